This is an optimization exercise on Yosys and OpenROAD, whose aim is small area, a short achievable clock period and few clock cycles per item, not a production implementation.
RTL that was checked went through simulation tests only; none was proved equivalent to the original.
Order is by start time. A run may have started before the one above it ended, and the first run may already hold edits.
Some runs may be left out. An edit can pass the tests and still lose a function that they never use.
For runs 2 to 4, 6, 7, 9, 10, 12 and 14, only the layout was checked, not whether the RTL still works.

==> flow/design.v <==
module pe_diag (
    input clk,
    input rst_n,
    input clr_pre,
    input [15:0] xqn,
    input [15:0] xin,
    output reg [32:0] acc
);
    reg clr;
    always @(posedge clk or negedge rst_n) begin
        if (!rst_n) begin
            clr <= 1'b0;
        end else begin
            clr <= clr_pre;
        end
    end
    wire n1;
    wire n2;
    wire n3;
    wire n4;
    wire n5;
    wire n6;
    wire n7;
    wire n8;
    wire n9;
    wire n10;
    wire n11;
    wire n12;
    wire n13;
    wire n14;
    wire n15;
    wire n16;
    wire n17;
    wire n18;
    wire n19;
    wire n20;
    wire n21;
    wire n22;
    wire n23;
    wire n24;
    wire n25;
    wire n26;
    wire n27;
    wire n28;
    wire n29;
    wire n30;
    wire n31;
    wire n32;
    wire n33;
    wire n34;
    wire n35;
    wire n36;
    wire n37;
    wire n38;
    wire n39;
    wire n40;
    wire n41;
    wire n42;
    wire n43;
    wire n44;
    wire n45;
    wire n46;
    wire n47;
    wire n48;
    wire n49;
    wire n50;
    wire n51;
    wire n52;
    wire n53;
    wire n54;
    wire n55;
    wire n56;
    wire n57;
    wire n58;
    wire n59;
    wire n60;
    wire n61;
    wire n62;
    wire n63;
    wire n64;
    wire n65;
    wire n66;
    wire n67;
    wire n68;
    wire n69;
    wire n70;
    wire n71;
    wire n72;
    wire n73;
    wire n74;
    wire n75;
    wire n76;
    wire n77;
    wire n78;
    wire n79;
    wire n80;
    wire n81;
    wire n82;
    wire n83;
    wire n84;
    wire n85;
    wire n86;
    wire n87;
    wire n88;
    wire n89;
    wire n90;
    wire n91;
    wire n92;
    wire n93;
    wire n94;
    wire n95;
    wire n96;
    wire n97;
    wire n98;
    wire n99;
    wire n100;
    wire n101;
    wire n102;
    wire n103;
    wire n104;
    wire n105;
    wire n106;
    wire n107;
    wire n108;
    wire n109;
    wire n110;
    wire n111;
    wire n112;
    wire n113;
    wire n114;
    wire n115;
    wire n116;
    wire n117;
    wire n118;
    wire n119;
    wire n120;
    wire n121;
    wire n122;
    wire n123;
    wire n124;
    wire n125;
    wire n126;
    wire n127;
    wire n128;
    wire n129;
    wire n130;
    wire n131;
    wire n132;
    wire n133;
    wire n134;
    wire n135;
    wire n136;
    wire n137;
    wire n138;
    wire n139;
    wire n140;
    wire n141;
    wire n142;
    wire n143;
    wire n144;
    wire n145;
    wire n146;
    wire n147;
    wire n148;
    wire n149;
    wire n150;
    wire n151;
    wire n152;
    wire n153;
    wire n154;
    wire n155;
    wire n156;
    wire n157;
    wire n158;
    wire n159;
    wire n160;
    wire n161;
    wire n162;
    wire n163;
    wire n164;
    wire n165;
    wire n166;
    wire n167;
    wire n168;
    wire n169;
    wire n170;
    wire n171;
    wire n172;
    wire n173;
    wire n174;
    wire n175;
    wire n176;
    wire n177;
    wire n178;
    wire n179;
    wire n180;
    wire n181;
    wire n182;
    wire n183;
    wire n184;
    wire n185;
    wire n186;
    wire n187;
    wire n188;
    wire n189;
    wire n190;
    wire n191;
    wire n192;
    wire n193;
    wire n194;
    wire n195;
    wire n196;
    wire n197;
    wire n198;
    wire n199;
    wire n200;
    wire n201;
    wire n202;
    wire n203;
    wire n204;
    wire n205;
    wire n206;
    wire n207;
    wire n208;
    wire n209;
    wire n210;
    wire n211;
    wire n212;
    wire n213;
    wire n214;
    wire n215;
    wire n216;
    wire n217;
    wire n218;
    wire n219;
    wire n220;
    wire n221;
    wire n222;
    wire n223;
    wire n224;
    wire n225;
    wire n226;
    wire n227;
    wire n228;
    wire n229;
    wire n230;
    wire n231;
    wire n232;
    wire n233;
    wire n234;
    wire n235;
    wire n236;
    wire n237;
    wire n238;
    wire n239;
    wire n240;
    wire n241;
    wire n242;
    wire n243;
    wire n244;
    wire n245;
    wire n246;
    wire n247;
    wire n248;
    wire n249;
    wire n250;
    wire n251;
    wire n252;
    wire n253;
    wire n254;
    wire n255;
    wire n256;
    wire n257;
    wire n258;
    wire n259;
    wire n260;
    wire n261;
    wire n262;
    wire n263;
    wire n264;
    wire n265;
    wire n266;
    wire n267;
    wire n268;
    wire n269;
    wire n270;
    wire n271;
    wire n272;
    wire n273;
    wire n274;
    wire n275;
    wire n276;
    wire n277;
    wire n278;
    wire n279;
    wire n280;
    wire n281;
    wire n282;
    wire n283;
    wire n284;
    wire n285;
    wire n286;
    wire n287;
    wire n288;
    wire n289;
    wire n290;
    wire n291;
    wire n292;
    wire n293;
    wire n294;
    wire n295;
    wire n296;
    wire n297;
    wire n298;
    wire n299;
    wire n300;
    wire n301;
    wire n302;
    wire n303;
    wire n304;
    wire n305;
    wire n306;
    wire n307;
    wire n308;
    wire n309;
    wire n310;
    wire n311;
    wire n312;
    wire n313;
    wire n314;
    wire n315;
    wire n316;
    wire n317;
    wire n318;
    wire n319;
    wire n320;
    wire n321;
    wire n322;
    wire n323;
    wire n324;
    wire n325;
    wire n326;
    wire n327;
    wire n328;
    wire n329;
    wire n330;
    wire n331;
    wire n332;
    wire n333;
    wire n334;
    wire n335;
    wire n336;
    wire n337;
    wire n338;
    wire n339;
    wire n340;
    wire n341;
    wire n342;
    wire n343;
    wire n344;
    wire n345;
    wire n346;
    wire n347;
    wire n348;
    wire n349;
    wire n350;
    wire n351;
    wire n352;
    wire n353;
    wire n354;
    wire n355;
    wire n356;
    wire n357;
    wire n358;
    wire n359;
    wire n360;
    wire n361;
    wire n362;
    wire n363;
    wire n364;
    wire n365;
    wire n366;
    wire n367;
    wire n368;
    wire n369;
    wire n370;
    wire n371;
    wire n372;
    wire n373;
    wire n374;
    wire n375;
    wire n376;
    wire n377;
    wire n378;
    wire n379;
    wire n380;
    wire n381;
    wire n382;
    wire n383;
    wire n384;
    wire n385;
    wire n386;
    wire n387;
    wire n388;
    wire n389;
    wire n390;
    wire n391;
    wire n392;
    wire n393;
    wire n394;
    wire n395;
    wire n396;
    wire n397;
    wire n398;
    wire n399;
    wire n400;
    wire n401;
    wire n402;
    wire n403;
    wire n404;
    wire n405;
    wire n406;
    wire n407;
    wire n408;
    wire n409;
    wire n410;
    wire n411;
    wire n412;
    wire n413;
    wire n414;
    wire n415;
    wire n416;
    wire n417;
    wire n418;
    wire n419;
    wire n420;
    wire n421;
    wire n422;
    wire n423;
    wire n424;
    wire n425;
    wire n426;
    wire n427;
    wire n428;
    wire n429;
    wire n430;
    wire n431;
    wire n432;
    wire n433;
    wire n434;
    wire n435;
    wire n436;
    wire n437;
    wire n438;
    wire n439;
    wire n440;
    wire n441;
    wire n442;
    wire n443;
    wire n444;
    wire n445;
    wire n446;
    wire n447;
    wire n448;
    wire n449;
    wire n450;
    wire n451;
    wire n452;
    wire n453;
    wire n454;
    wire n455;
    wire n456;
    cov_fa f2 (.a(~xqn[1]), .b(~xin[1]), .c(~(xqn[0] | xqn[1])), .s(n1), .co(n2));
    cov_ha h4 (.a(~(xqn[0] | xqn[2])), .b(~(xin[0] | xin[2])), .s(n3), .co(n4));
    cov_fa f6 (.a(~xqn[2]), .b(~xin[2]), .c(~(xqn[0] | xqn[3])), .s(n5), .co(n6));
    cov_fa f8 (.a(~(xqn[1] | xqn[2])), .b(~(xin[0] | xin[3])), .c(~(xin[1] | xin[2])), .s(n7), .co(n8));
    cov_ha h10 (.a(n4), .b(n5), .s(n9), .co(n10));
    cov_fa f12 (.a(~(xqn[0] | xqn[4])), .b(~(xqn[1] | xqn[3])), .c(~(xin[0] | xin[4])), .s(n11), .co(n12));
    cov_fa f14 (.a(~(xin[1] | xin[3])), .b(n6), .c(n8), .s(n13), .co(n14));
    cov_ha h16 (.a(n11), .b(n10), .s(n15), .co(n16));
    cov_fa f18 (.a(~xqn[3]), .b(~xin[3]), .c(~(xqn[0] | xqn[5])), .s(n17), .co(n18));
    cov_fa f20 (.a(~(xqn[1] | xqn[4])), .b(~(xqn[2] | xqn[3])), .c(~(xin[0] | xin[5])), .s(n19), .co(n20));
    cov_fa f22 (.a(~(xin[1] | xin[4])), .b(~(xin[2] | xin[3])), .c(n12), .s(n21), .co(n22));
    cov_fa f24 (.a(n17), .b(n19), .c(n14), .s(n23), .co(n24));
    cov_ha h26 (.a(n21), .b(n16), .s(n25), .co(n26));
    cov_fa f28 (.a(~(xqn[0] | xqn[6])), .b(~(xqn[1] | xqn[5])), .c(~(xqn[2] | xqn[4])), .s(n27), .co(n28));
    cov_fa f30 (.a(~(xin[0] | xin[6])), .b(~(xin[1] | xin[5])), .c(~(xin[2] | xin[4])), .s(n29), .co(n30));
    cov_fa f32 (.a(n18), .b(n20), .c(n27), .s(n31), .co(n32));
    cov_fa f34 (.a(n29), .b(n22), .c(n31), .s(n33), .co(n34));
    cov_ha h36 (.a(n26), .b(n24), .s(n35), .co(n36));
    cov_fa f38 (.a(~xqn[4]), .b(~xin[4]), .c(~(xqn[0] | xqn[7])), .s(n37), .co(n38));
    cov_fa f40 (.a(~(xqn[1] | xqn[6])), .b(~(xqn[2] | xqn[5])), .c(~(xqn[3] | xqn[4])), .s(n39), .co(n40));
    cov_fa f42 (.a(~(xin[0] | xin[7])), .b(~(xin[1] | xin[6])), .c(~(xin[2] | xin[5])), .s(n41), .co(n42));
    cov_fa f44 (.a(~(xin[3] | xin[4])), .b(n28), .c(n30), .s(n43), .co(n44));
    cov_fa f46 (.a(n37), .b(n39), .c(n41), .s(n45), .co(n46));
    cov_fa f48 (.a(n32), .b(n43), .c(n45), .s(n47), .co(n48));
    cov_ha h50 (.a(n34), .b(n47), .s(n49), .co(n50));
    cov_fa f52 (.a(~(xqn[0] | xqn[8])), .b(~(xqn[1] | xqn[7])), .c(~(xqn[2] | xqn[6])), .s(n51), .co(n52));
    cov_fa f54 (.a(~(xqn[3] | xqn[5])), .b(~(xin[0] | xin[8])), .c(~(xin[1] | xin[7])), .s(n53), .co(n54));
    cov_fa f56 (.a(~(xin[2] | xin[6])), .b(~(xin[3] | xin[5])), .c(n38), .s(n55), .co(n56));
    cov_fa f58 (.a(n40), .b(n42), .c(n51), .s(n57), .co(n58));
    cov_fa f60 (.a(n53), .b(n44), .c(n46), .s(n59), .co(n60));
    cov_fa f62 (.a(n55), .b(n57), .c(n48), .s(n61), .co(n62));
    cov_ha h64 (.a(n59), .b(n50), .s(n63), .co(n64));
    cov_fa f66 (.a(~xqn[5]), .b(~xin[5]), .c(~(xqn[0] | xqn[9])), .s(n65), .co(n66));
    cov_fa f68 (.a(~(xqn[1] | xqn[8])), .b(~(xqn[2] | xqn[7])), .c(~(xqn[3] | xqn[6])), .s(n67), .co(n68));
    cov_fa f70 (.a(~(xqn[4] | xqn[5])), .b(~(xin[0] | xin[9])), .c(~(xin[1] | xin[8])), .s(n69), .co(n70));
    cov_fa f72 (.a(~(xin[2] | xin[7])), .b(~(xin[3] | xin[6])), .c(~(xin[4] | xin[5])), .s(n71), .co(n72));
    cov_fa f74 (.a(n52), .b(n54), .c(n65), .s(n73), .co(n74));
    cov_fa f76 (.a(n67), .b(n69), .c(n71), .s(n75), .co(n76));
    cov_fa f78 (.a(n56), .b(n58), .c(n73), .s(n77), .co(n78));
    cov_fa f80 (.a(n75), .b(n60), .c(n77), .s(n79), .co(n80));
    cov_ha h82 (.a(n62), .b(n64), .s(n81), .co(n82));
    cov_fa f84 (.a(~(xqn[0] | xqn[10])), .b(~(xqn[1] | xqn[9])), .c(~(xqn[2] | xqn[8])), .s(n83), .co(n84));
    cov_fa f86 (.a(~(xqn[3] | xqn[7])), .b(~(xqn[4] | xqn[6])), .c(~(xin[0] | xin[10])), .s(n85), .co(n86));
    cov_fa f88 (.a(~(xin[1] | xin[9])), .b(~(xin[2] | xin[8])), .c(~(xin[3] | xin[7])), .s(n87), .co(n88));
    cov_fa f90 (.a(~(xin[4] | xin[6])), .b(n66), .c(n68), .s(n89), .co(n90));
    cov_fa f92 (.a(n70), .b(n72), .c(n83), .s(n91), .co(n92));
    cov_fa f94 (.a(n85), .b(n87), .c(n74), .s(n93), .co(n94));
    cov_fa f96 (.a(n76), .b(n89), .c(n91), .s(n95), .co(n96));
    cov_fa f98 (.a(n78), .b(n93), .c(n95), .s(n97), .co(n98));
    cov_ha h100 (.a(n80), .b(n97), .s(n99), .co(n100));
    cov_fa f102 (.a(~xqn[6]), .b(~xin[6]), .c(~(xqn[0] | xqn[11])), .s(n101), .co(n102));
    cov_fa f104 (.a(~(xqn[1] | xqn[10])), .b(~(xqn[2] | xqn[9])), .c(~(xqn[3] | xqn[8])), .s(n103), .co(n104));
    cov_fa f106 (.a(~(xqn[4] | xqn[7])), .b(~(xqn[5] | xqn[6])), .c(~(xin[0] | xin[11])), .s(n105), .co(n106));
    cov_fa f108 (.a(~(xin[1] | xin[10])), .b(~(xin[2] | xin[9])), .c(~(xin[3] | xin[8])), .s(n107), .co(n108));
    cov_fa f110 (.a(~(xin[4] | xin[7])), .b(~(xin[5] | xin[6])), .c(n84), .s(n109), .co(n110));
    cov_fa f112 (.a(n86), .b(n88), .c(n101), .s(n111), .co(n112));
    cov_fa f114 (.a(n103), .b(n105), .c(n107), .s(n113), .co(n114));
    cov_fa f116 (.a(n90), .b(n92), .c(n109), .s(n115), .co(n116));
    cov_fa f118 (.a(n111), .b(n113), .c(n94), .s(n117), .co(n118));
    cov_fa f120 (.a(n96), .b(n115), .c(n117), .s(n119), .co(n120));
    cov_ha h122 (.a(n98), .b(n100), .s(n121), .co(n122));
    cov_fa f124 (.a(~(xqn[0] | xqn[12])), .b(~(xqn[1] | xqn[11])), .c(~(xqn[2] | xqn[10])), .s(n123), .co(n124));
    cov_fa f126 (.a(~(xqn[3] | xqn[9])), .b(~(xqn[4] | xqn[8])), .c(~(xqn[5] | xqn[7])), .s(n125), .co(n126));
    cov_fa f128 (.a(~(xin[0] | xin[12])), .b(~(xin[1] | xin[11])), .c(~(xin[2] | xin[10])), .s(n127), .co(n128));
    cov_fa f130 (.a(~(xin[3] | xin[9])), .b(~(xin[4] | xin[8])), .c(~(xin[5] | xin[7])), .s(n129), .co(n130));
    cov_fa f132 (.a(n102), .b(n104), .c(n106), .s(n131), .co(n132));
    cov_fa f134 (.a(n108), .b(n123), .c(n125), .s(n133), .co(n134));
    cov_fa f136 (.a(n127), .b(n129), .c(n110), .s(n135), .co(n136));
    cov_fa f138 (.a(n112), .b(n114), .c(n131), .s(n137), .co(n138));
    cov_fa f140 (.a(n133), .b(n116), .c(n135), .s(n139), .co(n140));
    cov_fa f142 (.a(n137), .b(n118), .c(n139), .s(n141), .co(n142));
    cov_ha h144 (.a(n120), .b(n141), .s(n143), .co(n144));
    cov_fa f146 (.a(~xqn[7]), .b(~xin[7]), .c(~(xqn[0] | xqn[13])), .s(n145), .co(n146));
    cov_fa f148 (.a(~(xqn[1] | xqn[12])), .b(~(xqn[2] | xqn[11])), .c(~(xqn[3] | xqn[10])), .s(n147), .co(n148));
    cov_fa f150 (.a(~(xqn[4] | xqn[9])), .b(~(xqn[5] | xqn[8])), .c(~(xqn[6] | xqn[7])), .s(n149), .co(n150));
    cov_fa f152 (.a(~(xin[0] | xin[13])), .b(~(xin[1] | xin[12])), .c(~(xin[2] | xin[11])), .s(n151), .co(n152));
    cov_fa f154 (.a(~(xin[3] | xin[10])), .b(~(xin[4] | xin[9])), .c(~(xin[5] | xin[8])), .s(n153), .co(n154));
    cov_fa f156 (.a(~(xin[6] | xin[7])), .b(n124), .c(n126), .s(n155), .co(n156));
    cov_fa f158 (.a(n128), .b(n130), .c(n145), .s(n157), .co(n158));
    cov_fa f160 (.a(n147), .b(n149), .c(n151), .s(n159), .co(n160));
    cov_fa f162 (.a(n153), .b(n132), .c(n134), .s(n161), .co(n162));
    cov_fa f164 (.a(n155), .b(n157), .c(n159), .s(n163), .co(n164));
    cov_fa f166 (.a(n136), .b(n138), .c(n161), .s(n165), .co(n166));
    cov_fa f168 (.a(n163), .b(n140), .c(n165), .s(n167), .co(n168));
    cov_ha h170 (.a(n142), .b(n167), .s(n169), .co(n170));
    cov_fa f172 (.a(~(xqn[0] | xqn[14])), .b(~(xqn[1] | xqn[13])), .c(~(xqn[2] | xqn[12])), .s(n171), .co(n172));
    cov_fa f174 (.a(~(xqn[3] | xqn[11])), .b(~(xqn[4] | xqn[10])), .c(~(xqn[5] | xqn[9])), .s(n173), .co(n174));
    cov_fa f176 (.a(~(xqn[6] | xqn[8])), .b(~(xin[0] | xin[14])), .c(~(xin[1] | xin[13])), .s(n175), .co(n176));
    cov_fa f178 (.a(~(xin[2] | xin[12])), .b(~(xin[3] | xin[11])), .c(~(xin[4] | xin[10])), .s(n177), .co(n178));
    cov_fa f180 (.a(~(xin[5] | xin[9])), .b(~(xin[6] | xin[8])), .c(n146), .s(n179), .co(n180));
    cov_fa f182 (.a(n148), .b(n150), .c(n152), .s(n181), .co(n182));
    cov_fa f184 (.a(n154), .b(n171), .c(n173), .s(n183), .co(n184));
    cov_fa f186 (.a(n175), .b(n177), .c(n156), .s(n185), .co(n186));
    cov_fa f188 (.a(n158), .b(n160), .c(n179), .s(n187), .co(n188));
    cov_fa f190 (.a(n181), .b(n183), .c(n162), .s(n189), .co(n190));
    cov_fa f192 (.a(n185), .b(n164), .c(n187), .s(n191), .co(n192));
    cov_fa f194 (.a(n166), .b(n189), .c(n191), .s(n193), .co(n194));
    cov_ha h196 (.a(n168), .b(n193), .s(n195), .co(n196));
    cov_fa f198 (.a(~xqn[8]), .b(~xqn[15]), .c(~xin[8]), .s(n197), .co(n198));
    cov_fa f200 (.a(~xin[15]), .b(~(xqn[1] | xqn[14])), .c(~(xqn[2] | xqn[13])), .s(n199), .co(n200));
    cov_fa f202 (.a(~(xqn[3] | xqn[12])), .b(~(xqn[4] | xqn[11])), .c(~(xqn[5] | xqn[10])), .s(n201), .co(n202));
    cov_fa f204 (.a(~(xqn[6] | xqn[9])), .b(~(xqn[7] | xqn[8])), .c((xqn[0] & ~xqn[15])), .s(n203), .co(n204));
    cov_fa f206 (.a(~(xin[1] | xin[14])), .b(~(xin[2] | xin[13])), .c(~(xin[3] | xin[12])), .s(n205), .co(n206));
    cov_fa f208 (.a(~(xin[4] | xin[11])), .b(~(xin[5] | xin[10])), .c(~(xin[6] | xin[9])), .s(n207), .co(n208));
    cov_fa f210 (.a(~(xin[7] | xin[8])), .b((xin[0] & ~xin[15])), .c(n172), .s(n209), .co(n210));
    cov_fa f212 (.a(n174), .b(n176), .c(n178), .s(n211), .co(n212));
    cov_fa f214 (.a(n197), .b(n199), .c(n201), .s(n213), .co(n214));
    cov_fa f216 (.a(n203), .b(n205), .c(n207), .s(n215), .co(n216));
    cov_fa f218 (.a(n180), .b(n182), .c(n184), .s(n217), .co(n218));
    cov_fa f220 (.a(n209), .b(n211), .c(n213), .s(n219), .co(n220));
    cov_fa f222 (.a(n215), .b(n186), .c(n188), .s(n221), .co(n222));
    cov_fa f224 (.a(n217), .b(n219), .c(n190), .s(n223), .co(n224));
    cov_fa f226 (.a(n192), .b(n221), .c(n223), .s(n225), .co(n226));
    cov_ha h228 (.a(n194), .b(n196), .s(n227), .co(n228));
    cov_fa f230 (.a(~(xqn[2] | xqn[14])), .b(~(xqn[3] | xqn[13])), .c(~(xqn[4] | xqn[12])), .s(n229), .co(n230));
    cov_fa f232 (.a(~(xqn[5] | xqn[11])), .b(~(xqn[6] | xqn[10])), .c(~(xqn[7] | xqn[9])), .s(n231), .co(n232));
    cov_fa f234 (.a((xqn[1] & ~xqn[15])), .b(~(xin[2] | xin[14])), .c(~(xin[3] | xin[13])), .s(n233), .co(n234));
    cov_fa f236 (.a(~(xin[4] | xin[12])), .b(~(xin[5] | xin[11])), .c(~(xin[6] | xin[10])), .s(n235), .co(n236));
    cov_fa f238 (.a(~(xin[7] | xin[9])), .b((xin[1] & ~xin[15])), .c(n198), .s(n237), .co(n238));
    cov_fa f240 (.a(n200), .b(n202), .c(n204), .s(n239), .co(n240));
    cov_fa f242 (.a(n206), .b(n208), .c(n229), .s(n241), .co(n242));
    cov_fa f244 (.a(n231), .b(n233), .c(n235), .s(n243), .co(n244));
    cov_fa f246 (.a(n210), .b(n212), .c(n237), .s(n245), .co(n246));
    cov_fa f248 (.a(n214), .b(n216), .c(n239), .s(n247), .co(n248));
    cov_fa f250 (.a(n241), .b(n243), .c(n218), .s(n249), .co(n250));
    cov_fa f252 (.a(n245), .b(n220), .c(n247), .s(n251), .co(n252));
    cov_fa f254 (.a(n222), .b(n249), .c(n251), .s(n253), .co(n254));
    cov_fa f256 (.a(n224), .b(n253), .c(n226), .s(n255), .co(n256));
    cov_fa f258 (.a(~xqn[9]), .b(~xin[9]), .c(~(xqn[3] | xqn[14])), .s(n257), .co(n258));
    cov_fa f260 (.a(~(xqn[4] | xqn[13])), .b(~(xqn[5] | xqn[12])), .c(~(xqn[6] | xqn[11])), .s(n259), .co(n260));
    cov_fa f262 (.a(~(xqn[7] | xqn[10])), .b(~(xqn[8] | xqn[9])), .c((xqn[2] & ~xqn[15])), .s(n261), .co(n262));
    cov_fa f264 (.a(~(xin[3] | xin[14])), .b(~(xin[4] | xin[13])), .c(~(xin[5] | xin[12])), .s(n263), .co(n264));
    cov_fa f266 (.a(~(xin[6] | xin[11])), .b(~(xin[7] | xin[10])), .c(~(xin[8] | xin[9])), .s(n265), .co(n266));
    cov_fa f268 (.a((xin[2] & ~xin[15])), .b(n230), .c(n232), .s(n267), .co(n268));
    cov_fa f270 (.a(n234), .b(n236), .c(n257), .s(n269), .co(n270));
    cov_fa f272 (.a(n259), .b(n261), .c(n263), .s(n271), .co(n272));
    cov_fa f274 (.a(n265), .b(n238), .c(n240), .s(n273), .co(n274));
    cov_fa f276 (.a(n242), .b(n244), .c(n267), .s(n275), .co(n276));
    cov_fa f278 (.a(n269), .b(n271), .c(n246), .s(n277), .co(n278));
    cov_fa f280 (.a(n248), .b(n273), .c(n275), .s(n279), .co(n280));
    cov_fa f282 (.a(n250), .b(n277), .c(n252), .s(n281), .co(n282));
    cov_fa f284 (.a(n279), .b(n281), .c(n254), .s(n283), .co(n284));
    cov_fa f286 (.a(~(xqn[4] | xqn[14])), .b(~(xqn[5] | xqn[13])), .c(~(xqn[6] | xqn[12])), .s(n285), .co(n286));
    cov_fa f288 (.a(~(xqn[7] | xqn[11])), .b(~(xqn[8] | xqn[10])), .c((xqn[3] & ~xqn[15])), .s(n287), .co(n288));
    cov_fa f290 (.a(~(xin[4] | xin[14])), .b(~(xin[5] | xin[13])), .c(~(xin[6] | xin[12])), .s(n289), .co(n290));
    cov_fa f292 (.a(~(xin[7] | xin[11])), .b(~(xin[8] | xin[10])), .c((xin[3] & ~xin[15])), .s(n291), .co(n292));
    cov_fa f294 (.a(n258), .b(n260), .c(n262), .s(n293), .co(n294));
    cov_fa f296 (.a(n264), .b(n266), .c(n285), .s(n295), .co(n296));
    cov_fa f298 (.a(n287), .b(n289), .c(n291), .s(n297), .co(n298));
    cov_fa f300 (.a(n268), .b(n270), .c(n272), .s(n299), .co(n300));
    cov_fa f302 (.a(n293), .b(n295), .c(n297), .s(n301), .co(n302));
    cov_fa f304 (.a(n274), .b(n276), .c(n299), .s(n303), .co(n304));
    cov_fa f306 (.a(n301), .b(n278), .c(n280), .s(n305), .co(n306));
    cov_fa f308 (.a(n303), .b(n282), .c(n305), .s(n307), .co(n308));
    cov_fa f310 (.a(~xqn[10]), .b(~xin[10]), .c(~(xqn[5] | xqn[14])), .s(n309), .co(n310));
    cov_fa f312 (.a(~(xqn[6] | xqn[13])), .b(~(xqn[7] | xqn[12])), .c(~(xqn[8] | xqn[11])), .s(n311), .co(n312));
    cov_fa f314 (.a(~(xqn[9] | xqn[10])), .b((xqn[4] & ~xqn[15])), .c(~(xin[5] | xin[14])), .s(n313), .co(n314));
    cov_fa f316 (.a(~(xin[6] | xin[13])), .b(~(xin[7] | xin[12])), .c(~(xin[8] | xin[11])), .s(n315), .co(n316));
    cov_fa f318 (.a(~(xin[9] | xin[10])), .b((xin[4] & ~xin[15])), .c(n286), .s(n317), .co(n318));
    cov_fa f320 (.a(n288), .b(n290), .c(n292), .s(n319), .co(n320));
    cov_fa f322 (.a(n309), .b(n311), .c(n313), .s(n321), .co(n322));
    cov_fa f324 (.a(n315), .b(n294), .c(n296), .s(n323), .co(n324));
    cov_fa f326 (.a(n298), .b(n317), .c(n319), .s(n325), .co(n326));
    cov_fa f328 (.a(n321), .b(n300), .c(n302), .s(n327), .co(n328));
    cov_fa f330 (.a(n323), .b(n325), .c(n304), .s(n329), .co(n330));
    cov_fa f332 (.a(n327), .b(n306), .c(n329), .s(n331), .co(n332));
    cov_fa f334 (.a(~(xqn[6] | xqn[14])), .b(~(xqn[7] | xqn[13])), .c(~(xqn[8] | xqn[12])), .s(n333), .co(n334));
    cov_fa f336 (.a(~(xqn[9] | xqn[11])), .b((xqn[5] & ~xqn[15])), .c(~(xin[6] | xin[14])), .s(n335), .co(n336));
    cov_fa f338 (.a(~(xin[7] | xin[13])), .b(~(xin[8] | xin[12])), .c(~(xin[9] | xin[11])), .s(n337), .co(n338));
    cov_fa f340 (.a((xin[5] & ~xin[15])), .b(n310), .c(n312), .s(n339), .co(n340));
    cov_fa f342 (.a(n314), .b(n316), .c(n333), .s(n341), .co(n342));
    cov_fa f344 (.a(n335), .b(n337), .c(n318), .s(n343), .co(n344));
    cov_fa f346 (.a(n320), .b(n322), .c(n339), .s(n345), .co(n346));
    cov_fa f348 (.a(n341), .b(n324), .c(n326), .s(n347), .co(n348));
    cov_fa f350 (.a(n343), .b(n345), .c(n328), .s(n349), .co(n350));
    cov_fa f352 (.a(n347), .b(n330), .c(n349), .s(n351), .co(n352));
    cov_fa f354 (.a(~xqn[11]), .b(~xin[11]), .c(~(xqn[7] | xqn[14])), .s(n353), .co(n354));
    cov_fa f356 (.a(~(xqn[8] | xqn[13])), .b(~(xqn[9] | xqn[12])), .c(~(xqn[10] | xqn[11])), .s(n355), .co(n356));
    cov_fa f358 (.a((xqn[6] & ~xqn[15])), .b(~(xin[7] | xin[14])), .c(~(xin[8] | xin[13])), .s(n357), .co(n358));
    cov_fa f360 (.a(~(xin[9] | xin[12])), .b(~(xin[10] | xin[11])), .c((xin[6] & ~xin[15])), .s(n359), .co(n360));
    cov_fa f362 (.a(n334), .b(n336), .c(n338), .s(n361), .co(n362));
    cov_fa f364 (.a(n353), .b(n355), .c(n357), .s(n363), .co(n364));
    cov_fa f366 (.a(n359), .b(n340), .c(n342), .s(n365), .co(n366));
    cov_fa f368 (.a(n361), .b(n363), .c(n344), .s(n367), .co(n368));
    cov_fa f370 (.a(n346), .b(n365), .c(n348), .s(n369), .co(n370));
    cov_fa f372 (.a(n367), .b(n350), .c(n369), .s(n371), .co(n372));
    cov_fa f374 (.a(~(xqn[8] | xqn[14])), .b(~(xqn[9] | xqn[13])), .c(~(xqn[10] | xqn[12])), .s(n373), .co(n374));
    cov_fa f376 (.a((xqn[7] & ~xqn[15])), .b(~(xin[8] | xin[14])), .c(~(xin[9] | xin[13])), .s(n375), .co(n376));
    cov_fa f378 (.a(~(xin[10] | xin[12])), .b((xin[7] & ~xin[15])), .c(n354), .s(n377), .co(n378));
    cov_fa f380 (.a(n356), .b(n358), .c(n360), .s(n379), .co(n380));
    cov_fa f382 (.a(n373), .b(n375), .c(n362), .s(n381), .co(n382));
    cov_fa f384 (.a(n364), .b(n377), .c(n379), .s(n383), .co(n384));
    cov_fa f386 (.a(n366), .b(n381), .c(n383), .s(n385), .co(n386));
    cov_fa f388 (.a(n368), .b(n385), .c(n370), .s(n387), .co(n388));
    cov_fa f390 (.a(~xqn[12]), .b(~xin[12]), .c(~(xqn[9] | xqn[14])), .s(n389), .co(n390));
    cov_fa f392 (.a(~(xqn[10] | xqn[13])), .b(~(xqn[11] | xqn[12])), .c((xqn[8] & ~xqn[15])), .s(n391), .co(n392));
    cov_fa f394 (.a(~(xin[9] | xin[14])), .b(~(xin[10] | xin[13])), .c(~(xin[11] | xin[12])), .s(n393), .co(n394));
    cov_fa f396 (.a((xin[8] & ~xin[15])), .b(n374), .c(n376), .s(n395), .co(n396));
    cov_fa f398 (.a(n389), .b(n391), .c(n393), .s(n397), .co(n398));
    cov_fa f400 (.a(n378), .b(n380), .c(n395), .s(n399), .co(n400));
    cov_fa f402 (.a(n397), .b(n382), .c(n384), .s(n401), .co(n402));
    cov_fa f404 (.a(n399), .b(n386), .c(n401), .s(n403), .co(n404));
    cov_fa f406 (.a(~(xqn[10] | xqn[14])), .b(~(xqn[11] | xqn[13])), .c((xqn[9] & ~xqn[15])), .s(n405), .co(n406));
    cov_fa f408 (.a(~(xin[10] | xin[14])), .b(~(xin[11] | xin[13])), .c((xin[9] & ~xin[15])), .s(n407), .co(n408));
    cov_fa f410 (.a(n390), .b(n392), .c(n394), .s(n409), .co(n410));
    cov_fa f412 (.a(n405), .b(n407), .c(n396), .s(n411), .co(n412));
    cov_fa f414 (.a(n398), .b(n409), .c(n400), .s(n413), .co(n414));
    cov_fa f416 (.a(n411), .b(n402), .c(n413), .s(n415), .co(n416));
    cov_fa f418 (.a(~xqn[13]), .b(~xin[13]), .c(~(xqn[11] | xqn[14])), .s(n417), .co(n418));
    cov_fa f420 (.a(~(xqn[12] | xqn[13])), .b((xqn[10] & ~xqn[15])), .c(~(xin[11] | xin[14])), .s(n419), .co(n420));
    cov_fa f422 (.a(~(xin[12] | xin[13])), .b((xin[10] & ~xin[15])), .c(n406), .s(n421), .co(n422));
    cov_fa f424 (.a(n408), .b(n417), .c(n419), .s(n423), .co(n424));
    cov_fa f426 (.a(n410), .b(n421), .c(n423), .s(n425), .co(n426));
    cov_fa f428 (.a(n412), .b(n425), .c(n414), .s(n427), .co(n428));
    cov_fa f430 (.a(~(xqn[12] | xqn[14])), .b((xqn[11] & ~xqn[15])), .c(~(xin[12] | xin[14])), .s(n429), .co(n430));
    cov_fa f432 (.a((xin[11] & ~xin[15])), .b(n418), .c(n420), .s(n431), .co(n432));
    cov_fa f434 (.a(n429), .b(n422), .c(n424), .s(n433), .co(n434));
    cov_fa f436 (.a(n431), .b(n426), .c(n433), .s(n435), .co(n436));
    cov_fa f438 (.a(~xqn[14]), .b(~xin[14]), .c(~(xqn[13] | xqn[14])), .s(n437), .co(n438));
    cov_fa f440 (.a((xqn[12] & ~xqn[15])), .b(~(xin[13] | xin[14])), .c((xin[12] & ~xin[15])), .s(n439), .co(n440));
    cov_fa f442 (.a(n430), .b(n437), .c(n439), .s(n441), .co(n442));
    cov_fa f444 (.a(n432), .b(n441), .c(n434), .s(n443), .co(n444));
    cov_fa f446 (.a((xqn[13] & ~xqn[15])), .b((xin[13] & ~xin[15])), .c(n438), .s(n445), .co(n446));
    cov_fa f448 (.a(n440), .b(n442), .c(n445), .s(n447), .co(n448));
    cov_fa f450 (.a(~xqn[15]), .b(~xin[15]), .c((xqn[14] & ~xqn[15])), .s(n449), .co(n450));
    cov_fa f452 (.a((xin[14] & ~xin[15])), .b(n449), .c(n446), .s(n451), .co(n452));
    cov_fa f454 (.a(~xqn[15]), .b(~xin[15]), .c(n450), .s(n453), .co(n454));
    cov_ha h456 (.a(~xqn[15]), .b(~xin[15]), .s(n455), .co(n456));
    reg [32:0] ra, rb;
    always @(posedge clk) begin
        ra <= {n454, n452, n448, n444, n436, n428, n416, n404, n388, n372, n352, n332, n308, n284, n256, n228, n225, n170, n144, n122, n119, n82, n79, n61, n36, n33, n23, n13, n7, n2, ~(xin[0] | xin[1]), 1'b0, ~xqn[0]};
        rb <= {n455, n453, n451, n447, n443, n435, n427, n415, n403, n387, n371, n351, n331, n307, n283, n255, n227, n195, n169, n143, n121, n99, n81, n63, n49, n35, n25, n15, n9, n3, n1, 1'b0, ~xin[0]};
    end
    wire [32:0] fb = acc & {33{~clr}};
    wire [32:0] s2, c2;
    genvar j;
    generate for (j = 0; j < 33; j = j + 1) begin : g_csa
        cov_fa fs (.a(fb[j]), .b(ra[j]), .c(rb[j]), .s(s2[j]), .co(c2[j]));
    end endgenerate
    always @(posedge clk) acc <= s2 + {c2[31:0], 1'b0};
endmodule
module cov_fa (input a, input b, input c, output s, output co);
    assign s = a ^ b ^ c;
    assign co = (a & b) | (a & c) | (b & c);
endmodule
module cov_ha (input a, input b, output s, output co);
    assign s = a ^ b;
    assign co = a & b;
endmodule
module pe_offdiag (
    input clk,
    input rst_n,
    input clr_pre,
    input corr_pre,
    input [16:0] y1n,
    input [16:0] y2n,
    input [32:0] drn,
    input [32:0] dcn,
    output reg [32:0] acc
);
    reg clr;
    reg corr;
    always @(posedge clk or negedge rst_n) begin
        if (!rst_n) begin
            clr <= 1'b0;
            corr <= 1'b0;
        end else begin
            clr <= clr_pre;
            corr <= corr_pre;
        end
    end
    wire n1;
    wire n2;
    wire n3;
    wire n4;
    wire n5;
    wire n6;
    wire n7;
    wire n8;
    wire n9;
    wire n10;
    wire n11;
    wire n12;
    wire n13;
    wire n14;
    wire n15;
    wire n16;
    wire n17;
    wire n18;
    wire n19;
    wire n20;
    wire n21;
    wire n22;
    wire n23;
    wire n24;
    wire n25;
    wire n26;
    wire n27;
    wire n28;
    wire n29;
    wire n30;
    wire n31;
    wire n32;
    wire n33;
    wire n34;
    wire n35;
    wire n36;
    wire n37;
    wire n38;
    wire n39;
    wire n40;
    wire n41;
    wire n42;
    wire n43;
    wire n44;
    wire n45;
    wire n46;
    wire n47;
    wire n48;
    wire n49;
    wire n50;
    wire n51;
    wire n52;
    wire n53;
    wire n54;
    wire n55;
    wire n56;
    wire n57;
    wire n58;
    wire n59;
    wire n60;
    wire n61;
    wire n62;
    wire n63;
    wire n64;
    wire n65;
    wire n66;
    wire n67;
    wire n68;
    wire n69;
    wire n70;
    wire n71;
    wire n72;
    wire n73;
    wire n74;
    wire n75;
    wire n76;
    wire n77;
    wire n78;
    wire n79;
    wire n80;
    wire n81;
    wire n82;
    wire n83;
    wire n84;
    wire n85;
    wire n86;
    wire n87;
    wire n88;
    wire n89;
    wire n90;
    wire n91;
    wire n92;
    wire n93;
    wire n94;
    wire n95;
    wire n96;
    wire n97;
    wire n98;
    wire n99;
    wire n100;
    wire n101;
    wire n102;
    wire n103;
    wire n104;
    wire n105;
    wire n106;
    wire n107;
    wire n108;
    wire n109;
    wire n110;
    wire n111;
    wire n112;
    wire n113;
    wire n114;
    wire n115;
    wire n116;
    wire n117;
    wire n118;
    wire n119;
    wire n120;
    wire n121;
    wire n122;
    wire n123;
    wire n124;
    wire n125;
    wire n126;
    wire n127;
    wire n128;
    wire n129;
    wire n130;
    wire n131;
    wire n132;
    wire n133;
    wire n134;
    wire n135;
    wire n136;
    wire n137;
    wire n138;
    wire n139;
    wire n140;
    wire n141;
    wire n142;
    wire n143;
    wire n144;
    wire n145;
    wire n146;
    wire n147;
    wire n148;
    wire n149;
    wire n150;
    wire n151;
    wire n152;
    wire n153;
    wire n154;
    wire n155;
    wire n156;
    wire n157;
    wire n158;
    wire n159;
    wire n160;
    wire n161;
    wire n162;
    wire n163;
    wire n164;
    wire n165;
    wire n166;
    wire n167;
    wire n168;
    wire n169;
    wire n170;
    wire n171;
    wire n172;
    wire n173;
    wire n174;
    wire n175;
    wire n176;
    wire n177;
    wire n178;
    wire n179;
    wire n180;
    wire n181;
    wire n182;
    wire n183;
    wire n184;
    wire n185;
    wire n186;
    wire n187;
    wire n188;
    wire n189;
    wire n190;
    wire n191;
    wire n192;
    wire n193;
    wire n194;
    wire n195;
    wire n196;
    wire n197;
    wire n198;
    wire n199;
    wire n200;
    wire n201;
    wire n202;
    wire n203;
    wire n204;
    wire n205;
    wire n206;
    wire n207;
    wire n208;
    wire n209;
    wire n210;
    wire n211;
    wire n212;
    wire n213;
    wire n214;
    wire n215;
    wire n216;
    wire n217;
    wire n218;
    wire n219;
    wire n220;
    wire n221;
    wire n222;
    wire n223;
    wire n224;
    wire n225;
    wire n226;
    wire n227;
    wire n228;
    wire n229;
    wire n230;
    wire n231;
    wire n232;
    wire n233;
    wire n234;
    wire n235;
    wire n236;
    wire n237;
    wire n238;
    wire n239;
    wire n240;
    wire n241;
    wire n242;
    wire n243;
    wire n244;
    wire n245;
    wire n246;
    wire n247;
    wire n248;
    wire n249;
    wire n250;
    wire n251;
    wire n252;
    wire n253;
    wire n254;
    wire n255;
    wire n256;
    wire n257;
    wire n258;
    wire n259;
    wire n260;
    wire n261;
    wire n262;
    wire n263;
    wire n264;
    wire n265;
    wire n266;
    wire n267;
    wire n268;
    wire n269;
    wire n270;
    wire n271;
    wire n272;
    wire n273;
    wire n274;
    wire n275;
    wire n276;
    wire n277;
    wire n278;
    wire n279;
    wire n280;
    wire n281;
    wire n282;
    wire n283;
    wire n284;
    wire n285;
    wire n286;
    wire n287;
    wire n288;
    wire n289;
    wire n290;
    wire n291;
    wire n292;
    wire n293;
    wire n294;
    wire n295;
    wire n296;
    wire n297;
    wire n298;
    wire n299;
    wire n300;
    wire n301;
    wire n302;
    wire n303;
    wire n304;
    wire n305;
    wire n306;
    wire n307;
    wire n308;
    wire n309;
    wire n310;
    wire n311;
    wire n312;
    wire n313;
    wire n314;
    wire n315;
    wire n316;
    wire n317;
    wire n318;
    wire n319;
    wire n320;
    wire n321;
    wire n322;
    wire n323;
    wire n324;
    wire n325;
    wire n326;
    wire n327;
    wire n328;
    wire n329;
    wire n330;
    wire n331;
    wire n332;
    wire n333;
    wire n334;
    wire n335;
    wire n336;
    wire n337;
    wire n338;
    wire n339;
    wire n340;
    wire n341;
    wire n342;
    wire n343;
    wire n344;
    wire n345;
    wire n346;
    wire n347;
    wire n348;
    wire n349;
    wire n350;
    wire n351;
    wire n352;
    wire n353;
    wire n354;
    wire n355;
    wire n356;
    wire n357;
    wire n358;
    wire n359;
    wire n360;
    wire n361;
    wire n362;
    wire n363;
    wire n364;
    wire n365;
    wire n366;
    wire n367;
    wire n368;
    wire n369;
    wire n370;
    wire n371;
    wire n372;
    wire n373;
    wire n374;
    wire n375;
    wire n376;
    wire n377;
    wire n378;
    wire n379;
    wire n380;
    wire n381;
    wire n382;
    wire n383;
    wire n384;
    wire n385;
    wire n386;
    wire n387;
    wire n388;
    wire n389;
    wire n390;
    wire n391;
    wire n392;
    wire n393;
    wire n394;
    wire n395;
    wire n396;
    wire n397;
    wire n398;
    wire n399;
    wire n400;
    wire n401;
    wire n402;
    wire n403;
    wire n404;
    wire n405;
    wire n406;
    wire n407;
    wire n408;
    wire n409;
    wire n410;
    wire n411;
    wire n412;
    wire n413;
    wire n414;
    wire n415;
    wire n416;
    wire n417;
    wire n418;
    wire n419;
    wire n420;
    wire n421;
    wire n422;
    wire n423;
    wire n424;
    wire n425;
    wire n426;
    wire n427;
    wire n428;
    wire n429;
    wire n430;
    wire n431;
    wire n432;
    wire n433;
    wire n434;
    wire n435;
    wire n436;
    wire n437;
    wire n438;
    wire n439;
    wire n440;
    wire n441;
    wire n442;
    wire n443;
    wire n444;
    wire n445;
    wire n446;
    wire n447;
    wire n448;
    wire n449;
    wire n450;
    wire n451;
    wire n452;
    wire n453;
    wire n454;
    wire n455;
    wire n456;
    wire n457;
    wire n458;
    wire n459;
    wire n460;
    wire n461;
    wire n462;
    wire n463;
    wire n464;
    wire n465;
    wire n466;
    wire n467;
    wire n468;
    wire n469;
    wire n470;
    wire n471;
    wire n472;
    wire n473;
    wire n474;
    wire n475;
    wire n476;
    wire n477;
    wire n478;
    wire n479;
    wire n480;
    wire n481;
    wire n482;
    wire n483;
    wire n484;
    wire n485;
    wire n486;
    wire n487;
    wire n488;
    wire n489;
    wire n490;
    wire n491;
    wire n492;
    wire n493;
    wire n494;
    wire n495;
    wire n496;
    wire n497;
    wire n498;
    wire n499;
    wire n500;
    wire n501;
    wire n502;
    wire n503;
    wire n504;
    wire n505;
    wire n506;
    wire n507;
    wire n508;
    wire n509;
    wire n510;
    wire n511;
    wire n512;
    wire n513;
    wire n514;
    wire n515;
    wire n516;
    wire n517;
    wire n518;
    wire n519;
    wire n520;
    wire n521;
    wire n522;
    cov_ha h2 (.a((corr & drn[1])), .b((corr & dcn[1])), .s(n1), .co(n2));
    cov_fa f4 (.a(~y1n[1]), .b(~y2n[1]), .c((~(y1n[0] | y1n[1]) | (corr & drn[2]))), .s(n3), .co(n4));
    cov_ha h6 (.a((~(y2n[0] | y2n[1]) | (corr & dcn[2]))), .b(n2), .s(n5), .co(n6));
    cov_fa f8 (.a((~(y1n[0] | y1n[2]) | (corr & drn[3]))), .b((~(y2n[0] | y2n[2]) | (corr & dcn[3]))), .c(n4), .s(n7), .co(n8));
    cov_fa f10 (.a(~y1n[2]), .b(~y2n[2]), .c(~(y2n[0] | y2n[3])), .s(n9), .co(n10));
    cov_fa f12 (.a(~(y2n[1] | y2n[2])), .b((~(y1n[0] | y1n[3]) | (corr & drn[4]))), .c((~(y1n[1] | y1n[2]) | (corr & dcn[4]))), .s(n11), .co(n12));
    cov_ha h14 (.a(n9), .b(n11), .s(n13), .co(n14));
    cov_fa f16 (.a(~(y2n[0] | y2n[4])), .b(~(y2n[1] | y2n[3])), .c((~(y1n[0] | y1n[4]) | (corr & drn[5]))), .s(n15), .co(n16));
    cov_fa f18 (.a((~(y1n[1] | y1n[3]) | (corr & dcn[5]))), .b(n10), .c(n12), .s(n17), .co(n18));
    cov_ha h20 (.a(n15), .b(n14), .s(n19), .co(n20));
    cov_fa f22 (.a(~y1n[3]), .b(~y2n[3]), .c(~(y1n[2] | y1n[3])), .s(n21), .co(n22));
    cov_fa f24 (.a(~(y2n[0] | y2n[5])), .b(~(y2n[1] | y2n[4])), .c(~(y2n[2] | y2n[3])), .s(n23), .co(n24));
    cov_fa f26 (.a((~(y1n[0] | y1n[5]) | (corr & drn[6]))), .b((~(y1n[1] | y1n[4]) | (corr & dcn[6]))), .c(n21), .s(n25), .co(n26));
    cov_fa f28 (.a(n23), .b(n16), .c(n25), .s(n27), .co(n28));
    cov_ha h30 (.a(n18), .b(n20), .s(n29), .co(n30));
    cov_fa f32 (.a(~(y1n[2] | y1n[4])), .b(~(y2n[0] | y2n[6])), .c(~(y2n[1] | y2n[5])), .s(n31), .co(n32));
    cov_fa f34 (.a(~(y2n[2] | y2n[4])), .b((~(y1n[0] | y1n[6]) | (corr & drn[7]))), .c((~(y1n[1] | y1n[5]) | (corr & dcn[7]))), .s(n33), .co(n34));
    cov_fa f36 (.a(n22), .b(n24), .c(n31), .s(n35), .co(n36));
    cov_fa f38 (.a(n26), .b(n33), .c(n35), .s(n37), .co(n38));
    cov_ha h40 (.a(n28), .b(n37), .s(n39), .co(n40));
    cov_fa f42 (.a(~y1n[4]), .b(~y2n[4]), .c(~(y1n[2] | y1n[5])), .s(n41), .co(n42));
    cov_fa f44 (.a(~(y1n[3] | y1n[4])), .b(~(y2n[0] | y2n[7])), .c(~(y2n[1] | y2n[6])), .s(n43), .co(n44));
    cov_fa f46 (.a(~(y2n[2] | y2n[5])), .b(~(y2n[3] | y2n[4])), .c((~(y1n[0] | y1n[7]) | (corr & drn[8]))), .s(n45), .co(n46));
    cov_fa f48 (.a((~(y1n[1] | y1n[6]) | (corr & dcn[8]))), .b(n32), .c(n41), .s(n47), .co(n48));
    cov_fa f50 (.a(n43), .b(n34), .c(n36), .s(n49), .co(n50));
    cov_fa f52 (.a(n45), .b(n47), .c(n38), .s(n51), .co(n52));
    cov_ha h54 (.a(n49), .b(n40), .s(n53), .co(n54));
    cov_fa f56 (.a(~(y1n[2] | y1n[6])), .b(~(y1n[3] | y1n[5])), .c(~(y2n[0] | y2n[8])), .s(n55), .co(n56));
    cov_fa f58 (.a(~(y2n[1] | y2n[7])), .b(~(y2n[2] | y2n[6])), .c(~(y2n[3] | y2n[5])), .s(n57), .co(n58));
    cov_fa f60 (.a((~(y1n[0] | y1n[8]) | (corr & drn[9]))), .b((~(y1n[1] | y1n[7]) | (corr & dcn[9]))), .c(n42), .s(n59), .co(n60));
    cov_fa f62 (.a(n44), .b(n55), .c(n57), .s(n61), .co(n62));
    cov_fa f64 (.a(n46), .b(n48), .c(n59), .s(n63), .co(n64));
    cov_fa f66 (.a(n61), .b(n50), .c(n63), .s(n65), .co(n66));
    cov_ha h68 (.a(n52), .b(n65), .s(n67), .co(n68));
    cov_fa f70 (.a(~y1n[5]), .b(~y2n[5]), .c(~(y1n[2] | y1n[7])), .s(n69), .co(n70));
    cov_fa f72 (.a(~(y1n[3] | y1n[6])), .b(~(y1n[4] | y1n[5])), .c(~(y2n[0] | y2n[9])), .s(n71), .co(n72));
    cov_fa f74 (.a(~(y2n[1] | y2n[8])), .b(~(y2n[2] | y2n[7])), .c(~(y2n[3] | y2n[6])), .s(n73), .co(n74));
    cov_fa f76 (.a(~(y2n[4] | y2n[5])), .b((~(y1n[0] | y1n[9]) | (corr & drn[10]))), .c((~(y1n[1] | y1n[8]) | (corr & dcn[10]))), .s(n75), .co(n76));
    cov_fa f78 (.a(n56), .b(n58), .c(n69), .s(n77), .co(n78));
    cov_fa f80 (.a(n71), .b(n73), .c(n60), .s(n79), .co(n80));
    cov_fa f82 (.a(n62), .b(n75), .c(n77), .s(n81), .co(n82));
    cov_fa f84 (.a(n64), .b(n79), .c(n81), .s(n83), .co(n84));
    cov_ha h86 (.a(n66), .b(n83), .s(n85), .co(n86));
    cov_fa f88 (.a(~(y1n[2] | y1n[8])), .b(~(y1n[3] | y1n[7])), .c(~(y1n[4] | y1n[6])), .s(n87), .co(n88));
    cov_fa f90 (.a(~(y2n[0] | y2n[10])), .b(~(y2n[1] | y2n[9])), .c(~(y2n[2] | y2n[8])), .s(n89), .co(n90));
    cov_fa f92 (.a(~(y2n[3] | y2n[7])), .b(~(y2n[4] | y2n[6])), .c((~(y1n[0] | y1n[10]) | (corr & drn[11]))), .s(n91), .co(n92));
    cov_fa f94 (.a((~(y1n[1] | y1n[9]) | (corr & dcn[11]))), .b(n70), .c(n72), .s(n93), .co(n94));
    cov_fa f96 (.a(n74), .b(n87), .c(n89), .s(n95), .co(n96));
    cov_fa f98 (.a(n76), .b(n78), .c(n91), .s(n97), .co(n98));
    cov_fa f100 (.a(n93), .b(n95), .c(n80), .s(n99), .co(n100));
    cov_fa f102 (.a(n82), .b(n97), .c(n99), .s(n101), .co(n102));
    cov_ha h104 (.a(n84), .b(n86), .s(n103), .co(n104));
    cov_fa f106 (.a(~y1n[6]), .b(~y2n[6]), .c(~(y1n[2] | y1n[9])), .s(n105), .co(n106));
    cov_fa f108 (.a(~(y1n[3] | y1n[8])), .b(~(y1n[4] | y1n[7])), .c(~(y1n[5] | y1n[6])), .s(n107), .co(n108));
    cov_fa f110 (.a(~(y2n[0] | y2n[11])), .b(~(y2n[1] | y2n[10])), .c(~(y2n[2] | y2n[9])), .s(n109), .co(n110));
    cov_fa f112 (.a(~(y2n[3] | y2n[8])), .b(~(y2n[4] | y2n[7])), .c(~(y2n[5] | y2n[6])), .s(n111), .co(n112));
    cov_fa f114 (.a((~(y1n[0] | y1n[11]) | (corr & drn[12]))), .b((~(y1n[1] | y1n[10]) | (corr & dcn[12]))), .c(n88), .s(n113), .co(n114));
    cov_fa f116 (.a(n90), .b(n105), .c(n107), .s(n115), .co(n116));
    cov_fa f118 (.a(n109), .b(n111), .c(n92), .s(n117), .co(n118));
    cov_fa f120 (.a(n94), .b(n96), .c(n113), .s(n119), .co(n120));
    cov_fa f122 (.a(n115), .b(n98), .c(n117), .s(n121), .co(n122));
    cov_fa f124 (.a(n119), .b(n100), .c(n121), .s(n123), .co(n124));
    cov_ha h126 (.a(n102), .b(n123), .s(n125), .co(n126));
    cov_fa f128 (.a(~(y1n[2] | y1n[10])), .b(~(y1n[3] | y1n[9])), .c(~(y1n[4] | y1n[8])), .s(n127), .co(n128));
    cov_fa f130 (.a(~(y1n[5] | y1n[7])), .b(~(y2n[0] | y2n[12])), .c(~(y2n[1] | y2n[11])), .s(n129), .co(n130));
    cov_fa f132 (.a(~(y2n[2] | y2n[10])), .b(~(y2n[3] | y2n[9])), .c(~(y2n[4] | y2n[8])), .s(n131), .co(n132));
    cov_fa f134 (.a(~(y2n[5] | y2n[7])), .b((~(y1n[0] | y1n[12]) | (corr & drn[13]))), .c((~(y1n[1] | y1n[11]) | (corr & dcn[13]))), .s(n133), .co(n134));
    cov_fa f136 (.a(n106), .b(n108), .c(n110), .s(n135), .co(n136));
    cov_fa f138 (.a(n112), .b(n127), .c(n129), .s(n137), .co(n138));
    cov_fa f140 (.a(n131), .b(n114), .c(n116), .s(n139), .co(n140));
    cov_fa f142 (.a(n133), .b(n135), .c(n137), .s(n141), .co(n142));
    cov_fa f144 (.a(n118), .b(n120), .c(n139), .s(n143), .co(n144));
    cov_fa f146 (.a(n141), .b(n122), .c(n143), .s(n145), .co(n146));
    cov_ha h148 (.a(n124), .b(n145), .s(n147), .co(n148));
    cov_fa f150 (.a(~y1n[7]), .b(~y2n[7]), .c(~(y1n[2] | y1n[11])), .s(n149), .co(n150));
    cov_fa f152 (.a(~(y1n[3] | y1n[10])), .b(~(y1n[4] | y1n[9])), .c(~(y1n[5] | y1n[8])), .s(n151), .co(n152));
    cov_fa f154 (.a(~(y1n[6] | y1n[7])), .b(~(y2n[0] | y2n[13])), .c(~(y2n[1] | y2n[12])), .s(n153), .co(n154));
    cov_fa f156 (.a(~(y2n[2] | y2n[11])), .b(~(y2n[3] | y2n[10])), .c(~(y2n[4] | y2n[9])), .s(n155), .co(n156));
    cov_fa f158 (.a(~(y2n[5] | y2n[8])), .b(~(y2n[6] | y2n[7])), .c((~(y1n[0] | y1n[13]) | (corr & drn[14]))), .s(n157), .co(n158));
    cov_fa f160 (.a((~(y1n[1] | y1n[12]) | (corr & dcn[14]))), .b(n128), .c(n130), .s(n159), .co(n160));
    cov_fa f162 (.a(n132), .b(n149), .c(n151), .s(n161), .co(n162));
    cov_fa f164 (.a(n153), .b(n155), .c(n134), .s(n163), .co(n164));
    cov_fa f166 (.a(n136), .b(n138), .c(n157), .s(n165), .co(n166));
    cov_fa f168 (.a(n159), .b(n161), .c(n140), .s(n167), .co(n168));
    cov_fa f170 (.a(n163), .b(n142), .c(n165), .s(n169), .co(n170));
    cov_fa f172 (.a(n144), .b(n167), .c(n169), .s(n171), .co(n172));
    cov_ha h174 (.a(n146), .b(n171), .s(n173), .co(n174));
    cov_fa f176 (.a(~(y1n[2] | y1n[12])), .b(~(y1n[3] | y1n[11])), .c(~(y1n[4] | y1n[10])), .s(n175), .co(n176));
    cov_fa f178 (.a(~(y1n[5] | y1n[9])), .b(~(y1n[6] | y1n[8])), .c(~(y2n[0] | y2n[14])), .s(n177), .co(n178));
    cov_fa f180 (.a(~(y2n[1] | y2n[13])), .b(~(y2n[2] | y2n[12])), .c(~(y2n[3] | y2n[11])), .s(n179), .co(n180));
    cov_fa f182 (.a(~(y2n[4] | y2n[10])), .b(~(y2n[5] | y2n[9])), .c(~(y2n[6] | y2n[8])), .s(n181), .co(n182));
    cov_fa f184 (.a((~(y1n[0] | y1n[14]) | (corr & drn[15]))), .b((~(y1n[1] | y1n[13]) | (corr & dcn[15]))), .c(n150), .s(n183), .co(n184));
    cov_fa f186 (.a(n152), .b(n154), .c(n156), .s(n185), .co(n186));
    cov_fa f188 (.a(n175), .b(n177), .c(n179), .s(n187), .co(n188));
    cov_fa f190 (.a(n181), .b(n158), .c(n160), .s(n189), .co(n190));
    cov_fa f192 (.a(n162), .b(n183), .c(n185), .s(n191), .co(n192));
    cov_fa f194 (.a(n187), .b(n164), .c(n166), .s(n193), .co(n194));
    cov_fa f196 (.a(n189), .b(n191), .c(n168), .s(n195), .co(n196));
    cov_fa f198 (.a(n170), .b(n193), .c(n195), .s(n197), .co(n198));
    cov_ha h200 (.a(n172), .b(n174), .s(n199), .co(n200));
    cov_fa f202 (.a(~y1n[8]), .b(~y2n[8]), .c(~(y1n[2] | y1n[13])), .s(n201), .co(n202));
    cov_fa f204 (.a(~(y1n[3] | y1n[12])), .b(~(y1n[4] | y1n[11])), .c(~(y1n[5] | y1n[10])), .s(n203), .co(n204));
    cov_fa f206 (.a(~(y1n[6] | y1n[9])), .b(~(y1n[7] | y1n[8])), .c(~(y2n[0] | y2n[15])), .s(n205), .co(n206));
    cov_fa f208 (.a(~(y2n[1] | y2n[14])), .b(~(y2n[2] | y2n[13])), .c(~(y2n[3] | y2n[12])), .s(n207), .co(n208));
    cov_fa f210 (.a(~(y2n[4] | y2n[11])), .b(~(y2n[5] | y2n[10])), .c(~(y2n[6] | y2n[9])), .s(n209), .co(n210));
    cov_fa f212 (.a(~(y2n[7] | y2n[8])), .b((~(y1n[0] | y1n[15]) | (corr & drn[16]))), .c((~(y1n[1] | y1n[14]) | (corr & dcn[16]))), .s(n211), .co(n212));
    cov_fa f214 (.a(n176), .b(n178), .c(n180), .s(n213), .co(n214));
    cov_fa f216 (.a(n182), .b(n201), .c(n203), .s(n215), .co(n216));
    cov_fa f218 (.a(n205), .b(n207), .c(n209), .s(n217), .co(n218));
    cov_fa f220 (.a(n184), .b(n186), .c(n188), .s(n219), .co(n220));
    cov_fa f222 (.a(n211), .b(n213), .c(n215), .s(n221), .co(n222));
    cov_fa f224 (.a(n217), .b(n190), .c(n192), .s(n223), .co(n224));
    cov_fa f226 (.a(n219), .b(n221), .c(n194), .s(n225), .co(n226));
    cov_fa f228 (.a(n223), .b(n196), .c(n225), .s(n227), .co(n228));
    cov_ha h230 (.a(n198), .b(n227), .s(n229), .co(n230));
    cov_fa f232 (.a(~y1n[16]), .b(~y2n[16]), .c(~(y1n[3] | y1n[13])), .s(n231), .co(n232));
    cov_fa f234 (.a(~(y1n[4] | y1n[12])), .b(~(y1n[5] | y1n[11])), .c(~(y1n[6] | y1n[10])), .s(n233), .co(n234));
    cov_fa f236 (.a(~(y1n[7] | y1n[9])), .b((y1n[0] & ~y1n[16])), .c(~(y2n[1] | y2n[15])), .s(n235), .co(n236));
    cov_fa f238 (.a(~(y2n[2] | y2n[14])), .b(~(y2n[3] | y2n[13])), .c(~(y2n[4] | y2n[12])), .s(n237), .co(n238));
    cov_fa f240 (.a(~(y2n[5] | y2n[11])), .b(~(y2n[6] | y2n[10])), .c(~(y2n[7] | y2n[9])), .s(n239), .co(n240));
    cov_fa f242 (.a((y2n[0] & ~y2n[16])), .b((~(y1n[1] | y1n[15]) | (corr & drn[17]))), .c((~(y1n[2] | y1n[14]) | (corr & dcn[17]))), .s(n241), .co(n242));
    cov_fa f244 (.a(n202), .b(n204), .c(n206), .s(n243), .co(n244));
    cov_fa f246 (.a(n208), .b(n210), .c(n231), .s(n245), .co(n246));
    cov_fa f248 (.a(n233), .b(n235), .c(n237), .s(n247), .co(n248));
    cov_fa f250 (.a(n239), .b(n212), .c(n214), .s(n249), .co(n250));
    cov_fa f252 (.a(n216), .b(n218), .c(n241), .s(n251), .co(n252));
    cov_fa f254 (.a(n243), .b(n245), .c(n247), .s(n253), .co(n254));
    cov_fa f256 (.a(n220), .b(n249), .c(n222), .s(n255), .co(n256));
    cov_fa f258 (.a(n251), .b(n253), .c(n224), .s(n257), .co(n258));
    cov_fa f260 (.a(n255), .b(n226), .c(n257), .s(n259), .co(n260));
    cov_ha h262 (.a(n228), .b(n259), .s(n261), .co(n262));
    cov_fa f264 (.a(~y1n[9]), .b(~y2n[9]), .c(~(y1n[4] | y1n[13])), .s(n263), .co(n264));
    cov_fa f266 (.a(~(y1n[5] | y1n[12])), .b(~(y1n[6] | y1n[11])), .c(~(y1n[7] | y1n[10])), .s(n265), .co(n266));
    cov_fa f268 (.a(~(y1n[8] | y1n[9])), .b((y1n[1] & ~y1n[16])), .c(~(y2n[2] | y2n[15])), .s(n267), .co(n268));
    cov_fa f270 (.a(~(y2n[3] | y2n[14])), .b(~(y2n[4] | y2n[13])), .c(~(y2n[5] | y2n[12])), .s(n269), .co(n270));
    cov_fa f272 (.a(~(y2n[6] | y2n[11])), .b(~(y2n[7] | y2n[10])), .c(~(y2n[8] | y2n[9])), .s(n271), .co(n272));
    cov_fa f274 (.a((y2n[1] & ~y2n[16])), .b((~(y1n[2] | y1n[15]) | (corr & drn[18]))), .c((~(y1n[3] | y1n[14]) | (corr & dcn[18]))), .s(n273), .co(n274));
    cov_fa f276 (.a(n232), .b(n234), .c(n236), .s(n275), .co(n276));
    cov_fa f278 (.a(n238), .b(n240), .c(n263), .s(n277), .co(n278));
    cov_fa f280 (.a(n265), .b(n267), .c(n269), .s(n279), .co(n280));
    cov_fa f282 (.a(n271), .b(n242), .c(n244), .s(n281), .co(n282));
    cov_fa f284 (.a(n246), .b(n248), .c(n273), .s(n283), .co(n284));
    cov_fa f286 (.a(n275), .b(n277), .c(n279), .s(n285), .co(n286));
    cov_fa f288 (.a(n250), .b(n252), .c(n281), .s(n287), .co(n288));
    cov_fa f290 (.a(n254), .b(n283), .c(n285), .s(n289), .co(n290));
    cov_fa f292 (.a(n256), .b(n287), .c(n289), .s(n291), .co(n292));
    cov_fa f294 (.a(n258), .b(n291), .c(n260), .s(n293), .co(n294));
    cov_fa f296 (.a(~(y1n[5] | y1n[13])), .b(~(y1n[6] | y1n[12])), .c(~(y1n[7] | y1n[11])), .s(n295), .co(n296));
    cov_fa f298 (.a(~(y1n[8] | y1n[10])), .b((y1n[2] & ~y1n[16])), .c(~(y2n[3] | y2n[15])), .s(n297), .co(n298));
    cov_fa f300 (.a(~(y2n[4] | y2n[14])), .b(~(y2n[5] | y2n[13])), .c(~(y2n[6] | y2n[12])), .s(n299), .co(n300));
    cov_fa f302 (.a(~(y2n[7] | y2n[11])), .b(~(y2n[8] | y2n[10])), .c((y2n[2] & ~y2n[16])), .s(n301), .co(n302));
    cov_fa f304 (.a((~(y1n[3] | y1n[15]) | (corr & drn[19]))), .b((~(y1n[4] | y1n[14]) | (corr & dcn[19]))), .c(n264), .s(n303), .co(n304));
    cov_fa f306 (.a(n266), .b(n268), .c(n270), .s(n305), .co(n306));
    cov_fa f308 (.a(n272), .b(n295), .c(n297), .s(n307), .co(n308));
    cov_fa f310 (.a(n299), .b(n301), .c(n274), .s(n309), .co(n310));
    cov_fa f312 (.a(n276), .b(n278), .c(n280), .s(n311), .co(n312));
    cov_fa f314 (.a(n303), .b(n305), .c(n307), .s(n313), .co(n314));
    cov_fa f316 (.a(n282), .b(n284), .c(n309), .s(n315), .co(n316));
    cov_fa f318 (.a(n286), .b(n311), .c(n313), .s(n317), .co(n318));
    cov_fa f320 (.a(n288), .b(n315), .c(n290), .s(n319), .co(n320));
    cov_fa f322 (.a(n317), .b(n292), .c(n319), .s(n321), .co(n322));
    cov_fa f324 (.a(~y1n[10]), .b(~y2n[10]), .c(~(y1n[6] | y1n[13])), .s(n323), .co(n324));
    cov_fa f326 (.a(~(y1n[7] | y1n[12])), .b(~(y1n[8] | y1n[11])), .c(~(y1n[9] | y1n[10])), .s(n325), .co(n326));
    cov_fa f328 (.a((y1n[3] & ~y1n[16])), .b(~(y2n[4] | y2n[15])), .c(~(y2n[5] | y2n[14])), .s(n327), .co(n328));
    cov_fa f330 (.a(~(y2n[6] | y2n[13])), .b(~(y2n[7] | y2n[12])), .c(~(y2n[8] | y2n[11])), .s(n329), .co(n330));
    cov_fa f332 (.a(~(y2n[9] | y2n[10])), .b((y2n[3] & ~y2n[16])), .c((~(y1n[4] | y1n[15]) | (corr & drn[20]))), .s(n331), .co(n332));
    cov_fa f334 (.a((~(y1n[5] | y1n[14]) | (corr & dcn[20]))), .b(n296), .c(n298), .s(n333), .co(n334));
    cov_fa f336 (.a(n300), .b(n302), .c(n323), .s(n335), .co(n336));
    cov_fa f338 (.a(n325), .b(n327), .c(n329), .s(n337), .co(n338));
    cov_fa f340 (.a(n304), .b(n306), .c(n308), .s(n339), .co(n340));
    cov_fa f342 (.a(n331), .b(n333), .c(n335), .s(n341), .co(n342));
    cov_fa f344 (.a(n337), .b(n310), .c(n312), .s(n343), .co(n344));
    cov_fa f346 (.a(n314), .b(n339), .c(n341), .s(n345), .co(n346));
    cov_fa f348 (.a(n316), .b(n343), .c(n318), .s(n347), .co(n348));
    cov_fa f350 (.a(n345), .b(n320), .c(n347), .s(n349), .co(n350));
    cov_fa f352 (.a(~(y1n[7] | y1n[13])), .b(~(y1n[8] | y1n[12])), .c(~(y1n[9] | y1n[11])), .s(n351), .co(n352));
    cov_fa f354 (.a((y1n[4] & ~y1n[16])), .b(~(y2n[5] | y2n[15])), .c(~(y2n[6] | y2n[14])), .s(n353), .co(n354));
    cov_fa f356 (.a(~(y2n[7] | y2n[13])), .b(~(y2n[8] | y2n[12])), .c(~(y2n[9] | y2n[11])), .s(n355), .co(n356));
    cov_fa f358 (.a((y2n[4] & ~y2n[16])), .b((~(y1n[5] | y1n[15]) | (corr & drn[21]))), .c((~(y1n[6] | y1n[14]) | (corr & dcn[21]))), .s(n357), .co(n358));
    cov_fa f360 (.a(n324), .b(n326), .c(n328), .s(n359), .co(n360));
    cov_fa f362 (.a(n330), .b(n351), .c(n353), .s(n361), .co(n362));
    cov_fa f364 (.a(n355), .b(n332), .c(n334), .s(n363), .co(n364));
    cov_fa f366 (.a(n336), .b(n338), .c(n357), .s(n365), .co(n366));
    cov_fa f368 (.a(n359), .b(n361), .c(n340), .s(n367), .co(n368));
    cov_fa f370 (.a(n363), .b(n342), .c(n365), .s(n369), .co(n370));
    cov_fa f372 (.a(n344), .b(n367), .c(n346), .s(n371), .co(n372));
    cov_fa f374 (.a(n369), .b(n348), .c(n371), .s(n373), .co(n374));
    cov_fa f376 (.a(~y1n[11]), .b(~y2n[11]), .c(~(y1n[8] | y1n[13])), .s(n375), .co(n376));
    cov_fa f378 (.a(~(y1n[9] | y1n[12])), .b(~(y1n[10] | y1n[11])), .c((y1n[5] & ~y1n[16])), .s(n377), .co(n378));
    cov_fa f380 (.a(~(y2n[6] | y2n[15])), .b(~(y2n[7] | y2n[14])), .c(~(y2n[8] | y2n[13])), .s(n379), .co(n380));
    cov_fa f382 (.a(~(y2n[9] | y2n[12])), .b(~(y2n[10] | y2n[11])), .c((y2n[5] & ~y2n[16])), .s(n381), .co(n382));
    cov_fa f384 (.a((~(y1n[6] | y1n[15]) | (corr & drn[22]))), .b((~(y1n[7] | y1n[14]) | (corr & dcn[22]))), .c(n352), .s(n383), .co(n384));
    cov_fa f386 (.a(n354), .b(n356), .c(n375), .s(n385), .co(n386));
    cov_fa f388 (.a(n377), .b(n379), .c(n381), .s(n387), .co(n388));
    cov_fa f390 (.a(n358), .b(n360), .c(n362), .s(n389), .co(n390));
    cov_fa f392 (.a(n383), .b(n385), .c(n387), .s(n391), .co(n392));
    cov_fa f394 (.a(n364), .b(n366), .c(n389), .s(n393), .co(n394));
    cov_fa f396 (.a(n391), .b(n368), .c(n370), .s(n395), .co(n396));
    cov_fa f398 (.a(n393), .b(n395), .c(n372), .s(n397), .co(n398));
    cov_fa f400 (.a(~(y1n[9] | y1n[13])), .b(~(y1n[10] | y1n[12])), .c((y1n[6] & ~y1n[16])), .s(n399), .co(n400));
    cov_fa f402 (.a(~(y2n[7] | y2n[15])), .b(~(y2n[8] | y2n[14])), .c(~(y2n[9] | y2n[13])), .s(n401), .co(n402));
    cov_fa f404 (.a(~(y2n[10] | y2n[12])), .b((y2n[6] & ~y2n[16])), .c((~(y1n[7] | y1n[15]) | (corr & drn[23]))), .s(n403), .co(n404));
    cov_fa f406 (.a((~(y1n[8] | y1n[14]) | (corr & dcn[23]))), .b(n376), .c(n378), .s(n405), .co(n406));
    cov_fa f408 (.a(n380), .b(n382), .c(n399), .s(n407), .co(n408));
    cov_fa f410 (.a(n401), .b(n384), .c(n386), .s(n409), .co(n410));
    cov_fa f412 (.a(n388), .b(n403), .c(n405), .s(n411), .co(n412));
    cov_fa f414 (.a(n407), .b(n390), .c(n392), .s(n413), .co(n414));
    cov_fa f416 (.a(n409), .b(n411), .c(n394), .s(n415), .co(n416));
    cov_fa f418 (.a(n413), .b(n396), .c(n415), .s(n417), .co(n418));
    cov_fa f420 (.a(~y1n[12]), .b(~y2n[12]), .c(~(y1n[10] | y1n[13])), .s(n419), .co(n420));
    cov_fa f422 (.a(~(y1n[11] | y1n[12])), .b((y1n[7] & ~y1n[16])), .c(~(y2n[8] | y2n[15])), .s(n421), .co(n422));
    cov_fa f424 (.a(~(y2n[9] | y2n[14])), .b(~(y2n[10] | y2n[13])), .c(~(y2n[11] | y2n[12])), .s(n423), .co(n424));
    cov_fa f426 (.a((y2n[7] & ~y2n[16])), .b((~(y1n[8] | y1n[15]) | (corr & drn[24]))), .c((~(y1n[9] | y1n[14]) | (corr & dcn[24]))), .s(n425), .co(n426));
    cov_fa f428 (.a(n400), .b(n402), .c(n419), .s(n427), .co(n428));
    cov_fa f430 (.a(n421), .b(n423), .c(n404), .s(n429), .co(n430));
    cov_fa f432 (.a(n406), .b(n408), .c(n425), .s(n431), .co(n432));
    cov_fa f434 (.a(n427), .b(n410), .c(n412), .s(n433), .co(n434));
    cov_fa f436 (.a(n429), .b(n431), .c(n414), .s(n435), .co(n436));
    cov_fa f438 (.a(n433), .b(n416), .c(n435), .s(n437), .co(n438));
    cov_fa f440 (.a(~(y1n[11] | y1n[13])), .b((y1n[8] & ~y1n[16])), .c(~(y2n[9] | y2n[15])), .s(n439), .co(n440));
    cov_fa f442 (.a(~(y2n[10] | y2n[14])), .b(~(y2n[11] | y2n[13])), .c((y2n[8] & ~y2n[16])), .s(n441), .co(n442));
    cov_fa f444 (.a((~(y1n[9] | y1n[15]) | (corr & drn[25]))), .b((~(y1n[10] | y1n[14]) | (corr & dcn[25]))), .c(n420), .s(n443), .co(n444));
    cov_fa f446 (.a(n422), .b(n424), .c(n439), .s(n445), .co(n446));
    cov_fa f448 (.a(n441), .b(n426), .c(n428), .s(n447), .co(n448));
    cov_fa f450 (.a(n443), .b(n445), .c(n430), .s(n449), .co(n450));
    cov_fa f452 (.a(n432), .b(n447), .c(n434), .s(n451), .co(n452));
    cov_fa f454 (.a(n449), .b(n436), .c(n451), .s(n453), .co(n454));
    cov_fa f456 (.a(~y1n[13]), .b(~y2n[13]), .c(~(y1n[12] | y1n[13])), .s(n455), .co(n456));
    cov_fa f458 (.a((y1n[9] & ~y1n[16])), .b(~(y2n[10] | y2n[15])), .c(~(y2n[11] | y2n[14])), .s(n457), .co(n458));
    cov_fa f460 (.a(~(y2n[12] | y2n[13])), .b((y2n[9] & ~y2n[16])), .c((~(y1n[10] | y1n[15]) | (corr & drn[26]))), .s(n459), .co(n460));
    cov_fa f462 (.a((~(y1n[11] | y1n[14]) | (corr & dcn[26]))), .b(n440), .c(n442), .s(n461), .co(n462));
    cov_fa f464 (.a(n455), .b(n457), .c(n444), .s(n463), .co(n464));
    cov_fa f466 (.a(n446), .b(n459), .c(n461), .s(n465), .co(n466));
    cov_fa f468 (.a(n448), .b(n463), .c(n465), .s(n467), .co(n468));
    cov_fa f470 (.a(n450), .b(n467), .c(n452), .s(n469), .co(n470));
    cov_fa f472 (.a((y1n[10] & ~y1n[16])), .b(~(y2n[11] | y2n[15])), .c(~(y2n[12] | y2n[14])), .s(n471), .co(n472));
    cov_fa f474 (.a((y2n[10] & ~y2n[16])), .b((~(y1n[11] | y1n[15]) | (corr & drn[27]))), .c((~(y1n[12] | y1n[14]) | (corr & dcn[27]))), .s(n473), .co(n474));
    cov_fa f476 (.a(n456), .b(n458), .c(n471), .s(n475), .co(n476));
    cov_fa f478 (.a(n460), .b(n462), .c(n473), .s(n477), .co(n478));
    cov_fa f480 (.a(n475), .b(n464), .c(n466), .s(n479), .co(n480));
    cov_fa f482 (.a(n477), .b(n468), .c(n479), .s(n481), .co(n482));
    cov_fa f484 (.a(~y1n[14]), .b(~y2n[14]), .c((y1n[11] & ~y1n[16])), .s(n483), .co(n484));
    cov_fa f486 (.a(~(y2n[12] | y2n[15])), .b(~(y2n[13] | y2n[14])), .c((y2n[11] & ~y2n[16])), .s(n485), .co(n486));
    cov_fa f488 (.a((~(y1n[12] | y1n[15]) | (corr & drn[28]))), .b((~(y1n[13] | y1n[14]) | (corr & dcn[28]))), .c(n472), .s(n487), .co(n488));
    cov_fa f490 (.a(n483), .b(n485), .c(n474), .s(n489), .co(n490));
    cov_fa f492 (.a(n476), .b(n487), .c(n478), .s(n491), .co(n492));
    cov_fa f494 (.a(n489), .b(n480), .c(n491), .s(n493), .co(n494));
    cov_fa f496 (.a((y1n[12] & ~y1n[16])), .b((y2n[12] & ~y2n[16])), .c((~(y1n[13] | y1n[15]) | (corr & drn[29]))), .s(n495), .co(n496));
    cov_fa f498 (.a((~(y2n[13] | y2n[15]) | (corr & dcn[29]))), .b(n484), .c(n486), .s(n497), .co(n498));
    cov_fa f500 (.a(n488), .b(n495), .c(n497), .s(n499), .co(n500));
    cov_fa f502 (.a(n490), .b(n499), .c(n492), .s(n501), .co(n502));
    cov_fa f504 (.a(~y1n[15]), .b(~y2n[15]), .c((y1n[13] & ~y1n[16])), .s(n503), .co(n504));
    cov_fa f506 (.a((y2n[13] & ~y2n[16])), .b((~(y1n[14] | y1n[15]) | (corr & drn[30]))), .c((~(y2n[14] | y2n[15]) | (corr & dcn[30]))), .s(n505), .co(n506));
    cov_fa f508 (.a(n503), .b(n496), .c(n498), .s(n507), .co(n508));
    cov_fa f510 (.a(n505), .b(n500), .c(n507), .s(n509), .co(n510));
    cov_fa f512 (.a((y1n[14] & ~y1n[16])), .b((y2n[14] & ~y2n[16])), .c((corr & drn[31])), .s(n511), .co(n512));
    cov_fa f514 (.a((corr & dcn[31])), .b(n504), .c(n506), .s(n513), .co(n514));
    cov_fa f516 (.a(n511), .b(n508), .c(n513), .s(n515), .co(n516));
    cov_fa f518 (.a((y1n[15] & ~y1n[16])), .b((y2n[15] & ~y2n[16])), .c((~y1n[16] | (corr & drn[32]))), .s(n517), .co(n518));
    cov_fa f520 (.a((~y2n[16] | (corr & dcn[32]))), .b(n512), .c(n517), .s(n519), .co(n520));
    cov_ha h522 (.a(n514), .b(n519), .s(n521), .co(n522));
    reg [32:0] ra, rb;
    always @(posedge clk) begin
        ra <= {n516, n510, n502, n494, n482, n470, n454, n438, n418, n398, n374, n350, n322, n294, n262, n230, n200, n197, n148, n126, n104, n101, n68, n54, n51, n30, n27, n17, n8, n6, n3, (corr & 1'b1), (~y1n[0] | (corr & drn[0]))};
        rb <= {n521, n515, n509, n501, n493, n481, n469, n453, n437, n417, n397, n373, n349, n321, n293, n261, n229, n199, n173, n147, n125, n103, n85, n67, n53, n39, n29, n19, n13, n7, n5, n1, (~y2n[0] | (corr & dcn[0]))};
    end
    wire [32:0] fb = acc & {33{~clr}};
    wire [32:0] s2, c2;
    genvar j;
    generate for (j = 0; j < 33; j = j + 1) begin : g_csa
        cov_fa fs (.a(fb[j]), .b(ra[j]), .c(rb[j]), .s(s2[j]), .co(c2[j]));
    end endgenerate
    always @(posedge clk) acc <= s2 + {c2[31:0], 1'b0};
endmodule
module Calu_Covariance_Top #(
    parameter N           = 4,
    parameter DATA_WIDTH  = 16,
    parameter ACC_WIDTH   = 32,
    parameter SAMPLES_NUM = 128,
    parameter DONE_WAIT_CYCLES = 10
)(
    input  wire                       iclk,
    input  wire                       irst_n,
    input  wire                       istart,
    input  wire                       idata_valid,
    input  wire [N*DATA_WIDTH-1:0]    idata_i,
    input  wire [N*DATA_WIDTH-1:0]    idata_q,
    output wire [N*ACC_WIDTH-1:0]           oresult_diag,
    output wire [(N*(N-1)/2)*ACC_WIDTH-1:0] oresult_upper_q,
    output wire [(N*(N-1)/2)*ACC_WIDTH-1:0] oresult_upper_i,
    output wire                       oresult_valid,
    output wire                       ocalu_done
);
    localparam [2:0] S_IDLE = 3'd0, S_SKIP = 3'd1, S_COLL = 3'd2, S_P1 = 3'd3,
                     S_P2   = 3'd4, S_P3   = 3'd5, S_P4   = 3'd6, S_DONE = 3'd7;
    reg [2:0] st;
    reg [6:0] cnt;
    reg [3:0] dcnt;
    reg       done_r;
    wire idle  = (st == S_IDLE) || (st == S_DONE && dcnt == 4'd10);
    wire take  = (st == S_COLL) && idata_valid;
    wire start = idle && istart;
    always @(posedge iclk or negedge irst_n) begin
        if (!irst_n) begin
            st <= S_IDLE;
            cnt <= 7'd0;
            dcnt <= 4'd0;
            done_r <= 1'b0;
        end else begin
            if (start) begin
                st <= S_SKIP;
                done_r <= 1'b0;
            end else begin
                case (st)
                    S_SKIP: begin st <= S_COLL; cnt <= 7'd0; end
                    S_COLL: if (idata_valid) begin
                                cnt <= cnt + 7'd1;
                                if (cnt == 7'd127) st <= S_P1;
                            end
                    S_P1:   st <= S_P2;
                    S_P2:   st <= S_P3;
                    S_P3:   st <= S_P4;
                    S_P4:   begin st <= S_DONE; dcnt <= 4'd0; done_r <= 1'b1; end
                    S_DONE: begin
                                dcnt <= dcnt + 4'd1;
                                if (dcnt == 4'd10) begin st <= S_IDLE; done_r <= 1'b0; end
                            end
                    default: st <= S_IDLE;
                endcase
            end
        end
    end
    assign ocalu_done = done_r;
    assign oresult_valid = done_r;
    wire clr_pre  = (st == S_SKIP);
    wire corr_pre = (st == S_P2);
    reg [15:0] xq [0:3];
    reg [15:0] xi [0:3];
    wire [15:0] q [0:3];
    wire [15:0] i [0:3];
    genvar k;
    generate
        for (k = 0; k < 4; k = k + 1) begin : g_in
            always @(posedge iclk) begin
                xq[k] <= ~(idata_q[16*k +: 16] & {16{take}});
                xi[k] <= ~(idata_i[16*k +: 16] & {16{take}});
            end
            assign q[k] = ~xq[k];
            assign i[k] = ~xi[k];
        end
    endgenerate
    reg [16:0] ya0, yb0, yc0, yd0;
    always @(posedge iclk) begin
        ya0 <= ~({q[0][15], q[0]} + {q[1][15], q[1]});
        yb0 <= ~({i[0][15], i[0]} + {i[1][15], i[1]});
        yc0 <= ~({q[0][15], q[0]} - {i[1][15], i[1]});
        yd0 <= ~({i[0][15], i[0]} + {q[1][15], q[1]});
    end
    reg [16:0] ya1, yb1, yc1, yd1;
    always @(posedge iclk) begin
        ya1 <= ~({q[0][15], q[0]} + {q[2][15], q[2]});
        yb1 <= ~({i[0][15], i[0]} + {i[2][15], i[2]});
        yc1 <= ~({q[0][15], q[0]} - {i[2][15], i[2]});
        yd1 <= ~({i[0][15], i[0]} + {q[2][15], q[2]});
    end
    reg [16:0] ya2, yb2, yc2, yd2;
    always @(posedge iclk) begin
        ya2 <= ~({q[0][15], q[0]} + {q[3][15], q[3]});
        yb2 <= ~({i[0][15], i[0]} + {i[3][15], i[3]});
        yc2 <= ~({q[0][15], q[0]} - {i[3][15], i[3]});
        yd2 <= ~({i[0][15], i[0]} + {q[3][15], q[3]});
    end
    reg [16:0] ya3, yb3, yc3, yd3;
    always @(posedge iclk) begin
        ya3 <= ~({q[1][15], q[1]} + {q[2][15], q[2]});
        yb3 <= ~({i[1][15], i[1]} + {i[2][15], i[2]});
        yc3 <= ~({q[1][15], q[1]} - {i[2][15], i[2]});
        yd3 <= ~({i[1][15], i[1]} + {q[2][15], q[2]});
    end
    reg [16:0] ya4, yb4, yc4, yd4;
    always @(posedge iclk) begin
        ya4 <= ~({q[1][15], q[1]} + {q[3][15], q[3]});
        yb4 <= ~({i[1][15], i[1]} + {i[3][15], i[3]});
        yc4 <= ~({q[1][15], q[1]} - {i[3][15], i[3]});
        yd4 <= ~({i[1][15], i[1]} + {q[3][15], q[3]});
    end
    reg [16:0] ya5, yb5, yc5, yd5;
    always @(posedge iclk) begin
        ya5 <= ~({q[2][15], q[2]} + {q[3][15], q[3]});
        yb5 <= ~({i[2][15], i[2]} + {i[3][15], i[3]});
        yc5 <= ~({q[2][15], q[2]} - {i[3][15], i[3]});
        yd5 <= ~({i[2][15], i[2]} + {q[3][15], q[3]});
    end
    wire [32:0] d0;
    wire [32:0] dn0 = ~d0;
    pe_diag u_d0 (.clk(iclk), .rst_n(irst_n), .clr_pre(clr_pre), .xqn(xq[0]), .xin(xi[0]), .acc(d0));
    wire [32:0] d1;
    wire [32:0] dn1 = ~d1;
    pe_diag u_d1 (.clk(iclk), .rst_n(irst_n), .clr_pre(clr_pre), .xqn(xq[1]), .xin(xi[1]), .acc(d1));
    wire [32:0] d2;
    wire [32:0] dn2 = ~d2;
    pe_diag u_d2 (.clk(iclk), .rst_n(irst_n), .clr_pre(clr_pre), .xqn(xq[2]), .xin(xi[2]), .acc(d2));
    wire [32:0] d3;
    wire [32:0] dn3 = ~d3;
    pe_diag u_d3 (.clk(iclk), .rst_n(irst_n), .clr_pre(clr_pre), .xqn(xq[3]), .xin(xi[3]), .acc(d3));
    wire [32:0] re0, im0;
    pe_offdiag u_re0 (.clk(iclk), .rst_n(irst_n), .clr_pre(clr_pre), .corr_pre(corr_pre), .y1n(ya0), .y2n(yb0), .drn(dn0), .dcn(dn1), .acc(re0));
    pe_offdiag u_im0 (.clk(iclk), .rst_n(irst_n), .clr_pre(clr_pre), .corr_pre(corr_pre), .y1n(yc0), .y2n(yd0), .drn(dn0), .dcn(dn1), .acc(im0));
    wire [32:0] re1, im1;
    pe_offdiag u_re1 (.clk(iclk), .rst_n(irst_n), .clr_pre(clr_pre), .corr_pre(corr_pre), .y1n(ya1), .y2n(yb1), .drn(dn0), .dcn(dn2), .acc(re1));
    pe_offdiag u_im1 (.clk(iclk), .rst_n(irst_n), .clr_pre(clr_pre), .corr_pre(corr_pre), .y1n(yc1), .y2n(yd1), .drn(dn0), .dcn(dn2), .acc(im1));
    wire [32:0] re2, im2;
    pe_offdiag u_re2 (.clk(iclk), .rst_n(irst_n), .clr_pre(clr_pre), .corr_pre(corr_pre), .y1n(ya2), .y2n(yb2), .drn(dn0), .dcn(dn3), .acc(re2));
    pe_offdiag u_im2 (.clk(iclk), .rst_n(irst_n), .clr_pre(clr_pre), .corr_pre(corr_pre), .y1n(yc2), .y2n(yd2), .drn(dn0), .dcn(dn3), .acc(im2));
    wire [32:0] re3, im3;
    pe_offdiag u_re3 (.clk(iclk), .rst_n(irst_n), .clr_pre(clr_pre), .corr_pre(corr_pre), .y1n(ya3), .y2n(yb3), .drn(dn1), .dcn(dn2), .acc(re3));
    pe_offdiag u_im3 (.clk(iclk), .rst_n(irst_n), .clr_pre(clr_pre), .corr_pre(corr_pre), .y1n(yc3), .y2n(yd3), .drn(dn1), .dcn(dn2), .acc(im3));
    wire [32:0] re4, im4;
    pe_offdiag u_re4 (.clk(iclk), .rst_n(irst_n), .clr_pre(clr_pre), .corr_pre(corr_pre), .y1n(ya4), .y2n(yb4), .drn(dn1), .dcn(dn3), .acc(re4));
    pe_offdiag u_im4 (.clk(iclk), .rst_n(irst_n), .clr_pre(clr_pre), .corr_pre(corr_pre), .y1n(yc4), .y2n(yd4), .drn(dn1), .dcn(dn3), .acc(im4));
    wire [32:0] re5, im5;
    pe_offdiag u_re5 (.clk(iclk), .rst_n(irst_n), .clr_pre(clr_pre), .corr_pre(corr_pre), .y1n(ya5), .y2n(yb5), .drn(dn2), .dcn(dn3), .acc(re5));
    pe_offdiag u_im5 (.clk(iclk), .rst_n(irst_n), .clr_pre(clr_pre), .corr_pre(corr_pre), .y1n(yc5), .y2n(yd5), .drn(dn2), .dcn(dn3), .acc(im5));
    assign oresult_diag[0 +: 32] = {{7{d0[31]}}, d0[31:7]};
    assign oresult_diag[32 +: 32] = {{7{d1[31]}}, d1[31:7]};
    assign oresult_diag[64 +: 32] = {{7{d2[31]}}, d2[31:7]};
    assign oresult_diag[96 +: 32] = {{7{d3[31]}}, d3[31:7]};
    assign oresult_upper_q[0 +: 32] = {{7{re0[32]}}, re0[32:8]};
    assign oresult_upper_i[0 +: 32] = {{7{im0[32]}}, im0[32:8]};
    assign oresult_upper_q[32 +: 32] = {{7{re1[32]}}, re1[32:8]};
    assign oresult_upper_i[32 +: 32] = {{7{im1[32]}}, im1[32:8]};
    assign oresult_upper_q[64 +: 32] = {{7{re2[32]}}, re2[32:8]};
    assign oresult_upper_i[64 +: 32] = {{7{im2[32]}}, im2[32:8]};
    assign oresult_upper_q[96 +: 32] = {{7{re3[32]}}, re3[32:8]};
    assign oresult_upper_i[96 +: 32] = {{7{im3[32]}}, im3[32:8]};
    assign oresult_upper_q[128 +: 32] = {{7{re4[32]}}, re4[32:8]};
    assign oresult_upper_i[128 +: 32] = {{7{im4[32]}}, im4[32:8]};
    assign oresult_upper_q[160 +: 32] = {{7{re5[32]}}, re5[32:8]};
    assign oresult_upper_i[160 +: 32] = {{7{im5[32]}}, im5[32:8]};
endmodule
==> flow/run.sh <==
#!/bin/bash
# synth_recipe.tcl (not shown) runs the flow's synth.tcl, then flattens the netlist and writes it again
# the make line also repeats each setting of config.mk as NAME=value (left out here)
make -C /OpenROAD-flow-scripts/flow DESIGN_CONFIG=/design/flow/config.mk WORK_HOME=/design/flow/orfs CLKGATE_MAP_FILE= SYNTH_SCRIPT=/design/flow/synth_recipe.tcl finish
==> flow/config.mk <==
export PLATFORM = sky130hd
export DESIGN_NAME = Calu_Covariance_Top
export DESIGN_NICKNAME = Calu_Covariance_Top
export VERILOG_FILES = /design/flow/design.v
export SDC_FILE = /design/flow/constraint.sdc
export NUM_CORES = 8
export LEC_CHECK = 0
export CAP_MARGIN = 20
export CORE_MARGIN = 2
export CORE_UTILIZATION = 55
export SETUP_SLACK_MARGIN = 5
export SLEW_MARGIN = 20
export SYNTH_HIERARCHICAL = 1
==> flow/constraint.sdc <==
create_clock -name core_clock -period 9.0 [get_ports {iclk}]
set_input_delay 1.8000 -clock core_clock [delete_from_list [all_inputs] [get_ports {iclk}]]
set_output_delay 1.8000 -clock core_clock [all_outputs]
set_load 0.01 [all_outputs]
==> flow_metrics.py, run 1 <==
metrics = {
    "outcome": {
        "status": "no timing/DRC/antenna violations",
    },
    "finish": {
        "final_area_mm2": 0.232,
        "final_layout_size_suffix_gt1_frac": 0.0738,
        "reg_top3": "xi (64), xq (64)",
        "nNetsFinal": 26300,
        "fillers": 32000,
        "area_growth_pct": 10.9,
        "final_cells": 26200,
    },
    "grt": {
        "antenna_found_initial": 138,
        "grt_overflow_total": 0,
        "track_usage": 0.436,
        "grt_pass1_vias": 165000,
        "grt_max_degree": 89,
        "grt_pass1_wl_um": 1180000,
    },
    "clocking": {
        "clkLatencyLatePin_ps": 1000,
        "cts_tree": "built",
        "cts_sinks": 2155,
        "cts_hold_buf": 0,
        "cts.path.max_buffers": 4,
        "htreeDepth": 5,
        "cts.clk_slew.worst_paths_ps": 60,
        "cts_root_buffer": "clkbuf_16",
        "cts_made_buffers": 270,
    },
    "critical_path": {
        "worstSetupStartpointType": "flop",
        "cp.required_ps": 9840,
        "slowest_stage": "fa_1",
        "worstPathBufferInverterCount": 2,
        "cpPeakStageDelay_ps": 570,
        "crit_path_max_fanout": 5,
        "cp_data_arrival_time_ps": 4880,
        "crit_type": "flop to flop",
        "crit_path_end_kind": "flop",
        "cp_common_cell": "fa_1",
        "critical_path.top_delay_family": "adder cells",
        "crit_chain": "inv_1 > buf_4 > nand2_1 > o21ai_0 > fa_1 > fa_1 > fa_1 > fa_1 > ha_1 > ha_1",
    },
    "sta": {
        "clock.fmax_ghz": 0.247,
        "hold_slack_ps": 482,
        "fin_skew_ps": 58.6,
        "worstMarginPinSlew_ps": 1370,
        "finalHoldViolations": 0,
        "finalCritPeriodShare": 0.449,
        "rsz0062_at_grt": "yes",
        "setup_viol": 0,
        "relSlewSlack": 0.0844,
        "drv_slew": 0,
        "min_period_ps": 4050,
        "setup-tns-final_ps": 0,
    },
    "detailed_routing": {
        "top_layer": "met5",
        "dr_total_vias": 165000,
        "drt_pass1_iterations": 9,
        "drt-met1-wl_um": 297000,
        "met3RoutedLength_um": 126000,
        "vias_per_cell": 6.31,
        "drt-wirelength-per-cell_um": 31.8,
        "drt-total-wl_um": 835000,
        "drt-initial-drc-count": 18100,
        "antenna_left": 0,
        "wl_met2_um": 339000,
        "drc": 0,
    },
    "synth": {
        "yosysUniqueCellTypes": 101,
        "synth_area_mm2": 0.209,
        "synth_ff_type": "dfxtp_1",
        "synthArstFlopShare": 0.0200,
        "yosysSeqAreaShare": 0.207,
        "synth_edf_count": 0,
        "synth_warnings": 13,
        "postSynthAreaPerCell_um2": 10.2,
        "syn_inst": 20500,
        "ys_seq_elements": 2155,
    },
    "place": {
        "dp.cells": 25400,
        "dp_hpwl_um": 622000,
        "port_buffers": 645,
        "gp_congestion": 1.03,
        "post_dp_cell_area_mm2": 0.220,
    },
    "job": {
        "drv_cap": 0,
    },
    "power_and_ir_drop": {
        "peakVddDrop_mv": 0.232,
        "p_per_area_mw_per_mm2": 200,
        "leakagePower_uw": 0.117,
        "switching_share": 0.448,
        "total_power_uw": 46400,
        "combPwrFrac": 0.458,
        "clkPwrFrac": 0.257,
        "switching_power_uw": 20800,
        "power_frac_seq": 0.285,
        "internal_power_uw": 25600,
    },
    "floorplanning": {
        "die_h_um": 621,
        "pin_count": 646,
        "die_area_mm2": 0.386,
        "core_mm2": 0.379,
        "rows": 226,
        "start_util": 0.553,
        "die_width_um": 621,
    },
    "min_path": {
        "hold_class": "flop to flop",
    },
}
[power by group through the flow]
stage | clock [uW] | sequential (uW) | combinational (uW)
2_1_floorplan | 0 | 12700 | 10500
3_3_place_gp | 0 | 13300 | 20100
3_5_place_dp | 0 | 13300 | 20100
4_1_cts | 12100 | 13200 | 20300
5_1_grt | 12400 | 13300 | 22300
6_report | 11900 | 13200 | 21300
[per-module statistics from Yosys, one instance, submodules excluded]
module,times used,flip-flops and latches,cells inside
pe_diag,4,98,674
cov_fa,4308,0,1
cov_ha,264,0,1
pe_offdiag,12,101,801
Calu_Covariance_Top,1,551,3650
[worst reg2reg max path, delay by kind of cell, from the launching register on]
family | cells | cell delay, ps
simple gates | 1 | 130
compound gates | 1 | 170
fa+ha+maj | 6 | 2500
buf+inv | 2 | 800
flops | 1 | 320
[Yosys cell counts, types with 46 or more instances]
cell type,count,share of area
o21a_1,112,0.0040
a21o_1,328,0.012
clkbuf_1,883,0.016
xor2_1,375,0.016
o21bai_1,125,0.0045
xnor2_1,359,0.015
fa_1,4348,0.42
o211ai_1,57,0.0020
nand2b_1,90,0.0027
nand2_1,1379,0.025
dfxtp_1,2112,0.20
nor3_1,138,0.0033
nand4_1,117,0.0035
and3_1,57,0.0017
o31ai_1,53,0.0019
a21oi_1,758,0.018
nand3_1,106,0.0025
a211oi_1,117,0.0042
nor2_1,4026,0.072
ha_1,1147,0.069
buf_4,113,0.0041
o21ai_0,1149,0.027
and2_1,86,0.0026
nor2b_1,624,0.019
a31oi_1,83,0.0025
nor4_1,46,0.0014
inv_1,1024,0.018
[cell usage in the layout, fill, tap and decap left out, drive strengths merged, types with 37 or more instances in the layout]
master,count
a211oi,129
a21o,341
a21oi,758
a31o,42
a31oi,83
and2,86
and3,62
buf,313
bufinv,37
clkbuf,352
clkdlybuf4s50,627
clkinv,78
clkinvlp,37
dfrtp,43
dfxtp,2112
diode,288
fa,4348
ha,1147
inv,1014
nand2,1379
nand2b,90
nand3,106
nand4,117
nor2,4026
nor2b,628
nor3,138
nor4,46
o211ai,61
o21a,112
o21ai,1152
o21bai,125
o31ai,55
o41ai,37
xnor2,359
xor2,375
[through the flow]
step                worst slack (ps)   util
floorplan                       5020      -
global placement                4580  0.580
detailed placement              4550  0.580
CTS                             4940  0.607
global route                    4940  0.611
finish                          4950  0.613
[timing repair]
item / CTS / global route
gates resized for setup: 497 / 334
endpoints found under the hold margin: 0 / 0
cloned: 0 / 2
setup buffers: 6 / 25
setup endpoints to repair: 401 / 213
pin swaps: 0 / 1
[path summary, 6_finish.rpt]
kind | startpoint | slack (ps) | depth (start not counted) | endpoint
setup reg to reg | u_d2.acc[13]$_DFF_P_ | 4950 | 10 | u_re1.rb[15]$_DFF_P_
setup / recovery | u_d2.acc[13]$_DFF_P_ | 4950 | 10 | u_re1.rb[15]$_DFF_P_
hold reg to reg | u_d3.rb[0]$_DFF_P_ | 480 | 1 | u_d3.acc[0]$_DFF_P_
max in group asynchronous | irst_n | 6860 | 2 | u_re2.corr$_DFF_PN0_
min in group asynchronous | irst_n | 910 | 1 | u_d2.clr$_DFF_PN0_
hold / removal | u_d3.rb[0]$_DFF_P_ | 480 | 1 | u_d3.acc[0]$_DFF_P_
[layer usage]
metal  vias up  global-route usage
met5         -             0.00631
met4        83               0.343
met3      2897               0.205
met2     12500               0.581
met1     82900               0.538
li1      67100                   -
[logic make-up after synthesis]
family,synth area share
simple gates,0.139
compound gates,0.0988
fa+ha+maj,0.484
other cells,0.0000717
mux,0.000490
buf+inv,0.0398
flops,0.207
xor+xnor,0.0307
[final cells by class]
class,count,area (um^2),area share
Antenna cell,288,721,0.00311
Clock buffer,348,7580,0.0327
Clock inverter,142,1980,0.00855
Inverter,1024,3910,0.0169
Multi-Input combinational cell,16300,158000,0.680
Sequential cell,2155,44500,0.192
Tap cell,5016,6280,0.0270
Timing Repair Buffer,961,9380,0.0404
Testbench counts, summed over its fixed seeds: cycles 18,352, frames 128.
==> run 2, diff against run 1 <==
==> flow/design.v (replaced) <==
module pe_diag (
    input clk,
    input rst_n,
    input clr_pre,
    input [15:0] xqn,
    input [15:0] xin,
    output reg [32:0] acc
);
    reg clr;
    always @(posedge clk or negedge rst_n) begin
        if (!rst_n) begin
            clr <= 1'b0;
        end else begin
            clr <= clr_pre;
        end
    end
    wire ts1, tc1;
    wire ts2, tc2;
    wire ts3, tc3;
    wire ts4, tc4;
    wire ts5, tc5;
    wire ts6, tc6;
    wire ts7, tc7;
    wire ts8, tc8;
    wire ts9, tc9;
    wire ts10, tc10;
    wire ts11, tc11;
    wire ts12, tc12;
    wire ts13, tc13;
    wire ts14, tc14;
    wire ts15, tc15;
    wire ts16, tc16;
    wire ts17, tc17;
    wire ts18, tc18;
    wire ts19, tc19;
    wire ts20, tc20;
    wire ts21, tc21;
    wire ts22, tc22;
    wire ts23, tc23;
    wire ts24, tc24;
    wire ts25, tc25;
    wire ts26, tc26;
    wire ts27, tc27;
    wire ts28, tc28;
    wire ts29, tc29;
    wire ts30, tc30;
    wire ts31, tc31;
    wire ts32, tc32;
    wire ts33, tc33;
    wire ts34, tc34;
    wire ts35, tc35;
    wire ts36, tc36;
    wire ts37, tc37;
    wire ts38, tc38;
    wire ts39, tc39;
    wire ts40, tc40;
    wire ts41, tc41;
    wire ts42, tc42;
    wire ts43, tc43;
    wire ts44, tc44;
    wire ts45, tc45;
    wire ts46, tc46;
    wire ts47, tc47;
    wire ts48, tc48;
    wire ts49, tc49;
    wire ts50, tc50;
    wire ts51, tc51;
    wire ts52, tc52;
    wire ts53, tc53;
    wire ts54, tc54;
    wire ts55, tc55;
    wire ts56, tc56;
    wire ts57, tc57;
    wire ts58, tc58;
    wire ts59, tc59;
    wire ts60, tc60;
    wire ts61, tc61;
    wire ts62, tc62;
    wire ts63, tc63;
    wire ts64, tc64;
    wire ts65, tc65;
    wire ts66, tc66;
    wire ts67, tc67;
    wire ts68, tc68;
    wire ts69, tc69;
    wire ts70, tc70;
    wire ts71, tc71;
    wire ts72, tc72;
    wire ts73, tc73;
    wire ts74, tc74;
    wire ts75, tc75;
    wire ts76, tc76;
    wire ts77, tc77;
    wire ts78, tc78;
    wire ts79, tc79;
    wire ts80, tc80;
    wire ts81, tc81;
    wire ts82, tc82;
    wire ts83, tc83;
    wire ts84, tc84;
    wire ts85, tc85;
    wire ts86, tc86;
    wire ts87, tc87;
    wire ts88, tc88;
    wire ts89, tc89;
    wire ts90, tc90;
    wire ts91, tc91;
    wire ts92, tc92;
    wire ts93, tc93;
    wire ts94, tc94;
    wire ts95, tc95;
    wire ts96, tc96;
    wire ts97, tc97;
    wire ts98, tc98;
    wire ts99, tc99;
    wire ts100, tc100;
    wire ts101, tc101;
    wire ts102, tc102;
    wire ts103, tc103;
    wire ts104, tc104;
    wire ts105, tc105;
    wire ts106, tc106;
    wire ts107, tc107;
    wire ts108, tc108;
    wire ts109, tc109;
    wire ts110, tc110;
    wire ts111, tc111;
    wire ts112, tc112;
    wire ts113, tc113;
    wire ts114, tc114;
    wire ts115, tc115;
    wire ts116, tc116;
    wire ts117, tc117;
    wire ts118, tc118;
    wire ts119, tc119;
    wire ts120, tc120;
    wire ts121, tc121;
    wire ts122, tc122;
    wire ts123, tc123;
    wire ts124, tc124;
    wire ts125, tc125;
    wire ts126, tc126;
    wire ts127, tc127;
    wire ts128, tc128;
    wire ts129, tc129;
    wire ts130, tc130;
    wire ts131, tc131;
    wire ts132, tc132;
    wire ts133, tc133;
    wire ts134, tc134;
    wire ts135, tc135;
    wire ts136, tc136;
    wire ts137, tc137;
    wire ts138, tc138;
    wire ts139, tc139;
    wire ts140, tc140;
    wire ts141, tc141;
    wire ts142, tc142;
    wire ts143, tc143;
    wire ts144, tc144;
    wire ts145, tc145;
    wire ts146, tc146;
    wire ts147, tc147;
    wire ts148, tc148;
    wire ts149, tc149;
    wire ts150, tc150;
    wire ts151, tc151;
    wire ts152, tc152;
    wire ts153, tc153;
    wire ts154, tc154;
    wire ts155, tc155;
    wire ts156, tc156;
    wire ts157, tc157;
    wire ts158, tc158;
    wire ts159, tc159;
    wire ts160, tc160;
    wire ts161, tc161;
    wire ts162, tc162;
    wire ts163, tc163;
    wire ts164, tc164;
    wire ts165, tc165;
    wire ts166, tc166;
    wire ts167, tc167;
    wire ts168, tc168;
    wire ts169, tc169;
    wire ts170, tc170;
    wire ts171, tc171;
    wire ts172, tc172;
    wire ts173, tc173;
    wire ts174, tc174;
    wire ts175, tc175;
    wire ts176, tc176;
    wire ts177, tc177;
    wire ts178, tc178;
    wire ts179, tc179;
    wire ts180, tc180;
    wire ts181, tc181;
    wire ts182, tc182;
    wire ts183, tc183;
    wire ts184, tc184;
    wire ts185, tc185;
    wire ts186, tc186;
    wire ts187, tc187;
    wire ts188, tc188;
    wire ts189, tc189;
    wire ts190, tc190;
    wire ts191, tc191;
    wire ts192, tc192;
    wire ts193, tc193;
    wire ts194, tc194;
    wire ts195, tc195;
    wire ts196, tc196;
    wire ts197, tc197;
    wire ts198, tc198;
    wire ts199, tc199;
    wire ts200, tc200;
    wire ts201, tc201;
    wire ts202, tc202;
    wire ts203, tc203;
    wire ts204, tc204;
    wire ts205, tc205;
    wire ts206, tc206;
    wire ts207, tc207;
    wire ts208, tc208;
    wire ts209, tc209;
    wire ts210, tc210;
    wire ts211, tc211;
    wire ts212, tc212;
    wire ts213, tc213;
    wire ts214, tc214;
    wire ts215, tc215;
    wire ts216, tc216;
    wire ts217, tc217;
    wire ts218, tc218;
    wire ts219, tc219;
    wire ts220, tc220;
    wire ts221, tc221;
    wire ts222, tc222;
    wire ts223, tc223;
    wire ts224, tc224;
    wire ts225, tc225;
    wire ts226, tc226;
    wire ts227, tc227;
    wire ts228, tc228;
    wire ts229, tc229;
    wire ts230, tc230;
    cov_fa f1 (.a(~xqn[1]), .b(~xin[1]), .c(~(xqn[0] | xqn[1])), .s(ts1), .co(tc1));
    cov_ha h2 (.a(~(xqn[0] | xqn[2])), .b(~(xin[0] | xin[2])), .s(ts2), .co(tc2));
    cov_fa f3 (.a(~xqn[2]), .b(~xin[2]), .c(~(xqn[0] | xqn[3])), .s(ts3), .co(tc3));
    cov_fa f4 (.a(~(xqn[1] | xqn[2])), .b(~(xin[0] | xin[3])), .c(~(xin[1] | xin[2])), .s(ts4), .co(tc4));
    cov_ha h5 (.a(tc2), .b(ts3), .s(ts5), .co(tc5));
    cov_fa f6 (.a(~(xqn[0] | xqn[4])), .b(~(xqn[1] | xqn[3])), .c(~(xin[0] | xin[4])), .s(ts6), .co(tc6));
    cov_fa f7 (.a(~(xin[1] | xin[3])), .b(tc3), .c(tc4), .s(ts7), .co(tc7));
    cov_ha h8 (.a(ts6), .b(tc5), .s(ts8), .co(tc8));
    cov_fa f9 (.a(~xqn[3]), .b(~xin[3]), .c(~(xqn[0] | xqn[5])), .s(ts9), .co(tc9));
    cov_fa f10 (.a(~(xqn[1] | xqn[4])), .b(~(xqn[2] | xqn[3])), .c(~(xin[0] | xin[5])), .s(ts10), .co(tc10));
    cov_fa f11 (.a(~(xin[1] | xin[4])), .b(~(xin[2] | xin[3])), .c(ts9), .s(ts11), .co(tc11));
    cov_fa f12 (.a(tc6), .b(ts10), .c(ts11), .s(ts12), .co(tc12));
    cov_ha h13 (.a(tc7), .b(ts12), .s(ts13), .co(tc13));
    cov_fa f14 (.a(~(xqn[0] | xqn[6])), .b(~(xqn[1] | xqn[5])), .c(~(xqn[2] | xqn[4])), .s(ts14), .co(tc14));
    cov_fa f15 (.a(~(xin[0] | xin[6])), .b(~(xin[1] | xin[5])), .c(~(xin[2] | xin[4])), .s(ts15), .co(tc15));
    cov_fa f16 (.a(tc9), .b(tc10), .c(ts14), .s(ts16), .co(tc16));
    cov_fa f17 (.a(ts15), .b(tc11), .c(ts16), .s(ts17), .co(tc17));
    cov_ha h18 (.a(tc12), .b(tc13), .s(ts18), .co(tc18));
    cov_fx f19 (.a(~xqn[4]), .b(~xin[4]), .c(~(xqn[0] | xqn[7])), .s(ts19), .co(tc19));
    cov_fa f20 (.a(~(xqn[1] | xqn[6])), .b(~(xqn[2] | xqn[5])), .c(~(xqn[3] | xqn[4])), .s(ts20), .co(tc20));
    cov_fa f21 (.a(~(xin[0] | xin[7])), .b(~(xin[1] | xin[6])), .c(~(xin[2] | xin[5])), .s(ts21), .co(tc21));
    cov_fa f22 (.a(~(xin[3] | xin[4])), .b(ts19), .c(tc14), .s(ts22), .co(tc22));
    cov_fa f23 (.a(tc15), .b(ts20), .c(ts21), .s(ts23), .co(tc23));
    cov_fa f24 (.a(ts22), .b(tc16), .c(ts23), .s(ts24), .co(tc24));
    cov_ha h25 (.a(tc17), .b(ts24), .s(ts25), .co(tc25));
    cov_fx f26 (.a(~(xqn[0] | xqn[8])), .b(~(xqn[1] | xqn[7])), .c(~(xqn[2] | xqn[6])), .s(ts26), .co(tc26));
    cov_fx f27 (.a(~(xqn[3] | xqn[5])), .b(~(xin[0] | xin[8])), .c(~(xin[1] | xin[7])), .s(ts27), .co(tc27));
    cov_fa f28 (.a(~(xin[2] | xin[6])), .b(~(xin[3] | xin[5])), .c(tc19), .s(ts28), .co(tc28));
    cov_fa f29 (.a(tc20), .b(tc21), .c(ts26), .s(ts29), .co(tc29));
    cov_fa f30 (.a(ts27), .b(ts28), .c(tc22), .s(ts30), .co(tc30));
    cov_fa f31 (.a(tc23), .b(ts29), .c(ts30), .s(ts31), .co(tc31));
    cov_ha h32 (.a(tc24), .b(ts31), .s(ts32), .co(tc32));
    cov_fx f33 (.a(~xqn[5]), .b(~xin[5]), .c(~(xqn[0] | xqn[9])), .s(ts33), .co(tc33));
    cov_fx f34 (.a(~(xqn[1] | xqn[8])), .b(~(xqn[2] | xqn[7])), .c(~(xqn[3] | xqn[6])), .s(ts34), .co(tc34));
    cov_fx f35 (.a(~(xqn[4] | xqn[5])), .b(~(xin[0] | xin[9])), .c(~(xin[1] | xin[8])), .s(ts35), .co(tc35));
    cov_fx f36 (.a(~(xin[2] | xin[7])), .b(~(xin[3] | xin[6])), .c(~(xin[4] | xin[5])), .s(ts36), .co(tc36));
    cov_fx f37 (.a(ts33), .b(tc26), .c(tc27), .s(ts37), .co(tc37));
    cov_fa f38 (.a(ts34), .b(ts35), .c(ts36), .s(ts38), .co(tc38));
    cov_fa f39 (.a(tc28), .b(tc29), .c(ts37), .s(ts39), .co(tc39));
    cov_fa f40 (.a(ts38), .b(tc30), .c(ts39), .s(ts40), .co(tc40));
    cov_ha h41 (.a(tc31), .b(tc32), .s(ts41), .co(tc41));
    cov_fx f42 (.a(~(xqn[0] | xqn[10])), .b(~(xqn[1] | xqn[9])), .c(~(xqn[2] | xqn[8])), .s(ts42), .co(tc42));
    cov_fx f43 (.a(~(xqn[3] | xqn[7])), .b(~(xqn[4] | xqn[6])), .c(~(xin[0] | xin[10])), .s(ts43), .co(tc43));
    cov_fx f44 (.a(~(xin[1] | xin[9])), .b(~(xin[2] | xin[8])), .c(~(xin[3] | xin[7])), .s(ts44), .co(tc44));
    cov_fx f45 (.a(~(xin[4] | xin[6])), .b(tc33), .c(tc34), .s(ts45), .co(tc45));
    cov_fx f46 (.a(tc35), .b(tc36), .c(ts42), .s(ts46), .co(tc46));
    cov_fx f47 (.a(ts43), .b(ts44), .c(tc37), .s(ts47), .co(tc47));
    cov_fa f48 (.a(tc38), .b(ts45), .c(ts46), .s(ts48), .co(tc48));
    cov_fa f49 (.a(ts47), .b(tc39), .c(ts48), .s(ts49), .co(tc49));
    cov_ha h50 (.a(tc40), .b(ts49), .s(ts50), .co(tc50));
    cov_fx f51 (.a(~xqn[6]), .b(~xin[6]), .c(~(xqn[0] | xqn[11])), .s(ts51), .co(tc51));
    cov_fx f52 (.a(~(xqn[1] | xqn[10])), .b(~(xqn[2] | xqn[9])), .c(~(xqn[3] | xqn[8])), .s(ts52), .co(tc52));
    cov_fx f53 (.a(~(xqn[4] | xqn[7])), .b(~(xqn[5] | xqn[6])), .c(~(xin[0] | xin[11])), .s(ts53), .co(tc53));
    cov_fx f54 (.a(~(xin[1] | xin[10])), .b(~(xin[2] | xin[9])), .c(~(xin[3] | xin[8])), .s(ts54), .co(tc54));
    cov_fx f55 (.a(~(xin[4] | xin[7])), .b(~(xin[5] | xin[6])), .c(ts51), .s(ts55), .co(tc55));
    cov_fx f56 (.a(tc42), .b(tc43), .c(tc44), .s(ts56), .co(tc56));
    cov_fx f57 (.a(ts52), .b(ts53), .c(ts54), .s(ts57), .co(tc57));
    cov_fx f58 (.a(ts55), .b(tc45), .c(tc46), .s(ts58), .co(tc58));
    cov_fa f59 (.a(ts56), .b(ts57), .c(tc47), .s(ts59), .co(tc59));
    cov_fa f60 (.a(tc48), .b(ts58), .c(ts59), .s(ts60), .co(tc60));
    cov_ha h61 (.a(tc49), .b(ts60), .s(ts61), .co(tc61));
    cov_fx f62 (.a(~(xqn[0] | xqn[12])), .b(~(xqn[1] | xqn[11])), .c(~(xqn[2] | xqn[10])), .s(ts62), .co(tc62));
    cov_fx f63 (.a(~(xqn[3] | xqn[9])), .b(~(xqn[4] | xqn[8])), .c(~(xqn[5] | xqn[7])), .s(ts63), .co(tc63));
    cov_fx f64 (.a(~(xin[0] | xin[12])), .b(~(xin[1] | xin[11])), .c(~(xin[2] | xin[10])), .s(ts64), .co(tc64));
    cov_fx f65 (.a(~(xin[3] | xin[9])), .b(~(xin[4] | xin[8])), .c(~(xin[5] | xin[7])), .s(ts65), .co(tc65));
    cov_fx f66 (.a(tc51), .b(tc52), .c(tc53), .s(ts66), .co(tc66));
    cov_fx f67 (.a(tc54), .b(ts62), .c(ts63), .s(ts67), .co(tc67));
    cov_fx f68 (.a(ts64), .b(ts65), .c(tc55), .s(ts68), .co(tc68));
    cov_fx f69 (.a(tc56), .b(tc57), .c(ts66), .s(ts69), .co(tc69));
    cov_fa f70 (.a(ts67), .b(ts68), .c(tc58), .s(ts70), .co(tc70));
    cov_fa f71 (.a(ts69), .b(ts70), .c(tc59), .s(ts71), .co(tc71));
    cov_ha h72 (.a(tc60), .b(ts71), .s(ts72), .co(tc72));
    cov_fx f73 (.a(~xqn[7]), .b(~xin[7]), .c(~(xqn[0] | xqn[13])), .s(ts73), .co(tc73));
    cov_fx f74 (.a(~(xqn[1] | xqn[12])), .b(~(xqn[2] | xqn[11])), .c(~(xqn[3] | xqn[10])), .s(ts74), .co(tc74));
    cov_fx f75 (.a(~(xqn[4] | xqn[9])), .b(~(xqn[5] | xqn[8])), .c(~(xqn[6] | xqn[7])), .s(ts75), .co(tc75));
    cov_fx f76 (.a(~(xin[0] | xin[13])), .b(~(xin[1] | xin[12])), .c(~(xin[2] | xin[11])), .s(ts76), .co(tc76));
    cov_fa f77 (.a(~(xin[3] | xin[10])), .b(~(xin[4] | xin[9])), .c(~(xin[5] | xin[8])), .s(ts77), .co(tc77));
    cov_fx f78 (.a(~(xin[6] | xin[7])), .b(ts73), .c(tc62), .s(ts78), .co(tc78));
    cov_fx f79 (.a(tc63), .b(tc64), .c(tc65), .s(ts79), .co(tc79));
    cov_fx f80 (.a(ts74), .b(ts75), .c(ts76), .s(ts80), .co(tc80));
    cov_fx f81 (.a(ts77), .b(ts78), .c(tc66), .s(ts81), .co(tc81));
    cov_fx f82 (.a(tc67), .b(ts79), .c(ts80), .s(ts82), .co(tc82));
    cov_fa f83 (.a(tc68), .b(ts81), .c(tc69), .s(ts83), .co(tc83));
    cov_fa f84 (.a(ts82), .b(ts83), .c(tc70), .s(ts84), .co(tc84));
    cov_ha h85 (.a(ts84), .b(tc71), .s(ts85), .co(tc85));
    cov_fx f86 (.a(~xqn[8]), .b(~xqn[15]), .c(~xqn[8]), .s(ts86), .co(tc86));
    cov_fx f87 (.a(~xqn[15]), .b(~(xqn[0] | xqn[14])), .c(~(xqn[1] | xqn[13])), .s(ts87), .co(tc87));
    cov_fx f88 (.a(~(xqn[2] | xqn[12])), .b(~(xqn[3] | xqn[11])), .c(~(xqn[4] | xqn[10])), .s(ts88), .co(tc88));
    cov_fx f89 (.a(~(xqn[5] | xqn[9])), .b(~(xqn[6] | xqn[8])), .c(~(xin[0] | xin[14])), .s(ts89), .co(tc89));
    cov_fa f90 (.a(~(xin[1] | xin[13])), .b(~(xin[2] | xin[12])), .c(~(xin[3] | xin[11])), .s(ts90), .co(tc90));
    cov_fa f91 (.a(~(xin[4] | xin[10])), .b(~(xin[5] | xin[9])), .c(~(xin[6] | xin[8])), .s(ts91), .co(tc91));
    cov_fx f92 (.a(ts86), .b(tc73), .c(tc74), .s(ts92), .co(tc92));
    cov_fa f93 (.a(tc75), .b(tc76), .c(tc77), .s(ts93), .co(tc93));
    cov_fx f94 (.a(ts87), .b(ts88), .c(ts89), .s(ts94), .co(tc94));
    cov_fx f95 (.a(ts90), .b(ts91), .c(tc78), .s(ts95), .co(tc95));
    cov_fx f96 (.a(tc79), .b(tc80), .c(ts92), .s(ts96), .co(tc96));
    cov_fx f97 (.a(ts93), .b(ts94), .c(ts95), .s(ts97), .co(tc97));
    cov_fa f98 (.a(tc81), .b(tc82), .c(ts96), .s(ts98), .co(tc98));
    cov_fa f99 (.a(ts97), .b(tc83), .c(ts98), .s(ts99), .co(tc99));
    cov_ha h100 (.a(tc84), .b(ts99), .s(ts100), .co(tc100));
    cov_fx f101 (.a(~xin[8]), .b(~xin[15]), .c(~(xqn[1] | xqn[14])), .s(ts101), .co(tc101));
    cov_fx f102 (.a(~(xqn[2] | xqn[13])), .b(~(xqn[3] | xqn[12])), .c(~(xqn[4] | xqn[11])), .s(ts102), .co(tc102));
    cov_fx f103 (.a(~(xqn[5] | xqn[10])), .b(~(xqn[6] | xqn[9])), .c(~(xqn[7] | xqn[8])), .s(ts103), .co(tc103));
    cov_fa f104 (.a(~(xin[1] | xin[14])), .b(~(xin[2] | xin[13])), .c(~(xin[3] | xin[12])), .s(ts104), .co(tc104));
    cov_fa f105 (.a(~(xin[4] | xin[11])), .b(~(xin[5] | xin[10])), .c(~(xin[6] | xin[9])), .s(ts105), .co(tc105));
    cov_fa f106 (.a(~(xin[7] | xin[8])), .b((xqn[0] & ~xqn[15])), .c((xin[0] & ~xin[15])), .s(ts106), .co(tc106));
    cov_fx f107 (.a(tc86), .b(ts101), .c(tc87), .s(ts107), .co(tc107));
    cov_fx f108 (.a(tc88), .b(tc89), .c(tc90), .s(ts108), .co(tc108));
    cov_fx f109 (.a(tc91), .b(ts102), .c(ts103), .s(ts109), .co(tc109));
    cov_fa f110 (.a(ts104), .b(ts105), .c(ts106), .s(ts110), .co(tc110));
    cov_fx f111 (.a(ts107), .b(tc92), .c(tc93), .s(ts111), .co(tc111));
    cov_fx f112 (.a(tc94), .b(ts108), .c(ts109), .s(ts112), .co(tc112));
    cov_fx f113 (.a(ts110), .b(tc95), .c(tc96), .s(ts113), .co(tc113));
    cov_fx f114 (.a(ts111), .b(ts112), .c(tc97), .s(ts114), .co(tc114));
    cov_fa f115 (.a(ts113), .b(tc98), .c(ts114), .s(ts115), .co(tc115));
    cov_ha h116 (.a(tc99), .b(ts115), .s(ts116), .co(tc116));
    cov_fx f117 (.a(~(xqn[2] | xqn[14])), .b(~(xqn[3] | xqn[13])), .c(~(xqn[4] | xqn[12])), .s(ts117), .co(tc117));
    cov_fx f118 (.a(~(xqn[5] | xqn[11])), .b(~(xqn[6] | xqn[10])), .c(~(xqn[7] | xqn[9])), .s(ts118), .co(tc118));
    cov_fx f119 (.a(~(xin[2] | xin[14])), .b(~(xin[3] | xin[13])), .c(~(xin[4] | xin[12])), .s(ts119), .co(tc119));
    cov_fx f120 (.a(~(xin[5] | xin[11])), .b(~(xin[6] | xin[10])), .c(~(xin[7] | xin[9])), .s(ts120), .co(tc120));
    cov_fx f121 (.a((xqn[1] & ~xqn[15])), .b((xin[1] & ~xin[15])), .c(tc101), .s(ts121), .co(tc121));
    cov_fx f122 (.a(tc102), .b(tc103), .c(tc104), .s(ts122), .co(tc122));
    cov_fx f123 (.a(tc105), .b(ts117), .c(ts118), .s(ts123), .co(tc123));
    cov_fa f124 (.a(ts119), .b(ts120), .c(tc106), .s(ts124), .co(tc124));
    cov_fx f125 (.a(ts121), .b(tc107), .c(tc108), .s(ts125), .co(tc125));
    cov_fx f126 (.a(tc109), .b(ts122), .c(ts123), .s(ts126), .co(tc126));
    cov_fx f127 (.a(ts124), .b(tc110), .c(tc111), .s(ts127), .co(tc127));
    cov_fx f128 (.a(ts125), .b(tc112), .c(ts126), .s(ts128), .co(tc128));
    cov_fx f129 (.a(ts127), .b(tc113), .c(ts128), .s(ts129), .co(tc129));
    cov_fa f130 (.a(tc114), .b(ts129), .c(tc115), .s(ts130), .co(tc130));
    cov_fx f131 (.a(~xqn[9]), .b(~xin[9]), .c(~(xqn[3] | xqn[14])), .s(ts131), .co(tc131));
    cov_fx f132 (.a(~(xqn[4] | xqn[13])), .b(~(xqn[5] | xqn[12])), .c(~(xqn[6] | xqn[11])), .s(ts132), .co(tc132));
    cov_fx f133 (.a(~(xqn[7] | xqn[10])), .b(~(xqn[8] | xqn[9])), .c(~(xin[3] | xin[14])), .s(ts133), .co(tc133));
    cov_fx f134 (.a(~(xin[4] | xin[13])), .b(~(xin[5] | xin[12])), .c(~(xin[6] | xin[11])), .s(ts134), .co(tc134));
    cov_fa f135 (.a(~(xin[7] | xin[10])), .b(~(xin[8] | xin[9])), .c((xqn[2] & ~xqn[15])), .s(ts135), .co(tc135));
    cov_fx f136 (.a((xin[2] & ~xin[15])), .b(ts131), .c(tc117), .s(ts136), .co(tc136));
    cov_fa f137 (.a(tc118), .b(tc119), .c(tc120), .s(ts137), .co(tc137));
    cov_fa f138 (.a(ts132), .b(ts133), .c(ts134), .s(ts138), .co(tc138));
    cov_fx f139 (.a(ts135), .b(ts136), .c(tc121), .s(ts139), .co(tc139));
    cov_fx f140 (.a(tc122), .b(tc123), .c(ts137), .s(ts140), .co(tc140));
    cov_fa f141 (.a(ts138), .b(tc124), .c(ts139), .s(ts141), .co(tc141));
    cov_fa f142 (.a(tc125), .b(tc126), .c(ts140), .s(ts142), .co(tc142));
    cov_fx f143 (.a(ts141), .b(tc127), .c(tc128), .s(ts143), .co(tc143));
    cov_fa f144 (.a(ts142), .b(ts143), .c(tc129), .s(ts144), .co(tc144));
    cov_fx f145 (.a(~(xqn[4] | xqn[14])), .b(~(xqn[5] | xqn[13])), .c(~(xqn[6] | xqn[12])), .s(ts145), .co(tc145));
    cov_fx f146 (.a(~(xqn[7] | xqn[11])), .b(~(xqn[8] | xqn[10])), .c(~(xin[4] | xin[14])), .s(ts146), .co(tc146));
    cov_fx f147 (.a(~(xin[5] | xin[13])), .b(~(xin[6] | xin[12])), .c(~(xin[7] | xin[11])), .s(ts147), .co(tc147));
    cov_fx f148 (.a(~(xin[8] | xin[10])), .b((xqn[3] & ~xqn[15])), .c((xin[3] & ~xin[15])), .s(ts148), .co(tc148));
    cov_fa f149 (.a(tc131), .b(tc132), .c(tc133), .s(ts149), .co(tc149));
    cov_fa f150 (.a(tc134), .b(ts145), .c(ts146), .s(ts150), .co(tc150));
    cov_fa f151 (.a(ts147), .b(tc135), .c(ts148), .s(ts151), .co(tc151));
    cov_fa f152 (.a(tc136), .b(tc137), .c(tc138), .s(ts152), .co(tc152));
    cov_fa f153 (.a(ts149), .b(ts150), .c(ts151), .s(ts153), .co(tc153));
    cov_fa f154 (.a(tc139), .b(tc140), .c(ts152), .s(ts154), .co(tc154));
    cov_fx f155 (.a(ts153), .b(tc141), .c(tc142), .s(ts155), .co(tc155));
    cov_fa f156 (.a(ts154), .b(ts155), .c(tc143), .s(ts156), .co(tc156));
    cov_fx f157 (.a(~xqn[10]), .b(~xin[10]), .c(~(xqn[5] | xqn[14])), .s(ts157), .co(tc157));
    cov_fx f158 (.a(~(xqn[6] | xqn[13])), .b(~(xqn[7] | xqn[12])), .c(~(xqn[8] | xqn[11])), .s(ts158), .co(tc158));
    cov_fx f159 (.a(~(xqn[9] | xqn[10])), .b(~(xin[5] | xin[14])), .c(~(xin[6] | xin[13])), .s(ts159), .co(tc159));
    cov_fx f160 (.a(~(xin[7] | xin[12])), .b(~(xin[8] | xin[11])), .c(~(xin[9] | xin[10])), .s(ts160), .co(tc160));
    cov_fx f161 (.a((xqn[4] & ~xqn[15])), .b((xin[4] & ~xin[15])), .c(ts157), .s(ts161), .co(tc161));
    cov_fa f162 (.a(tc145), .b(tc146), .c(tc147), .s(ts162), .co(tc162));
    cov_fa f163 (.a(ts158), .b(ts159), .c(ts160), .s(ts163), .co(tc163));
    cov_fx f164 (.a(tc148), .b(ts161), .c(tc149), .s(ts164), .co(tc164));
    cov_fa f165 (.a(tc150), .b(ts162), .c(ts163), .s(ts165), .co(tc165));
    cov_fx f166 (.a(tc151), .b(ts164), .c(tc152), .s(ts166), .co(tc166));
    cov_fa f167 (.a(ts165), .b(tc153), .c(ts166), .s(ts167), .co(tc167));
    cov_fa f168 (.a(tc154), .b(ts167), .c(tc155), .s(ts168), .co(tc168));
    cov_fx f169 (.a(~(xqn[6] | xqn[14])), .b(~(xqn[7] | xqn[13])), .c(~(xqn[8] | xqn[12])), .s(ts169), .co(tc169));
    cov_fa f170 (.a(~(xqn[9] | xqn[11])), .b(~(xin[6] | xin[14])), .c(~(xin[7] | xin[13])), .s(ts170), .co(tc170));
    cov_fa f171 (.a(~(xin[8] | xin[12])), .b(~(xin[9] | xin[11])), .c((xqn[5] & ~xqn[15])), .s(ts171), .co(tc171));
    cov_fa f172 (.a((xin[5] & ~xin[15])), .b(tc157), .c(tc158), .s(ts172), .co(tc172));
    cov_fa f173 (.a(tc159), .b(tc160), .c(ts169), .s(ts173), .co(tc173));
    cov_fx f174 (.a(ts170), .b(ts171), .c(tc161), .s(ts174), .co(tc174));
    cov_fa f175 (.a(tc162), .b(tc163), .c(ts172), .s(ts175), .co(tc175));
    cov_fx f176 (.a(ts173), .b(ts174), .c(tc164), .s(ts176), .co(tc176));
    cov_fa f177 (.a(tc165), .b(ts175), .c(ts176), .s(ts177), .co(tc177));
    cov_fa f178 (.a(tc166), .b(ts177), .c(tc167), .s(ts178), .co(tc178));
    cov_fx f179 (.a(~xqn[11]), .b(~xin[11]), .c(~(xqn[7] | xqn[14])), .s(ts179), .co(tc179));
    cov_fx f180 (.a(~(xqn[8] | xqn[13])), .b(~(xqn[9] | xqn[12])), .c(~(xqn[10] | xqn[11])), .s(ts180), .co(tc180));
    cov_fx f181 (.a(~(xin[7] | xin[14])), .b(~(xin[8] | xin[13])), .c(~(xin[9] | xin[12])), .s(ts181), .co(tc181));
    cov_fa f182 (.a(~(xin[10] | xin[11])), .b((xqn[6] & ~xqn[15])), .c((xin[6] & ~xin[15])), .s(ts182), .co(tc182));
    cov_fa f183 (.a(ts179), .b(tc169), .c(tc170), .s(ts183), .co(tc183));
    cov_fa f184 (.a(ts180), .b(ts181), .c(tc171), .s(ts184), .co(tc184));
    cov_fa f185 (.a(ts182), .b(tc172), .c(tc173), .s(ts185), .co(tc185));
    cov_fx f186 (.a(ts183), .b(ts184), .c(tc174), .s(ts186), .co(tc186));
    cov_fa f187 (.a(tc175), .b(ts185), .c(ts186), .s(ts187), .co(tc187));
    cov_fa f188 (.a(tc176), .b(ts187), .c(tc177), .s(ts188), .co(tc188));
    cov_fx f189 (.a(~(xqn[8] | xqn[14])), .b(~(xqn[9] | xqn[13])), .c(~(xqn[10] | xqn[12])), .s(ts189), .co(tc189));
    cov_fa f190 (.a(~(xin[8] | xin[14])), .b(~(xin[9] | xin[13])), .c(~(xin[10] | xin[12])), .s(ts190), .co(tc190));
    cov_fa f191 (.a((xqn[7] & ~xqn[15])), .b((xin[7] & ~xin[15])), .c(tc179), .s(ts191), .co(tc191));
    cov_fa f192 (.a(tc180), .b(tc181), .c(ts189), .s(ts192), .co(tc192));
    cov_fa f193 (.a(ts190), .b(tc182), .c(ts191), .s(ts193), .co(tc193));
    cov_fa f194 (.a(tc183), .b(ts192), .c(tc184), .s(ts194), .co(tc194));
    cov_fa f195 (.a(ts193), .b(tc185), .c(ts194), .s(ts195), .co(tc195));
    cov_fa f196 (.a(tc186), .b(ts195), .c(tc187), .s(ts196), .co(tc196));
    cov_fx f197 (.a(~xqn[12]), .b(~xin[12]), .c(~(xqn[9] | xqn[14])), .s(ts197), .co(tc197));
    cov_fa f198 (.a(~(xqn[10] | xqn[13])), .b(~(xqn[11] | xqn[12])), .c(~(xin[9] | xin[14])), .s(ts198), .co(tc198));
    cov_fa f199 (.a(~(xin[10] | xin[13])), .b(~(xin[11] | xin[12])), .c((xqn[8] & ~xqn[15])), .s(ts199), .co(tc199));
    cov_fa f200 (.a((xin[8] & ~xin[15])), .b(ts197), .c(tc189), .s(ts200), .co(tc200));
    cov_fa f201 (.a(tc190), .b(ts198), .c(ts199), .s(ts201), .co(tc201));
    cov_fa f202 (.a(ts200), .b(tc191), .c(tc192), .s(ts202), .co(tc202));
    cov_fa f203 (.a(ts201), .b(tc193), .c(ts202), .s(ts203), .co(tc203));
    cov_fa f204 (.a(tc194), .b(ts203), .c(tc195), .s(ts204), .co(tc204));
    cov_fa f205 (.a(~(xqn[10] | xqn[14])), .b(~(xqn[11] | xqn[13])), .c(~(xin[10] | xin[14])), .s(ts205), .co(tc205));
    cov_fa f206 (.a(~(xin[11] | xin[13])), .b((xqn[9] & ~xqn[15])), .c((xin[9] & ~xin[15])), .s(ts206), .co(tc206));
    cov_fa f207 (.a(tc197), .b(tc198), .c(ts205), .s(ts207), .co(tc207));
    cov_fa f208 (.a(tc199), .b(ts206), .c(tc200), .s(ts208), .co(tc208));
    cov_fa f209 (.a(tc201), .b(ts207), .c(ts208), .s(ts209), .co(tc209));
    cov_fa f210 (.a(tc202), .b(ts209), .c(tc203), .s(ts210), .co(tc210));
    cov_fa f211 (.a(~xqn[13]), .b(~xin[13]), .c(~(xqn[11] | xqn[14])), .s(ts211), .co(tc211));
    cov_fa f212 (.a(~(xqn[12] | xqn[13])), .b(~(xin[11] | xin[14])), .c(~(xin[12] | xin[13])), .s(ts212), .co(tc212));
    cov_fa f213 (.a((xqn[10] & ~xqn[15])), .b((xin[10] & ~xin[15])), .c(ts211), .s(ts213), .co(tc213));
    cov_fa f214 (.a(tc205), .b(ts212), .c(tc206), .s(ts214), .co(tc214));
    cov_fa f215 (.a(ts213), .b(tc207), .c(ts214), .s(ts215), .co(tc215));
    cov_fa f216 (.a(tc208), .b(ts215), .c(tc209), .s(ts216), .co(tc216));
    cov_fa f217 (.a(~(xqn[12] | xqn[14])), .b(~(xin[12] | xin[14])), .c((xqn[11] & ~xqn[15])), .s(ts217), .co(tc217));
    cov_fa f218 (.a((xin[11] & ~xin[15])), .b(tc211), .c(tc212), .s(ts218), .co(tc218));
    cov_fa f219 (.a(ts217), .b(tc213), .c(ts218), .s(ts219), .co(tc219));
    cov_fa f220 (.a(tc214), .b(ts219), .c(tc215), .s(ts220), .co(tc220));
    cov_fa f221 (.a(~xqn[14]), .b(~xin[14]), .c(~(xqn[13] | xqn[14])), .s(ts221), .co(tc221));
    cov_fa f222 (.a(~(xin[13] | xin[14])), .b((xqn[12] & ~xqn[15])), .c((xin[12] & ~xin[15])), .s(ts222), .co(tc222));
    cov_fa f223 (.a(ts221), .b(tc217), .c(ts222), .s(ts223), .co(tc223));
    cov_fa f224 (.a(tc218), .b(ts223), .c(tc219), .s(ts224), .co(tc224));
    cov_fa f225 (.a((xqn[13] & ~xqn[15])), .b((xin[13] & ~xin[15])), .c(tc221), .s(ts225), .co(tc225));
    cov_fa f226 (.a(tc222), .b(ts225), .c(tc223), .s(ts226), .co(tc226));
    cov_fa f227 (.a(~xqn[15]), .b(~xin[15]), .c((xqn[14] & ~xqn[15])), .s(ts227), .co(tc227));
    cov_fa f228 (.a((xin[14] & ~xin[15])), .b(ts227), .c(tc225), .s(ts228), .co(tc228));
    cov_fa f229 (.a(~xqn[15]), .b(~xin[15]), .c(tc227), .s(ts229), .co(tc229));
    cov_ha h230 (.a(~xqn[15]), .b(~xin[15]), .s(ts230), .co(tc230));
    reg [32:0] ra, rb;
    always @(posedge clk) begin
        ra <= {tc229, tc228, tc226, tc224, tc220, tc216, tc210, tc204, tc196, tc188, tc178, tc168, tc156, tc144, tc130, tc116, tc100, tc85, tc72, tc61, tc50, tc41, ts40, tc25, tc18, ts17, tc8, ts7, ts4, tc1, ~(xin[0] | xin[1]), 1'b0, ~xqn[0]};
        rb <= {ts230, ts229, ts228, ts226, ts224, ts220, ts216, ts210, ts204, ts196, ts188, ts178, ts168, ts156, ts144, ts130, ts116, ts100, ts85, ts72, ts61, ts50, ts41, ts32, ts25, ts18, ts13, ts8, ts5, ts2, ts1, 1'b0, ~xin[0]};
    end
    wire [32:0] fb = acc & {33{~clr}};
    wire [32:0] s2, c2;
    genvar j;
    generate for (j = 0; j < 33; j = j + 1) begin : g_csa
        cov_fa fs (.a(ra[j]), .b(rb[j]), .c(fb[j]), .s(s2[j]), .co(c2[j]));
    end endgenerate
    always @(posedge clk) acc <= s2 + {c2[31:0], 1'b0};
endmodule
module cov_fa (input a, input b, input c, output s, output co);
    assign s = a ^ b ^ c;
    assign co = (a & b) | (a & c) | (b & c);
endmodule
module cov_fx (input a, input b, input c, output s, output co);
    wire x;
    cov_xor2 u_x (.a(a), .b(b), .y(x));
    cov_xor2 u_s (.a(x), .b(c), .y(s));
    cov_maj3 u_c (.a(a), .b(b), .c(c), .y(co));
endmodule
module cov_xor2 (input a, input b, output y);
    assign y = a ^ b;
endmodule
module cov_maj3 (input a, input b, input c, output y);
    assign y = (a & b) | (a & c) | (b & c);
endmodule
module cov_ha (input a, input b, output s, output co);
    assign s = a ^ b;
    assign co = a & b;
endmodule
module pe_offdiag (
    input clk,
    input rst_n,
    input clr_pre,
    input corr_pre,
    input [16:0] y1n,
    input [16:0] y2n,
    input [32:0] drn,
    input [32:0] dcn,
    output reg [32:0] acc
);
    reg clr;
    reg corr;
    always @(posedge clk or negedge rst_n) begin
        if (!rst_n) begin
            clr <= 1'b0;
            corr <= 1'b0;
        end else begin
            clr <= clr_pre;
            corr <= corr_pre;
        end
    end
    wire ts1, tc1;
    wire ts2, tc2;
    wire ts3, tc3;
    wire ts4, tc4;
    wire ts5, tc5;
    wire ts6, tc6;
    wire ts7, tc7;
    wire ts8, tc8;
    wire ts9, tc9;
    wire ts10, tc10;
    wire ts11, tc11;
    wire ts12, tc12;
    wire ts13, tc13;
    wire ts14, tc14;
    wire ts15, tc15;
    wire ts16, tc16;
    wire ts17, tc17;
    wire ts18, tc18;
    wire ts19, tc19;
    wire ts20, tc20;
    wire ts21, tc21;
    wire ts22, tc22;
    wire ts23, tc23;
    wire ts24, tc24;
    wire ts25, tc25;
    wire ts26, tc26;
    wire ts27, tc27;
    wire ts28, tc28;
    wire ts29, tc29;
    wire ts30, tc30;
    wire ts31, tc31;
    wire ts32, tc32;
    wire ts33, tc33;
    wire ts34, tc34;
    wire ts35, tc35;
    wire ts36, tc36;
    wire ts37, tc37;
    wire ts38, tc38;
    wire ts39, tc39;
    wire ts40, tc40;
    wire ts41, tc41;
    wire ts42, tc42;
    wire ts43, tc43;
    wire ts44, tc44;
    wire ts45, tc45;
    wire ts46, tc46;
    wire ts47, tc47;
    wire ts48, tc48;
    wire ts49, tc49;
    wire ts50, tc50;
    wire ts51, tc51;
    wire ts52, tc52;
    wire ts53, tc53;
    wire ts54, tc54;
    wire ts55, tc55;
    wire ts56, tc56;
    wire ts57, tc57;
    wire ts58, tc58;
    wire ts59, tc59;
    wire ts60, tc60;
    wire ts61, tc61;
    wire ts62, tc62;
    wire ts63, tc63;
    wire ts64, tc64;
    wire ts65, tc65;
    wire ts66, tc66;
    wire ts67, tc67;
    wire ts68, tc68;
    wire ts69, tc69;
    wire ts70, tc70;
    wire ts71, tc71;
    wire ts72, tc72;
    wire ts73, tc73;
    wire ts74, tc74;
    wire ts75, tc75;
    wire ts76, tc76;
    wire ts77, tc77;
    wire ts78, tc78;
    wire ts79, tc79;
    wire ts80, tc80;
    wire ts81, tc81;
    wire ts82, tc82;
    wire ts83, tc83;
    wire ts84, tc84;
    wire ts85, tc85;
    wire ts86, tc86;
    wire ts87, tc87;
    wire ts88, tc88;
    wire ts89, tc89;
    wire ts90, tc90;
    wire ts91, tc91;
    wire ts92, tc92;
    wire ts93, tc93;
    wire ts94, tc94;
    wire ts95, tc95;
    wire ts96, tc96;
    wire ts97, tc97;
    wire ts98, tc98;
    wire ts99, tc99;
    wire ts100, tc100;
    wire ts101, tc101;
    wire ts102, tc102;
    wire ts103, tc103;
    wire ts104, tc104;
    wire ts105, tc105;
    wire ts106, tc106;
    wire ts107, tc107;
    wire ts108, tc108;
    wire ts109, tc109;
    wire ts110, tc110;
    wire ts111, tc111;
    wire ts112, tc112;
    wire ts113, tc113;
    wire ts114, tc114;
    wire ts115, tc115;
    wire ts116, tc116;
    wire ts117, tc117;
    wire ts118, tc118;
    wire ts119, tc119;
    wire ts120, tc120;
    wire ts121, tc121;
    wire ts122, tc122;
    wire ts123, tc123;
    wire ts124, tc124;
    wire ts125, tc125;
    wire ts126, tc126;
    wire ts127, tc127;
    wire ts128, tc128;
    wire ts129, tc129;
    wire ts130, tc130;
    wire ts131, tc131;
    wire ts132, tc132;
    wire ts133, tc133;
    wire ts134, tc134;
    wire ts135, tc135;
    wire ts136, tc136;
    wire ts137, tc137;
    wire ts138, tc138;
    wire ts139, tc139;
    wire ts140, tc140;
    wire ts141, tc141;
    wire ts142, tc142;
    wire ts143, tc143;
    wire ts144, tc144;
    wire ts145, tc145;
    wire ts146, tc146;
    wire ts147, tc147;
    wire ts148, tc148;
    wire ts149, tc149;
    wire ts150, tc150;
    wire ts151, tc151;
    wire ts152, tc152;
    wire ts153, tc153;
    wire ts154, tc154;
    wire ts155, tc155;
    wire ts156, tc156;
    wire ts157, tc157;
    wire ts158, tc158;
    wire ts159, tc159;
    wire ts160, tc160;
    wire ts161, tc161;
    wire ts162, tc162;
    wire ts163, tc163;
    wire ts164, tc164;
    wire ts165, tc165;
    wire ts166, tc166;
    wire ts167, tc167;
    wire ts168, tc168;
    wire ts169, tc169;
    wire ts170, tc170;
    wire ts171, tc171;
    wire ts172, tc172;
    wire ts173, tc173;
    wire ts174, tc174;
    wire ts175, tc175;
    wire ts176, tc176;
    wire ts177, tc177;
    wire ts178, tc178;
    wire ts179, tc179;
    wire ts180, tc180;
    wire ts181, tc181;
    wire ts182, tc182;
    wire ts183, tc183;
    wire ts184, tc184;
    wire ts185, tc185;
    wire ts186, tc186;
    wire ts187, tc187;
    wire ts188, tc188;
    wire ts189, tc189;
    wire ts190, tc190;
    wire ts191, tc191;
    wire ts192, tc192;
    wire ts193, tc193;
    wire ts194, tc194;
    wire ts195, tc195;
    wire ts196, tc196;
    wire ts197, tc197;
    wire ts198, tc198;
    wire ts199, tc199;
    wire ts200, tc200;
    wire ts201, tc201;
    wire ts202, tc202;
    wire ts203, tc203;
    wire ts204, tc204;
    wire ts205, tc205;
    wire ts206, tc206;
    wire ts207, tc207;
    wire ts208, tc208;
    wire ts209, tc209;
    wire ts210, tc210;
    wire ts211, tc211;
    wire ts212, tc212;
    wire ts213, tc213;
    wire ts214, tc214;
    wire ts215, tc215;
    wire ts216, tc216;
    wire ts217, tc217;
    wire ts218, tc218;
    wire ts219, tc219;
    wire ts220, tc220;
    wire ts221, tc221;
    wire ts222, tc222;
    wire ts223, tc223;
    wire ts224, tc224;
    wire ts225, tc225;
    wire ts226, tc226;
    wire ts227, tc227;
    wire ts228, tc228;
    wire ts229, tc229;
    wire ts230, tc230;
    wire ts231, tc231;
    wire ts232, tc232;
    wire ts233, tc233;
    wire ts234, tc234;
    wire ts235, tc235;
    wire ts236, tc236;
    wire ts237, tc237;
    wire ts238, tc238;
    wire ts239, tc239;
    wire ts240, tc240;
    wire ts241, tc241;
    wire ts242, tc242;
    wire ts243, tc243;
    wire ts244, tc244;
    wire ts245, tc245;
    wire ts246, tc246;
    wire ts247, tc247;
    wire ts248, tc248;
    wire ts249, tc249;
    wire ts250, tc250;
    wire ts251, tc251;
    wire ts252, tc252;
    wire ts253, tc253;
    wire ts254, tc254;
    wire ts255, tc255;
    wire ts256, tc256;
    wire ts257, tc257;
    wire ts258, tc258;
    wire ts259, tc259;
    wire ts260, tc260;
    wire ts261, tc261;
    wire ts262, tc262;
    cov_ha h1 (.a((corr & drn[1])), .b((corr & dcn[1])), .s(ts1), .co(tc1));
    cov_fa f2 (.a(~y1n[1]), .b(~y2n[1]), .c((~(y1n[0] | y1n[1]) | (corr & drn[2]))), .s(ts2), .co(tc2));
    cov_ha h3 (.a((~(y2n[0] | y2n[1]) | (corr & dcn[2]))), .b(ts2), .s(ts3), .co(tc3));
    cov_fa f4 (.a((~(y1n[0] | y1n[2]) | (corr & drn[3]))), .b((~(y2n[0] | y2n[2]) | (corr & dcn[3]))), .c(tc2), .s(ts4), .co(tc4));
    cov_fa f5 (.a(~y1n[2]), .b(~y2n[2]), .c(~(y2n[0] | y2n[3])), .s(ts5), .co(tc5));
    cov_fa f6 (.a(~(y2n[1] | y2n[2])), .b((~(y1n[0] | y1n[3]) | (corr & drn[4]))), .c((~(y1n[1] | y1n[2]) | (corr & dcn[4]))), .s(ts6), .co(tc6));
    cov_ha h7 (.a(ts5), .b(ts6), .s(ts7), .co(tc7));
    cov_fa f8 (.a(~(y2n[0] | y2n[4])), .b(~(y2n[1] | y2n[3])), .c((~(y1n[0] | y1n[4]) | (corr & drn[5]))), .s(ts8), .co(tc8));
    cov_fa f9 (.a((~(y1n[1] | y1n[3]) | (corr & dcn[5]))), .b(tc5), .c(ts8), .s(ts9), .co(tc9));
    cov_ha h10 (.a(tc6), .b(tc7), .s(ts10), .co(tc10));
    cov_fa f11 (.a(~y1n[3]), .b(~y2n[3]), .c(~(y1n[2] | y1n[3])), .s(ts11), .co(tc11));
    cov_fa f12 (.a(~(y2n[0] | y2n[5])), .b(~(y2n[1] | y2n[4])), .c(~(y2n[2] | y2n[3])), .s(ts12), .co(tc12));
    cov_fa f13 (.a((~(y1n[0] | y1n[5]) | (corr & drn[6]))), .b((~(y1n[1] | y1n[4]) | (corr & dcn[6]))), .c(ts11), .s(ts13), .co(tc13));
    cov_fa f14 (.a(ts12), .b(tc8), .c(ts13), .s(ts14), .co(tc14));
    cov_ha h15 (.a(tc9), .b(ts14), .s(ts15), .co(tc15));
    cov_fa f16 (.a(~(y1n[2] | y1n[4])), .b(~(y2n[0] | y2n[6])), .c(~(y2n[1] | y2n[5])), .s(ts16), .co(tc16));
    cov_fa f17 (.a(~(y2n[2] | y2n[4])), .b((~(y1n[0] | y1n[6]) | (corr & drn[7]))), .c((~(y1n[1] | y1n[5]) | (corr & dcn[7]))), .s(ts17), .co(tc17));
    cov_fa f18 (.a(tc11), .b(tc12), .c(ts16), .s(ts18), .co(tc18));
    cov_fa f19 (.a(ts17), .b(tc13), .c(ts18), .s(ts19), .co(tc19));
    cov_ha h20 (.a(tc14), .b(ts19), .s(ts20), .co(tc20));
    cov_fx f21 (.a(~y1n[4]), .b(~y2n[4]), .c(~(y1n[2] | y1n[5])), .s(ts21), .co(tc21));
    cov_fa f22 (.a(~(y1n[3] | y1n[4])), .b(~(y2n[0] | y2n[7])), .c(~(y2n[1] | y2n[6])), .s(ts22), .co(tc22));
    cov_fa f23 (.a(~(y2n[2] | y2n[5])), .b(~(y2n[3] | y2n[4])), .c((~(y1n[0] | y1n[7]) | (corr & drn[8]))), .s(ts23), .co(tc23));
    cov_fa f24 (.a((~(y1n[1] | y1n[6]) | (corr & dcn[8]))), .b(ts21), .c(tc16), .s(ts24), .co(tc24));
    cov_fa f25 (.a(ts22), .b(ts23), .c(tc17), .s(ts25), .co(tc25));
    cov_fa f26 (.a(ts24), .b(tc18), .c(ts25), .s(ts26), .co(tc26));
    cov_ha h27 (.a(tc19), .b(ts26), .s(ts27), .co(tc27));
    cov_fx f28 (.a(~(y1n[2] | y1n[6])), .b(~(y1n[3] | y1n[5])), .c(~(y2n[0] | y2n[8])), .s(ts28), .co(tc28));
    cov_fx f29 (.a(~(y2n[1] | y2n[7])), .b(~(y2n[2] | y2n[6])), .c(~(y2n[3] | y2n[5])), .s(ts29), .co(tc29));
    cov_fa f30 (.a((~(y1n[0] | y1n[8]) | (corr & drn[9]))), .b((~(y1n[1] | y1n[7]) | (corr & dcn[9]))), .c(tc21), .s(ts30), .co(tc30));
    cov_fa f31 (.a(tc22), .b(ts28), .c(ts29), .s(ts31), .co(tc31));
    cov_fa f32 (.a(tc23), .b(ts30), .c(tc24), .s(ts32), .co(tc32));
    cov_fa f33 (.a(ts31), .b(tc25), .c(ts32), .s(ts33), .co(tc33));
    cov_ha h34 (.a(tc26), .b(ts33), .s(ts34), .co(tc34));
    cov_fx f35 (.a(~y1n[5]), .b(~y2n[5]), .c(~(y1n[2] | y1n[7])), .s(ts35), .co(tc35));
    cov_fx f36 (.a(~(y1n[3] | y1n[6])), .b(~(y1n[4] | y1n[5])), .c(~(y2n[0] | y2n[9])), .s(ts36), .co(tc36));
    cov_fx f37 (.a(~(y2n[1] | y2n[8])), .b(~(y2n[2] | y2n[7])), .c(~(y2n[3] | y2n[6])), .s(ts37), .co(tc37));
    cov_fa f38 (.a(~(y2n[4] | y2n[5])), .b((~(y1n[0] | y1n[9]) | (corr & drn[10]))), .c((~(y1n[1] | y1n[8]) | (corr & dcn[10]))), .s(ts38), .co(tc38));
    cov_fx f39 (.a(ts35), .b(tc28), .c(tc29), .s(ts39), .co(tc39));
    cov_fa f40 (.a(ts36), .b(ts37), .c(ts38), .s(ts40), .co(tc40));
    cov_fa f41 (.a(tc30), .b(tc31), .c(ts39), .s(ts41), .co(tc41));
    cov_fa f42 (.a(ts40), .b(tc32), .c(ts41), .s(ts42), .co(tc42));
    cov_ha h43 (.a(tc33), .b(tc34), .s(ts43), .co(tc43));
    cov_fx f44 (.a(~(y1n[2] | y1n[8])), .b(~(y1n[3] | y1n[7])), .c(~(y1n[4] | y1n[6])), .s(ts44), .co(tc44));
    cov_fx f45 (.a(~(y2n[0] | y2n[10])), .b(~(y2n[1] | y2n[9])), .c(~(y2n[2] | y2n[8])), .s(ts45), .co(tc45));
    cov_fa f46 (.a(~(y2n[3] | y2n[7])), .b(~(y2n[4] | y2n[6])), .c((~(y1n[0] | y1n[10]) | (corr & drn[11]))), .s(ts46), .co(tc46));
    cov_fx f47 (.a((~(y1n[1] | y1n[9]) | (corr & dcn[11]))), .b(tc35), .c(tc36), .s(ts47), .co(tc47));
    cov_fx f48 (.a(tc37), .b(ts44), .c(ts45), .s(ts48), .co(tc48));
    cov_fx f49 (.a(ts46), .b(tc38), .c(tc39), .s(ts49), .co(tc49));
    cov_fa f50 (.a(ts47), .b(ts48), .c(tc40), .s(ts50), .co(tc50));
    cov_fa f51 (.a(ts49), .b(tc41), .c(ts50), .s(ts51), .co(tc51));
    cov_ha h52 (.a(tc42), .b(ts51), .s(ts52), .co(tc52));
    cov_fx f53 (.a(~y1n[6]), .b(~y2n[6]), .c(~(y1n[2] | y1n[9])), .s(ts53), .co(tc53));
    cov_fx f54 (.a(~(y1n[3] | y1n[8])), .b(~(y1n[4] | y1n[7])), .c(~(y1n[5] | y1n[6])), .s(ts54), .co(tc54));
    cov_fx f55 (.a(~(y2n[0] | y2n[11])), .b(~(y2n[1] | y2n[10])), .c(~(y2n[2] | y2n[9])), .s(ts55), .co(tc55));
    cov_fx f56 (.a(~(y2n[3] | y2n[8])), .b(~(y2n[4] | y2n[7])), .c(~(y2n[5] | y2n[6])), .s(ts56), .co(tc56));
    cov_fx f57 (.a((~(y1n[0] | y1n[11]) | (corr & drn[12]))), .b((~(y1n[1] | y1n[10]) | (corr & dcn[12]))), .c(ts53), .s(ts57), .co(tc57));
    cov_fx f58 (.a(tc44), .b(tc45), .c(ts54), .s(ts58), .co(tc58));
    cov_fa f59 (.a(ts55), .b(ts56), .c(tc46), .s(ts59), .co(tc59));
    cov_fx f60 (.a(ts57), .b(tc47), .c(tc48), .s(ts60), .co(tc60));
    cov_fa f61 (.a(ts58), .b(ts59), .c(tc49), .s(ts61), .co(tc61));
    cov_fa f62 (.a(ts60), .b(tc50), .c(ts61), .s(ts62), .co(tc62));
    cov_ha h63 (.a(tc51), .b(ts62), .s(ts63), .co(tc63));
    cov_fx f64 (.a(~(y1n[2] | y1n[10])), .b(~(y1n[3] | y1n[9])), .c(~(y1n[4] | y1n[8])), .s(ts64), .co(tc64));
    cov_fx f65 (.a(~(y1n[5] | y1n[7])), .b(~(y2n[0] | y2n[12])), .c(~(y2n[1] | y2n[11])), .s(ts65), .co(tc65));
    cov_fx f66 (.a(~(y2n[2] | y2n[10])), .b(~(y2n[3] | y2n[9])), .c(~(y2n[4] | y2n[8])), .s(ts66), .co(tc66));
    cov_fa f67 (.a(~(y2n[5] | y2n[7])), .b((~(y1n[0] | y1n[12]) | (corr & drn[13]))), .c((~(y1n[1] | y1n[11]) | (corr & dcn[13]))), .s(ts67), .co(tc67));
    cov_fx f68 (.a(tc53), .b(tc54), .c(tc55), .s(ts68), .co(tc68));
    cov_fx f69 (.a(tc56), .b(ts64), .c(ts65), .s(ts69), .co(tc69));
    cov_fx f70 (.a(ts66), .b(ts67), .c(tc57), .s(ts70), .co(tc70));
    cov_fx f71 (.a(tc58), .b(ts68), .c(ts69), .s(ts71), .co(tc71));
    cov_fa f72 (.a(tc59), .b(ts70), .c(tc60), .s(ts72), .co(tc72));
    cov_fa f73 (.a(ts71), .b(ts72), .c(tc61), .s(ts73), .co(tc73));
    cov_ha h74 (.a(tc62), .b(ts73), .s(ts74), .co(tc74));
    cov_fx f75 (.a(~y1n[7]), .b(~y2n[7]), .c(~(y1n[2] | y1n[11])), .s(ts75), .co(tc75));
    cov_fx f76 (.a(~(y1n[3] | y1n[10])), .b(~(y1n[4] | y1n[9])), .c(~(y1n[5] | y1n[8])), .s(ts76), .co(tc76));
    cov_fx f77 (.a(~(y1n[6] | y1n[7])), .b(~(y2n[0] | y2n[13])), .c(~(y2n[1] | y2n[12])), .s(ts77), .co(tc77));
    cov_fx f78 (.a(~(y2n[2] | y2n[11])), .b(~(y2n[3] | y2n[10])), .c(~(y2n[4] | y2n[9])), .s(ts78), .co(tc78));
    cov_fx f79 (.a(~(y2n[5] | y2n[8])), .b(~(y2n[6] | y2n[7])), .c((~(y1n[0] | y1n[13]) | (corr & drn[14]))), .s(ts79), .co(tc79));
    cov_fx f80 (.a((~(y1n[1] | y1n[12]) | (corr & dcn[14]))), .b(ts75), .c(tc64), .s(ts80), .co(tc80));
    cov_fx f81 (.a(tc65), .b(tc66), .c(ts76), .s(ts81), .co(tc81));
    cov_fx f82 (.a(ts77), .b(ts78), .c(ts79), .s(ts82), .co(tc82));
    cov_fx f83 (.a(tc67), .b(ts80), .c(tc68), .s(ts83), .co(tc83));
    cov_fx f84 (.a(tc69), .b(ts81), .c(ts82), .s(ts84), .co(tc84));
    cov_fa f85 (.a(tc70), .b(ts83), .c(tc71), .s(ts85), .co(tc85));
    cov_fa f86 (.a(ts84), .b(ts85), .c(tc72), .s(ts86), .co(tc86));
    cov_ha h87 (.a(ts86), .b(tc73), .s(ts87), .co(tc87));
    cov_fx f88 (.a(~y1n[8]), .b(~y1n[8]), .c(~(y1n[2] | y1n[12])), .s(ts88), .co(tc88));
    cov_fx f89 (.a(~(y1n[3] | y1n[11])), .b(~(y1n[4] | y1n[10])), .c(~(y1n[5] | y1n[9])), .s(ts89), .co(tc89));
    cov_fx f90 (.a(~(y1n[6] | y1n[8])), .b(~(y2n[0] | y2n[14])), .c(~(y2n[1] | y2n[13])), .s(ts90), .co(tc90));
    cov_fx f91 (.a(~(y2n[2] | y2n[12])), .b(~(y2n[3] | y2n[11])), .c(~(y2n[4] | y2n[10])), .s(ts91), .co(tc91));
    cov_fx f92 (.a(~(y2n[5] | y2n[9])), .b(~(y2n[6] | y2n[8])), .c((~(y1n[0] | y1n[14]) | (corr & drn[15]))), .s(ts92), .co(tc92));
    cov_fx f93 (.a((~(y1n[1] | y1n[13]) | (corr & dcn[15]))), .b(ts88), .c(tc75), .s(ts93), .co(tc93));
    cov_fx f94 (.a(tc76), .b(tc77), .c(tc78), .s(ts94), .co(tc94));
    cov_fx f95 (.a(ts89), .b(ts90), .c(ts91), .s(ts95), .co(tc95));
    cov_fx f96 (.a(ts92), .b(tc79), .c(ts93), .s(ts96), .co(tc96));
    cov_fx f97 (.a(tc80), .b(tc81), .c(tc82), .s(ts97), .co(tc97));
    cov_fa f98 (.a(ts94), .b(ts95), .c(ts96), .s(ts98), .co(tc98));
    cov_fa f99 (.a(tc83), .b(tc84), .c(ts97), .s(ts99), .co(tc99));
    cov_fa f100 (.a(ts98), .b(tc85), .c(ts99), .s(ts100), .co(tc100));
    cov_ha h101 (.a(tc86), .b(ts100), .s(ts101), .co(tc101));
    cov_fx f102 (.a(~y2n[8]), .b(~(y1n[2] | y1n[13])), .c(~(y1n[3] | y1n[12])), .s(ts102), .co(tc102));
    cov_fx f103 (.a(~(y1n[4] | y1n[11])), .b(~(y1n[5] | y1n[10])), .c(~(y1n[6] | y1n[9])), .s(ts103), .co(tc103));
    cov_fx f104 (.a(~(y1n[7] | y1n[8])), .b(~(y2n[0] | y2n[15])), .c(~(y2n[1] | y2n[14])), .s(ts104), .co(tc104));
    cov_fx f105 (.a(~(y2n[2] | y2n[13])), .b(~(y2n[3] | y2n[12])), .c(~(y2n[4] | y2n[11])), .s(ts105), .co(tc105));
    cov_fx f106 (.a(~(y2n[5] | y2n[10])), .b(~(y2n[6] | y2n[9])), .c(~(y2n[7] | y2n[8])), .s(ts106), .co(tc106));
    cov_fx f107 (.a((~(y1n[0] | y1n[15]) | (corr & drn[16]))), .b((~(y1n[1] | y1n[14]) | (corr & dcn[16]))), .c(tc88), .s(ts107), .co(tc107));
    cov_fx f108 (.a(tc89), .b(tc90), .c(tc91), .s(ts108), .co(tc108));
    cov_fx f109 (.a(ts102), .b(ts103), .c(ts104), .s(ts109), .co(tc109));
    cov_fx f110 (.a(ts105), .b(ts106), .c(tc92), .s(ts110), .co(tc110));
    cov_fx f111 (.a(ts107), .b(tc93), .c(tc94), .s(ts111), .co(tc111));
    cov_fx f112 (.a(tc95), .b(ts108), .c(ts109), .s(ts112), .co(tc112));
    cov_fa f113 (.a(ts110), .b(tc96), .c(tc97), .s(ts113), .co(tc113));
    cov_fx f114 (.a(ts111), .b(ts112), .c(tc98), .s(ts114), .co(tc114));
    cov_fa f115 (.a(ts113), .b(tc99), .c(ts114), .s(ts115), .co(tc115));
    cov_ha h116 (.a(tc100), .b(ts115), .s(ts116), .co(tc116));
    cov_fx f117 (.a(~y1n[16]), .b(~y2n[16]), .c(~(y1n[3] | y1n[13])), .s(ts117), .co(tc117));
    cov_fx f118 (.a(~(y1n[4] | y1n[12])), .b(~(y1n[5] | y1n[11])), .c(~(y1n[6] | y1n[10])), .s(ts118), .co(tc118));
    cov_fx f119 (.a(~(y1n[7] | y1n[9])), .b(~(y2n[1] | y2n[15])), .c(~(y2n[2] | y2n[14])), .s(ts119), .co(tc119));
    cov_fx f120 (.a(~(y2n[3] | y2n[13])), .b(~(y2n[4] | y2n[12])), .c(~(y2n[5] | y2n[11])), .s(ts120), .co(tc120));
    cov_fa f121 (.a(~(y2n[6] | y2n[10])), .b(~(y2n[7] | y2n[9])), .c((y1n[0] & ~y1n[16])), .s(ts121), .co(tc121));
    cov_fa f122 (.a((y2n[0] & ~y2n[16])), .b((~(y1n[1] | y1n[15]) | (corr & drn[17]))), .c((~(y1n[2] | y1n[14]) | (corr & dcn[17]))), .s(ts122), .co(tc122));
    cov_fx f123 (.a(ts117), .b(tc102), .c(tc103), .s(ts123), .co(tc123));
    cov_fx f124 (.a(tc104), .b(tc105), .c(tc106), .s(ts124), .co(tc124));
    cov_fx f125 (.a(ts118), .b(ts119), .c(ts120), .s(ts125), .co(tc125));
    cov_fx f126 (.a(ts121), .b(ts122), .c(tc107), .s(ts126), .co(tc126));
    cov_fa f127 (.a(tc108), .b(tc109), .c(ts123), .s(ts127), .co(tc127));
    cov_fa f128 (.a(ts124), .b(ts125), .c(tc110), .s(ts128), .co(tc128));
    cov_fa f129 (.a(ts126), .b(tc111), .c(tc112), .s(ts129), .co(tc129));
    cov_fx f130 (.a(ts127), .b(ts128), .c(tc113), .s(ts130), .co(tc130));
    cov_fx f131 (.a(ts129), .b(tc114), .c(ts130), .s(ts131), .co(tc131));
    cov_ha h132 (.a(tc115), .b(ts131), .s(ts132), .co(tc132));
    cov_fx f133 (.a(~y1n[9]), .b(~y2n[9]), .c(~(y1n[4] | y1n[13])), .s(ts133), .co(tc133));
    cov_fx f134 (.a(~(y1n[5] | y1n[12])), .b(~(y1n[6] | y1n[11])), .c(~(y1n[7] | y1n[10])), .s(ts134), .co(tc134));
    cov_fx f135 (.a(~(y1n[8] | y1n[9])), .b(~(y2n[2] | y2n[15])), .c(~(y2n[3] | y2n[14])), .s(ts135), .co(tc135));
    cov_fx f136 (.a(~(y2n[4] | y2n[13])), .b(~(y2n[5] | y2n[12])), .c(~(y2n[6] | y2n[11])), .s(ts136), .co(tc136));
    cov_fx f137 (.a(~(y2n[7] | y2n[10])), .b(~(y2n[8] | y2n[9])), .c((y1n[1] & ~y1n[16])), .s(ts137), .co(tc137));
    cov_fa f138 (.a((y2n[1] & ~y2n[16])), .b((~(y1n[2] | y1n[15]) | (corr & drn[18]))), .c((~(y1n[3] | y1n[14]) | (corr & dcn[18]))), .s(ts138), .co(tc138));
    cov_fx f139 (.a(ts133), .b(tc117), .c(tc118), .s(ts139), .co(tc139));
    cov_fx f140 (.a(tc119), .b(tc120), .c(ts134), .s(ts140), .co(tc140));
    cov_fx f141 (.a(ts135), .b(ts136), .c(ts137), .s(ts141), .co(tc141));
    cov_fa f142 (.a(tc121), .b(tc122), .c(ts138), .s(ts142), .co(tc142));
    cov_fx f143 (.a(tc123), .b(tc124), .c(tc125), .s(ts143), .co(tc143));
    cov_fx f144 (.a(ts139), .b(ts140), .c(ts141), .s(ts144), .co(tc144));
    cov_fx f145 (.a(ts142), .b(tc126), .c(tc127), .s(ts145), .co(tc145));
    cov_fx f146 (.a(ts143), .b(ts144), .c(tc128), .s(ts146), .co(tc146));
    cov_fa f147 (.a(ts145), .b(tc129), .c(ts146), .s(ts147), .co(tc147));
    cov_fx f148 (.a(tc130), .b(ts147), .c(tc131), .s(ts148), .co(tc148));
    cov_fx f149 (.a(~(y1n[5] | y1n[13])), .b(~(y1n[6] | y1n[12])), .c(~(y1n[7] | y1n[11])), .s(ts149), .co(tc149));
    cov_fx f150 (.a(~(y1n[8] | y1n[10])), .b(~(y2n[3] | y2n[15])), .c(~(y2n[4] | y2n[14])), .s(ts150), .co(tc150));
    cov_fx f151 (.a(~(y2n[5] | y2n[13])), .b(~(y2n[6] | y2n[12])), .c(~(y2n[7] | y2n[11])), .s(ts151), .co(tc151));
    cov_fa f152 (.a(~(y2n[8] | y2n[10])), .b((y1n[2] & ~y1n[16])), .c((y2n[2] & ~y2n[16])), .s(ts152), .co(tc152));
    cov_fx f153 (.a((~(y1n[3] | y1n[15]) | (corr & drn[19]))), .b((~(y1n[4] | y1n[14]) | (corr & dcn[19]))), .c(tc133), .s(ts153), .co(tc153));
    cov_fx f154 (.a(tc134), .b(tc135), .c(tc136), .s(ts154), .co(tc154));
    cov_fx f155 (.a(ts149), .b(ts150), .c(ts151), .s(ts155), .co(tc155));
    cov_fa f156 (.a(tc137), .b(ts152), .c(tc138), .s(ts156), .co(tc156));
    cov_fx f157 (.a(ts153), .b(tc139), .c(tc140), .s(ts157), .co(tc157));
    cov_fx f158 (.a(tc141), .b(ts154), .c(ts155), .s(ts158), .co(tc158));
    cov_fx f159 (.a(ts156), .b(tc142), .c(tc143), .s(ts159), .co(tc159));
    cov_fx f160 (.a(ts157), .b(tc144), .c(ts158), .s(ts160), .co(tc160));
    cov_fx f161 (.a(ts159), .b(tc145), .c(ts160), .s(ts161), .co(tc161));
    cov_fa f162 (.a(tc146), .b(ts161), .c(tc147), .s(ts162), .co(tc162));
    cov_fx f163 (.a(~y1n[10]), .b(~y2n[10]), .c(~(y1n[6] | y1n[13])), .s(ts163), .co(tc163));
    cov_fx f164 (.a(~(y1n[7] | y1n[12])), .b(~(y1n[8] | y1n[11])), .c(~(y1n[9] | y1n[10])), .s(ts164), .co(tc164));
    cov_fa f165 (.a(~(y2n[4] | y2n[15])), .b(~(y2n[5] | y2n[14])), .c(~(y2n[6] | y2n[13])), .s(ts165), .co(tc165));
    cov_fa f166 (.a(~(y2n[7] | y2n[12])), .b(~(y2n[8] | y2n[11])), .c(~(y2n[9] | y2n[10])), .s(ts166), .co(tc166));
    cov_fx f167 (.a((y1n[3] & ~y1n[16])), .b((y2n[3] & ~y2n[16])), .c((~(y1n[4] | y1n[15]) | (corr & drn[20]))), .s(ts167), .co(tc167));
    cov_fx f168 (.a((~(y1n[5] | y1n[14]) | (corr & dcn[20]))), .b(ts163), .c(tc149), .s(ts168), .co(tc168));
    cov_fa f169 (.a(tc150), .b(tc151), .c(ts164), .s(ts169), .co(tc169));
    cov_fa f170 (.a(ts165), .b(ts166), .c(tc152), .s(ts170), .co(tc170));
    cov_fx f171 (.a(ts167), .b(ts168), .c(tc153), .s(ts171), .co(tc171));
    cov_fx f172 (.a(tc154), .b(tc155), .c(ts169), .s(ts172), .co(tc172));
    cov_fa f173 (.a(ts170), .b(tc156), .c(ts171), .s(ts173), .co(tc173));
    cov_fa f174 (.a(tc157), .b(tc158), .c(ts172), .s(ts174), .co(tc174));
    cov_fx f175 (.a(ts173), .b(tc159), .c(tc160), .s(ts175), .co(tc175));
    cov_fa f176 (.a(ts174), .b(ts175), .c(tc161), .s(ts176), .co(tc176));
    cov_fx f177 (.a(~(y1n[7] | y1n[13])), .b(~(y1n[8] | y1n[12])), .c(~(y1n[9] | y1n[11])), .s(ts177), .co(tc177));
    cov_fx f178 (.a(~(y2n[5] | y2n[15])), .b(~(y2n[6] | y2n[14])), .c(~(y2n[7] | y2n[13])), .s(ts178), .co(tc178));
    cov_fx f179 (.a(~(y2n[8] | y2n[12])), .b(~(y2n[9] | y2n[11])), .c((y1n[4] & ~y1n[16])), .s(ts179), .co(tc179));
    cov_fx f180 (.a((y2n[4] & ~y2n[16])), .b((~(y1n[5] | y1n[15]) | (corr & drn[21]))), .c((~(y1n[6] | y1n[14]) | (corr & dcn[21]))), .s(ts180), .co(tc180));
    cov_fx f181 (.a(tc163), .b(tc164), .c(tc165), .s(ts181), .co(tc181));
    cov_fa f182 (.a(tc166), .b(ts177), .c(ts178), .s(ts182), .co(tc182));
    cov_fa f183 (.a(ts179), .b(tc167), .c(ts180), .s(ts183), .co(tc183));
    cov_fa f184 (.a(tc168), .b(tc169), .c(ts181), .s(ts184), .co(tc184));
    cov_fa f185 (.a(ts182), .b(tc170), .c(ts183), .s(ts185), .co(tc185));
    cov_fa f186 (.a(tc171), .b(tc172), .c(ts184), .s(ts186), .co(tc186));
    cov_fx f187 (.a(ts185), .b(tc173), .c(tc174), .s(ts187), .co(tc187));
    cov_fa f188 (.a(ts186), .b(ts187), .c(tc175), .s(ts188), .co(tc188));
    cov_fx f189 (.a(~y1n[11]), .b(~y2n[11]), .c(~(y1n[8] | y1n[13])), .s(ts189), .co(tc189));
    cov_fx f190 (.a(~(y1n[9] | y1n[12])), .b(~(y1n[10] | y1n[11])), .c(~(y2n[6] | y2n[15])), .s(ts190), .co(tc190));
    cov_fx f191 (.a(~(y2n[7] | y2n[14])), .b(~(y2n[8] | y2n[13])), .c(~(y2n[9] | y2n[12])), .s(ts191), .co(tc191));
    cov_fa f192 (.a(~(y2n[10] | y2n[11])), .b((y1n[5] & ~y1n[16])), .c((y2n[5] & ~y2n[16])), .s(ts192), .co(tc192));
    cov_fx f193 (.a((~(y1n[6] | y1n[15]) | (corr & drn[22]))), .b((~(y1n[7] | y1n[14]) | (corr & dcn[22]))), .c(ts189), .s(ts193), .co(tc193));
    cov_fa f194 (.a(tc177), .b(tc178), .c(ts190), .s(ts194), .co(tc194));
    cov_fx f195 (.a(ts191), .b(tc179), .c(ts192), .s(ts195), .co(tc195));
    cov_fx f196 (.a(tc180), .b(ts193), .c(tc181), .s(ts196), .co(tc196));
    cov_fa f197 (.a(tc182), .b(ts194), .c(ts195), .s(ts197), .co(tc197));
    cov_fx f198 (.a(tc183), .b(ts196), .c(tc184), .s(ts198), .co(tc198));
    cov_fa f199 (.a(ts197), .b(tc185), .c(ts198), .s(ts199), .co(tc199));
    cov_fa f200 (.a(tc186), .b(ts199), .c(tc187), .s(ts200), .co(tc200));
    cov_fx f201 (.a(~(y1n[9] | y1n[13])), .b(~(y1n[10] | y1n[12])), .c(~(y2n[7] | y2n[15])), .s(ts201), .co(tc201));
    cov_fx f202 (.a(~(y2n[8] | y2n[14])), .b(~(y2n[9] | y2n[13])), .c(~(y2n[10] | y2n[12])), .s(ts202), .co(tc202));
    cov_fx f203 (.a((y1n[6] & ~y1n[16])), .b((y2n[6] & ~y2n[16])), .c((~(y1n[7] | y1n[15]) | (corr & drn[23]))), .s(ts203), .co(tc203));
    cov_fa f204 (.a((~(y1n[8] | y1n[14]) | (corr & dcn[23]))), .b(tc189), .c(tc190), .s(ts204), .co(tc204));
    cov_fa f205 (.a(tc191), .b(ts201), .c(ts202), .s(ts205), .co(tc205));
    cov_fx f206 (.a(tc192), .b(ts203), .c(tc193), .s(ts206), .co(tc206));
    cov_fa f207 (.a(tc194), .b(ts204), .c(ts205), .s(ts207), .co(tc207));
    cov_fx f208 (.a(tc195), .b(ts206), .c(tc196), .s(ts208), .co(tc208));
    cov_fa f209 (.a(ts207), .b(tc197), .c(ts208), .s(ts209), .co(tc209));
    cov_fa f210 (.a(tc198), .b(ts209), .c(tc199), .s(ts210), .co(tc210));
    cov_fx f211 (.a(~y1n[12]), .b(~y2n[12]), .c(~(y1n[10] | y1n[13])), .s(ts211), .co(tc211));
    cov_fx f212 (.a(~(y1n[11] | y1n[12])), .b(~(y2n[8] | y2n[15])), .c(~(y2n[9] | y2n[14])), .s(ts212), .co(tc212));
    cov_fx f213 (.a(~(y2n[10] | y2n[13])), .b(~(y2n[11] | y2n[12])), .c((y1n[7] & ~y1n[16])), .s(ts213), .co(tc213));
    cov_fa f214 (.a((y2n[7] & ~y2n[16])), .b((~(y1n[8] | y1n[15]) | (corr & drn[24]))), .c((~(y1n[9] | y1n[14]) | (corr & dcn[24]))), .s(ts214), .co(tc214));
    cov_fa f215 (.a(ts211), .b(tc201), .c(tc202), .s(ts215), .co(tc215));
    cov_fa f216 (.a(ts212), .b(ts213), .c(tc203), .s(ts216), .co(tc216));
    cov_fa f217 (.a(ts214), .b(tc204), .c(tc205), .s(ts217), .co(tc217));
    cov_fx f218 (.a(ts215), .b(ts216), .c(tc206), .s(ts218), .co(tc218));
    cov_fa f219 (.a(ts217), .b(tc207), .c(ts218), .s(ts219), .co(tc219));
    cov_fa f220 (.a(tc208), .b(ts219), .c(tc209), .s(ts220), .co(tc220));
    cov_fx f221 (.a(~(y1n[11] | y1n[13])), .b(~(y2n[9] | y2n[15])), .c(~(y2n[10] | y2n[14])), .s(ts221), .co(tc221));
    cov_fa f222 (.a(~(y2n[11] | y2n[13])), .b((y1n[8] & ~y1n[16])), .c((y2n[8] & ~y2n[16])), .s(ts222), .co(tc222));
    cov_fa f223 (.a((~(y1n[9] | y1n[15]) | (corr & drn[25]))), .b((~(y1n[10] | y1n[14]) | (corr & dcn[25]))), .c(tc211), .s(ts223), .co(tc223));
    cov_fx f224 (.a(tc212), .b(ts221), .c(tc213), .s(ts224), .co(tc224));
    cov_fa f225 (.a(ts222), .b(tc214), .c(ts223), .s(ts225), .co(tc225));
    cov_fa f226 (.a(tc215), .b(ts224), .c(tc216), .s(ts226), .co(tc226));
    cov_fa f227 (.a(ts225), .b(tc217), .c(ts226), .s(ts227), .co(tc227));
    cov_fa f228 (.a(tc218), .b(ts227), .c(tc219), .s(ts228), .co(tc228));
    cov_fx f229 (.a(~y1n[13]), .b(~y2n[13]), .c(~(y1n[12] | y1n[13])), .s(ts229), .co(tc229));
    cov_fa f230 (.a(~(y2n[10] | y2n[15])), .b(~(y2n[11] | y2n[14])), .c(~(y2n[12] | y2n[13])), .s(ts230), .co(tc230));
    cov_fa f231 (.a((y1n[9] & ~y1n[16])), .b((y2n[9] & ~y2n[16])), .c((~(y1n[10] | y1n[15]) | (corr & drn[26]))), .s(ts231), .co(tc231));
    cov_fa f232 (.a((~(y1n[11] | y1n[14]) | (corr & dcn[26]))), .b(ts229), .c(tc221), .s(ts232), .co(tc232));
    cov_fa f233 (.a(ts230), .b(tc222), .c(ts231), .s(ts233), .co(tc233));
    cov_fa f234 (.a(ts232), .b(tc223), .c(tc224), .s(ts234), .co(tc234));
    cov_fa f235 (.a(ts233), .b(tc225), .c(ts234), .s(ts235), .co(tc235));
    cov_fa f236 (.a(tc226), .b(ts235), .c(tc227), .s(ts236), .co(tc236));
    cov_fa f237 (.a(~(y2n[11] | y2n[15])), .b(~(y2n[12] | y2n[14])), .c((y1n[10] & ~y1n[16])), .s(ts237), .co(tc237));
    cov_fa f238 (.a((y2n[10] & ~y2n[16])), .b((~(y1n[11] | y1n[15]) | (corr & drn[27]))), .c((~(y1n[12] | y1n[14]) | (corr & dcn[27]))), .s(ts238), .co(tc238));
    cov_fa f239 (.a(tc229), .b(tc230), .c(ts237), .s(ts239), .co(tc239));
    cov_fa f240 (.a(tc231), .b(ts238), .c(tc232), .s(ts240), .co(tc240));
    cov_fa f241 (.a(ts239), .b(tc233), .c(ts240), .s(ts241), .co(tc241));
    cov_fa f242 (.a(tc234), .b(ts241), .c(tc235), .s(ts242), .co(tc242));
    cov_fa f243 (.a(~y1n[14]), .b(~y2n[14]), .c(~(y2n[12] | y2n[15])), .s(ts243), .co(tc243));
    cov_fa f244 (.a(~(y2n[13] | y2n[14])), .b((y1n[11] & ~y1n[16])), .c((y2n[11] & ~y2n[16])), .s(ts244), .co(tc244));
    cov_fa f245 (.a((~(y1n[12] | y1n[15]) | (corr & drn[28]))), .b((~(y1n[13] | y1n[14]) | (corr & dcn[28]))), .c(ts243), .s(ts245), .co(tc245));
    cov_fa f246 (.a(tc237), .b(ts244), .c(tc238), .s(ts246), .co(tc246));
    cov_fa f247 (.a(ts245), .b(tc239), .c(ts246), .s(ts247), .co(tc247));
    cov_fa f248 (.a(tc240), .b(ts247), .c(tc241), .s(ts248), .co(tc248));
    cov_fa f249 (.a((y1n[12] & ~y1n[16])), .b((y2n[12] & ~y2n[16])), .c((~(y1n[13] | y1n[15]) | (corr & drn[29]))), .s(ts249), .co(tc249));
    cov_fa f250 (.a((~(y2n[13] | y2n[15]) | (corr & dcn[29]))), .b(tc243), .c(tc244), .s(ts250), .co(tc250));
    cov_fa f251 (.a(ts249), .b(tc245), .c(ts250), .s(ts251), .co(tc251));
    cov_fa f252 (.a(tc246), .b(ts251), .c(tc247), .s(ts252), .co(tc252));
    cov_fa f253 (.a(~y1n[15]), .b(~y2n[15]), .c((y1n[13] & ~y1n[16])), .s(ts253), .co(tc253));
    cov_fa f254 (.a((y2n[13] & ~y2n[16])), .b((~(y1n[14] | y1n[15]) | (corr & drn[30]))), .c((~(y2n[14] | y2n[15]) | (corr & dcn[30]))), .s(ts254), .co(tc254));
    cov_fa f255 (.a(ts253), .b(tc249), .c(ts254), .s(ts255), .co(tc255));
    cov_fa f256 (.a(tc250), .b(ts255), .c(tc251), .s(ts256), .co(tc256));
    cov_fa f257 (.a((y1n[14] & ~y1n[16])), .b((y2n[14] & ~y2n[16])), .c((corr & drn[31])), .s(ts257), .co(tc257));
    cov_fa f258 (.a((corr & dcn[31])), .b(tc253), .c(ts257), .s(ts258), .co(tc258));
    cov_fa f259 (.a(tc254), .b(ts258), .c(tc255), .s(ts259), .co(tc259));
    cov_fa f260 (.a((y1n[15] & ~y1n[16])), .b((y2n[15] & ~y2n[16])), .c((~y1n[16] | (corr & drn[32]))), .s(ts260), .co(tc260));
    cov_fa f261 (.a((~y2n[16] | (corr & dcn[32]))), .b(ts260), .c(tc257), .s(ts261), .co(tc261));
    cov_ha h262 (.a(tc258), .b(ts261), .s(ts262), .co(tc262));
    reg [32:0] ra, rb;
    always @(posedge clk) begin
        ra <= {tc259, tc256, tc252, tc248, tc242, tc236, tc228, tc220, tc210, tc200, tc188, tc176, tc162, tc148, tc132, tc116, tc101, tc87, tc74, tc63, tc52, tc43, ts42, tc27, tc20, tc15, tc10, ts9, tc4, tc3, tc1, (corr & 1'b1), (~y1n[0] | (corr & drn[0]))};
        rb <= {ts262, ts259, ts256, ts252, ts248, ts242, ts236, ts228, ts220, ts210, ts200, ts188, ts176, ts162, ts148, ts132, ts116, ts101, ts87, ts74, ts63, ts52, ts43, ts34, ts27, ts20, ts15, ts10, ts7, ts4, ts3, ts1, (~y2n[0] | (corr & dcn[0]))};
    end
    wire [32:0] fb = acc & {33{~clr}};
    wire [32:0] s2, c2;
    genvar j;
    generate for (j = 0; j < 33; j = j + 1) begin : g_csa
        cov_fa fs (.a(ra[j]), .b(rb[j]), .c(fb[j]), .s(s2[j]), .co(c2[j]));
    end endgenerate
    always @(posedge clk) acc <= s2 + {c2[31:0], 1'b0};
endmodule
module Calu_Covariance_Top #(
    parameter N           = 4,
    parameter DATA_WIDTH  = 16,
    parameter ACC_WIDTH   = 32,
    parameter SAMPLES_NUM = 128,
    parameter DONE_WAIT_CYCLES = 10
)(
    input  wire                       iclk,
    input  wire                       irst_n,
    input  wire                       istart,
    input  wire                       idata_valid,
    input  wire [N*DATA_WIDTH-1:0]    idata_i,
    input  wire [N*DATA_WIDTH-1:0]    idata_q,
    output wire [N*ACC_WIDTH-1:0]           oresult_diag,
    output wire [(N*(N-1)/2)*ACC_WIDTH-1:0] oresult_upper_q,
    output wire [(N*(N-1)/2)*ACC_WIDTH-1:0] oresult_upper_i,
    output wire                       oresult_valid,
    output wire                       ocalu_done
);
    localparam [2:0] S_IDLE = 3'd0, S_SKIP = 3'd1, S_COLL = 3'd2, S_P1 = 3'd3,
                     S_P2   = 3'd4, S_P3   = 3'd5, S_P4   = 3'd6, S_DONE = 3'd7;
    reg [2:0] st;
    reg [6:0] cnt;
    reg [3:0] dcnt;
    reg       done_r;
    reg       coll;       
    wire idle  = (st == S_IDLE) || (st == S_DONE && dcnt == 4'd10);
    wire take  = coll && idata_valid;
    wire start = idle && istart;
    always @(posedge iclk or negedge irst_n) begin
        if (!irst_n) begin
            st <= S_IDLE;
            cnt <= 7'd0;
            dcnt <= 4'd0;
            done_r <= 1'b0;
            coll <= 1'b0;
        end else begin
            if (start) begin
                st <= S_SKIP;
                done_r <= 1'b0;
            end else begin
                case (st)
                    S_SKIP: begin st <= S_COLL; cnt <= 7'd0; coll <= 1'b1; end
                    S_COLL: if (idata_valid) begin
                                cnt <= cnt + 7'd1;
                                if (cnt == 7'd127) begin st <= S_P1; coll <= 1'b0; end
                            end
                    S_P1:   st <= S_P2;
                    S_P2:   st <= S_P3;
                    S_P3:   st <= S_P4;
                    S_P4:   begin st <= S_DONE; dcnt <= 4'd0; done_r <= 1'b1; end
                    S_DONE: begin
                                dcnt <= dcnt + 4'd1;
                                if (dcnt == 4'd10) begin st <= S_IDLE; done_r <= 1'b0; end
                            end
                    default: st <= S_IDLE;
                endcase
            end
        end
    end
    assign ocalu_done = done_r;
    assign oresult_valid = done_r;
    wire clr_pre  = (st == S_SKIP);
    wire corr_pre = (st == S_P2);
    reg [15:0] xq [0:3];
    reg [15:0] xi [0:3];
    wire [15:0] q [0:3];
    wire [15:0] i [0:3];
    genvar k;
    generate
        for (k = 0; k < 4; k = k + 1) begin : g_in
            always @(posedge iclk) begin
                xq[k] <= ~(idata_q[16*k +: 16] & {16{take}});
                xi[k] <= ~(idata_i[16*k +: 16] & {16{take}});
            end
            assign q[k] = ~xq[k];
            assign i[k] = ~xi[k];
        end
    endgenerate
    reg [16:0] ya0, yb0, yc0, yd0;
    always @(posedge iclk) begin
        ya0 <= ~({q[0][15], q[0]} + {q[1][15], q[1]});
        yb0 <= ~({i[0][15], i[0]} + {i[1][15], i[1]});
        yc0 <= ~({q[0][15], q[0]} - {i[1][15], i[1]});
        yd0 <= ~({i[0][15], i[0]} + {q[1][15], q[1]});
    end
    reg [16:0] ya1, yb1, yc1, yd1;
    always @(posedge iclk) begin
        ya1 <= ~({q[0][15], q[0]} + {q[2][15], q[2]});
        yb1 <= ~({i[0][15], i[0]} + {i[2][15], i[2]});
        yc1 <= ~({q[0][15], q[0]} - {i[2][15], i[2]});
        yd1 <= ~({i[0][15], i[0]} + {q[2][15], q[2]});
    end
    reg [16:0] ya2, yb2, yc2, yd2;
    always @(posedge iclk) begin
        ya2 <= ~({q[0][15], q[0]} + {q[3][15], q[3]});
        yb2 <= ~({i[0][15], i[0]} + {i[3][15], i[3]});
        yc2 <= ~({q[0][15], q[0]} - {i[3][15], i[3]});
        yd2 <= ~({i[0][15], i[0]} + {q[3][15], q[3]});
    end
    reg [16:0] ya3, yb3, yc3, yd3;
    always @(posedge iclk) begin
        ya3 <= ~({q[1][15], q[1]} + {q[2][15], q[2]});
        yb3 <= ~({i[1][15], i[1]} + {i[2][15], i[2]});
        yc3 <= ~({q[1][15], q[1]} - {i[2][15], i[2]});
        yd3 <= ~({i[1][15], i[1]} + {q[2][15], q[2]});
    end
    reg [16:0] ya4, yb4, yc4, yd4;
    always @(posedge iclk) begin
        ya4 <= ~({q[1][15], q[1]} + {q[3][15], q[3]});
        yb4 <= ~({i[1][15], i[1]} + {i[3][15], i[3]});
        yc4 <= ~({q[1][15], q[1]} - {i[3][15], i[3]});
        yd4 <= ~({i[1][15], i[1]} + {q[3][15], q[3]});
    end
    reg [16:0] ya5, yb5, yc5, yd5;
    always @(posedge iclk) begin
        ya5 <= ~({q[2][15], q[2]} + {q[3][15], q[3]});
        yb5 <= ~({i[2][15], i[2]} + {i[3][15], i[3]});
        yc5 <= ~({q[2][15], q[2]} - {i[3][15], i[3]});
        yd5 <= ~({i[2][15], i[2]} + {q[3][15], q[3]});
    end
    wire [32:0] d0;
    wire [32:0] dn0 = ~d0;
    pe_diag u_d0 (.clk(iclk), .rst_n(irst_n), .clr_pre(clr_pre), .xqn(xq[0]), .xin(xi[0]), .acc(d0));
    wire [32:0] d1;
    wire [32:0] dn1 = ~d1;
    pe_diag u_d1 (.clk(iclk), .rst_n(irst_n), .clr_pre(clr_pre), .xqn(xq[1]), .xin(xi[1]), .acc(d1));
    wire [32:0] d2;
    wire [32:0] dn2 = ~d2;
    pe_diag u_d2 (.clk(iclk), .rst_n(irst_n), .clr_pre(clr_pre), .xqn(xq[2]), .xin(xi[2]), .acc(d2));
    wire [32:0] d3;
    wire [32:0] dn3 = ~d3;
    pe_diag u_d3 (.clk(iclk), .rst_n(irst_n), .clr_pre(clr_pre), .xqn(xq[3]), .xin(xi[3]), .acc(d3));
    wire [32:0] re0, im0;
    pe_offdiag u_re0 (.clk(iclk), .rst_n(irst_n), .clr_pre(clr_pre), .corr_pre(corr_pre), .y1n(ya0), .y2n(yb0), .drn(dn0), .dcn(dn1), .acc(re0));
    pe_offdiag u_im0 (.clk(iclk), .rst_n(irst_n), .clr_pre(clr_pre), .corr_pre(corr_pre), .y1n(yc0), .y2n(yd0), .drn(dn0), .dcn(dn1), .acc(im0));
    wire [32:0] re1, im1;
    pe_offdiag u_re1 (.clk(iclk), .rst_n(irst_n), .clr_pre(clr_pre), .corr_pre(corr_pre), .y1n(ya1), .y2n(yb1), .drn(dn0), .dcn(dn2), .acc(re1));
    pe_offdiag u_im1 (.clk(iclk), .rst_n(irst_n), .clr_pre(clr_pre), .corr_pre(corr_pre), .y1n(yc1), .y2n(yd1), .drn(dn0), .dcn(dn2), .acc(im1));
    wire [32:0] re2, im2;
    pe_offdiag u_re2 (.clk(iclk), .rst_n(irst_n), .clr_pre(clr_pre), .corr_pre(corr_pre), .y1n(ya2), .y2n(yb2), .drn(dn0), .dcn(dn3), .acc(re2));
    pe_offdiag u_im2 (.clk(iclk), .rst_n(irst_n), .clr_pre(clr_pre), .corr_pre(corr_pre), .y1n(yc2), .y2n(yd2), .drn(dn0), .dcn(dn3), .acc(im2));
    wire [32:0] re3, im3;
    pe_offdiag u_re3 (.clk(iclk), .rst_n(irst_n), .clr_pre(clr_pre), .corr_pre(corr_pre), .y1n(ya3), .y2n(yb3), .drn(dn1), .dcn(dn2), .acc(re3));
    pe_offdiag u_im3 (.clk(iclk), .rst_n(irst_n), .clr_pre(clr_pre), .corr_pre(corr_pre), .y1n(yc3), .y2n(yd3), .drn(dn1), .dcn(dn2), .acc(im3));
    wire [32:0] re4, im4;
    pe_offdiag u_re4 (.clk(iclk), .rst_n(irst_n), .clr_pre(clr_pre), .corr_pre(corr_pre), .y1n(ya4), .y2n(yb4), .drn(dn1), .dcn(dn3), .acc(re4));
    pe_offdiag u_im4 (.clk(iclk), .rst_n(irst_n), .clr_pre(clr_pre), .corr_pre(corr_pre), .y1n(yc4), .y2n(yd4), .drn(dn1), .dcn(dn3), .acc(im4));
    wire [32:0] re5, im5;
    pe_offdiag u_re5 (.clk(iclk), .rst_n(irst_n), .clr_pre(clr_pre), .corr_pre(corr_pre), .y1n(ya5), .y2n(yb5), .drn(dn2), .dcn(dn3), .acc(re5));
    pe_offdiag u_im5 (.clk(iclk), .rst_n(irst_n), .clr_pre(clr_pre), .corr_pre(corr_pre), .y1n(yc5), .y2n(yd5), .drn(dn2), .dcn(dn3), .acc(im5));
    assign oresult_diag[0 +: 32] = {{7{d0[31]}}, d0[31:7]};
    assign oresult_diag[32 +: 32] = {{7{d1[31]}}, d1[31:7]};
    assign oresult_diag[64 +: 32] = {{7{d2[31]}}, d2[31:7]};
    assign oresult_diag[96 +: 32] = {{7{d3[31]}}, d3[31:7]};
    assign oresult_upper_q[0 +: 32] = {{7{re0[32]}}, re0[32:8]};
    assign oresult_upper_i[0 +: 32] = {{7{im0[32]}}, im0[32:8]};
    assign oresult_upper_q[32 +: 32] = {{7{re1[32]}}, re1[32:8]};
    assign oresult_upper_i[32 +: 32] = {{7{im1[32]}}, im1[32:8]};
    assign oresult_upper_q[64 +: 32] = {{7{re2[32]}}, re2[32:8]};
    assign oresult_upper_i[64 +: 32] = {{7{im2[32]}}, im2[32:8]};
    assign oresult_upper_q[96 +: 32] = {{7{re3[32]}}, re3[32:8]};
    assign oresult_upper_i[96 +: 32] = {{7{im3[32]}}, im3[32:8]};
    assign oresult_upper_q[128 +: 32] = {{7{re4[32]}}, re4[32:8]};
    assign oresult_upper_i[128 +: 32] = {{7{im4[32]}}, im4[32:8]};
    assign oresult_upper_q[160 +: 32] = {{7{re5[32]}}, re5[32:8]};
    assign oresult_upper_i[160 +: 32] = {{7{im5[32]}}, im5[32:8]};
endmodule
==> flow/flow/run.sh (new file) <==
#!/bin/bash
# Own layout flow: the standard layout (standard.sh, unchanged synthesis,
# floorplan, power grid, placement, CTS and routing), run with extra make
# settings on the command line:
#   SETUP_SLACK_MARGIN   timing repair aims for this much setup slack
#   BUFFER_PORTS_ARGS    port buffers are buf_4 cells, not delay buffers
#   MATCH_CELL_FOOTPRINT repair may swap a cell for any cell of the same function
# The clock period and constraints are the standard flow's (constraint.sdc).
# make's full output goes to flow_make.log in this folder; ORFS's per-step
# logs stay under orfs/logs/.
set -euo pipefail
EXTRA="SETUP_SLACK_MARGIN=${FLOW_SETUP_MARGIN:-5.6} 'BUFFER_PORTS_ARGS=-buffer_cell sky130_fd_sc_hd__buf_4' MATCH_CELL_FOOTPRINT=0"
sed "s|CLKGATE_MAP_FILE= |CLKGATE_MAP_FILE= ${EXTRA} |" standard.sh > flow_standard.sh
grep -q "SETUP_SLACK_MARGIN=" flow_standard.sh
bash flow_standard.sh > flow_make.log 2>&1
test -s out/final.def
==> flow/standard.sh (new file) <==
#!/bin/bash
# synth_recipe.tcl (not shown) runs the flow's synth.tcl, then flattens the netlist and writes it again
# the make line also repeats each setting of config.mk as NAME=value (left out here)
make -C /OpenROAD-flow-scripts/flow DESIGN_CONFIG=/design/flow/config.mk WORK_HOME=/design/flow/orfs CLKGATE_MAP_FILE= SYNTH_SCRIPT=/design/flow/synth_recipe.tcl "${@:-finish}"
--- a/flow/config.mk
+++ b/flow/config.mk
@@ -7,7 +7,9 @@
 export LEC_CHECK = 0
 export CAP_MARGIN = 20
 export CORE_MARGIN = 2
-export CORE_UTILIZATION = 55
-export SETUP_SLACK_MARGIN = 5
+export CORE_UTILIZATION = 60
+export CTS_CLUSTER_DIAMETER = 120
+export CTS_CLUSTER_SIZE = 20
+export PLACE_DENSITY = 0.68
 export SLEW_MARGIN = 20
 export SYNTH_HIERARCHICAL = 1
removed: flow/run.sh
==> run 2 against run 1 <==
Still clean on timing, DRC and antenna. First-iteration DRC count is 26% higher. Design area is 12% higher. Critical path depth rose by 2. Synthesized area increased by 7.6%. Global-route usage grew 2.1 points. Clock skew is 2.1 ps higher. Utilization rose by 8.2 points. Die area is 1.3% lower.
==> flow_metrics.py, run 2 <==
metrics = {
    "outcome": {
        "status": "no timing/DRC/antenna violations",
    },
    "sta": {
        "worstMarginPinSlew_ps": 1350,
        "relSlewSlack": 0.0971,
        "finalHoldViolations": 0,
        "min_period_ps": 3560,
        "rsz0062_at_grt": "yes",
        "fin_skew_ps": 60.7,
        "finalCritPeriodShare": 0.396,
        "clock.fmax_ghz": 0.281,
        "drv_slew": 0,
        "setup_slack_ps": 5440,
        "setup_viol": 0,
        "setup-tns-final_ps": 0,
    },
    "clocking": {
        "cts.path.max_buffers": 4,
        "cts_tree": "built",
        "clkLatencyLatePin_ps": 960,
        "cts_root_buffer": "clkbuf_16",
        "htreeDepth": 4,
        "cts_sinks": 2156,
        "cts_hold_buf": 0,
        "cts.clk_slew.worst_paths_ps": 90,
        "cts_made_buffers": 143,
    },
    "detailed_routing": {
        "drc": 0,
        "vias_per_cell": 6.33,
        "drt_pass1_iterations": 7,
        "drt-total-wl_um": 920000,
        "dr_total_vias": 195000,
        "drt-initial-drc-count": 22800,
        "antenna_left": 0,
        "drt-wirelength-per-cell_um": 29.9,
    },
    "grt": {
        "grt_pass1_vias": 181000,
        "grt_overflow_total": 0,
        "grt_pass1_wl_um": 1250000,
        "grt_max_degree": 82,
        "antenna_found_initial": 174,
        "track_usage": 0.457,
    },
    "synth": {
        "synth_area_mm2": 0.225,
        "yosysTopAreaCell": "fa_1",
        "yosysSeqAreaShare": 0.192,
        "yosysMostFrequentCell": "xor2_1",
        "ys_seq_elements": 2156,
        "synthArstFlopShare": 0.0204,
        "synth.area.top_cells": "fa_1, dfxtp_1, xor2_1",
        "synth_ff_type": "dfxtp_1",
        "ys_top_cells_by_count": "xor2_1, nor2_1, fa_1",
        "yosysUniqueCellTypes": 99,
        "postSynthAreaPerCell_um2": 9.34,
        "synth_edf_count": 0,
        "syn_inst": 24100,
        "synth_warnings": 13,
        "synth.top_cell.area_share": 0.221,
    },
    "place": {
        "dp_hpwl_um": 659000,
        "port_buffers": 645,
        "pre_cts_ws_ps": 4730,
        "gp_congestion": 1.04,
    },
    "finish": {
        "area_growth_pct": 15.6,
        "final_cell_mix": "xor2_1, nor2_1, fa_1",
        "layout.area.seq_mm2": 0.0450,
        "nNetsFinal": 29100,
        "reg_top3": "xi (64), xq (64)",
        "multi_input_area_mm2": 0.179,
        "mostFrequentLayoutCell": "xor2_1",
        "final_layout_size_suffix_gt1_frac": 0.240,
        "fillers": 29400,
    },
    "floorplanning": {
        "die_h_um": 617,
        "die_area_mm2": 0.381,
        "core_mm2": 0.375,
        "pin_count": 646,
        "die_width_um": 617,
        "start_util": 0.601,
        "rows": 225,
    },
    "min_path": {
        "hold_class": "flop to flop",
    },
    "critical_path": {
        "worstSetupStartpointType": "flop",
        "crit_chain": "buf_12 > buf_4 > nor2b_2 > fa_1 > ha_2 > nand2_1 > nor3b_4 > inv_1 > o311ai_4 > o2bb2ai_4 > o41ai_4 > xor2_1",
        "critical_path.top_delay_family": "compound AO/OA/AOI/OAI gates",
        "slowest_stage": "o311ai_4",
        "cp_data_arrival_time_ps": 4430,
        "cpPeakStageDelay_ps": 460,
        "crit_type": "flop to flop",
        "worstPathBufferInverterCount": 3,
        "cp.required_ps": 9860,
        "crit_path_max_fanout": 15,
        "crit_path_end_kind": "flop",
    },
    "job": {
        "drv_cap": 0,
    },
}
run 2: cell count changes in the layout (fill, tap and decap cells not counted), sizes merged, moves of 120 or more:
| cell | change |
|---|---|
| buf | +1729 |
| clkdlybuf4s50 | -627 |
| fa | -1864 |
| diode | +120 |
| maj3 | +1884 |
| clkbuf | -133 |
| xor2 | +3767 |
run 2: per-module statistics from Yosys (local to each module, per instance), a selection:
module               flops+latches  cells  area (um^2)
Calu_Covariance_Top            552   3457        31100
cov_fa                           0      1         20.0
cov_ha                           0      1         12.5
cov_maj3                         0      1         11.3
cov_xor2                         0      1         8.76
pe_diag                         98    674         5060
pe_offdiag                     101    801         5640
run 2: worst reg2reg max path, cell delays in order, from the launching register on:
cell       delay [ps]
dfrtp_2           450
buf_12            170
buf_4             150
nor2b_2           140
fa_1              450
ha_2              410
nand2_1           150
nor3b_4           240
inv_1             100
o311ai_4          460
o2bb2ai_4         170
o41ai_4           400
xor2_1            210
run 2: per-stage QoR:
stage          hold WS, ps  std cells  cell area, um^2   util
6_report               512      30800           260000  0.695
4_1_cts                515      29500           244000  0.651
5_1_grt                536      30600           260000  0.693
2_1_floorplan          382      24100           225000      -
3_3_place_gp           491      29000           235000  0.626
3_5_place_dp           500      29100           235000  0.626
run 2: area by class of cell:
| class | count | area share |
|---|---|---|
| Antenna cell | 408 | 0.00392 |
| Clock buffer | 172 | 0.0145 |
| Clock inverter | 42 | 0.00211 |
| Inverter | 1002 | 0.0161 |
| Multi-Input combinational cell | 19900 | 0.689 |
| Sequential cell | 2156 | 0.173 |
| Tap cell | 4994 | 0.0240 |
| Timing Repair Buffer | 2089 | 0.0775 |
run 2: kinds of logic (layout without fill, tap and decap cells):
group	Yosys count	count (layout)	share of synthesized area
AO/OA/AOI/OAI	3217	3217	0.0906
XOR/XNOR	4532	4532	0.176
adder cells (fa/ha/maj)	5515	5515	0.378
buffers and inverters	2048	3305	0.0364
flip-flops	2156	2156	0.192
multiplexers	6	6	0.000266
other	4	416	0.0000666
AND/OR/NAND/NOR	6647	6647	0.126
run 2: final timing paths:
| path | from | endpoint | slack, ps | cells past startpoint |
|---|---|---|---|---|
| min in group asynchronous | irst_n | u_re0.clr$_DFF_PN0_ | 940 | 1 |
| setup reg to reg | u_re0.clr$_DFF_PN0_ | u_re0.acc[30]$_DFF_P_ | 5440 | 12 |
| setup / recovery | u_re0.clr$_DFF_PN0_ | u_re0.acc[30]$_DFF_P_ | 5440 | 12 |
| max in group asynchronous | irst_n | u_d3.clr$_DFF_PN0_ | 6570 | 2 |
| hold / removal | u_re1.rb[0]$_DFF_P_ | u_re1.acc[0]$_DFF_P_ | 510 | 1 |
| hold reg to reg | u_re1.rb[0]$_DFF_P_ | u_re1.acc[0]$_DFF_P_ | 510 | 1 |
run 2: routing by layer:
metal  wire length [um]  global-route usage
met5               1280                   0
met1             338000               0.572
met3             131000               0.183
met2             369000               0.624
met4              79300               0.352
run 2: timing repair:
item                       4_1_cts  5_1_grt
setup endpoints to repair     1136      667
buffers inserted               195      880
pin swaps                      115      974
gates resized for setup       1155     1947
gates cloned                     7       33
Power of run 2 is not shown: the default activity estimate is doubtful for this run.
==> run 3: too many edits to list; what changed since run 2 <==
flow/design.v: 1236 -> 1232 lines; modules unchanged: 5
  pe_diag: edited, 489 -> 489 lines, not shown
  pe_offdiag: edited, 559 -> 559 lines, shown in part
  Calu_Covariance_Top: edited, 168 -> 164 lines, not shown
==> module pe_offdiag, changes in run 3, first 29 of 473 lines <==
@@ -5,8 +5,8 @@
     input corr_pre,
     input [16:0] y1n,
     input [16:0] y2n,
-    input [32:0] drn,
-    input [32:0] dcn,
+    input [32:0] dr,
+    input [32:0] dc,
     output reg [32:0] acc
 );
     reg clr;
@@ -282,272 +282,272 @@
     wire ts260, tc260;
     wire ts261, tc261;
     wire ts262, tc262;
-    cov_ha h1 (.a((corr & drn[1])), .b((corr & dcn[1])), .s(ts1), .co(tc1));
-    cov_fa f2 (.a(~y1n[1]), .b(~y2n[1]), .c((~(y1n[0] | y1n[1]) | (corr & drn[2]))), .s(ts2), .co(tc2));
-    cov_ha h3 (.a((~(y2n[0] | y2n[1]) | (corr & dcn[2]))), .b(ts2), .s(ts3), .co(tc3));
-    cov_fa f4 (.a((~(y1n[0] | y1n[2]) | (corr & drn[3]))), .b((~(y2n[0] | y2n[2]) | (corr & dcn[3]))), .c(tc2), .s(ts4), .co(tc4));
+    cov_ha h1 (.a((corr & 1'b1)), .b((corr & ~dr[1])), .s(ts1), .co(tc1));
+    cov_fa f2 (.a(~y1n[1]), .b(~y2n[1]), .c((~(y1n[0] | y1n[1]) | (corr & ~dr[2]))), .s(ts2), .co(tc2));
+    cov_ha h3 (.a((~(y2n[0] | y2n[1]) | (corr & ~dc[2]))), .b(tc1), .s(ts3), .co(tc3));
+    cov_fa f4 (.a((~(y1n[0] | y1n[2]) | (corr & ~dr[3]))), .b((~(y2n[0] | y2n[2]) | (corr & ~dc[3]))), .c(tc2), .s(ts4), .co(tc4));
     cov_fa f5 (.a(~y1n[2]), .b(~y2n[2]), .c(~(y2n[0] | y2n[3])), .s(ts5), .co(tc5));
-    cov_fa f6 (.a(~(y2n[1] | y2n[2])), .b((~(y1n[0] | y1n[3]) | (corr & drn[4]))), .c((~(y1n[1] | y1n[2]) | (corr & dcn[4]))), .s(ts6), .co(tc6));
-    cov_ha h7 (.a(ts5), .b(ts6), .s(ts7), .co(tc7));
-    cov_fa f8 (.a(~(y2n[0] | y2n[4])), .b(~(y2n[1] | y2n[3])), .c((~(y1n[0] | y1n[4]) | (corr & drn[5]))), .s(ts8), .co(tc8));
-    cov_fa f9 (.a((~(y1n[1] | y1n[3]) | (corr & dcn[5]))), .b(tc5), .c(ts8), .s(ts9), .co(tc9));
-    cov_ha h10 (.a(tc6), .b(tc7), .s(ts10), .co(tc10));
removed: flow/flow/run.sh
removed: flow/standard.sh
==> flow/run.sh (new file) <==
#!/bin/bash
# synth_recipe.tcl (not shown) runs the flow's synth.tcl, then flattens the netlist and writes it again
# the make line also repeats each setting of config.mk as NAME=value (left out here)
make -C /OpenROAD-flow-scripts/flow DESIGN_CONFIG=/design/flow/config.mk WORK_HOME=/design/flow/orfs CLKGATE_MAP_FILE= SYNTH_SCRIPT=/design/flow/synth_recipe.tcl finish
--- a/flow/config.mk
+++ b/flow/config.mk
@@ -11,5 +11,6 @@
 export CTS_CLUSTER_DIAMETER = 120
 export CTS_CLUSTER_SIZE = 20
 export PLACE_DENSITY = 0.68
+export SETUP_SLACK_MARGIN = 5
 export SLEW_MARGIN = 20
 export SYNTH_HIERARCHICAL = 1
==> run 3 against run 2 <==
Largest cell class unchanged. Non-clock buffer count is 1091 lower. Global-route usage is 0.83 points higher. Highest routed layer unchanged. Critical path type unchanged. Routed wire length is 9.4% lower. Still clean on timing, DRC and antenna. Via count is 13% lower.
==> flow_metrics.py, run 3 <==
metrics = {
    "critical_path": {
        "cpPeakStageDelay_ps": 870,
        "cp_common_cell": "o21ai_0",
        "crit_path_max_fanout": 22,
        "crit_type": "flop to flop",
        "worstPathBufferInverterCount": 2,
        "worstSetupStartpointType": "flop",
        "cp_data_arrival_time_ps": 4960,
        "crit_chain": "buf_6 > inv_1 > ha_1 > nor2b_1 > o21ai_0 > a21oi_1 > o41ai_1 > o21ai_0 > a31oi_1 > xor2_1",
        "critical_path.top_delay_family": "compound AO/OA/AOI/OAI gates",
        "cp.required_ps": 9880,
        "slowest_stage": "o41ai_1",
        "crit_path_end_kind": "flop",
    },
    "finish": {
        "area_growth_pct": 7.56,
        "mostFrequentLayoutCell": "nor2_1",
        "reg_top3": "xi (64), xq (64)",
        "final_area_mm2": 0.228,
        "final_layout_size_suffix_gt1_frac": 0.0884,
        "nNetsFinal": 25700,
        "final_cell_mix": "nor2_1, fa_1, dfxtp_1",
    },
    "floorplanning": {
        "start_util": 0.602,
        "die_area_mm2": 0.358,
        "die_width_um": 598,
        "rows": 218,
        "core_mm2": 0.352,
        "die_h_um": 598,
        "pin_count": 646,
    },
    "sta": {
        "worstMarginPinSlew_ps": 1340,
        "fin_skew_ps": 51.2,
        "finalCritPeriodShare": 0.453,
        "setup-tns-final_ps": 0,
        "hold_slack_ps": 510,
        "min_period_ps": 4080,
        "relSlewSlack": 0.108,
        "drv_slew": 0,
        "finalHoldViolations": 0,
        "setup_viol": 0,
        "rsz0062_at_grt": "yes",
        "clock.fmax_ghz": 0.245,
    },
    "synth": {
        "yosysSeqAreaShare": 0.205,
        "yosysUniqueCellTypes": 95,
        "ys_top_cells_by_count": "nor2_1, fa_1, dfxtp_1",
        "synth.top_cell.area_share": 0.366,
        "synth_ff_type": "dfxtp_1",
        "synthArstFlopShare": 0.0204,
        "yosysMostFrequentCell": "nor2_1",
        "synth_area_mm2": 0.212,
        "ys_seq_elements": 2156,
        "synth.area.top_cells": "fa_1, dfxtp_1, nor2_1",
        "syn_inst": 20700,
        "postSynthAreaPerCell_um2": 10.2,
        "synth_warnings": 13,
        "synth_edf_count": 0,
        "yosysTopAreaCell": "fa_1",
    },
    "place": {
        "post_dp_cell_area_mm2": 0.221,
        "dp_hpwl_um": 613000,
        "gp_congestion": 1.05,
        "port_buffers": 645,
    },
    "detailed_routing": {
        "drc": 0,
        "dr_total_vias": 169000,
        "drt-total-wl_um": 833000,
        "antenna_left": 0,
        "drt-wirelength-per-cell_um": 32.6,
        "drt_pass1_iterations": 9,
        "vias_per_cell": 6.62,
        "drt-initial-drc-count": 21000,
    },
    "grt": {
        "antenna_found_initial": 182,
        "grt_pass1_vias": 166000,
        "grt_max_degree": 75,
        "grt_overflow_total": 0,
        "grt_pass1_wl_um": 1170000,
        "track_usage": 0.465,
    },
    "clocking": {
        "cts.clk_slew.worst_paths_ps": 100,
        "cts_made_buffers": 137,
        "cts_root_buffer": "clkbuf_16",
        "cts.path.max_buffers": 4,
        "cts_tree": "built",
        "cts_sinks": 2156,
        "cts_hold_buf": 0,
        "clkLatencyLatePin_ps": 950,
        "htreeDepth": 4,
    },
    "outcome": {
        "status": "no timing/DRC/antenna violations",
    },
    "job": {
        "drv_cap": 0,
    },
    "min_path": {
        "hold_class": "flop to flop",
    },
}
## run 3: changes by cell type in the layout (fill, tap and decap cells not counted), sizes merged, moves of 71 or more
| cell | delta |
|---|---|
| o21ai | -674 |
| o22ai | +697 |
| clkdlybuf4s50 | +629 |
| fa | +1392 |
| maj3 | -1392 |
| diode | -79 |
| nand2 | -775 |
| clkinvlp | -71 |
| xor2 | -2777 |
| buf | -1689 |
## run 3: final timing paths
| path | cells after the start | start | endpoint | slack, ps |
|---|---|---|---|---|
| hold / removal | 1 | u_d3.rb[0]$_DFF_P_ | u_d3.acc[0]$_DFF_P_ | 510 |
| hold reg to reg | 1 | u_d3.rb[0]$_DFF_P_ | u_d3.acc[0]$_DFF_P_ | 510 |
| setup / recovery | 10 | xq[2][1]$_DFF_P_ | yc5[11]$_DFF_P_ | 4920 |
| min in group asynchronous | 1 | irst_n | u_re5.clr$_DFF_PN0_ | 1010 |
| setup reg to reg | 10 | xq[2][1]$_DFF_P_ | yc5[11]$_DFF_P_ | 4920 |
| max in group asynchronous | 2 | irst_n | u_im2.clr$_DFF_PN0_ | 6420 |
## run 3: kinds of logic (layout without fill, tap and decap cells)
kind of cell	count (synthesis)	after routing	share of synthesized area
adder cells (fa/ha/maj)	5515	5515	0.460
AO/OA/AOI/OAI	3236	3236	0.101
flip-flops	2156	2156	0.205
buffers and inverters	2173	2036	0.0410
XOR/XNOR	1742	1742	0.0720
multiplexers	8	8	0.000414
AND/OR/NAND/NOR	5888	5888	0.120
other	4	337	0.0000709
## run 3: routing by layer
metal	wire length (um)	global-route usage	vias to the layer above
li1	-	-	67800
met1	293000	0.563	83900
met2	333000	0.615	13800
met3	136000	0.255	3378
met4	69500	0.346	71
met5	1460	0.00976	-
## run 3: timing repair
item | CTS | global route
resized for setup | 635 | 147
buffers inserted | 75 | 21
cloned | 0 | 0
setup endpoints to repair | 405 | 250
pin swaps | 2 | 2
## run 3: Yosys stat by module, one instance, submodules excluded, excerpt
module               cells inside  flip-flops and latches
pe_offdiag                    762                     101
cov_maj3                        1                       0
cov_fa                          1                       0
Calu_Covariance_Top          3306                     552
cov_xor2                        1                       0
cov_ha                          1                       0
## run 3: metrics by stage
stage | worst slack, ps | instances | util
6_report | 4920 | 25500 | 0.647
5_1_grt | 4980 | 25300 | 0.646
4_1_cts | 4740 | 25200 | 0.643
3_5_place_dp | 4480 | 24900 | 0.627
3_3_place_gp | 4140 | 24900 | 0.627
2_1_floorplan | 5050 | 20700 | -
## run 3: layout make-up
cell class | instances | area, um^2
inverters | 851 | 3220
clock inverters | 22 | 284
multi-input cells | 16400 | 160000
flip-flops and latches | 2156 | 44200
clock buffers | 165 | 3620
fillers | 28500 | 124000
well taps | 4620 | 5780
repair buffers | 998 | 10000
diodes | 329 | 823
Power of run 3 is not shown: the default activity estimate is doubtful for this run.
==> run 4: too many edits to list; what changed since run 3 <==
flow/design.v: 1232 -> 1247 lines; modules unchanged: 5
  pe_diag: edited, 489 -> 490 lines, not shown
  pe_offdiag: edited, 559 -> 558 lines, shown in part
  Calu_Covariance_Top: edited, 164 -> 179 lines, not shown
==> module pe_offdiag, changes in run 4, first 21 of 457 lines <==
@@ -282,278 +282,277 @@
     wire ts260, tc260;
     wire ts261, tc261;
     wire ts262, tc262;
-    cov_ha h1 (.a((corr & 1'b1)), .b((corr & ~dr[1])), .s(ts1), .co(tc1));
-    cov_fa f2 (.a(~y1n[1]), .b(~y2n[1]), .c((~(y1n[0] | y1n[1]) | (corr & ~dr[2]))), .s(ts2), .co(tc2));
-    cov_ha h3 (.a((~(y2n[0] | y2n[1]) | (corr & ~dc[2]))), .b(tc1), .s(ts3), .co(tc3));
-    cov_fa f4 (.a((~(y1n[0] | y1n[2]) | (corr & ~dr[3]))), .b((~(y2n[0] | y2n[2]) | (corr & ~dc[3]))), .c(tc2), .s(ts4), .co(tc4));
+    cov_ha h1 (.a(dr[1]), .b(dc[1]), .s(ts1), .co(tc1));
+    cov_fa f2 (.a(~y1n[1]), .b(~y2n[1]), .c((~(y1n[0] | y1n[1]) | dr[2])), .s(ts2), .co(tc2));
+    cov_ha h3 (.a((~(y2n[0] | y2n[1]) | dc[2])), .b(tc1), .s(ts3), .co(tc3));
+    cov_fa f4 (.a((~(y1n[0] | y1n[2]) | dr[3])), .b((~(y2n[0] | y2n[2]) | dc[3])), .c(tc2), .s(ts4), .co(tc4));
     cov_fa f5 (.a(~y1n[2]), .b(~y2n[2]), .c(~(y2n[0] | y2n[3])), .s(ts5), .co(tc5));
-    cov_fa f6 (.a(~(y2n[1] | y2n[2])), .b(ts5), .c((~(y1n[0] | y1n[3]) | (corr & ~dr[4]))), .s(ts6), .co(tc6));
-    cov_ha h7 (.a((~(y1n[1] | y1n[2]) | (corr & ~dc[4]))), .b(ts6), .s(ts7), .co(tc7));
-    cov_fa f8 (.a(~(y2n[0] | y2n[4])), .b(~(y2n[1] | y2n[3])), .c(tc5), .s(ts8), .co(tc8));
-    cov_fa f9 (.a((~(y1n[0] | y1n[4]) | (corr & ~dr[5]))), .b((~(y1n[1] | y1n[3]) | (corr & ~dc[5]))), .c(ts8), .s(ts9), .co(tc9));
-    cov_ha h10 (.a(tc6), .b(ts9), .s(ts10), .co(tc10));
+    cov_fa f6 (.a(~(y2n[1] | y2n[2])), .b((~(y1n[0] | y1n[3]) | dr[4])), .c((~(y1n[1] | y1n[2]) | dc[4])), .s(ts6), .co(tc6));
+    cov_ha h7 (.a(ts5), .b(ts6), .s(ts7), .co(tc7));
+    cov_fa f8 (.a(~(y2n[0] | y2n[4])), .b(~(y2n[1] | y2n[3])), .c((~(y1n[0] | y1n[4]) | dr[5])), .s(ts8), .co(tc8));
removed: flow/run.sh
==> flow/flow/run.sh (new file) <==
#!/bin/bash
# Own layout flow: the standard layout (standard.sh, unchanged synthesis,
# floorplan, power grid, placement, CTS and routing), run with extra make
# settings on the command line:
#   SETUP_SLACK_MARGIN   timing repair aims for this much setup slack
#   BUFFER_PORTS_ARGS    port buffers are buf_4 cells, not delay buffers
#   MATCH_CELL_FOOTPRINT repair may swap a cell for any cell of the same function
# The clock period and constraints are the standard flow's (constraint.sdc).
# make's full output goes to flow_make.log in this folder; ORFS's per-step
# logs stay under orfs/logs/.
set -euo pipefail
EXTRA="SETUP_SLACK_MARGIN=${FLOW_SETUP_MARGIN:-5.5} 'BUFFER_PORTS_ARGS=-buffer_cell sky130_fd_sc_hd__buf_4' MATCH_CELL_FOOTPRINT=0"
sed "s|CLKGATE_MAP_FILE= |CLKGATE_MAP_FILE= ${EXTRA} |" standard.sh > flow_standard.sh
grep -q "SETUP_SLACK_MARGIN=" flow_standard.sh
bash flow_standard.sh > flow_make.log 2>&1
test -s out/final.def
==> flow/standard.sh (new file) <==
#!/bin/bash
# synth_recipe.tcl (not shown) runs the flow's synth.tcl, then flattens the netlist and writes it again
# the make line also repeats each setting of config.mk as NAME=value (left out here)
make -C /OpenROAD-flow-scripts/flow DESIGN_CONFIG=/design/flow/config.mk WORK_HOME=/design/flow/orfs CLKGATE_MAP_FILE= SYNTH_SCRIPT=/design/flow/synth_recipe.tcl "${@:-finish}"
--- a/flow/config.mk
+++ b/flow/config.mk
@@ -11,6 +11,5 @@
 export CTS_CLUSTER_DIAMETER = 120
 export CTS_CLUSTER_SIZE = 20
 export PLACE_DENSITY = 0.68
-export SETUP_SLACK_MARGIN = 5
 export SLEW_MARGIN = 20
 export SYNTH_HIERARCHICAL = 1
==> run 4 against run 3 <==
Global-route usage fell by 2.3 points. First-iteration DRC count fell by 8.2%. Via count rose by 7.8%. Routed wire length rose by 3.6%. Design area rose by 7.2%. Critical endpoint is now u_im1.rb[10]$_DFF_P_.
==> flow_metrics.py, run 4 <==
metrics = {
    "grt": {
        "grt_pass1_wl_um": 1220000,
        "grt_overflow_total": 0,
        "grt_max_degree": 66,
        "track_usage": 0.442,
        "antenna_found_initial": 191,
        "grt_pass1_vias": 179000,
    },
    "critical_path": {
        "cp_common_cell": "fa_1",
        "worstSetupStartpointType": "flop",
        "crit_path_end_kind": "flop",
        "worstPathBufferInverterCount": 0,
        "cp_data_arrival_time_ps": 4530,
        "cpPeakStageDelay_ps": 1260,
        "slowest_stage": "dfxtp_1",
        "critical_path.top_delay_family": "adder cells",
        "cp.required_ps": 9840,
        "crit_type": "flop to flop",
        "crit_chain": "o21bai_1 > fa_1 > fa_1 > fa_1 > ha_1 > ha_1",
        "crit_path_max_fanout": 8,
    },
    "floorplanning": {
        "start_util": 0.601,
        "die_width_um": 620,
        "core_mm2": 0.378,
        "die_h_um": 620,
        "rows": 226,
        "pin_count": 646,
        "die_area_mm2": 0.384,
    },
    "synth": {
        "synth.area.top_cells": "fa_1, dfxtp_1, xor2_1",
        "ys_seq_elements": 2419,
        "synth.top_cell.area_share": 0.281,
        "synth_ff_type": "dfxtp_1",
        "postSynthAreaPerCell_um2": 9.75,
        "yosysTopAreaCell": "fa_1",
        "ys_top_cells_by_count": "nor2_1, fa_1, xor2_1",
        "yosysUniqueCellTypes": 91,
        "synth_edf_count": 0,
        "syn_inst": 23300,
        "synth_warnings": 13,
        "synthArstFlopShare": 0.0194,
        "synth_area_mm2": 0.228,
        "yosysSeqAreaShare": 0.214,
        "yosysMostFrequentCell": "nor2_1",
    },
    "detailed_routing": {
        "drt-initial-drc-count": 19300,
        "drt_pass1_iterations": 7,
        "drt-wirelength-per-cell_um": 30.1,
        "drt-total-wl_um": 863000,
        "drc": 0,
        "dr_total_vias": 182000,
        "vias_per_cell": 6.36,
        "antenna_left": 0,
    },
    "finish": {
        "reg_top3": "xi (64), xq (64)",
        "area_growth_pct": 7.32,
        "mostFrequentLayoutCell": "nor2_1",
        "final_cell_mix": "nor2_1, fa_1, xor2_1",
        "final_area_mm2": 0.244,
        "nNetsFinal": 27600,
        "final_layout_size_suffix_gt1_frac": 0.140,
    },
    "clocking": {
        "cts_hold_buf": 0,
        "cts.clk_slew.worst_paths_ps": 90,
        "cts_made_buffers": 151,
        "clkLatencyLatePin_ps": 970,
        "cts.path.max_buffers": 4,
        "cts_root_buffer": "clkbuf_16",
        "cts_tree": "built",
        "cts_sinks": 2419,
        "htreeDepth": 4,
    },
    "place": {
        "post_dp_cell_area_mm2": 0.235,
        "gp_congestion": 1.04,
        "port_buffers": 645,
        "dp_hpwl_um": 664000,
    },
    "sta": {
        "drv_slew": 0,
        "setup_viol": 0,
        "setup-tns-final_ps": 0,
        "min_period_ps": 3680,
        "clock.fmax_ghz": 0.271,
        "fin_skew_ps": 66.2,
        "rsz0062_at_grt": "yes",
        "worstMarginPinSlew_ps": 1420,
        "finalHoldViolations": 0,
        "relSlewSlack": 0.0556,
        "finalCritPeriodShare": 0.409,
    },
    "outcome": {
        "status": "no timing/DRC/antenna violations",
    },
    "min_path": {
        "hold_class": "flop to flop",
    },
    "job": {
        "drv_cap": 0,
    },
}
[run 4: changes by cell type after synthesis, moves of 208 or more]
| cell | delta |
|---|---|
| o22ai_1 | -699 |
| fa_1 | -680 |
| xor2_1 | +1209 |
| o21bai_1 | +618 |
| nor3_1 | +208 |
| nor2_1 | +341 |
| inv_1 | +272 |
| nor2b_1 | -332 |
| maj3_2 | +680 |
| dfxtp_1 | +260 |
[run 4: modules after synthesis (local to each module, per instance), excerpt]
| module | cells | copies in the design | flip-flops and latches |
|---|---|---|---|
| Calu_Covariance_Top | 3693 | 1 | 687 |
| cov_fa | 1 | 3156 | 0 |
| cov_ha | 1 | 264 | 0 |
| cov_maj3 | 1 | 1172 | 0 |
| cov_xor2 | 1 | 2344 | 0 |
| pe_diag | 788 | 4 | 130 |
| pe_offdiag | 796 | 12 | 101 |
[run 4: what timing repair did]
action | CTS | global route
gates resized for setup | 724 | 353
setup buffers | 7 | 187
endpoints found under the setup margin | 702 | 314
hold endpoints to repair | 0 | 0
pin swaps | 0 | 24
[run 4: worst paths after layout]
check,cells past startpoint,start,end,slack [ps]
min in group asynchronous,1,irst_n,u_d1.clr$_DFF_PN0_,790
min,0,u_im0.corr$_DFF_PN0_,u_im0.ra[1]$_DFF_P_,340
max in group asynchronous,2,irst_n,u_re2.clr$_DFF_PN0_,7110
max,6,dm0[8]$_DFF_P_,u_im1.rb[10]$_DFF_P_,5320
max reg2reg,6,dm0[8]$_DFF_P_,u_im1.rb[10]$_DFF_P_,5320
min reg2reg,0,u_im0.corr$_DFF_PN0_,u_im0.ra[1]$_DFF_P_,340
[run 4: metal layers]
metal  track usage  vias to the layer above  share of wire
met5       0.00215                        -        0.00094
met4         0.354                       56          0.087
met3         0.147                     3328           0.12
met2         0.644                    12200           0.43
met1         0.536                    90000           0.36
li1              -                    76500              -
[run 4: metrics by stage]
step	util	std cells	setup WS (ps)	hold slack, ps
3_3_place_gp	0.620	27800	5030	325
5_1_grt	0.644	28400	5420	354
4_1_cts	0.635	28000	5460	348
2_1_floorplan	-	23300	5490	324
3_5_place_dp	0.620	27800	5020	327
6_report	0.645	28700	5320	344
[run 4: cell type report]
| cell class | count | area, um^2 |
|---|---|---|
| flip-flops and latches | 2419 | 50400 |
| well taps | 5016 | 6280 |
| inverters | 1123 | 4250 |
| clock buffers | 182 | 3970 |
| multi-input cells | 18400 | 169000 |
| repair buffers | 1044 | 8530 |
| fillers | 31300 | 134000 |
| diodes | 423 | 1060 |
| clock inverters | 34 | 419 |
[run 4: logic make-up after synthesis]
group                    Yosys count  share of synthesized area
AND/OR/NAND/NOR                 6444                      0.121
adder cells (fa/ha/maj)         5518                      0.402
AO/OA/AOI/OAI                   3511                      0.105
XOR/XNOR                        2816                      0.108
buffers and inverters           2504                     0.0435
flip-flops                      2419                      0.214
multiplexers                     117                    0.00578
other                              4                  0.0000660
Power of run 4 is left out: the tool's default activity adds up to more than one toggle a clock period on the data nets, which glitch-free logic cannot reach.
## Run 5: large edit since run 4, in outline
flow/design.v: 1247 -> 1864 lines; modules unchanged: 5
  pe_diag: edited, 490 -> 496 lines, not shown
  cov_fm: new, 6 lines
  cov_mux2: new, 3 lines
  cov_g0: new, 3 lines
  cov_g1: new, 3 lines
  cov_g2: new, 3 lines
  cov_g3: new, 3 lines
  cov_g4: new, 3 lines
  cov_g5: new, 3 lines
  pe_offdiag: edited, 558 -> 561 lines, shown in part
  cov_cpa: new, 264 lines, not shown
  Calu_Covariance_Top: edited, 179 -> 187 lines, not shown
  cov_add_nn: new, 146 lines, not shown
  cov_add_pn: new, 163 lines, not shown
==> module cov_fm as of run 5 <==
module cov_fm (input a, input b, input c, output s, output co);
    wire x;
    cov_xor2 u_x (.a(a), .b(b), .y(x));
    cov_xor2 u_s (.a(x), .b(c), .y(s));
    cov_mux2 u_c (.s(x), .a0(a), .a1(c), .y(co));
endmodule
==> module cov_mux2 as of run 5 <==
module cov_mux2 (input s, input a0, input a1, output y);
    assign y = s ? a1 : a0;
endmodule
==> module cov_g0 as of run 5 <==
module cov_g0 (input a, input b, input c, output y);
    assign y = (a & b) | c;
endmodule
==> module cov_g1 as of run 5 <==
module cov_g1 (input a, input b, output y);
    assign y = a & b;
endmodule
==> module cov_g2 as of run 5 <==
module cov_g2 (input a, input b, output y);
    assign y = a ^ b;
endmodule
==> module cov_g3 as of run 5 <==
module cov_g3 (input a, input b, output y);
    assign y = ~(a ^ b);
endmodule
==> module cov_g4 as of run 5 <==
module cov_g4 (input a, input b, output y);
    assign y = ~(a | b);
endmodule
==> module cov_g5 as of run 5 <==
module cov_g5 (input a, output y);
    assign y = ~a;
endmodule
==> module pe_offdiag, changes in run 5, first 22 of 229 lines <==
@@ -316,7 +316,7 @@
     cov_fa f32 (.a(tc23), .b(ts30), .c(tc24), .s(ts32), .co(tc32));
     cov_fa f33 (.a(tc25), .b(ts31), .c(ts32), .s(ts33), .co(tc33));
     cov_ha h34 (.a(tc26), .b(ts33), .s(ts34), .co(tc34));
-    cov_fa f35 (.a(~y1n[5]), .b(~y2n[5]), .c(~(y1n[2] | y1n[7])), .s(ts35), .co(tc35));
+    cov_fx f35 (.a(~y1n[5]), .b(~y2n[5]), .c(~(y1n[2] | y1n[7])), .s(ts35), .co(tc35));
     cov_fa f36 (.a(~(y1n[3] | y1n[6])), .b(~(y1n[4] | y1n[5])), .c(~(y2n[0] | y2n[9])), .s(ts36), .co(tc36));
     cov_fa f37 (.a(~(y2n[1] | y2n[8])), .b(~(y2n[2] | y2n[7])), .c(~(y2n[3] | y2n[6])), .s(ts37), .co(tc37));
     cov_fa f38 (.a(~(y2n[4] | y2n[5])), .b((~(y1n[0] | y1n[9]) | dr[10])), .c((~(y1n[1] | y1n[8]) | dc[10])), .s(ts38), .co(tc38));
@@ -325,8 +325,8 @@
     cov_fa f41 (.a(tc30), .b(tc31), .c(ts39), .s(ts41), .co(tc41));
     cov_fa f42 (.a(ts40), .b(tc32), .c(ts41), .s(ts42), .co(tc42));
     cov_ha h43 (.a(tc33), .b(tc34), .s(ts43), .co(tc43));
-    cov_fa f44 (.a(~(y1n[2] | y1n[8])), .b(~(y1n[3] | y1n[7])), .c(~(y1n[4] | y1n[6])), .s(ts44), .co(tc44));
-    cov_fa f45 (.a(~(y2n[0] | y2n[10])), .b(~(y2n[1] | y2n[9])), .c(~(y2n[2] | y2n[8])), .s(ts45), .co(tc45));
+    cov_fx f44 (.a(~(y1n[2] | y1n[8])), .b(~(y1n[3] | y1n[7])), .c(~(y1n[4] | y1n[6])), .s(ts44), .co(tc44));
+    cov_fx f45 (.a(~(y2n[0] | y2n[10])), .b(~(y2n[1] | y2n[9])), .c(~(y2n[2] | y2n[8])), .s(ts45), .co(tc45));
     cov_fx f46 (.a(~(y2n[3] | y2n[7])), .b(~(y2n[4] | y2n[6])), .c((~(y1n[0] | y1n[10]) | dr[11])), .s(ts46), .co(tc46));
     cov_fa f47 (.a((~(y1n[1] | y1n[9]) | dc[11])), .b(tc35), .c(tc36), .s(ts47), .co(tc47));
     cov_fa f48 (.a(tc37), .b(ts44), .c(ts45), .s(ts48), .co(tc48));
@@ -334,13 +334,13 @@
     cov_fa f50 (.a(ts47), .b(ts48), .c(tc40), .s(ts50), .co(tc50));
==> run 5 against run 4 <==
Now fails the layout checks on antenna violations. Die area decreased by 2.0%. Sequential cell count unchanged. Register-to-register slack better by 90 ps. Routed wire length down 13%. Setup slack gained 90 ps. Critical path type unchanged. Largest cell class unchanged. Highest routed layer unchanged.
==> flow_metrics.py, run 5 <==
metrics = {
    "finish": {
        "final_util": 0.650,
        "final_cell_mix": "nor2_1, xor2_1, fa_1",
        "fillers": 29600,
        "area_growth_pct": 7.60,
        "final_cells": 26500,
        "final_layout_size_suffix_gt1_frac": 0.176,
        "reg_top3": "xi (64), xq (64)",
        "nNetsFinal": 25300,
        "mostFrequentLayoutCell": "nor2_1",
    },
    "detailed_routing": {
        "vias_per_cell": 5.90,
        "drt-wirelength-per-cell_um": 28.2,
        "drt-total-wl_um": 748000,
        "dr_total_vias": 157000,
        "drt-initial-drc-count": 15200,
        "drt_pass1_iterations": 9,
        "wl_met2_um": 308000,
        "met3RoutedLength_um": 95200,
        "drt-met1-wl_um": 268000,
        "drc": 0,
        "antenna_left": 1,
        "top_layer": "met5",
    },
    "sta": {
        "rsz0062_at_grt": "yes",
        "setup-tns-final_ps": 0,
        "fin_skew_ps": 81.7,
        "drv_slew": 0,
        "worstMarginPinSlew_ps": 1420,
        "relSlewSlack": 0.0517,
        "setup_viol": 0,
        "finalCritPeriodShare": 0.399,
        "min_period_ps": 3590,
        "clock.fmax_ghz": 0.278,
        "finalHoldViolations": 0,
    },
    "floorplanning": {
        "rows": 223,
        "start_util": 0.604,
        "core_mm2": 0.369,
        "die_width_um": 614,
        "pin_count": 646,
        "die_h_um": 614,
        "die_area_mm2": 0.377,
    },
    "grt": {
        "grt_pass1_vias": 156000,
        "track_usage": 0.394,
        "grt_overflow_total": 0,
        "grt_max_degree": 113,
        "grt_pass1_wl_um": 1060000,
        "antenna_found_initial": 128,
    },
    "clocking": {
        "cts_made_buffers": 150,
        "cts.path.max_buffers": 4,
        "cts.clk_slew.worst_paths_ps": 90,
        "clkLatencyLatePin_ps": 960,
        "htreeDepth": 4,
        "cts_tree": "built",
        "cts_root_buffer": "clkbuf_16",
        "cts_sinks": 2419,
    },
    "min_path": {
        "hold_class": "flop to flop",
    },
    "critical_path": {
        "slowest_stage": "dfxtp_2",
        "crit_chain": "o21bai_1 > fa_1 > fa_1 > fa_1 > fa_1 > ha_1",
        "worst-r2r-setup-slack_ps": 5410,
        "worstReg2RegStart": "u_d2.dm[10]$_DFF_P_",
        "cp_common_cell": "fa_1",
        "r2r_end": "u_re5.rb[11]$_DFF_P_",
        "r2r_cells": 6,
        "crit_start": "u_d2.dm[10]$_DFF_P_",
        "cp.required_ps": 9780,
        "crit_path_end_kind": "flop",
        "cp_data_arrival_time_ps": 4380,
        "crit_type": "flop to flop",
        "worstSetupStartpointType": "flop",
        "crit_path_max_fanout": 15,
        "endpoint": "u_re5.rb[11]$_DFF_P_",
        "cpPeakStageDelay_ps": 960,
    },
    "place": {
        "dp.cells": 25500,
        "gp_congestion": 0.998,
        "port_buffers": 645,
        "dp_hpwl_um": 528000,
    },
    "synth": {
        "synth_area_mm2": 0.223,
        "synth.area.top_cells": "fa_1, dfxtp_1, xor2_1",
        "syn_inst": 20900,
        "synth_ff_type": "dfxtp_1",
        "postSynthAreaPerCell_um2": 10.7,
        "ys_seq_elements": 2419,
        "ys_top_cells_by_count": "xor2_1, nor2_1, fa_1",
        "synth.top_cell.area_share": 0.275,
        "synthArstFlopShare": 0.0194,
        "synth_edf_count": 0,
        "yosysMostFrequentCell": "xor2_1",
        "yosysUniqueCellTypes": 51,
        "synth_warnings": 13,
        "yosysTopAreaCell": "fa_1",
        "yosysSeqAreaShare": 0.218,
    },
    "job": {
        "drv_cap": 0,
    },
    "outcome": {
        "failed_checks": "antenna violations",
        "status": "finished with violations",
    },
}
[run 5: cell types whose count changed after synthesis, moves of 448 or more]
cell / delta
a21oi_1: -862
xor2_1: +852
and2_1: +606
buf_6: +478
nor2_1: -1070
nand2_1: -448
nor2b_1: +627
clkbuf_1: -1201
a21o_1: +1083
[run 5: worst max-delay path, delay by kind of cell (launching register included)]
kind / cells / cell delay, ps
AO/OA/AOI/OAI: 1 / 260
adder cells (fa/ha/maj): 5 / 2130
flip-flops: 1 / 960
[run 5: cells by family after synthesis]
kind of cell	count (synthesis)	share of synthesized area
muxes	285	0.0191
DFF	2419	0.218
and+or+nand+nor	5314	0.112
adders and majority gates	4932	0.374
other	4	0.0000673
AOI/OAI and AO/OA	2187	0.0735
xor gates and xnor gates	3714	0.146
buffers and inverters	2029	0.0571
[run 5: final cells by class]
cell class,count,area (um^2),area share
inverter,895,3370,0.0141
clock inverter,29,379,0.00158
multi-input combinational,16400,164000,0.682
tap,4950,6190,0.0258
clock buffer,185,3960,0.0165
antenna,332,831,0.00346
sequential,2419,50800,0.212
timing repair buffer,1280,10700,0.0448
[run 5: metal layers]
| metal | track usage | up-vias |
|---|---|---|
| li1 | - | 66500 |
| met1 | 0.465 | 78300 |
| met2 | 0.549 | 9278 |
| met3 | 0.162 | 2460 |
| met4 | 0.353 | 61 |
| met5 | 0.00542 | - |
[run 5: repair_timing]
| action | in CTS | in global routing |
|---|---|---|
| pin swaps | 36 | 156 |
| endpoints found under the setup margin | 647 | 278 |
| gates resized for setup | 1063 | 494 |
| cloned | 0 | 2 |
| buffers inserted | 91 | 342 |
| hold buffers | 0 | 0 |
[run 5: Yosys stat by module, one instance, submodules excluded, excerpt]
module	area, um^2	cells	times used	flip-flops and latches
pe_diag	5210	572	4	163
pe_offdiag	4320	511	12	101
cov_ha	12.5	1	878	0
cov_xor2	8.76	1	2528	0
cov_g2	8.76	1	898	0
cov_g3	8.76	1	288	0
cov_add_pn	7.51	1	6	0
cov_g0	7.51	1	1456	0
cov_cpa	7.51	1	16	0
cov_g1	6.26	1	616	0
cov_g5	3.75	1	120	0
cov_g4	3.75	1	288	0
[run 5: stage by stage]
| stage | setup slack (ps) | area (um^2) | hold WS, ps |
|---|---|---|---|
| 6_report | 5410 | 240000 | 344 |
| 5_1_grt | 5380 | 240000 | 351 |
| 4_1_cts | 5430 | 234000 | 346 |
| 3_5_place_dp | 4730 | 226000 | 327 |
| 3_3_place_gp | 4770 | 226000 | 324 |
| 2_1_floorplan | 5570 | 223000 | 324 |
[run 5: how the worst min path moves through the flow]
stage,start,to,cells after the start
after global routing,u_re2.corr$_DFF_PN0_,u_re2.ra[1]$_DFF_P_,0
final,u_re0.corr$_DFF_PN0_,u_re0.ra[1]$_DFF_P_,0
after CTS,u_im1.corr$_DFF_PN0_,u_im1.ra[1]$_DFF_P_,0
after global placement,u_re1.corr$_DFF_PN0_,u_re1.ra[1]$_DFF_P_,0
after detailed placement,u_im5.corr$_DFF_PN0_,u_im5.ra[1]$_DFF_P_,0
after floorplan,u_im0.corr$_DFF_PN0_,u_im0.ra[1]$_DFF_P_,0
Testbench counts for the RTL of run 5, summed over its fixed seeds: cycles 18,352, frames 128.
Power of run 5 is not shown: the default activity estimate is doubtful for this run.
--- run 6: outline of the changes from run 5 ---
flow/design.v: 1864 -> 2123 lines; modules unchanged: 16
  pe_diag: edited, 496 -> 493 lines
  pe_offdiag: edited, 561 -> 553 lines, shown in part
  cov_cpac: new, 266 lines, not shown
  Calu_Covariance_Top: edited, 187 -> 191 lines, not shown
==> module pe_diag, changes in run 6 <==
@@ -4,8 +4,6 @@
     input clr_pre,
     input [15:0] qin,
     input [15:0] iin,
-    input dm_pre,
-    output reg [32:0] dm,
     output reg [32:0] acc
 );
     reg clr;
@@ -492,5 +490,4 @@
     assign sum[0] = s2[0];
     cov_cpa u_cpa (.a(s2[32:1]), .b(c2[31:0]), .s(sum[32:1]));
     always @(posedge clk) acc <= sum & {33{~clr}};
-    always @(posedge clk) dm <= ~sum & {33{dm_pre}};
 endmodule
==> module pe_offdiag as of run 6, first 86 of 553 lines <==
module pe_offdiag (
    input clk,
    input rst_n,
    input clr_pre,
    input corr_pre,
    input [16:0] y1n,
    input [16:0] y2n,
    input [32:0] dr,
    input [32:0] dc,
    output reg [32:0] acc
);
    reg clr;
    reg corr;
    always @(posedge clk or negedge rst_n) begin
        if (!rst_n) begin
            clr <= 1'b0;
            corr <= 1'b0;
        end else begin
            clr <= clr_pre;
            corr <= corr_pre;
        end
    end
    wire ts1, tc1;
    wire ts2, tc2;
    wire ts3, tc3;
    wire ts4, tc4;
    wire ts5, tc5;
    wire ts6, tc6;
    wire ts7, tc7;
    wire ts8, tc8;
    wire ts9, tc9;
    wire ts10, tc10;
    wire ts11, tc11;
    wire ts12, tc12;
    wire ts13, tc13;
    wire ts14, tc14;
    wire ts15, tc15;
    wire ts16, tc16;
    wire ts17, tc17;
    wire ts18, tc18;
    wire ts19, tc19;
    wire ts20, tc20;
    wire ts21, tc21;
    wire ts22, tc22;
    wire ts23, tc23;
    wire ts24, tc24;
    wire ts25, tc25;
    wire ts26, tc26;
    wire ts27, tc27;
    wire ts28, tc28;
    wire ts29, tc29;
    wire ts30, tc30;
    wire ts31, tc31;
    wire ts32, tc32;
    wire ts33, tc33;
    wire ts34, tc34;
    wire ts35, tc35;
    wire ts36, tc36;
    wire ts37, tc37;
    wire ts38, tc38;
    wire ts39, tc39;
    wire ts40, tc40;
    wire ts41, tc41;
    wire ts42, tc42;
    wire ts43, tc43;
    wire ts44, tc44;
    wire ts45, tc45;
    wire ts46, tc46;
    wire ts47, tc47;
    wire ts48, tc48;
    wire ts49, tc49;
    wire ts50, tc50;
    wire ts51, tc51;
    wire ts52, tc52;
    wire ts53, tc53;
    wire ts54, tc54;
    wire ts55, tc55;
    wire ts56, tc56;
    wire ts57, tc57;
    wire ts58, tc58;
    wire ts59, tc59;
    wire ts60, tc60;
    wire ts61, tc61;
    wire ts62, tc62;
    wire ts63, tc63;
    wire ts64, tc64;
==> run 6 against run 5 <==
Clock skew fell by 22 ps. Design area up 2.0%. The layout still fails its checks (antenna violations). Critical endpoint is now u_im1.acc[32]$_DFF_P_. Routed wire length increased by 2.2%. Via count rose by 1.8%. Setup slack got worse by 110 ps. Cell count is 2.9% higher. First-iteration DRC count shrank 6.5%. Critical path depth grew 7.
==> flow_metrics.py, run 6 <==
metrics = {
    "synth": {
        "synth_edf_count": 0,
        "syn_inst": 21400,
        "synth_ff_type": "dfxtp_1",
        "synth_warnings": 13,
        "synthArstFlopShare": 0.0196,
        "yosysSeqAreaShare": 0.217,
        "synth.top_cell.area_share": 0.279,
        "yosysMostFrequentCell": "nor2_1",
        "postSynthAreaPerCell_um2": 10.4,
        "synth_area_mm2": 0.222,
        "yosysTopAreaCell": "fa_1",
        "yosysUniqueCellTypes": 51,
        "ys_seq_elements": 2395,
        "ys_top_cells_by_count": "nor2_1, xor2_1, fa_1",
        "synth.area.top_cells": "fa_1, dfxtp_1, xor2_1",
    },
    "finish": {
        "area_growth_pct": 10.0,
        "final_cell_mix": "nor2_1, xor2_1, fa_1",
        "mostFrequentLayoutCell": "nor2_1",
        "final_layout_size_suffix_gt1_frac": 0.224,
        "nNetsFinal": 26100,
        "reg_top3": "xi (64), xq (64)",
    },
    "floorplanning": {
        "pin_count": 646,
        "rows": 223,
        "die_width_um": 613,
        "die_area_mm2": 0.376,
        "die_h_um": 613,
        "core_mm2": 0.369,
        "start_util": 0.603,
    },
    "place": {
        "port_buffers": 645,
        "gp_congestion": 0.952,
        "dp_hpwl_um": 545000,
    },
    "critical_path": {
        "cp.required_ps": 9810,
        "slowest_stage": "dfxtp_4",
        "worstSetupStartpointType": "flop",
        "cp_common_cell": "a21o_1",
        "crit_path_end_kind": "flop",
        "cpPeakStageDelay_ps": 740,
        "r2r_cells": 13,
        "crit_type": "flop to flop",
        "cp_data_arrival_time_ps": 4520,
        "crit_path_max_fanout": 8,
        "crit_chain": "or2_4 > fa_1 > ha_1 > and2_1 > and2_4 > a21o_1 > a21o_4 > a21o_4 > a21o_1 > a21o_1 > a21o_1 > xor2_1 > nor2b_1",
    },
    "grt": {
        "grt_pass1_vias": 160000,
        "grt_pass1_wl_um": 1080000,
        "grt_max_degree": 68,
        "track_usage": 0.400,
        "antenna_found_initial": 118,
        "grt_overflow_total": 0,
    },
    "clocking": {
        "cts_tree": "built",
        "cts.clk_slew.worst_paths_ps": 90,
        "htreeDepth": 4,
        "cts.path.max_buffers": 4,
        "clkLatencyLatePin_ps": 950,
        "cts_hold_buf": 0,
        "cts_made_buffers": 150,
        "cts_root_buffer": "clkbuf_16",
        "cts_sinks": 2395,
    },
    "sta": {
        "rsz0062_at_grt": "yes",
        "setup_viol": 0,
        "clock.fmax_ghz": 0.270,
        "drv_slew": 0,
        "relSlewSlack": 0.116,
        "min_period_ps": 3710,
        "setup-tns-final_ps": 0,
        "worstMarginPinSlew_ps": 1330,
        "fin_skew_ps": 59.4,
        "finalCritPeriodShare": 0.412,
        "finalHoldViolations": 0,
    },
    "outcome": {
        "failed_checks": "antenna violations",
        "status": "finished with violations",
    },
    "detailed_routing": {
        "drt-total-wl_um": 764000,
        "drc": 0,
        "drt-wirelength-per-cell_um": 28.0,
        "drt-initial-drc-count": 14200,
        "vias_per_cell": 5.84,
        "dr_total_vias": 159000,
        "drt_pass1_iterations": 6,
        "antenna_left": 1,
    },
    "job": {
        "drv_cap": 0,
    },
    "min_path": {
        "whs_path_depth": 1,
        "hold_class": "flop to flop",
    },
}
-- run 6: cell types whose count changed after synthesis, sizes merged, moves of 24 or more --
cell,change
ha,-36
or2,+767
maj3,-48
dfxtp,-24
nor2b,+69
fa,+36
o21bai,-695
and2b,-201
nand2b,-53
nor2,+832
inv,+24
xor2,-93
-- run 6: what timing repair did --
item,4_1_cts,5_1_grt
buffers inserted,214,460
pin swaps,430,322
gates resized for setup,1510,634
cloned,0,6
setup endpoints to repair,888,361
-- run 6: area by class of cell --
class / instances / area, um^2
Multi-Input combinational cell: 17000 / 166000
Fill cell: 29100 / 124000
Sequential cell: 2395 / 50500
Timing Repair Buffer: 1550 / 13800
Tap cell: 4950 / 6190
Clock buffer: 177 / 3960
Inverter: 919 / 3460
Antenna cell: 272 / 681
Clock inverter: 25 / 267
-- run 6: metal layers --
metal,wire length (um),vias up,global-route usage
met2,319000,9135,0.569
met3,104000,2304,0.159
met5,499,-,0
li1,-,67900,-
met4,60400,46,0.293
met1,280000,79900,0.490
-- run 6: cells by family (layout without fill, tap and decap cells) --
logic type               count (synthesis)  in the layout  synth area share
AND/OR/NAND/NOR                       6724           6724             0.142
AO/OA/AOI/OAI                         1483           1483            0.0500
XOR/XNOR                              3621           3621             0.143
adder cells (fa/ha/maj)               4884           4884             0.374
other                                    4            280         0.0000675
flip-flops                            2395           2395             0.217
buffers and inverters                 2054           2671            0.0558
multiplexers                           283            283            0.0190
-- run 6: worst paths after layout --
| check | start | endpoint | slack [ps] |
|---|---|---|---|
| max reg2reg | dm2[13]$_DFF_P_ | u_im1.acc[32]$_DFF_P_ | 5290 |
| min | yb5[0]$_DFF_P_ | u_re5.rb[0]$_DFF_P_ | 410 |
| max | dm2[13]$_DFF_P_ | u_im1.acc[32]$_DFF_P_ | 5290 |
| max in group asynchronous | irst_n | u_im0.clr$_DFF_PN0_ | 7180 |
| min in group asynchronous | irst_n | u_d2.clr$_DFF_PN0_ | 900 |
| min reg2reg | yb5[0]$_DFF_P_ | u_re5.rb[0]$_DFF_P_ | 410 |
-- run 6: critical path, delay by kind of cell (launching register included) --
family / cells / cell delay (ps)
AOI/OAI and AO/OA: 6 / 1230
xor gates and xnor gates: 1 / 150
adders and majority gates: 2 / 750
DFF: 1 / 740
and+or+nand+nor: 4 / 670
-- run 6: per-stage QoR --
step,setup slack (ps),util,cells,area (um^2),hold WS (ps)
floorplan,5620,-,21500,222000,413
global placement,4800,0.614,26100,226000,380
detailed placement,4810,0.614,26100,226000,382
CTS,5300,0.642,26600,237000,393
global route,5240,0.662,27100,244000,413
finish,5290,0.663,27300,245000,409
-- run 6: Yosys stat by module, one instance, submodules excluded, a selection --
module | copies in the design | area [um^2]
cov_add_pn | 6 | 7.51
cov_xor2 | 2432 | 8.76
cov_g1 | 616 | 6.26
Calu_Covariance_Top | 1 | 16900
cov_maj3 | 936 | 11.3
pe_diag | 4 | 4310
cov_mux2 | 280 | 15.0
cov_g3 | 288 | 8.76
pe_offdiag | 12 | 4400
cov_g2 | 898 | 8.76
cov_g0 | 1456 | 7.51
Power of run 6 is not shown: the default activity estimate is doubtful for this run.
==> run 7, diff against run 6 <==
--- a/flow/design.v
+++ b/flow/design.v
@@ -1894,68 +1894,92 @@
     cov_g0 ua15_1 (.a(p15), .b(g14_0), .c(g15_0), .y(g15_1));
     wire pp15_1;
     cov_g1 um15_1 (.a(p15), .b(p14), .y(pp15_1));
+    wire g2_2;
+    cov_g0 ua2_2 (.a(p2), .b(g1_1), .c(g2_0), .y(g2_2));
     wire g3_2;
     cov_g0 ua3_2 (.a(pp3_1), .b(g1_1), .c(g3_1), .y(g3_2));
+    wire g6_2;
+    cov_g0 ua6_2 (.a(p6), .b(g5_1), .c(g6_0), .y(g6_2));
+    wire pp6_2;
+    cov_g1 um6_2 (.a(p6), .b(pp5_1), .y(pp6_2));
     wire g7_2;
     cov_g0 ua7_2 (.a(pp7_1), .b(g5_1), .c(g7_1), .y(g7_2));
     wire pp7_2;
     cov_g1 um7_2 (.a(pp7_1), .b(pp5_1), .y(pp7_2));
+    wire g10_2;
+    cov_g0 ua10_2 (.a(p10), .b(g9_1), .c(g10_0), .y(g10_2));
+    wire pp10_2;
+    cov_g1 um10_2 (.a(p10), .b(pp9_1), .y(pp10_2));
     wire g11_2;
     cov_g0 ua11_2 (.a(pp11_1), .b(g9_1), .c(g11_1), .y(g11_2));
     wire pp11_2;
     cov_g1 um11_2 (.a(pp11_1), .b(pp9_1), .y(pp11_2));
+    wire g14_2;
+    cov_g0 ua14_2 (.a(p14), .b(g13_1), .c(g14_0), .y(g14_2));
+    wire pp14_2;
+    cov_g1 um14_2 (.a(p14), .b(pp13_1), .y(pp14_2));
     wire g15_2;
     cov_g0 ua15_2 (.a(pp15_1), .b(g13_1), .c(g15_1), .y(g15_2));
     wire pp15_2;
     cov_g1 um15_2 (.a(pp15_1), .b(pp13_1), .y(pp15_2));
+    wire g4_3;
+    cov_g0 ua4_3 (.a(p4), .b(g3_2), .c(g4_0), .y(g4_3));
+    wire g5_3;
+    cov_g0 ua5_3 (.a(pp5_1), .b(g3_2), .c(g5_1), .y(g5_3));
+    wire g6_3;
+    cov_g0 ua6_3 (.a(pp6_2), .b(g3_2), .c(g6_2), .y(g6_3));
     wire g7_3;
     cov_g0 ua7_3 (.a(pp7_2), .b(g3_2), .c(g7_2), .y(g7_3));
+    wire g12_3;
+    cov_g0 ua12_3 (.a(p12), .b(g11_2), .c(g12_0), .y(g12_3));
+    wire pp12_3;
+    cov_g1 um12_3 (.a(p12), .b(pp11_2), .y(pp12_3));
+    wire g13_3;
+    cov_g0 ua13_3 (.a(pp13_1), .b(g11_2), .c(g13_1), .y(g13_3));
+    wire pp13_3;
+    cov_g1 um13_3 (.a(pp13_1), .b(pp11_2), .y(pp13_3));
+    wire g14_3;
+    cov_g0 ua14_3 (.a(pp14_2), .b(g11_2), .c(g14_2), .y(g14_3));
+    wire pp14_3;
+    cov_g1 um14_3 (.a(pp14_2), .b(pp11_2), .y(pp14_3));
     wire g15_3;
     cov_g0 ua15_3 (.a(pp15_2), .b(g11_2), .c(g15_2), .y(g15_3));
     wire pp15_3;
     cov_g1 um15_3 (.a(pp15_2), .b(pp11_2), .y(pp15_3));
+    wire g8_4;
+    cov_g0 ua8_4 (.a(p8), .b(g7_3), .c(g8_0), .y(g8_4));
+    wire g9_4;
+    cov_g0 ua9_4 (.a(pp9_1), .b(g7_3), .c(g9_1), .y(g9_4));
+    wire g10_4;
+    cov_g0 ua10_4 (.a(pp10_2), .b(g7_3), .c(g10_2), .y(g10_4));
+    wire g11_4;
+    cov_g0 ua11_4 (.a(pp11_2), .b(g7_3), .c(g11_2), .y(g11_4));
+    wire g12_4;
+    cov_g0 ua12_4 (.a(pp12_3), .b(g7_3), .c(g12_3), .y(g12_4));
+    wire g13_4;
+    cov_g0 ua13_4 (.a(pp13_3), .b(g7_3), .c(g13_3), .y(g13_4));
+    wire g14_4;
+    cov_g0 ua14_4 (.a(pp14_3), .b(g7_3), .c(g14_3), .y(g14_4));
     wire g15_4;
     cov_g0 ua15_4 (.a(pp15_3), .b(g7_3), .c(g15_3), .y(g15_4));
-    wire g11_5;
-    cov_g0 ua11_5 (.a(pp11_2), .b(g7_3), .c(g11_2), .y(g11_5));
-    wire g5_6;
-    cov_g0 ua5_6 (.a(pp5_1), .b(g3_2), .c(g5_1), .y(g5_6));
-    wire g9_6;
-    cov_g0 ua9_6 (.a(pp9_1), .b(g7_3), .c(g9_1), .y(g9_6));
-    wire g13_6;
-    cov_g0 ua13_6 (.a(pp13_1), .b(g11_5), .c(g13_1), .y(g13_6));
-    wire g2_7;
-    cov_g0 ua2_7 (.a(p2), .b(g1_1), .c(g2_0), .y(g2_7));
-    wire g4_7;
-    cov_g0 ua4_7 (.a(p4), .b(g3_2), .c(g4_0), .y(g4_7));
-    wire g6_7;
-    cov_g0 ua6_7 (.a(p6), .b(g5_6), .c(g6_0), .y(g6_7));
-    wire g8_7;
-    cov_g0 ua8_7 (.a(p8), .b(g7_3), .c(g8_0), .y(g8_7));
-    wire g10_7;
-    cov_g0 ua10_7 (.a(p10), .b(g9_6), .c(g10_0), .y(g10_7));
-    wire g12_7;
-    cov_g0 ua12_7 (.a(p12), .b(g11_5), .c(g12_0), .y(g12_7));
-    wire g14_7;
-    cov_g0 ua14_7 (.a(p14), .b(g13_6), .c(g14_0), .y(g14_7));
-    wire g16_7;
-    cov_g0 ua16_7 (.a(p16), .b(g15_4), .c(g16_0), .y(g16_7));
+    wire g16_5;
+    cov_g0 ua16_5 (.a(p16), .b(g15_4), .c(g16_0), .y(g16_5));
     cov_g5 us0 (.a(p0), .y(s[0]));
     cov_g3 us1 (.a(p1), .b(g0_0), .y(s[1]));
     cov_g3 us2 (.a(p2), .b(g1_1), .y(s[2]));
-    cov_g3 us3 (.a(p3), .b(g2_7), .y(s[3]));
+    cov_g3 us3 (.a(p3), .b(g2_2), .y(s[3]));
     cov_g3 us4 (.a(p4), .b(g3_2), .y(s[4]));
-    cov_g3 us5 (.a(p5), .b(g4_7), .y(s[5]));
-    cov_g3 us6 (.a(p6), .b(g5_6), .y(s[6]));
-    cov_g3 us7 (.a(p7), .b(g6_7), .y(s[7]));
+    cov_g3 us5 (.a(p5), .b(g4_3), .y(s[5]));
+    cov_g3 us6 (.a(p6), .b(g5_3), .y(s[6]));
+    cov_g3 us7 (.a(p7), .b(g6_3), .y(s[7]));
     cov_g3 us8 (.a(p8), .b(g7_3), .y(s[8]));
-    cov_g3 us9 (.a(p9), .b(g8_7), .y(s[9]));
-    cov_g3 us10 (.a(p10), .b(g9_6), .y(s[10]));
-    cov_g3 us11 (.a(p11), .b(g10_7), .y(s[11]));
-    cov_g3 us12 (.a(p12), .b(g11_5), .y(s[12]));
-    cov_g3 us13 (.a(p13), .b(g12_7), .y(s[13]));
-    cov_g3 us14 (.a(p14), .b(g13_6), .y(s[14]));
-    cov_g3 us15 (.a(p15), .b(g14_7), .y(s[15]));
+    cov_g3 us9 (.a(p9), .b(g8_4), .y(s[9]));
+    cov_g3 us10 (.a(p10), .b(g9_4), .y(s[10]));
+    cov_g3 us11 (.a(p11), .b(g10_4), .y(s[11]));
+    cov_g3 us12 (.a(p12), .b(g11_4), .y(s[12]));
+    cov_g3 us13 (.a(p13), .b(g12_4), .y(s[13]));
+    cov_g3 us14 (.a(p14), .b(g13_4), .y(s[14]));
+    cov_g3 us15 (.a(p15), .b(g14_4), .y(s[15]));
     cov_g3 us16 (.a(p16), .b(g15_4), .y(s[16]));
 endmodule
 module cov_add_pn (input [16:0] a, input [16:0] b, output [16:0] s);
@@ -2057,67 +2081,91 @@
     cov_g0 ua15_1 (.a(p15), .b(g14_0), .c(g15_0), .y(g15_1));
     wire pp15_1;
     cov_g1 um15_1 (.a(p15), .b(p14), .y(pp15_1));
+    wire g2_2;
+    cov_g0 ua2_2 (.a(p2), .b(g1_1), .c(g2_0), .y(g2_2));
     wire g3_2;
     cov_g0 ua3_2 (.a(pp3_1), .b(g1_1), .c(g3_1), .y(g3_2));
+    wire g6_2;
+    cov_g0 ua6_2 (.a(p6), .b(g5_1), .c(g6_0), .y(g6_2));
+    wire pp6_2;
+    cov_g1 um6_2 (.a(p6), .b(pp5_1), .y(pp6_2));
     wire g7_2;
     cov_g0 ua7_2 (.a(pp7_1), .b(g5_1), .c(g7_1), .y(g7_2));
     wire pp7_2;
     cov_g1 um7_2 (.a(pp7_1), .b(pp5_1), .y(pp7_2));
+    wire g10_2;
+    cov_g0 ua10_2 (.a(p10), .b(g9_1), .c(g10_0), .y(g10_2));
+    wire pp10_2;
+    cov_g1 um10_2 (.a(p10), .b(pp9_1), .y(pp10_2));
     wire g11_2;
     cov_g0 ua11_2 (.a(pp11_1), .b(g9_1), .c(g11_1), .y(g11_2));
     wire pp11_2;
     cov_g1 um11_2 (.a(pp11_1), .b(pp9_1), .y(pp11_2));
+    wire g14_2;
+    cov_g0 ua14_2 (.a(p14), .b(g13_1), .c(g14_0), .y(g14_2));
+    wire pp14_2;
+    cov_g1 um14_2 (.a(p14), .b(pp13_1), .y(pp14_2));
     wire g15_2;
     cov_g0 ua15_2 (.a(pp15_1), .b(g13_1), .c(g15_1), .y(g15_2));
     wire pp15_2;
     cov_g1 um15_2 (.a(pp15_1), .b(pp13_1), .y(pp15_2));
+    wire g4_3;
+    cov_g0 ua4_3 (.a(p4), .b(g3_2), .c(g4_0), .y(g4_3));
+    wire g5_3;
+    cov_g0 ua5_3 (.a(pp5_1), .b(g3_2), .c(g5_1), .y(g5_3));
+    wire g6_3;
+    cov_g0 ua6_3 (.a(pp6_2), .b(g3_2), .c(g6_2), .y(g6_3));
     wire g7_3;
     cov_g0 ua7_3 (.a(pp7_2), .b(g3_2), .c(g7_2), .y(g7_3));
+    wire g12_3;
+    cov_g0 ua12_3 (.a(p12), .b(g11_2), .c(g12_0), .y(g12_3));
+    wire pp12_3;
+    cov_g1 um12_3 (.a(p12), .b(pp11_2), .y(pp12_3));
+    wire g13_3;
+    cov_g0 ua13_3 (.a(pp13_1), .b(g11_2), .c(g13_1), .y(g13_3));
+    wire pp13_3;
+    cov_g1 um13_3 (.a(pp13_1), .b(pp11_2), .y(pp13_3));
+    wire g14_3;
+    cov_g0 ua14_3 (.a(pp14_2), .b(g11_2), .c(g14_2), .y(g14_3));
+    wire pp14_3;
+    cov_g1 um14_3 (.a(pp14_2), .b(pp11_2), .y(pp14_3));
     wire g15_3;
     cov_g0 ua15_3 (.a(pp15_2), .b(g11_2), .c(g15_2), .y(g15_3));
     wire pp15_3;
     cov_g1 um15_3 (.a(pp15_2), .b(pp11_2), .y(pp15_3));
+    wire g8_4;
+    cov_g0 ua8_4 (.a(p8), .b(g7_3), .c(g8_0), .y(g8_4));
+    wire g9_4;
+    cov_g0 ua9_4 (.a(pp9_1), .b(g7_3), .c(g9_1), .y(g9_4));
+    wire g10_4;
+    cov_g0 ua10_4 (.a(pp10_2), .b(g7_3), .c(g10_2), .y(g10_4));
+    wire g11_4;
+    cov_g0 ua11_4 (.a(pp11_2), .b(g7_3), .c(g11_2), .y(g11_4));
+    wire g12_4;
+    cov_g0 ua12_4 (.a(pp12_3), .b(g7_3), .c(g12_3), .y(g12_4));
+    wire g13_4;
+    cov_g0 ua13_4 (.a(pp13_3), .b(g7_3), .c(g13_3), .y(g13_4));
+    wire g14_4;
+    cov_g0 ua14_4 (.a(pp14_3), .b(g7_3), .c(g14_3), .y(g14_4));
     wire g15_4;
     cov_g0 ua15_4 (.a(pp15_3), .b(g7_3), .c(g15_3), .y(g15_4));
-    wire g11_5;
-    cov_g0 ua11_5 (.a(pp11_2), .b(g7_3), .c(g11_2), .y(g11_5));
-    wire g5_6;
-    cov_g0 ua5_6 (.a(pp5_1), .b(g3_2), .c(g5_1), .y(g5_6));
-    wire g9_6;
-    cov_g0 ua9_6 (.a(pp9_1), .b(g7_3), .c(g9_1), .y(g9_6));
-    wire g13_6;
-    cov_g0 ua13_6 (.a(pp13_1), .b(g11_5), .c(g13_1), .y(g13_6));
-    wire g2_7;
-    cov_g0 ua2_7 (.a(p2), .b(g1_1), .c(g2_0), .y(g2_7));
-    wire g4_7;
-    cov_g0 ua4_7 (.a(p4), .b(g3_2), .c(g4_0), .y(g4_7));
-    wire g6_7;
-    cov_g0 ua6_7 (.a(p6), .b(g5_6), .c(g6_0), .y(g6_7));
-    wire g8_7;
-    cov_g0 ua8_7 (.a(p8), .b(g7_3), .c(g8_0), .y(g8_7));
-    wire g10_7;
-    cov_g0 ua10_7 (.a(p10), .b(g9_6), .c(g10_0), .y(g10_7));
-    wire g12_7;
-    cov_g0 ua12_7 (.a(p12), .b(g11_5), .c(g12_0), .y(g12_7));
-    wire g14_7;
-    cov_g0 ua14_7 (.a(p14), .b(g13_6), .c(g14_0), .y(g14_7));
-    wire g16_7;
-    cov_g0 ua16_7 (.a(p16), .b(g15_4), .c(g16_0), .y(g16_7));
+    wire g16_5;
+    cov_g0 ua16_5 (.a(p16), .b(g15_4), .c(g16_0), .y(g16_5));
     assign s[0] = p0;
     cov_g2 us1 (.a(p1), .b(g0_0), .y(s[1]));
     cov_g2 us2 (.a(p2), .b(g1_1), .y(s[2]));
-    cov_g2 us3 (.a(p3), .b(g2_7), .y(s[3]));
+    cov_g2 us3 (.a(p3), .b(g2_2), .y(s[3]));
     cov_g2 us4 (.a(p4), .b(g3_2), .y(s[4]));
-    cov_g2 us5 (.a(p5), .b(g4_7), .y(s[5]));
-    cov_g2 us6 (.a(p6), .b(g5_6), .y(s[6]));
-    cov_g2 us7 (.a(p7), .b(g6_7), .y(s[7]));
+    cov_g2 us5 (.a(p5), .b(g4_3), .y(s[5]));
+    cov_g2 us6 (.a(p6), .b(g5_3), .y(s[6]));
+    cov_g2 us7 (.a(p7), .b(g6_3), .y(s[7]));
     cov_g2 us8 (.a(p8), .b(g7_3), .y(s[8]));
-    cov_g2 us9 (.a(p9), .b(g8_7), .y(s[9]));
-    cov_g2 us10 (.a(p10), .b(g9_6), .y(s[10]));
-    cov_g2 us11 (.a(p11), .b(g10_7), .y(s[11]));
-    cov_g2 us12 (.a(p12), .b(g11_5), .y(s[12]));
-    cov_g2 us13 (.a(p13), .b(g12_7), .y(s[13]));
-    cov_g2 us14 (.a(p14), .b(g13_6), .y(s[14]));
-    cov_g2 us15 (.a(p15), .b(g14_7), .y(s[15]));
+    cov_g2 us9 (.a(p9), .b(g8_4), .y(s[9]));
+    cov_g2 us10 (.a(p10), .b(g9_4), .y(s[10]));
+    cov_g2 us11 (.a(p11), .b(g10_4), .y(s[11]));
+    cov_g2 us12 (.a(p12), .b(g11_4), .y(s[12]));
+    cov_g2 us13 (.a(p13), .b(g12_4), .y(s[13]));
+    cov_g2 us14 (.a(p14), .b(g13_4), .y(s[14]));
+    cov_g2 us15 (.a(p15), .b(g14_4), .y(s[15]));
     cov_g2 us16 (.a(p16), .b(g15_4), .y(s[16]));
 endmodule
--- a/flow/config.mk
+++ b/flow/config.mk
@@ -7,9 +7,9 @@
 export LEC_CHECK = 0
 export CAP_MARGIN = 20
 export CORE_MARGIN = 2
-export CORE_UTILIZATION = 60
+export CORE_UTILIZATION = 70
 export CTS_CLUSTER_DIAMETER = 120
 export CTS_CLUSTER_SIZE = 20
-export PLACE_DENSITY = 0.68
+export PLACE_DENSITY = 0.78
 export SLEW_MARGIN = 20
 export SYNTH_HIERARCHICAL = 1
==> run 7 against run 6 <==
Now clean on timing, DRC and antenna. Clock skew increased by 28 ps. Synthesized cell count up 1.3%. Synthesized area increased by 0.89%. Utilization increased by 10 points. Routed wire length is 1.7% lower. Non-clock buffer count decreased by 176. Setup slack got worse by 59 ps. Clock-buffer cell count is 9 lower.
==> flow_metrics.py, run 7 <==
metrics = {
    "detailed_routing": {
        "dr_total_vias": 164000,
        "antenna_left": 0,
        "drc": 0,
        "vias_per_cell": 6.17,
        "drt-wirelength-per-cell_um": 28.2,
        "drt-initial-drc-count": 18000,
        "drt_pass1_iterations": 9,
        "drt-total-wl_um": 751000,
    },
    "clocking": {
        "cts_tree": "built",
        "cts_root_buffer": "clkbuf_16",
        "htreeDepth": 4,
        "cts_sinks": 2395,
        "cts.path.max_buffers": 4,
        "cts_made_buffers": 146,
        "clkLatencyLatePin_ps": 950,
        "cts.clk_slew.worst_paths_ps": 100,
    },
    "critical_path": {
        "r2r_end": "u_re0.acc[32]$_DFF_P_",
        "crit_chain": "buf_12 > buf_6 > or2_4 > fa_1 > ha_4 > a21o_1 > a21o_1 > a21o_1 > a21o_4 > a21o_4 > a21o_1 > a21o_1 > a21o_1 > xor2_1 > nor2b_1",
        "cp.required_ps": 9720,
        "slowest_stage": "fa_1",
        "worstPathBufferInverterCount": 2,
        "crit_type": "flop to flop",
        "critical_path.top_delay_family": "compound AO/OA/AOI/OAI gates",
        "worstSetupStartpointType": "flop",
        "crit_path_end_kind": "flop",
        "crit_path_max_fanout": 3,
        "worstReg2RegStart": "dm1[10]$_DFF_P_",
        "cpPeakStageDelay_ps": 600,
        "r2r_cells": 15,
        "cp_data_arrival_time_ps": 4490,
        "cp_common_cell": "a21o_1",
        "worst-r2r-setup-slack_ps": 5230,
    },
    "grt": {
        "grt_overflow_total": 0,
        "grt_pass1_vias": 165000,
        "track_usage": 0.453,
        "grt_pass1_wl_um": 1060000,
        "antenna_found_initial": 114,
        "grt_max_degree": 69,
    },
    "synth": {
        "synth_warnings": 13,
        "ys_top_cells_by_count": "nor2_1, xor2_1, fa_1",
        "synth_edf_count": 0,
        "postSynthAreaPerCell_um2": 10.3,
        "synth.top_cell.area_share": 0.277,
        "yosysUniqueCellTypes": 51,
        "synth_area_mm2": 0.224,
        "synthArstFlopShare": 0.0196,
        "syn_inst": 21700,
        "ys_seq_elements": 2395,
        "synth_ff_type": "dfxtp_1",
        "yosysMostFrequentCell": "nor2_1",
        "synth.area.top_cells": "fa_1, dfxtp_1, xor2_1",
        "yosysSeqAreaShare": 0.215,
        "yosysTopAreaCell": "fa_1",
    },
    "floorplanning": {
        "die_area_mm2": 0.325,
        "die_width_um": 570,
        "rows": 207,
        "core_mm2": 0.319,
        "die_h_um": 570,
        "start_util": 0.704,
        "pin_count": 646,
    },
    "sta": {
        "setup_slack_ps": 5230,
        "finalCritPeriodShare": 0.419,
        "setup-tns-final_ps": 0,
        "rsz0062_at_grt": "yes",
        "finalHoldViolations": 0,
        "drv_slew": 0,
        "clock.fmax_ghz": 0.265,
        "setup_viol": 0,
        "worstMarginPinSlew_ps": 1370,
        "min_period_ps": 3770,
        "fin_skew_ps": 87.1,
        "relSlewSlack": 0.0839,
    },
    "place": {
        "port_buffers": 645,
        "pre_cts_ws_ps": 4660,
        "gp_congestion": 0.980,
        "dp_hpwl_um": 532000,
    },
    "finish": {
        "nNetsFinal": 26200,
        "final_layout_size_suffix_gt1_frac": 0.211,
        "area_growth_pct": 8.41,
        "final_cell_mix": "nor2_1, xor2_1, fa_1",
        "reg_top3": "xi (64), xq (64)",
        "mostFrequentLayoutCell": "nor2_1",
    },
    "min_path": {
        "hold_class": "flop to flop",
        "hold_start": "ya2[0]$_DFF_P_",
        "whs_path_depth": 1,
        "min_to": "u_re2.ra[0]$_DFF_P_",
    },
    "outcome": {
        "status": "no timing/DRC/antenna violations",
    },
    "job": {
        "drv_cap": 0,
    },
}
run 7: cell types whose count changed after synthesis, sizes merged:
cell	delta
a21o	+144
and2	+144
run 7: worst max-delay path by stage:
stage	from	end	cells after the start
finish	dm1[10]$_DFF_P_	u_re0.acc[32]$_DFF_P_	15
global route	dm1[10]$_DFF_P_	u_re0.acc[32]$_DFF_P_	15
CTS	dm2[2]$_DFF_P_	u_re1.acc[32]$_DFF_P_	13
detailed placement	dm1[8]$_DFF_P_	u_re4.acc[32]$_DFF_P_	13
global placement	dm1[8]$_DFF_P_	u_re0.acc[32]$_DFF_P_	13
floorplan	dm1[1]$_DFF_P_	u_im0.acc[32]$_DFF_P_	12
run 7: logic make-up (layout without fill, tap and decap cells):
kind of cell / after synthesis / after routing / synth area share
buffers and inverters: 2054 / 2485 / 0.0553
flip-flops: 2395 / 2395 / 0.215
adder cells (fa/ha/maj): 4884 / 4884 / 0.371
AO/OA/AOI/OAI: 1627 / 1627 / 0.0544
other: 4 / 270 / 0.0000669
AND/OR/NAND/NOR: 6868 / 6869 / 0.144
multiplexers: 283 / 283 / 0.0189
XOR/XNOR: 3621 / 3621 / 0.141
run 7: repair_timing:
item,CTS,global route
pin swaps,272,408
setup buffers,159,375
hold buffers,0,0
gates cloned,0,1
resized for setup,1315,658
endpoints found under the setup margin,776,380
run 7: area by class of cell:
class	count	area (um^2)
Clock inverter	24	259
Sequential cell	2395	50400
Tap cell	4180	5230
Fill cell	21500	75300
Inverter	919	3460
Timing Repair Buffer	1374	11700
Clock buffer	168	3810
Multi-Input combinational cell	17300	168000
Antenna cell	262	656
run 7: per-layer routing:
metal / up-vias / track usage / wire (um)
li1: 68500 / - / -
met1: 81500 / 0.535 / 263000
met2: 11100 / 0.627 / 306000
met3: 2973 / 0.230 / 116000
met4: 56 / 0.340 / 64800
met5: - / 0.00149 / 1200
run 7: metrics by stage:
stage               area [um^2]  std cells  utilization  hold slack (ps)
finish                   243000      26600        0.763              418
global route             243000      26500        0.763              432
CTS                      236000      26000        0.740              408
detailed placement       227000      25600        0.713              375
global placement         227000      25600        0.713              367
floorplan                224000      21700            -              413
run 7: Yosys stat by module (local to each module, per instance), a selection:
module | copies in the design | cells inside | flops+latches | cell area (um^2)
cov_g4 | 288 | 1 | 0 | 3.75
cov_mux2 | 280 | 1 | 0 | 15.0
cov_g0 | 1600 | 1 | 0 | 7.51
pe_diag | 4 | 503 | 130 | 4310
Calu_Covariance_Top | 1 | 1306 | 687 | 16900
cov_xor2 | 2432 | 1 | 0 | 8.76
cov_add_pn | 6 | 1 | 0 | 7.51
cov_g2 | 898 | 1 | 0 | 8.76
cov_cpa | 4 | 1 | 0 | 7.51
pe_offdiag | 12 | 571 | 99 | 4400
cov_cpac | 12 | 1 | 0 | 7.51
cov_ha | 842 | 1 | 0 | 12.5
cov_g1 | 760 | 1 | 0 | 6.26
cov_fa | 3100 | 1 | 0 | 20.0
Power of run 7 is not shown: the default activity estimate is doubtful for this run.
==> run 8, diff against run 7 <==
==> flow/design.v: back to that of run 5 <==
--- a/flow/flow/run.sh
+++ b/flow/flow/run.sh
@@ -5,11 +5,12 @@
 #   SETUP_SLACK_MARGIN   timing repair aims for this much setup slack
 #   BUFFER_PORTS_ARGS    port buffers are buf_4 cells, not delay buffers
 #   MATCH_CELL_FOOTPRINT repair may swap a cell for any cell of the same function
+#   MAX_REPAIR_ANTENNAS_ITER_* more antenna-repair rounds after routing
 # The clock period and constraints are the standard flow's (constraint.sdc).
 # make's full output goes to flow_make.log in this folder; ORFS's per-step
 # logs stay under orfs/logs/.
 set -euo pipefail
-EXTRA="SETUP_SLACK_MARGIN=${FLOW_SETUP_MARGIN:-5.5} 'BUFFER_PORTS_ARGS=-buffer_cell sky130_fd_sc_hd__buf_4' MATCH_CELL_FOOTPRINT=0"
+EXTRA="SETUP_SLACK_MARGIN=${FLOW_SETUP_MARGIN:-5.5} 'BUFFER_PORTS_ARGS=-buffer_cell sky130_fd_sc_hd__buf_4' MATCH_CELL_FOOTPRINT=0 MAX_REPAIR_ANTENNAS_ITER_DRT=20 MAX_REPAIR_ANTENNAS_ITER_GRT=20"
 sed "s|CLKGATE_MAP_FILE= |CLKGATE_MAP_FILE= ${EXTRA} |" standard.sh > flow_standard.sh
 grep -q "SETUP_SLACK_MARGIN=" flow_standard.sh
 bash flow_standard.sh > flow_make.log 2>&1
--- a/flow/config.mk
+++ b/flow/config.mk
@@ -7,9 +7,9 @@
 export LEC_CHECK = 0
 export CAP_MARGIN = 20
 export CORE_MARGIN = 2
-export CORE_UTILIZATION = 70
+export CORE_UTILIZATION = 60
 export CTS_CLUSTER_DIAMETER = 120
 export CTS_CLUSTER_SIZE = 20
-export PLACE_DENSITY = 0.78
+export PLACE_DENSITY = 0.68
 export SLEW_MARGIN = 20
 export SYNTH_HIERARCHICAL = 1
==> run 8 against run 7 <==
Sequential share of layout area rose by 0.43 points. Sequential cell count increased by 24. Synthesized area fell by 0.60%. Setup slack gained 170 ps.
==> flow_metrics.py, run 8 <==
metrics = {
    "sta": {
        "fin_skew_ps": 81.7,
        "setup-tns-final_ps": 0,
        "clock.fmax_ghz": 0.278,
        "drv_slew": 0,
        "relSlewSlack": 0.0517,
        "min_period_ps": 3590,
        "finalHoldViolations": 0,
        "rsz0062_at_grt": "yes",
        "worstMarginPinSlew_ps": 1420,
        "hold_slack_ps": 344,
        "setup_viol": 0,
        "finalCritPeriodShare": 0.399,
    },
    "synth": {
        "yosysUniqueCellTypes": 51,
        "synth_fa_ha_area_frac": 0.374,
        "synth_area_mm2": 0.223,
        "synth.top_cell.area_share": 0.275,
        "yosysSeqAreaShare": 0.218,
        "yosysMostFrequentCell": "xor2_1",
        "ys_seq_elements": 2419,
        "ys_top_cells_by_count": "xor2_1, nor2_1, fa_1",
        "synth_compound_area_frac": 0.0735,
        "synth_warnings": 13,
        "synth_top_family_by_area": "adder cells",
        "synth-simple-area-share": 0.112,
        "synthArstFlopShare": 0.0194,
        "synth.area.top_cells": "fa_1, dfxtp_1, xor2_1",
        "synthXorXnorAreaFrac": 0.146,
        "yosysTopAreaCell": "fa_1",
        "synth.area.mux_share": 0.0191,
        "syn_inst": 20900,
        "postSynthAreaPerCell_um2": 10.7,
        "synth_edf_count": 0,
        "synth_ff_type": "dfxtp_1",
    },
    "place": {
        "post_dp_cell_area_mm2": 0.226,
        "port_buffers": 645,
        "dp_hpwl_um": 528000,
        "gp_congestion": 0.998,
    },
    "finish": {
        "mostFrequentLayoutCell": "nor2_1",
        "reg_top3": "xi (64), xq (64)",
        "fillers": 29600,
        "nNetsFinal": 25300,
        "final_area_mm2": 0.240,
        "area_growth_pct": 7.61,
        "final_cell_mix": "nor2_1, xor2_1, fa_1",
        "final_layout_size_suffix_gt1_frac": 0.176,
    },
    "clocking": {
        "cts_root_buffer": "clkbuf_16",
        "cts.path.max_buffers": 4,
        "cts_sinks": 2419,
        "cts_hold_buf": 0,
        "cts.clk_slew.worst_paths_ps": 90,
        "cts_tree": "built",
        "cts_made_buffers": 150,
        "htreeDepth": 4,
        "clkLatencyLatePin_ps": 960,
    },
    "grt": {
        "grt_overflow_total": 0,
        "track_usage": 0.394,
        "grt_pass1_wl_um": 1060000,
        "grt_pass1_vias": 156000,
        "grt_max_degree": 113,
        "antenna_found_initial": 128,
    },
    "floorplanning": {
        "die_width_um": 614,
        "start_util": 0.604,
        "die_area_mm2": 0.377,
        "pin_count": 646,
        "rows": 223,
        "core_mm2": 0.369,
        "die_h_um": 614,
    },
    "critical_path": {
        "cpPeakStageDelay_ps": 960,
        "cp.required_ps": 9780,
        "cp_common_cell": "fa_1",
        "crit_chain": "o21bai_1 > fa_1 > fa_1 > fa_1 > fa_1 > ha_1",
        "worstSetupStartpointType": "flop",
        "slowest_stage": "dfxtp_2",
        "crit_type": "flop to flop",
        "crit_path_end_kind": "flop",
        "r2r_cells": 6,
        "cp_data_arrival_time_ps": 4380,
        "crit_path_max_fanout": 15,
        "worst-r2r-setup-slack_ps": 5410,
    },
    "detailed_routing": {
        "drt-initial-drc-count": 15200,
        "drc": 0,
        "drt-wirelength-per-cell_um": 28.2,
        "vias_per_cell": 5.90,
        "dr_total_vias": 157000,
        "drt_pass1_iterations": 9,
        "drt-total-wl_um": 748000,
        "antenna_left": 0,
    },
    "outcome": {
        "status": "no timing/DRC/antenna violations",
    },
    "job": {
        "drv_cap": 0,
    },
    "min_path": {
        "whs_path_depth": 0,
        "hold_class": "flop to flop",
    },
}
## run 8: per-layer routing
| layer | track usage | routed length (um) | vias to the layer above |
|---|---|---|---|
| li1 | - | - | 66500 |
| met1 | 0.465 | 268000 | 78300 |
| met2 | 0.549 | 308000 | 9272 |
| met3 | 0.162 | 95300 | 2457 |
| met4 | 0.353 | 75400 | 61 |
| met5 | 0.00542 | 1130 | - |
## run 8: worst paths after layout
check / startpoint / endpoint
min reg2reg: u_re0.corr$_DFF_PN0_ / u_re0.ra[1]$_DFF_P_
min in group asynchronous: irst_n / cnt[1]$_DFFE_PN0P_
min: u_re0.corr$_DFF_PN0_ / u_re0.ra[1]$_DFF_P_
max reg2reg: u_d2.dm[10]$_DFF_P_ / u_re5.rb[11]$_DFF_P_
max: u_d2.dm[10]$_DFF_P_ / u_re5.rb[11]$_DFF_P_
max in group asynchronous: irst_n / u_re3.clr$_DFF_PN0_
## run 8: final cells by class
| class | count | area [um^2] | area share |
|---|---|---|---|
| repair buffers | 1280 | 10700 | 0.0448 |
| diodes | 335 | 838 | 0.00349 |
| well taps | 4950 | 6190 | 0.0258 |
| clock inverters | 29 | 379 | 0.00158 |
| clock buffers | 185 | 3960 | 0.0165 |
| multi-input cells | 16400 | 164000 | 0.682 |
| flip-flops and latches | 2419 | 50800 | 0.212 |
| inverters | 895 | 3370 | 0.0141 |
## run 8: through the flow
stage               instances  worst slack, ps   util
floorplan               20900             5570      -
global placement        25500             4770  0.613
detailed placement      25500             4730  0.613
CTS                     25900             5430  0.633
global route            26300             5380  0.648
finish                  26500             5410  0.650
## run 8: Yosys stat by module, one instance, submodules excluded, excerpt
module	area (um^2)	cells	copies in the design	flip-flops and latches
cov_g5	3.75	1	120	0
Calu_Covariance_Top	13800	1042	1	555
cov_ha	12.5	1	878	0
cov_g3	8.76	1	288	0
cov_cpa	7.51	1	16	0
cov_g2	8.76	1	898	0
cov_fa	20.0	1	3064	0
cov_g0	7.51	1	1456	0
cov_g4	3.75	1	288	0
cov_mux2	15.0	1	280	0
pe_diag	5210	572	4	163
pe_offdiag	4320	511	12	101
cov_maj3	11.3	1	984	0
cov_xor2	8.76	1	2528	0
cov_g1	6.26	1	616	0
## run 8: timing repair
item | 4_1_cts | 5_1_grt
setup buffers | 91 | 342
gates resized for setup | 1063 | 494
endpoints found under the setup margin | 647 | 278
pin swaps | 36 | 156
gates cloned | 0 | 2
## run 8: worst max-delay path: cells and delay by family (launching register included)
family	cells	cell delay, ps
DFF	1	960
adders and majority gates	5	2130
AOI/OAI and AO/OA	1	260
## run 8: kinds of logic (layout without fill, tap and decap cells)
logic type      count (synthesis)  in the layout
simple gates                 5314           5314
fa+ha+maj                    4932           4932
xor+xnor                     3714           3714
flops                        2419           2419
compound gates               2187           2187
buf+inv                      2029           2389
mux                           285            285
other cells                     4            343
Testbench counts for the RTL of run 8, summed over its fixed seeds: cycles 18,352, frames 128.
Power of run 8 is not shown: the default activity estimate is doubtful for this run.
--- run 9: outline of the changes from run 8 ---
flow/design.v: 1864 -> 1886 lines; modules unchanged: 13
  cov_g4: edited, 3 -> 3 lines
  pe_offdiag: edited, 561 -> 561 lines, shown in part
  Calu_Covariance_Top: edited, 187 -> 181 lines, not shown
  cov_add_hh: new, 153 lines, not shown
  cov_add_pn: edited, 163 -> 187 lines, not shown
  removed: cov_g5, cov_add_nn
==> module cov_g4 as of run 9 <==
module cov_g4 (input a, output y);
    assign y = ~a;
endmodule
==> module pe_offdiag, changes in run 9, first 23 of 418 lines <==
@@ -282,88 +282,88 @@
     wire ts260, tc260;
     wire ts261, tc261;
     wire ts262, tc262;
-    cov_ha h1 (.a(dr[1]), .b(dc[1]), .s(ts1), .co(tc1));
+    cov_ha h1 (.a(corr), .b(dr[1]), .s(ts1), .co(tc1));
     cov_fa f2 (.a(~y1n[1]), .b(~y2n[1]), .c((~(y1n[0] | y1n[1]) | dr[2])), .s(ts2), .co(tc2));
     cov_ha h3 (.a((~(y2n[0] | y2n[1]) | dc[2])), .b(tc1), .s(ts3), .co(tc3));
     cov_fa f4 (.a((~(y1n[0] | y1n[2]) | dr[3])), .b((~(y2n[0] | y2n[2]) | dc[3])), .c(tc2), .s(ts4), .co(tc4));
     cov_fa f5 (.a(~y1n[2]), .b(~y2n[2]), .c(~(y2n[0] | y2n[3])), .s(ts5), .co(tc5));
-    cov_fa f6 (.a(~(y2n[1] | y2n[2])), .b((~(y1n[0] | y1n[3]) | dr[4])), .c((~(y1n[1] | y1n[2]) | dc[4])), .s(ts6), .co(tc6));
-    cov_ha h7 (.a(ts5), .b(ts6), .s(ts7), .co(tc7));
-    cov_fa f8 (.a(~(y2n[0] | y2n[4])), .b(~(y2n[1] | y2n[3])), .c((~(y1n[0] | y1n[4]) | dr[5])), .s(ts8), .co(tc8));
-    cov_fa f9 (.a((~(y1n[1] | y1n[3]) | dc[5])), .b(tc5), .c(ts8), .s(ts9), .co(tc9));
-    cov_ha h10 (.a(tc6), .b(tc7), .s(ts10), .co(tc10));
+    cov_fa f6 (.a(~(y2n[1] | y2n[2])), .b(ts5), .c((~(y1n[0] | y1n[3]) | dr[4])), .s(ts6), .co(tc6));
+    cov_ha h7 (.a((~(y1n[1] | y1n[2]) | dc[4])), .b(ts6), .s(ts7), .co(tc7));
+    cov_fa f8 (.a(~(y2n[0] | y2n[4])), .b(~(y2n[1] | y2n[3])), .c(tc5), .s(ts8), .co(tc8));
+    cov_fa f9 (.a((~(y1n[0] | y1n[4]) | dr[5])), .b((~(y1n[1] | y1n[3]) | dc[5])), .c(ts8), .s(ts9), .co(tc9));
+    cov_ha h10 (.a(tc6), .b(ts9), .s(ts10), .co(tc10));
     cov_fa f11 (.a(~y1n[3]), .b(~y2n[3]), .c(~(y1n[2] | y1n[3])), .s(ts11), .co(tc11));
     cov_fa f12 (.a(~(y2n[0] | y2n[5])), .b(~(y2n[1] | y2n[4])), .c(~(y2n[2] | y2n[3])), .s(ts12), .co(tc12));
-    cov_fa f13 (.a((~(y1n[0] | y1n[5]) | dr[6])), .b((~(y1n[1] | y1n[4]) | dc[6])), .c(ts11), .s(ts13), .co(tc13));
==> run 9 against run 8 <==
Via count grew 2.4%. Setup slack worse by 8.2 ps. Maximum frequency is 0.23% lower. Still clean on timing, DRC and antenna. Clock skew increased by 7.0 ps.
==> flow_metrics.py, run 9 <==
metrics = {
    "clocking": {
        "cts_hold_buf": 0,
        "cts_root_buffer": "clkbuf_16",
        "cts_tree": "built",
        "cts_sinks": 2291,
        "cts.path.max_buffers": 4,
        "htreeDepth": 4,
        "cts.clk_slew.worst_paths_ps": 90,
        "clkLatencyLatePin_ps": 980,
        "cts_made_buffers": 145,
    },
    "sta": {
        "setup-tns-final_ps": 0,
        "setup_viol": 0,
        "relSlewSlack": 0.153,
        "finalHoldViolations": 0,
        "finalCritPeriodShare": 0.400,
        "clock.fmax_ghz": 0.278,
        "min_period_ps": 3600,
        "rsz0062_at_grt": "yes",
        "worstMarginPinSlew_ps": 1270,
        "drv_slew": 0,
        "fin_skew_ps": 88.7,
    },
    "place": {
        "port_buffers": 645,
        "dp_hpwl_um": 552000,
        "gp_congestion": 0.986,
    },
    "finish": {
        "final_layout_size_suffix_gt1_frac": 0.200,
        "final_util": 0.665,
        "final_cell_mix": "xor2_1, fa_1, nor2_1",
        "fillers": 28900,
        "mostFrequentLayoutCell": "xor2_1",
        "nNetsFinal": 25800,
        "area_growth_pct": 10.4,
    },
    "synth": {
        "ys_seq_elements": 2291,
        "synth.area.top_cells": "fa_1, dfxtp_1, xor2_1",
        "synth_ff_type": "dfxtp_1",
        "yosysMostFrequentCell": "xor2_1",
        "postSynthAreaPerCell_um2": 10.8,
        "synth.top_cell.area_share": 0.276,
        "ys_top_cells_by_count": "xor2_1, fa_1, nor2_1",
        "yosysSeqAreaShare": 0.207,
        "synth_area_mm2": 0.222,
        "synth_warnings": 9,
        "synth-simple-area-share": 0.113,
        "synth_top_family_by_area": "adder cells",
        "yosysTopAreaCell": "fa_1",
        "synth_compound_area_frac": 0.0783,
        "synth_edf_count": 0,
        "yosysUniqueCellTypes": 48,
        "synth_fa_ha_area_frac": 0.394,
        "syn_inst": 20600,
        "synth.area.mux_share": 0.0177,
        "synthArstFlopShare": 0.0205,
        "synthXorXnorAreaFrac": 0.134,
    },
    "critical_path": {
        "crit_path_max_fanout": 17,
        "cp_data_arrival_time_ps": 4450,
        "worstSetupStartpointType": "flop",
        "cp.required_ps": 9850,
        "crit_type": "flop to flop",
        "crit_path_end_kind": "flop",
        "r2r_cells": 11,
    },
    "floorplanning": {
        "core_mm2": 0.369,
        "start_util": 0.602,
        "die_width_um": 613,
        "pin_count": 646,
        "rows": 223,
        "die_h_um": 613,
        "die_area_mm2": 0.375,
    },
    "detailed_routing": {
        "drt_pass1_iterations": 8,
        "vias_per_cell": 6.00,
        "antenna_left": 0,
        "drt-initial-drc-count": 15400,
        "drc": 0,
        "drt-total-wl_um": 775000,
        "drt-wirelength-per-cell_um": 29.0,
        "dr_total_vias": 160000,
    },
    "grt": {
        "grt_pass1_vias": 159000,
        "grt_busiest_layer": "met2",
        "grt_use_met2": 0.572,
        "grt_use_met3": 0.148,
        "use_met1": 0.481,
        "grt_overflow_total": 0,
        "antenna_found_initial": 143,
        "grt_pass1_wl_um": 1080000,
        "grt_max_degree": 71,
        "track_usage": 0.400,
    },
    "job": {
        "drv_cap": 0,
    },
    "outcome": {
        "status": "no timing/DRC/antenna violations",
    },
    "min_path": {
        "hold_class": "flop to flop",
        "whs_path_depth": 1,
    },
}
## run 9: cell types whose count changed after synthesis, moves of 24 or more
| cell | change |
|---|---|
| mux2_4 | -24 |
| maj3_2 | +24 |
| nand2_1 | -129 |
| nor2_1 | -289 |
| inv_1 | -131 |
| ha_1 | +306 |
| and3_1 | +126 |
| a21o_1 | +145 |
| dfxtp_1 | -128 |
| and2_1 | +144 |
| xor2_1 | -306 |
| clkbuf_1 | +28 |
## run 9: worst max-delay path, cell delays in order (launching register included)
cell and delay, ps:
dfxtp_1 330, buf_12 160, nor2_2 180, xor2_1 200, xor2_1 280, xor2_1 330, mux2_4 350, maj3_2 320
fa_2 590, xor2_2 190, xor2_2 210, mux2_4 310
## run 9: worst paths after layout
kind / startpoint / end / slack [ps]
min in group asynchronous: irst_n / u_im5.clr$_DFF_PN0_ / 1010
min reg2reg: u_im5.corr$_DFF_PN0_ / u_im5.rb[1]$_DFF_P_ / 480
max in group asynchronous: irst_n / u_im1.corr$_DFF_PN0_ / 6530
min: u_im5.corr$_DFF_PN0_ / u_im5.rb[1]$_DFF_P_ / 480
max reg2reg: yb0[12]$_DFF_P_ / u_re0.ra[19]$_DFF_P_ / 5400
max: yb0[12]$_DFF_P_ / u_re0.ra[19]$_DFF_P_ / 5400
## run 9: modules after synthesis (local to each module, per instance), excerpt
module / cells / flip-flops and latches / copies in the design
cov_g2: 1 / 0 / 592
cov_g1: 1 / 0 / 760
cov_ha: 1 / 0 / 1184
cov_mux2: 1 / 0 / 256
cov_add_pn: 1 / 0 / 6
cov_maj3: 1 / 0 / 1008
Calu_Covariance_Top: 786 / 427 / 1
cov_g0: 1 / 0 / 1600
pe_offdiag: 511 / 101 / 12
cov_g3: 1 / 0 / 288
cov_g4: 1 / 0 / 120
cov_xor2: 1 / 0 / 2528
pe_diag: 572 / 163 / 4
cov_fa: 1 / 0 / 3064
cov_cpa: 1 / 0 / 16
## run 9: repair_timing
action / 4_1_cts / 5_1_grt
gates cloned: 1 / 12
gates resized for setup: 1031 / 723
buffers inserted: 189 / 644
pin swaps: 54 / 260
setup endpoints to repair: 968 / 472
## run 9: layout make-up
cell class,count,area (um^2),share of cell area
well taps,4950,6190,0.0252
multi-input cells,16400,167000,0.680
clock inverters,31,419,0.00171
diodes,343,858,0.00350
repair buffers,1752,16700,0.0681
clock buffers,175,3760,0.0153
inverters,765,2900,0.0118
flip-flops and latches,2291,47700,0.194
## run 9: kinds of logic after synthesis
kind of cell / count (synthesis)
adder cells (fa/ha/maj): 5262
XOR/XNOR: 3408
multiplexers: 265
other: 4
buffers and inverters: 1912
AND/OR/NAND/NOR: 5167
AO/OA/AOI/OAI: 2319
flip-flops: 2291
## run 9: layer usage
layer	wire length, um	vias up
met4	71500	54
met2	324000	10000
met1	285000	80100
met5	1690	-
li1	-	67300
met3	93800	2861
## run 9: metrics by stage
stage          setup WS (ps)  hold WS, ps  cell area [um^2]  std cells
3_3_place_gp            3890          453            227000      25300
6_report                5400          478            245000      26700
5_1_grt                 5300          490            245000      26600
4_1_cts                 5400          481            235000      25700
2_1_floorplan           5360          373            223000      20600
3_5_place_dp            3890          459            227000      25300
Power of run 9 is not shown: default switching activity piles up to over one toggle a cycle in this logic, so the estimate is an artifact.
==> run 10, diff against run 9 <==
--- a/flow/design.v
+++ b/flow/design.v
@@ -535,7 +535,10 @@
 module cov_g3 (input a, input b, output y);
     assign y = ~(a ^ b);
 endmodule
-module cov_g4 (input a, output y);
+module cov_g4 (input a, input b, output y);
+    assign y = ~(a | b);
+endmodule
+module cov_g5 (input a, output y);
     assign y = ~a;
 endmodule
 module pe_offdiag (
@@ -1428,6 +1431,8 @@
     assign ocalu_done = done_r;
     assign oresult_valid = done_r;
     wire clr_pre  = (st == S_SKIP);
+    reg [15:0] xq [0:3];
+    reg [15:0] xi [0:3];
     wire [15:0] q [0:3];
     wire [15:0] i [0:3];
     wire [15:0] gq [0:3];
@@ -1437,8 +1442,12 @@
         for (k = 0; k < 4; k = k + 1) begin : g_in
             assign gq[k] = idata_q[16*k +: 16] & {16{take}};
             assign gi[k] = idata_i[16*k +: 16] & {16{take}};
-            assign q[k] = gq[k];
-            assign i[k] = gi[k];
+            always @(posedge iclk) begin
+                xq[k] <= ~gq[k];
+                xi[k] <= ~gi[k];
+            end
+            assign q[k] = ~xq[k];
+            assign i[k] = ~xi[k];
         end
     endgenerate
     reg [16:0] ya0, yb0, yc0, yd0;
@@ -1446,55 +1455,55 @@
         ya0 <= sa0; yb0 <= sb0; yc0 <= sc0; yd0 <= sd0;
     end
     wire [16:0] sa0, sb0, sc0, sd0;
-    cov_add_hh u_sa0 (.a({q[0][15], q[0]}), .b({q[1][15], q[1]}), .s(sa0));
-    cov_add_hh u_sb0 (.a({i[0][15], i[0]}), .b({i[1][15], i[1]}), .s(sb0));
-    cov_add_pn u_sc0 (.a({i[1][15], i[1]}), .b({q[0][15], q[0]}), .s(sc0));
-    cov_add_hh u_sd0 (.a({i[0][15], i[0]}), .b({q[1][15], q[1]}), .s(sd0));
+    cov_add_nn u_sa0 (.a({xq[0][15], xq[0]}), .b({xq[1][15], xq[1]}), .s(sa0));
+    cov_add_nn u_sb0 (.a({xi[0][15], xi[0]}), .b({xi[1][15], xi[1]}), .s(sb0));
+    cov_add_pn u_sc0 (.a({xq[0][15], xq[0]}), .b({xi[1][15], xi[1]}), .s(sc0));
+    cov_add_nn u_sd0 (.a({xi[0][15], xi[0]}), .b({xq[1][15], xq[1]}), .s(sd0));
     reg [16:0] ya1, yb1, yc1, yd1;
     always @(posedge iclk) begin
         ya1 <= sa1; yb1 <= sb1; yc1 <= sc1; yd1 <= sd1;
     end
     wire [16:0] sa1, sb1, sc1, sd1;
-    cov_add_hh u_sa1 (.a({q[0][15], q[0]}), .b({q[2][15], q[2]}), .s(sa1));
-    cov_add_hh u_sb1 (.a({i[0][15], i[0]}), .b({i[2][15], i[2]}), .s(sb1));
-    cov_add_pn u_sc1 (.a({i[2][15], i[2]}), .b({q[0][15], q[0]}), .s(sc1));
-    cov_add_hh u_sd1 (.a({i[0][15], i[0]}), .b({q[2][15], q[2]}), .s(sd1));
+    cov_add_nn u_sa1 (.a({xq[0][15], xq[0]}), .b({xq[2][15], xq[2]}), .s(sa1));
+    cov_add_nn u_sb1 (.a({xi[0][15], xi[0]}), .b({xi[2][15], xi[2]}), .s(sb1));
+    cov_add_pn u_sc1 (.a({xq[0][15], xq[0]}), .b({xi[2][15], xi[2]}), .s(sc1));
+    cov_add_nn u_sd1 (.a({xi[0][15], xi[0]}), .b({xq[2][15], xq[2]}), .s(sd1));
     reg [16:0] ya2, yb2, yc2, yd2;
     always @(posedge iclk) begin
         ya2 <= sa2; yb2 <= sb2; yc2 <= sc2; yd2 <= sd2;
     end
     wire [16:0] sa2, sb2, sc2, sd2;
-    cov_add_hh u_sa2 (.a({q[0][15], q[0]}), .b({q[3][15], q[3]}), .s(sa2));
-    cov_add_hh u_sb2 (.a({i[0][15], i[0]}), .b({i[3][15], i[3]}), .s(sb2));
-    cov_add_pn u_sc2 (.a({i[3][15], i[3]}), .b({q[0][15], q[0]}), .s(sc2));
-    cov_add_hh u_sd2 (.a({i[0][15], i[0]}), .b({q[3][15], q[3]}), .s(sd2));
+    cov_add_nn u_sa2 (.a({xq[0][15], xq[0]}), .b({xq[3][15], xq[3]}), .s(sa2));
+    cov_add_nn u_sb2 (.a({xi[0][15], xi[0]}), .b({xi[3][15], xi[3]}), .s(sb2));
+    cov_add_pn u_sc2 (.a({xq[0][15], xq[0]}), .b({xi[3][15], xi[3]}), .s(sc2));
+    cov_add_nn u_sd2 (.a({xi[0][15], xi[0]}), .b({xq[3][15], xq[3]}), .s(sd2));
     reg [16:0] ya3, yb3, yc3, yd3;
     always @(posedge iclk) begin
         ya3 <= sa3; yb3 <= sb3; yc3 <= sc3; yd3 <= sd3;
     end
     wire [16:0] sa3, sb3, sc3, sd3;
-    cov_add_hh u_sa3 (.a({q[1][15], q[1]}), .b({q[2][15], q[2]}), .s(sa3));
-    cov_add_hh u_sb3 (.a({i[1][15], i[1]}), .b({i[2][15], i[2]}), .s(sb3));
-    cov_add_pn u_sc3 (.a({i[2][15], i[2]}), .b({q[1][15], q[1]}), .s(sc3));
-    cov_add_hh u_sd3 (.a({i[1][15], i[1]}), .b({q[2][15], q[2]}), .s(sd3));
+    cov_add_nn u_sa3 (.a({xq[1][15], xq[1]}), .b({xq[2][15], xq[2]}), .s(sa3));
+    cov_add_nn u_sb3 (.a({xi[1][15], xi[1]}), .b({xi[2][15], xi[2]}), .s(sb3));
+    cov_add_pn u_sc3 (.a({xq[1][15], xq[1]}), .b({xi[2][15], xi[2]}), .s(sc3));
+    cov_add_nn u_sd3 (.a({xi[1][15], xi[1]}), .b({xq[2][15], xq[2]}), .s(sd3));
     reg [16:0] ya4, yb4, yc4, yd4;
     always @(posedge iclk) begin
         ya4 <= sa4; yb4 <= sb4; yc4 <= sc4; yd4 <= sd4;
     end
     wire [16:0] sa4, sb4, sc4, sd4;
-    cov_add_hh u_sa4 (.a({q[1][15], q[1]}), .b({q[3][15], q[3]}), .s(sa4));
-    cov_add_hh u_sb4 (.a({i[1][15], i[1]}), .b({i[3][15], i[3]}), .s(sb4));
-    cov_add_pn u_sc4 (.a({i[3][15], i[3]}), .b({q[1][15], q[1]}), .s(sc4));
-    cov_add_hh u_sd4 (.a({i[1][15], i[1]}), .b({q[3][15], q[3]}), .s(sd4));
+    cov_add_nn u_sa4 (.a({xq[1][15], xq[1]}), .b({xq[3][15], xq[3]}), .s(sa4));
+    cov_add_nn u_sb4 (.a({xi[1][15], xi[1]}), .b({xi[3][15], xi[3]}), .s(sb4));
+    cov_add_pn u_sc4 (.a({xq[1][15], xq[1]}), .b({xi[3][15], xi[3]}), .s(sc4));
+    cov_add_nn u_sd4 (.a({xi[1][15], xi[1]}), .b({xq[3][15], xq[3]}), .s(sd4));
     reg [16:0] ya5, yb5, yc5, yd5;
     always @(posedge iclk) begin
         ya5 <= sa5; yb5 <= sb5; yc5 <= sc5; yd5 <= sd5;
     end
     wire [16:0] sa5, sb5, sc5, sd5;
-    cov_add_hh u_sa5 (.a({q[2][15], q[2]}), .b({q[3][15], q[3]}), .s(sa5));
-    cov_add_hh u_sb5 (.a({i[2][15], i[2]}), .b({i[3][15], i[3]}), .s(sb5));
-    cov_add_pn u_sc5 (.a({i[3][15], i[3]}), .b({q[2][15], q[2]}), .s(sc5));
-    cov_add_hh u_sd5 (.a({i[2][15], i[2]}), .b({q[3][15], q[3]}), .s(sd5));
+    cov_add_nn u_sa5 (.a({xq[2][15], xq[2]}), .b({xq[3][15], xq[3]}), .s(sa5));
+    cov_add_nn u_sb5 (.a({xi[2][15], xi[2]}), .b({xi[3][15], xi[3]}), .s(sb5));
+    cov_add_pn u_sc5 (.a({xq[2][15], xq[2]}), .b({xi[3][15], xi[3]}), .s(sc5));
+    cov_add_nn u_sd5 (.a({xi[2][15], xi[2]}), .b({xq[3][15], xq[3]}), .s(sd5));
     wire [32:0] d0;
     wire [32:0] dm0;
     pe_diag u_d0 (.clk(iclk), .rst_n(irst_n), .clr_pre(clr_pre), .dm_pre(dm_pre), .dm(dm0), .qin(gq[0]), .iin(gi[0]), .acc(d0));
@@ -1544,41 +1553,58 @@
     assign oresult_upper_q[160 +: 32] = {{7{re5[32]}}, re5[32:8]};
     assign oresult_upper_i[160 +: 32] = {{7{im5[32]}}, im5[32:8]};
 endmodule
-module cov_add_hh (input [16:0] a, input [16:0] b, output [16:0] s);
+module cov_add_nn (input [16:0] a, input [16:0] b, output [16:0] s);
     wire p0, g0_0;
-    cov_ha ug0 (.a(a[0]), .b(b[0]), .s(p0), .co(g0_0));
+    cov_g2 up0 (.a(a[0]), .b(b[0]), .y(p0));
+    cov_g4 ug0 (.a(a[0]), .b(b[0]), .y(g0_0));
     wire p1, g1_0;
-    cov_ha ug1 (.a(a[1]), .b(b[1]), .s(p1), .co(g1_0));
+    cov_g2 up1 (.a(a[1]), .b(b[1]), .y(p1));
+    cov_g4 ug1 (.a(a[1]), .b(b[1]), .y(g1_0));
     wire p2, g2_0;
-    cov_ha ug2 (.a(a[2]), .b(b[2]), .s(p2), .co(g2_0));
+    cov_g2 up2 (.a(a[2]), .b(b[2]), .y(p2));
+    cov_g4 ug2 (.a(a[2]), .b(b[2]), .y(g2_0));
     wire p3, g3_0;
-    cov_ha ug3 (.a(a[3]), .b(b[3]), .s(p3), .co(g3_0));
+    cov_g2 up3 (.a(a[3]), .b(b[3]), .y(p3));
+    cov_g4 ug3 (.a(a[3]), .b(b[3]), .y(g3_0));
     wire p4, g4_0;
-    cov_ha ug4 (.a(a[4]), .b(b[4]), .s(p4), .co(g4_0));
+    cov_g2 up4 (.a(a[4]), .b(b[4]), .y(p4));
+    cov_g4 ug4 (.a(a[4]), .b(b[4]), .y(g4_0));
     wire p5, g5_0;
-    cov_ha ug5 (.a(a[5]), .b(b[5]), .s(p5), .co(g5_0));
+    cov_g2 up5 (.a(a[5]), .b(b[5]), .y(p5));
+    cov_g4 ug5 (.a(a[5]), .b(b[5]), .y(g5_0));
     wire p6, g6_0;
-    cov_ha ug6 (.a(a[6]), .b(b[6]), .s(p6), .co(g6_0));
+    cov_g2 up6 (.a(a[6]), .b(b[6]), .y(p6));
+    cov_g4 ug6 (.a(a[6]), .b(b[6]), .y(g6_0));
     wire p7, g7_0;
-    cov_ha ug7 (.a(a[7]), .b(b[7]), .s(p7), .co(g7_0));
+    cov_g2 up7 (.a(a[7]), .b(b[7]), .y(p7));
+    cov_g4 ug7 (.a(a[7]), .b(b[7]), .y(g7_0));
     wire p8, g8_0;
-    cov_ha ug8 (.a(a[8]), .b(b[8]), .s(p8), .co(g8_0));
+    cov_g2 up8 (.a(a[8]), .b(b[8]), .y(p8));
+    cov_g4 ug8 (.a(a[8]), .b(b[8]), .y(g8_0));
     wire p9, g9_0;
-    cov_ha ug9 (.a(a[9]), .b(b[9]), .s(p9), .co(g9_0));
+    cov_g2 up9 (.a(a[9]), .b(b[9]), .y(p9));
+    cov_g4 ug9 (.a(a[9]), .b(b[9]), .y(g9_0));
     wire p10, g10_0;
-    cov_ha ug10 (.a(a[10]), .b(b[10]), .s(p10), .co(g10_0));
+    cov_g2 up10 (.a(a[10]), .b(b[10]), .y(p10));
+    cov_g4 ug10 (.a(a[10]), .b(b[10]), .y(g10_0));
     wire p11, g11_0;
-    cov_ha ug11 (.a(a[11]), .b(b[11]), .s(p11), .co(g11_0));
+    cov_g2 up11 (.a(a[11]), .b(b[11]), .y(p11));
+    cov_g4 ug11 (.a(a[11]), .b(b[11]), .y(g11_0));
     wire p12, g12_0;
-    cov_ha ug12 (.a(a[12]), .b(b[12]), .s(p12), .co(g12_0));
+    cov_g2 up12 (.a(a[12]), .b(b[12]), .y(p12));
+    cov_g4 ug12 (.a(a[12]), .b(b[12]), .y(g12_0));
     wire p13, g13_0;
-    cov_ha ug13 (.a(a[13]), .b(b[13]), .s(p13), .co(g13_0));
+    cov_g2 up13 (.a(a[13]), .b(b[13]), .y(p13));
+    cov_g4 ug13 (.a(a[13]), .b(b[13]), .y(g13_0));
     wire p14, g14_0;
-    cov_ha ug14 (.a(a[14]), .b(b[14]), .s(p14), .co(g14_0));
+    cov_g2 up14 (.a(a[14]), .b(b[14]), .y(p14));
+    cov_g4 ug14 (.a(a[14]), .b(b[14]), .y(g14_0));
     wire p15, g15_0;
-    cov_ha ug15 (.a(a[15]), .b(b[15]), .s(p15), .co(g15_0));
+    cov_g2 up15 (.a(a[15]), .b(b[15]), .y(p15));
+    cov_g4 ug15 (.a(a[15]), .b(b[15]), .y(g15_0));
     wire p16, g16_0;
-    cov_ha ug16 (.a(a[16]), .b(b[16]), .s(p16), .co(g16_0));
+    cov_g2 up16 (.a(a[16]), .b(b[16]), .y(p16));
+    cov_g4 ug16 (.a(a[16]), .b(b[16]), .y(g16_0));
     wire g1_1;
     cov_g0 ua1_1 (.a(p1), .b(g0_0), .c(g1_0), .y(g1_1));
     wire g3_1;
@@ -1609,162 +1635,138 @@
     cov_g0 ua15_1 (.a(p15), .b(g14_0), .c(g15_0), .y(g15_1));
     wire pp15_1;
     cov_g1 um15_1 (.a(p15), .b(p14), .y(pp15_1));
-    wire g2_2;
-    cov_g0 ua2_2 (.a(p2), .b(g1_1), .c(g2_0), .y(g2_2));
     wire g3_2;
     cov_g0 ua3_2 (.a(pp3_1), .b(g1_1), .c(g3_1), .y(g3_2));
-    wire g6_2;
-    cov_g0 ua6_2 (.a(p6), .b(g5_1), .c(g6_0), .y(g6_2));
-    wire pp6_2;
-    cov_g1 um6_2 (.a(p6), .b(pp5_1), .y(pp6_2));
     wire g7_2;
     cov_g0 ua7_2 (.a(pp7_1), .b(g5_1), .c(g7_1), .y(g7_2));
     wire pp7_2;
     cov_g1 um7_2 (.a(pp7_1), .b(pp5_1), .y(pp7_2));
-    wire g10_2;
-    cov_g0 ua10_2 (.a(p10), .b(g9_1), .c(g10_0), .y(g10_2));
-    wire pp10_2;
-    cov_g1 um10_2 (.a(p10), .b(pp9_1), .y(pp10_2));
     wire g11_2;
     cov_g0 ua11_2 (.a(pp11_1), .b(g9_1), .c(g11_1), .y(g11_2));
     wire pp11_2;
     cov_g1 um11_2 (.a(pp11_1), .b(pp9_1), .y(pp11_2));
-    wire g14_2;
-    cov_g0 ua14_2 (.a(p14), .b(g13_1), .c(g14_0), .y(g14_2));
-    wire pp14_2;
-    cov_g1 um14_2 (.a(p14), .b(pp13_1), .y(pp14_2));
     wire g15_2;
     cov_g0 ua15_2 (.a(pp15_1), .b(g13_1), .c(g15_1), .y(g15_2));
     wire pp15_2;
     cov_g1 um15_2 (.a(pp15_1), .b(pp13_1), .y(pp15_2));
-    wire g4_3;
-    cov_g0 ua4_3 (.a(p4), .b(g3_2), .c(g4_0), .y(g4_3));
-    wire g5_3;
-    cov_g0 ua5_3 (.a(pp5_1), .b(g3_2), .c(g5_1), .y(g5_3));
-    wire g6_3;
-    cov_g0 ua6_3 (.a(pp6_2), .b(g3_2), .c(g6_2), .y(g6_3));
     wire g7_3;
     cov_g0 ua7_3 (.a(pp7_2), .b(g3_2), .c(g7_2), .y(g7_3));
-    wire g12_3;
-    cov_g0 ua12_3 (.a(p12), .b(g11_2), .c(g12_0), .y(g12_3));
-    wire pp12_3;
-    cov_g1 um12_3 (.a(p12), .b(pp11_2), .y(pp12_3));
-    wire g13_3;
-    cov_g0 ua13_3 (.a(pp13_1), .b(g11_2), .c(g13_1), .y(g13_3));
-    wire pp13_3;
-    cov_g1 um13_3 (.a(pp13_1), .b(pp11_2), .y(pp13_3));
-    wire g14_3;
-    cov_g0 ua14_3 (.a(pp14_2), .b(g11_2), .c(g14_2), .y(g14_3));
-    wire pp14_3;
-    cov_g1 um14_3 (.a(pp14_2), .b(pp11_2), .y(pp14_3));
     wire g15_3;
     cov_g0 ua15_3 (.a(pp15_2), .b(g11_2), .c(g15_2), .y(g15_3));
     wire pp15_3;
     cov_g1 um15_3 (.a(pp15_2), .b(pp11_2), .y(pp15_3));
-    wire g8_4;
-    cov_g0 ua8_4 (.a(p8), .b(g7_3), .c(g8_0), .y(g8_4));
-    wire g9_4;
-    cov_g0 ua9_4 (.a(pp9_1), .b(g7_3), .c(g9_1), .y(g9_4));
-    wire g10_4;
-    cov_g0 ua10_4 (.a(pp10_2), .b(g7_3), .c(g10_2), .y(g10_4));
-    wire g11_4;
-    cov_g0 ua11_4 (.a(pp11_2), .b(g7_3), .c(g11_2), .y(g11_4));
-    wire g12_4;
-    cov_g0 ua12_4 (.a(pp12_3), .b(g7_3), .c(g12_3), .y(g12_4));
-    wire g13_4;
-    cov_g0 ua13_4 (.a(pp13_3), .b(g7_3), .c(g13_3), .y(g13_4));
-    wire g14_4;
-    cov_g0 ua14_4 (.a(pp14_3), .b(g7_3), .c(g14_3), .y(g14_4));
     wire g15_4;
     cov_g0 ua15_4 (.a(pp15_3), .b(g7_3), .c(g15_3), .y(g15_4));
-    wire g16_5;
-    cov_g0 ua16_5 (.a(p16), .b(g15_4), .c(g16_0), .y(g16_5));
-    cov_g4 us0 (.a(p0), .y(s[0]));
+    wire g11_5;
+    cov_g0 ua11_5 (.a(pp11_2), .b(g7_3), .c(g11_2), .y(g11_5));
+    wire g5_6;
+    cov_g0 ua5_6 (.a(pp5_1), .b(g3_2), .c(g5_1), .y(g5_6));
+    wire g9_6;
+    cov_g0 ua9_6 (.a(pp9_1), .b(g7_3), .c(g9_1), .y(g9_6));
+    wire g13_6;
+    cov_g0 ua13_6 (.a(pp13_1), .b(g11_5), .c(g13_1), .y(g13_6));
+    wire g2_7;
+    cov_g0 ua2_7 (.a(p2), .b(g1_1), .c(g2_0), .y(g2_7));
+    wire g4_7;
+    cov_g0 ua4_7 (.a(p4), .b(g3_2), .c(g4_0), .y(g4_7));
+    wire g6_7;
+    cov_g0 ua6_7 (.a(p6), .b(g5_6), .c(g6_0), .y(g6_7));
+    wire g8_7;
+    cov_g0 ua8_7 (.a(p8), .b(g7_3), .c(g8_0), .y(g8_7));
+    wire g10_7;
+    cov_g0 ua10_7 (.a(p10), .b(g9_6), .c(g10_0), .y(g10_7));
+    wire g12_7;
+    cov_g0 ua12_7 (.a(p12), .b(g11_5), .c(g12_0), .y(g12_7));
+    wire g14_7;
+    cov_g0 ua14_7 (.a(p14), .b(g13_6), .c(g14_0), .y(g14_7));
+    wire g16_7;
+    cov_g0 ua16_7 (.a(p16), .b(g15_4), .c(g16_0), .y(g16_7));
+    cov_g5 us0 (.a(p0), .y(s[0]));
     cov_g3 us1 (.a(p1), .b(g0_0), .y(s[1]));
     cov_g3 us2 (.a(p2), .b(g1_1), .y(s[2]));
-    cov_g3 us3 (.a(p3), .b(g2_2), .y(s[3]));
+    cov_g3 us3 (.a(p3), .b(g2_7), .y(s[3]));
     cov_g3 us4 (.a(p4), .b(g3_2), .y(s[4]));
-    cov_g3 us5 (.a(p5), .b(g4_3), .y(s[5]));
-    cov_g3 us6 (.a(p6), .b(g5_3), .y(s[6]));
-    cov_g3 us7 (.a(p7), .b(g6_3), .y(s[7]));
+    cov_g3 us5 (.a(p5), .b(g4_7), .y(s[5]));
+    cov_g3 us6 (.a(p6), .b(g5_6), .y(s[6]));
+    cov_g3 us7 (.a(p7), .b(g6_7), .y(s[7]));
     cov_g3 us8 (.a(p8), .b(g7_3), .y(s[8]));
-    cov_g3 us9 (.a(p9), .b(g8_4), .y(s[9]));
-    cov_g3 us10 (.a(p10), .b(g9_4), .y(s[10]));
-    cov_g3 us11 (.a(p11), .b(g10_4), .y(s[11]));
-    cov_g3 us12 (.a(p12), .b(g11_4), .y(s[12]));
-    cov_g3 us13 (.a(p13), .b(g12_4), .y(s[13]));
-    cov_g3 us14 (.a(p14), .b(g13_4), .y(s[14]));
-    cov_g3 us15 (.a(p15), .b(g14_4), .y(s[15]));
+    cov_g3 us9 (.a(p9), .b(g8_7), .y(s[9]));
+    cov_g3 us10 (.a(p10), .b(g9_6), .y(s[10]));
+    cov_g3 us11 (.a(p11), .b(g10_7), .y(s[11]));
+    cov_g3 us12 (.a(p12), .b(g11_5), .y(s[12]));
+    cov_g3 us13 (.a(p13), .b(g12_7), .y(s[13]));
+    cov_g3 us14 (.a(p14), .b(g13_6), .y(s[14]));
+    cov_g3 us15 (.a(p15), .b(g14_7), .y(s[15]));
     cov_g3 us16 (.a(p16), .b(g15_4), .y(s[16]));
 endmodule
 module cov_add_pn (input [16:0] a, input [16:0] b, output [16:0] s);
     wire p0, g0_0;
     wire bn0;
-    cov_g4 ui0 (.a(b[0]), .y(bn0));
+    cov_g5 ui0 (.a(b[0]), .y(bn0));
     cov_ha ug0 (.a(a[0]), .b(bn0), .s(p0), .co(g0_0));
     wire p1, g1_0;
     wire bn1;
-    cov_g4 ui1 (.a(b[1]), .y(bn1));
+    cov_g5 ui1 (.a(b[1]), .y(bn1));
     cov_ha ug1 (.a(a[1]), .b(bn1), .s(p1), .co(g1_0));
     wire p2, g2_0;
     wire bn2;
-    cov_g4 ui2 (.a(b[2]), .y(bn2));
+    cov_g5 ui2 (.a(b[2]), .y(bn2));
     cov_ha ug2 (.a(a[2]), .b(bn2), .s(p2), .co(g2_0));
     wire p3, g3_0;
     wire bn3;
-    cov_g4 ui3 (.a(b[3]), .y(bn3));
+    cov_g5 ui3 (.a(b[3]), .y(bn3));
     cov_ha ug3 (.a(a[3]), .b(bn3), .s(p3), .co(g3_0));
     wire p4, g4_0;
     wire bn4;
-    cov_g4 ui4 (.a(b[4]), .y(bn4));
+    cov_g5 ui4 (.a(b[4]), .y(bn4));
     cov_ha ug4 (.a(a[4]), .b(bn4), .s(p4), .co(g4_0));
     wire p5, g5_0;
     wire bn5;
-    cov_g4 ui5 (.a(b[5]), .y(bn5));
+    cov_g5 ui5 (.a(b[5]), .y(bn5));
     cov_ha ug5 (.a(a[5]), .b(bn5), .s(p5), .co(g5_0));
     wire p6, g6_0;
     wire bn6;
-    cov_g4 ui6 (.a(b[6]), .y(bn6));
+    cov_g5 ui6 (.a(b[6]), .y(bn6));
     cov_ha ug6 (.a(a[6]), .b(bn6), .s(p6), .co(g6_0));
     wire p7, g7_0;
     wire bn7;
-    cov_g4 ui7 (.a(b[7]), .y(bn7));
+    cov_g5 ui7 (.a(b[7]), .y(bn7));
     cov_ha ug7 (.a(a[7]), .b(bn7), .s(p7), .co(g7_0));
     wire p8, g8_0;
     wire bn8;
-    cov_g4 ui8 (.a(b[8]), .y(bn8));
+    cov_g5 ui8 (.a(b[8]), .y(bn8));
     cov_ha ug8 (.a(a[8]), .b(bn8), .s(p8), .co(g8_0));
     wire p9, g9_0;
     wire bn9;
-    cov_g4 ui9 (.a(b[9]), .y(bn9));
+    cov_g5 ui9 (.a(b[9]), .y(bn9));
     cov_ha ug9 (.a(a[9]), .b(bn9), .s(p9), .co(g9_0));
     wire p10, g10_0;
     wire bn10;
-    cov_g4 ui10 (.a(b[10]), .y(bn10));
+    cov_g5 ui10 (.a(b[10]), .y(bn10));
     cov_ha ug10 (.a(a[10]), .b(bn10), .s(p10), .co(g10_0));
     wire p11, g11_0;
     wire bn11;
-    cov_g4 ui11 (.a(b[11]), .y(bn11));
+    cov_g5 ui11 (.a(b[11]), .y(bn11));
     cov_ha ug11 (.a(a[11]), .b(bn11), .s(p11), .co(g11_0));
     wire p12, g12_0;
     wire bn12;
-    cov_g4 ui12 (.a(b[12]), .y(bn12));
+    cov_g5 ui12 (.a(b[12]), .y(bn12));
     cov_ha ug12 (.a(a[12]), .b(bn12), .s(p12), .co(g12_0));
     wire p13, g13_0;
     wire bn13;
-    cov_g4 ui13 (.a(b[13]), .y(bn13));
+    cov_g5 ui13 (.a(b[13]), .y(bn13));
     cov_ha ug13 (.a(a[13]), .b(bn13), .s(p13), .co(g13_0));
     wire p14, g14_0;
     wire bn14;
-    cov_g4 ui14 (.a(b[14]), .y(bn14));
+    cov_g5 ui14 (.a(b[14]), .y(bn14));
     cov_ha ug14 (.a(a[14]), .b(bn14), .s(p14), .co(g14_0));
     wire p15, g15_0;
     wire bn15;
-    cov_g4 ui15 (.a(b[15]), .y(bn15));
+    cov_g5 ui15 (.a(b[15]), .y(bn15));
     cov_ha ug15 (.a(a[15]), .b(bn15), .s(p15), .co(g15_0));
     wire p16, g16_0;
     wire bn16;
-    cov_g4 ui16 (.a(b[16]), .y(bn16));
+    cov_g5 ui16 (.a(b[16]), .y(bn16));
     cov_ha ug16 (.a(a[16]), .b(bn16), .s(p16), .co(g16_0));
     wire g1_1;
     cov_g0 ua1_1 (.a(p1), .b(g0_0), .c(g1_0), .y(g1_1));
@@ -1796,91 +1798,67 @@
     cov_g0 ua15_1 (.a(p15), .b(g14_0), .c(g15_0), .y(g15_1));
     wire pp15_1;
     cov_g1 um15_1 (.a(p15), .b(p14), .y(pp15_1));
-    wire g2_2;
-    cov_g0 ua2_2 (.a(p2), .b(g1_1), .c(g2_0), .y(g2_2));
     wire g3_2;
     cov_g0 ua3_2 (.a(pp3_1), .b(g1_1), .c(g3_1), .y(g3_2));
-    wire g6_2;
-    cov_g0 ua6_2 (.a(p6), .b(g5_1), .c(g6_0), .y(g6_2));
-    wire pp6_2;
-    cov_g1 um6_2 (.a(p6), .b(pp5_1), .y(pp6_2));
     wire g7_2;
     cov_g0 ua7_2 (.a(pp7_1), .b(g5_1), .c(g7_1), .y(g7_2));
     wire pp7_2;
     cov_g1 um7_2 (.a(pp7_1), .b(pp5_1), .y(pp7_2));
-    wire g10_2;
-    cov_g0 ua10_2 (.a(p10), .b(g9_1), .c(g10_0), .y(g10_2));
-    wire pp10_2;
-    cov_g1 um10_2 (.a(p10), .b(pp9_1), .y(pp10_2));
     wire g11_2;
     cov_g0 ua11_2 (.a(pp11_1), .b(g9_1), .c(g11_1), .y(g11_2));
     wire pp11_2;
     cov_g1 um11_2 (.a(pp11_1), .b(pp9_1), .y(pp11_2));
-    wire g14_2;
-    cov_g0 ua14_2 (.a(p14), .b(g13_1), .c(g14_0), .y(g14_2));
-    wire pp14_2;
-    cov_g1 um14_2 (.a(p14), .b(pp13_1), .y(pp14_2));
     wire g15_2;
     cov_g0 ua15_2 (.a(pp15_1), .b(g13_1), .c(g15_1), .y(g15_2));
     wire pp15_2;
     cov_g1 um15_2 (.a(pp15_1), .b(pp13_1), .y(pp15_2));
-    wire g4_3;
-    cov_g0 ua4_3 (.a(p4), .b(g3_2), .c(g4_0), .y(g4_3));
-    wire g5_3;
-    cov_g0 ua5_3 (.a(pp5_1), .b(g3_2), .c(g5_1), .y(g5_3));
-    wire g6_3;
-    cov_g0 ua6_3 (.a(pp6_2), .b(g3_2), .c(g6_2), .y(g6_3));
     wire g7_3;
     cov_g0 ua7_3 (.a(pp7_2), .b(g3_2), .c(g7_2), .y(g7_3));
-    wire g12_3;
-    cov_g0 ua12_3 (.a(p12), .b(g11_2), .c(g12_0), .y(g12_3));
-    wire pp12_3;
-    cov_g1 um12_3 (.a(p12), .b(pp11_2), .y(pp12_3));
-    wire g13_3;
-    cov_g0 ua13_3 (.a(pp13_1), .b(g11_2), .c(g13_1), .y(g13_3));
-    wire pp13_3;
-    cov_g1 um13_3 (.a(pp13_1), .b(pp11_2), .y(pp13_3));
-    wire g14_3;
-    cov_g0 ua14_3 (.a(pp14_2), .b(g11_2), .c(g14_2), .y(g14_3));
-    wire pp14_3;
-    cov_g1 um14_3 (.a(pp14_2), .b(pp11_2), .y(pp14_3));
     wire g15_3;
     cov_g0 ua15_3 (.a(pp15_2), .b(g11_2), .c(g15_2), .y(g15_3));
     wire pp15_3;
     cov_g1 um15_3 (.a(pp15_2), .b(pp11_2), .y(pp15_3));
-    wire g8_4;
-    cov_g0 ua8_4 (.a(p8), .b(g7_3), .c(g8_0), .y(g8_4));
-    wire g9_4;
-    cov_g0 ua9_4 (.a(pp9_1), .b(g7_3), .c(g9_1), .y(g9_4));
-    wire g10_4;
-    cov_g0 ua10_4 (.a(pp10_2), .b(g7_3), .c(g10_2), .y(g10_4));
-    wire g11_4;
-    cov_g0 ua11_4 (.a(pp11_2), .b(g7_3), .c(g11_2), .y(g11_4));
-    wire g12_4;
-    cov_g0 ua12_4 (.a(pp12_3), .b(g7_3), .c(g12_3), .y(g12_4));
-    wire g13_4;
-    cov_g0 ua13_4 (.a(pp13_3), .b(g7_3), .c(g13_3), .y(g13_4));
-    wire g14_4;
-    cov_g0 ua14_4 (.a(pp14_3), .b(g7_3), .c(g14_3), .y(g14_4));
     wire g15_4;
     cov_g0 ua15_4 (.a(pp15_3), .b(g7_3), .c(g15_3), .y(g15_4));
-    wire g16_5;
-    cov_g0 ua16_5 (.a(p16), .b(g15_4), .c(g16_0), .y(g16_5));
+    wire g11_5;
+    cov_g0 ua11_5 (.a(pp11_2), .b(g7_3), .c(g11_2), .y(g11_5));
+    wire g5_6;
+    cov_g0 ua5_6 (.a(pp5_1), .b(g3_2), .c(g5_1), .y(g5_6));
+    wire g9_6;
+    cov_g0 ua9_6 (.a(pp9_1), .b(g7_3), .c(g9_1), .y(g9_6));
+    wire g13_6;
+    cov_g0 ua13_6 (.a(pp13_1), .b(g11_5), .c(g13_1), .y(g13_6));
+    wire g2_7;
+    cov_g0 ua2_7 (.a(p2), .b(g1_1), .c(g2_0), .y(g2_7));
+    wire g4_7;
+    cov_g0 ua4_7 (.a(p4), .b(g3_2), .c(g4_0), .y(g4_7));
+    wire g6_7;
+    cov_g0 ua6_7 (.a(p6), .b(g5_6), .c(g6_0), .y(g6_7));
+    wire g8_7;
+    cov_g0 ua8_7 (.a(p8), .b(g7_3), .c(g8_0), .y(g8_7));
+    wire g10_7;
+    cov_g0 ua10_7 (.a(p10), .b(g9_6), .c(g10_0), .y(g10_7));
+    wire g12_7;
+    cov_g0 ua12_7 (.a(p12), .b(g11_5), .c(g12_0), .y(g12_7));
+    wire g14_7;
+    cov_g0 ua14_7 (.a(p14), .b(g13_6), .c(g14_0), .y(g14_7));
+    wire g16_7;
+    cov_g0 ua16_7 (.a(p16), .b(g15_4), .c(g16_0), .y(g16_7));
     assign s[0] = p0;
     cov_g2 us1 (.a(p1), .b(g0_0), .y(s[1]));
     cov_g2 us2 (.a(p2), .b(g1_1), .y(s[2]));
-    cov_g2 us3 (.a(p3), .b(g2_2), .y(s[3]));
+    cov_g2 us3 (.a(p3), .b(g2_7), .y(s[3]));
     cov_g2 us4 (.a(p4), .b(g3_2), .y(s[4]));
-    cov_g2 us5 (.a(p5), .b(g4_3), .y(s[5]));
-    cov_g2 us6 (.a(p6), .b(g5_3), .y(s[6]));
-    cov_g2 us7 (.a(p7), .b(g6_3), .y(s[7]));
+    cov_g2 us5 (.a(p5), .b(g4_7), .y(s[5]));
+    cov_g2 us6 (.a(p6), .b(g5_6), .y(s[6]));
+    cov_g2 us7 (.a(p7), .b(g6_7), .y(s[7]));
     cov_g2 us8 (.a(p8), .b(g7_3), .y(s[8]));
-    cov_g2 us9 (.a(p9), .b(g8_4), .y(s[9]));
-    cov_g2 us10 (.a(p10), .b(g9_4), .y(s[10]));
-    cov_g2 us11 (.a(p11), .b(g10_4), .y(s[11]));
-    cov_g2 us12 (.a(p12), .b(g11_4), .y(s[12]));
-    cov_g2 us13 (.a(p13), .b(g12_4), .y(s[13]));
-    cov_g2 us14 (.a(p14), .b(g13_4), .y(s[14]));
-    cov_g2 us15 (.a(p15), .b(g14_4), .y(s[15]));
+    cov_g2 us9 (.a(p9), .b(g8_7), .y(s[9]));
+    cov_g2 us10 (.a(p10), .b(g9_6), .y(s[10]));
+    cov_g2 us11 (.a(p11), .b(g10_7), .y(s[11]));
+    cov_g2 us12 (.a(p12), .b(g11_5), .y(s[12]));
+    cov_g2 us13 (.a(p13), .b(g12_7), .y(s[13]));
+    cov_g2 us14 (.a(p14), .b(g13_6), .y(s[14]));
+    cov_g2 us15 (.a(p15), .b(g14_7), .y(s[15]));
     cov_g2 us16 (.a(p16), .b(g15_4), .y(s[16]));
 endmodule
==> run 10 against run 9 <==
Critical path depth unchanged. Worst hold slack better by 0.93 ps. Utilization fell by 1.6 points. Synthesized area is 0.31% higher. Sequential share of layout area increased by 1.7 points. Clock-buffer cell count is 9 higher. Maximum frequency up 0.20%. Sequential cell count rose by 128. Critical path type unchanged.
==> flow_metrics.py, run 10 <==
metrics = {
    "outcome": {
        "status": "no timing/DRC/antenna violations",
    },
    "synth": {
        "synth_warnings": 13,
        "synthArstFlopShare": 0.0194,
        "postSynthAreaPerCell_um2": 10.7,
        "synth_compound_area_frac": 0.0735,
        "syn_inst": 20900,
        "synth_area_mm2": 0.223,
        "synth_ff_type": "dfxtp_1",
        "synth_edf_count": 0,
        "synthXorXnorAreaFrac": 0.146,
        "synth.top_cell.area_share": 0.275,
        "yosysMostFrequentCell": "xor2_1",
        "yosysSeqAreaShare": 0.218,
        "ys_top_cells_by_count": "xor2_1, nor2_1, fa_1",
        "yosysTopAreaCell": "fa_1",
        "ys_seq_elements": 2419,
        "synth.area.mux_share": 0.0175,
        "synth_fa_ha_area_frac": 0.376,
        "synth-simple-area-share": 0.112,
        "synth.area.top_cells": "fa_1, dfxtp_1, xor2_1",
        "synth_top_family_by_area": "adder cells",
        "yosysUniqueCellTypes": 51,
    },
    "finish": {
        "final_layout_size_suffix_gt1_frac": 0.179,
        "area_growth_pct": 7.62,
        "final_util": 0.649,
        "final_area_mm2": 0.240,
        "nNetsFinal": 25400,
        "reg_top3": "xi (64), xq (64)",
        "final_cell_mix": "xor2_1, nor2_1, fa_1",
        "mostFrequentLayoutCell": "xor2_1",
    },
    "critical_path": {
        "crit_start": "yb0[16]$_DFF_P_",
        "slowest_stage": "dfxtp_4",
        "worstReg2RegStart": "yb0[16]$_DFF_P_",
        "crit_path_max_fanout": 18,
        "cpPeakStageDelay_ps": 510,
        "r2r_cells": 11,
        "worstSetupStartpointType": "flop",
        "cp.required_ps": 9820,
        "cp_common_cell": "xor2_1",
        "cp_data_arrival_time_ps": 4410,
        "critical_path.top_delay_family": "XOR/XNOR gates",
        "crit_type": "flop to flop",
        "worstPathBufferInverterCount": 1,
        "r2r_end": "u_re0.ra[19]$_DFF_P_",
        "crit_path_end_kind": "flop",
        "crit_chain": "inv_1 > xor2_1 > xor2_1 > xor2_1 > xor2_2 > xor2_1 > xor2_1 > xor2_1 > mux2_4 > xor2_1 > mux2_4",
        "worst-r2r-setup-slack_ps": 5400,
    },
    "sta": {
        "drv_slew": 0,
        "worstMarginPinSlew_ps": 1370,
        "min_period_ps": 3600,
        "fin_skew_ps": 65.8,
        "setup_viol": 0,
        "rsz0062_at_grt": "yes",
        "finalHoldViolations": 0,
        "finalCritPeriodShare": 0.400,
        "setup-tns-final_ps": 0,
        "relSlewSlack": 0.0848,
        "clock.fmax_ghz": 0.278,
    },
    "detailed_routing": {
        "dr_total_vias": 159000,
        "vias_per_cell": 5.96,
        "drt-wirelength-per-cell_um": 29.0,
        "drt-total-wl_um": 775000,
        "drt_pass1_iterations": 8,
        "drc": 0,
        "antenna_left": 0,
        "drt-initial-drc-count": 14900,
    },
    "clocking": {
        "clkLatencyLatePin_ps": 980,
        "cts_root_buffer": "clkbuf_16",
        "cts_sinks": 2419,
        "cts_hold_buf": 0,
        "cts.clk_slew.worst_paths_ps": 90,
        "cts_tree": "built",
        "cts_made_buffers": 152,
        "cts.path.max_buffers": 4,
        "htreeDepth": 4,
    },
    "min_path": {
        "hold_start": "u_im5.corr$_DFF_PN0_",
        "whs_path_depth": 1,
        "hold_class": "flop to flop",
        "min_to": "u_im5.rb[1]$_DFF_P_",
    },
    "place": {
        "gp_congestion": 0.997,
        "port_buffers": 645,
        "dp_hpwl_um": 541000,
        "post_dp_cell_area_mm2": 0.226,
    },
    "floorplanning": {
        "start_util": 0.603,
        "die_width_um": 614,
        "pin_count": 646,
        "rows": 223,
        "die_area_mm2": 0.376,
        "die_h_um": 614,
        "core_mm2": 0.369,
    },
    "grt": {
        "grt_pass1_wl_um": 1080000,
        "track_usage": 0.402,
        "antenna_found_initial": 152,
        "grt_max_degree": 116,
        "grt_overflow_total": 0,
        "grt_pass1_vias": 157000,
    },
    "job": {
        "drv_cap": 0,
    },
}
-- run 10: cell count changes after synthesis, moves of 131 or more --
cell    previous run  this run
ha_1            1190       884
xor2_1          3120      3426
nor2_1          3014      3303
a21o_1          1601      1456
and2_1           761       617
inv_1            764       895
-- run 10: worst max path at each step --
| stage | cells after the start | to | slack (ps) |
|---|---|---|---|
| finish | 11 | u_re0.ra[19]$_DFF_P_ | 5400 |
| global route | 11 | u_re0.ra[19]$_DFF_P_ | 5220 |
| CTS | 8 | u_im2.rb[16]$_DFF_P_ | 5470 |
| detailed placement | 8 | u_re2.rb[16]$_DFF_P_ | 4960 |
| global placement | 8 | u_re2.rb[16]$_DFF_P_ | 5020 |
| floorplan | 12 | u_im0.ra[19]$_DFF_P_ | 5690 |
-- run 10: metrics by stage --
step | hold WS, ps | setup WS, ps | std cells
final | 479 | 5400 | 26700
after global routing | 495 | 5220 | 26500
after CTS | 480 | 5470 | 25800
after detailed placement | 460 | 4960 | 25500
after global placement | 453 | 5020 | 25500
after floorplan | 373 | 5690 | 20900
-- run 10: kinds of logic (layout without fill, tap and decap cells) --
kind of cell | after synthesis | in the layout
muxes | 261 | 261
AOI/OAI and AO/OA | 2187 | 2187
adders and majority gates | 4956 | 4956
buffers and inverters | 2029 | 2505
and+or+nand+nor | 5314 | 5314
other | 4 | 418
DFF | 2419 | 2419
xor gates and xnor gates | 3714 | 3714
-- run 10: area by class of cell --
cell class	instances	area, um^2
fill	29600	129000
multi-input combinational	16400	163000
tap	4950	6190
clock inverter	33	367
inverter	895	3370
sequential	2419	50700
timing repair buffer	1393	11400
antenna	410	1030
clock buffer	184	4000
-- run 10: what timing repair did --
action                     4_1_cts  5_1_grt
resized for setup              911      477
setup endpoints to repair      708      407
setup buffers                   30      534
pin swaps                        5      136
-- run 10: routing by layer --
layer / up-vias / part of all wire / GRT usage
met5: - / 0.00080 / 0.00362
met4: 36 / 0.10 / 0.359
met3: 3130 / 0.12 / 0.151
met2: 10100 / 0.43 / 0.595
met1: 79100 / 0.34 / 0.453
li1: 66900 / - / -
-- run 10: per-module statistics from Yosys (local to each module, per instance), excerpt --
module / cells / area (um^2) / flops+latches / times used
pe_diag: 572 / 5210 / 163 / 4
pe_offdiag: 511 / 4320 / 101 / 12
cov_fa: 1 / 20.0 / 0 / 3064
cov_mux2: 1 / 15.0 / 0 / 256
cov_ha: 1 / 12.5 / 0 / 878
cov_maj3: 1 / 11.3 / 0 / 1008
cov_g3: 1 / 8.76 / 0 / 288
cov_xor2: 1 / 8.76 / 0 / 2528
cov_g2: 1 / 8.76 / 0 / 898
cov_cpa: 1 / 7.51 / 0 / 16
cov_g0: 1 / 7.51 / 0 / 1456
cov_add_pn: 1 / 7.51 / 0 / 6
cov_g1: 1 / 6.26 / 0 / 616
cov_g4: 1 / 3.75 / 0 / 288
cov_g5: 1 / 3.75 / 0 / 120
Power of run 10 is not shown: the default activity estimate is doubtful for this run.
==> run 11, diff against run 10 <==
--- a/flow/design.v
+++ b/flow/design.v
@@ -273,27 +273,27 @@
     cov_fa f23 (.a(ts19), .b(ts20), .c(ts21), .s(ts23), .co(tc23));
     cov_fa f24 (.a(tc16), .b(ts22), .c(ts23), .s(ts24), .co(tc24));
     cov_ha h25 (.a(tc17), .b(tc18), .s(ts25), .co(tc25));
-    cov_fx f26 (.a(~(xqn[0] | xqn[8])), .b(~(xqn[1] | xqn[7])), .c(~(xqn[2] | xqn[6])), .s(ts26), .co(tc26));
-    cov_fx f27 (.a(~(xqn[3] | xqn[5])), .b(~(xin[0] | xin[8])), .c(~(xin[1] | xin[7])), .s(ts27), .co(tc27));
+    cov_fa f26 (.a(~(xqn[0] | xqn[8])), .b(~(xqn[1] | xqn[7])), .c(~(xqn[2] | xqn[6])), .s(ts26), .co(tc26));
+    cov_fa f27 (.a(~(xqn[3] | xqn[5])), .b(~(xin[0] | xin[8])), .c(~(xin[1] | xin[7])), .s(ts27), .co(tc27));
     cov_fa f28 (.a(~(xin[2] | xin[6])), .b(~(xin[3] | xin[5])), .c(tc19), .s(ts28), .co(tc28));
     cov_fa f29 (.a(tc20), .b(tc21), .c(ts26), .s(ts29), .co(tc29));
     cov_fa f30 (.a(ts27), .b(ts28), .c(tc22), .s(ts30), .co(tc30));
     cov_fa f31 (.a(tc23), .b(ts29), .c(ts30), .s(ts31), .co(tc31));
     cov_ha h32 (.a(tc24), .b(ts31), .s(ts32), .co(tc32));
-    cov_fx f33 (.a(~xqn[5]), .b(~xin[5]), .c(~(xqn[0] | xqn[9])), .s(ts33), .co(tc33));
-    cov_fx f34 (.a(~(xqn[1] | xqn[8])), .b(~(xqn[2] | xqn[7])), .c(~(xqn[3] | xqn[6])), .s(ts34), .co(tc34));
+    cov_fa f33 (.a(~xqn[5]), .b(~xin[5]), .c(~(xqn[0] | xqn[9])), .s(ts33), .co(tc33));
+    cov_fa f34 (.a(~(xqn[1] | xqn[8])), .b(~(xqn[2] | xqn[7])), .c(~(xqn[3] | xqn[6])), .s(ts34), .co(tc34));
     cov_fa f35 (.a(~(xqn[4] | xqn[5])), .b(~(xin[0] | xin[9])), .c(~(xin[1] | xin[8])), .s(ts35), .co(tc35));
     cov_fa f36 (.a(~(xin[2] | xin[7])), .b(~(xin[3] | xin[6])), .c(~(xin[4] | xin[5])), .s(ts36), .co(tc36));
-    cov_fx f37 (.a(tc26), .b(tc27), .c(ts33), .s(ts37), .co(tc37));
+    cov_fa f37 (.a(tc26), .b(tc27), .c(ts33), .s(ts37), .co(tc37));
     cov_fa f38 (.a(ts34), .b(ts35), .c(ts36), .s(ts38), .co(tc38));
     cov_fa f39 (.a(tc28), .b(tc29), .c(ts37), .s(ts39), .co(tc39));
     cov_fa f40 (.a(ts38), .b(tc30), .c(ts39), .s(ts40), .co(tc40));
     cov_ha h41 (.a(tc31), .b(tc32), .s(ts41), .co(tc41));
-    cov_fx f42 (.a(~(xqn[0] | xqn[10])), .b(~(xqn[1] | xqn[9])), .c(~(xqn[2] | xqn[8])), .s(ts42), .co(tc42));
-    cov_fx f43 (.a(~(xqn[3] | xqn[7])), .b(~(xqn[4] | xqn[6])), .c(~(xin[0] | xin[10])), .s(ts43), .co(tc43));
-    cov_fx f44 (.a(~(xin[1] | xin[9])), .b(~(xin[2] | xin[8])), .c(~(xin[3] | xin[7])), .s(ts44), .co(tc44));
+    cov_fa f42 (.a(~(xqn[0] | xqn[10])), .b(~(xqn[1] | xqn[9])), .c(~(xqn[2] | xqn[8])), .s(ts42), .co(tc42));
+    cov_fa f43 (.a(~(xqn[3] | xqn[7])), .b(~(xqn[4] | xqn[6])), .c(~(xin[0] | xin[10])), .s(ts43), .co(tc43));
+    cov_fa f44 (.a(~(xin[1] | xin[9])), .b(~(xin[2] | xin[8])), .c(~(xin[3] | xin[7])), .s(ts44), .co(tc44));
     cov_fa f45 (.a(~(xin[4] | xin[6])), .b(tc33), .c(tc34), .s(ts45), .co(tc45));
-    cov_fx f46 (.a(tc35), .b(tc36), .c(ts42), .s(ts46), .co(tc46));
+    cov_fa f46 (.a(tc35), .b(tc36), .c(ts42), .s(ts46), .co(tc46));
     cov_fa f47 (.a(ts43), .b(ts44), .c(tc37), .s(ts47), .co(tc47));
     cov_fa f48 (.a(tc38), .b(ts45), .c(ts46), .s(ts48), .co(tc48));
     cov_fa f49 (.a(ts47), .b(tc39), .c(ts48), .s(ts49), .co(tc49));
@@ -302,22 +302,22 @@
     cov_fx f52 (.a(~(xqn[1] | xqn[10])), .b(~(xqn[2] | xqn[9])), .c(~(xqn[3] | xqn[8])), .s(ts52), .co(tc52));
     cov_fx f53 (.a(~(xqn[4] | xqn[7])), .b(~(xqn[5] | xqn[6])), .c(~(xin[0] | xin[11])), .s(ts53), .co(tc53));
     cov_fx f54 (.a(~(xin[1] | xin[10])), .b(~(xin[2] | xin[9])), .c(~(xin[3] | xin[8])), .s(ts54), .co(tc54));
-    cov_fm f55 (.a(~(xin[4] | xin[7])), .b(~(xin[5] | xin[6])), .c(tc42), .s(ts55), .co(tc55));
+    cov_fa f55 (.a(~(xin[4] | xin[7])), .b(~(xin[5] | xin[6])), .c(tc42), .s(ts55), .co(tc55));
     cov_fa f56 (.a(tc43), .b(tc44), .c(ts51), .s(ts56), .co(tc56));
-    cov_fx f57 (.a(ts52), .b(ts53), .c(ts54), .s(ts57), .co(tc57));
-    cov_fx f58 (.a(ts55), .b(tc45), .c(tc46), .s(ts58), .co(tc58));
-    cov_fa f59 (.a(ts56), .b(ts57), .c(tc47), .s(ts59), .co(tc59));
+    cov_fa f57 (.a(ts52), .b(ts53), .c(ts54), .s(ts57), .co(tc57));
+    cov_fa f58 (.a(ts55), .b(tc45), .c(tc46), .s(ts58), .co(tc58));
+    cov_fm f59 (.a(ts56), .b(ts57), .c(tc47), .s(ts59), .co(tc59));
     cov_fa f60 (.a(tc48), .b(ts58), .c(ts59), .s(ts60), .co(tc60));
     cov_ha h61 (.a(tc49), .b(ts60), .s(ts61), .co(tc61));
     cov_fx f62 (.a(~(xqn[0] | xqn[12])), .b(~(xqn[1] | xqn[11])), .c(~(xqn[2] | xqn[10])), .s(ts62), .co(tc62));
     cov_fx f63 (.a(~(xqn[3] | xqn[9])), .b(~(xqn[4] | xqn[8])), .c(~(xqn[5] | xqn[7])), .s(ts63), .co(tc63));
     cov_fa f64 (.a(~(xin[0] | xin[12])), .b(~(xin[1] | xin[11])), .c(~(xin[2] | xin[10])), .s(ts64), .co(tc64));
     cov_fa f65 (.a(~(xin[3] | xin[9])), .b(~(xin[4] | xin[8])), .c(~(xin[5] | xin[7])), .s(ts65), .co(tc65));
-    cov_fx f66 (.a(tc51), .b(tc52), .c(tc53), .s(ts66), .co(tc66));
+    cov_fa f66 (.a(tc51), .b(tc52), .c(tc53), .s(ts66), .co(tc66));
     cov_fa f67 (.a(tc54), .b(ts62), .c(ts63), .s(ts67), .co(tc67));
-    cov_fa f68 (.a(ts64), .b(ts65), .c(tc55), .s(ts68), .co(tc68));
+    cov_fm f68 (.a(ts64), .b(ts65), .c(tc55), .s(ts68), .co(tc68));
     cov_fx f69 (.a(tc56), .b(tc57), .c(ts66), .s(ts69), .co(tc69));
-    cov_fa f70 (.a(ts67), .b(ts68), .c(tc58), .s(ts70), .co(tc70));
+    cov_fm f70 (.a(ts67), .b(ts68), .c(tc58), .s(ts70), .co(tc70));
     cov_fa f71 (.a(ts69), .b(tc59), .c(ts70), .s(ts71), .co(tc71));
     cov_ha h72 (.a(tc60), .b(ts71), .s(ts72), .co(tc72));
     cov_fx f73 (.a(~xqn[7]), .b(~xin[7]), .c(~(xqn[0] | xqn[13])), .s(ts73), .co(tc73));
@@ -330,7 +330,7 @@
     cov_fx f80 (.a(ts74), .b(ts75), .c(ts76), .s(ts80), .co(tc80));
     cov_fx f81 (.a(ts77), .b(tc66), .c(tc67), .s(ts81), .co(tc81));
     cov_fa f82 (.a(ts78), .b(ts79), .c(ts80), .s(ts82), .co(tc82));
-    cov_fa f83 (.a(tc68), .b(tc69), .c(ts81), .s(ts83), .co(tc83));
+    cov_fx f83 (.a(tc68), .b(tc69), .c(ts81), .s(ts83), .co(tc83));
     cov_fa f84 (.a(ts82), .b(tc70), .c(ts83), .s(ts84), .co(tc84));
     cov_ha h85 (.a(tc71), .b(ts84), .s(ts85), .co(tc85));
     cov_fx f86 (.a(~xqn[8]), .b(~xqn[15]), .c(~xqn[8]), .s(ts86), .co(tc86));
@@ -338,7 +338,7 @@
     cov_fx f88 (.a(~(xqn[2] | xqn[12])), .b(~(xqn[3] | xqn[11])), .c(~(xqn[4] | xqn[10])), .s(ts88), .co(tc88));
     cov_fx f89 (.a(~(xqn[5] | xqn[9])), .b(~(xqn[6] | xqn[8])), .c(~(xin[0] | xin[14])), .s(ts89), .co(tc89));
     cov_fx f90 (.a(~(xin[1] | xin[13])), .b(~(xin[2] | xin[12])), .c(~(xin[3] | xin[11])), .s(ts90), .co(tc90));
-    cov_fx f91 (.a(~(xin[4] | xin[10])), .b(~(xin[5] | xin[9])), .c(~(xin[6] | xin[8])), .s(ts91), .co(tc91));
+    cov_fa f91 (.a(~(xin[4] | xin[10])), .b(~(xin[5] | xin[9])), .c(~(xin[6] | xin[8])), .s(ts91), .co(tc91));
     cov_fa f92 (.a(tc73), .b(tc74), .c(tc75), .s(ts92), .co(tc92));
     cov_fx f93 (.a(tc76), .b(tc77), .c(ts86), .s(ts93), .co(tc93));
     cov_fx f94 (.a(ts87), .b(ts88), .c(ts89), .s(ts94), .co(tc94));
@@ -348,12 +348,12 @@
     cov_fx f98 (.a(tc81), .b(ts96), .c(tc82), .s(ts98), .co(tc98));
     cov_fa f99 (.a(ts97), .b(tc83), .c(ts98), .s(ts99), .co(tc99));
     cov_ha h100 (.a(tc84), .b(ts99), .s(ts100), .co(tc100));
-    cov_fx f101 (.a(~xin[8]), .b(~xin[15]), .c(~(xqn[1] | xqn[14])), .s(ts101), .co(tc101));
-    cov_fx f102 (.a(~(xqn[2] | xqn[13])), .b(~(xqn[3] | xqn[12])), .c(~(xqn[4] | xqn[11])), .s(ts102), .co(tc102));
-    cov_fx f103 (.a(~(xqn[5] | xqn[10])), .b(~(xqn[6] | xqn[9])), .c(~(xqn[7] | xqn[8])), .s(ts103), .co(tc103));
-    cov_fx f104 (.a(~(xin[1] | xin[14])), .b(~(xin[2] | xin[13])), .c(~(xin[3] | xin[12])), .s(ts104), .co(tc104));
-    cov_fx f105 (.a(~(xin[4] | xin[11])), .b(~(xin[5] | xin[10])), .c(~(xin[6] | xin[9])), .s(ts105), .co(tc105));
-    cov_fx f106 (.a(~(xin[7] | xin[8])), .b((xqn[0] & ~xqn[15])), .c((xin[0] & ~xin[15])), .s(ts106), .co(tc106));
+    cov_fa f101 (.a(~xin[8]), .b(~xin[15]), .c(~(xqn[1] | xqn[14])), .s(ts101), .co(tc101));
+    cov_fa f102 (.a(~(xqn[2] | xqn[13])), .b(~(xqn[3] | xqn[12])), .c(~(xqn[4] | xqn[11])), .s(ts102), .co(tc102));
+    cov_fa f103 (.a(~(xqn[5] | xqn[10])), .b(~(xqn[6] | xqn[9])), .c(~(xqn[7] | xqn[8])), .s(ts103), .co(tc103));
+    cov_fa f104 (.a(~(xin[1] | xin[14])), .b(~(xin[2] | xin[13])), .c(~(xin[3] | xin[12])), .s(ts104), .co(tc104));
+    cov_fa f105 (.a(~(xin[4] | xin[11])), .b(~(xin[5] | xin[10])), .c(~(xin[6] | xin[9])), .s(ts105), .co(tc105));
+    cov_fa f106 (.a(~(xin[7] | xin[8])), .b((xqn[0] & ~xqn[15])), .c((xin[0] & ~xin[15])), .s(ts106), .co(tc106));
     cov_fx f107 (.a(tc86), .b(tc87), .c(tc88), .s(ts107), .co(tc107));
     cov_fx f108 (.a(tc89), .b(tc90), .c(tc91), .s(ts108), .co(tc108));
     cov_fx f109 (.a(ts101), .b(ts102), .c(ts103), .s(ts109), .co(tc109));
@@ -364,10 +364,10 @@
     cov_fx f114 (.a(ts111), .b(ts112), .c(tc97), .s(ts114), .co(tc114));
     cov_fx f115 (.a(ts113), .b(tc98), .c(ts114), .s(ts115), .co(tc115));
     cov_ha h116 (.a(tc99), .b(ts115), .s(ts116), .co(tc116));
-    cov_fx f117 (.a(~(xqn[2] | xqn[14])), .b(~(xqn[3] | xqn[13])), .c(~(xqn[4] | xqn[12])), .s(ts117), .co(tc117));
-    cov_fx f118 (.a(~(xqn[5] | xqn[11])), .b(~(xqn[6] | xqn[10])), .c(~(xqn[7] | xqn[9])), .s(ts118), .co(tc118));
-    cov_fx f119 (.a(~(xin[2] | xin[14])), .b(~(xin[3] | xin[13])), .c(~(xin[4] | xin[12])), .s(ts119), .co(tc119));
-    cov_fx f120 (.a(~(xin[5] | xin[11])), .b(~(xin[6] | xin[10])), .c(~(xin[7] | xin[9])), .s(ts120), .co(tc120));
+    cov_fa f117 (.a(~(xqn[2] | xqn[14])), .b(~(xqn[3] | xqn[13])), .c(~(xqn[4] | xqn[12])), .s(ts117), .co(tc117));
+    cov_fa f118 (.a(~(xqn[5] | xqn[11])), .b(~(xqn[6] | xqn[10])), .c(~(xqn[7] | xqn[9])), .s(ts118), .co(tc118));
+    cov_fa f119 (.a(~(xin[2] | xin[14])), .b(~(xin[3] | xin[13])), .c(~(xin[4] | xin[12])), .s(ts119), .co(tc119));
+    cov_fa f120 (.a(~(xin[5] | xin[11])), .b(~(xin[6] | xin[10])), .c(~(xin[7] | xin[9])), .s(ts120), .co(tc120));
     cov_fm f121 (.a((xqn[1] & ~xqn[15])), .b((xin[1] & ~xin[15])), .c(tc101), .s(ts121), .co(tc121));
     cov_fx f122 (.a(tc102), .b(tc103), .c(tc104), .s(ts122), .co(tc122));
     cov_fx f123 (.a(tc105), .b(tc106), .c(ts117), .s(ts123), .co(tc123));
@@ -375,21 +375,21 @@
     cov_fa f125 (.a(ts121), .b(tc107), .c(tc108), .s(ts125), .co(tc125));
     cov_fx f126 (.a(tc109), .b(ts122), .c(tc110), .s(ts126), .co(tc126));
     cov_fm f127 (.a(ts123), .b(ts124), .c(tc111), .s(ts127), .co(tc127));
-    cov_fa f128 (.a(ts125), .b(ts126), .c(tc112), .s(ts128), .co(tc128));
+    cov_fx f128 (.a(ts125), .b(ts126), .c(tc112), .s(ts128), .co(tc128));
     cov_fm f129 (.a(ts127), .b(tc113), .c(ts128), .s(ts129), .co(tc129));
     cov_fx f130 (.a(tc114), .b(ts129), .c(tc115), .s(ts130), .co(tc130));
-    cov_fx f131 (.a(~xqn[9]), .b(~xin[9]), .c(~(xqn[3] | xqn[14])), .s(ts131), .co(tc131));
-    cov_fx f132 (.a(~(xqn[4] | xqn[13])), .b(~(xqn[5] | xqn[12])), .c(~(xqn[6] | xqn[11])), .s(ts132), .co(tc132));
-    cov_fx f133 (.a(~(xqn[7] | xqn[10])), .b(~(xqn[8] | xqn[9])), .c(~(xin[3] | xin[14])), .s(ts133), .co(tc133));
-    cov_fx f134 (.a(~(xin[4] | xin[13])), .b(~(xin[5] | xin[12])), .c(~(xin[6] | xin[11])), .s(ts134), .co(tc134));
+    cov_fa f131 (.a(~xqn[9]), .b(~xin[9]), .c(~(xqn[3] | xqn[14])), .s(ts131), .co(tc131));
+    cov_fa f132 (.a(~(xqn[4] | xqn[13])), .b(~(xqn[5] | xqn[12])), .c(~(xqn[6] | xqn[11])), .s(ts132), .co(tc132));
+    cov_fa f133 (.a(~(xqn[7] | xqn[10])), .b(~(xqn[8] | xqn[9])), .c(~(xin[3] | xin[14])), .s(ts133), .co(tc133));
+    cov_fa f134 (.a(~(xin[4] | xin[13])), .b(~(xin[5] | xin[12])), .c(~(xin[6] | xin[11])), .s(ts134), .co(tc134));
     cov_fa f135 (.a(~(xin[7] | xin[10])), .b(~(xin[8] | xin[9])), .c((xqn[2] & ~xqn[15])), .s(ts135), .co(tc135));
     cov_fa f136 (.a((xin[2] & ~xin[15])), .b(tc117), .c(tc118), .s(ts136), .co(tc136));
     cov_fa f137 (.a(tc119), .b(tc120), .c(ts131), .s(ts137), .co(tc137));
-    cov_fx f138 (.a(ts132), .b(ts133), .c(ts134), .s(ts138), .co(tc138));
+    cov_fa f138 (.a(ts132), .b(ts133), .c(ts134), .s(ts138), .co(tc138));
     cov_fm f139 (.a(ts135), .b(tc121), .c(tc122), .s(ts139), .co(tc139));
     cov_fx f140 (.a(tc123), .b(tc124), .c(ts136), .s(ts140), .co(tc140));
     cov_fm f141 (.a(ts137), .b(ts138), .c(ts139), .s(ts141), .co(tc141));
-    cov_fa f142 (.a(tc125), .b(tc126), .c(ts140), .s(ts142), .co(tc142));
+    cov_fx f142 (.a(tc125), .b(tc126), .c(ts140), .s(ts142), .co(tc142));
     cov_fm f143 (.a(ts141), .b(tc127), .c(tc128), .s(ts143), .co(tc143));
     cov_fm f144 (.a(ts142), .b(ts143), .c(tc129), .s(ts144), .co(tc144));
     cov_fx f145 (.a(~(xqn[4] | xqn[14])), .b(~(xqn[5] | xqn[13])), .c(~(xqn[6] | xqn[12])), .s(ts145), .co(tc145));
@@ -414,17 +414,17 @@
     cov_fm f164 (.a(ts160), .b(ts161), .c(tc149), .s(ts164), .co(tc164));
     cov_fa f165 (.a(tc150), .b(ts162), .c(tc151), .s(ts165), .co(tc165));
     cov_fm f166 (.a(ts163), .b(ts164), .c(tc152), .s(ts166), .co(tc166));
-    cov_fa f167 (.a(ts165), .b(tc153), .c(ts166), .s(ts167), .co(tc167));
+    cov_fm f167 (.a(ts165), .b(tc153), .c(ts166), .s(ts167), .co(tc167));
     cov_fa f168 (.a(tc154), .b(ts167), .c(tc155), .s(ts168), .co(tc168));
     cov_fa f169 (.a(~(xqn[6] | xqn[14])), .b(~(xqn[7] | xqn[13])), .c(~(xqn[8] | xqn[12])), .s(ts169), .co(tc169));
     cov_fa f170 (.a(~(xqn[9] | xqn[11])), .b(~(xin[6] | xin[14])), .c(~(xin[7] | xin[13])), .s(ts170), .co(tc170));
     cov_fa f171 (.a(~(xin[8] | xin[12])), .b(~(xin[9] | xin[11])), .c((xqn[5] & ~xqn[15])), .s(ts171), .co(tc171));
     cov_fa f172 (.a((xin[5] & ~xin[15])), .b(tc157), .c(tc158), .s(ts172), .co(tc172));
     cov_fa f173 (.a(tc159), .b(tc160), .c(ts169), .s(ts173), .co(tc173));
-    cov_fm f174 (.a(ts170), .b(ts171), .c(tc161), .s(ts174), .co(tc174));
+    cov_fa f174 (.a(ts170), .b(ts171), .c(tc161), .s(ts174), .co(tc174));
     cov_fa f175 (.a(tc162), .b(tc163), .c(ts172), .s(ts175), .co(tc175));
-    cov_fm f176 (.a(ts173), .b(ts174), .c(tc164), .s(ts176), .co(tc176));
-    cov_fa f177 (.a(tc165), .b(ts175), .c(ts176), .s(ts177), .co(tc177));
+    cov_fa f176 (.a(ts173), .b(ts174), .c(tc164), .s(ts176), .co(tc176));
+    cov_fx f177 (.a(tc165), .b(ts175), .c(ts176), .s(ts177), .co(tc177));
     cov_fa f178 (.a(tc166), .b(ts177), .c(tc167), .s(ts178), .co(tc178));
     cov_fa f179 (.a(~xqn[11]), .b(~xin[11]), .c(~(xqn[7] | xqn[14])), .s(ts179), .co(tc179));
     cov_fa f180 (.a(~(xqn[8] | xqn[13])), .b(~(xqn[9] | xqn[12])), .c(~(xqn[10] | xqn[11])), .s(ts180), .co(tc180));
@@ -434,8 +434,8 @@
     cov_fa f184 (.a(tc171), .b(ts180), .c(ts181), .s(ts184), .co(tc184));
     cov_fa f185 (.a(ts182), .b(tc172), .c(tc173), .s(ts185), .co(tc185));
     cov_fa f186 (.a(ts183), .b(ts184), .c(tc174), .s(ts186), .co(tc186));
-    cov_fa f187 (.a(tc175), .b(ts185), .c(ts186), .s(ts187), .co(tc187));
-    cov_fa f188 (.a(tc176), .b(ts187), .c(tc177), .s(ts188), .co(tc188));
+    cov_fx f187 (.a(tc175), .b(ts185), .c(ts186), .s(ts187), .co(tc187));
+    cov_fx f188 (.a(tc176), .b(ts187), .c(tc177), .s(ts188), .co(tc188));
     cov_fa f189 (.a(~(xqn[8] | xqn[14])), .b(~(xqn[9] | xqn[13])), .c(~(xqn[10] | xqn[12])), .s(ts189), .co(tc189));
     cov_fa f190 (.a(~(xin[8] | xin[14])), .b(~(xin[9] | xin[13])), .c(~(xin[10] | xin[12])), .s(ts190), .co(tc190));
     cov_fa f191 (.a((xqn[7] & ~xqn[15])), .b((xin[7] & ~xin[15])), .c(tc179), .s(ts191), .co(tc191));
@@ -877,52 +877,52 @@
     cov_fa f50 (.a(ts47), .b(ts48), .c(tc40), .s(ts50), .co(tc50));
     cov_fa f51 (.a(ts49), .b(tc41), .c(ts50), .s(ts51), .co(tc51));
     cov_ha h52 (.a(tc42), .b(ts51), .s(ts52), .co(tc52));
-    cov_fx f53 (.a(~y1n[6]), .b(~y2n[6]), .c(~(y1n[2] | y1n[9])), .s(ts53), .co(tc53));
-    cov_fx f54 (.a(~(y1n[3] | y1n[8])), .b(~(y1n[4] | y1n[7])), .c(~(y1n[5] | y1n[6])), .s(ts54), .co(tc54));
+    cov_fa f53 (.a(~y1n[6]), .b(~y2n[6]), .c(~(y1n[2] | y1n[9])), .s(ts53), .co(tc53));
+    cov_fa f54 (.a(~(y1n[3] | y1n[8])), .b(~(y1n[4] | y1n[7])), .c(~(y1n[5] | y1n[6])), .s(ts54), .co(tc54));
     cov_fa f55 (.a(~(y2n[0] | y2n[11])), .b(~(y2n[1] | y2n[10])), .c(~(y2n[2] | y2n[9])), .s(ts55), .co(tc55));
     cov_fa f56 (.a(~(y2n[3] | y2n[8])), .b(~(y2n[4] | y2n[7])), .c(~(y2n[5] | y2n[6])), .s(ts56), .co(tc56));
     cov_fa f57 (.a(tc44), .b(tc45), .c(ts53), .s(ts57), .co(tc57));
     cov_fa f58 (.a((~(y1n[0] | y1n[11]) | dr[12])), .b((~(y1n[1] | y1n[10]) | dc[12])), .c(ts54), .s(ts58), .co(tc58));
-    cov_fa f59 (.a(ts55), .b(ts56), .c(tc46), .s(ts59), .co(tc59));
+    cov_fm f59 (.a(ts55), .b(ts56), .c(tc46), .s(ts59), .co(tc59));
     cov_fa f60 (.a(tc47), .b(tc48), .c(ts57), .s(ts60), .co(tc60));
     cov_fa f61 (.a(ts58), .b(ts59), .c(tc49), .s(ts61), .co(tc61));
     cov_fa f62 (.a(ts60), .b(tc50), .c(ts61), .s(ts62), .co(tc62));
     cov_ha h63 (.a(tc51), .b(ts62), .s(ts63), .co(tc63));
-    cov_fx f64 (.a(~(y1n[2] | y1n[10])), .b(~(y1n[3] | y1n[9])), .c(~(y1n[4] | y1n[8])), .s(ts64), .co(tc64));
-    cov_fx f65 (.a(~(y1n[5] | y1n[7])), .b(~(y2n[0] | y2n[12])), .c(~(y2n[1] | y2n[11])), .s(ts65), .co(tc65));
+    cov_fa f64 (.a(~(y1n[2] | y1n[10])), .b(~(y1n[3] | y1n[9])), .c(~(y1n[4] | y1n[8])), .s(ts64), .co(tc64));
+    cov_fa f65 (.a(~(y1n[5] | y1n[7])), .b(~(y2n[0] | y2n[12])), .c(~(y2n[1] | y2n[11])), .s(ts65), .co(tc65));
     cov_fa f66 (.a(~(y2n[2] | y2n[10])), .b(~(y2n[3] | y2n[9])), .c(~(y2n[4] | y2n[8])), .s(ts66), .co(tc66));
     cov_fa f67 (.a(~(y2n[5] | y2n[7])), .b(tc53), .c(tc54), .s(ts67), .co(tc67));
     cov_fa f68 (.a(tc55), .b(tc56), .c((~(y1n[0] | y1n[12]) | dr[13])), .s(ts68), .co(tc68));
     cov_fa f69 (.a((~(y1n[1] | y1n[11]) | dc[13])), .b(ts64), .c(ts65), .s(ts69), .co(tc69));
     cov_fa f70 (.a(ts66), .b(tc57), .c(tc58), .s(ts70), .co(tc70));
     cov_fa f71 (.a(ts67), .b(ts68), .c(ts69), .s(ts71), .co(tc71));
-    cov_fa f72 (.a(tc59), .b(tc60), .c(ts70), .s(ts72), .co(tc72));
+    cov_fx f72 (.a(tc59), .b(tc60), .c(ts70), .s(ts72), .co(tc72));
     cov_fa f73 (.a(ts71), .b(tc61), .c(ts72), .s(ts73), .co(tc73));
     cov_ha h74 (.a(tc62), .b(ts73), .s(ts74), .co(tc74));
     cov_fx f75 (.a(~y1n[7]), .b(~y2n[7]), .c(~(y1n[2] | y1n[11])), .s(ts75), .co(tc75));
     cov_fx f76 (.a(~(y1n[3] | y1n[10])), .b(~(y1n[4] | y1n[9])), .c(~(y1n[5] | y1n[8])), .s(ts76), .co(tc76));
-    cov_fx f77 (.a(~(y1n[6] | y1n[7])), .b(~(y2n[0] | y2n[13])), .c(~(y2n[1] | y2n[12])), .s(ts77), .co(tc77));
-    cov_fx f78 (.a(~(y2n[2] | y2n[11])), .b(~(y2n[3] | y2n[10])), .c(~(y2n[4] | y2n[9])), .s(ts78), .co(tc78));
+    cov_fa f77 (.a(~(y1n[6] | y1n[7])), .b(~(y2n[0] | y2n[13])), .c(~(y2n[1] | y2n[12])), .s(ts77), .co(tc77));
+    cov_fa f78 (.a(~(y2n[2] | y2n[11])), .b(~(y2n[3] | y2n[10])), .c(~(y2n[4] | y2n[9])), .s(ts78), .co(tc78));
     cov_fm f79 (.a(~(y2n[5] | y2n[8])), .b(~(y2n[6] | y2n[7])), .c(tc64), .s(ts79), .co(tc79));
     cov_fa f80 (.a(tc65), .b(tc66), .c(ts75), .s(ts80), .co(tc80));
     cov_fa f81 (.a((~(y1n[0] | y1n[13]) | dr[14])), .b((~(y1n[1] | y1n[12]) | dc[14])), .c(ts76), .s(ts81), .co(tc81));
     cov_fm f82 (.a(ts77), .b(ts78), .c(ts79), .s(ts82), .co(tc82));
     cov_fa f83 (.a(tc67), .b(tc68), .c(tc69), .s(ts83), .co(tc83));
     cov_fa f84 (.a(ts80), .b(ts81), .c(ts82), .s(ts84), .co(tc84));
-    cov_fa f85 (.a(tc70), .b(ts83), .c(tc71), .s(ts85), .co(tc85));
+    cov_fx f85 (.a(tc70), .b(ts83), .c(tc71), .s(ts85), .co(tc85));
     cov_fa f86 (.a(ts84), .b(tc72), .c(ts85), .s(ts86), .co(tc86));
     cov_ha h87 (.a(tc73), .b(ts86), .s(ts87), .co(tc87));
     cov_fx f88 (.a(~y1n[8]), .b(~y1n[8]), .c(~(y1n[2] | y1n[12])), .s(ts88), .co(tc88));
-    cov_fx f89 (.a(~(y1n[3] | y1n[11])), .b(~(y1n[4] | y1n[10])), .c(~(y1n[5] | y1n[9])), .s(ts89), .co(tc89));
-    cov_fx f90 (.a(~(y1n[6] | y1n[8])), .b(~(y2n[0] | y2n[14])), .c(~(y2n[1] | y2n[13])), .s(ts90), .co(tc90));
-    cov_fx f91 (.a(~(y2n[2] | y2n[12])), .b(~(y2n[3] | y2n[11])), .c(~(y2n[4] | y2n[10])), .s(ts91), .co(tc91));
+    cov_fa f89 (.a(~(y1n[3] | y1n[11])), .b(~(y1n[4] | y1n[10])), .c(~(y1n[5] | y1n[9])), .s(ts89), .co(tc89));
+    cov_fa f90 (.a(~(y1n[6] | y1n[8])), .b(~(y2n[0] | y2n[14])), .c(~(y2n[1] | y2n[13])), .s(ts90), .co(tc90));
+    cov_fa f91 (.a(~(y2n[2] | y2n[12])), .b(~(y2n[3] | y2n[11])), .c(~(y2n[4] | y2n[10])), .s(ts91), .co(tc91));
     cov_fm f92 (.a(~(y2n[5] | y2n[9])), .b(~(y2n[6] | y2n[8])), .c(tc75), .s(ts92), .co(tc92));
-    cov_fa f93 (.a(tc76), .b(tc77), .c(tc78), .s(ts93), .co(tc93));
+    cov_fx f93 (.a(tc76), .b(tc77), .c(tc78), .s(ts93), .co(tc93));
     cov_fx f94 (.a(ts88), .b((~(y1n[0] | y1n[14]) | dr[15])), .c((~(y1n[1] | y1n[13]) | dc[15])), .s(ts94), .co(tc94));
-    cov_fa f95 (.a(ts89), .b(ts90), .c(ts91), .s(ts95), .co(tc95));
-    cov_fm f96 (.a(ts92), .b(tc79), .c(tc80), .s(ts96), .co(tc96));
+    cov_fx f95 (.a(ts89), .b(ts90), .c(ts91), .s(ts95), .co(tc95));
+    cov_fa f96 (.a(ts92), .b(tc79), .c(tc80), .s(ts96), .co(tc96));
     cov_fa f97 (.a(tc81), .b(ts93), .c(ts94), .s(ts97), .co(tc97));
-    cov_fa f98 (.a(ts95), .b(tc82), .c(ts96), .s(ts98), .co(tc98));
+    cov_fm f98 (.a(ts95), .b(tc82), .c(ts96), .s(ts98), .co(tc98));
     cov_fa f99 (.a(tc83), .b(ts97), .c(tc84), .s(ts99), .co(tc99));
     cov_fa f100 (.a(ts98), .b(tc85), .c(ts99), .s(ts100), .co(tc100));
     cov_ha h101 (.a(tc86), .b(ts100), .s(ts101), .co(tc101));
@@ -930,25 +930,25 @@
     cov_fx f103 (.a(~(y1n[4] | y1n[11])), .b(~(y1n[5] | y1n[10])), .c(~(y1n[6] | y1n[9])), .s(ts103), .co(tc103));
     cov_fx f104 (.a(~(y1n[7] | y1n[8])), .b(~(y2n[0] | y2n[15])), .c(~(y2n[1] | y2n[14])), .s(ts104), .co(tc104));
     cov_fx f105 (.a(~(y2n[2] | y2n[13])), .b(~(y2n[3] | y2n[12])), .c(~(y2n[4] | y2n[11])), .s(ts105), .co(tc105));
-    cov_fx f106 (.a(~(y2n[5] | y2n[10])), .b(~(y2n[6] | y2n[9])), .c(~(y2n[7] | y2n[8])), .s(ts106), .co(tc106));
-    cov_fa f107 (.a(tc88), .b(tc89), .c(tc90), .s(ts107), .co(tc107));
+    cov_fa f106 (.a(~(y2n[5] | y2n[10])), .b(~(y2n[6] | y2n[9])), .c(~(y2n[7] | y2n[8])), .s(ts106), .co(tc106));
+    cov_fx f107 (.a(tc88), .b(tc89), .c(tc90), .s(ts107), .co(tc107));
     cov_fx f108 (.a(tc91), .b((~(y1n[0] | y1n[15]) | dr[16])), .c((~(y1n[1] | y1n[14]) | dc[16])), .s(ts108), .co(tc108));
     cov_fx f109 (.a(ts102), .b(ts103), .c(ts104), .s(ts109), .co(tc109));
-    cov_fm f110 (.a(ts105), .b(ts106), .c(tc92), .s(ts110), .co(tc110));
+    cov_fa f110 (.a(ts105), .b(ts106), .c(tc92), .s(ts110), .co(tc110));
     cov_fx f111 (.a(tc93), .b(tc94), .c(tc95), .s(ts111), .co(tc111));
     cov_fa f112 (.a(ts107), .b(ts108), .c(ts109), .s(ts112), .co(tc112));
-    cov_fa f113 (.a(ts110), .b(tc96), .c(ts111), .s(ts113), .co(tc113));
+    cov_fx f113 (.a(ts110), .b(tc96), .c(ts111), .s(ts113), .co(tc113));
     cov_fm f114 (.a(tc97), .b(ts112), .c(tc98), .s(ts114), .co(tc114));
     cov_fa f115 (.a(ts113), .b(tc99), .c(ts114), .s(ts115), .co(tc115));
     cov_ha h116 (.a(tc100), .b(ts115), .s(ts116), .co(tc116));
     cov_fx f117 (.a(~y1n[16]), .b(~y2n[16]), .c(~(y1n[3] | y1n[13])), .s(ts117), .co(tc117));
     cov_fx f118 (.a(~(y1n[4] | y1n[12])), .b(~(y1n[5] | y1n[11])), .c(~(y1n[6] | y1n[10])), .s(ts118), .co(tc118));
-    cov_fx f119 (.a(~(y1n[7] | y1n[9])), .b(~(y2n[1] | y2n[15])), .c(~(y2n[2] | y2n[14])), .s(ts119), .co(tc119));
-    cov_fx f120 (.a(~(y2n[3] | y2n[13])), .b(~(y2n[4] | y2n[12])), .c(~(y2n[5] | y2n[11])), .s(ts120), .co(tc120));
+    cov_fa f119 (.a(~(y1n[7] | y1n[9])), .b(~(y2n[1] | y2n[15])), .c(~(y2n[2] | y2n[14])), .s(ts119), .co(tc119));
+    cov_fa f120 (.a(~(y2n[3] | y2n[13])), .b(~(y2n[4] | y2n[12])), .c(~(y2n[5] | y2n[11])), .s(ts120), .co(tc120));
     cov_fa f121 (.a(~(y2n[6] | y2n[10])), .b(~(y2n[7] | y2n[9])), .c((y1n[0] & ~y1n[16])), .s(ts121), .co(tc121));
     cov_fx f122 (.a((y2n[0] & ~y2n[16])), .b(tc102), .c(tc103), .s(ts122), .co(tc122));
     cov_fx f123 (.a(tc104), .b(tc105), .c(tc106), .s(ts123), .co(tc123));
-    cov_fx f124 (.a(ts117), .b((~(y1n[1] | y1n[15]) | dr[17])), .c((~(y1n[2] | y1n[14]) | dc[17])), .s(ts124), .co(tc124));
+    cov_fa f124 (.a(ts117), .b((~(y1n[1] | y1n[15]) | dr[17])), .c((~(y1n[2] | y1n[14]) | dc[17])), .s(ts124), .co(tc124));
     cov_fx f125 (.a(ts118), .b(ts119), .c(ts120), .s(ts125), .co(tc125));
     cov_fx f126 (.a(ts121), .b(tc107), .c(tc108), .s(ts126), .co(tc126));
     cov_fx f127 (.a(tc109), .b(ts122), .c(ts123), .s(ts127), .co(tc127));
@@ -960,30 +960,30 @@
     cov_fx f133 (.a(~y1n[9]), .b(~y2n[9]), .c(~(y1n[4] | y1n[13])), .s(ts133), .co(tc133));
     cov_fx f134 (.a(~(y1n[5] | y1n[12])), .b(~(y1n[6] | y1n[11])), .c(~(y1n[7] | y1n[10])), .s(ts134), .co(tc134));
     cov_fx f135 (.a(~(y1n[8] | y1n[9])), .b(~(y2n[2] | y2n[15])), .c(~(y2n[3] | y2n[14])), .s(ts135), .co(tc135));
-    cov_fa f136 (.a(~(y2n[4] | y2n[13])), .b(~(y2n[5] | y2n[12])), .c(~(y2n[6] | y2n[11])), .s(ts136), .co(tc136));
+    cov_fx f136 (.a(~(y2n[4] | y2n[13])), .b(~(y2n[5] | y2n[12])), .c(~(y2n[6] | y2n[11])), .s(ts136), .co(tc136));
     cov_fa f137 (.a(~(y2n[7] | y2n[10])), .b(~(y2n[8] | y2n[9])), .c((y1n[1] & ~y1n[16])), .s(ts137), .co(tc137));
     cov_fx f138 (.a((y2n[1] & ~y2n[16])), .b(tc117), .c(tc118), .s(ts138), .co(tc138));
-    cov_fa f139 (.a(tc119), .b(tc120), .c(ts133), .s(ts139), .co(tc139));
+    cov_fx f139 (.a(tc119), .b(tc120), .c(ts133), .s(ts139), .co(tc139));
     cov_fx f140 (.a(tc121), .b((~(y1n[2] | y1n[15]) | dr[18])), .c((~(y1n[3] | y1n[14]) | dc[18])), .s(ts140), .co(tc140));
     cov_fx f141 (.a(ts134), .b(ts135), .c(ts136), .s(ts141), .co(tc141));
     cov_fa f142 (.a(ts137), .b(tc122), .c(tc123), .s(ts142), .co(tc142));
-    cov_fx f143 (.a(tc124), .b(tc125), .c(ts138), .s(ts143), .co(tc143));
-    cov_fx f144 (.a(ts139), .b(ts140), .c(ts141), .s(ts144), .co(tc144));
+    cov_fa f143 (.a(tc124), .b(tc125), .c(ts138), .s(ts143), .co(tc143));
+    cov_fa f144 (.a(ts139), .b(ts140), .c(ts141), .s(ts144), .co(tc144));
     cov_fx f145 (.a(tc126), .b(tc127), .c(ts142), .s(ts145), .co(tc145));
-    cov_fa f146 (.a(ts143), .b(ts144), .c(tc128), .s(ts146), .co(tc146));
+    cov_fx f146 (.a(ts143), .b(ts144), .c(tc128), .s(ts146), .co(tc146));
     cov_fx f147 (.a(tc129), .b(ts145), .c(ts146), .s(ts147), .co(tc147));
     cov_fm f148 (.a(tc130), .b(ts147), .c(tc131), .s(ts148), .co(tc148));
-    cov_fx f149 (.a(~(y1n[5] | y1n[13])), .b(~(y1n[6] | y1n[12])), .c(~(y1n[7] | y1n[11])), .s(ts149), .co(tc149));
-    cov_fx f150 (.a(~(y1n[8] | y1n[10])), .b(~(y2n[3] | y2n[15])), .c(~(y2n[4] | y2n[14])), .s(ts150), .co(tc150));
-    cov_fx f151 (.a(~(y2n[5] | y2n[13])), .b(~(y2n[6] | y2n[12])), .c(~(y2n[7] | y2n[11])), .s(ts151), .co(tc151));
+    cov_fa f149 (.a(~(y1n[5] | y1n[13])), .b(~(y1n[6] | y1n[12])), .c(~(y1n[7] | y1n[11])), .s(ts149), .co(tc149));
+    cov_fa f150 (.a(~(y1n[8] | y1n[10])), .b(~(y2n[3] | y2n[15])), .c(~(y2n[4] | y2n[14])), .s(ts150), .co(tc150));
+    cov_fa f151 (.a(~(y2n[5] | y2n[13])), .b(~(y2n[6] | y2n[12])), .c(~(y2n[7] | y2n[11])), .s(ts151), .co(tc151));
     cov_fa f152 (.a(~(y2n[8] | y2n[10])), .b((y1n[2] & ~y1n[16])), .c((y2n[2] & ~y2n[16])), .s(ts152), .co(tc152));
     cov_fa f153 (.a(tc133), .b(tc134), .c(tc135), .s(ts153), .co(tc153));
-    cov_fx f154 (.a(tc136), .b(tc137), .c((~(y1n[3] | y1n[15]) | dr[19])), .s(ts154), .co(tc154));
-    cov_fx f155 (.a((~(y1n[4] | y1n[14]) | dc[19])), .b(ts149), .c(ts150), .s(ts155), .co(tc155));
-    cov_fm f156 (.a(ts151), .b(ts152), .c(tc138), .s(ts156), .co(tc156));
+    cov_fa f154 (.a(tc136), .b(tc137), .c((~(y1n[3] | y1n[15]) | dr[19])), .s(ts154), .co(tc154));
+    cov_fa f155 (.a((~(y1n[4] | y1n[14]) | dc[19])), .b(ts149), .c(ts150), .s(ts155), .co(tc155));
+    cov_fa f156 (.a(ts151), .b(ts152), .c(tc138), .s(ts156), .co(tc156));
     cov_fx f157 (.a(tc139), .b(tc140), .c(tc141), .s(ts157), .co(tc157));
     cov_fx f158 (.a(ts153), .b(ts154), .c(ts155), .s(ts158), .co(tc158));
-    cov_fa f159 (.a(ts156), .b(tc142), .c(tc143), .s(ts159), .co(tc159));
+    cov_fx f159 (.a(ts156), .b(tc142), .c(tc143), .s(ts159), .co(tc159));
     cov_fx f160 (.a(ts157), .b(tc144), .c(ts158), .s(ts160), .co(tc160));
     cov_fx f161 (.a(tc145), .b(ts159), .c(ts160), .s(ts161), .co(tc161));
     cov_fx f162 (.a(tc146), .b(ts161), .c(tc147), .s(ts162), .co(tc162));
@@ -992,17 +992,17 @@
     cov_fa f165 (.a(~(y2n[4] | y2n[15])), .b(~(y2n[5] | y2n[14])), .c(~(y2n[6] | y2n[13])), .s(ts165), .co(tc165));
     cov_fa f166 (.a(~(y2n[7] | y2n[12])), .b(~(y2n[8] | y2n[11])), .c(~(y2n[9] | y2n[10])), .s(ts166), .co(tc166));
     cov_fm f167 (.a((y1n[3] & ~y1n[16])), .b((y2n[3] & ~y2n[16])), .c(tc149), .s(ts167), .co(tc167));
-    cov_fx f168 (.a(tc150), .b(tc151), .c(ts163), .s(ts168), .co(tc168));
+    cov_fa f168 (.a(tc150), .b(tc151), .c(ts163), .s(ts168), .co(tc168));
     cov_fa f169 (.a(tc152), .b((~(y1n[4] | y1n[15]) | dr[20])), .c((~(y1n[5] | y1n[14]) | dc[20])), .s(ts169), .co(tc169));
     cov_fa f170 (.a(ts164), .b(ts165), .c(ts166), .s(ts170), .co(tc170));
-    cov_fx f171 (.a(ts167), .b(tc153), .c(tc154), .s(ts171), .co(tc171));
-    cov_fx f172 (.a(tc155), .b(ts168), .c(ts169), .s(ts172), .co(tc172));
-    cov_fm f173 (.a(ts170), .b(tc156), .c(tc157), .s(ts173), .co(tc173));
+    cov_fa f171 (.a(ts167), .b(tc153), .c(tc154), .s(ts171), .co(tc171));
+    cov_fa f172 (.a(tc155), .b(ts168), .c(ts169), .s(ts172), .co(tc172));
+    cov_fa f173 (.a(ts170), .b(tc156), .c(tc157), .s(ts173), .co(tc173));
     cov_fa f174 (.a(ts171), .b(ts172), .c(tc158), .s(ts174), .co(tc174));
     cov_fx f175 (.a(ts173), .b(tc159), .c(tc160), .s(ts175), .co(tc175));
-    cov_fa f176 (.a(ts174), .b(ts175), .c(tc161), .s(ts176), .co(tc176));
-    cov_fx f177 (.a(~(y1n[7] | y1n[13])), .b(~(y1n[8] | y1n[12])), .c(~(y1n[9] | y1n[11])), .s(ts177), .co(tc177));
-    cov_fx f178 (.a(~(y2n[5] | y2n[15])), .b(~(y2n[6] | y2n[14])), .c(~(y2n[7] | y2n[13])), .s(ts178), .co(tc178));
+    cov_fx f176 (.a(ts174), .b(ts175), .c(tc161), .s(ts176), .co(tc176));
+    cov_fa f177 (.a(~(y1n[7] | y1n[13])), .b(~(y1n[8] | y1n[12])), .c(~(y1n[9] | y1n[11])), .s(ts177), .co(tc177));
+    cov_fa f178 (.a(~(y2n[5] | y2n[15])), .b(~(y2n[6] | y2n[14])), .c(~(y2n[7] | y2n[13])), .s(ts178), .co(tc178));
     cov_fa f179 (.a(~(y2n[8] | y2n[12])), .b(~(y2n[9] | y2n[11])), .c((y1n[4] & ~y1n[16])), .s(ts179), .co(tc179));
     cov_fa f180 (.a((y2n[4] & ~y2n[16])), .b(tc163), .c(tc164), .s(ts180), .co(tc180));
     cov_fa f181 (.a(tc165), .b(tc166), .c((~(y1n[5] | y1n[15]) | dr[21])), .s(ts181), .co(tc181));
@@ -1012,7 +1012,7 @@
     cov_fa f185 (.a(ts181), .b(ts182), .c(ts183), .s(ts185), .co(tc185));
     cov_fa f186 (.a(tc171), .b(ts184), .c(tc172), .s(ts186), .co(tc186));
     cov_fx f187 (.a(ts185), .b(tc173), .c(tc174), .s(ts187), .co(tc187));
-    cov_fa f188 (.a(ts186), .b(ts187), .c(tc175), .s(ts188), .co(tc188));
+    cov_fx f188 (.a(ts186), .b(ts187), .c(tc175), .s(ts188), .co(tc188));
     cov_fx f189 (.a(~y1n[11]), .b(~y2n[11]), .c(~(y1n[8] | y1n[13])), .s(ts189), .co(tc189));
     cov_fa f190 (.a(~(y1n[9] | y1n[12])), .b(~(y1n[10] | y1n[11])), .c(~(y2n[6] | y2n[15])), .s(ts190), .co(tc190));
     cov_fa f191 (.a(~(y2n[7] | y2n[14])), .b(~(y2n[8] | y2n[13])), .c(~(y2n[9] | y2n[12])), .s(ts191), .co(tc191));
@@ -1022,9 +1022,9 @@
     cov_fa f195 (.a(ts190), .b(ts191), .c(ts192), .s(ts195), .co(tc195));
     cov_fa f196 (.a(tc180), .b(tc181), .c(tc182), .s(ts196), .co(tc196));
     cov_fa f197 (.a(ts193), .b(ts194), .c(ts195), .s(ts197), .co(tc197));
-    cov_fa f198 (.a(tc183), .b(tc184), .c(ts196), .s(ts198), .co(tc198));
+    cov_fx f198 (.a(tc183), .b(tc184), .c(ts196), .s(ts198), .co(tc198));
     cov_fm f199 (.a(ts197), .b(tc185), .c(ts198), .s(ts199), .co(tc199));
-    cov_fa f200 (.a(tc186), .b(ts199), .c(tc187), .s(ts200), .co(tc200));
+    cov_fm f200 (.a(tc186), .b(ts199), .c(tc187), .s(ts200), .co(tc200));
     cov_fa f201 (.a(~(y1n[9] | y1n[13])), .b(~(y1n[10] | y1n[12])), .c(~(y2n[7] | y2n[15])), .s(ts201), .co(tc201));
     cov_fa f202 (.a(~(y2n[8] | y2n[14])), .b(~(y2n[9] | y2n[13])), .c(~(y2n[10] | y2n[12])), .s(ts202), .co(tc202));
     cov_fm f203 (.a((y1n[6] & ~y1n[16])), .b((y2n[6] & ~y2n[16])), .c(tc189), .s(ts203), .co(tc203));
@@ -1032,8 +1032,8 @@
     cov_fa f205 (.a((~(y1n[7] | y1n[15]) | dr[23])), .b((~(y1n[8] | y1n[14]) | dc[23])), .c(ts201), .s(ts205), .co(tc205));
     cov_fm f206 (.a(ts202), .b(ts203), .c(tc193), .s(ts206), .co(tc206));
     cov_fa f207 (.a(tc194), .b(ts204), .c(tc195), .s(ts207), .co(tc207));
-    cov_fm f208 (.a(ts205), .b(ts206), .c(tc196), .s(ts208), .co(tc208));
-    cov_fa f209 (.a(ts207), .b(tc197), .c(ts208), .s(ts209), .co(tc209));
+    cov_fa f208 (.a(ts205), .b(ts206), .c(tc196), .s(ts208), .co(tc208));
+    cov_fm f209 (.a(ts207), .b(tc197), .c(ts208), .s(ts209), .co(tc209));
     cov_fa f210 (.a(tc198), .b(ts209), .c(tc199), .s(ts210), .co(tc210));
     cov_fa f211 (.a(~y1n[12]), .b(~y2n[12]), .c(~(y1n[10] | y1n[13])), .s(ts211), .co(tc211));
     cov_fa f212 (.a(~(y1n[11] | y1n[12])), .b(~(y2n[8] | y2n[15])), .c(~(y2n[9] | y2n[14])), .s(ts212), .co(tc212));
==> run 11 against run 10 <==
Via count decreased by 2.3%. Critical path depth decreased by 4. Cell count is 1.9% lower. Maximum frequency rose by 1.6%. Non-clock buffer count grew 22. Register-to-register slack better by 60 ps. Sequential cell count unchanged. Utilization down 0.065 points. Clock-buffer cell count shrank 6.
==> flow_metrics.py, run 11 <==
metrics = {
    "sta": {
        "worstMarginPinSlew_ps": 1280,
        "setup_viol": 0,
        "min_period_ps": 3540,
        "finalHoldViolations": 0,
        "rsz0062_at_grt": "yes",
        "fin_skew_ps": 65.2,
        "clock.fmax_ghz": 0.282,
        "setup-tns-final_ps": 0,
        "drv_slew": 0,
        "relSlewSlack": 0.146,
        "finalCritPeriodShare": 0.393,
    },
    "floorplanning": {
        "rows": 222,
        "core_mm2": 0.366,
        "die_h_um": 611,
        "pin_count": 646,
        "start_util": 0.603,
        "die_area_mm2": 0.373,
        "die_width_um": 611,
    },
    "grt": {
        "grt_overflow_total": 0,
        "grt_pass1_vias": 153000,
        "grt_pass1_wl_um": 1050000,
        "antenna_found_initial": 145,
        "track_usage": 0.392,
        "grt_max_degree": 145,
    },
    "clocking": {
        "cts_made_buffers": 150,
        "cts_root_buffer": "clkbuf_16",
        "cts_tree": "built",
        "clkLatencyLatePin_ps": 950,
        "htreeDepth": 4,
        "cts.clk_slew.worst_paths_ps": 90,
        "cts_sinks": 2419,
        "cts.path.max_buffers": 4,
        "cts_hold_buf": 0,
    },
    "finish": {
        "final_cell_mix": "fa_1, nor2_1, xor2_1",
        "reg_top3": "xi (64), xq (64)",
        "layout.area.seq_mm2": 0.0506,
        "final_util": 0.649,
        "area_growth_pct": 7.58,
        "fillers": 29700,
        "final_layout_size_suffix_gt1_frac": 0.167,
        "multi_input_area_mm2": 0.160,
        "nNetsFinal": 25200,
        "mostFrequentLayoutCell": "fa_1",
    },
    "synth": {
        "synth_edf_count": 0,
        "ys_seq_elements": 2419,
        "ys_top_cells_by_count": "fa_1, nor2_1, xor2_1",
        "yosysTopAreaCell": "fa_1",
        "synthArstFlopShare": 0.0194,
        "yosysUniqueCellTypes": 51,
        "synth.area.top_cells": "fa_1, dfxtp_1, xor2_1",
        "syn_inst": 20400,
        "yosysMostFrequentCell": "fa_1",
        "yosysSeqAreaShare": 0.220,
        "synth.top_cell.area_share": 0.300,
        "postSynthAreaPerCell_um2": 10.8,
        "synth_warnings": 13,
        "synth_area_mm2": 0.221,
        "synth_ff_type": "dfxtp_1",
    },
    "critical_path": {
        "worstSetupStartpointType": "flop",
        "slowest_stage": "dfxtp_2",
        "crit_path_end_kind": "flop",
        "cp_data_arrival_time_ps": 4350,
        "critical_path.top_delay_family": "flip-flops",
        "crit_path_max_fanout": 11,
        "worstPathBufferInverterCount": 0,
        "cpPeakStageDelay_ps": 1050,
        "cp.required_ps": 9810,
        "crit_chain": "o21bai_1 > fa_1 > fa_1 > xor2_2 > xor2_1 > xor2_1 > mux2_4",
        "crit_type": "flop to flop",
    },
    "job": {
        "drv_cap": 0,
    },
    "min_path": {
        "hold_class": "flop to flop",
    },
    "place": {
        "port_buffers": 645,
        "dp_hpwl_um": 522000,
        "gp_congestion": 1.01,
    },
    "detailed_routing": {
        "vias_per_cell": 5.94,
        "drt_pass1_iterations": 12,
        "drt-total-wl_um": 745000,
        "drt-initial-drc-count": 15600,
        "antenna_left": 0,
        "drt-wirelength-per-cell_um": 28.4,
        "dr_total_vias": 156000,
        "drc": 0,
    },
    "outcome": {
        "status": "no timing/DRC/antenna violations",
    },
}
[run 11: routing by layer]
metal	GRT usage	part of all wire
met1	0.471	0.36
met3	0.172	0.14
met2	0.542	0.41
met4	0.318	0.089
met5	0.00788	0.00098
[run 11: what timing repair did]
item / CTS / global route
setup buffers: 11 / 551
pin swaps: 6 / 117
resized for setup: 865 / 407
setup endpoints to repair: 623 / 289
[run 11: path summary, 6_finish.rpt]
kind | startpoint | endpoint | slack (ps) | cells after the start
worst max-delay path | u_d2.dm[21]$_DFF_P_ | u_re1.ra[23]$_DFF_P_ | 5460 | 7
worst min-delay path | u_re0.corr$_DFF_PN0_ | u_re0.rb[1]$_DFF_P_ | 480 | 1
worst max register to register | u_d2.dm[21]$_DFF_P_ | u_re1.ra[23]$_DFF_P_ | 5460 | 7
worst min register to register | u_re0.corr$_DFF_PN0_ | u_re0.rb[1]$_DFF_P_ | 480 | 1
max in group asynchronous | irst_n | dcnt[1]$_DFFE_PN0P_ | 6910 | 2
min in group asynchronous | irst_n | u_im0.clr$_DFF_PN0_ | 900 | 1
[run 11: through the flow]
| step | instances | hold slack, ps | setup WS (ps) | area, um^2 |
|---|---|---|---|---|
| after floorplan | 20400 | 373 | 5660 | 221000 |
| after global placement | 24900 | 454 | 5050 | 224000 |
| after detailed placement | 24900 | 465 | 5000 | 224000 |
| after CTS | 25200 | 485 | 5380 | 230000 |
| after global routing | 26000 | 493 | 5400 | 237000 |
| final | 26200 | 484 | 5460 | 238000 |
[run 11: cells by family (layout without fill, tap and decap cells)]
group	count (synthesis)	in the layout	synth area share
simple gates	5314	5314	0.113
fa+ha+maj	4964	4964	0.389
xor+xnor	3234	3234	0.128
flops	2419	2419	0.220
compound gates	2187	2187	0.0742
buf+inv	2029	2517	0.0577
mux	253	253	0.0171
other cells	4	520	0.0000680
[run 11: Yosys stat by module, one instance, submodules excluded, a selection]
| module | cell area, um^2 | copies in the design | flip-flops and latches | cells |
|---|---|---|---|---|
| Calu_Covariance_Top | 13800 | 1 | 555 | 1042 |
| cov_g0 | 7.51 | 1456 | 0 | 1 |
| cov_g1 | 6.26 | 616 | 0 | 1 |
| cov_g2 | 8.76 | 898 | 0 | 1 |
| cov_g5 | 3.75 | 120 | 0 | 1 |
| cov_ha | 12.5 | 878 | 0 | 1 |
| cov_xor2 | 8.76 | 2048 | 0 | 1 |
| pe_diag | 5210 | 4 | 163 | 572 |
| pe_offdiag | 4320 | 12 | 101 | 511 |
[run 11: cell type report]
| cell class | instances | share of cell area |
|---|---|---|
| sequential | 2419 | 0.213 |
| clock inverter | 29 | 0.00161 |
| inverter | 895 | 0.0142 |
| timing repair buffer | 1415 | 0.0478 |
| multi-input combinational | 16000 | 0.676 |
| antenna | 512 | 0.00539 |
| clock buffer | 178 | 0.0167 |
| tap | 4816 | 0.0254 |
Testbench counts for the RTL of run 11, summed over its fixed seeds: cycles 18,352, frames 128.
Power of run 11 is not shown: the default activity estimate is doubtful for this run.
==> run 12, diff against run 11 <==
--- a/flow/design.v
+++ b/flow/design.v
@@ -280,7 +280,7 @@
     cov_fa f30 (.a(ts27), .b(ts28), .c(tc22), .s(ts30), .co(tc30));
     cov_fa f31 (.a(tc23), .b(ts29), .c(ts30), .s(ts31), .co(tc31));
     cov_ha h32 (.a(tc24), .b(ts31), .s(ts32), .co(tc32));
-    cov_fa f33 (.a(~xqn[5]), .b(~xin[5]), .c(~(xqn[0] | xqn[9])), .s(ts33), .co(tc33));
+    cov_fx f33 (.a(~xqn[5]), .b(~xin[5]), .c(~(xqn[0] | xqn[9])), .s(ts33), .co(tc33));
     cov_fa f34 (.a(~(xqn[1] | xqn[8])), .b(~(xqn[2] | xqn[7])), .c(~(xqn[3] | xqn[6])), .s(ts34), .co(tc34));
     cov_fa f35 (.a(~(xqn[4] | xqn[5])), .b(~(xin[0] | xin[9])), .c(~(xin[1] | xin[8])), .s(ts35), .co(tc35));
     cov_fa f36 (.a(~(xin[2] | xin[7])), .b(~(xin[3] | xin[6])), .c(~(xin[4] | xin[5])), .s(ts36), .co(tc36));
@@ -306,42 +306,42 @@
     cov_fa f56 (.a(tc43), .b(tc44), .c(ts51), .s(ts56), .co(tc56));
     cov_fa f57 (.a(ts52), .b(ts53), .c(ts54), .s(ts57), .co(tc57));
     cov_fa f58 (.a(ts55), .b(tc45), .c(tc46), .s(ts58), .co(tc58));
-    cov_fm f59 (.a(ts56), .b(ts57), .c(tc47), .s(ts59), .co(tc59));
+    cov_fa f59 (.a(ts56), .b(ts57), .c(tc47), .s(ts59), .co(tc59));
     cov_fa f60 (.a(tc48), .b(ts58), .c(ts59), .s(ts60), .co(tc60));
     cov_ha h61 (.a(tc49), .b(ts60), .s(ts61), .co(tc61));
-    cov_fx f62 (.a(~(xqn[0] | xqn[12])), .b(~(xqn[1] | xqn[11])), .c(~(xqn[2] | xqn[10])), .s(ts62), .co(tc62));
-    cov_fx f63 (.a(~(xqn[3] | xqn[9])), .b(~(xqn[4] | xqn[8])), .c(~(xqn[5] | xqn[7])), .s(ts63), .co(tc63));
+    cov_fa f62 (.a(~(xqn[0] | xqn[12])), .b(~(xqn[1] | xqn[11])), .c(~(xqn[2] | xqn[10])), .s(ts62), .co(tc62));
+    cov_fa f63 (.a(~(xqn[3] | xqn[9])), .b(~(xqn[4] | xqn[8])), .c(~(xqn[5] | xqn[7])), .s(ts63), .co(tc63));
     cov_fa f64 (.a(~(xin[0] | xin[12])), .b(~(xin[1] | xin[11])), .c(~(xin[2] | xin[10])), .s(ts64), .co(tc64));
     cov_fa f65 (.a(~(xin[3] | xin[9])), .b(~(xin[4] | xin[8])), .c(~(xin[5] | xin[7])), .s(ts65), .co(tc65));
     cov_fa f66 (.a(tc51), .b(tc52), .c(tc53), .s(ts66), .co(tc66));
     cov_fa f67 (.a(tc54), .b(ts62), .c(ts63), .s(ts67), .co(tc67));
     cov_fm f68 (.a(ts64), .b(ts65), .c(tc55), .s(ts68), .co(tc68));
-    cov_fx f69 (.a(tc56), .b(tc57), .c(ts66), .s(ts69), .co(tc69));
+    cov_fa f69 (.a(tc56), .b(tc57), .c(ts66), .s(ts69), .co(tc69));
     cov_fm f70 (.a(ts67), .b(ts68), .c(tc58), .s(ts70), .co(tc70));
     cov_fa f71 (.a(ts69), .b(tc59), .c(ts70), .s(ts71), .co(tc71));
     cov_ha h72 (.a(tc60), .b(ts71), .s(ts72), .co(tc72));
     cov_fx f73 (.a(~xqn[7]), .b(~xin[7]), .c(~(xqn[0] | xqn[13])), .s(ts73), .co(tc73));
     cov_fx f74 (.a(~(xqn[1] | xqn[12])), .b(~(xqn[2] | xqn[11])), .c(~(xqn[3] | xqn[10])), .s(ts74), .co(tc74));
     cov_fx f75 (.a(~(xqn[4] | xqn[9])), .b(~(xqn[5] | xqn[8])), .c(~(xqn[6] | xqn[7])), .s(ts75), .co(tc75));
-    cov_fx f76 (.a(~(xin[0] | xin[13])), .b(~(xin[1] | xin[12])), .c(~(xin[2] | xin[11])), .s(ts76), .co(tc76));
+    cov_fa f76 (.a(~(xin[0] | xin[13])), .b(~(xin[1] | xin[12])), .c(~(xin[2] | xin[11])), .s(ts76), .co(tc76));
     cov_fa f77 (.a(~(xin[3] | xin[10])), .b(~(xin[4] | xin[9])), .c(~(xin[5] | xin[8])), .s(ts77), .co(tc77));
-    cov_fx f78 (.a(~(xin[6] | xin[7])), .b(tc62), .c(tc63), .s(ts78), .co(tc78));
-    cov_fx f79 (.a(tc64), .b(tc65), .c(ts73), .s(ts79), .co(tc79));
+    cov_fa f78 (.a(~(xin[6] | xin[7])), .b(tc62), .c(tc63), .s(ts78), .co(tc78));
+    cov_fa f79 (.a(tc64), .b(tc65), .c(ts73), .s(ts79), .co(tc79));
     cov_fx f80 (.a(ts74), .b(ts75), .c(ts76), .s(ts80), .co(tc80));
     cov_fx f81 (.a(ts77), .b(tc66), .c(tc67), .s(ts81), .co(tc81));
     cov_fa f82 (.a(ts78), .b(ts79), .c(ts80), .s(ts82), .co(tc82));
-    cov_fx f83 (.a(tc68), .b(tc69), .c(ts81), .s(ts83), .co(tc83));
+    cov_fa f83 (.a(tc68), .b(tc69), .c(ts81), .s(ts83), .co(tc83));
     cov_fa f84 (.a(ts82), .b(tc70), .c(ts83), .s(ts84), .co(tc84));
     cov_ha h85 (.a(tc71), .b(ts84), .s(ts85), .co(tc85));
-    cov_fx f86 (.a(~xqn[8]), .b(~xqn[15]), .c(~xqn[8]), .s(ts86), .co(tc86));
-    cov_fx f87 (.a(~xqn[15]), .b(~(xqn[0] | xqn[14])), .c(~(xqn[1] | xqn[13])), .s(ts87), .co(tc87));
-    cov_fx f88 (.a(~(xqn[2] | xqn[12])), .b(~(xqn[3] | xqn[11])), .c(~(xqn[4] | xqn[10])), .s(ts88), .co(tc88));
-    cov_fx f89 (.a(~(xqn[5] | xqn[9])), .b(~(xqn[6] | xqn[8])), .c(~(xin[0] | xin[14])), .s(ts89), .co(tc89));
-    cov_fx f90 (.a(~(xin[1] | xin[13])), .b(~(xin[2] | xin[12])), .c(~(xin[3] | xin[11])), .s(ts90), .co(tc90));
+    cov_fa f86 (.a(~xqn[8]), .b(~xqn[15]), .c(~xqn[8]), .s(ts86), .co(tc86));
+    cov_fa f87 (.a(~xqn[15]), .b(~(xqn[0] | xqn[14])), .c(~(xqn[1] | xqn[13])), .s(ts87), .co(tc87));
+    cov_fa f88 (.a(~(xqn[2] | xqn[12])), .b(~(xqn[3] | xqn[11])), .c(~(xqn[4] | xqn[10])), .s(ts88), .co(tc88));
+    cov_fa f89 (.a(~(xqn[5] | xqn[9])), .b(~(xqn[6] | xqn[8])), .c(~(xin[0] | xin[14])), .s(ts89), .co(tc89));
+    cov_fa f90 (.a(~(xin[1] | xin[13])), .b(~(xin[2] | xin[12])), .c(~(xin[3] | xin[11])), .s(ts90), .co(tc90));
     cov_fa f91 (.a(~(xin[4] | xin[10])), .b(~(xin[5] | xin[9])), .c(~(xin[6] | xin[8])), .s(ts91), .co(tc91));
     cov_fa f92 (.a(tc73), .b(tc74), .c(tc75), .s(ts92), .co(tc92));
-    cov_fx f93 (.a(tc76), .b(tc77), .c(ts86), .s(ts93), .co(tc93));
-    cov_fx f94 (.a(ts87), .b(ts88), .c(ts89), .s(ts94), .co(tc94));
+    cov_fa f93 (.a(tc76), .b(tc77), .c(ts86), .s(ts93), .co(tc93));
+    cov_fa f94 (.a(ts87), .b(ts88), .c(ts89), .s(ts94), .co(tc94));
     cov_fm f95 (.a(ts90), .b(ts91), .c(tc78), .s(ts95), .co(tc95));
     cov_fx f96 (.a(tc79), .b(tc80), .c(ts92), .s(ts96), .co(tc96));
     cov_fa f97 (.a(ts93), .b(ts94), .c(ts95), .s(ts97), .co(tc97));
@@ -354,26 +354,26 @@
     cov_fa f104 (.a(~(xin[1] | xin[14])), .b(~(xin[2] | xin[13])), .c(~(xin[3] | xin[12])), .s(ts104), .co(tc104));
     cov_fa f105 (.a(~(xin[4] | xin[11])), .b(~(xin[5] | xin[10])), .c(~(xin[6] | xin[9])), .s(ts105), .co(tc105));
     cov_fa f106 (.a(~(xin[7] | xin[8])), .b((xqn[0] & ~xqn[15])), .c((xin[0] & ~xin[15])), .s(ts106), .co(tc106));
-    cov_fx f107 (.a(tc86), .b(tc87), .c(tc88), .s(ts107), .co(tc107));
-    cov_fx f108 (.a(tc89), .b(tc90), .c(tc91), .s(ts108), .co(tc108));
-    cov_fx f109 (.a(ts101), .b(ts102), .c(ts103), .s(ts109), .co(tc109));
+    cov_fa f107 (.a(tc86), .b(tc87), .c(tc88), .s(ts107), .co(tc107));
+    cov_fa f108 (.a(tc89), .b(tc90), .c(tc91), .s(ts108), .co(tc108));
+    cov_fa f109 (.a(ts101), .b(ts102), .c(ts103), .s(ts109), .co(tc109));
     cov_fa f110 (.a(ts104), .b(ts105), .c(ts106), .s(ts110), .co(tc110));
     cov_fx f111 (.a(tc92), .b(tc93), .c(tc94), .s(ts111), .co(tc111));
     cov_fx f112 (.a(ts107), .b(ts108), .c(ts109), .s(ts112), .co(tc112));
-    cov_fm f113 (.a(ts110), .b(tc95), .c(tc96), .s(ts113), .co(tc113));
+    cov_fa f113 (.a(ts110), .b(tc95), .c(tc96), .s(ts113), .co(tc113));
     cov_fx f114 (.a(ts111), .b(ts112), .c(tc97), .s(ts114), .co(tc114));
     cov_fx f115 (.a(ts113), .b(tc98), .c(ts114), .s(ts115), .co(tc115));
     cov_ha h116 (.a(tc99), .b(ts115), .s(ts116), .co(tc116));
-    cov_fa f117 (.a(~(xqn[2] | xqn[14])), .b(~(xqn[3] | xqn[13])), .c(~(xqn[4] | xqn[12])), .s(ts117), .co(tc117));
-    cov_fa f118 (.a(~(xqn[5] | xqn[11])), .b(~(xqn[6] | xqn[10])), .c(~(xqn[7] | xqn[9])), .s(ts118), .co(tc118));
+    cov_fx f117 (.a(~(xqn[2] | xqn[14])), .b(~(xqn[3] | xqn[13])), .c(~(xqn[4] | xqn[12])), .s(ts117), .co(tc117));
+    cov_fx f118 (.a(~(xqn[5] | xqn[11])), .b(~(xqn[6] | xqn[10])), .c(~(xqn[7] | xqn[9])), .s(ts118), .co(tc118));
     cov_fa f119 (.a(~(xin[2] | xin[14])), .b(~(xin[3] | xin[13])), .c(~(xin[4] | xin[12])), .s(ts119), .co(tc119));
     cov_fa f120 (.a(~(xin[5] | xin[11])), .b(~(xin[6] | xin[10])), .c(~(xin[7] | xin[9])), .s(ts120), .co(tc120));
     cov_fm f121 (.a((xqn[1] & ~xqn[15])), .b((xin[1] & ~xin[15])), .c(tc101), .s(ts121), .co(tc121));
-    cov_fx f122 (.a(tc102), .b(tc103), .c(tc104), .s(ts122), .co(tc122));
-    cov_fx f123 (.a(tc105), .b(tc106), .c(ts117), .s(ts123), .co(tc123));
+    cov_fa f122 (.a(tc102), .b(tc103), .c(tc104), .s(ts122), .co(tc122));
+    cov_fa f123 (.a(tc105), .b(tc106), .c(ts117), .s(ts123), .co(tc123));
     cov_fx f124 (.a(ts118), .b(ts119), .c(ts120), .s(ts124), .co(tc124));
     cov_fa f125 (.a(ts121), .b(tc107), .c(tc108), .s(ts125), .co(tc125));
-    cov_fx f126 (.a(tc109), .b(ts122), .c(tc110), .s(ts126), .co(tc126));
+    cov_fa f126 (.a(tc109), .b(ts122), .c(tc110), .s(ts126), .co(tc126));
     cov_fm f127 (.a(ts123), .b(ts124), .c(tc111), .s(ts127), .co(tc127));
     cov_fx f128 (.a(ts125), .b(ts126), .c(tc112), .s(ts128), .co(tc128));
     cov_fm f129 (.a(ts127), .b(tc113), .c(ts128), .s(ts129), .co(tc129));
@@ -387,9 +387,9 @@
     cov_fa f137 (.a(tc119), .b(tc120), .c(ts131), .s(ts137), .co(tc137));
     cov_fa f138 (.a(ts132), .b(ts133), .c(ts134), .s(ts138), .co(tc138));
     cov_fm f139 (.a(ts135), .b(tc121), .c(tc122), .s(ts139), .co(tc139));
-    cov_fx f140 (.a(tc123), .b(tc124), .c(ts136), .s(ts140), .co(tc140));
-    cov_fm f141 (.a(ts137), .b(ts138), .c(ts139), .s(ts141), .co(tc141));
-    cov_fx f142 (.a(tc125), .b(tc126), .c(ts140), .s(ts142), .co(tc142));
+    cov_fa f140 (.a(tc123), .b(tc124), .c(ts136), .s(ts140), .co(tc140));
+    cov_fa f141 (.a(ts137), .b(ts138), .c(ts139), .s(ts141), .co(tc141));
+    cov_fa f142 (.a(tc125), .b(tc126), .c(ts140), .s(ts142), .co(tc142));
     cov_fm f143 (.a(ts141), .b(tc127), .c(tc128), .s(ts143), .co(tc143));
     cov_fm f144 (.a(ts142), .b(ts143), .c(tc129), .s(ts144), .co(tc144));
     cov_fx f145 (.a(~(xqn[4] | xqn[14])), .b(~(xqn[5] | xqn[13])), .c(~(xqn[6] | xqn[12])), .s(ts145), .co(tc145));
@@ -403,7 +403,7 @@
     cov_fa f153 (.a(ts149), .b(ts150), .c(ts151), .s(ts153), .co(tc153));
     cov_fa f154 (.a(tc139), .b(tc140), .c(ts152), .s(ts154), .co(tc154));
     cov_fm f155 (.a(ts153), .b(tc141), .c(tc142), .s(ts155), .co(tc155));
-    cov_fa f156 (.a(ts154), .b(ts155), .c(tc143), .s(ts156), .co(tc156));
+    cov_fx f156 (.a(ts154), .b(ts155), .c(tc143), .s(ts156), .co(tc156));
     cov_fa f157 (.a(~xqn[10]), .b(~xin[10]), .c(~(xqn[5] | xqn[14])), .s(ts157), .co(tc157));
     cov_fa f158 (.a(~(xqn[6] | xqn[13])), .b(~(xqn[7] | xqn[12])), .c(~(xqn[8] | xqn[11])), .s(ts158), .co(tc158));
     cov_fa f159 (.a(~(xqn[9] | xqn[10])), .b(~(xin[5] | xin[14])), .c(~(xin[6] | xin[13])), .s(ts159), .co(tc159));
@@ -413,7 +413,7 @@
     cov_fa f163 (.a(tc148), .b(ts158), .c(ts159), .s(ts163), .co(tc163));
     cov_fm f164 (.a(ts160), .b(ts161), .c(tc149), .s(ts164), .co(tc164));
     cov_fa f165 (.a(tc150), .b(ts162), .c(tc151), .s(ts165), .co(tc165));
-    cov_fm f166 (.a(ts163), .b(ts164), .c(tc152), .s(ts166), .co(tc166));
+    cov_fa f166 (.a(ts163), .b(ts164), .c(tc152), .s(ts166), .co(tc166));
     cov_fm f167 (.a(ts165), .b(tc153), .c(ts166), .s(ts167), .co(tc167));
     cov_fa f168 (.a(tc154), .b(ts167), .c(tc155), .s(ts168), .co(tc168));
     cov_fa f169 (.a(~(xqn[6] | xqn[14])), .b(~(xqn[7] | xqn[13])), .c(~(xqn[8] | xqn[12])), .s(ts169), .co(tc169));
@@ -424,8 +424,8 @@
     cov_fa f174 (.a(ts170), .b(ts171), .c(tc161), .s(ts174), .co(tc174));
     cov_fa f175 (.a(tc162), .b(tc163), .c(ts172), .s(ts175), .co(tc175));
     cov_fa f176 (.a(ts173), .b(ts174), .c(tc164), .s(ts176), .co(tc176));
-    cov_fx f177 (.a(tc165), .b(ts175), .c(ts176), .s(ts177), .co(tc177));
-    cov_fa f178 (.a(tc166), .b(ts177), .c(tc167), .s(ts178), .co(tc178));
+    cov_fa f177 (.a(tc165), .b(ts175), .c(ts176), .s(ts177), .co(tc177));
+    cov_fx f178 (.a(tc166), .b(ts177), .c(tc167), .s(ts178), .co(tc178));
     cov_fa f179 (.a(~xqn[11]), .b(~xin[11]), .c(~(xqn[7] | xqn[14])), .s(ts179), .co(tc179));
     cov_fa f180 (.a(~(xqn[8] | xqn[13])), .b(~(xqn[9] | xqn[12])), .c(~(xqn[10] | xqn[11])), .s(ts180), .co(tc180));
     cov_fa f181 (.a(~(xin[7] | xin[14])), .b(~(xin[8] | xin[13])), .c(~(xin[9] | xin[12])), .s(ts181), .co(tc181));
@@ -434,8 +434,8 @@
     cov_fa f184 (.a(tc171), .b(ts180), .c(ts181), .s(ts184), .co(tc184));
     cov_fa f185 (.a(ts182), .b(tc172), .c(tc173), .s(ts185), .co(tc185));
     cov_fa f186 (.a(ts183), .b(ts184), .c(tc174), .s(ts186), .co(tc186));
-    cov_fx f187 (.a(tc175), .b(ts185), .c(ts186), .s(ts187), .co(tc187));
-    cov_fx f188 (.a(tc176), .b(ts187), .c(tc177), .s(ts188), .co(tc188));
+    cov_fa f187 (.a(tc175), .b(ts185), .c(ts186), .s(ts187), .co(tc187));
+    cov_fa f188 (.a(tc176), .b(ts187), .c(tc177), .s(ts188), .co(tc188));
     cov_fa f189 (.a(~(xqn[8] | xqn[14])), .b(~(xqn[9] | xqn[13])), .c(~(xqn[10] | xqn[12])), .s(ts189), .co(tc189));
     cov_fa f190 (.a(~(xin[8] | xin[14])), .b(~(xin[9] | xin[13])), .c(~(xin[10] | xin[12])), .s(ts190), .co(tc190));
     cov_fa f191 (.a((xqn[7] & ~xqn[15])), .b((xin[7] & ~xin[15])), .c(tc179), .s(ts191), .co(tc191));
==> run 12 against run 11 <==
Routed wire length decreased by 0.44%. Non-clock buffer count increased by 146. Synthesized area decreased by 0.41%. Via count decreased by 0.30%. Design area increased by 0.26%. Synthesized cell count decreased by 0.94%. Highest routed layer unchanged.
==> flow_metrics.py, run 12 <==
metrics = {
    "floorplanning": {
        "die_width_um": 609,
        "core_mm2": 0.365,
        "die_area_mm2": 0.371,
        "die_h_um": 609,
        "start_util": 0.602,
        "rows": 222,
        "pin_count": 646,
    },
    "synth": {
        "yosysUniqueCellTypes": 51,
        "synth_edf_count": 0,
        "synth_area_mm2": 0.220,
        "yosysMostFrequentCell": "fa_1",
        "synth.top_cell.area_share": 0.310,
        "synthArstFlopShare": 0.0194,
        "synth_ff_type": "dfxtp_1",
        "ys_seq_elements": 2419,
        "synth_warnings": 13,
        "yosysSeqAreaShare": 0.221,
        "synth.area.top_cells": "fa_1, dfxtp_1, xor2_1",
        "ys_top_cells_by_count": "fa_1, nor2_1, xor2_1",
        "yosysTopAreaCell": "fa_1",
        "postSynthAreaPerCell_um2": 10.9,
        "syn_inst": 20200,
    },
    "grt": {
        "antenna_found_initial": 155,
        "track_usage": 0.390,
        "grt_max_degree": 145,
        "grt_pass1_vias": 152000,
        "grt_pass1_wl_um": 1040000,
        "grt_overflow_total": 0,
    },
    "detailed_routing": {
        "drt-total-wl_um": 742000,
        "drt-initial-drc-count": 15600,
        "antenna_left": 0,
        "dr_total_vias": 155000,
        "drc": 0,
        "vias_per_cell": 5.96,
        "drt_pass1_iterations": 8,
        "drt-wirelength-per-cell_um": 28.5,
    },
    "finish": {
        "area_growth_pct": 8.30,
        "fillers": 28900,
        "final_util": 0.652,
        "final_cell_mix": "fa_1, nor2_1, xor2_1",
        "reg_top3": "xi (64), xq (64)",
        "mostFrequentLayoutCell": "fa_1",
        "final_layout_size_suffix_gt1_frac": 0.175,
        "nNetsFinal": 25200,
        "layout.area.seq_mm2": 0.0508,
        "multi_input_area_mm2": 0.160,
    },
    "sta": {
        "setup_slack_ps": 5440,
        "clock.fmax_ghz": 0.281,
        "hold_slack_ps": 461,
        "relSlewSlack": 0.152,
        "min_period_ps": 3560,
        "fin_skew_ps": 87.1,
        "worstMarginPinSlew_ps": 1270,
        "finalCritPeriodShare": 0.396,
        "drv_slew": 0,
        "setup_viol": 0,
        "finalHoldViolations": 0,
        "rsz0062_at_grt": "yes",
        "setup-tns-final_ps": 0,
    },
    "critical_path": {
        "cpPeakStageDelay_ps": 1050,
        "cp_common_cell": "fa_1",
        "worstReg2RegStart": "u_d1.dm[25]$_DFF_P_",
        "r2r_cells": 5,
        "r2r_end": "u_re0.rb[25]$_DFF_P_",
        "crit_type": "flop to flop",
        "crit_chain": "o21bai_1 > fa_1 > fa_1 > fa_1 > fa_1",
        "crit_path_end_kind": "flop",
        "cp.required_ps": 9780,
        "worst-r2r-setup-slack_ps": 5440,
        "crit_path_max_fanout": 8,
        "worstSetupStartpointType": "flop",
        "cp_data_arrival_time_ps": 4340,
        "slowest_stage": "dfxtp_2",
    },
    "place": {
        "pre_cts_ws_ps": 4950,
        "gp_congestion": 1.00,
        "dp_hpwl_um": 523000,
        "port_buffers": 645,
    },
    "job": {
        "drv_cap": 0,
    },
    "clocking": {
        "clkLatencyLatePin_ps": 960,
        "cts_root_buffer": "clkbuf_16",
        "cts_made_buffers": 149,
        "cts_sinks": 2419,
        "cts_tree": "built",
        "cts.clk_slew.worst_paths_ps": 90,
        "cts.path.max_buffers": 4,
        "htreeDepth": 4,
    },
    "min_path": {
        "whs_path_depth": 1,
        "hold_start": "u_d0.clr$_DFF_PN0_",
        "hold_class": "flop to flop",
        "min_to": "u_d0.acc[18]$_DFF_P_",
    },
    "outcome": {
        "status": "no timing/DRC/antenna violations",
    },
}
[run 12: cell count changes in the layout (fill, tap and decap cells not counted), moves of 54 or more]
cell     change
buf_4      +110
fa_1        +84
xor2_1     -209
maj3_2      -80
diode_2    -120
dfxtp_1     -54
[run 12: kinds of logic after synthesis]
| group | count (synthesis) | share of synthesized area |
|---|---|---|
| fa+ha+maj | 4980 | 0.395 |
| simple gates | 5314 | 0.114 |
| other cells | 4 | 0.0000683 |
| compound gates | 2187 | 0.0745 |
| flops | 2419 | 0.221 |
| buf+inv | 2029 | 0.0579 |
| xor+xnor | 3042 | 0.121 |
| mux | 237 | 0.0161 |
[run 12: worst max-delay path by stage]
stage                     cells after the start  slack (ps)            startpoint                    to
final                                         5        5440   u_d1.dm[25]$_DFF_P_  u_re0.rb[25]$_DFF_P_
after CTS                                     9        5350  u_d3.xqn[13]$_DFF_P_   u_d3.ra[19]$_DFF_P_
after floorplan                              10        5570  u_d0.xqn[15]$_DFF_P_   u_d0.ra[19]$_DFF_P_
after detailed placement                     10        4950  u_d3.xin[15]$_DFF_P_   u_d3.ra[19]$_DFF_P_
after global placement                       10        4990  u_d2.xin[15]$_DFF_P_   u_d2.ra[19]$_DFF_P_
after global routing                         10        5380       yd0[13]$_DFF_P_  u_im0.ra[19]$_DFF_P_
[run 12: Yosys stat by module (local to each module, per instance), excerpt]
module / copies in the design / flops+latches
pe_offdiag: 12 / 101
cov_g0: 1456 / 0
cov_g2: 898 / 0
cov_xor2: 1856 / 0
cov_g3: 288 / 0
cov_mux2: 232 / 0
cov_g5: 120 / 0
cov_ha: 878 / 0
cov_cpa: 16 / 0
cov_g4: 288 / 0
Calu_Covariance_Top: 1 / 555
pe_diag: 4 / 163
cov_g1: 616 / 0
[run 12: what timing repair did]
action,4_1_cts,5_1_grt
setup buffers,27,712
endpoints found under the hold margin,0,0
pin swaps,11,174
hold buffers,0,0
gates resized for setup,932,504
endpoints found under the setup margin,670,299
cloned,0,1
[run 12: metal layers]
metal / up-vias / part of all wire / global-route usage / wire (um)
met5: - / 0.00070 / 0.00943 / 516
met4: 36 / 0.087 / 0.309 / 64300
met3: 2402 / 0.14 / 0.162 / 102000
met2: 10400 / 0.41 / 0.534 / 304000
met1: 77700 / 0.37 / 0.482 / 271000
li1: 64700 / - / - / -
[run 12: per-stage QoR]
| stage | instances | instance area [um^2] |
|---|---|---|
| after detailed placement | 24700 | 223000 |
| after floorplan | 20200 | 220000 |
| after global placement | 24700 | 223000 |
| after global routing | 25800 | 238000 |
| final | 26100 | 238000 |
| after CTS | 24900 | 229000 |
[run 12: critical path: cells and delay by family, from the launching register on]
kind | cells | cell delay [ps]
flip-flops | 1 | 1050
adder cells (fa/ha/maj) | 4 | 2030
AO/OA/AOI/OAI | 1 | 280
[run 12: final cells by class]
type / count / area share
multi-input combinational: 15800 / 0.671
sequential: 2419 / 0.213
timing repair buffer: 1561 / 0.0539
tap: 4816 / 0.0253
clock buffer: 178 / 0.0166
inverter: 895 / 0.0142
antenna: 392 / 0.00412
clock inverter: 22 / 0.00134
Power of run 12 is not shown: the default activity estimate is doubtful for this run.
==> run 13, diff against run 12 <==
==> flow/design.v: back to that of run 11 <==
--- a/flow/config.mk
+++ b/flow/config.mk
@@ -7,9 +7,9 @@
 export LEC_CHECK = 0
 export CAP_MARGIN = 20
 export CORE_MARGIN = 2
-export CORE_UTILIZATION = 60
+export CORE_UTILIZATION = 66
 export CTS_CLUSTER_DIAMETER = 120
 export CTS_CLUSTER_SIZE = 20
-export PLACE_DENSITY = 0.68
+export PLACE_DENSITY = 0.74
 export SLEW_MARGIN = 20
 export SYNTH_HIERARCHICAL = 1
==> run 13 against run 12 <==
Still clean on timing, DRC and antenna. Critical path depth is the same. Synthesized cell count grew 0.95%. Sequential cell count is the same.
==> flow_metrics.py, run 13 <==
metrics = {
    "critical_path": {
        "crit_path_max_fanout": 27,
        "crit_path_end_kind": "flop",
        "cp_data_arrival_time_ps": 4410,
        "cp_common_cell": "fa_1",
        "worst-r2r-setup-slack_ps": 5360,
        "crit_chain": "o21bai_1 > fa_1 > fa_1 > fa_1 > fa_1",
        "crit_type": "flop to flop",
        "worstSetupStartpointType": "flop",
        "cp.required_ps": 9760,
        "cpPeakStageDelay_ps": 1110,
        "slowest_stage": "dfxtp_2",
    },
    "synth": {
        "synth_edf_count": 0,
        "synth_area_mm2": 0.221,
        "synth_ff_type": "dfxtp_1",
        "syn_inst": 20400,
        "yosysTopAreaCell": "fa_1",
        "ys_top_cells_by_count": "fa_1, nor2_1, xor2_1",
        "synth.top_cell.area_share": 0.300,
        "synthArstFlopShare": 0.0194,
        "yosysSeqAreaShare": 0.220,
        "synth_warnings": 13,
        "synth.area.top_cells": "fa_1, dfxtp_1, xor2_1",
        "yosysUniqueCellTypes": 51,
        "ys_seq_elements": 2419,
        "postSynthAreaPerCell_um2": 10.8,
        "yosysMostFrequentCell": "fa_1",
    },
    "sta": {
        "min_period_ps": 3640,
        "rsz0062_at_grt": "yes",
        "finalCritPeriodShare": 0.405,
        "finalHoldViolations": 0,
        "hold_slack_ps": 469,
        "drv_slew": 0,
        "relSlewSlack": 0.0630,
        "setup-tns-final_ps": 0,
        "worstMarginPinSlew_ps": 1410,
        "clock.fmax_ghz": 0.274,
        "setup_viol": 0,
        "fin_skew_ps": 68.7,
    },
    "outcome": {
        "status": "no timing/DRC/antenna violations",
    },
    "detailed_routing": {
        "dr_total_vias": 157000,
        "antenna_left": 0,
        "drc": 0,
        "drt-wirelength-per-cell_um": 28.4,
        "vias_per_cell": 6.13,
        "drt-initial-drc-count": 16800,
        "drt-total-wl_um": 730000,
        "drt_pass1_iterations": 11,
    },
    "clocking": {
        "cts.path.max_buffers": 4,
        "cts_root_buffer": "clkbuf_16",
        "cts.clk_slew.worst_paths_ps": 90,
        "cts_tree": "built",
        "cts_sinks": 2419,
        "htreeDepth": 4,
        "cts_made_buffers": 149,
        "clkLatencyLatePin_ps": 970,
    },
    "grt": {
        "grt_max_degree": 145,
        "antenna_found_initial": 155,
        "grt_overflow_total": 0,
        "grt_pass1_wl_um": 1030000,
        "grt_pass1_vias": 155000,
        "track_usage": 0.423,
    },
    "finish": {
        "final_cell_mix": "fa_1, nor2_1, xor2_1",
        "area_growth_pct": 6.92,
        "nNetsFinal": 25000,
        "final_layout_size_suffix_gt1_frac": 0.164,
        "reg_top3": "xi (64), xq (64)",
        "mostFrequentLayoutCell": "fa_1",
        "fillers": 24600,
    },
    "floorplanning": {
        "die_area_mm2": 0.339,
        "die_width_um": 582,
        "start_util": 0.663,
        "die_h_um": 582,
        "rows": 212,
        "core_mm2": 0.333,
        "pin_count": 646,
    },
    "place": {
        "dp_hpwl_um": 510000,
        "port_buffers": 645,
        "gp_congestion": 1.03,
    },
    "min_path": {
        "hold_class": "flop to flop",
    },
    "job": {
        "drv_cap": 0,
    },
}
[run 13: changes by cell type after synthesis, sizes merged]
cell  delta
maj3    +80
fa      -96
mux2    +16
xor2   +192
[run 13: per-module statistics from Yosys (local to each module, per instance), a selection]
| module | cells | cell area, um^2 | flip-flops and latches |
|---|---|---|---|
| Calu_Covariance_Top | 1042 | 13800 | 555 |
| cov_add_pn | 1 | 7.51 | 0 |
| cov_cpa | 1 | 7.51 | 0 |
| cov_fa | 1 | 20.0 | 0 |
| cov_g0 | 1 | 7.51 | 0 |
| cov_g3 | 1 | 8.76 | 0 |
| cov_g4 | 1 | 3.75 | 0 |
| cov_g5 | 1 | 3.75 | 0 |
| cov_ha | 1 | 12.5 | 0 |
| cov_maj3 | 1 | 11.3 | 0 |
| cov_mux2 | 1 | 15.0 | 0 |
| cov_xor2 | 1 | 8.76 | 0 |
| pe_diag | 572 | 5210 | 163 |
| pe_offdiag | 511 | 4320 | 101 |
[run 13: path summary, 6_finish.rpt]
check,from,to,cells past startpoint
setup / recovery,u_d1.dm[25]$_DFF_P_,u_re4.rb[25]$_DFF_P_,5
hold / removal,u_im3.corr$_DFF_PN0_,u_im3.rb[1]$_DFF_P_,1
setup reg to reg,u_d1.dm[25]$_DFF_P_,u_re4.rb[25]$_DFF_P_,5
hold reg to reg,u_im3.corr$_DFF_PN0_,u_im3.rb[1]$_DFF_P_,1
max in group asynchronous,irst_n,u_re5.clr$_DFF_PN0_,2
min in group asynchronous,irst_n,u_im0.corr$_DFF_PN0_,1
[run 13: worst max-delay path: cells and delay by family, from the launching register on]
family	cells	cell delay, ps
adders and majority gates	4	2010
DFF	1	1110
AOI/OAI and AO/OA	1	270
[run 13: cells by family (layout without fill, tap and decap cells)]
group / count (synthesis) / count (layout) / share of synthesized area
AOI/OAI and AO/OA: 2187 / 2187 / 0.0742
other: 4 / 525 / 0.0000680
xor gates and xnor gates: 3234 / 3234 / 0.128
and+or+nand+nor: 5314 / 5314 / 0.113
buffers and inverters: 2029 / 2393 / 0.0577
DFF: 2419 / 2419 / 0.220
muxes: 253 / 253 / 0.0171
adders and majority gates: 4964 / 4964 / 0.389
[run 13: stage by stage]
step / utilization / area [um^2] / setup WS, ps / std cells
floorplan: - / 221000 / 5660 / 20400
global placement: 0.670 / 223000 / 5030 / 24500
detailed placement: 0.670 / 223000 / 5010 / 24500
CTS: 0.687 / 229000 / 5430 / 24700
global route: 0.706 / 235000 / 5390 / 25400
finish: 0.709 / 236000 / 5360 / 25700
[run 13: routing by layer]
layer  vias up  global-route usage  share of wire
li1      65000                   -              -
met1     77900               0.501           0.34
met2     11500               0.579           0.41
met3      2967               0.204           0.15
met4        61               0.347          0.091
met5         -              0.0130         0.0020
[run 13: repair_timing]
action	CTS	global route
cloned	0	0
setup buffers	7	482
hold buffers	0	0
pin swaps	8	111
endpoints found under the setup margin	638	265
resized for setup	876	395
[run 13: layout make-up]
type                       count  area (um^2)  share of cell area
clock buffer                 174         3910              0.0166
inverter                     895         3370              0.0143
sequential                  2419        50700               0.215
antenna                      517         1290             0.00548
multi-input combinational  16000       160000               0.680
clock inverter                26          302             0.00128
timing repair buffer        1298        10500              0.0446
tap                         4387         5490              0.0233
Testbench counts for the RTL of run 13, summed over its fixed seeds: cycles 18,352, frames 128.
Power of run 13 is not shown: the default activity estimate is doubtful for this run.
==> run 14, diff against run 13 <==
--- a/flow/design.v
+++ b/flow/design.v
@@ -4,8 +4,6 @@
     input clr_pre,
     input [15:0] qin,
     input [15:0] iin,
-    input dm_pre,
-    output reg [32:0] dm,
     output reg [32:0] acc
 );
     reg clr;
@@ -492,7 +490,6 @@
     assign sum[0] = s2[0];
     cov_cpa u_cpa (.a(s2[32:1]), .b(c2[31:0]), .s(sum[32:1]));
     always @(posedge clk) acc <= sum & {33{~clr}};
-    always @(posedge clk) dm <= ~sum & {33{dm_pre}};
 endmodule
 module cov_fa (input a, input b, input c, output s, output co);
     assign s = a ^ b ^ c;
@@ -825,54 +822,54 @@
     wire ts260, tc260;
     wire ts261, tc261;
     wire ts262, tc262;
-    cov_ha h1 (.a(corr), .b(dr[1]), .s(ts1), .co(tc1));
-    cov_fa f2 (.a(~y1n[1]), .b(~y2n[1]), .c((~(y1n[0] | y1n[1]) | dr[2])), .s(ts2), .co(tc2));
-    cov_ha h3 (.a((~(y2n[0] | y2n[1]) | dc[2])), .b(tc1), .s(ts3), .co(tc3));
-    cov_fa f4 (.a((~(y1n[0] | y1n[2]) | dr[3])), .b((~(y2n[0] | y2n[2]) | dc[3])), .c(tc2), .s(ts4), .co(tc4));
+    cov_ha h1 (.a(corr), .b((corr & ~dr[1])), .s(ts1), .co(tc1));
+    cov_fa f2 (.a(~y1n[1]), .b(~y2n[1]), .c((~(y1n[0] | y1n[1]) | (corr & ~dr[2]))), .s(ts2), .co(tc2));
+    cov_ha h3 (.a((~(y2n[0] | y2n[1]) | (corr & ~dc[2]))), .b(tc1), .s(ts3), .co(tc3));
+    cov_fa f4 (.a((~(y1n[0] | y1n[2]) | (corr & ~dr[3]))), .b((~(y2n[0] | y2n[2]) | (corr & ~dc[3]))), .c(tc2), .s(ts4), .co(tc4));
     cov_fa f5 (.a(~y1n[2]), .b(~y2n[2]), .c(~(y2n[0] | y2n[3])), .s(ts5), .co(tc5));
-    cov_fa f6 (.a(~(y2n[1] | y2n[2])), .b(ts5), .c((~(y1n[0] | y1n[3]) | dr[4])), .s(ts6), .co(tc6));
-    cov_ha h7 (.a((~(y1n[1] | y1n[2]) | dc[4])), .b(ts6), .s(ts7), .co(tc7));
+    cov_fa f6 (.a(~(y2n[1] | y2n[2])), .b(ts5), .c((~(y1n[0] | y1n[3]) | (corr & ~dr[4]))), .s(ts6), .co(tc6));
+    cov_ha h7 (.a((~(y1n[1] | y1n[2]) | (corr & ~dc[4]))), .b(ts6), .s(ts7), .co(tc7));
     cov_fa f8 (.a(~(y2n[0] | y2n[4])), .b(~(y2n[1] | y2n[3])), .c(tc5), .s(ts8), .co(tc8));
-    cov_fa f9 (.a((~(y1n[0] | y1n[4]) | dr[5])), .b((~(y1n[1] | y1n[3]) | dc[5])), .c(ts8), .s(ts9), .co(tc9));
+    cov_fa f9 (.a((~(y1n[0] | y1n[4]) | (corr & ~dr[5]))), .b((~(y1n[1] | y1n[3]) | (corr & ~dc[5]))), .c(ts8), .s(ts9), .co(tc9));
     cov_ha h10 (.a(tc6), .b(ts9), .s(ts10), .co(tc10));
     cov_fa f11 (.a(~y1n[3]), .b(~y2n[3]), .c(~(y1n[2] | y1n[3])), .s(ts11), .co(tc11));
     cov_fa f12 (.a(~(y2n[0] | y2n[5])), .b(~(y2n[1] | y2n[4])), .c(~(y2n[2] | y2n[3])), .s(ts12), .co(tc12));
-    cov_fa f13 (.a(ts11), .b((~(y1n[0] | y1n[5]) | dr[6])), .c((~(y1n[1] | y1n[4]) | dc[6])), .s(ts13), .co(tc13));
-    cov_fa f14 (.a(ts12), .b(tc8), .c(ts13), .s(ts14), .co(tc14));
-    cov_ha h15 (.a(tc9), .b(tc10), .s(ts15), .co(tc15));
+    cov_fa f13 (.a(ts11), .b(ts12), .c((~(y1n[0] | y1n[5]) | (corr & ~dr[6]))), .s(ts13), .co(tc13));
+    cov_fa f14 (.a((~(y1n[1] | y1n[4]) | (corr & ~dc[6]))), .b(tc8), .c(ts13), .s(ts14), .co(tc14));
+    cov_ha h15 (.a(tc9), .b(ts14), .s(ts15), .co(tc15));
     cov_fa f16 (.a(~(y1n[2] | y1n[4])), .b(~(y2n[0] | y2n[6])), .c(~(y2n[1] | y2n[5])), .s(ts16), .co(tc16));
     cov_fa f17 (.a(~(y2n[2] | y2n[4])), .b(tc11), .c(tc12), .s(ts17), .co(tc17));
-    cov_fa f18 (.a((~(y1n[0] | y1n[6]) | dr[7])), .b((~(y1n[1] | y1n[5]) | dc[7])), .c(ts16), .s(ts18), .co(tc18));
-    cov_fa f19 (.a(tc13), .b(ts17), .c(ts18), .s(ts19), .co(tc19));
-    cov_ha h20 (.a(tc14), .b(ts19), .s(ts20), .co(tc20));
+    cov_fa f18 (.a(ts16), .b((~(y1n[0] | y1n[6]) | (corr & ~dr[7]))), .c((~(y1n[1] | y1n[5]) | (corr & ~dc[7]))), .s(ts18), .co(tc18));
+    cov_fa f19 (.a(ts17), .b(tc13), .c(ts18), .s(ts19), .co(tc19));
+    cov_ha h20 (.a(tc14), .b(tc15), .s(ts20), .co(tc20));
     cov_fa f21 (.a(~y1n[4]), .b(~y2n[4]), .c(~(y1n[2] | y1n[5])), .s(ts21), .co(tc21));
     cov_fa f22 (.a(~(y1n[3] | y1n[4])), .b(~(y2n[0] | y2n[7])), .c(~(y2n[1] | y2n[6])), .s(ts22), .co(tc22));
     cov_fa f23 (.a(~(y2n[2] | y2n[5])), .b(~(y2n[3] | y2n[4])), .c(tc16), .s(ts23), .co(tc23));
-    cov_fa f24 (.a(ts21), .b((~(y1n[0] | y1n[7]) | dr[8])), .c((~(y1n[1] | y1n[6]) | dc[8])), .s(ts24), .co(tc24));
-    cov_fa f25 (.a(ts22), .b(ts23), .c(tc17), .s(ts25), .co(tc25));
-    cov_fa f26 (.a(tc18), .b(ts24), .c(ts25), .s(ts26), .co(tc26));
+    cov_fa f24 (.a(ts21), .b(ts22), .c((~(y1n[0] | y1n[7]) | (corr & ~dr[8]))), .s(ts24), .co(tc24));
+    cov_fa f25 (.a((~(y1n[1] | y1n[6]) | (corr & ~dc[8]))), .b(ts23), .c(tc17), .s(ts25), .co(tc25));
+    cov_fa f26 (.a(ts24), .b(tc18), .c(ts25), .s(ts26), .co(tc26));
     cov_ha h27 (.a(tc19), .b(ts26), .s(ts27), .co(tc27));
     cov_fa f28 (.a(~(y1n[2] | y1n[6])), .b(~(y1n[3] | y1n[5])), .c(~(y2n[0] | y2n[8])), .s(ts28), .co(tc28));
     cov_fa f29 (.a(~(y2n[1] | y2n[7])), .b(~(y2n[2] | y2n[6])), .c(~(y2n[3] | y2n[5])), .s(ts29), .co(tc29));
-    cov_fa f30 (.a(tc21), .b(tc22), .c((~(y1n[0] | y1n[8]) | dr[9])), .s(ts30), .co(tc30));
-    cov_fa f31 (.a((~(y1n[1] | y1n[7]) | dc[9])), .b(ts28), .c(ts29), .s(ts31), .co(tc31));
-    cov_fa f32 (.a(tc23), .b(tc24), .c(ts30), .s(ts32), .co(tc32));
+    cov_fa f30 (.a(tc21), .b(tc22), .c(ts28), .s(ts30), .co(tc30));
+    cov_fa f31 (.a(ts29), .b((~(y1n[0] | y1n[8]) | (corr & ~dr[9]))), .c((~(y1n[1] | y1n[7]) | (corr & ~dc[9]))), .s(ts31), .co(tc31));
+    cov_fa f32 (.a(tc23), .b(ts30), .c(tc24), .s(ts32), .co(tc32));
     cov_fa f33 (.a(ts31), .b(tc25), .c(ts32), .s(ts33), .co(tc33));
-    cov_ha h34 (.a(tc26), .b(tc27), .s(ts34), .co(tc34));
+    cov_ha h34 (.a(tc26), .b(ts33), .s(ts34), .co(tc34));
     cov_fa f35 (.a(~y1n[5]), .b(~y2n[5]), .c(~(y1n[2] | y1n[7])), .s(ts35), .co(tc35));
     cov_fa f36 (.a(~(y1n[3] | y1n[6])), .b(~(y1n[4] | y1n[5])), .c(~(y2n[0] | y2n[9])), .s(ts36), .co(tc36));
     cov_fa f37 (.a(~(y2n[1] | y2n[8])), .b(~(y2n[2] | y2n[7])), .c(~(y2n[3] | y2n[6])), .s(ts37), .co(tc37));
     cov_fa f38 (.a(~(y2n[4] | y2n[5])), .b(tc28), .c(tc29), .s(ts38), .co(tc38));
-    cov_fa f39 (.a(ts35), .b((~(y1n[0] | y1n[9]) | dr[10])), .c((~(y1n[1] | y1n[8]) | dc[10])), .s(ts39), .co(tc39));
-    cov_fa f40 (.a(ts36), .b(ts37), .c(tc30), .s(ts40), .co(tc40));
-    cov_fa f41 (.a(tc31), .b(ts38), .c(ts39), .s(ts41), .co(tc41));
-    cov_fa f42 (.a(ts40), .b(tc32), .c(ts41), .s(ts42), .co(tc42));
+    cov_fa f39 (.a(ts35), .b(ts36), .c(ts37), .s(ts39), .co(tc39));
+    cov_fa f40 (.a((~(y1n[0] | y1n[9]) | (corr & ~dr[10]))), .b((~(y1n[1] | y1n[8]) | (corr & ~dc[10]))), .c(tc30), .s(ts40), .co(tc40));
+    cov_fa f41 (.a(ts38), .b(ts39), .c(tc31), .s(ts41), .co(tc41));
+    cov_fa f42 (.a(ts40), .b(ts41), .c(tc32), .s(ts42), .co(tc42));
     cov_ha h43 (.a(tc33), .b(ts42), .s(ts43), .co(tc43));
     cov_fa f44 (.a(~(y1n[2] | y1n[8])), .b(~(y1n[3] | y1n[7])), .c(~(y1n[4] | y1n[6])), .s(ts44), .co(tc44));
     cov_fa f45 (.a(~(y2n[0] | y2n[10])), .b(~(y2n[1] | y2n[9])), .c(~(y2n[2] | y2n[8])), .s(ts45), .co(tc45));
     cov_fa f46 (.a(~(y2n[3] | y2n[7])), .b(~(y2n[4] | y2n[6])), .c(tc35), .s(ts46), .co(tc46));
-    cov_fa f47 (.a(tc36), .b(tc37), .c((~(y1n[0] | y1n[10]) | dr[11])), .s(ts47), .co(tc47));
-    cov_fa f48 (.a((~(y1n[1] | y1n[9]) | dc[11])), .b(ts44), .c(ts45), .s(ts48), .co(tc48));
+    cov_fa f47 (.a(tc36), .b(tc37), .c(ts44), .s(ts47), .co(tc47));
+    cov_fa f48 (.a(ts45), .b((~(y1n[0] | y1n[10]) | (corr & ~dr[11]))), .c((~(y1n[1] | y1n[9]) | (corr & ~dc[11]))), .s(ts48), .co(tc48));
     cov_fa f49 (.a(ts46), .b(tc38), .c(tc39), .s(ts49), .co(tc49));
     cov_fa f50 (.a(ts47), .b(ts48), .c(tc40), .s(ts50), .co(tc50));
     cov_fa f51 (.a(ts49), .b(tc41), .c(ts50), .s(ts51), .co(tc51));
@@ -882,64 +879,64 @@
     cov_fa f55 (.a(~(y2n[0] | y2n[11])), .b(~(y2n[1] | y2n[10])), .c(~(y2n[2] | y2n[9])), .s(ts55), .co(tc55));
     cov_fa f56 (.a(~(y2n[3] | y2n[8])), .b(~(y2n[4] | y2n[7])), .c(~(y2n[5] | y2n[6])), .s(ts56), .co(tc56));
     cov_fa f57 (.a(tc44), .b(tc45), .c(ts53), .s(ts57), .co(tc57));
-    cov_fa f58 (.a((~(y1n[0] | y1n[11]) | dr[12])), .b((~(y1n[1] | y1n[10]) | dc[12])), .c(ts54), .s(ts58), .co(tc58));
-    cov_fm f59 (.a(ts55), .b(ts56), .c(tc46), .s(ts59), .co(tc59));
-    cov_fa f60 (.a(tc47), .b(tc48), .c(ts57), .s(ts60), .co(tc60));
-    cov_fa f61 (.a(ts58), .b(ts59), .c(tc49), .s(ts61), .co(tc61));
-    cov_fa f62 (.a(ts60), .b(tc50), .c(ts61), .s(ts62), .co(tc62));
+    cov_fa f58 (.a(ts54), .b(ts55), .c(ts56), .s(ts58), .co(tc58));
+    cov_fx f59 (.a((~(y1n[0] | y1n[11]) | (corr & ~dr[12]))), .b((~(y1n[1] | y1n[10]) | (corr & ~dc[12]))), .c(tc46), .s(ts59), .co(tc59));
+    cov_fa f60 (.a(tc47), .b(ts57), .c(ts58), .s(ts60), .co(tc60));
+    cov_fa f61 (.a(tc48), .b(ts59), .c(tc49), .s(ts61), .co(tc61));
+    cov_fa f62 (.a(ts60), .b(ts61), .c(tc50), .s(ts62), .co(tc62));
     cov_ha h63 (.a(tc51), .b(ts62), .s(ts63), .co(tc63));
     cov_fa f64 (.a(~(y1n[2] | y1n[10])), .b(~(y1n[3] | y1n[9])), .c(~(y1n[4] | y1n[8])), .s(ts64), .co(tc64));
     cov_fa f65 (.a(~(y1n[5] | y1n[7])), .b(~(y2n[0] | y2n[12])), .c(~(y2n[1] | y2n[11])), .s(ts65), .co(tc65));
     cov_fa f66 (.a(~(y2n[2] | y2n[10])), .b(~(y2n[3] | y2n[9])), .c(~(y2n[4] | y2n[8])), .s(ts66), .co(tc66));
     cov_fa f67 (.a(~(y2n[5] | y2n[7])), .b(tc53), .c(tc54), .s(ts67), .co(tc67));
-    cov_fa f68 (.a(tc55), .b(tc56), .c((~(y1n[0] | y1n[12]) | dr[13])), .s(ts68), .co(tc68));
-    cov_fa f69 (.a((~(y1n[1] | y1n[11]) | dc[13])), .b(ts64), .c(ts65), .s(ts69), .co(tc69));
-    cov_fa f70 (.a(ts66), .b(tc57), .c(tc58), .s(ts70), .co(tc70));
-    cov_fa f71 (.a(ts67), .b(ts68), .c(ts69), .s(ts71), .co(tc71));
-    cov_fx f72 (.a(tc59), .b(tc60), .c(ts70), .s(ts72), .co(tc72));
-    cov_fa f73 (.a(ts71), .b(tc61), .c(ts72), .s(ts73), .co(tc73));
+    cov_fa f68 (.a(tc55), .b(tc56), .c(ts64), .s(ts68), .co(tc68));
+    cov_fa f69 (.a(ts65), .b(ts66), .c((~(y1n[0] | y1n[12]) | (corr & ~dr[13]))), .s(ts69), .co(tc69));
+    cov_fa f70 (.a((~(y1n[1] | y1n[11]) | (corr & ~dc[13]))), .b(tc57), .c(tc58), .s(ts70), .co(tc70));
+    cov_fx f71 (.a(ts67), .b(ts68), .c(ts69), .s(ts71), .co(tc71));
+    cov_fx f72 (.a(tc59), .b(ts70), .c(ts71), .s(ts72), .co(tc72));
+    cov_fa f73 (.a(tc60), .b(tc61), .c(ts72), .s(ts73), .co(tc73));
     cov_ha h74 (.a(tc62), .b(ts73), .s(ts74), .co(tc74));
     cov_fx f75 (.a(~y1n[7]), .b(~y2n[7]), .c(~(y1n[2] | y1n[11])), .s(ts75), .co(tc75));
-    cov_fx f76 (.a(~(y1n[3] | y1n[10])), .b(~(y1n[4] | y1n[9])), .c(~(y1n[5] | y1n[8])), .s(ts76), .co(tc76));
+    cov_fa f76 (.a(~(y1n[3] | y1n[10])), .b(~(y1n[4] | y1n[9])), .c(~(y1n[5] | y1n[8])), .s(ts76), .co(tc76));
     cov_fa f77 (.a(~(y1n[6] | y1n[7])), .b(~(y2n[0] | y2n[13])), .c(~(y2n[1] | y2n[12])), .s(ts77), .co(tc77));
     cov_fa f78 (.a(~(y2n[2] | y2n[11])), .b(~(y2n[3] | y2n[10])), .c(~(y2n[4] | y2n[9])), .s(ts78), .co(tc78));
     cov_fm f79 (.a(~(y2n[5] | y2n[8])), .b(~(y2n[6] | y2n[7])), .c(tc64), .s(ts79), .co(tc79));
     cov_fa f80 (.a(tc65), .b(tc66), .c(ts75), .s(ts80), .co(tc80));
-    cov_fa f81 (.a((~(y1n[0] | y1n[13]) | dr[14])), .b((~(y1n[1] | y1n[12]) | dc[14])), .c(ts76), .s(ts81), .co(tc81));
-    cov_fm f82 (.a(ts77), .b(ts78), .c(ts79), .s(ts82), .co(tc82));
-    cov_fa f83 (.a(tc67), .b(tc68), .c(tc69), .s(ts83), .co(tc83));
-    cov_fa f84 (.a(ts80), .b(ts81), .c(ts82), .s(ts84), .co(tc84));
+    cov_fa f81 (.a(ts76), .b(ts77), .c(ts78), .s(ts81), .co(tc81));
+    cov_fa f82 (.a((~(y1n[0] | y1n[13]) | (corr & ~dr[14]))), .b((~(y1n[1] | y1n[12]) | (corr & ~dc[14]))), .c(ts79), .s(ts82), .co(tc82));
+    cov_fa f83 (.a(tc67), .b(tc68), .c(ts80), .s(ts83), .co(tc83));
+    cov_fa f84 (.a(ts81), .b(tc69), .c(ts82), .s(ts84), .co(tc84));
     cov_fx f85 (.a(tc70), .b(ts83), .c(tc71), .s(ts85), .co(tc85));
     cov_fa f86 (.a(ts84), .b(tc72), .c(ts85), .s(ts86), .co(tc86));
     cov_ha h87 (.a(tc73), .b(ts86), .s(ts87), .co(tc87));
-    cov_fx f88 (.a(~y1n[8]), .b(~y1n[8]), .c(~(y1n[2] | y1n[12])), .s(ts88), .co(tc88));
+    cov_fa f88 (.a(~y1n[8]), .b(~y1n[8]), .c(~(y1n[2] | y1n[12])), .s(ts88), .co(tc88));
     cov_fa f89 (.a(~(y1n[3] | y1n[11])), .b(~(y1n[4] | y1n[10])), .c(~(y1n[5] | y1n[9])), .s(ts89), .co(tc89));
     cov_fa f90 (.a(~(y1n[6] | y1n[8])), .b(~(y2n[0] | y2n[14])), .c(~(y2n[1] | y2n[13])), .s(ts90), .co(tc90));
     cov_fa f91 (.a(~(y2n[2] | y2n[12])), .b(~(y2n[3] | y2n[11])), .c(~(y2n[4] | y2n[10])), .s(ts91), .co(tc91));
     cov_fm f92 (.a(~(y2n[5] | y2n[9])), .b(~(y2n[6] | y2n[8])), .c(tc75), .s(ts92), .co(tc92));
-    cov_fx f93 (.a(tc76), .b(tc77), .c(tc78), .s(ts93), .co(tc93));
-    cov_fx f94 (.a(ts88), .b((~(y1n[0] | y1n[14]) | dr[15])), .c((~(y1n[1] | y1n[13]) | dc[15])), .s(ts94), .co(tc94));
-    cov_fx f95 (.a(ts89), .b(ts90), .c(ts91), .s(ts95), .co(tc95));
-    cov_fa f96 (.a(ts92), .b(tc79), .c(tc80), .s(ts96), .co(tc96));
+    cov_fa f93 (.a(tc76), .b(tc77), .c(tc78), .s(ts93), .co(tc93));
+    cov_fx f94 (.a(ts88), .b(ts89), .c(ts90), .s(ts94), .co(tc94));
+    cov_fa f95 (.a(ts91), .b((~(y1n[0] | y1n[14]) | (corr & ~dr[15]))), .c((~(y1n[1] | y1n[13]) | (corr & ~dc[15]))), .s(ts95), .co(tc95));
+    cov_fm f96 (.a(ts92), .b(tc79), .c(tc80), .s(ts96), .co(tc96));
     cov_fa f97 (.a(tc81), .b(ts93), .c(ts94), .s(ts97), .co(tc97));
-    cov_fm f98 (.a(ts95), .b(tc82), .c(ts96), .s(ts98), .co(tc98));
-    cov_fa f99 (.a(tc83), .b(ts97), .c(tc84), .s(ts99), .co(tc99));
+    cov_fa f98 (.a(tc82), .b(ts95), .c(ts96), .s(ts98), .co(tc98));
+    cov_fm f99 (.a(tc83), .b(ts97), .c(tc84), .s(ts99), .co(tc99));
     cov_fa f100 (.a(ts98), .b(tc85), .c(ts99), .s(ts100), .co(tc100));
     cov_ha h101 (.a(tc86), .b(ts100), .s(ts101), .co(tc101));
     cov_fx f102 (.a(~y2n[8]), .b(~(y1n[2] | y1n[13])), .c(~(y1n[3] | y1n[12])), .s(ts102), .co(tc102));
     cov_fx f103 (.a(~(y1n[4] | y1n[11])), .b(~(y1n[5] | y1n[10])), .c(~(y1n[6] | y1n[9])), .s(ts103), .co(tc103));
     cov_fx f104 (.a(~(y1n[7] | y1n[8])), .b(~(y2n[0] | y2n[15])), .c(~(y2n[1] | y2n[14])), .s(ts104), .co(tc104));
     cov_fx f105 (.a(~(y2n[2] | y2n[13])), .b(~(y2n[3] | y2n[12])), .c(~(y2n[4] | y2n[11])), .s(ts105), .co(tc105));
-    cov_fa f106 (.a(~(y2n[5] | y2n[10])), .b(~(y2n[6] | y2n[9])), .c(~(y2n[7] | y2n[8])), .s(ts106), .co(tc106));
+    cov_fx f106 (.a(~(y2n[5] | y2n[10])), .b(~(y2n[6] | y2n[9])), .c(~(y2n[7] | y2n[8])), .s(ts106), .co(tc106));
     cov_fx f107 (.a(tc88), .b(tc89), .c(tc90), .s(ts107), .co(tc107));
-    cov_fx f108 (.a(tc91), .b((~(y1n[0] | y1n[15]) | dr[16])), .c((~(y1n[1] | y1n[14]) | dc[16])), .s(ts108), .co(tc108));
-    cov_fx f109 (.a(ts102), .b(ts103), .c(ts104), .s(ts109), .co(tc109));
-    cov_fa f110 (.a(ts105), .b(ts106), .c(tc92), .s(ts110), .co(tc110));
-    cov_fx f111 (.a(tc93), .b(tc94), .c(tc95), .s(ts111), .co(tc111));
-    cov_fa f112 (.a(ts107), .b(ts108), .c(ts109), .s(ts112), .co(tc112));
+    cov_fx f108 (.a(tc91), .b(ts102), .c(ts103), .s(ts108), .co(tc108));
+    cov_fx f109 (.a(ts104), .b(ts105), .c(ts106), .s(ts109), .co(tc109));
+    cov_fa f110 (.a((~(y1n[0] | y1n[15]) | (corr & ~dr[16]))), .b((~(y1n[1] | y1n[14]) | (corr & ~dc[16]))), .c(tc92), .s(ts110), .co(tc110));
+    cov_fx f111 (.a(tc93), .b(tc94), .c(ts107), .s(ts111), .co(tc111));
+    cov_fx f112 (.a(ts108), .b(ts109), .c(tc95), .s(ts112), .co(tc112));
     cov_fx f113 (.a(ts110), .b(tc96), .c(ts111), .s(ts113), .co(tc113));
     cov_fm f114 (.a(tc97), .b(ts112), .c(tc98), .s(ts114), .co(tc114));
-    cov_fa f115 (.a(ts113), .b(tc99), .c(ts114), .s(ts115), .co(tc115));
+    cov_fx f115 (.a(ts113), .b(ts114), .c(tc99), .s(ts115), .co(tc115));
     cov_ha h116 (.a(tc100), .b(ts115), .s(ts116), .co(tc116));
     cov_fx f117 (.a(~y1n[16]), .b(~y2n[16]), .c(~(y1n[3] | y1n[13])), .s(ts117), .co(tc117));
     cov_fx f118 (.a(~(y1n[4] | y1n[12])), .b(~(y1n[5] | y1n[11])), .c(~(y1n[6] | y1n[10])), .s(ts118), .co(tc118));
@@ -948,27 +945,27 @@
     cov_fa f121 (.a(~(y2n[6] | y2n[10])), .b(~(y2n[7] | y2n[9])), .c((y1n[0] & ~y1n[16])), .s(ts121), .co(tc121));
     cov_fx f122 (.a((y2n[0] & ~y2n[16])), .b(tc102), .c(tc103), .s(ts122), .co(tc122));
     cov_fx f123 (.a(tc104), .b(tc105), .c(tc106), .s(ts123), .co(tc123));
-    cov_fa f124 (.a(ts117), .b((~(y1n[1] | y1n[15]) | dr[17])), .c((~(y1n[2] | y1n[14]) | dc[17])), .s(ts124), .co(tc124));
-    cov_fx f125 (.a(ts118), .b(ts119), .c(ts120), .s(ts125), .co(tc125));
-    cov_fx f126 (.a(ts121), .b(tc107), .c(tc108), .s(ts126), .co(tc126));
+    cov_fx f124 (.a(ts117), .b(ts118), .c(ts119), .s(ts124), .co(tc124));
+    cov_fa f125 (.a(ts120), .b(ts121), .c((~(y1n[1] | y1n[15]) | (corr & ~dr[17]))), .s(ts125), .co(tc125));
+    cov_fx f126 (.a((~(y1n[2] | y1n[14]) | (corr & ~dc[17]))), .b(tc107), .c(tc108), .s(ts126), .co(tc126));
     cov_fx f127 (.a(tc109), .b(ts122), .c(ts123), .s(ts127), .co(tc127));
-    cov_fx f128 (.a(ts124), .b(ts125), .c(tc110), .s(ts128), .co(tc128));
+    cov_fm f128 (.a(ts124), .b(ts125), .c(tc110), .s(ts128), .co(tc128));
     cov_fx f129 (.a(tc111), .b(ts126), .c(ts127), .s(ts129), .co(tc129));
-    cov_fm f130 (.a(tc112), .b(ts128), .c(tc113), .s(ts130), .co(tc130));
+    cov_fm f130 (.a(ts128), .b(tc112), .c(tc113), .s(ts130), .co(tc130));
     cov_fx f131 (.a(ts129), .b(tc114), .c(ts130), .s(ts131), .co(tc131));
     cov_ha h132 (.a(tc115), .b(ts131), .s(ts132), .co(tc132));
-    cov_fx f133 (.a(~y1n[9]), .b(~y2n[9]), .c(~(y1n[4] | y1n[13])), .s(ts133), .co(tc133));
-    cov_fx f134 (.a(~(y1n[5] | y1n[12])), .b(~(y1n[6] | y1n[11])), .c(~(y1n[7] | y1n[10])), .s(ts134), .co(tc134));
-    cov_fx f135 (.a(~(y1n[8] | y1n[9])), .b(~(y2n[2] | y2n[15])), .c(~(y2n[3] | y2n[14])), .s(ts135), .co(tc135));
+    cov_fa f133 (.a(~y1n[9]), .b(~y2n[9]), .c(~(y1n[4] | y1n[13])), .s(ts133), .co(tc133));
+    cov_fa f134 (.a(~(y1n[5] | y1n[12])), .b(~(y1n[6] | y1n[11])), .c(~(y1n[7] | y1n[10])), .s(ts134), .co(tc134));
+    cov_fa f135 (.a(~(y1n[8] | y1n[9])), .b(~(y2n[2] | y2n[15])), .c(~(y2n[3] | y2n[14])), .s(ts135), .co(tc135));
     cov_fx f136 (.a(~(y2n[4] | y2n[13])), .b(~(y2n[5] | y2n[12])), .c(~(y2n[6] | y2n[11])), .s(ts136), .co(tc136));
-    cov_fa f137 (.a(~(y2n[7] | y2n[10])), .b(~(y2n[8] | y2n[9])), .c((y1n[1] & ~y1n[16])), .s(ts137), .co(tc137));
+    cov_fx f137 (.a(~(y2n[7] | y2n[10])), .b(~(y2n[8] | y2n[9])), .c((y1n[1] & ~y1n[16])), .s(ts137), .co(tc137));
     cov_fx f138 (.a((y2n[1] & ~y2n[16])), .b(tc117), .c(tc118), .s(ts138), .co(tc138));
     cov_fx f139 (.a(tc119), .b(tc120), .c(ts133), .s(ts139), .co(tc139));
-    cov_fx f140 (.a(tc121), .b((~(y1n[2] | y1n[15]) | dr[18])), .c((~(y1n[3] | y1n[14]) | dc[18])), .s(ts140), .co(tc140));
-    cov_fx f141 (.a(ts134), .b(ts135), .c(ts136), .s(ts141), .co(tc141));
-    cov_fa f142 (.a(ts137), .b(tc122), .c(tc123), .s(ts142), .co(tc142));
-    cov_fa f143 (.a(tc124), .b(tc125), .c(ts138), .s(ts143), .co(tc143));
-    cov_fa f144 (.a(ts139), .b(ts140), .c(ts141), .s(ts144), .co(tc144));
+    cov_fx f140 (.a(tc121), .b(ts134), .c(ts135), .s(ts140), .co(tc140));
+    cov_fm f141 (.a(ts136), .b(ts137), .c((~(y1n[2] | y1n[15]) | (corr & ~dr[18]))), .s(ts141), .co(tc141));
+    cov_fa f142 (.a((~(y1n[3] | y1n[14]) | (corr & ~dc[18]))), .b(tc122), .c(tc123), .s(ts142), .co(tc142));
+    cov_fa f143 (.a(tc124), .b(ts138), .c(ts139), .s(ts143), .co(tc143));
+    cov_fx f144 (.a(ts140), .b(ts141), .c(tc125), .s(ts144), .co(tc144));
     cov_fx f145 (.a(tc126), .b(tc127), .c(ts142), .s(ts145), .co(tc145));
     cov_fx f146 (.a(ts143), .b(ts144), .c(tc128), .s(ts146), .co(tc146));
     cov_fx f147 (.a(tc129), .b(ts145), .c(ts146), .s(ts147), .co(tc147));
@@ -978,50 +975,50 @@
     cov_fa f151 (.a(~(y2n[5] | y2n[13])), .b(~(y2n[6] | y2n[12])), .c(~(y2n[7] | y2n[11])), .s(ts151), .co(tc151));
     cov_fa f152 (.a(~(y2n[8] | y2n[10])), .b((y1n[2] & ~y1n[16])), .c((y2n[2] & ~y2n[16])), .s(ts152), .co(tc152));
     cov_fa f153 (.a(tc133), .b(tc134), .c(tc135), .s(ts153), .co(tc153));
-    cov_fa f154 (.a(tc136), .b(tc137), .c((~(y1n[3] | y1n[15]) | dr[19])), .s(ts154), .co(tc154));
-    cov_fa f155 (.a((~(y1n[4] | y1n[14]) | dc[19])), .b(ts149), .c(ts150), .s(ts155), .co(tc155));
-    cov_fa f156 (.a(ts151), .b(ts152), .c(tc138), .s(ts156), .co(tc156));
-    cov_fx f157 (.a(tc139), .b(tc140), .c(tc141), .s(ts157), .co(tc157));
-    cov_fx f158 (.a(ts153), .b(ts154), .c(ts155), .s(ts158), .co(tc158));
+    cov_fa f154 (.a(tc136), .b(tc137), .c(ts149), .s(ts154), .co(tc154));
+    cov_fx f155 (.a(ts150), .b(ts151), .c(ts152), .s(ts155), .co(tc155));
+    cov_fa f156 (.a((~(y1n[3] | y1n[15]) | (corr & ~dr[19]))), .b((~(y1n[4] | y1n[14]) | (corr & ~dc[19]))), .c(tc138), .s(ts156), .co(tc156));
+    cov_fa f157 (.a(tc139), .b(tc140), .c(ts153), .s(ts157), .co(tc157));
+    cov_fa f158 (.a(ts154), .b(ts155), .c(tc141), .s(ts158), .co(tc158));
     cov_fx f159 (.a(ts156), .b(tc142), .c(tc143), .s(ts159), .co(tc159));
-    cov_fx f160 (.a(ts157), .b(tc144), .c(ts158), .s(ts160), .co(tc160));
-    cov_fx f161 (.a(tc145), .b(ts159), .c(ts160), .s(ts161), .co(tc161));
+    cov_fa f160 (.a(ts157), .b(ts158), .c(tc144), .s(ts160), .co(tc160));
+    cov_fm f161 (.a(tc145), .b(ts159), .c(ts160), .s(ts161), .co(tc161));
     cov_fx f162 (.a(tc146), .b(ts161), .c(tc147), .s(ts162), .co(tc162));
     cov_fa f163 (.a(~y1n[10]), .b(~y2n[10]), .c(~(y1n[6] | y1n[13])), .s(ts163), .co(tc163));
     cov_fa f164 (.a(~(y1n[7] | y1n[12])), .b(~(y1n[8] | y1n[11])), .c(~(y1n[9] | y1n[10])), .s(ts164), .co(tc164));
     cov_fa f165 (.a(~(y2n[4] | y2n[15])), .b(~(y2n[5] | y2n[14])), .c(~(y2n[6] | y2n[13])), .s(ts165), .co(tc165));
     cov_fa f166 (.a(~(y2n[7] | y2n[12])), .b(~(y2n[8] | y2n[11])), .c(~(y2n[9] | y2n[10])), .s(ts166), .co(tc166));
     cov_fm f167 (.a((y1n[3] & ~y1n[16])), .b((y2n[3] & ~y2n[16])), .c(tc149), .s(ts167), .co(tc167));
-    cov_fa f168 (.a(tc150), .b(tc151), .c(ts163), .s(ts168), .co(tc168));
-    cov_fa f169 (.a(tc152), .b((~(y1n[4] | y1n[15]) | dr[20])), .c((~(y1n[5] | y1n[14]) | dc[20])), .s(ts169), .co(tc169));
-    cov_fa f170 (.a(ts164), .b(ts165), .c(ts166), .s(ts170), .co(tc170));
-    cov_fa f171 (.a(ts167), .b(tc153), .c(tc154), .s(ts171), .co(tc171));
-    cov_fa f172 (.a(tc155), .b(ts168), .c(ts169), .s(ts172), .co(tc172));
-    cov_fa f173 (.a(ts170), .b(tc156), .c(tc157), .s(ts173), .co(tc173));
-    cov_fa f174 (.a(ts171), .b(ts172), .c(tc158), .s(ts174), .co(tc174));
-    cov_fx f175 (.a(ts173), .b(tc159), .c(tc160), .s(ts175), .co(tc175));
-    cov_fx f176 (.a(ts174), .b(ts175), .c(tc161), .s(ts176), .co(tc176));
+    cov_fx f168 (.a(tc150), .b(tc151), .c(ts163), .s(ts168), .co(tc168));
+    cov_fa f169 (.a(tc152), .b(ts164), .c(ts165), .s(ts169), .co(tc169));
+    cov_fa f170 (.a(ts166), .b((~(y1n[4] | y1n[15]) | (corr & ~dr[20]))), .c((~(y1n[5] | y1n[14]) | (corr & ~dc[20]))), .s(ts170), .co(tc170));
+    cov_fx f171 (.a(ts167), .b(tc153), .c(tc154), .s(ts171), .co(tc171));
+    cov_fx f172 (.a(ts168), .b(tc155), .c(ts169), .s(ts172), .co(tc172));
+    cov_fm f173 (.a(ts170), .b(tc156), .c(tc157), .s(ts173), .co(tc173));
+    cov_fx f174 (.a(ts171), .b(ts172), .c(tc158), .s(ts174), .co(tc174));
+    cov_fx f175 (.a(ts173), .b(tc159), .c(ts174), .s(ts175), .co(tc175));
+    cov_fx f176 (.a(tc160), .b(ts175), .c(tc161), .s(ts176), .co(tc176));
     cov_fa f177 (.a(~(y1n[7] | y1n[13])), .b(~(y1n[8] | y1n[12])), .c(~(y1n[9] | y1n[11])), .s(ts177), .co(tc177));
     cov_fa f178 (.a(~(y2n[5] | y2n[15])), .b(~(y2n[6] | y2n[14])), .c(~(y2n[7] | y2n[13])), .s(ts178), .co(tc178));
     cov_fa f179 (.a(~(y2n[8] | y2n[12])), .b(~(y2n[9] | y2n[11])), .c((y1n[4] & ~y1n[16])), .s(ts179), .co(tc179));
     cov_fa f180 (.a((y2n[4] & ~y2n[16])), .b(tc163), .c(tc164), .s(ts180), .co(tc180));
-    cov_fa f181 (.a(tc165), .b(tc166), .c((~(y1n[5] | y1n[15]) | dr[21])), .s(ts181), .co(tc181));
-    cov_fa f182 (.a((~(y1n[6] | y1n[14]) | dc[21])), .b(ts177), .c(ts178), .s(ts182), .co(tc182));
-    cov_fm f183 (.a(ts179), .b(tc167), .c(tc168), .s(ts183), .co(tc183));
-    cov_fa f184 (.a(tc169), .b(tc170), .c(ts180), .s(ts184), .co(tc184));
-    cov_fa f185 (.a(ts181), .b(ts182), .c(ts183), .s(ts185), .co(tc185));
+    cov_fa f181 (.a(tc165), .b(tc166), .c(ts177), .s(ts181), .co(tc181));
+    cov_fa f182 (.a(ts178), .b(ts179), .c((~(y1n[5] | y1n[15]) | (corr & ~dr[21]))), .s(ts182), .co(tc182));
+    cov_fm f183 (.a((~(y1n[6] | y1n[14]) | (corr & ~dc[21]))), .b(tc167), .c(tc168), .s(ts183), .co(tc183));
+    cov_fa f184 (.a(tc169), .b(ts180), .c(ts181), .s(ts184), .co(tc184));
+    cov_fa f185 (.a(ts182), .b(tc170), .c(ts183), .s(ts185), .co(tc185));
     cov_fa f186 (.a(tc171), .b(ts184), .c(tc172), .s(ts186), .co(tc186));
-    cov_fx f187 (.a(ts185), .b(tc173), .c(tc174), .s(ts187), .co(tc187));
-    cov_fx f188 (.a(ts186), .b(ts187), .c(tc175), .s(ts188), .co(tc188));
-    cov_fx f189 (.a(~y1n[11]), .b(~y2n[11]), .c(~(y1n[8] | y1n[13])), .s(ts189), .co(tc189));
+    cov_fx f187 (.a(ts185), .b(tc173), .c(ts186), .s(ts187), .co(tc187));
+    cov_fx f188 (.a(tc174), .b(ts187), .c(tc175), .s(ts188), .co(tc188));
+    cov_fa f189 (.a(~y1n[11]), .b(~y2n[11]), .c(~(y1n[8] | y1n[13])), .s(ts189), .co(tc189));
     cov_fa f190 (.a(~(y1n[9] | y1n[12])), .b(~(y1n[10] | y1n[11])), .c(~(y2n[6] | y2n[15])), .s(ts190), .co(tc190));
     cov_fa f191 (.a(~(y2n[7] | y2n[14])), .b(~(y2n[8] | y2n[13])), .c(~(y2n[9] | y2n[12])), .s(ts191), .co(tc191));
     cov_fa f192 (.a(~(y2n[10] | y2n[11])), .b((y1n[5] & ~y1n[16])), .c((y2n[5] & ~y2n[16])), .s(ts192), .co(tc192));
     cov_fa f193 (.a(tc177), .b(tc178), .c(ts189), .s(ts193), .co(tc193));
-    cov_fa f194 (.a(tc179), .b((~(y1n[6] | y1n[15]) | dr[22])), .c((~(y1n[7] | y1n[14]) | dc[22])), .s(ts194), .co(tc194));
-    cov_fa f195 (.a(ts190), .b(ts191), .c(ts192), .s(ts195), .co(tc195));
-    cov_fa f196 (.a(tc180), .b(tc181), .c(tc182), .s(ts196), .co(tc196));
-    cov_fa f197 (.a(ts193), .b(ts194), .c(ts195), .s(ts197), .co(tc197));
+    cov_fa f194 (.a(tc179), .b(ts190), .c(ts191), .s(ts194), .co(tc194));
+    cov_fa f195 (.a(ts192), .b((~(y1n[6] | y1n[15]) | (corr & ~dr[22]))), .c((~(y1n[7] | y1n[14]) | (corr & ~dc[22]))), .s(ts195), .co(tc195));
+    cov_fa f196 (.a(tc180), .b(tc181), .c(ts193), .s(ts196), .co(tc196));
+    cov_fa f197 (.a(ts194), .b(tc182), .c(ts195), .s(ts197), .co(tc197));
     cov_fx f198 (.a(tc183), .b(tc184), .c(ts196), .s(ts198), .co(tc198));
     cov_fm f199 (.a(ts197), .b(tc185), .c(ts198), .s(ts199), .co(tc199));
     cov_fm f200 (.a(tc186), .b(ts199), .c(tc187), .s(ts200), .co(tc200));
@@ -1029,68 +1026,68 @@
     cov_fa f202 (.a(~(y2n[8] | y2n[14])), .b(~(y2n[9] | y2n[13])), .c(~(y2n[10] | y2n[12])), .s(ts202), .co(tc202));
     cov_fm f203 (.a((y1n[6] & ~y1n[16])), .b((y2n[6] & ~y2n[16])), .c(tc189), .s(ts203), .co(tc203));
     cov_fa f204 (.a(tc190), .b(tc191), .c(tc192), .s(ts204), .co(tc204));
-    cov_fa f205 (.a((~(y1n[7] | y1n[15]) | dr[23])), .b((~(y1n[8] | y1n[14]) | dc[23])), .c(ts201), .s(ts205), .co(tc205));
-    cov_fm f206 (.a(ts202), .b(ts203), .c(tc193), .s(ts206), .co(tc206));
-    cov_fa f207 (.a(tc194), .b(ts204), .c(tc195), .s(ts207), .co(tc207));
-    cov_fa f208 (.a(ts205), .b(ts206), .c(tc196), .s(ts208), .co(tc208));
-    cov_fm f209 (.a(ts207), .b(tc197), .c(ts208), .s(ts209), .co(tc209));
+    cov_fa f205 (.a(ts201), .b(ts202), .c((~(y1n[7] | y1n[15]) | (corr & ~dr[23]))), .s(ts205), .co(tc205));
+    cov_fm f206 (.a((~(y1n[8] | y1n[14]) | (corr & ~dc[23]))), .b(ts203), .c(tc193), .s(ts206), .co(tc206));
+    cov_fa f207 (.a(tc194), .b(ts204), .c(ts205), .s(ts207), .co(tc207));
+    cov_fm f208 (.a(tc195), .b(ts206), .c(tc196), .s(ts208), .co(tc208));
+    cov_fx f209 (.a(ts207), .b(tc197), .c(ts208), .s(ts209), .co(tc209));
     cov_fa f210 (.a(tc198), .b(ts209), .c(tc199), .s(ts210), .co(tc210));
     cov_fa f211 (.a(~y1n[12]), .b(~y2n[12]), .c(~(y1n[10] | y1n[13])), .s(ts211), .co(tc211));
     cov_fa f212 (.a(~(y1n[11] | y1n[12])), .b(~(y2n[8] | y2n[15])), .c(~(y2n[9] | y2n[14])), .s(ts212), .co(tc212));
     cov_fa f213 (.a(~(y2n[10] | y2n[13])), .b(~(y2n[11] | y2n[12])), .c((y1n[7] & ~y1n[16])), .s(ts213), .co(tc213));
     cov_fa f214 (.a((y2n[7] & ~y2n[16])), .b(tc201), .c(tc202), .s(ts214), .co(tc214));
-    cov_fa f215 (.a(ts211), .b((~(y1n[8] | y1n[15]) | dr[24])), .c((~(y1n[9] | y1n[14]) | dc[24])), .s(ts215), .co(tc215));
-    cov_fa f216 (.a(ts212), .b(ts213), .c(tc203), .s(ts216), .co(tc216));
-    cov_fa f217 (.a(tc204), .b(tc205), .c(ts214), .s(ts217), .co(tc217));
-    cov_fa f218 (.a(ts215), .b(ts216), .c(tc206), .s(ts218), .co(tc218));
-    cov_fa f219 (.a(tc207), .b(ts217), .c(ts218), .s(ts219), .co(tc219));
+    cov_fa f215 (.a(ts211), .b(ts212), .c(ts213), .s(ts215), .co(tc215));
+    cov_fa f216 (.a((~(y1n[8] | y1n[15]) | (corr & ~dr[24]))), .b((~(y1n[9] | y1n[14]) | (corr & ~dc[24]))), .c(tc203), .s(ts216), .co(tc216));
+    cov_fa f217 (.a(tc204), .b(ts214), .c(ts215), .s(ts217), .co(tc217));
+    cov_fa f218 (.a(tc205), .b(ts216), .c(tc206), .s(ts218), .co(tc218));
+    cov_fm f219 (.a(ts217), .b(tc207), .c(ts218), .s(ts219), .co(tc219));
     cov_fa f220 (.a(tc208), .b(ts219), .c(tc209), .s(ts220), .co(tc220));
     cov_fa f221 (.a(~(y1n[11] | y1n[13])), .b(~(y2n[9] | y2n[15])), .c(~(y2n[10] | y2n[14])), .s(ts221), .co(tc221));
     cov_fa f222 (.a(~(y2n[11] | y2n[13])), .b((y1n[8] & ~y1n[16])), .c((y2n[8] & ~y2n[16])), .s(ts222), .co(tc222));
     cov_fa f223 (.a(tc211), .b(tc212), .c(tc213), .s(ts223), .co(tc223));
-    cov_fa f224 (.a((~(y1n[9] | y1n[15]) | dr[25])), .b((~(y1n[10] | y1n[14]) | dc[25])), .c(ts221), .s(ts224), .co(tc224));
-    cov_fa f225 (.a(ts222), .b(tc214), .c(tc215), .s(ts225), .co(tc225));
+    cov_fa f224 (.a(ts221), .b(ts222), .c((~(y1n[9] | y1n[15]) | (corr & ~dr[25]))), .s(ts224), .co(tc224));
+    cov_fa f225 (.a((~(y1n[10] | y1n[14]) | (corr & ~dc[25]))), .b(tc214), .c(tc215), .s(ts225), .co(tc225));
     cov_fa f226 (.a(ts223), .b(ts224), .c(tc216), .s(ts226), .co(tc226));
-    cov_fa f227 (.a(tc217), .b(ts225), .c(ts226), .s(ts227), .co(tc227));
+    cov_fa f227 (.a(ts225), .b(tc217), .c(ts226), .s(ts227), .co(tc227));
     cov_fa f228 (.a(tc218), .b(ts227), .c(tc219), .s(ts228), .co(tc228));
     cov_fa f229 (.a(~y1n[13]), .b(~y2n[13]), .c(~(y1n[12] | y1n[13])), .s(ts229), .co(tc229));
     cov_fa f230 (.a(~(y2n[10] | y2n[15])), .b(~(y2n[11] | y2n[14])), .c(~(y2n[12] | y2n[13])), .s(ts230), .co(tc230));
     cov_fa f231 (.a((y1n[9] & ~y1n[16])), .b((y2n[9] & ~y2n[16])), .c(tc221), .s(ts231), .co(tc231));
-    cov_fa f232 (.a(ts229), .b(tc222), .c((~(y1n[10] | y1n[15]) | dr[26])), .s(ts232), .co(tc232));
-    cov_fa f233 (.a((~(y1n[11] | y1n[14]) | dc[26])), .b(ts230), .c(ts231), .s(ts233), .co(tc233));
-    cov_fa f234 (.a(tc223), .b(tc224), .c(ts232), .s(ts234), .co(tc234));
+    cov_fa f232 (.a(ts229), .b(tc222), .c(ts230), .s(ts232), .co(tc232));
+    cov_fa f233 (.a((~(y1n[10] | y1n[15]) | (corr & ~dr[26]))), .b((~(y1n[11] | y1n[14]) | (corr & ~dc[26]))), .c(ts231), .s(ts233), .co(tc233));
+    cov_fa f234 (.a(tc223), .b(ts232), .c(tc224), .s(ts234), .co(tc234));
     cov_fa f235 (.a(ts233), .b(tc225), .c(ts234), .s(ts235), .co(tc235));
     cov_fa f236 (.a(tc226), .b(ts235), .c(tc227), .s(ts236), .co(tc236));
     cov_fa f237 (.a(~(y2n[11] | y2n[15])), .b(~(y2n[12] | y2n[14])), .c((y1n[10] & ~y1n[16])), .s(ts237), .co(tc237));
     cov_fa f238 (.a((y2n[10] & ~y2n[16])), .b(tc229), .c(tc230), .s(ts238), .co(tc238));
-    cov_fa f239 (.a((~(y1n[11] | y1n[15]) | dr[27])), .b((~(y1n[12] | y1n[14]) | dc[27])), .c(ts237), .s(ts239), .co(tc239));
+    cov_fa f239 (.a(ts237), .b((~(y1n[11] | y1n[15]) | (corr & ~dr[27]))), .c((~(y1n[12] | y1n[14]) | (corr & ~dc[27]))), .s(ts239), .co(tc239));
     cov_fa f240 (.a(tc231), .b(tc232), .c(ts238), .s(ts240), .co(tc240));
-    cov_fa f241 (.a(ts239), .b(tc233), .c(tc234), .s(ts241), .co(tc241));
-    cov_fa f242 (.a(ts240), .b(ts241), .c(tc235), .s(ts242), .co(tc242));
+    cov_fa f241 (.a(tc233), .b(ts239), .c(ts240), .s(ts241), .co(tc241));
+    cov_fa f242 (.a(tc234), .b(ts241), .c(tc235), .s(ts242), .co(tc242));
     cov_fa f243 (.a(~y1n[14]), .b(~y2n[14]), .c(~(y2n[12] | y2n[15])), .s(ts243), .co(tc243));
     cov_fa f244 (.a(~(y2n[13] | y2n[14])), .b((y1n[11] & ~y1n[16])), .c((y2n[11] & ~y2n[16])), .s(ts244), .co(tc244));
-    cov_fa f245 (.a(ts243), .b(tc237), .c((~(y1n[12] | y1n[15]) | dr[28])), .s(ts245), .co(tc245));
-    cov_fa f246 (.a((~(y1n[13] | y1n[14]) | dc[28])), .b(ts244), .c(tc238), .s(ts246), .co(tc246));
-    cov_fa f247 (.a(tc239), .b(ts245), .c(ts246), .s(ts247), .co(tc247));
+    cov_fa f245 (.a(ts243), .b(tc237), .c(ts244), .s(ts245), .co(tc245));
+    cov_fa f246 (.a((~(y1n[12] | y1n[15]) | (corr & ~dr[28]))), .b((~(y1n[13] | y1n[14]) | (corr & ~dc[28]))), .c(tc238), .s(ts246), .co(tc246));
+    cov_fa f247 (.a(ts245), .b(tc239), .c(ts246), .s(ts247), .co(tc247));
     cov_fa f248 (.a(tc240), .b(ts247), .c(tc241), .s(ts248), .co(tc248));
     cov_fa f249 (.a((y1n[12] & ~y1n[16])), .b((y2n[12] & ~y2n[16])), .c(tc243), .s(ts249), .co(tc249));
-    cov_fa f250 (.a(tc244), .b((~(y1n[13] | y1n[15]) | dr[29])), .c((~(y2n[13] | y2n[15]) | dc[29])), .s(ts250), .co(tc250));
+    cov_fa f250 (.a(tc244), .b((~(y1n[13] | y1n[15]) | (corr & ~dr[29]))), .c((~(y2n[13] | y2n[15]) | (corr & ~dc[29]))), .s(ts250), .co(tc250));
     cov_fa f251 (.a(ts249), .b(tc245), .c(ts250), .s(ts251), .co(tc251));
     cov_fa f252 (.a(tc246), .b(ts251), .c(tc247), .s(ts252), .co(tc252));
     cov_fa f253 (.a(~y1n[15]), .b(~y2n[15]), .c((y1n[13] & ~y1n[16])), .s(ts253), .co(tc253));
-    cov_fa f254 (.a((y2n[13] & ~y2n[16])), .b(ts253), .c((~(y1n[14] | y1n[15]) | dr[30])), .s(ts254), .co(tc254));
-    cov_fa f255 (.a((~(y2n[14] | y2n[15]) | dc[30])), .b(tc249), .c(tc250), .s(ts255), .co(tc255));
-    cov_fa f256 (.a(ts254), .b(ts255), .c(tc251), .s(ts256), .co(tc256));
+    cov_fa f254 (.a((y2n[13] & ~y2n[16])), .b(ts253), .c((~(y1n[14] | y1n[15]) | (corr & ~dr[30]))), .s(ts254), .co(tc254));
+    cov_fa f255 (.a((~(y2n[14] | y2n[15]) | (corr & ~dc[30]))), .b(tc249), .c(ts254), .s(ts255), .co(tc255));
+    cov_fa f256 (.a(tc250), .b(ts255), .c(tc251), .s(ts256), .co(tc256));
     cov_fa f257 (.a((y1n[14] & ~y1n[16])), .b((y2n[14] & ~y2n[16])), .c(tc253), .s(ts257), .co(tc257));
-    cov_fa f258 (.a(dr[31]), .b(dc[31]), .c(ts257), .s(ts258), .co(tc258));
+    cov_fa f258 (.a((corr & ~dr[31])), .b((corr & ~dc[31])), .c(ts257), .s(ts258), .co(tc258));
     cov_fa f259 (.a(tc254), .b(ts258), .c(tc255), .s(ts259), .co(tc259));
-    cov_fa f260 (.a((y1n[15] & ~y1n[16])), .b((y2n[15] & ~y2n[16])), .c((~y1n[16] | dr[32])), .s(ts260), .co(tc260));
-    cov_fa f261 (.a((~y2n[16] | dc[32])), .b(ts260), .c(tc257), .s(ts261), .co(tc261));
+    cov_fa f260 (.a((y1n[15] & ~y1n[16])), .b((y2n[15] & ~y2n[16])), .c((~y1n[16] | (corr & ~dr[32]))), .s(ts260), .co(tc260));
+    cov_fa f261 (.a((~y2n[16] | (corr & ~dc[32]))), .b(tc257), .c(ts260), .s(ts261), .co(tc261));
     cov_ha h262 (.a(tc258), .b(ts261), .s(ts262), .co(tc262));
     reg [32:0] ra, rb;
     always @(posedge clk) begin
-        ra <= {tc259, tc256, tc252, tc248, tc242, tc236, tc228, tc220, tc210, tc200, tc188, tc176, tc162, tc148, tc132, tc116, tc101, tc87, tc74, tc63, tc52, tc43, tc34, ts33, tc20, tc15, ts14, tc7, tc4, tc3, ts2, dc[1], (~y1n[0] | dr[0])};
-        rb <= {ts262, ts259, ts256, ts252, ts248, ts242, ts236, ts228, ts220, ts210, ts200, ts188, ts176, ts162, ts148, ts132, ts116, ts101, ts87, ts74, ts63, ts52, ts43, ts34, ts27, ts20, ts15, ts10, ts7, ts4, ts3, ts1, (~y2n[0] | dc[0])};
+        ra <= {tc259, tc256, tc252, tc248, tc242, tc236, tc228, tc220, tc210, tc200, tc188, tc176, tc162, tc148, tc132, tc116, tc101, tc87, tc74, tc63, tc52, tc43, tc34, tc27, tc20, ts19, tc10, tc7, tc4, tc3, ts2, (corr & ~dc[1]), (~y1n[0] | (corr & ~dr[0]))};
+        rb <= {ts262, ts259, ts256, ts252, ts248, ts242, ts236, ts228, ts220, ts210, ts200, ts188, ts176, ts162, ts148, ts132, ts116, ts101, ts87, ts74, ts63, ts52, ts43, ts34, ts27, ts20, ts15, ts10, ts7, ts4, ts3, ts1, (~y2n[0] | (corr & ~dc[0]))};
     end
     wire [32:0] s2, c2;
     genvar j;
@@ -1505,37 +1502,32 @@
     cov_add_pn u_sc5 (.a({xq[2][15], xq[2]}), .b({xi[3][15], xi[3]}), .s(sc5));
     cov_add_nn u_sd5 (.a({xi[2][15], xi[2]}), .b({xq[3][15], xq[3]}), .s(sd5));
     wire [32:0] d0;
-    wire [32:0] dm0;
-    pe_diag u_d0 (.clk(iclk), .rst_n(irst_n), .clr_pre(clr_pre), .dm_pre(dm_pre), .dm(dm0), .qin(gq[0]), .iin(gi[0]), .acc(d0));
+    pe_diag u_d0 (.clk(iclk), .rst_n(irst_n), .clr_pre(clr_pre), .qin(gq[0]), .iin(gi[0]), .acc(d0));
     wire [32:0] d1;
-    wire [32:0] dm1;
-    pe_diag u_d1 (.clk(iclk), .rst_n(irst_n), .clr_pre(clr_pre), .dm_pre(dm_pre), .dm(dm1), .qin(gq[1]), .iin(gi[1]), .acc(d1));
+    pe_diag u_d1 (.clk(iclk), .rst_n(irst_n), .clr_pre(clr_pre), .qin(gq[1]), .iin(gi[1]), .acc(d1));
     wire [32:0] d2;
-    wire [32:0] dm2;
-    pe_diag u_d2 (.clk(iclk), .rst_n(irst_n), .clr_pre(clr_pre), .dm_pre(dm_pre), .dm(dm2), .qin(gq[2]), .iin(gi[2]), .acc(d2));
+    pe_diag u_d2 (.clk(iclk), .rst_n(irst_n), .clr_pre(clr_pre), .qin(gq[2]), .iin(gi[2]), .acc(d2));
     wire [32:0] d3;
-    wire [32:0] dm3;
-    pe_diag u_d3 (.clk(iclk), .rst_n(irst_n), .clr_pre(clr_pre), .dm_pre(dm_pre), .dm(dm3), .qin(gq[3]), .iin(gi[3]), .acc(d3));
-    wire dm_pre = (st == S_DRAIN) && (pcnt == 3'd1);
-    wire corr_pre = dm_pre;
+    pe_diag u_d3 (.clk(iclk), .rst_n(irst_n), .clr_pre(clr_pre), .qin(gq[3]), .iin(gi[3]), .acc(d3));
+    wire corr_pre = (st == S_DRAIN) && (pcnt == 3'd1);
     wire [32:0] re0, im0;
-    pe_offdiag u_re0 (.clk(iclk), .rst_n(irst_n), .clr_pre(clr_pre), .corr_pre(corr_pre), .y1n(ya0), .y2n(yb0), .dr(dm0), .dc(dm1), .acc(re0));
-    pe_offdiag u_im0 (.clk(iclk), .rst_n(irst_n), .clr_pre(clr_pre), .corr_pre(corr_pre), .y1n(yc0), .y2n(yd0), .dr(dm0), .dc(dm1), .acc(im0));
+    pe_offdiag u_re0 (.clk(iclk), .rst_n(irst_n), .clr_pre(clr_pre), .corr_pre(corr_pre), .y1n(ya0), .y2n(yb0), .dr(d0), .dc(d1), .acc(re0));
+    pe_offdiag u_im0 (.clk(iclk), .rst_n(irst_n), .clr_pre(clr_pre), .corr_pre(corr_pre), .y1n(yc0), .y2n(yd0), .dr(d0), .dc(d1), .acc(im0));
     wire [32:0] re1, im1;
-    pe_offdiag u_re1 (.clk(iclk), .rst_n(irst_n), .clr_pre(clr_pre), .corr_pre(corr_pre), .y1n(ya1), .y2n(yb1), .dr(dm0), .dc(dm2), .acc(re1));
-    pe_offdiag u_im1 (.clk(iclk), .rst_n(irst_n), .clr_pre(clr_pre), .corr_pre(corr_pre), .y1n(yc1), .y2n(yd1), .dr(dm0), .dc(dm2), .acc(im1));
+    pe_offdiag u_re1 (.clk(iclk), .rst_n(irst_n), .clr_pre(clr_pre), .corr_pre(corr_pre), .y1n(ya1), .y2n(yb1), .dr(d0), .dc(d2), .acc(re1));
+    pe_offdiag u_im1 (.clk(iclk), .rst_n(irst_n), .clr_pre(clr_pre), .corr_pre(corr_pre), .y1n(yc1), .y2n(yd1), .dr(d0), .dc(d2), .acc(im1));
     wire [32:0] re2, im2;
-    pe_offdiag u_re2 (.clk(iclk), .rst_n(irst_n), .clr_pre(clr_pre), .corr_pre(corr_pre), .y1n(ya2), .y2n(yb2), .dr(dm0), .dc(dm3), .acc(re2));
-    pe_offdiag u_im2 (.clk(iclk), .rst_n(irst_n), .clr_pre(clr_pre), .corr_pre(corr_pre), .y1n(yc2), .y2n(yd2), .dr(dm0), .dc(dm3), .acc(im2));
+    pe_offdiag u_re2 (.clk(iclk), .rst_n(irst_n), .clr_pre(clr_pre), .corr_pre(corr_pre), .y1n(ya2), .y2n(yb2), .dr(d0), .dc(d3), .acc(re2));
+    pe_offdiag u_im2 (.clk(iclk), .rst_n(irst_n), .clr_pre(clr_pre), .corr_pre(corr_pre), .y1n(yc2), .y2n(yd2), .dr(d0), .dc(d3), .acc(im2));
     wire [32:0] re3, im3;
-    pe_offdiag u_re3 (.clk(iclk), .rst_n(irst_n), .clr_pre(clr_pre), .corr_pre(corr_pre), .y1n(ya3), .y2n(yb3), .dr(dm1), .dc(dm2), .acc(re3));
-    pe_offdiag u_im3 (.clk(iclk), .rst_n(irst_n), .clr_pre(clr_pre), .corr_pre(corr_pre), .y1n(yc3), .y2n(yd3), .dr(dm1), .dc(dm2), .acc(im3));
+    pe_offdiag u_re3 (.clk(iclk), .rst_n(irst_n), .clr_pre(clr_pre), .corr_pre(corr_pre), .y1n(ya3), .y2n(yb3), .dr(d1), .dc(d2), .acc(re3));
+    pe_offdiag u_im3 (.clk(iclk), .rst_n(irst_n), .clr_pre(clr_pre), .corr_pre(corr_pre), .y1n(yc3), .y2n(yd3), .dr(d1), .dc(d2), .acc(im3));
     wire [32:0] re4, im4;
-    pe_offdiag u_re4 (.clk(iclk), .rst_n(irst_n), .clr_pre(clr_pre), .corr_pre(corr_pre), .y1n(ya4), .y2n(yb4), .dr(dm1), .dc(dm3), .acc(re4));
-    pe_offdiag u_im4 (.clk(iclk), .rst_n(irst_n), .clr_pre(clr_pre), .corr_pre(corr_pre), .y1n(yc4), .y2n(yd4), .dr(dm1), .dc(dm3), .acc(im4));
+    pe_offdiag u_re4 (.clk(iclk), .rst_n(irst_n), .clr_pre(clr_pre), .corr_pre(corr_pre), .y1n(ya4), .y2n(yb4), .dr(d1), .dc(d3), .acc(re4));
+    pe_offdiag u_im4 (.clk(iclk), .rst_n(irst_n), .clr_pre(clr_pre), .corr_pre(corr_pre), .y1n(yc4), .y2n(yd4), .dr(d1), .dc(d3), .acc(im4));
     wire [32:0] re5, im5;
-    pe_offdiag u_re5 (.clk(iclk), .rst_n(irst_n), .clr_pre(clr_pre), .corr_pre(corr_pre), .y1n(ya5), .y2n(yb5), .dr(dm2), .dc(dm3), .acc(re5));
-    pe_offdiag u_im5 (.clk(iclk), .rst_n(irst_n), .clr_pre(clr_pre), .corr_pre(corr_pre), .y1n(yc5), .y2n(yd5), .dr(dm2), .dc(dm3), .acc(im5));
+    pe_offdiag u_re5 (.clk(iclk), .rst_n(irst_n), .clr_pre(clr_pre), .corr_pre(corr_pre), .y1n(ya5), .y2n(yb5), .dr(d2), .dc(d3), .acc(re5));
+    pe_offdiag u_im5 (.clk(iclk), .rst_n(irst_n), .clr_pre(clr_pre), .corr_pre(corr_pre), .y1n(yc5), .y2n(yd5), .dr(d2), .dc(d3), .acc(im5));
     assign oresult_diag[0 +: 32] = {{7{d0[31]}}, d0[31:7]};
     assign oresult_diag[32 +: 32] = {{7{d1[31]}}, d1[31:7]};
     assign oresult_diag[64 +: 32] = {{7{d2[31]}}, d2[31:7]};
--- a/flow/config.mk
+++ b/flow/config.mk
@@ -7,9 +7,9 @@
 export LEC_CHECK = 0
 export CAP_MARGIN = 20
 export CORE_MARGIN = 2
-export CORE_UTILIZATION = 66
+export CORE_UTILIZATION = 60
 export CTS_CLUSTER_DIAMETER = 120
 export CTS_CLUSTER_SIZE = 20
-export PLACE_DENSITY = 0.74
+export PLACE_DENSITY = 0.68
 export SLEW_MARGIN = 20
 export SYNTH_HIERARCHICAL = 1
==> run 14 against run 13 <==
Register-to-register slack improved by 50 ps. Still clean on timing, DRC and antenna. Non-clock buffer count rose by 824. Via count is 1.7% higher. Design area increased by 3.3%. Clock-buffer cell count increased by 4. Critical path depth is 4 higher. Sequential cell count fell by 132. Clock skew is 2.5 ps lower. Routed wire length is 10% higher.
==> flow_metrics.py, run 14 <==
metrics = {
    "synth": {
        "synth_warnings": 13,
        "synthArstFlopShare": 0.0206,
        "yosysSeqAreaShare": 0.210,
        "yosysUniqueCellTypes": 53,
        "postSynthAreaPerCell_um2": 10.7,
        "ys_top_cells_by_count": "nor2_1, fa_1, xor2_1",
        "synth_ff_type": "dfxtp_1",
        "ys_seq_elements": 2287,
        "yosysTopAreaCell": "fa_1",
        "synth.area.top_cells": "fa_1, dfxtp_1, xor2_1",
        "yosysMostFrequentCell": "nor2_1",
        "syn_inst": 20400,
        "synth.top_cell.area_share": 0.299,
        "synth_edf_count": 0,
        "synth_area_mm2": 0.219,
    },
    "detailed_routing": {
        "antenna_left": 0,
        "vias_per_cell": 6.07,
        "drc": 0,
        "drt-wirelength-per-cell_um": 30.5,
        "dr_total_vias": 160000,
        "drt_pass1_iterations": 9,
        "drt-total-wl_um": 803000,
        "drt-initial-drc-count": 17700,
    },
    "grt": {
        "grt_max_degree": 85,
        "track_usage": 0.422,
        "grt_overflow_total": 0,
        "grt_pass1_wl_um": 1110000,
        "antenna_found_initial": 77,
        "grt_pass1_vias": 156000,
    },
    "critical_path": {
        "crit_type": "flop to flop",
        "worstSetupStartpointType": "flop",
        "cp.required_ps": 9800,
        "crit_path_max_fanout": 6,
        "crit_path_end_kind": "flop",
        "cp_data_arrival_time_ps": 4390,
    },
    "finish": {
        "final_layout_size_suffix_gt1_frac": 0.234,
        "final_util": 0.673,
        "final_cell_mix": "nor2_1, fa_1, xor2_1",
        "fillers": 28200,
        "nNetsFinal": 25700,
        "mostFrequentLayoutCell": "nor2_1",
        "reg_top3": "xi (64), xq (64)",
        "area_growth_pct": 11.5,
    },
    "floorplanning": {
        "die_area_mm2": 0.369,
        "die_width_um": 608,
        "start_util": 0.603,
        "die_h_um": 608,
        "rows": 221,
        "core_mm2": 0.363,
        "pin_count": 646,
    },
    "clocking": {
        "cts_root_buffer": "clkbuf_16",
        "htreeDepth": 4,
        "cts_made_buffers": 145,
        "cts.path.max_buffers": 4,
        "cts_hold_buf": 0,
        "cts_sinks": 2287,
        "cts_tree": "built",
        "clkLatencyLatePin_ps": 960,
        "cts.clk_slew.worst_paths_ps": 90,
    },
    "place": {
        "gp_congestion": 1.01,
        "pre_cts_ws_ps": 4730,
        "port_buffers": 645,
        "dp_hpwl_um": 564000,
    },
    "sta": {
        "fin_skew_ps": 66.2,
        "setup-tns-final_ps": 0,
        "finalHoldViolations": 0,
        "drv_slew": 0,
        "worstMarginPinSlew_ps": 1280,
        "setup_slack_ps": 5410,
        "rsz0062_at_grt": "yes",
        "relSlewSlack": 0.149,
        "hold_slack_ps": 528,
        "min_period_ps": 3590,
        "setup_viol": 0,
        "clock.fmax_ghz": 0.279,
        "finalCritPeriodShare": 0.399,
    },
    "outcome": {
        "status": "no timing/DRC/antenna violations",
    },
    "min_path": {
        "hold_class": "flop to flop",
    },
    "job": {
        "drv_cap": 0,
    },
}
## run 14: cell types whose count changed after synthesis, moves of 244 or more
cell and change:
and2b_1 -248, clkbuf_2 +300, nor2_1 +420, nor2b_1 -244, o21bai_1 -696, o22ai_2 +480
## run 14: modules after synthesis, one instance, submodules excluded, a selection
module	flip-flops and latches	cells inside
cov_g3	0	1
pe_diag	130	503
cov_add_pn	0	1
Calu_Covariance_Top	555	1042
pe_offdiag	101	525
cov_maj3	0	1
cov_g4	0	1
## run 14: cell type report
type | instances | area [um^2] | share of cell area
well taps | 4794 | 6000 | 0.0246
clock buffers | 178 | 3860 | 0.0158
diodes | 98 | 245 | 0.00101
multi-input cells | 15900 | 163000 | 0.668
flip-flops and latches | 2287 | 48100 | 0.198
inverters | 907 | 3460 | 0.0142
repair buffers | 2122 | 18800 | 0.0773
clock inverters | 29 | 414 | 0.00170
## run 14: cells by family after synthesis
| kind of cell | synth area share |
|---|---|
| simple gates | 0.104 |
| xor+xnor | 0.132 |
| flops | 0.210 |
| fa+ha+maj | 0.389 |
| compound gates | 0.0858 |
| other cells | 0.0000686 |
| mux | 0.0206 |
| buf+inv | 0.0575 |
## run 14: per-layer routing
| metal | part of all wire | track usage | vias up |
|---|---|---|---|
| met5 | 0.00093 | 0 | - |
| li1 | - | - | 66500 |
| met4 | 0.10 | 0.352 | 51 |
| met3 | 0.14 | 0.163 | 2876 |
| met1 | 0.36 | 0.513 | 80200 |
| met2 | 0.41 | 0.588 | 10400 |
## run 14: metrics by stage
step,area (um^2),std cells
2_1_floorplan,219000,20400
3_3_place_gp,222000,24800
3_5_place_dp,222000,24800
4_1_cts,233000,25400
5_1_grt,244000,26300
6_report,244000,26400
## run 14: path summary, 6_finish.rpt
kind / startpoint / to / slack, ps / depth (start not counted)
hold reg to reg: u_re4.corr$_DFF_PN0_ / u_re4.rb[1]$_DFF_P_ / 530 / 1
hold / removal: u_re4.corr$_DFF_PN0_ / u_re4.rb[1]$_DFF_P_ / 530 / 1
setup / recovery: ya3[5]$_DFF_P_ / u_re3.rb[11]$_DFF_P_ / 5410 / 9
min in group asynchronous: irst_n / cnt[5]$_DFFE_PN0P_ / 750 / 1
max in group asynchronous: irst_n / u_re4.clr$_DFF_PN0_ / 6660 / 2
setup reg to reg: ya3[5]$_DFF_P_ / u_re3.rb[11]$_DFF_P_ / 5410 / 9
## run 14: what timing repair did
item	4_1_cts	5_1_grt
resized for setup	1366	707
cloned	0	6
endpoints found under the hold margin	0	0
setup buffers	378	830
pin swaps	51	397
setup endpoints to repair	811	314
## run 14: critical path, stage by stage (launching register included)
cell and delay, ps:
dfxtp_4 430, buf_4 190, buf_4 120, nor2_1 50, fa_1 450, fa_1 470, fa_1 500, fa_1 550
fa_1 420, ha_1 290
Power of run 14 is not shown: the default activity estimate is doubtful for this run.
==> run 15, diff against run 14 <==
==> flow/design.v: back to that of run 11 <==
--- a/flow/config.mk
+++ b/flow/config.mk
@@ -8,7 +8,7 @@
 export CAP_MARGIN = 20
 export CORE_MARGIN = 2
 export CORE_UTILIZATION = 60
-export CTS_CLUSTER_DIAMETER = 120
+export CTS_CLUSTER_DIAMETER = 150
 export CTS_CLUSTER_SIZE = 20
 export PLACE_DENSITY = 0.68
 export SLEW_MARGIN = 20
==> run 15 against run 14 <==
First-iteration DRC count down 17%. Sequential cell count is 132 higher. Cell count fell by 0.58%. Clock-buffer cell count down 9. Global-route usage shrank 2.9 points. Design area shrank 2.5%. Critical path depth fell by 2. Non-clock buffer count shrank 663. Via count fell by 2.8%. Register-to-register slack worse by 30 ps.
==> flow_metrics.py, run 15 <==
metrics = {
    "clocking": {
        "cts_hold_buf": 0,
        "clkLatencyLatePin_ps": 960,
        "htreeDepth": 4,
        "cts.path.max_buffers": 4,
        "cts.clk_slew.worst_paths_ps": 90,
        "cts_tree": "built",
        "cts_sinks": 2419,
        "cts_root_buffer": "clkbuf_16",
        "cts_made_buffers": 143,
    },
    "synth": {
        "yosysSeqAreaShare": 0.220,
        "synth.area.top_cells": "fa_1, dfxtp_1, xor2_1",
        "synth_area_mm2": 0.221,
        "synthArstFlopShare": 0.0194,
        "postSynthAreaPerCell_um2": 10.8,
        "ys_top_cells_by_count": "fa_1, nor2_1, xor2_1",
        "yosysMostFrequentCell": "fa_1",
        "synth_warnings": 13,
        "ys_seq_elements": 2419,
        "syn_inst": 20400,
        "synth.top_cell.area_share": 0.300,
        "synth_edf_count": 0,
        "synth_ff_type": "dfxtp_1",
        "yosysUniqueCellTypes": 51,
        "yosysTopAreaCell": "fa_1",
    },
    "grt": {
        "grt_overflow_total": 0,
        "antenna_found_initial": 153,
        "grt_pass1_wl_um": 1050000,
        "grt_max_degree": 145,
        "grt_pass1_vias": 153000,
        "track_usage": 0.392,
    },
    "floorplanning": {
        "pin_count": 646,
        "rows": 222,
        "core_mm2": 0.366,
        "die_h_um": 611,
        "die_area_mm2": 0.373,
        "die_width_um": 611,
        "start_util": 0.603,
    },
    "outcome": {
        "status": "no timing/DRC/antenna violations",
    },
    "min_path": {
        "hold_start": "u_re2.corr$_DFF_PN0_",
        "whs_path_depth": 1,
        "min_to": "u_re2.rb[1]$_DFF_P_",
        "hold_class": "flop to flop",
    },
    "sta": {
        "finalHoldViolations": 0,
        "setup-tns-final_ps": 0,
        "drv_slew": 0,
        "min_period_ps": 3620,
        "rsz0062_at_grt": "yes",
        "finalCritPeriodShare": 0.402,
        "setup_slack_ps": 5380,
        "relSlewSlack": 0.150,
        "fin_skew_ps": 73.0,
        "clock.fmax_ghz": 0.277,
        "worstMarginPinSlew_ps": 1270,
        "setup_viol": 0,
    },
    "detailed_routing": {
        "drc": 0,
        "drt-total-wl_um": 746000,
        "vias_per_cell": 5.93,
        "dr_total_vias": 155000,
        "drt-wirelength-per-cell_um": 28.4,
        "antenna_left": 0,
        "drt_pass1_iterations": 7,
        "drt-initial-drc-count": 14700,
    },
    "finish": {
        "reg_top3": "xi (64), xq (64)",
        "fillers": 29600,
        "final_cell_mix": "fa_1, nor2_1, xor2_1",
        "area_growth_pct": 7.65,
        "mostFrequentLayoutCell": "fa_1",
        "nNetsFinal": 25200,
        "final_layout_size_suffix_gt1_frac": 0.168,
    },
    "critical_path": {
        "worstPathBufferInverterCount": 0,
        "worst-r2r-setup-slack_ps": 5380,
        "critical_path.top_delay_family": "flip-flops",
        "worstReg2RegStart": "u_d2.dm[21]$_DFF_P_",
        "cp.required_ps": 9810,
        "slowest_stage": "dfxtp_2",
        "crit_chain": "o21bai_1 > fa_1 > fa_1 > xor2_2 > xor2_1 > xor2_1 > mux2_4",
        "cp_data_arrival_time_ps": 4420,
        "crit_path_max_fanout": 10,
        "r2r_cells": 7,
        "crit_type": "flop to flop",
        "r2r_end": "u_re1.ra[23]$_DFF_P_",
        "worstSetupStartpointType": "flop",
        "crit_path_end_kind": "flop",
        "cpPeakStageDelay_ps": 1120,
    },
    "place": {
        "dp_hpwl_um": 522000,
        "gp_congestion": 1.01,
        "pre_cts_ws_ps": 5000,
        "port_buffers": 645,
    },
    "job": {
        "drv_cap": 0,
    },
}
run 15: cell types whose count changed after synthesis, sizes merged, moves of 36 or more:
cell,before,now
clkbuf,301,1
nand2b,6,54
dfxtp,2240,2372
and2b,2,250
xor2,3018,2946
mux2,296,248
fa,3268,3304
o21ai,60,12
nor2b,672,916
o22ai,696,0
buf,929,1133
nor2,3723,3315
o21bai,0,696
run 15: cells by family (layout without fill, tap and decap cells):
logic type,count (synthesis),after routing,share of synthesized area
other cells,4,491,0.0000680
xor+xnor,3234,3234,0.128
simple gates,5314,5314,0.113
mux,253,253,0.0171
fa+ha+maj,4964,4964,0.389
flops,2419,2419,0.220
buf+inv,2029,2532,0.0577
compound gates,2187,2187,0.0742
run 15: through the flow:
stage                     hold slack [ps]  instances  utilization  cell area [um^2]
after floorplan                       373      20400            -            221000
after global placement                454      24900        0.612            224000
after detailed placement              465      24900        0.612            224000
after CTS                             444      25200        0.628            230000
after global routing                  465      25900        0.647            237000
final                                 446      26200        0.649            238000
run 15: final cells by class:
class	instances	area (um^2)	area share
clock buffer	169	3780	0.0159
sequential	2419	50600	0.213
timing repair buffer	1459	11900	0.0501
antenna	483	1210	0.00509
multi-input combinational	16000	161000	0.676
tap	4816	6030	0.0254
inverter	895	3370	0.0142
clock inverter	9	129	0.000542
run 15: worst max-delay path by stage:
stage                               startpoint                   end  slack, ps  cells past startpoint
after floorplan           u_d0.xqn[13]$_DFF_P_   u_d0.rb[20]$_DFF_P_       5660                      9
after global placement          ya2[7]$_DFF_P_  u_re2.ra[23]$_DFF_P_       5050                      9
after detailed placement        ya2[6]$_DFF_P_  u_re2.ra[19]$_DFF_P_       5000                     11
after CTS                      yb2[16]$_DFF_P_  u_re2.ra[19]$_DFF_P_       5400                     11
after global routing           ya4[11]$_DFF_P_  u_re4.rb[16]$_DFF_P_       5380                      9
final                      u_d2.dm[21]$_DFF_P_  u_re1.ra[23]$_DFF_P_       5380                      7
run 15: worst reg2reg max path, stage by stage, from the launching register on:
cell	delay [ps]
dfxtp_2	1120
o21bai_1	350
fa_1	510
fa_1	460
xor2_2	230
xor2_1	250
xor2_1	250
mux2_4	320
run 15: Yosys stat by module (local to each module, per instance), excerpt:
module / area (um^2) / cells
cov_g1: 6.26 / 1
cov_g5: 3.75 / 1
cov_cpa: 7.51 / 1
cov_mux2: 15.0 / 1
cov_g3: 8.76 / 1
cov_g4: 3.75 / 1
cov_maj3: 11.3 / 1
cov_xor2: 8.76 / 1
pe_offdiag: 4320 / 511
cov_fa: 20.0 / 1
cov_g0: 7.51 / 1
cov_ha: 12.5 / 1
Calu_Covariance_Top: 13800 / 1042
pe_diag: 5210 / 572
cov_add_pn: 7.51 / 1
cov_g2: 8.76 / 1
run 15: layer usage:
metal / wire (um) / up-vias / global-route usage / part of all wire
met3: 102000 / 2438 / 0.169 / 0.14
met1: 270000 / 77500 / 0.473 / 0.36
li1: - / 65200 / - / -
met2: 309000 / 10300 / 0.541 / 0.41
met4: 64900 / 36 / 0.322 / 0.087
met5: 340 / - / 0.0120 / 0.00046
run 15: timing repair:
action / 4_1_cts / 5_1_grt
buffers inserted: 44 / 562
endpoints found under the setup margin: 601 / 271
resized for setup: 859 / 444
pin swaps: 5 / 158
Testbench counts for the RTL of run 15, summed over its fixed seeds: cycles 18,352, frames 128.
Power of run 15 is not shown: the default activity estimate is doubtful for this run.
==> run 16, diff against run 15 <==
--- a/flow/config.mk
+++ b/flow/config.mk
@@ -8,8 +8,9 @@
 export CAP_MARGIN = 20
 export CORE_MARGIN = 2
 export CORE_UTILIZATION = 60
-export CTS_CLUSTER_DIAMETER = 150
+export CTS_CLUSTER_DIAMETER = 120
 export CTS_CLUSTER_SIZE = 20
+export GPL_ROUTABILITY_DRIVEN = 0
 export PLACE_DENSITY = 0.68
 export SLEW_MARGIN = 20
 export SYNTH_HIERARCHICAL = 1
==> run 16 against run 15 <==
Clock skew up 19 ps. Critical path depth unchanged. Register-to-register slack improved by 20 ps. Via count grew 1.2%. Routed wire length grew 0.14%. Clock-buffer cell count is 9 higher. Global-route usage fell by 0.32 points. Maximum frequency rose by 0.52%. Design area rose by 0.58%. Setup slack improved by 19 ps. First-iteration DRC count grew 7.8%. Non-clock buffer count increased by 95. Critical path type unchanged. Largest cell class unchanged. Highest routed layer unchanged.
==> flow_metrics.py, run 16 <==
metrics = {
    "outcome": {
        "status": "no timing/DRC/antenna violations",
    },
    "detailed_routing": {
        "vias_per_cell": 5.97,
        "drt-wirelength-per-cell_um": 28.3,
        "antenna_left": 0,
        "drc": 0,
        "drt_pass1_iterations": 11,
        "dr_total_vias": 157000,
        "drt-total-wl_um": 747000,
        "drt-initial-drc-count": 15900,
    },
    "sta": {
        "min_period_ps": 3600,
        "clock.fmax_ghz": 0.278,
        "finalHoldViolations": 0,
        "rsz0062_at_grt": "yes",
        "relSlewSlack": 0.130,
        "finalCritPeriodShare": 0.400,
        "setup_viol": 0,
        "setup-tns-final_ps": 0,
        "hold_slack_ps": 463,
        "worstMarginPinSlew_ps": 1300,
        "drv_slew": 0,
        "fin_skew_ps": 92.0,
    },
    "synth": {
        "yosysSeqAreaShare": 0.220,
        "synth.top_cell.area_share": 0.300,
        "yosysUniqueCellTypes": 51,
        "postSynthAreaPerCell_um2": 10.8,
        "synth_warnings": 13,
        "syn_inst": 20400,
        "synth.area.top_cells": "fa_1, dfxtp_1, xor2_1",
        "yosysMostFrequentCell": "fa_1",
        "synth_edf_count": 0,
        "ys_seq_elements": 2419,
        "ys_top_cells_by_count": "fa_1, nor2_1, xor2_1",
        "synth_ff_type": "dfxtp_1",
        "yosysTopAreaCell": "fa_1",
        "synth_area_mm2": 0.221,
        "synthArstFlopShare": 0.0194,
    },
    "finish": {
        "nNetsFinal": 25300,
        "final_util": 0.653,
        "reg_top3": "xi (64), xq (64)",
        "mostFrequentLayoutCell": "fa_1",
        "final_cell_mix": "fa_1, nor2_1, xor2_1",
        "area_growth_pct": 8.28,
        "final_layout_size_suffix_gt1_frac": 0.176,
        "final_area_mm2": 0.239,
    },
    "job": {
        "drv_cap": 0,
    },
    "clocking": {
        "cts_root_buffer": "clkbuf_16",
        "cts_sinks": 2419,
        "cts.clk_slew.worst_paths_ps": 90,
        "cts_tree": "built",
        "cts_hold_buf": 0,
        "clkLatencyLatePin_ps": 980,
        "cts.path.max_buffers": 4,
        "htreeDepth": 4,
        "cts_made_buffers": 148,
    },
    "floorplanning": {
        "rows": 222,
        "start_util": 0.603,
        "pin_count": 646,
        "die_h_um": 611,
        "core_mm2": 0.366,
        "die_area_mm2": 0.373,
        "die_width_um": 611,
    },
    "critical_path": {
        "cp_data_arrival_time_ps": 4440,
        "crit_path_max_fanout": 11,
        "crit_type": "flop to flop",
        "crit_path_end_kind": "flop",
        "worstSetupStartpointType": "flop",
        "cp.required_ps": 9840,
    },
    "grt": {
        "track_usage": 0.389,
        "grt_overflow_total": 0,
        "grt_pass1_vias": 154000,
        "grt_max_degree": 145,
        "antenna_found_initial": 151,
        "grt_pass1_wl_um": 1040000,
    },
    "place": {
        "port_buffers": 645,
        "post_dp_cell_area_mm2": 0.224,
        "dp_hpwl_um": 519000,
    },
    "min_path": {
        "hold_class": "flop to flop",
    },
}
==> run 16: cell counts after synthesis <==
Identical to the previous run, type by type.
==> run 16: layer usage <==
| layer | vias up | global-route usage | wire [um] |
|---|---|---|---|
| li1 | 65500 | - | - |
| met3 | 2921 | 0.181 | 107000 |
| met4 | 48 | 0.321 | 69700 |
| met5 | - | 0.0103 | 1020 |
| met2 | 11000 | 0.535 | 306000 |
| met1 | 78000 | 0.461 | 264000 |
==> run 16: logic make-up (layout without fill, tap and decap cells) <==
group | Yosys count | after routing | share of synthesized area
DFF | 2419 | 2419 | 0.220
buffers and inverters | 2029 | 2655 | 0.0577
AOI/OAI and AO/OA | 2187 | 2187 | 0.0742
other | 4 | 518 | 0.0000680
xor gates and xnor gates | 3234 | 3234 | 0.128
adders and majority gates | 4964 | 4964 | 0.389
muxes | 253 | 253 | 0.0171
and+or+nand+nor | 5314 | 5314 | 0.113
==> run 16: critical path: stages, from the launching register on <==
cell and delay (ps):
dfxtp_2 1100, o21bai_1 280, fa_1 500, fa_1 480, xor2_2 240, xor2_1 240
xor2_1 270, mux2_4 330
==> run 16: per-stage QoR <==
stage	setup slack (ps)	std cells
after floorplan	5660	20400
after global placement	5060	24900
after detailed placement	5040	24900
after CTS	5410	25200
after global routing	5360	26100
final	5400	26400
==> run 16: final timing paths <==
path / slack (ps) / end / cells after the start / start
worst max-delay path: 5400 / u_re1.ra[23]$_DFF_P_ / 7 / u_d2.dm[21]$_DFF_P_
worst min-delay path: 460 / u_im3.acc[32]$_DFF_P_ / 1 / u_im3.clr$_DFF_PN0_
worst max register to register: 5400 / u_re1.ra[23]$_DFF_P_ / 7 / u_d2.dm[21]$_DFF_P_
worst min register to register: 460 / u_im3.acc[32]$_DFF_P_ / 1 / u_im3.clr$_DFF_PN0_
max in group asynchronous: 6790 / u_re5.clr$_DFF_PN0_ / 2 / irst_n
min in group asynchronous: 810 / u_im0.clr$_DFF_PN0_ / 1 / irst_n
==> run 16: layout make-up <==
class	instances	area, um^2
Clock buffer	178	3900
Clock inverter	28	363
Fill cell	28900	127000
Multi-Input combinational cell	16000	161000
Timing Repair Buffer	1554	12700
Sequential cell	2419	50700
Antenna cell	510	1280
Tap cell	4816	6030
Inverter	895	3380
==> run 16: timing repair <==
| item | 4_1_cts | 5_1_grt |
|---|---|---|
| resized for setup | 854 | 529 |
| pin swaps | 8 | 162 |
| buffers inserted | 19 | 697 |
| setup endpoints to repair | 626 | 277 |
==> run 16: per-module statistics from Yosys (local to each module, per instance), a selection <==
| module | cell area, um^2 | copies in the design | cells |
|---|---|---|---|
| cov_g2 | 8.76 | 898 | 1 |
| cov_xor2 | 8.76 | 2048 | 1 |
| cov_add_pn | 7.51 | 6 | 1 |
| cov_g4 | 3.75 | 288 | 1 |
| cov_g1 | 6.26 | 616 | 1 |
| cov_mux2 | 15.0 | 248 | 1 |
| cov_fa | 20.0 | 3304 | 1 |
| cov_g5 | 3.75 | 120 | 1 |
| pe_diag | 5210 | 4 | 572 |
| Calu_Covariance_Top | 13800 | 1 | 1042 |
| cov_g3 | 8.76 | 288 | 1 |
| pe_offdiag | 4320 | 12 | 511 |
Power of run 16 is not shown: the default activity estimate is doubtful for this run.

-- re-timing with driven ports --
The results above use ideal ports. As a check the final layouts listed here were re-extracted and re-timed, cells and wires unchanged. Step 1 sets driving cells, clkbuf_16 on the clock port and buf_2 on the other inputs (assumed; they add their load-dependent delay and slew). Step 2 adds t to the input delays and takes it off the output delays; t is the mean of the earliest and latest rising clock arrival at the registers after step 1. Input paths then give back, and output paths get back, about the clock's delay inside the block. Slacks: ideal / step 1 / step 2; pairs: ideal / step 1.
| run | t, ns | setup slack, ns | worst setup path at the end | worst slew at a driven data input, ns | pins driven straight from the clock port |
|---|---|---|---|---|---|
| run 1 | 1.089 | 4.955 / 4.862 / 4.551 | input to register | 0.06 | 1 |
| run 2 | 1.054 | 5.437 / 5.437 / 4.716 | input to register | 0.09 | 1 |
| run 3 | 1.046 | 4.921 / 4.835 / 4.590 | input to register | 0.09 | 1 |
| run 4 | 1.078 | 5.315 / 5.315 / 4.974 | input to register | 0.09 | 1 |
| run 5 | 1.038 | 5.405 / 5.398 / 4.908 | input to register | 0.07 | 1 |
| run 6 | 1.047 | 5.292 / 5.292 / 5.039 | input to register | 0.15 | 1 |
| run 7 | 1.030 | 5.232 / 5.232 / 4.959 | input to register | 0.06 | 1 |
| run 8 | 1.038 | 5.405 / 5.398 / 4.908 | input to register | 0.07 | 1 |
| run 9 | 1.051 | 5.397 / 5.365 / 4.535 | input to register | 0.24 | 1 |
| run 10 | 1.078 | 5.404 / 5.371 / 5.280 | input to register | 0.17 | 1 |
| run 11 | 1.051 | 5.459 / 5.373 / 4.982 | input to register | 0.14 | 1 |
| run 12 | 1.042 | 5.435 / 5.393 / 4.895 | input to register | 0.07 | 1 |
| run 13 | 1.053 | 5.356 / 5.356 / 5.099 | input to register | 0.13 | 1 |
| run 14 | 1.058 | 5.410 / 5.351 / 5.018 | input to register | 0.09 | 1 |
| run 15 | 1.056 | 5.383 / 5.383 / 5.005 | input to register | 0.12 | 1 |
| run 16 | 1.050 | 5.402 / 5.374 / 5.076 | input to register | 0.14 | 1 |
For run 9, which loses most, drivers alone change the setup slack by -0.032 ns; drivers and shift together by -0.862 ns.
